What follows belongs to an exercise in optimizing a design on an open flow for small area; a production flow would make more cautious choices. At most, simulation tests tie the RTL to the original design; equivalence was not proved. The runs stand in the order in which they began. Some may have run side by side, so a run need not build on the results above it, and the first need not be the original design. Some runs may be left out. An edit can pass the tests and still lose a function that they never use. Only the layout flow was run in runs 1, 2, 4 and 6 to 8; the RTL was not checked for function there. The flow treats the clock pin as an ideal source, which a real chip does not have.

--- config.mk ---
export PLATFORM = sky130hd
export DESIGN_NAME = Top
export DESIGN_NICKNAME = Top
export VERILOG_FILES = /design/flow/design.v
export SDC_FILE = /design/flow/constraint.sdc
export NUM_CORES = 8
export LEC_CHECK = 0
export CAP_MARGIN = 20
export CORE_MARGIN = 2
export CORE_UTILIZATION = 40
export SLEW_MARGIN = 20
--- constraint.sdc ---
create_clock -name core_clock -period 20.0 [get_ports {i_Clk}]
set_input_delay 4.0000 -clock core_clock [delete_from_list [all_inputs] [get_ports {i_Clk}]]
set_output_delay 4.0000 -clock core_clock [all_outputs]
set_load 0.01 [all_outputs]
--- design.v ---
parameter
    IDLE        = 3'b000,
    RUNNING     = 3'b001,
    MOVE        = 3'b010,
    LV_CHECK    = 3'b011,
    CLEAR       = 3'b100;
parameter
    PIXEL_EZ = 6'd40,
    PIXEL_MI = 6'd20,
    PIXEL_HD = 6'd16;
parameter
    ROW     = 6'd40,
    COLUMN  = 5'd30;
parameter
    LEFT    = 2'b00,
    UP      = 2'b01,
    DOWN    = 2'b10,
    RIGHT   = 2'b11;
parameter
    BLOCK_EZ_COL = 6'd16,  
    BLOCK_EZ_ROW = 5'd12,
    BLOCK_MI_COL = 6'd32,  
    BLOCK_MI_ROW = 5'd24,
    BLOCK_HD_COL = 6'd40,  
    BLOCK_HD_ROW = 5'd30;
parameter
    [ROW * COLUMN - 1:0] MAZE_EZ = {
        40'b1111111111111111000000000000000000000000,
        40'b1010000000000001000000000000000000000000,
        40'b1010101111111101000000000000000000000000,
        40'b1000100010000001000000000000000000000000,
        40'b1110111010010111000000000000000000000000,  
        40'b1000100011110001000000000000000000000000,
        40'b1011101110000101000000000000000000000000,
        40'b1000001011110111000000000000000000000000,
        40'b1011101000000001000000000000000000000000,
        40'b1010101111011101000000000000000000000000,  
        40'b1000100001000101000000000000000000000000,
        40'b1111111111111111000000000000000000000000,
        40'b0000000000000000000000000000000000000000,
        40'b0000000000000000000000000000000000000000,
        40'b0000000000000000000000000000000000000000,  
        40'b0000000000000000000000000000000000000000,
        40'b0000000000000000000000000000000000000000,
        40'b0000000000000000000000000000000000000000,
        40'b0000000000000000000000000000000000000000,
        40'b0000000000000000000000000000000000000000,  
        40'b0000000000000000000000000000000000000000,
        40'b0000000000000000000000000000000000000000,
        40'b0000000000000000000000000000000000000000,
        40'b0000000000000000000000000000000000000000,
        40'b0000000000000000000000000000000000000000,  
        40'b0000000000000000000000000000000000000000,
        40'b0000000000000000000000000000000000000000,
        40'b0000000000000000000000000000000000000000,
        40'b0000000000000000000000000000000000000000,
        40'b0000000000000000000000000000000000000000  
    },
    MAZE_MI = {
        40'b1111111111111111111111111111111100000000,
        40'b1000001000000000000100000000000100000000,
        40'b1011101011111111110111011111110100000000,
        40'b1010001000001000010000010001000100000000,
        40'b1011101110101101011111111101011100000000,  
        40'b1000100010100101000000000001000100000000,
        40'b1010111011110101111111011111110100000000,
        40'b1010001000000101010000010000010100000000,
        40'b1011101110101101010111110111010100000000,
        40'b1000101010100101000001000100000100000000,  
        40'b1111101010101001110111011101111100000000,
        40'b1000001000101010010100000101000100000000,
        40'b1011111110111011010101110101110100000000,
        40'b1000000010000010010101000101000100000000,
        40'b1011111011111110110101011101011100000000,  
        40'b1000001000000010100101000100010100000000,
        40'b1011101110111010111101111111010100000000,
        40'b1010000010001000100101000001000100000000,
        40'b1010111111101110101101011101110100000000,
        40'b1010101000111010101111010101011100000000,  
        40'b1010001010000010101000010001000100000000,
        40'b1011101010111011101011011011010100000000,
        40'b1000100010001000000001001000010100000000,
        40'b1111111111111111111111111111111100000000,
        40'b0000000000000000000000000000000000000000,  
        40'b0000000000000000000000000000000000000000,
        40'b0000000000000000000000000000000000000000,
        40'b0000000000000000000000000000000000000000,
        40'b0000000000000000000000000000000000000000,
        40'b0000000000000000000000000000000000000000  
    },
    MAZE_HD = {
        40'b1111111111111111111111111111111111111111,
        40'b1000001000000000010000000001000100000001,
        40'b1110101011101111011011110101011101010101,
        40'b1000100010001010001000010100000101010101,
        40'b1011111111101000100011011111111101011101,
        40'b1000000001000101010101000000000001010001,
        40'b1111111101111101011101111111111111010111,
        40'b1000000000000101000001000000010001010001,
        40'b1011111111111101011111110101110101011111,
        40'b1000100000010001010000010100000100000001,
        40'b1110101111010111110111010111111111111111,
        40'b1000100000100100010001000000000000000001,
        40'b1011101010111101011101111111111111111101,
        40'b1010001010000001000101010000000100000001,
        40'b1011111011111111110111010111110101111111,
        40'b1010000010000001000001000100010100000001,
        40'b1010111110111101011101011101110111111101,
        40'b1010101000100101010001110001010000000101,
        40'b1000001010001001011100000101000101110001,
        40'b1011111011111011010101111101111101010111,
        40'b1010000010000000000101000000000000010001,
        40'b1010111110111111111101111111111111111101,
        40'b1000100010100000000100010000000000000101,
        40'b1111101110111101111111010111111111011101,
        40'b1000100010000100000001000100000001000001,
        40'b1010101011110111110101111111011101111111,
        40'b1010001000010000000100010001010001000001,
        40'b1011111110111111111111010101110111011101,
        40'b1000000010000000000000000100000000000101,
        40'b1111111111111111111111111111111111111111
    };
module Key(i_Clk, i_Rst, i_Push, o_Push, o_fOut, o_LED);
    input i_Clk, i_Rst;
    input [3:0] i_Push;
    output [3:0] o_Push;
    output [3:0] o_LED;
    output o_fOut;
    reg c_State, n_State;
    reg [5:0] c_ClkCnt, n_ClkCnt;
    reg [3:0] c_Pushed, n_Pushed;
    reg [3:0] c_LED, n_LED;
    wire 
        fChanged,
        fLstClk;
    parameter
        IDLE = 1'b0,
        CHANGE = 1'b1;
    always@(posedge i_Clk, negedge i_Rst)
        if(!i_Rst) begin
            c_State <= IDLE;
            c_ClkCnt <= 0;
            c_Pushed <= 0;
            c_LED <= 0;
        end else begin
            c_State <= n_State;
            c_ClkCnt <= n_ClkCnt;
            c_Pushed <= n_Pushed;
            c_LED <= n_LED;
        end
    assign 
        fChanged = |(i_Push ^ c_Pushed),
        fLstClk = &c_ClkCnt;
    assign
        o_fOut = (fLstClk && fChanged) && |o_Push,
        o_Push = ~(i_Push | c_Pushed),
        o_LED = c_LED;
    always@*
    begin
        n_ClkCnt = fChanged ? c_ClkCnt + 1 : 0;
        n_Pushed = fChanged && fLstClk ? ~i_Push : c_Pushed;
        n_LED = o_fOut ? c_LED ^ o_Push : c_LED;
        n_State = c_State;
        case (c_State)
            IDLE:
                n_State = fChanged ? CHANGE : c_State;
            CHANGE:
                n_State = fLstClk ? IDLE : c_State;
        endcase
    end
endmodule
module Timer(
    input i_Clk,
    input i_Rst,
    input i_Enable,
    output [3:0] o_Sec0, o_Sec1, o_Sec2
);
    parameter LST_CLK = 1_000_000 / 20 - 1;
    reg [3:0] c_Sec0, n_Sec0;
    reg [3:0] c_Sec1, n_Sec1;
    reg [3:0] c_Sec2, n_Sec2;
    reg [25:0] c_ClkCnt, n_ClkCnt;
    wire fLstClk;
    wire fIncSec0, fIncSec1, fIncSec2;
    wire fLstSec0, fLstSec1, fLstSec2;
    always@ (posedge i_Clk, negedge i_Rst)
        if (!i_Rst) begin
            c_Sec0   <= 0;
            c_Sec1   <= 0;
            c_Sec2   <= 0;
            c_ClkCnt <= 0;
        end else begin
            c_Sec0   <= n_Sec0;
            c_Sec1   <= n_Sec1;
            c_Sec2   <= n_Sec2;
            c_ClkCnt <= n_ClkCnt;
        end
    assign  o_Sec0 = c_Sec0,
            o_Sec1 = c_Sec1,
            o_Sec2 = c_Sec2;
    assign  fLstClk = c_ClkCnt == LST_CLK;
    assign  fLstSec0 = c_Sec0 == 9,
            fLstSec1 = c_Sec1 == 9,
            fLstSec2 = c_Sec2 == 9;
    assign  fIncSec0 = fLstClk,
            fIncSec1 = fIncSec0 && fLstSec0,
            fIncSec2 = fIncSec1 && fLstSec1;
    always@*
    begin  
        n_ClkCnt = i_Enable ? (fLstClk ? 0 : c_ClkCnt + 1) : 0;
        n_Sec0 = i_Enable ? (fIncSec0 ? (fLstSec0 ? 0 : c_Sec0 + 1) : c_Sec0) : 0;
        n_Sec1 = i_Enable ? (fIncSec1 ? (fLstSec1 ? 0 : c_Sec1 + 1) : c_Sec1) : 0;
        n_Sec2 = i_Enable ? (fIncSec2 ? (fLstSec2 ? 0 : c_Sec2 + 1) : c_Sec2) : 0;
    end
endmodule
module FND(i_Data, o_FND);
input	[3:0] i_Data;
output	reg	[6:0] o_FND;	 
always@*
	case(i_Data)
		4'h0	: o_FND = 7'b1000000;
		4'h1	: o_FND = 7'b1111001;
		4'h2	: o_FND = 7'b0100100;
		4'h3	: o_FND = 7'b0110000;
		4'h4	: o_FND = 7'b0011001;
		4'h5	: o_FND = 7'b0010010;
		4'h6	: o_FND = 7'b0000010;
		4'h7	: o_FND = 7'b1011000;
		4'h8	: o_FND = 7'b0000000;
		4'h9	: o_FND = 7'b0011000;
		default	: o_FND = 7'h7f;
	endcase
endmodule
module ClkDiv(
	input Clk,
	input Rst,
	output Clk25m);
	reg r_Clk;
	assign Clk25m = r_Clk;
always@(posedge Clk, negedge Rst)
begin
	if (!Rst)
		r_Clk <= 0;
	else
		r_Clk <= ~r_Clk;
end
endmodule
module Draw (
    input i_Clk, i_Rst,
    input [1:0] i_Level,
    input [1199:0] i_Map,
    input [5:0] i_PlayerPos_X, i_GoalPos_X, 
    input [4:0] i_PlayerPos_Y, i_GoalPos_Y, 
    output wire [7:0] o_Red, o_Green, o_Blue, 
    output wire o_Clk, o_blank, o_hsync, o_vsync, o_fDrawDone);
    reg [9:0] r_PixelPos_X, r_PixelPos_Y;
	reg [5:0] r_BorderCnt_X, r_BorderCnt_Y, r_BlockPos_X; 
    reg [4:0] r_BlockPos_Y;
    wire [5:0] BlockSize;
    wire [10:0] BlockPosition;
    wire fPlayer, fWall, fGoal;
    wire fBorder_X, fBorder_Y;   
    wire halfClk;
    wire hDrawDone, vDrawDone;
    wire hBlank, vBlank;
    ClkDiv  clk25m(i_Clk, i_Rst, halfClk);
    parameter 
        PIXEL_EZ = 6'd40,
        PIXEL_MI = 6'd20,
        PIXEL_HD = 6'd16;
    parameter
        ROW      = 6'd40;
    parameter
        H_DISPLAY = 640,
        V_DISPLAY = 480,
        H_LIMIT = 800,
        V_LIMIT = 525;
    assign  BlockSize = i_Level == 2'b01 ? PIXEL_EZ : 
                       (i_Level == 2'b10 ? PIXEL_MI : 
                       (i_Level == 2'b11 ? PIXEL_HD : 6'b111_111));
    assign  fPlayer = (r_BlockPos_X == i_PlayerPos_X & r_BlockPos_Y == i_PlayerPos_Y),
            fWall   = i_Map[1199-BlockPosition],
            fGoal   = (r_BlockPos_X == i_GoalPos_X & r_BlockPos_Y == i_GoalPos_Y);
    assign  BlockPosition = (r_BlockPos_Y * ROW) + r_BlockPos_X;
    assign  o_Clk       = halfClk;
    assign  o_hsync     = r_PixelPos_X < 656 || r_PixelPos_X >= 752,
            o_vsync     = r_PixelPos_Y < 490 || r_PixelPos_Y >= 492;
    assign  hBlank 	    = r_PixelPos_X >= 640,
            vBlank 	    = r_PixelPos_Y >= 480,
            o_blank     = ~(hBlank || vBlank);
    assign  hDrawDone 	= r_PixelPos_X == H_DISPLAY - 1,
            vDrawDone 	= r_PixelPos_Y == V_DISPLAY - 1;
    assign  fBorder_X   = r_BorderCnt_X == BlockSize - 1,
            fBorder_Y   = r_BorderCnt_Y == BlockSize - 1;
    assign  o_Red   = fPlayer | fWall ? 8'b1111_1111 : 8'b0000_0000, 
            o_Green = fGoal | fWall ? 8'b1111_1111 : 8'b0000_0000, 
            o_Blue  = fWall ? 8'b1111_1111 : 8'b0000_0000;
    assign  o_fDrawDone  = hDrawDone & vDrawDone;
    always@(posedge i_Clk, negedge i_Rst)
		if (!i_Rst) begin
			r_PixelPos_X    <= 0;
            r_PixelPos_Y    <= 0;
			r_BorderCnt_X   <= 0;
            r_BorderCnt_Y   <= 0;
            r_BlockPos_X    <= 0;
            r_BlockPos_Y    <= 0;
		end else if (!halfClk) begin
			r_PixelPos_X    <= r_PixelPos_X < H_LIMIT ? r_PixelPos_X + 1 : 0;
            r_PixelPos_Y    <= r_PixelPos_X == H_LIMIT - 1 ? (r_PixelPos_Y == V_LIMIT - 1 ? 0 : r_PixelPos_Y + 1) : r_PixelPos_Y;
			r_BorderCnt_X   <= hBlank | fBorder_X ? 0 : r_BorderCnt_X + 1;
            r_BorderCnt_Y   <= hDrawDone ? (fBorder_Y | vBlank ? 0 : r_BorderCnt_Y + 1) : r_BorderCnt_Y;
            r_BlockPos_X    <= hBlank ? 0 : (fBorder_X ? r_BlockPos_X + 1 : r_BlockPos_X);
            r_BlockPos_Y    <= vBlank ? 0 : (hDrawDone & fBorder_Y ? r_BlockPos_Y + 1 : r_BlockPos_Y);
		end
endmodule
module Top(
    input i_Clk, i_Rst,
    input [3:0] i_Keyboard,
    output [6:0] o_FND0, o_FND1, o_FND2,
    output [7:0] o_Red, o_Green, o_Blue,
    output o_Clk, o_blank, o_hsync, o_vsync,
    output [1:0] o_LED0,
    output [3:0] o_LED1,
    output [3:0] o_LED2);
parameter
    IDLE        = 3'b000,
    RUNNING     = 3'b001,
    MOVE        = 3'b010,
    LV_CHECK    = 3'b011,
    CLEAR       = 3'b100;
parameter
    PIXEL_EZ = 6'd40,
    PIXEL_MI = 6'd20,
    PIXEL_HD = 6'd16;
parameter
    ROW     = 6'd40,
    COLUMN  = 5'd30;
parameter
    LEFT    = 2'b00,
    UP      = 2'b01,
    DOWN    = 2'b10,
    RIGHT   = 2'b11;
parameter
    BLOCK_EZ_COL = 6'd16,  
    BLOCK_EZ_ROW = 5'd12,
    BLOCK_MI_COL = 6'd32,  
    BLOCK_MI_ROW = 5'd24,
    BLOCK_HD_COL = 6'd40,  
    BLOCK_HD_ROW = 5'd30;
parameter
    [ROW * COLUMN - 1:0] MAZE_EZ = {
        40'b1111111111111111000000000000000000000000,
        40'b1010000000000001000000000000000000000000,
        40'b1010101111111101000000000000000000000000,
        40'b1000100010000001000000000000000000000000,
        40'b1110111010010111000000000000000000000000,  
        40'b1000100011110001000000000000000000000000,
        40'b1011101110000101000000000000000000000000,
        40'b1000001011110111000000000000000000000000,
        40'b1011101000000001000000000000000000000000,
        40'b1010101111011101000000000000000000000000,  
        40'b1000100001000101000000000000000000000000,
        40'b1111111111111111000000000000000000000000,
        40'b0000000000000000000000000000000000000000,
        40'b0000000000000000000000000000000000000000,
        40'b0000000000000000000000000000000000000000,  
        40'b0000000000000000000000000000000000000000,
        40'b0000000000000000000000000000000000000000,
        40'b0000000000000000000000000000000000000000,
        40'b0000000000000000000000000000000000000000,
        40'b0000000000000000000000000000000000000000,  
        40'b0000000000000000000000000000000000000000,
        40'b0000000000000000000000000000000000000000,
        40'b0000000000000000000000000000000000000000,
        40'b0000000000000000000000000000000000000000,
        40'b0000000000000000000000000000000000000000,  
        40'b0000000000000000000000000000000000000000,
        40'b0000000000000000000000000000000000000000,
        40'b0000000000000000000000000000000000000000,
        40'b0000000000000000000000000000000000000000,
        40'b0000000000000000000000000000000000000000  
    },
    MAZE_MI = {
        40'b1111111111111111111111111111111100000000,
        40'b1000001000000000000100000000000100000000,
        40'b1011101011111111110111011111110100000000,
        40'b1010001000001000010000010001000100000000,
        40'b1011101110101101011111111101011100000000,  
        40'b1000100010100101000000000001000100000000,
        40'b1010111011110101111111011111110100000000,
        40'b1010001000000101010000010000010100000000,
        40'b1011101110101101010111110111010100000000,
        40'b1000101010100101000001000100000100000000,  
        40'b1111101010101001110111011101111100000000,
        40'b1000001000101010010100000101000100000000,
        40'b1011111110111011010101110101110100000000,
        40'b1000000010000010010101000101000100000000,
        40'b1011111011111110110101011101011100000000,  
        40'b1000001000000010100101000100010100000000,
        40'b1011101110111010111101111111010100000000,
        40'b1010000010001000100101000001000100000000,
        40'b1010111111101110101101011101110100000000,
        40'b1010101000111010101111010101011100000000,  
        40'b1010001010000010101000010001000100000000,
        40'b1011101010111011101011011011010100000000,
        40'b1000100010001000000001001000010100000000,
        40'b1111111111111111111111111111111100000000,
        40'b0000000000000000000000000000000000000000,  
        40'b0000000000000000000000000000000000000000,
        40'b0000000000000000000000000000000000000000,
        40'b0000000000000000000000000000000000000000,
        40'b0000000000000000000000000000000000000000,
        40'b0000000000000000000000000000000000000000  
    },
    MAZE_HD = {
        40'b1111111111111111111111111111111111111111,
        40'b1000001000000000010000000001000100000001,
        40'b1110101011101111011011110101011101010101,
        40'b1000100010001010001000010100000101010101,
        40'b1011111111101000100011011111111101011101,
        40'b1000000001000101010101000000000001010001,
        40'b1111111101111101011101111111111111010111,
        40'b1000000000000101000001000000010001010001,
        40'b1011111111111101011111110101110101011111,
        40'b1000100000010001010000010100000100000001,
        40'b1110101111010111110111010111111111111111,
        40'b1000100000100100010001000000000000000001,
        40'b1011101010111101011101111111111111111101,
        40'b1010001010000001000101010000000100000001,
        40'b1011111011111111110111010111110101111111,
        40'b1010000010000001000001000100010100000001,
        40'b1010111110111101011101011101110111111101,
        40'b1010101000100101010001110001010000000101,
        40'b1000001010001001011100000101000101110001,
        40'b1011111011111011010101111101111101010111,
        40'b1010000010000000000101000000000000010001,
        40'b1010111110111111111101111111111111111101,
        40'b1000100010100000000100010000000000000101,
        40'b1111101110111101111111010111111111011101,
        40'b1000100010000100000001000100000001000001,
        40'b1010101011110111110101111111011101111111,
        40'b1010001000010000000100010001010001000001,
        40'b1011111110111111111111010101110111011101,
        40'b1000000010000000000000000100000000000101,
        40'b1111111111111111111111111111111111111111
    };
    reg [2:0] c_State, n_State;
    reg [ROW*COLUMN-1:0] c_Map, n_Map;
    reg [5:0] c_Col, n_Col;
    reg [4:0] c_Row, n_Row;
    reg [1:0] c_Level, n_Level;
    reg [5:0] c_PlayerPos_X, n_PlayerPos_X;  
    reg [4:0] c_PlayerPos_Y, n_PlayerPos_Y;  
    reg [1:0] c_NextDirection, n_NextDirection;
    reg c_NeedMove, n_NeedMove;
    wire [3:0] Key_o_Direction;
    wire Key_o_fOut;
    wire [3:0] Timer_o_Sec0, Timer_o_Sec1, Timer_o_Sec2;
    wire [5:0] GoalPos_X;
    wire [4:0] GoalPos_Y;
    wire fStart;
    wire fRunning;
    wire fMove, fLvCheck;
    wire fNeedMove, fNeedLevelUP;
    wire fLevelUP;
    wire fDrawDone;
    wire fLeft, fUp, fDown, fRight;
    wire [10:0] PlayerPos;
    Key K0(i_Clk, i_Rst, i_Keyboard, Key_o_Direction, Key_o_fOut, );
    Timer T0(i_Clk, i_Rst, fRunning, Timer_o_Sec0, Timer_o_Sec1, Timer_o_Sec2);
    Draw D0(i_Clk, i_Rst, c_Level, c_Map, c_PlayerPos_X, GoalPos_X, c_PlayerPos_Y, GoalPos_Y, o_Red, o_Green, o_Blue, o_Clk, o_blank, o_hsync, o_vsync, fDrawDone);
    FND F0(Timer_o_Sec0, o_FND0);
    FND F1(Timer_o_Sec1, o_FND1);
    FND F2(Timer_o_Sec2, o_FND2);
    assign  PlayerPos = (c_PlayerPos_Y * ROW) + c_PlayerPos_X;
    assign  GoalPos_X = c_Col - 2,
            GoalPos_Y = c_Row - 2;
    assign  fLeft   = !c_Map[1199 - (PlayerPos - 1)],
            fUp     = !c_Map[1199 - (PlayerPos - ROW)],
            fDown   = !c_Map[1199 - (PlayerPos + ROW)],
            fRight  = !c_Map[1199 - (PlayerPos + 1)];
    assign  fLevelUP = fLvCheck & fNeedLevelUP;
    assign  fStart      = c_State == IDLE & Key_o_fOut,
            fRunning    = c_State != IDLE,
            fMove       = c_State == MOVE,
            fLvCheck    = c_State == LV_CHECK,
            fNeedMove   = fRunning ? (
                (Key_o_Direction[3] & fLeft) |
                (Key_o_Direction[2] & fUp)   |
                (Key_o_Direction[1] & fDown) |
                (Key_o_Direction[0] & fRight)
            ) : 0,
            fNeedLevelUP = c_PlayerPos_X == GoalPos_X & c_PlayerPos_Y == GoalPos_Y;
    assign  o_LED0 = c_State,
            o_LED1 = i_Keyboard,
            o_LED2 = {fLeft, fUp, fDown, fRight};  
    always@ (posedge i_Clk, negedge i_Rst)
        if (!i_Rst) begin
            c_State <= IDLE;
            c_Map   <= 0;
            c_Col   <= 0;
            c_Row   <= 0;
            c_Level <= 0;
            c_PlayerPos_X   <= 0;
            c_PlayerPos_Y   <= 0;
            c_NeedMove      <= 0;
            c_NextDirection <= 0;
        end else begin
            c_State <= n_State;
            c_Map   <= n_Map;
            c_Col   <= n_Col;
            c_Row   <= n_Row;
            c_Level <= n_Level;
            c_PlayerPos_X   <= n_PlayerPos_X;
            c_PlayerPos_Y   <= n_PlayerPos_Y;
            c_NeedMove      <= n_NeedMove;
            c_NextDirection <= n_NextDirection;
        end
    always@*
    begin
        n_NeedMove = fNeedMove ? 1 : (fMove ? 0 : c_NeedMove);
        n_Map =  c_Level == 1 ? MAZE_EZ :
                (c_Level == 2 ? MAZE_MI :
                (c_Level == 3 ? MAZE_HD : 0));
        n_Col =  c_Level == 1 ? BLOCK_EZ_COL : 
                (c_Level == 2 ? BLOCK_MI_COL :
                (c_Level == 3 ? BLOCK_HD_COL : 0));
        n_Row =  c_Level == 1 ? BLOCK_EZ_ROW : 
                (c_Level == 2 ? BLOCK_MI_ROW :
                (c_Level == 3 ? BLOCK_HD_ROW : 0));
        n_PlayerPos_X = fLevelUP | fStart ? 1 : (fMove ? (c_NextDirection == LEFT  ? c_PlayerPos_X - 1 : 
                                                         (c_NextDirection == RIGHT ? c_PlayerPos_X + 1 : c_PlayerPos_X)) : c_PlayerPos_X);
        n_PlayerPos_Y = fLevelUP | fStart ? 1 : (fMove ? (c_NextDirection == UP    ? c_PlayerPos_Y - 1 :
                                                         (c_NextDirection == DOWN  ? c_PlayerPos_Y + 1 : c_PlayerPos_Y)) : c_PlayerPos_Y);
        n_Level = fStart | (fLevelUP & fNeedLevelUP) ? c_Level + 1 : c_Level;
        n_NextDirection = fNeedMove ? (Key_o_Direction[3] ? LEFT : 
                                      (Key_o_Direction[2] ? UP :
                                      (Key_o_Direction[1] ? DOWN : RIGHT))) : c_NextDirection;
        n_State = c_State;
        case(c_State)
            IDLE:
                n_State = fStart ? RUNNING : c_State;
            RUNNING:
                n_State = fDrawDone && c_NeedMove ? MOVE : c_State;
            MOVE:
                n_State = LV_CHECK;
            LV_CHECK:
                n_State = RUNNING;
        endcase
    end
endmodule
--- run.sh ---
#!/bin/bash
# synth_recipe.tcl (not shown) runs the flow's synth.tcl, then flattens the netlist and writes it again
# the make line also repeats each setting of config.mk as NAME=value (left out here)
make -C /OpenROAD-flow-scripts/flow DESIGN_CONFIG=/design/flow/config.mk WORK_HOME=/design/flow/orfs CLKGATE_MAP_FILE= SYNTH_SCRIPT=/design/flow/synth_recipe.tcl finish
==> summary.txt, run 1 <==
cell depth of the worst hold path: 1
Final TNS setup: 0 ns
worst-case clock buffer depth: 2
CTS tree: built
worst r2r path cells: 18
cell count after synthesis: 3745
number of global-route vias before repair: 28405
Main synth FF type: dfrtp_1
synth top area cells: dfrtp_1 (12%), o21ai_0 (7.6%), nand2_1 (6.5%)
critical path peak fanout: 47
Layout Nets: 3579
Clock Latency Late Sink: 0.43 ns
outcome: timing/DRC/antenna clean
Max-Slew Margin vs Limit: 14.9%
Finish-stage setup viols: 0
die area: 62900 sq um
starting density of the core: 40.4%
fmax: 88.0 MHz
cts repair resizes: 0
layout cells sized above 1: 6.42%
#FFs+latches synth: 117
largest net degree at the start of global routing: 81
most frequent cells in the layout: nand2_1 (419), o21ai_0 (366), nor2_1 (359)
Critical R2R Launch: c_PlayerPos_Y[0]$_DFFE_PN0P_
Tightest Pin Transition: 1.26 ns
Worst Hold Path EP: T0.c_ClkCnt[0]$_DFF_PN0_
Root Driver: clkbuf_16
Fin. Hold Viols: 0
vias per cell: 7.37
Post-CTS Setup Bufs: 0
synth unique cells: 116
global-route wire length before repair: 177000 um
dpl hpwl: 78300 um
RR Endpoint: c_NextDirection[0]$_DFFE_PN0P_
CTS Hold Bufs: 0
post-synthesis net count: 3830
via count: 31659
WL/cell: 27.6 um
Setup Skew: 0.0119 ns
commonest non-fill, non-tap cell in the layout: nand2_1
Crit Path Category: reg2out
HP Class: reg2reg
GRT Util Overall: 35.7%
die height: 251 um
Detailed Route Iter0 Violations: 6714
router iterations before antenna repair: 9
Critical Path Sink Type: output port
DRC viols: 0
top cell type's share of synthesized area: 12.0%
crit share post-route: 56.8%
Max Cap Violations: 0
Num CTS Buffers: 17
H-Tree Depth: 4
GR Overflow Total: 0
row count: 90
Worst-path clk slew: 0.06 ns
post-synthesis cell area: 24300 sq um
clock sinks: 117
antenna-violating nets left: 0
critical hold path startpoint: T0.c_ClkCnt[0]$_DFF_PN0_
Worst EP required: 16.00 ns
fin crit period: 11.37 ns
Synth async-reset ratio: 100%
Worst setup SP type: flip-flop
Max Slew Vio Count: 0
RSZ-0062 raised after global routing: no
sequential element share of the synthesized area: 12.0%
crit path DAT: 7.37 ns
yosys warns: 6
# IOs: 65
RePlAce Congestion: 1.10
fin util: 42.4%
biggest area consumer among synthesized cells: dfrtp_1
Area Growth Syn to Fin: 4.83%
average size of a mapped cell: 6.50 sq um
initial antenna violation count: 4
Core ar.: 60200 sq um
Routed WL: 118000 um
reg-to-reg setup timing slack: 12.61 ns
Post-synth EDFFs: 0
I/O Buffers: 64
Die Wd: 251 um
==> area by class of cell <==
type                            instances  area [sq um]
Antenna cell                            5          12.5
Clock buffer                           19           453
Clock inverter                         13           145
Fill cell                            6387         34700
Inverter                               71           267
Multi-Input combinational cell       3131         19400
Sequential cell                       117          2950
Tap cell                              782           978
Timing Repair Buffer                  156          1330
==> metal layers <==
metal	up-vias	track usage, %	wire length [um]
li1	13563	-	-
met1	14489	46.8	44400
met2	2867	50.6	46700
met3	734	12.4	18300
met4	6	20.2	8900
met5	-	0	78
==> flip-flops by register name, indices dropped and copies added (netlist names), 7 cells and up <==
| signal | flops |
|---|---|
| T0.c_ClkCnt | 26 |
| D0.r_PixelPos_Y | 10 |
| D0.r_PixelPos_X | 10 |
| c_Map | 7 |
==> kinds of logic (layout without fill, tap and decap cells) <==
logic type | count (synthesis) | after routing | share of synthesized area (%)
buffers and inverters | 497 | 259 | 8.91
DFF | 117 | 117 | 12.0
muxes | 40 | 40 | 1.95
AOI/OAI and AO/OA | 1500 | 1500 | 40.9
other | 0 | 5 | 0
and+or+nand+nor | 1344 | 1344 | 25.7
xor gates and xnor gates | 166 | 166 | 6.20
adders and majority gates | 81 | 81 | 4.33
==> Yosys cell counts, drive strengths merged, types with 43 or more instances <==
library cell    n
nand4          45
dfrtp         117
clkbuf        237
a22oi          43
nor3          108
o31ai          43
nand2b         55
nand3         129
a31oi          93
nor2b          44
a21oi         315
o211ai         81
ha             73
a211oi         73
nor2          366
o22ai          77
xnor2          90
xor2           73
buf           189
inv            62
nand2         420
o21ai         377
==> worst max path at each step <==
stage                            startpoint         to  slack, ns  cells after the start
4_1_cts        c_PlayerPos_Y[0]$_DFFE_PN0P_  o_LED2[3]       8.84                     17
5_1_grt        c_PlayerPos_Y[0]$_DFFE_PN0P_  o_LED2[3]       8.27                     18
6_report       c_PlayerPos_Y[0]$_DFFE_PN0P_  o_LED2[3]       8.63                     18
3_3_place_gp   c_PlayerPos_Y[0]$_DFFE_PN0P_  o_LED2[3]       9.38                     18
3_5_place_dp   c_PlayerPos_Y[0]$_DFFE_PN0P_  o_LED2[3]       9.34                     17
2_1_floorplan  c_PlayerPos_Y[0]$_DFFE_PN0P_  o_LED2[2]      10.68                     26
==> critical path, cell delays in order, from the launching register on <==
cell,delay [ns]
dfrtp_1,0.56
ha_4,0.23
inv_1,0.06
fa_1,1.01
clkinv_1,0.54
xnor2_2,0.27
buf_4,0.39
inv_1,0.07
buf_4,0.30
ha_1,0.98
nand2_1,0.15
nor2b_1,0.15
nor4b_1,0.31
a311oi_1,0.10
o311ai_0,0.33
a41oi_1,0.17
a311o_1,0.42
and2_1,0.28
clkdlybuf4s50_1,0.57
==> stage by stage <==
step           setup slack (ns)  area (sq um)  cells  hold slack, ns
5_1_grt                    8.27         25500   4289           0.489
4_1_cts                    8.84         25500   4289           0.453
3_5_place_dp               9.34         24900   4257           0.446
3_3_place_gp               9.38         24900   4257           0.440
6_report                   8.63         25500   4294           0.453
2_1_floorplan             10.68         24300   3745           0.425
Power of run 1 is not shown: the default activity estimate is doubtful for this run.
==> run 2, diff against run 1 <==
==> design.v (replaced) <==
localparam [12:0]
    START_WALLS_1 = 13'b0110100001111,
    START_WALLS_2 = 13'b0110000001111,
    START_WALLS_3 = 13'b0111000001111;
module Key(i_Clk, i_Rst, i_Push, o_Push, o_fOut);
    input i_Clk, i_Rst;
    input [3:0] i_Push;
    output [3:0] o_Push;
    output o_fOut;
    reg [5:0] c_ClkCnt;
    reg [3:0] c_Pushed;
    wire fChanged = |(i_Push ^ c_Pushed);
    wire fLstClk  = &c_ClkCnt;
    assign o_Push = ~(i_Push | c_Pushed),
           o_fOut = fLstClk && fChanged && |o_Push;
    always@(posedge i_Clk, negedge i_Rst)
        if(!i_Rst) begin
            c_ClkCnt <= 0;
            c_Pushed <= 0;
        end else begin
            c_ClkCnt <= fChanged ? c_ClkCnt + 6'd1 : 6'd0;
            if (fChanged && fLstClk) c_Pushed <= ~i_Push;
        end
endmodule
module Timer(
    input i_Clk,
    input i_Rst,
    input i_Enable,
    output reg [3:0] o_Sec0, o_Sec1, o_Sec2
);
    parameter LST_CLK = 1_000_000 / 20 - 1;
    reg [15:0] c_ClkCnt;
    wire fLstClk  = c_ClkCnt == LST_CLK;
    wire fLstSec0 = o_Sec0 == 9,
         fLstSec1 = o_Sec1 == 9,
         fLstSec2 = o_Sec2 == 9;
    wire fIncSec1 = fLstClk && fLstSec0,
         fIncSec2 = fIncSec1 && fLstSec1;
    always@ (posedge i_Clk, negedge i_Rst)
        if (!i_Rst) begin
            o_Sec0   <= 0;
            o_Sec1   <= 0;
            o_Sec2   <= 0;
            c_ClkCnt <= 0;
        end else if (!i_Enable) begin
            o_Sec0   <= 0;
            o_Sec1   <= 0;
            o_Sec2   <= 0;
            c_ClkCnt <= 0;
        end else begin
            c_ClkCnt <= fLstClk ? 16'd0 : c_ClkCnt + 16'd1;
            if (fLstClk)  o_Sec0 <= fLstSec0 ? 4'd0 : o_Sec0 + 4'd1;
            if (fIncSec1) o_Sec1 <= fLstSec1 ? 4'd0 : o_Sec1 + 4'd1;
            if (fIncSec2) o_Sec2 <= fLstSec2 ? 4'd0 : o_Sec2 + 4'd1;
        end
endmodule
module FND(i_Data, o_FND);
input	[3:0] i_Data;
output	reg	[6:0] o_FND;	 
always@*
	case(i_Data)
		4'h0	: o_FND = 7'b1000000;
		4'h1	: o_FND = 7'b1111001;
		4'h2	: o_FND = 7'b0100100;
		4'h3	: o_FND = 7'b0110000;
		4'h4	: o_FND = 7'b0011001;
		4'h5	: o_FND = 7'b0010010;
		4'h6	: o_FND = 7'b0000010;
		4'h7	: o_FND = 7'b1011000;
		4'h8	: o_FND = 7'b0000000;
		4'h9	: o_FND = 7'b0011000;
		default	: o_FND = 7'h7f;
	endcase
endmodule
module ClkDiv(
	input Clk,
	input Rst,
	output Clk25m);
	reg r_Clk;
	assign Clk25m = r_Clk;
always@(posedge Clk, negedge Rst)
begin
	if (!Rst)
		r_Clk <= 0;
	else
		r_Clk <= ~r_Clk;
end
endmodule
module Draw (
    input i_Clk, i_Rst,
    input [1:0] i_Level,
    output reg [5:0] o_BlockPos_X,
    output reg [4:0] o_BlockPos_Y,
    output o_Clk, o_blank, o_hsync, o_vsync, o_fDrawDone);
    reg [9:0] r_PixelPos_X, r_PixelPos_Y;
    reg [5:0] r_BorderCnt_X, r_BorderCnt_Y;
    wire halfClk;
    ClkDiv clk25m(i_Clk, i_Rst, halfClk);
    wire [5:0] BlockLast = i_Level == 2'b01 ? 6'd39 :
                          (i_Level == 2'b10 ? 6'd19 :
                          (i_Level == 2'b11 ? 6'd15 : 6'd62));
    wire hBlank    = r_PixelPos_X >= 640,
         vBlank    = r_PixelPos_Y >= 480,
         hDrawDone = r_PixelPos_X == 639,
         vDrawDone = r_PixelPos_Y == 479,
         fBorder_X = r_BorderCnt_X == BlockLast,
         fBorder_Y = r_BorderCnt_Y == BlockLast;
    assign o_Clk       = halfClk,
           o_hsync     = r_PixelPos_X < 656 || r_PixelPos_X >= 752,
           o_vsync     = r_PixelPos_Y < 490 || r_PixelPos_Y >= 492,
           o_blank     = ~(hBlank || vBlank),
           o_fDrawDone = hDrawDone & vDrawDone;
    always@(posedge i_Clk, negedge i_Rst)
        if (!i_Rst) begin
            r_PixelPos_X  <= 0;
            r_PixelPos_Y  <= 0;
            r_BorderCnt_X <= 0;
            r_BorderCnt_Y <= 0;
            o_BlockPos_X  <= 0;
            o_BlockPos_Y  <= 0;
        end else if (!halfClk) begin
            r_PixelPos_X  <= r_PixelPos_X < 800 ? r_PixelPos_X + 10'd1 : 10'd0;
            if (r_PixelPos_X == 799)
                r_PixelPos_Y <= r_PixelPos_Y == 524 ? 10'd0 : r_PixelPos_Y + 10'd1;
            r_BorderCnt_X <= hBlank | fBorder_X ? 6'd0 : r_BorderCnt_X + 6'd1;
            if (hDrawDone)
                r_BorderCnt_Y <= fBorder_Y | vBlank ? 6'd0 : r_BorderCnt_Y + 6'd1;
            o_BlockPos_X  <= hBlank ? 6'd0 : (fBorder_X ? o_BlockPos_X + 6'd1 : o_BlockPos_X);
            o_BlockPos_Y  <= vBlank ? 5'd0 : (hDrawDone & fBorder_Y ? o_BlockPos_Y + 5'd1 : o_BlockPos_Y);
        end
endmodule
module MazeRom(input [1:0] i_Level, input [4:0] i_Y, input [5:0] i_X, output reg o_Wall);
always @* begin
  case ({i_Level, i_Y, i_X})
    13'd2048: o_Wall = 1'b1;
    13'd2049: o_Wall = 1'b1;
    13'd2050: o_Wall = 1'b1;
    13'd2051: o_Wall = 1'b1;
    13'd2052: o_Wall = 1'b1;
    13'd2053: o_Wall = 1'b1;
    13'd2054: o_Wall = 1'b1;
    13'd2055: o_Wall = 1'b1;
    13'd2056: o_Wall = 1'b1;
    13'd2057: o_Wall = 1'b1;
    13'd2058: o_Wall = 1'b1;
    13'd2059: o_Wall = 1'b1;
    13'd2060: o_Wall = 1'b1;
    13'd2061: o_Wall = 1'b1;
    13'd2062: o_Wall = 1'b1;
    13'd2063: o_Wall = 1'b1;
    13'd2112: o_Wall = 1'b1;
    13'd2114: o_Wall = 1'b1;
    13'd2127: o_Wall = 1'b1;
    13'd2176: o_Wall = 1'b1;
    13'd2178: o_Wall = 1'b1;
    13'd2180: o_Wall = 1'b1;
    13'd2182: o_Wall = 1'b1;
    13'd2183: o_Wall = 1'b1;
    13'd2184: o_Wall = 1'b1;
    13'd2185: o_Wall = 1'b1;
    13'd2186: o_Wall = 1'b1;
    13'd2187: o_Wall = 1'b1;
    13'd2188: o_Wall = 1'b1;
    13'd2189: o_Wall = 1'b1;
    13'd2191: o_Wall = 1'b1;
    13'd2240: o_Wall = 1'b1;
    13'd2244: o_Wall = 1'b1;
    13'd2248: o_Wall = 1'b1;
    13'd2255: o_Wall = 1'b1;
    13'd2304: o_Wall = 1'b1;
    13'd2305: o_Wall = 1'b1;
    13'd2306: o_Wall = 1'b1;
    13'd2308: o_Wall = 1'b1;
    13'd2309: o_Wall = 1'b1;
    13'd2310: o_Wall = 1'b1;
    13'd2312: o_Wall = 1'b1;
    13'd2315: o_Wall = 1'b1;
    13'd2317: o_Wall = 1'b1;
    13'd2318: o_Wall = 1'b1;
    13'd2319: o_Wall = 1'b1;
    13'd2368: o_Wall = 1'b1;
    13'd2372: o_Wall = 1'b1;
    13'd2376: o_Wall = 1'b1;
    13'd2377: o_Wall = 1'b1;
    13'd2378: o_Wall = 1'b1;
    13'd2379: o_Wall = 1'b1;
    13'd2383: o_Wall = 1'b1;
    13'd2432: o_Wall = 1'b1;
    13'd2434: o_Wall = 1'b1;
    13'd2435: o_Wall = 1'b1;
    13'd2436: o_Wall = 1'b1;
    13'd2438: o_Wall = 1'b1;
    13'd2439: o_Wall = 1'b1;
    13'd2440: o_Wall = 1'b1;
    13'd2445: o_Wall = 1'b1;
    13'd2447: o_Wall = 1'b1;
    13'd2496: o_Wall = 1'b1;
    13'd2502: o_Wall = 1'b1;
    13'd2504: o_Wall = 1'b1;
    13'd2505: o_Wall = 1'b1;
    13'd2506: o_Wall = 1'b1;
    13'd2507: o_Wall = 1'b1;
    13'd2509: o_Wall = 1'b1;
    13'd2510: o_Wall = 1'b1;
    13'd2511: o_Wall = 1'b1;
    13'd2560: o_Wall = 1'b1;
    13'd2562: o_Wall = 1'b1;
    13'd2563: o_Wall = 1'b1;
    13'd2564: o_Wall = 1'b1;
    13'd2566: o_Wall = 1'b1;
    13'd2575: o_Wall = 1'b1;
    13'd2624: o_Wall = 1'b1;
    13'd2626: o_Wall = 1'b1;
    13'd2628: o_Wall = 1'b1;
    13'd2630: o_Wall = 1'b1;
    13'd2631: o_Wall = 1'b1;
    13'd2632: o_Wall = 1'b1;
    13'd2633: o_Wall = 1'b1;
    13'd2635: o_Wall = 1'b1;
    13'd2636: o_Wall = 1'b1;
    13'd2637: o_Wall = 1'b1;
    13'd2639: o_Wall = 1'b1;
    13'd2688: o_Wall = 1'b1;
    13'd2692: o_Wall = 1'b1;
    13'd2697: o_Wall = 1'b1;
    13'd2701: o_Wall = 1'b1;
    13'd2703: o_Wall = 1'b1;
    13'd2752: o_Wall = 1'b1;
    13'd2753: o_Wall = 1'b1;
    13'd2754: o_Wall = 1'b1;
    13'd2755: o_Wall = 1'b1;
    13'd2756: o_Wall = 1'b1;
    13'd2757: o_Wall = 1'b1;
    13'd2758: o_Wall = 1'b1;
    13'd2759: o_Wall = 1'b1;
    13'd2760: o_Wall = 1'b1;
    13'd2761: o_Wall = 1'b1;
    13'd2762: o_Wall = 1'b1;
    13'd2763: o_Wall = 1'b1;
    13'd2764: o_Wall = 1'b1;
    13'd2765: o_Wall = 1'b1;
    13'd2766: o_Wall = 1'b1;
    13'd2767: o_Wall = 1'b1;
    13'd4096: o_Wall = 1'b1;
    13'd4097: o_Wall = 1'b1;
    13'd4098: o_Wall = 1'b1;
    13'd4099: o_Wall = 1'b1;
    13'd4100: o_Wall = 1'b1;
    13'd4101: o_Wall = 1'b1;
    13'd4102: o_Wall = 1'b1;
    13'd4103: o_Wall = 1'b1;
    13'd4104: o_Wall = 1'b1;
    13'd4105: o_Wall = 1'b1;
    13'd4106: o_Wall = 1'b1;
    13'd4107: o_Wall = 1'b1;
    13'd4108: o_Wall = 1'b1;
    13'd4109: o_Wall = 1'b1;
    13'd4110: o_Wall = 1'b1;
    13'd4111: o_Wall = 1'b1;
    13'd4112: o_Wall = 1'b1;
    13'd4113: o_Wall = 1'b1;
    13'd4114: o_Wall = 1'b1;
    13'd4115: o_Wall = 1'b1;
    13'd4116: o_Wall = 1'b1;
    13'd4117: o_Wall = 1'b1;
    13'd4118: o_Wall = 1'b1;
    13'd4119: o_Wall = 1'b1;
    13'd4120: o_Wall = 1'b1;
    13'd4121: o_Wall = 1'b1;
    13'd4122: o_Wall = 1'b1;
    13'd4123: o_Wall = 1'b1;
    13'd4124: o_Wall = 1'b1;
    13'd4125: o_Wall = 1'b1;
    13'd4126: o_Wall = 1'b1;
    13'd4127: o_Wall = 1'b1;
    13'd4160: o_Wall = 1'b1;
    13'd4166: o_Wall = 1'b1;
    13'd4179: o_Wall = 1'b1;
    13'd4191: o_Wall = 1'b1;
    13'd4224: o_Wall = 1'b1;
    13'd4226: o_Wall = 1'b1;
    13'd4227: o_Wall = 1'b1;
    13'd4228: o_Wall = 1'b1;
    13'd4230: o_Wall = 1'b1;
    13'd4232: o_Wall = 1'b1;
    13'd4233: o_Wall = 1'b1;
    13'd4234: o_Wall = 1'b1;
    13'd4235: o_Wall = 1'b1;
    13'd4236: o_Wall = 1'b1;
    13'd4237: o_Wall = 1'b1;
    13'd4238: o_Wall = 1'b1;
    13'd4239: o_Wall = 1'b1;
    13'd4240: o_Wall = 1'b1;
    13'd4241: o_Wall = 1'b1;
    13'd4243: o_Wall = 1'b1;
    13'd4244: o_Wall = 1'b1;
    13'd4245: o_Wall = 1'b1;
    13'd4247: o_Wall = 1'b1;
    13'd4248: o_Wall = 1'b1;
    13'd4249: o_Wall = 1'b1;
    13'd4250: o_Wall = 1'b1;
    13'd4251: o_Wall = 1'b1;
    13'd4252: o_Wall = 1'b1;
    13'd4253: o_Wall = 1'b1;
    13'd4255: o_Wall = 1'b1;
    13'd4288: o_Wall = 1'b1;
    13'd4290: o_Wall = 1'b1;
    13'd4294: o_Wall = 1'b1;
    13'd4300: o_Wall = 1'b1;
    13'd4305: o_Wall = 1'b1;
    13'd4311: o_Wall = 1'b1;
    13'd4315: o_Wall = 1'b1;
    13'd4319: o_Wall = 1'b1;
    13'd4352: o_Wall = 1'b1;
    13'd4354: o_Wall = 1'b1;
    13'd4355: o_Wall = 1'b1;
    13'd4356: o_Wall = 1'b1;
    13'd4358: o_Wall = 1'b1;
    13'd4359: o_Wall = 1'b1;
    13'd4360: o_Wall = 1'b1;
    13'd4362: o_Wall = 1'b1;
    13'd4364: o_Wall = 1'b1;
    13'd4365: o_Wall = 1'b1;
    13'd4367: o_Wall = 1'b1;
    13'd4369: o_Wall = 1'b1;
    13'd4370: o_Wall = 1'b1;
    13'd4371: o_Wall = 1'b1;
    13'd4372: o_Wall = 1'b1;
    13'd4373: o_Wall = 1'b1;
    13'd4374: o_Wall = 1'b1;
    13'd4375: o_Wall = 1'b1;
    13'd4376: o_Wall = 1'b1;
    13'd4377: o_Wall = 1'b1;
    13'd4379: o_Wall = 1'b1;
    13'd4381: o_Wall = 1'b1;
    13'd4382: o_Wall = 1'b1;
    13'd4383: o_Wall = 1'b1;
    13'd4416: o_Wall = 1'b1;
    13'd4420: o_Wall = 1'b1;
    13'd4424: o_Wall = 1'b1;
    13'd4426: o_Wall = 1'b1;
    13'd4429: o_Wall = 1'b1;
    13'd4431: o_Wall = 1'b1;
    13'd4443: o_Wall = 1'b1;
    13'd4447: o_Wall = 1'b1;
    13'd4480: o_Wall = 1'b1;
    13'd4482: o_Wall = 1'b1;
    13'd4484: o_Wall = 1'b1;
    13'd4485: o_Wall = 1'b1;
    13'd4486: o_Wall = 1'b1;
    13'd4488: o_Wall = 1'b1;
    13'd4489: o_Wall = 1'b1;
    13'd4490: o_Wall = 1'b1;
    13'd4491: o_Wall = 1'b1;
    13'd4493: o_Wall = 1'b1;
    13'd4495: o_Wall = 1'b1;
    13'd4496: o_Wall = 1'b1;
    13'd4497: o_Wall = 1'b1;
    13'd4498: o_Wall = 1'b1;
    13'd4499: o_Wall = 1'b1;
    13'd4500: o_Wall = 1'b1;
    13'd4501: o_Wall = 1'b1;
    13'd4503: o_Wall = 1'b1;
    13'd4504: o_Wall = 1'b1;
    13'd4505: o_Wall = 1'b1;
    13'd4506: o_Wall = 1'b1;
    13'd4507: o_Wall = 1'b1;
    13'd4508: o_Wall = 1'b1;
    13'd4509: o_Wall = 1'b1;
    13'd4511: o_Wall = 1'b1;
    13'd4544: o_Wall = 1'b1;
    13'd4546: o_Wall = 1'b1;
    13'd4550: o_Wall = 1'b1;
    13'd4557: o_Wall = 1'b1;
    13'd4559: o_Wall = 1'b1;
    13'd4561: o_Wall = 1'b1;
    13'd4567: o_Wall = 1'b1;
    13'd4573: o_Wall = 1'b1;
    13'd4575: o_Wall = 1'b1;
    13'd4608: o_Wall = 1'b1;
    13'd4610: o_Wall = 1'b1;
    13'd4611: o_Wall = 1'b1;
    13'd4612: o_Wall = 1'b1;
    13'd4614: o_Wall = 1'b1;
    13'd4615: o_Wall = 1'b1;
    13'd4616: o_Wall = 1'b1;
    13'd4618: o_Wall = 1'b1;
    13'd4620: o_Wall = 1'b1;
    13'd4621: o_Wall = 1'b1;
    13'd4623: o_Wall = 1'b1;
    13'd4625: o_Wall = 1'b1;
    13'd4627: o_Wall = 1'b1;
    13'd4628: o_Wall = 1'b1;
    13'd4629: o_Wall = 1'b1;
    13'd4630: o_Wall = 1'b1;
    13'd4631: o_Wall = 1'b1;
    13'd4633: o_Wall = 1'b1;
    13'd4634: o_Wall = 1'b1;
    13'd4635: o_Wall = 1'b1;
    13'd4637: o_Wall = 1'b1;
    13'd4639: o_Wall = 1'b1;
    13'd4672: o_Wall = 1'b1;
    13'd4676: o_Wall = 1'b1;
    13'd4678: o_Wall = 1'b1;
    13'd4680: o_Wall = 1'b1;
    13'd4682: o_Wall = 1'b1;
    13'd4685: o_Wall = 1'b1;
    13'd4687: o_Wall = 1'b1;
    13'd4693: o_Wall = 1'b1;
    13'd4697: o_Wall = 1'b1;
    13'd4703: o_Wall = 1'b1;
    13'd4736: o_Wall = 1'b1;
    13'd4737: o_Wall = 1'b1;
    13'd4738: o_Wall = 1'b1;
    13'd4739: o_Wall = 1'b1;
    13'd4740: o_Wall = 1'b1;
    13'd4742: o_Wall = 1'b1;
    13'd4744: o_Wall = 1'b1;
    13'd4746: o_Wall = 1'b1;
    13'd4748: o_Wall = 1'b1;
    13'd4751: o_Wall = 1'b1;
    13'd4752: o_Wall = 1'b1;
    13'd4753: o_Wall = 1'b1;
    13'd4755: o_Wall = 1'b1;
    13'd4756: o_Wall = 1'b1;
    13'd4757: o_Wall = 1'b1;
    13'd4759: o_Wall = 1'b1;
    13'd4760: o_Wall = 1'b1;
    13'd4761: o_Wall = 1'b1;
    13'd4763: o_Wall = 1'b1;
    13'd4764: o_Wall = 1'b1;
    13'd4765: o_Wall = 1'b1;
    13'd4766: o_Wall = 1'b1;
    13'd4767: o_Wall = 1'b1;
    13'd4800: o_Wall = 1'b1;
    13'd4806: o_Wall = 1'b1;
    13'd4810: o_Wall = 1'b1;
    13'd4812: o_Wall = 1'b1;
    13'd4814: o_Wall = 1'b1;
    13'd4817: o_Wall = 1'b1;
    13'd4819: o_Wall = 1'b1;
    13'd4825: o_Wall = 1'b1;
    13'd4827: o_Wall = 1'b1;
    13'd4831: o_Wall = 1'b1;
    13'd4864: o_Wall = 1'b1;
    13'd4866: o_Wall = 1'b1;
    13'd4867: o_Wall = 1'b1;
    13'd4868: o_Wall = 1'b1;
    13'd4869: o_Wall = 1'b1;
    13'd4870: o_Wall = 1'b1;
    13'd4871: o_Wall = 1'b1;
    13'd4872: o_Wall = 1'b1;
    13'd4874: o_Wall = 1'b1;
    13'd4875: o_Wall = 1'b1;
    13'd4876: o_Wall = 1'b1;
    13'd4878: o_Wall = 1'b1;
    13'd4879: o_Wall = 1'b1;
    13'd4881: o_Wall = 1'b1;
    13'd4883: o_Wall = 1'b1;
    13'd4885: o_Wall = 1'b1;
    13'd4886: o_Wall = 1'b1;
    13'd4887: o_Wall = 1'b1;
    13'd4889: o_Wall = 1'b1;
    13'd4891: o_Wall = 1'b1;
    13'd4892: o_Wall = 1'b1;
    13'd4893: o_Wall = 1'b1;
    13'd4895: o_Wall = 1'b1;
    13'd4928: o_Wall = 1'b1;
    13'd4936: o_Wall = 1'b1;
    13'd4942: o_Wall = 1'b1;
    13'd4945: o_Wall = 1'b1;
    13'd4947: o_Wall = 1'b1;
    13'd4949: o_Wall = 1'b1;
    13'd4953: o_Wall = 1'b1;
    13'd4955: o_Wall = 1'b1;
    13'd4959: o_Wall = 1'b1;
    13'd4992: o_Wall = 1'b1;
    13'd4994: o_Wall = 1'b1;
    13'd4995: o_Wall = 1'b1;
    13'd4996: o_Wall = 1'b1;
    13'd4997: o_Wall = 1'b1;
    13'd4998: o_Wall = 1'b1;
    13'd5000: o_Wall = 1'b1;
    13'd5001: o_Wall = 1'b1;
    13'd5002: o_Wall = 1'b1;
    13'd5003: o_Wall = 1'b1;
    13'd5004: o_Wall = 1'b1;
    13'd5005: o_Wall = 1'b1;
    13'd5006: o_Wall = 1'b1;
    13'd5008: o_Wall = 1'b1;
    13'd5009: o_Wall = 1'b1;
    13'd5011: o_Wall = 1'b1;
    13'd5013: o_Wall = 1'b1;
    13'd5015: o_Wall = 1'b1;
    13'd5016: o_Wall = 1'b1;
    13'd5017: o_Wall = 1'b1;
    13'd5019: o_Wall = 1'b1;
    13'd5021: o_Wall = 1'b1;
    13'd5022: o_Wall = 1'b1;
    13'd5023: o_Wall = 1'b1;
    13'd5056: o_Wall = 1'b1;
    13'd5062: o_Wall = 1'b1;
    13'd5070: o_Wall = 1'b1;
    13'd5072: o_Wall = 1'b1;
    13'd5075: o_Wall = 1'b1;
    13'd5077: o_Wall = 1'b1;
    13'd5081: o_Wall = 1'b1;
    13'd5085: o_Wall = 1'b1;
    13'd5087: o_Wall = 1'b1;
    13'd5120: o_Wall = 1'b1;
    13'd5122: o_Wall = 1'b1;
    13'd5123: o_Wall = 1'b1;
    13'd5124: o_Wall = 1'b1;
    13'd5126: o_Wall = 1'b1;
    13'd5127: o_Wall = 1'b1;
    13'd5128: o_Wall = 1'b1;
    13'd5130: o_Wall = 1'b1;
    13'd5131: o_Wall = 1'b1;
    13'd5132: o_Wall = 1'b1;
    13'd5134: o_Wall = 1'b1;
    13'd5136: o_Wall = 1'b1;
    13'd5137: o_Wall = 1'b1;
    13'd5138: o_Wall = 1'b1;
    13'd5139: o_Wall = 1'b1;
    13'd5141: o_Wall = 1'b1;
    13'd5142: o_Wall = 1'b1;
    13'd5143: o_Wall = 1'b1;
    13'd5144: o_Wall = 1'b1;
    13'd5145: o_Wall = 1'b1;
    13'd5146: o_Wall = 1'b1;
    13'd5147: o_Wall = 1'b1;
    13'd5149: o_Wall = 1'b1;
    13'd5151: o_Wall = 1'b1;
    13'd5184: o_Wall = 1'b1;
    13'd5186: o_Wall = 1'b1;
    13'd5192: o_Wall = 1'b1;
    13'd5196: o_Wall = 1'b1;
    13'd5200: o_Wall = 1'b1;
    13'd5203: o_Wall = 1'b1;
    13'd5205: o_Wall = 1'b1;
    13'd5211: o_Wall = 1'b1;
    13'd5215: o_Wall = 1'b1;
    13'd5248: o_Wall = 1'b1;
    13'd5250: o_Wall = 1'b1;
    13'd5252: o_Wall = 1'b1;
    13'd5253: o_Wall = 1'b1;
    13'd5254: o_Wall = 1'b1;
    13'd5255: o_Wall = 1'b1;
    13'd5256: o_Wall = 1'b1;
    13'd5257: o_Wall = 1'b1;
    13'd5258: o_Wall = 1'b1;
    13'd5260: o_Wall = 1'b1;
    13'd5261: o_Wall = 1'b1;
    13'd5262: o_Wall = 1'b1;
    13'd5264: o_Wall = 1'b1;
    13'd5266: o_Wall = 1'b1;
    13'd5267: o_Wall = 1'b1;
    13'd5269: o_Wall = 1'b1;
    13'd5271: o_Wall = 1'b1;
    13'd5272: o_Wall = 1'b1;
    13'd5273: o_Wall = 1'b1;
    13'd5275: o_Wall = 1'b1;
    13'd5276: o_Wall = 1'b1;
    13'd5277: o_Wall = 1'b1;
    13'd5279: o_Wall = 1'b1;
    13'd5312: o_Wall = 1'b1;
    13'd5314: o_Wall = 1'b1;
    13'd5316: o_Wall = 1'b1;
    13'd5318: o_Wall = 1'b1;
    13'd5322: o_Wall = 1'b1;
    13'd5323: o_Wall = 1'b1;
    13'd5324: o_Wall = 1'b1;
    13'd5326: o_Wall = 1'b1;
    13'd5328: o_Wall = 1'b1;
    13'd5330: o_Wall = 1'b1;
    13'd5331: o_Wall = 1'b1;
    13'd5332: o_Wall = 1'b1;
    13'd5333: o_Wall = 1'b1;
    13'd5335: o_Wall = 1'b1;
    13'd5337: o_Wall = 1'b1;
    13'd5339: o_Wall = 1'b1;
    13'd5341: o_Wall = 1'b1;
    13'd5342: o_Wall = 1'b1;
    13'd5343: o_Wall = 1'b1;
    13'd5376: o_Wall = 1'b1;
    13'd5378: o_Wall = 1'b1;
    13'd5382: o_Wall = 1'b1;
    13'd5384: o_Wall = 1'b1;
    13'd5390: o_Wall = 1'b1;
    13'd5392: o_Wall = 1'b1;
    13'd5394: o_Wall = 1'b1;
    13'd5399: o_Wall = 1'b1;
    13'd5403: o_Wall = 1'b1;
    13'd5407: o_Wall = 1'b1;
    13'd5440: o_Wall = 1'b1;
    13'd5442: o_Wall = 1'b1;
    13'd5443: o_Wall = 1'b1;
    13'd5444: o_Wall = 1'b1;
    13'd5446: o_Wall = 1'b1;
    13'd5448: o_Wall = 1'b1;
    13'd5450: o_Wall = 1'b1;
    13'd5451: o_Wall = 1'b1;
    13'd5452: o_Wall = 1'b1;
    13'd5454: o_Wall = 1'b1;
    13'd5455: o_Wall = 1'b1;
    13'd5456: o_Wall = 1'b1;
    13'd5458: o_Wall = 1'b1;
    13'd5460: o_Wall = 1'b1;
    13'd5461: o_Wall = 1'b1;
    13'd5463: o_Wall = 1'b1;
    13'd5464: o_Wall = 1'b1;
    13'd5466: o_Wall = 1'b1;
    13'd5467: o_Wall = 1'b1;
    13'd5469: o_Wall = 1'b1;
    13'd5471: o_Wall = 1'b1;
    13'd5504: o_Wall = 1'b1;
    13'd5508: o_Wall = 1'b1;
    13'd5512: o_Wall = 1'b1;
    13'd5516: o_Wall = 1'b1;
    13'd5525: o_Wall = 1'b1;
    13'd5528: o_Wall = 1'b1;
    13'd5533: o_Wall = 1'b1;
    13'd5535: o_Wall = 1'b1;
    13'd5568: o_Wall = 1'b1;
    13'd5569: o_Wall = 1'b1;
    13'd5570: o_Wall = 1'b1;
    13'd5571: o_Wall = 1'b1;
    13'd5572: o_Wall = 1'b1;
    13'd5573: o_Wall = 1'b1;
    13'd5574: o_Wall = 1'b1;
    13'd5575: o_Wall = 1'b1;
    13'd5576: o_Wall = 1'b1;
    13'd5577: o_Wall = 1'b1;
    13'd5578: o_Wall = 1'b1;
    13'd5579: o_Wall = 1'b1;
    13'd5580: o_Wall = 1'b1;
    13'd5581: o_Wall = 1'b1;
    13'd5582: o_Wall = 1'b1;
    13'd5583: o_Wall = 1'b1;
    13'd5584: o_Wall = 1'b1;
    13'd5585: o_Wall = 1'b1;
    13'd5586: o_Wall = 1'b1;
    13'd5587: o_Wall = 1'b1;
    13'd5588: o_Wall = 1'b1;
    13'd5589: o_Wall = 1'b1;
    13'd5590: o_Wall = 1'b1;
    13'd5591: o_Wall = 1'b1;
    13'd5592: o_Wall = 1'b1;
    13'd5593: o_Wall = 1'b1;
    13'd5594: o_Wall = 1'b1;
    13'd5595: o_Wall = 1'b1;
    13'd5596: o_Wall = 1'b1;
    13'd5597: o_Wall = 1'b1;
    13'd5598: o_Wall = 1'b1;
    13'd5599: o_Wall = 1'b1;
    13'd6144: o_Wall = 1'b1;
    13'd6145: o_Wall = 1'b1;
    13'd6146: o_Wall = 1'b1;
    13'd6147: o_Wall = 1'b1;
    13'd6148: o_Wall = 1'b1;
    13'd6149: o_Wall = 1'b1;
    13'd6150: o_Wall = 1'b1;
    13'd6151: o_Wall = 1'b1;
    13'd6152: o_Wall = 1'b1;
    13'd6153: o_Wall = 1'b1;
    13'd6154: o_Wall = 1'b1;
    13'd6155: o_Wall = 1'b1;
    13'd6156: o_Wall = 1'b1;
    13'd6157: o_Wall = 1'b1;
    13'd6158: o_Wall = 1'b1;
    13'd6159: o_Wall = 1'b1;
    13'd6160: o_Wall = 1'b1;
    13'd6161: o_Wall = 1'b1;
    13'd6162: o_Wall = 1'b1;
    13'd6163: o_Wall = 1'b1;
    13'd6164: o_Wall = 1'b1;
    13'd6165: o_Wall = 1'b1;
    13'd6166: o_Wall = 1'b1;
    13'd6167: o_Wall = 1'b1;
    13'd6168: o_Wall = 1'b1;
    13'd6169: o_Wall = 1'b1;
    13'd6170: o_Wall = 1'b1;
    13'd6171: o_Wall = 1'b1;
    13'd6172: o_Wall = 1'b1;
    13'd6173: o_Wall = 1'b1;
    13'd6174: o_Wall = 1'b1;
    13'd6175: o_Wall = 1'b1;
    13'd6176: o_Wall = 1'b1;
    13'd6177: o_Wall = 1'b1;
    13'd6178: o_Wall = 1'b1;
    13'd6179: o_Wall = 1'b1;
    13'd6180: o_Wall = 1'b1;
    13'd6181: o_Wall = 1'b1;
    13'd6182: o_Wall = 1'b1;
    13'd6183: o_Wall = 1'b1;
    13'd6208: o_Wall = 1'b1;
    13'd6214: o_Wall = 1'b1;
    13'd6225: o_Wall = 1'b1;
    13'd6235: o_Wall = 1'b1;
    13'd6239: o_Wall = 1'b1;
    13'd6247: o_Wall = 1'b1;
    13'd6272: o_Wall = 1'b1;
    13'd6273: o_Wall = 1'b1;
    13'd6274: o_Wall = 1'b1;
    13'd6276: o_Wall = 1'b1;
    13'd6278: o_Wall = 1'b1;
    13'd6280: o_Wall = 1'b1;
    13'd6281: o_Wall = 1'b1;
    13'd6282: o_Wall = 1'b1;
    13'd6284: o_Wall = 1'b1;
    13'd6285: o_Wall = 1'b1;
    13'd6286: o_Wall = 1'b1;
    13'd6287: o_Wall = 1'b1;
    13'd6289: o_Wall = 1'b1;
    13'd6290: o_Wall = 1'b1;
    13'd6292: o_Wall = 1'b1;
    13'd6293: o_Wall = 1'b1;
    13'd6294: o_Wall = 1'b1;
    13'd6295: o_Wall = 1'b1;
    13'd6297: o_Wall = 1'b1;
    13'd6299: o_Wall = 1'b1;
    13'd6301: o_Wall = 1'b1;
    13'd6302: o_Wall = 1'b1;
    13'd6303: o_Wall = 1'b1;
    13'd6305: o_Wall = 1'b1;
    13'd6307: o_Wall = 1'b1;
    13'd6309: o_Wall = 1'b1;
    13'd6311: o_Wall = 1'b1;
    13'd6336: o_Wall = 1'b1;
    13'd6340: o_Wall = 1'b1;
    13'd6344: o_Wall = 1'b1;
    13'd6348: o_Wall = 1'b1;
    13'd6350: o_Wall = 1'b1;
    13'd6354: o_Wall = 1'b1;
    13'd6359: o_Wall = 1'b1;
    13'd6361: o_Wall = 1'b1;
    13'd6367: o_Wall = 1'b1;
    13'd6369: o_Wall = 1'b1;
    13'd6371: o_Wall = 1'b1;
    13'd6373: o_Wall = 1'b1;
    13'd6375: o_Wall = 1'b1;
    13'd6400: o_Wall = 1'b1;
    13'd6402: o_Wall = 1'b1;
    13'd6403: o_Wall = 1'b1;
    13'd6404: o_Wall = 1'b1;
    13'd6405: o_Wall = 1'b1;
    13'd6406: o_Wall = 1'b1;
    13'd6407: o_Wall = 1'b1;
    13'd6408: o_Wall = 1'b1;
    13'd6409: o_Wall = 1'b1;
    13'd6410: o_Wall = 1'b1;
    13'd6412: o_Wall = 1'b1;
    13'd6416: o_Wall = 1'b1;
    13'd6420: o_Wall = 1'b1;
    13'd6421: o_Wall = 1'b1;
    13'd6423: o_Wall = 1'b1;
    13'd6424: o_Wall = 1'b1;
    13'd6425: o_Wall = 1'b1;
    13'd6426: o_Wall = 1'b1;
    13'd6427: o_Wall = 1'b1;
    13'd6428: o_Wall = 1'b1;
    13'd6429: o_Wall = 1'b1;
    13'd6430: o_Wall = 1'b1;
    13'd6431: o_Wall = 1'b1;
    13'd6433: o_Wall = 1'b1;
    13'd6435: o_Wall = 1'b1;
    13'd6436: o_Wall = 1'b1;
    13'd6437: o_Wall = 1'b1;
    13'd6439: o_Wall = 1'b1;
    13'd6464: o_Wall = 1'b1;
    13'd6473: o_Wall = 1'b1;
    13'd6477: o_Wall = 1'b1;
    13'd6479: o_Wall = 1'b1;
    13'd6481: o_Wall = 1'b1;
    13'd6483: o_Wall = 1'b1;
    13'd6485: o_Wall = 1'b1;
    13'd6497: o_Wall = 1'b1;
    13'd6499: o_Wall = 1'b1;
    13'd6503: o_Wall = 1'b1;
    13'd6528: o_Wall = 1'b1;
    13'd6529: o_Wall = 1'b1;
    13'd6530: o_Wall = 1'b1;
    13'd6531: o_Wall = 1'b1;
    13'd6532: o_Wall = 1'b1;
    13'd6533: o_Wall = 1'b1;
    13'd6534: o_Wall = 1'b1;
    13'd6535: o_Wall = 1'b1;
    13'd6537: o_Wall = 1'b1;
    13'd6538: o_Wall = 1'b1;
    13'd6539: o_Wall = 1'b1;
    13'd6540: o_Wall = 1'b1;
    13'd6541: o_Wall = 1'b1;
    13'd6543: o_Wall = 1'b1;
    13'd6545: o_Wall = 1'b1;
    13'd6546: o_Wall = 1'b1;
    13'd6547: o_Wall = 1'b1;
    13'd6549: o_Wall = 1'b1;
    13'd6550: o_Wall = 1'b1;
    13'd6551: o_Wall = 1'b1;
    13'd6552: o_Wall = 1'b1;
    13'd6553: o_Wall = 1'b1;
    13'd6554: o_Wall = 1'b1;
    13'd6555: o_Wall = 1'b1;
    13'd6556: o_Wall = 1'b1;
    13'd6557: o_Wall = 1'b1;
    13'd6558: o_Wall = 1'b1;
    13'd6559: o_Wall = 1'b1;
    13'd6560: o_Wall = 1'b1;
    13'd6561: o_Wall = 1'b1;
    13'd6563: o_Wall = 1'b1;
    13'd6565: o_Wall = 1'b1;
    13'd6566: o_Wall = 1'b1;
    13'd6567: o_Wall = 1'b1;
    13'd6592: o_Wall = 1'b1;
    13'd6605: o_Wall = 1'b1;
    13'd6607: o_Wall = 1'b1;
    13'd6613: o_Wall = 1'b1;
    13'd6621: o_Wall = 1'b1;
    13'd6625: o_Wall = 1'b1;
    13'd6627: o_Wall = 1'b1;
    13'd6631: o_Wall = 1'b1;
    13'd6656: o_Wall = 1'b1;
    13'd6658: o_Wall = 1'b1;
    13'd6659: o_Wall = 1'b1;
    13'd6660: o_Wall = 1'b1;
    13'd6661: o_Wall = 1'b1;
    13'd6662: o_Wall = 1'b1;
    13'd6663: o_Wall = 1'b1;
    13'd6664: o_Wall = 1'b1;
    13'd6665: o_Wall = 1'b1;
    13'd6666: o_Wall = 1'b1;
    13'd6667: o_Wall = 1'b1;
    13'd6668: o_Wall = 1'b1;
    13'd6669: o_Wall = 1'b1;
    13'd6671: o_Wall = 1'b1;
    13'd6673: o_Wall = 1'b1;
    13'd6674: o_Wall = 1'b1;
    13'd6675: o_Wall = 1'b1;
    13'd6676: o_Wall = 1'b1;
    13'd6677: o_Wall = 1'b1;
    13'd6678: o_Wall = 1'b1;
    13'd6679: o_Wall = 1'b1;
    13'd6681: o_Wall = 1'b1;
    13'd6683: o_Wall = 1'b1;
    13'd6684: o_Wall = 1'b1;
    13'd6685: o_Wall = 1'b1;
    13'd6687: o_Wall = 1'b1;
    13'd6689: o_Wall = 1'b1;
    13'd6691: o_Wall = 1'b1;
    13'd6692: o_Wall = 1'b1;
    13'd6693: o_Wall = 1'b1;
    13'd6694: o_Wall = 1'b1;
    13'd6695: o_Wall = 1'b1;
    13'd6720: o_Wall = 1'b1;
    13'd6724: o_Wall = 1'b1;
    13'd6731: o_Wall = 1'b1;
    13'd6735: o_Wall = 1'b1;
    13'd6737: o_Wall = 1'b1;
    13'd6743: o_Wall = 1'b1;
    13'd6745: o_Wall = 1'b1;
    13'd6751: o_Wall = 1'b1;
    13'd6759: o_Wall = 1'b1;
    13'd6784: o_Wall = 1'b1;
    13'd6785: o_Wall = 1'b1;
    13'd6786: o_Wall = 1'b1;
    13'd6788: o_Wall = 1'b1;
    13'd6790: o_Wall = 1'b1;
    13'd6791: o_Wall = 1'b1;
    13'd6792: o_Wall = 1'b1;
    13'd6793: o_Wall = 1'b1;
    13'd6795: o_Wall = 1'b1;
    13'd6797: o_Wall = 1'b1;
    13'd6798: o_Wall = 1'b1;
    13'd6799: o_Wall = 1'b1;
    13'd6800: o_Wall = 1'b1;
    13'd6801: o_Wall = 1'b1;
    13'd6803: o_Wall = 1'b1;
    13'd6804: o_Wall = 1'b1;
    13'd6805: o_Wall = 1'b1;
    13'd6807: o_Wall = 1'b1;
    13'd6809: o_Wall = 1'b1;
    13'd6810: o_Wall = 1'b1;
    13'd6811: o_Wall = 1'b1;
    13'd6812: o_Wall = 1'b1;
    13'd6813: o_Wall = 1'b1;
    13'd6814: o_Wall = 1'b1;
    13'd6815: o_Wall = 1'b1;
    13'd6816: o_Wall = 1'b1;
    13'd6817: o_Wall = 1'b1;
    13'd6818: o_Wall = 1'b1;
    13'd6819: o_Wall = 1'b1;
    13'd6820: o_Wall = 1'b1;
    13'd6821: o_Wall = 1'b1;
    13'd6822: o_Wall = 1'b1;
    13'd6823: o_Wall = 1'b1;
    13'd6848: o_Wall = 1'b1;
    13'd6852: o_Wall = 1'b1;
    13'd6858: o_Wall = 1'b1;
    13'd6861: o_Wall = 1'b1;
    13'd6865: o_Wall = 1'b1;
    13'd6869: o_Wall = 1'b1;
    13'd6887: o_Wall = 1'b1;
    13'd6912: o_Wall = 1'b1;
    13'd6914: o_Wall = 1'b1;
    13'd6915: o_Wall = 1'b1;
    13'd6916: o_Wall = 1'b1;
    13'd6918: o_Wall = 1'b1;
    13'd6920: o_Wall = 1'b1;
    13'd6922: o_Wall = 1'b1;
    13'd6923: o_Wall = 1'b1;
    13'd6924: o_Wall = 1'b1;
    13'd6925: o_Wall = 1'b1;
    13'd6927: o_Wall = 1'b1;
    13'd6929: o_Wall = 1'b1;
    13'd6930: o_Wall = 1'b1;
    13'd6931: o_Wall = 1'b1;
    13'd6933: o_Wall = 1'b1;
    13'd6934: o_Wall = 1'b1;
    13'd6935: o_Wall = 1'b1;
    13'd6936: o_Wall = 1'b1;
    13'd6937: o_Wall = 1'b1;
    13'd6938: o_Wall = 1'b1;
    13'd6939: o_Wall = 1'b1;
    13'd6940: o_Wall = 1'b1;
    13'd6941: o_Wall = 1'b1;
    13'd6942: o_Wall = 1'b1;
    13'd6943: o_Wall = 1'b1;
    13'd6944: o_Wall = 1'b1;
    13'd6945: o_Wall = 1'b1;
    13'd6946: o_Wall = 1'b1;
    13'd6947: o_Wall = 1'b1;
    13'd6948: o_Wall = 1'b1;
    13'd6949: o_Wall = 1'b1;
    13'd6951: o_Wall = 1'b1;
    13'd6976: o_Wall = 1'b1;
    13'd6978: o_Wall = 1'b1;
    13'd6982: o_Wall = 1'b1;
    13'd6984: o_Wall = 1'b1;
    13'd6991: o_Wall = 1'b1;
    13'd6995: o_Wall = 1'b1;
    13'd6997: o_Wall = 1'b1;
    13'd6999: o_Wall = 1'b1;
    13'd7007: o_Wall = 1'b1;
    13'd7015: o_Wall = 1'b1;
    13'd7040: o_Wall = 1'b1;
    13'd7042: o_Wall = 1'b1;
    13'd7043: o_Wall = 1'b1;
    13'd7044: o_Wall = 1'b1;
    13'd7045: o_Wall = 1'b1;
    13'd7046: o_Wall = 1'b1;
    13'd7048: o_Wall = 1'b1;
    13'd7049: o_Wall = 1'b1;
    13'd7050: o_Wall = 1'b1;
    13'd7051: o_Wall = 1'b1;
    13'd7052: o_Wall = 1'b1;
    13'd7053: o_Wall = 1'b1;
    13'd7054: o_Wall = 1'b1;
    13'd7055: o_Wall = 1'b1;
    13'd7056: o_Wall = 1'b1;
    13'd7057: o_Wall = 1'b1;
    13'd7059: o_Wall = 1'b1;
    13'd7060: o_Wall = 1'b1;
    13'd7061: o_Wall = 1'b1;
    13'd7063: o_Wall = 1'b1;
    13'd7065: o_Wall = 1'b1;
    13'd7066: o_Wall = 1'b1;
    13'd7067: o_Wall = 1'b1;
    13'd7068: o_Wall = 1'b1;
    13'd7069: o_Wall = 1'b1;
    13'd7071: o_Wall = 1'b1;
    13'd7073: o_Wall = 1'b1;
    13'd7074: o_Wall = 1'b1;
    13'd7075: o_Wall = 1'b1;
    13'd7076: o_Wall = 1'b1;
    13'd7077: o_Wall = 1'b1;
    13'd7078: o_Wall = 1'b1;
    13'd7079: o_Wall = 1'b1;
    13'd7104: o_Wall = 1'b1;
    13'd7106: o_Wall = 1'b1;
    13'd7112: o_Wall = 1'b1;
    13'd7119: o_Wall = 1'b1;
    13'd7125: o_Wall = 1'b1;
    13'd7129: o_Wall = 1'b1;
    13'd7133: o_Wall = 1'b1;
    13'd7135: o_Wall = 1'b1;
    13'd7143: o_Wall = 1'b1;
    13'd7168: o_Wall = 1'b1;
    13'd7170: o_Wall = 1'b1;
    13'd7172: o_Wall = 1'b1;
    13'd7173: o_Wall = 1'b1;
    13'd7174: o_Wall = 1'b1;
    13'd7175: o_Wall = 1'b1;
    13'd7176: o_Wall = 1'b1;
    13'd7178: o_Wall = 1'b1;
    13'd7179: o_Wall = 1'b1;
    13'd7180: o_Wall = 1'b1;
    13'd7181: o_Wall = 1'b1;
    13'd7183: o_Wall = 1'b1;
    13'd7185: o_Wall = 1'b1;
    13'd7186: o_Wall = 1'b1;
    13'd7187: o_Wall = 1'b1;
    13'd7189: o_Wall = 1'b1;
    13'd7191: o_Wall = 1'b1;
    13'd7192: o_Wall = 1'b1;
    13'd7193: o_Wall = 1'b1;
    13'd7195: o_Wall = 1'b1;
    13'd7196: o_Wall = 1'b1;
    13'd7197: o_Wall = 1'b1;
    13'd7199: o_Wall = 1'b1;
    13'd7200: o_Wall = 1'b1;
    13'd7201: o_Wall = 1'b1;
    13'd7202: o_Wall = 1'b1;
    13'd7203: o_Wall = 1'b1;
    13'd7204: o_Wall = 1'b1;
    13'd7205: o_Wall = 1'b1;
    13'd7207: o_Wall = 1'b1;
    13'd7232: o_Wall = 1'b1;
    13'd7234: o_Wall = 1'b1;
    13'd7236: o_Wall = 1'b1;
    13'd7238: o_Wall = 1'b1;
    13'd7242: o_Wall = 1'b1;
    13'd7245: o_Wall = 1'b1;
    13'd7247: o_Wall = 1'b1;
    13'd7249: o_Wall = 1'b1;
    13'd7253: o_Wall = 1'b1;
    13'd7254: o_Wall = 1'b1;
    13'd7255: o_Wall = 1'b1;
    13'd7259: o_Wall = 1'b1;
    13'd7261: o_Wall = 1'b1;
    13'd7269: o_Wall = 1'b1;
    13'd7271: o_Wall = 1'b1;
    13'd7296: o_Wall = 1'b1;
    13'd7302: o_Wall = 1'b1;
    13'd7304: o_Wall = 1'b1;
    13'd7308: o_Wall = 1'b1;
    13'd7311: o_Wall = 1'b1;
    13'd7313: o_Wall = 1'b1;
    13'd7314: o_Wall = 1'b1;
    13'd7315: o_Wall = 1'b1;
    13'd7321: o_Wall = 1'b1;
    13'd7323: o_Wall = 1'b1;
    13'd7327: o_Wall = 1'b1;
    13'd7329: o_Wall = 1'b1;
    13'd7330: o_Wall = 1'b1;
    13'd7331: o_Wall = 1'b1;
    13'd7335: o_Wall = 1'b1;
    13'd7360: o_Wall = 1'b1;
    13'd7362: o_Wall = 1'b1;
    13'd7363: o_Wall = 1'b1;
    13'd7364: o_Wall = 1'b1;
    13'd7365: o_Wall = 1'b1;
    13'd7366: o_Wall = 1'b1;
    13'd7368: o_Wall = 1'b1;
    13'd7369: o_Wall = 1'b1;
    13'd7370: o_Wall = 1'b1;
    13'd7371: o_Wall = 1'b1;
    13'd7372: o_Wall = 1'b1;
    13'd7374: o_Wall = 1'b1;
    13'd7375: o_Wall = 1'b1;
    13'd7377: o_Wall = 1'b1;
    13'd7379: o_Wall = 1'b1;
    13'd7381: o_Wall = 1'b1;
    13'd7382: o_Wall = 1'b1;
    13'd7383: o_Wall = 1'b1;
    13'd7384: o_Wall = 1'b1;
    13'd7385: o_Wall = 1'b1;
    13'd7387: o_Wall = 1'b1;
    13'd7388: o_Wall = 1'b1;
    13'd7389: o_Wall = 1'b1;
    13'd7390: o_Wall = 1'b1;
    13'd7391: o_Wall = 1'b1;
    13'd7393: o_Wall = 1'b1;
    13'd7395: o_Wall = 1'b1;
    13'd7397: o_Wall = 1'b1;
    13'd7398: o_Wall = 1'b1;
    13'd7399: o_Wall = 1'b1;
    13'd7424: o_Wall = 1'b1;
    13'd7426: o_Wall = 1'b1;
    13'd7432: o_Wall = 1'b1;
    13'd7443: o_Wall = 1'b1;
    13'd7445: o_Wall = 1'b1;
    13'd7459: o_Wall = 1'b1;
    13'd7463: o_Wall = 1'b1;
    13'd7488: o_Wall = 1'b1;
    13'd7490: o_Wall = 1'b1;
    13'd7492: o_Wall = 1'b1;
    13'd7493: o_Wall = 1'b1;
    13'd7494: o_Wall = 1'b1;
    13'd7495: o_Wall = 1'b1;
    13'd7496: o_Wall = 1'b1;
    13'd7498: o_Wall = 1'b1;
    13'd7499: o_Wall = 1'b1;
    13'd7500: o_Wall = 1'b1;
    13'd7501: o_Wall = 1'b1;
    13'd7502: o_Wall = 1'b1;
    13'd7503: o_Wall = 1'b1;
    13'd7504: o_Wall = 1'b1;
    13'd7505: o_Wall = 1'b1;
    13'd7506: o_Wall = 1'b1;
    13'd7507: o_Wall = 1'b1;
    13'd7509: o_Wall = 1'b1;
    13'd7510: o_Wall = 1'b1;
    13'd7511: o_Wall = 1'b1;
    13'd7512: o_Wall = 1'b1;
    13'd7513: o_Wall = 1'b1;
    13'd7514: o_Wall = 1'b1;
    13'd7515: o_Wall = 1'b1;
    13'd7516: o_Wall = 1'b1;
    13'd7517: o_Wall = 1'b1;
    13'd7518: o_Wall = 1'b1;
    13'd7519: o_Wall = 1'b1;
    13'd7520: o_Wall = 1'b1;
    13'd7521: o_Wall = 1'b1;
    13'd7522: o_Wall = 1'b1;
    13'd7523: o_Wall = 1'b1;
    13'd7524: o_Wall = 1'b1;
    13'd7525: o_Wall = 1'b1;
    13'd7527: o_Wall = 1'b1;
    13'd7552: o_Wall = 1'b1;
    13'd7556: o_Wall = 1'b1;
    13'd7560: o_Wall = 1'b1;
    13'd7562: o_Wall = 1'b1;
    13'd7571: o_Wall = 1'b1;
    13'd7575: o_Wall = 1'b1;
    13'd7589: o_Wall = 1'b1;
    13'd7591: o_Wall = 1'b1;
    13'd7616: o_Wall = 1'b1;
    13'd7617: o_Wall = 1'b1;
    13'd7618: o_Wall = 1'b1;
    13'd7619: o_Wall = 1'b1;
    13'd7620: o_Wall = 1'b1;
    13'd7622: o_Wall = 1'b1;
    13'd7623: o_Wall = 1'b1;
    13'd7624: o_Wall = 1'b1;
    13'd7626: o_Wall = 1'b1;
    13'd7627: o_Wall = 1'b1;
    13'd7628: o_Wall = 1'b1;
    13'd7629: o_Wall = 1'b1;
    13'd7631: o_Wall = 1'b1;
    13'd7632: o_Wall = 1'b1;
    13'd7633: o_Wall = 1'b1;
    13'd7634: o_Wall = 1'b1;
    13'd7635: o_Wall = 1'b1;
    13'd7636: o_Wall = 1'b1;
    13'd7637: o_Wall = 1'b1;
    13'd7639: o_Wall = 1'b1;
    13'd7641: o_Wall = 1'b1;
    13'd7642: o_Wall = 1'b1;
    13'd7643: o_Wall = 1'b1;
    13'd7644: o_Wall = 1'b1;
    13'd7645: o_Wall = 1'b1;
    13'd7646: o_Wall = 1'b1;
    13'd7647: o_Wall = 1'b1;
    13'd7648: o_Wall = 1'b1;
    13'd7649: o_Wall = 1'b1;
    13'd7651: o_Wall = 1'b1;
    13'd7652: o_Wall = 1'b1;
    13'd7653: o_Wall = 1'b1;
    13'd7655: o_Wall = 1'b1;
    13'd7680: o_Wall = 1'b1;
    13'd7684: o_Wall = 1'b1;
    13'd7688: o_Wall = 1'b1;
    13'd7693: o_Wall = 1'b1;
    13'd7701: o_Wall = 1'b1;
    13'd7705: o_Wall = 1'b1;
    13'd7713: o_Wall = 1'b1;
    13'd7719: o_Wall = 1'b1;
    13'd7744: o_Wall = 1'b1;
    13'd7746: o_Wall = 1'b1;
    13'd7748: o_Wall = 1'b1;
    13'd7750: o_Wall = 1'b1;
    13'd7752: o_Wall = 1'b1;
    13'd7753: o_Wall = 1'b1;
    13'd7754: o_Wall = 1'b1;
    13'd7755: o_Wall = 1'b1;
    13'd7757: o_Wall = 1'b1;
    13'd7758: o_Wall = 1'b1;
    13'd7759: o_Wall = 1'b1;
    13'd7760: o_Wall = 1'b1;
    13'd7761: o_Wall = 1'b1;
    13'd7763: o_Wall = 1'b1;
    13'd7765: o_Wall = 1'b1;
    13'd7766: o_Wall = 1'b1;
    13'd7767: o_Wall = 1'b1;
    13'd7768: o_Wall = 1'b1;
    13'd7769: o_Wall = 1'b1;
    13'd7770: o_Wall = 1'b1;
    13'd7771: o_Wall = 1'b1;
    13'd7773: o_Wall = 1'b1;
    13'd7774: o_Wall = 1'b1;
    13'd7775: o_Wall = 1'b1;
    13'd7777: o_Wall = 1'b1;
    13'd7778: o_Wall = 1'b1;
    13'd7779: o_Wall = 1'b1;
    13'd7780: o_Wall = 1'b1;
    13'd7781: o_Wall = 1'b1;
    13'd7782: o_Wall = 1'b1;
    13'd7783: o_Wall = 1'b1;
    13'd7808: o_Wall = 1'b1;
    13'd7810: o_Wall = 1'b1;
    13'd7814: o_Wall = 1'b1;
    13'd7819: o_Wall = 1'b1;
    13'd7827: o_Wall = 1'b1;
    13'd7831: o_Wall = 1'b1;
    13'd7835: o_Wall = 1'b1;
    13'd7837: o_Wall = 1'b1;
    13'd7841: o_Wall = 1'b1;
    13'd7847: o_Wall = 1'b1;
    13'd7872: o_Wall = 1'b1;
    13'd7874: o_Wall = 1'b1;
    13'd7875: o_Wall = 1'b1;
    13'd7876: o_Wall = 1'b1;
    13'd7877: o_Wall = 1'b1;
    13'd7878: o_Wall = 1'b1;
    13'd7879: o_Wall = 1'b1;
    13'd7880: o_Wall = 1'b1;
    13'd7882: o_Wall = 1'b1;
    13'd7883: o_Wall = 1'b1;
    13'd7884: o_Wall = 1'b1;
    13'd7885: o_Wall = 1'b1;
    13'd7886: o_Wall = 1'b1;
    13'd7887: o_Wall = 1'b1;
    13'd7888: o_Wall = 1'b1;
    13'd7889: o_Wall = 1'b1;
    13'd7890: o_Wall = 1'b1;
    13'd7891: o_Wall = 1'b1;
    13'd7892: o_Wall = 1'b1;
    13'd7893: o_Wall = 1'b1;
    13'd7895: o_Wall = 1'b1;
    13'd7897: o_Wall = 1'b1;
    13'd7899: o_Wall = 1'b1;
    13'd7900: o_Wall = 1'b1;
    13'd7901: o_Wall = 1'b1;
    13'd7903: o_Wall = 1'b1;
    13'd7904: o_Wall = 1'b1;
    13'd7905: o_Wall = 1'b1;
    13'd7907: o_Wall = 1'b1;
    13'd7908: o_Wall = 1'b1;
    13'd7909: o_Wall = 1'b1;
    13'd7911: o_Wall = 1'b1;
    13'd7936: o_Wall = 1'b1;
    13'd7944: o_Wall = 1'b1;
    13'd7961: o_Wall = 1'b1;
    13'd7973: o_Wall = 1'b1;
    13'd7975: o_Wall = 1'b1;
    13'd8000: o_Wall = 1'b1;
    13'd8001: o_Wall = 1'b1;
    13'd8002: o_Wall = 1'b1;
    13'd8003: o_Wall = 1'b1;
    13'd8004: o_Wall = 1'b1;
    13'd8005: o_Wall = 1'b1;
    13'd8006: o_Wall = 1'b1;
    13'd8007: o_Wall = 1'b1;
    13'd8008: o_Wall = 1'b1;
    13'd8009: o_Wall = 1'b1;
    13'd8010: o_Wall = 1'b1;
    13'd8011: o_Wall = 1'b1;
    13'd8012: o_Wall = 1'b1;
    13'd8013: o_Wall = 1'b1;
    13'd8014: o_Wall = 1'b1;
    13'd8015: o_Wall = 1'b1;
    13'd8016: o_Wall = 1'b1;
    13'd8017: o_Wall = 1'b1;
    13'd8018: o_Wall = 1'b1;
    13'd8019: o_Wall = 1'b1;
    13'd8020: o_Wall = 1'b1;
    13'd8021: o_Wall = 1'b1;
    13'd8022: o_Wall = 1'b1;
    13'd8023: o_Wall = 1'b1;
    13'd8024: o_Wall = 1'b1;
    13'd8025: o_Wall = 1'b1;
    13'd8026: o_Wall = 1'b1;
    13'd8027: o_Wall = 1'b1;
    13'd8028: o_Wall = 1'b1;
    13'd8029: o_Wall = 1'b1;
    13'd8030: o_Wall = 1'b1;
    13'd8031: o_Wall = 1'b1;
    13'd8032: o_Wall = 1'b1;
    13'd8033: o_Wall = 1'b1;
    13'd8034: o_Wall = 1'b1;
    13'd8035: o_Wall = 1'b1;
    13'd8036: o_Wall = 1'b1;
    13'd8037: o_Wall = 1'b1;
    13'd8038: o_Wall = 1'b1;
    13'd8039: o_Wall = 1'b1;
    default: o_Wall = 1'b0;
  endcase
end
endmodule
module Top(
    input i_Clk, i_Rst,
    input [3:0] i_Keyboard,
    output [6:0] o_FND0, o_FND1, o_FND2,
    output [7:0] o_Red, o_Green, o_Blue,
    output o_Clk, o_blank, o_hsync, o_vsync,
    output [1:0] o_LED0,
    output [3:0] o_LED1,
    output [3:0] o_LED2);
localparam [12:0]
    START_WALLS_1 = 13'b0110100001111,
    START_WALLS_2 = 13'b0110000001111,
    START_WALLS_3 = 13'b0111000001111;
    localparam
        IDLE     = 2'b00,
        RUNNING  = 2'b01,
        MOVE     = 2'b10,
        LV_CHECK = 2'b11;
    localparam
        LEFT  = 2'b00,
        UP    = 2'b01,
        DOWN  = 2'b10,
        RIGHT = 2'b11;
    reg [1:0] c_State;
    reg [1:0] c_Level;
    reg       c_Lag;             
    reg [5:0] c_PlayerPos_X;     
    reg [4:0] c_PlayerPos_Y;     
    reg [1:0] c_NextDirection;
    reg       c_NeedMove;
    reg wC, wL, wU, wD, wR, wLL, wUU, wDD, wRR, wUL, wUR, wDL, wDR;
    wire [3:0] Key_o_Direction;
    wire       Key_o_fOut;
    wire [3:0] Timer_o_Sec0, Timer_o_Sec1, Timer_o_Sec2;
    wire [5:0] BlockPos_X;
    wire [4:0] BlockPos_Y;
    wire       fDrawDone;
    wire       RomWall;
    wire       fRunning = c_State != IDLE;
    Key K0(i_Clk, i_Rst, i_Keyboard, Key_o_Direction, Key_o_fOut);
    Timer T0(i_Clk, i_Rst, fRunning, Timer_o_Sec0, Timer_o_Sec1, Timer_o_Sec2);
    Draw D0(i_Clk, i_Rst, c_Level, BlockPos_X, BlockPos_Y, o_Clk, o_blank, o_hsync, o_vsync, fDrawDone);
    MazeRom R0(c_Level, BlockPos_Y, BlockPos_X, RomWall);
    FND F0(Timer_o_Sec0, o_FND0);
    FND F1(Timer_o_Sec1, o_FND1);
    FND F2(Timer_o_Sec2, o_FND2);
    wire [5:0] dX = BlockPos_X - c_PlayerPos_X;
    wire [4:0] dY = BlockPos_Y - c_PlayerPos_Y;
    wire dXm2 = dX == 6'd62, dXm1 = dX == 6'd63, dX0 = dX == 6'd0, dXp1 = dX == 6'd1, dXp2 = dX == 6'd2;
    wire dYm2 = dY == 5'd30, dYm1 = dY == 5'd31, dY0 = dY == 5'd0, dYp1 = dY == 5'd1, dYp2 = dY == 5'd2;
    wire fPlayer = dX0 & dY0;
    wire fWall   = RomWall & ~c_Lag & (c_Level != 2'd0);
    wire fGoal   = (c_Level == 2'd1 & BlockPos_X == 6'd14 & BlockPos_Y == 5'd10) |
                   (c_Level == 2'd2 & BlockPos_X == 6'd30 & BlockPos_Y == 5'd22) |
                   (c_Level == 2'd3 & BlockPos_X == 6'd38 & BlockPos_Y == 5'd28);
    assign o_Red   = {8{fPlayer | fWall}},
           o_Green = {8{fGoal | fWall}},
           o_Blue  = {8{fWall}};
    reg [3:0] LagFree;
    always @*
        case (c_Level)
            2'd2:    LagFree = ~START_WALLS_1[11:8];
            2'd3:    LagFree = ~START_WALLS_2[11:8];
            default: LagFree = 4'b1111;
        endcase
    wire [3:0] Free = c_Lag ? LagFree : ~{wL, wU, wD, wR};
    wire fLeft = Free[3], fUp = Free[2], fDown = Free[1], fRight = Free[0];
    wire fStart   = c_State == IDLE & Key_o_fOut,
         fMove    = c_State == MOVE,
         fLvCheck = c_State == LV_CHECK;
    wire fNeedMove = fRunning & |(Key_o_Direction & Free);
    wire fAtGoal = (c_Level == 2'd1 & c_PlayerPos_X == 6'd14 & c_PlayerPos_Y == 5'd10) |
                   (c_Level == 2'd2 & c_PlayerPos_X == 6'd30 & c_PlayerPos_Y == 5'd22) |
                   (c_Level == 2'd3 & c_PlayerPos_X == 6'd38 & c_PlayerPos_Y == 5'd28);
    wire fLevelUP = fLvCheck & fAtGoal;
    wire fLoad = fStart | fLevelUP;
    reg [12:0] StartWalls;
    always @*
        case (c_Level)
            2'd0:    StartWalls = START_WALLS_1;
            2'd1:    StartWalls = START_WALLS_2;
            default: StartWalls = START_WALLS_3;
        endcase
    assign o_LED0 = c_State,
           o_LED1 = i_Keyboard,
           o_LED2 = Free;
    always @(posedge i_Clk, negedge i_Rst)
        if (!i_Rst) begin
            c_State <= IDLE;
            c_Level <= 0;
            c_Lag   <= 0;
            c_PlayerPos_X   <= 0;
            c_PlayerPos_Y   <= 0;
            c_NeedMove      <= 0;
            c_NextDirection <= 0;
            {wC, wL, wU, wD, wR, wLL, wUU, wDD, wRR, wUL, wUR, wDL, wDR} <= 0;
        end else begin
            c_Lag <= fLoad;
            if (fLoad) c_Level <= c_Level + 2'd1;
            c_NeedMove <= fNeedMove ? 1'b1 : (fMove ? 1'b0 : c_NeedMove);
            if (fNeedMove)
                c_NextDirection <= Key_o_Direction[3] ? LEFT :
                                  (Key_o_Direction[2] ? UP :
                                  (Key_o_Direction[1] ? DOWN : RIGHT));
            case (c_State)
                IDLE:     if (fStart) c_State <= RUNNING;
                RUNNING:  if (fDrawDone && c_NeedMove) c_State <= MOVE;
                MOVE:     c_State <= LV_CHECK;
                LV_CHECK: c_State <= RUNNING;
            endcase
            if (fLoad) begin
                c_PlayerPos_X <= 1;
                c_PlayerPos_Y <= 1;
                {wC, wL, wU, wD, wR, wLL, wUU, wDD, wRR, wUL, wUR, wDL, wDR} <= StartWalls;
            end else if (fMove) begin
                case (c_NextDirection)
                    LEFT: begin
                        c_PlayerPos_X <= c_PlayerPos_X - 6'd1;
                        {wC, wL, wU, wD, wR} <= {wL, wLL, wUL, wDL, wC};
                        {wLL, wUU, wDD, wRR} <= {1'b0, 1'b0, 1'b0, wR};
                        {wUL, wUR, wDL, wDR} <= {1'b0, wU, 1'b0, wD};
                    end
                    RIGHT: begin
                        c_PlayerPos_X <= c_PlayerPos_X + 6'd1;
                        {wC, wL, wU, wD, wR} <= {wR, wC, wUR, wDR, wRR};
                        {wLL, wUU, wDD, wRR} <= {wL, 1'b0, 1'b0, 1'b0};
                        {wUL, wUR, wDL, wDR} <= {wU, 1'b0, wD, 1'b0};
                    end
                    UP: begin
                        c_PlayerPos_Y <= c_PlayerPos_Y - 5'd1;
                        {wC, wL, wU, wD, wR} <= {wU, wUL, wUU, wC, wUR};
                        {wLL, wUU, wDD, wRR} <= {1'b0, 1'b0, wD, 1'b0};
                        {wUL, wUR, wDL, wDR} <= {1'b0, 1'b0, wL, wR};
                    end
                    DOWN: begin
                        c_PlayerPos_Y <= c_PlayerPos_Y + 5'd1;
                        {wC, wL, wU, wD, wR} <= {wD, wDL, wC, wDD, wDR};
                        {wLL, wUU, wDD, wRR} <= {1'b0, wU, 1'b0, 1'b0};
                        {wUL, wUR, wDL, wDR} <= {wL, wR, 1'b0, 1'b0};
                    end
                endcase
            end else begin
                if (dX0  & dY0 ) wC  <= RomWall;
                if (dXm1 & dY0 ) wL  <= RomWall;
                if (dX0  & dYm1) wU  <= RomWall;
                if (dX0  & dYp1) wD  <= RomWall;
                if (dXp1 & dY0 ) wR  <= RomWall;
                if (dXm2 & dY0 ) wLL <= RomWall;
                if (dX0  & dYm2) wUU <= RomWall;
                if (dX0  & dYp2) wDD <= RomWall;
                if (dXp2 & dY0 ) wRR <= RomWall;
                if (dXm1 & dYm1) wUL <= RomWall;
                if (dXp1 & dYm1) wUR <= RomWall;
                if (dXm1 & dYp1) wDL <= RomWall;
                if (dXp1 & dYp1) wDR <= RomWall;
            end
        end
endmodule
==> run 2 against run 1 <==
Net effect:
- flip-flop and latch count decreased by 3
- critical path type unchanged
- largest cell class unchanged
- via count decreased by 58%
- final cell count decreased by 53%
==> summary.txt, run 2 <==
most instantiated cells after synthesis: nor2_1 (163), nand2_1 (138), dfrtp_1 (114) (was nand2_1 (419), o21ai_0 (368), nor2_1 (361))
delay of the slowest critical-path stage: 0.65 ns (was 1.01 ns)
Core ar.: 30700 sq um (was 60200 sq um)
die height: 181 um (was 251 um)
cts repair resizes: 0 (unchanged)
I/O Buffers: 64 (unchanged)
Area Growth Syn to Fin: 9.29% (was 4.83%)
starting density of the core: 40.8% (was 40.4%)
Finish-stage setup viols: 0 (unchanged)
Largest Register: T0.c_ClkCnt (unchanged)
Crit Path Category: reg2out (unchanged)
number of global-route vias before repair: 12656 (was 28405)
Synth async-reset ratio: 100% (unchanged)
layout cells sized above 1: 8.71% (was 6.42%)
outcome: timing/DRC/antenna clean (unchanged)
Tightest Pin Transition: 1.12 ns (was 1.26 ns)
worst-case clock buffer depth: 2 (unchanged)
average size of a mapped cell: 7.69 sq um (was 6.50 sq um)
Max-Slew Margin vs Limit: 25.4% (was 14.9%)
cell depth of the worst hold path: 1 (unchanged)
row count: 64 (was 90)
WL/cell: 27.8 um (was 27.6 um)
RePlAce Congestion: 1.06 (was 1.10)
fillers: 3104 (was 6387)
synth top area cells: dfrtp_1 (23%), ha_1 (5.8%), nor2_1 (4.9%) (was dfrtp_1 (12%), o21ai_0 (7.6%), nand2_1 (6.5%))
top cell type's share of synthesized area: 22.8% (was 12.0%)
Worst-path clk slew: 0.05 ns (was 0.06 ns)
crit path DAT: 5.98 ns (was 7.37 ns)
Critical Path Sink Type: output port (unchanged)
biggest area consumer among synthesized cells: dfrtp_1 (unchanged)
fin util: 44.6% (was 42.4%)
fmax: 100 MHz (was 88.0 MHz)
Post-CTS Setup Bufs: 0 (unchanged)
Max Slew Vio Count: 0 (unchanged)
slowest cell on the critical path: buf_4 (was fa_1)
CP dominant cell by count: buf_4
Num CTS Buffers: 17 (unchanged)
critical path peak fanout: 56 (was 47)
max reg flops: 16 (was 26)
clock sinks: 114 (was 117)
commonest non-fill, non-tap cell in the layout: nor2_1 (was nand2_1)
initial antenna violation count: 2 (was 4)
largest registers: T0.c_ClkCnt (16), D0.r_PixelPos_X (10), D0.r_PixelPos_Y (10) (was T0.c_ClkCnt (26), D0.r_PixelPos_X (10), D0.r_PixelPos_Y (10))
Final Non-Filler Cells: 2003 (was 4294)
cell with the most instances after synthesis: nor2_1 (was nand2_1)
CTS tree: built (unchanged)
cell count after synthesis: 1625 (was 3745)
GRT Util Overall: 33.3% (was 35.7%)
Root Driver: clkbuf_16 (unchanged)
synth unique cells: 106 (was 116)
Fin. Hold Viols: 0 (unchanged)
crit share post-route: 49.9% (was 56.8%)
worst r2r path cells: 11 (was 18)
#FFs+latches synth: 114 (was 117)
hold_ws: 0.460 ns (was 0.453 ns)
Worst EP required: 16.00 ns (about the same)
dpl hpwl: 40900 um (was 78300 um)
Worst setup SP type: flip-flop (unchanged)
fin crit period: 9.98 ns (was 11.37 ns)
HP Class: reg2reg (unchanged)
most frequent cells in the layout: nor2_1 (163), nand2_1 (138), dfrtp_1 (111) (was nand2_1 (419), o21ai_0 (366), nor2_1 (359))
via count: 13228 (was 31659)
Post-synth EDFFs: 0 (unchanged)
yosys warns: 7 (was 6)
GR Overflow Total: 0 (unchanged)
Main synth FF type: dfrtp_1 (unchanged)
largest net degree at the start of global routing: 66 (was 81)
Setup Skew: 0.0134 ns (was 0.0119 ns)
CTS Hold Bufs: 0 (unchanged)
Max Cap Violations: 0 (unchanged)
RSZ-0062 raised after global routing: no (unchanged)
Final TNS setup: 0 ns (unchanged)
Detailed Route Iter0 Violations: 1452 (was 6714)
die area: 32700 sq um (was 62900 sq um)
Die Wd: 181 um (was 251 um)
global-route wire length before repair: 82600 um (was 177000 um)
placed insts: 1971 (was 4257)
Antenna diodes: 0 (was 5)
router iterations before antenna repair: 6 (was 9)
vias per cell: 6.60 (was 7.37)
antenna-violating nets left: 0 (unchanged)
DRC viols: 0 (unchanged)
sequential element share of the synthesized area: 22.8% (was 12.0%)
Clock Latency Late Sink: 0.43 ns (about the same)
# IOs: 65 (unchanged)
post-synthesis cell area: 12500 sq um (was 24300 sq um)
CP cell instances: buf_4, buf_4, or2_1, nor3_1, or2_2, a2111oi_0, nand4_1, a32oi_1, o221ai_1, buf_4, nor3_1, o21ai_0, clkdlybuf4s50_1 (was ha_4, inv_1, fa_1, clkinv_1, xnor2_2, buf_4, inv_1, buf_4, ha_1, nand2_1, nor2b_1, nor4b_1, a311oi_1, o311ai_0, a41oi_1, a311o_1, and2_1, clkdlybuf4s50_1)
H-Tree Depth: 4 (unchanged)
Layout Nets: 1662 (was 3579)
Routed WL: 55600 um (was 118000 um)
post-synthesis net count: 1693 (was 3830)
[run 2: cell count changes after synthesis, sizes merged, moves of 76 or more]
cell / previous run / this run
clkbuf: 237 / 59
a21oi: 315 / 97
a31oi: 93 / 17
nor2: 366 / 164
nand2: 420 / 140
buf: 189 / 95
o21ai: 377 / 119
[run 2: critical path, delay by kind of cell (launching register included)]
kind | cells | cell delay, ns
buffers and inverters | 4 | 1.93
AND/OR/NAND/NOR | 5 | 1.74
AO/OA/AOI/OAI | 4 | 1.51
flip-flops | 1 | 0.33
[run 2: final timing paths]
check	from	to	slack (ns)
setup / recovery	D0.o_BlockPos_X[3]$_DFFE_PN0P_	o_Green[1]	10.02
hold / removal	T0.c_ClkCnt[0]$_DFF_PN0_	T0.c_ClkCnt[0]$_DFF_PN0_	0.46
setup reg to reg	D0.o_BlockPos_X[3]$_DFFE_PN0P_	wC$_DFFE_PN0P_	15.08
hold reg to reg	T0.c_ClkCnt[0]$_DFF_PN0_	T0.c_ClkCnt[0]$_DFF_PN0_	0.46
max in group asynchronous	i_Rst	D0.o_BlockPos_X[4]$_DFFE_PN0P_	15.07
min in group asynchronous	i_Rst	K0.c_ClkCnt[5]$_DFF_PN0_	3.59
[run 2: area by class of cell]
type | count | area, sq um | share of cell area, %
multi-input cells | 1293 | 8490 | 62.1
flip-flops and latches | 114 | 2860 | 20.9
repair buffers | 104 | 938 | 6.87
well taps | 396 | 495 | 3.63
clock buffers | 18 | 439 | 3.21
inverters | 64 | 240 | 1.76
clock inverters | 14 | 203 | 1.48
[run 2: cell families (layout without fill, tap and decap cells)]
group                    count (synthesis)  after routing  synth area share [%]
AO/OA/AOI/OAI                          448            448                  23.9
multiplexers                            29             29                  2.83
AND/OR/NAND/NOR                        679            679                  29.2
flip-flops                             114            114                  22.8
XOR/XNOR                                75             75                  5.31
adder cells (fa/ha/maj)                 62             62                  6.44
buffers and inverters                  218            200                  9.50
[run 2: per-stage QoR]
step,setup slack [ns],instance area (sq um)
2_1_floorplan,11.88,12500
3_3_place_gp,10.35,13000
3_5_place_dp,10.61,13000
4_1_cts,10.15,13700
5_1_grt,9.72,13700
6_report,10.02,13700
[run 2: metal layers]
layer / vias up / global-route usage, % / routed length, um
li1: 5870 / - / -
met1: 6432 / 44.0 / 23200
met2: 738 / 49.4 / 23900
met3: 188 / 8.57 / 5090
met4: 0 / 18.7 / 3360
met5: - / 0 / 0
Power of run 2 is not shown: the default activity estimate is doubtful for this run.
==> run 3, diff against run 2 <==
==> design.v (replaced) <==
localparam [12:0]
    START_WALLS_1 = 13'b0110100001111,
    START_WALLS_2 = 13'b0110000001111,
    START_WALLS_3 = 13'b0111000001111;
module Key(i_Clk, i_Rst, i_Push, o_Push, o_fOut);
    input i_Clk, i_Rst;
    input [3:0] i_Push;
    output [3:0] o_Push;
    output o_fOut;
    reg [5:0] c_ClkCnt;
    reg [3:0] c_Pushed;
    wire fChanged = |(i_Push ^ c_Pushed);
    wire fLstClk  = &c_ClkCnt;
    assign o_Push = ~(i_Push | c_Pushed),
           o_fOut = fLstClk && fChanged && |o_Push;
    always@(posedge i_Clk, negedge i_Rst)
        if(!i_Rst) begin
            c_ClkCnt <= 0;
            c_Pushed <= 0;
        end else begin
            c_ClkCnt <= fChanged ? c_ClkCnt + 6'd1 : 6'd0;
            if (fChanged && fLstClk) c_Pushed <= ~i_Push;
        end
endmodule
module Timer(
    input i_Clk,
    input i_Rst,
    input i_Enable,
    output reg [3:0] o_Sec0, o_Sec1, o_Sec2
);
    localparam [15:0] LST_CLK = 16'h9487;
    reg [15:0] c_ClkCnt;
    wire fLstClk  = c_ClkCnt == LST_CLK;
    wire fLstSec0 = o_Sec0 == 9,
         fLstSec1 = o_Sec1 == 9,
         fLstSec2 = o_Sec2 == 9;
    wire fIncSec1 = fLstClk && fLstSec0,
         fIncSec2 = fIncSec1 && fLstSec1;
    wire fFeedback = ~(c_ClkCnt[15] ^ c_ClkCnt[14] ^ c_ClkCnt[12] ^ c_ClkCnt[3]);
    always@ (posedge i_Clk, negedge i_Rst)
        if (!i_Rst) begin
            o_Sec0   <= 0;
            o_Sec1   <= 0;
            o_Sec2   <= 0;
            c_ClkCnt <= 0;
        end else if (!i_Enable) begin
            o_Sec0   <= 0;
            o_Sec1   <= 0;
            o_Sec2   <= 0;
            c_ClkCnt <= 0;
        end else begin
            c_ClkCnt <= fLstClk ? 16'd0 : {c_ClkCnt[14:0], fFeedback};
            if (fLstClk)  o_Sec0 <= fLstSec0 ? 4'd0 : o_Sec0 + 4'd1;
            if (fIncSec1) o_Sec1 <= fLstSec1 ? 4'd0 : o_Sec1 + 4'd1;
            if (fIncSec2) o_Sec2 <= fLstSec2 ? 4'd0 : o_Sec2 + 4'd1;
        end
endmodule
module FND(i_Data, o_FND);
input	[3:0] i_Data;
output	reg	[6:0] o_FND;	 
always@*
	case(i_Data)
		4'h0	: o_FND = 7'b1000000;
		4'h1	: o_FND = 7'b1111001;
		4'h2	: o_FND = 7'b0100100;
		4'h3	: o_FND = 7'b0110000;
		4'h4	: o_FND = 7'b0011001;
		4'h5	: o_FND = 7'b0010010;
		4'h6	: o_FND = 7'b0000010;
		4'h7	: o_FND = 7'b1011000;
		4'h8	: o_FND = 7'b0000000;
		4'h9	: o_FND = 7'b0011000;
		default	: o_FND = 7'h7f;
	endcase
endmodule
module ClkDiv(
	input Clk,
	input Rst,
	output Clk25m);
	reg r_Clk;
	assign Clk25m = r_Clk;
always@(posedge Clk, negedge Rst)
begin
	if (!Rst)
		r_Clk <= 0;
	else
		r_Clk <= ~r_Clk;
end
endmodule
module Draw (
    input i_Clk, i_Rst,
    input [1:0] i_Level,
    output reg [5:0] o_BlockPos_X,
    output reg [4:0] o_BlockPos_Y,
    output o_Clk, o_blank, o_hsync, o_vsync, o_fDrawDone);
    reg [9:0] r_PixelPos_X, r_PixelPos_Y;
    reg [5:0] r_BorderCnt_X, r_BorderCnt_Y;
    wire halfClk;
    ClkDiv clk25m(i_Clk, i_Rst, halfClk);
    wire [5:0] BlockLast = i_Level == 2'b01 ? 6'd39 :
                          (i_Level == 2'b10 ? 6'd19 :
                          (i_Level == 2'b11 ? 6'd15 : 6'd62));
    wire hBlank    = r_PixelPos_X >= 640,
         vBlank    = r_PixelPos_Y >= 480,
         hDrawDone = r_PixelPos_X == 639,
         vDrawDone = r_PixelPos_Y == 479,
         fBorder_X = r_BorderCnt_X == BlockLast,
         fBorder_Y = r_BorderCnt_Y == BlockLast;
    assign o_Clk       = halfClk,
           o_hsync     = r_PixelPos_X < 656 || r_PixelPos_X >= 752,
           o_vsync     = r_PixelPos_Y < 490 || r_PixelPos_Y >= 492,
           o_blank     = ~(hBlank || vBlank),
           o_fDrawDone = hDrawDone & vDrawDone;
    always@(posedge i_Clk, negedge i_Rst)
        if (!i_Rst) begin
            r_PixelPos_X  <= 0;
            r_PixelPos_Y  <= 0;
            r_BorderCnt_X <= 0;
            r_BorderCnt_Y <= 0;
            o_BlockPos_X  <= 0;
            o_BlockPos_Y  <= 0;
        end else if (!halfClk) begin
            r_PixelPos_X  <= r_PixelPos_X < 800 ? r_PixelPos_X + 10'd1 : 10'd0;
            if (r_PixelPos_X == 799)
                r_PixelPos_Y <= r_PixelPos_Y == 524 ? 10'd0 : r_PixelPos_Y + 10'd1;
            r_BorderCnt_X <= hBlank | fBorder_X ? 6'd0 : r_BorderCnt_X + 6'd1;
            if (hDrawDone)
                r_BorderCnt_Y <= fBorder_Y | vBlank ? 6'd0 : r_BorderCnt_Y + 6'd1;
            o_BlockPos_X  <= hBlank ? 6'd0 : (fBorder_X ? o_BlockPos_X + 6'd1 : o_BlockPos_X);
            o_BlockPos_Y  <= vBlank ? 5'd0 : (hDrawDone & fBorder_Y ? o_BlockPos_Y + 5'd1 : o_BlockPos_Y);
        end
endmodule
module MazeRom(input [1:0] i_Level, input [4:0] i_Y, input [5:0] i_X, output o_Wall);
  wire n0, n1, n2, n3, n4, n5, n6, n7, n8, n9, n10, n11, n12, n13, n14, n15, n16, n17, n18, n19, n20, n21, n22, n23, n24, n25, n26, n27, n28, n29, n30, n31, n32, n33, n34, n35, n36, n37, n38, n39, n40, n41, n42, n43, n44, n45, n46, n47, n48, n49, n50, n51, n52, n53, n54, n55, n56, n57, n58, n59, n60, n61, n62, n63, n64, n65, n66, n67, n68, n69, n70, n71, n72, n73, n74, n75, n76, n77, n78, n79, n80, n81, n82, n83, n84, n85, n86, n87, n88, n89, n90, n91, n92, n93, n94, n95, n96, n97, n98, n99, n100, n101, n102, n103, n104, n105, n106, n107, n108, n109, n110, n111, n112, n113, n114, n115, n116, n117, n118, n119, n120, n121, n122, n123, n124, n125, n126, n127, n128, n129, n130, n131, n132, n133, n134, n135, n136, n137, n138, n139, n140, n141, n142, n143, n144, n145, n146, n147, n148, n149, n150, n151, n152, n153, n154, n155, n156, n157, n158, n159, n160, n161, n162, n163, n164, n165, n166, n167, n168, n169, n170, n171, n172, n173, n174, n175, n176, n177, n178, n179, n180, n181, n182, n183, n184, n185, n186, n187, n188, n189, n190, n191, n192, n193, n194, n195, n196, n197, n198, n199, n200, n201, n202, n203, n204, n205, n206, n207, n208, n209, n210, n211, n212, n213, n214, n215, n216, n217, n218, n219, n220, n221, n222, n223, n224, n225, n226, n227, n228, n229, n230, n231, n232, n233, n234, n235, n236, n237, n238, n239, n240, n241, n242, n243, n244, n245, n246, n247, n248, n249, n250, n251, n252, n253, n254, n255, n256, n257, n258, n259, n260, n261, n262, n263, n264, n265, n266, n267, n268, n269, n270, n271, n272, n273, n274, n275, n276, n277, n278, n279, n280, n281, n282, n283, n284, n285, n286, n287, n288, n289, n290, n291, n292, n293, n294, n295, n296, n297, n298, n299, n300, n301, n302, n303, n304, n305, n306, n307, n308, n309, n310, n311, n312, n313, n314, n315, n316, n317, n318, n319, n320, n321, n322, n323;
  assign n0 = i_X[0] ? 1'b0 : 1'b1;
  assign n1 = i_X[2] ? 1'b0 : n0;
  assign n2 = i_X[0] ? 1'b1 : 1'b0;
  assign n3 = i_X[1] ? n2 : 1'b0;
  assign n4 = i_X[2] ? n3 : 1'b0;
  assign n5 = i_X[3] ? n4 : n1;
  assign n6 = i_Y[0] ? n5 : 1'b1;
  assign n7 = i_X[1] ? 1'b1 : n0;
  assign n8 = i_X[2] ? n7 : n0;
  assign n9 = i_X[1] ? n2 : 1'b1;
  assign n10 = i_X[2] ? n9 : 1'b1;
  assign n11 = i_X[3] ? n10 : n8;
  assign n12 = i_X[1] ? 1'b0 : n0;
  assign n13 = i_X[2] ? n3 : n12;
  assign n14 = i_X[3] ? n13 : n12;
  assign n15 = i_Y[0] ? n14 : n11;
  assign n16 = i_Y[1] ? n15 : n6;
  assign n17 = i_X[1] ? n0 : 1'b1;
  assign n18 = i_X[1] ? n2 : n0;
  assign n19 = i_X[1] ? 1'b1 : n2;
  assign n20 = i_X[2] ? n19 : n18;
  assign n21 = i_X[3] ? n20 : n17;
  assign n22 = i_X[2] ? n3 : 1'b1;
  assign n23 = i_X[3] ? n22 : n12;
  assign n24 = i_Y[0] ? n23 : n21;
  assign n25 = i_X[2] ? n2 : n12;
  assign n26 = i_X[3] ? n25 : n7;
  assign n27 = i_X[1] ? n0 : 1'b0;
  assign n28 = i_X[2] ? n27 : n12;
  assign n29 = i_X[2] ? n19 : 1'b1;
  assign n30 = i_X[3] ? n29 : n28;
  assign n31 = i_Y[0] ? n30 : n26;
  assign n32 = i_Y[1] ? n31 : n24;
  assign n33 = i_Y[2] ? n32 : n16;
  assign n34 = i_X[2] ? n0 : n7;
  assign n35 = i_X[3] ? n4 : n34;
  assign n36 = i_X[3] ? n9 : n8;
  assign n37 = i_Y[0] ? n36 : n35;
  assign n38 = i_X[1] ? 1'b0 : n2;
  assign n39 = i_X[2] ? n2 : n38;
  assign n40 = i_X[3] ? n39 : n12;
  assign n41 = i_Y[0] ? 1'b1 : n40;
  assign n42 = i_Y[1] ? n41 : n37;
  assign n43 = i_Y[3] ? n42 : n33;
  assign n44 = i_X[3] ? 1'b0 : n28;
  assign n45 = i_X[2] ? 1'b0 : n3;
  assign n46 = i_X[3] ? n4 : n45;
  assign n47 = i_X[4] ? n46 : n44;
  assign n48 = i_Y[0] ? n47 : 1'b1;
  assign n49 = i_X[3] ? 1'b1 : n34;
  assign n50 = i_X[3] ? n10 : n9;
  assign n51 = i_X[4] ? n50 : n49;
  assign n52 = i_X[2] ? n27 : n0;
  assign n53 = i_X[2] ? n12 : 1'b0;
  assign n54 = i_X[3] ? n53 : n52;
  assign n55 = i_X[2] ? n3 : n38;
  assign n56 = i_X[3] ? n3 : n55;
  assign n57 = i_X[4] ? n56 : n54;
  assign n58 = i_Y[0] ? n57 : n51;
  assign n59 = i_Y[1] ? n58 : n48;
  assign n60 = i_X[2] ? n9 : n0;
  assign n61 = i_X[3] ? n60 : n7;
  assign n62 = i_X[2] ? 1'b1 : n19;
  assign n63 = i_X[2] ? n19 : n9;
  assign n64 = i_X[3] ? n63 : n62;
  assign n65 = i_X[4] ? n64 : n61;
  assign n66 = i_X[2] ? n2 : n0;
  assign n67 = i_X[3] ? n66 : n12;
  assign n68 = i_X[3] ? n3 : 1'b0;
  assign n69 = i_X[4] ? n68 : n67;
  assign n70 = i_Y[0] ? n69 : n65;
  assign n71 = i_X[2] ? n17 : n0;
  assign n72 = i_X[2] ? n2 : 1'b1;
  assign n73 = i_X[3] ? n72 : n71;
  assign n74 = i_X[4] ? n10 : n73;
  assign n75 = i_X[2] ? n2 : 1'b0;
  assign n76 = i_X[3] ? n75 : n52;
  assign n77 = i_X[3] ? n75 : n55;
  assign n78 = i_X[4] ? n77 : n76;
  assign n79 = i_Y[0] ? n78 : n74;
  assign n80 = i_Y[1] ? n79 : n70;
  assign n81 = i_Y[2] ? n80 : n59;
  assign n82 = i_X[2] ? 1'b1 : n2;
  assign n83 = i_X[2] ? n2 : n19;
  assign n84 = i_X[3] ? n83 : n82;
  assign n85 = i_X[4] ? n84 : n61;
  assign n86 = i_X[2] ? n0 : n12;
  assign n87 = i_X[3] ? n66 : n86;
  assign n88 = i_X[2] ? n38 : 1'b0;
  assign n89 = i_X[3] ? n55 : n88;
  assign n90 = i_X[4] ? n89 : n87;
  assign n91 = i_Y[0] ? n90 : n85;
  assign n92 = i_X[2] ? n0 : 1'b1;
  assign n93 = i_X[2] ? n18 : n0;
  assign n94 = i_X[3] ? n93 : n92;
  assign n95 = i_X[2] ? 1'b1 : n9;
  assign n96 = i_X[3] ? n95 : n9;
  assign n97 = i_X[4] ? n96 : n94;
  assign n98 = i_X[2] ? n0 : n27;
  assign n99 = i_X[3] ? n98 : n28;
  assign n100 = i_X[2] ? 1'b0 : n2;
  assign n101 = i_X[2] ? n3 : n2;
  assign n102 = i_X[3] ? n101 : n100;
  assign n103 = i_X[4] ? n102 : n99;
  assign n104 = i_Y[0] ? n103 : n97;
  assign n105 = i_Y[1] ? n104 : n91;
  assign n106 = i_X[2] ? 1'b1 : n7;
  assign n107 = i_X[3] ? n7 : n106;
  assign n108 = i_X[2] ? n19 : n2;
  assign n109 = i_X[2] ? n9 : n2;
  assign n110 = i_X[3] ? n109 : n108;
  assign n111 = i_X[4] ? n110 : n107;
  assign n112 = i_X[2] ? 1'b0 : n12;
  assign n113 = i_X[3] ? n28 : n112;
  assign n114 = i_X[2] ? n38 : n2;
  assign n115 = i_X[3] ? n101 : n114;
  assign n116 = i_X[4] ? n115 : n113;
  assign n117 = i_Y[0] ? n116 : n111;
  assign n118 = i_X[2] ? n17 : n7;
  assign n119 = i_X[2] ? n17 : 1'b1;
  assign n120 = i_X[3] ? n119 : n118;
  assign n121 = i_X[2] ? n2 : n9;
  assign n122 = i_X[3] ? n63 : n121;
  assign n123 = i_X[4] ? n122 : n120;
  assign n124 = i_X[2] ? n27 : 1'b0;
  assign n125 = i_X[3] ? n124 : n28;
  assign n126 = i_X[2] ? n38 : n18;
  assign n127 = i_X[3] ? n39 : n126;
  assign n128 = i_X[4] ? n127 : n125;
  assign n129 = i_Y[0] ? n128 : n123;
  assign n130 = i_Y[1] ? n129 : n117;
  assign n131 = i_Y[2] ? n130 : n105;
  assign n132 = i_Y[3] ? n131 : n81;
  assign n133 = i_X[3] ? n34 : n7;
  assign n134 = i_X[3] ? n72 : n29;
  assign n135 = i_X[4] ? n134 : n133;
  assign n136 = i_X[3] ? n12 : n1;
  assign n137 = i_X[3] ? n3 : n126;
  assign n138 = i_X[4] ? n137 : n136;
  assign n139 = i_Y[0] ? n138 : n135;
  assign n140 = i_X[2] ? 1'b1 : n0;
  assign n141 = i_X[3] ? n17 : n140;
  assign n142 = i_X[2] ? n2 : n7;
  assign n143 = i_X[3] ? n9 : n142;
  assign n144 = i_X[4] ? n143 : n141;
  assign n145 = i_X[1] ? 1'b1 : 1'b0;
  assign n146 = i_X[2] ? n0 : n145;
  assign n147 = i_X[3] ? n146 : n0;
  assign n148 = i_X[2] ? n9 : n7;
  assign n149 = i_X[3] ? n108 : n148;
  assign n150 = i_X[4] ? n149 : n147;
  assign n151 = i_Y[0] ? n150 : n144;
  assign n152 = i_Y[1] ? n151 : n139;
  assign n153 = i_X[3] ? n28 : n52;
  assign n154 = i_X[2] ? n3 : n0;
  assign n155 = i_X[3] ? n3 : n154;
  assign n156 = i_X[4] ? n155 : n153;
  assign n157 = i_X[3] ? n7 : n34;
  assign n158 = i_X[3] ? n142 : n60;
  assign n159 = i_X[4] ? n158 : n157;
  assign n160 = i_Y[0] ? n159 : n156;
  assign n161 = i_X[3] ? n25 : n88;
  assign n162 = i_X[4] ? n161 : n12;
  assign n163 = i_Y[0] ? 1'b1 : n162;
  assign n164 = i_Y[1] ? n163 : n160;
  assign n165 = i_Y[2] ? n164 : n152;
  assign n166 = i_Y[4] ? n165 : n132;
  assign n167 = i_X[2] ? 1'b0 : n38;
  assign n168 = i_X[3] ? n3 : n167;
  assign n169 = i_X[4] ? n168 : n44;
  assign n170 = i_X[5] ? n4 : n169;
  assign n171 = i_Y[0] ? n170 : 1'b1;
  assign n172 = i_X[2] ? n0 : n17;
  assign n173 = i_X[2] ? 1'b1 : n17;
  assign n174 = i_X[3] ? n173 : n172;
  assign n175 = i_X[1] ? n0 : n2;
  assign n176 = i_X[2] ? 1'b1 : n175;
  assign n177 = i_X[3] ? n108 : n176;
  assign n178 = i_X[4] ? n177 : n174;
  assign n179 = i_X[5] ? n2 : n178;
  assign n180 = i_X[3] ? n86 : n12;
  assign n181 = i_X[2] ? n3 : n27;
  assign n182 = i_X[3] ? n55 : n181;
  assign n183 = i_X[4] ? n182 : n180;
  assign n184 = i_X[5] ? n2 : n183;
  assign n185 = i_Y[0] ? n184 : n179;
  assign n186 = i_Y[1] ? n185 : n171;
  assign n187 = i_X[2] ? n12 : n17;
  assign n188 = i_X[3] ? n187 : n106;
  assign n189 = i_X[2] ? n9 : n12;
  assign n190 = i_X[3] ? 1'b1 : n189;
  assign n191 = i_X[4] ? n190 : n188;
  assign n192 = i_X[5] ? n109 : n191;
  assign n193 = i_X[3] ? n39 : n112;
  assign n194 = i_X[3] ? 1'b0 : n114;
  assign n195 = i_X[4] ? n194 : n193;
  assign n196 = i_X[5] ? n101 : n195;
  assign n197 = i_Y[0] ? n196 : n192;
  assign n198 = i_X[2] ? n9 : n19;
  assign n199 = i_X[3] ? n198 : 1'b1;
  assign n200 = i_X[3] ? 1'b1 : n19;
  assign n201 = i_X[4] ? n200 : n199;
  assign n202 = i_X[5] ? n63 : n201;
  assign n203 = i_X[3] ? n75 : n112;
  assign n204 = i_X[4] ? n88 : n203;
  assign n205 = i_X[5] ? n101 : n204;
  assign n206 = i_Y[0] ? n205 : n202;
  assign n207 = i_Y[1] ? n206 : n197;
  assign n208 = i_Y[2] ? n207 : n186;
  assign n209 = i_X[3] ? n10 : n106;
  assign n210 = i_X[3] ? n109 : n62;
  assign n211 = i_X[4] ? n210 : n209;
  assign n212 = i_X[5] ? n84 : n211;
  assign n213 = i_X[3] ? n3 : n12;
  assign n214 = i_X[4] ? n55 : n213;
  assign n215 = i_X[5] ? n4 : n214;
  assign n216 = i_Y[0] ? n215 : n212;
  assign n217 = i_X[2] ? n7 : n17;
  assign n218 = i_X[3] ? n63 : n217;
  assign n219 = i_X[3] ? n62 : n9;
  assign n220 = i_X[4] ? n219 : n218;
  assign n221 = i_X[5] ? 1'b1 : n220;
  assign n222 = i_X[2] ? n38 : n27;
  assign n223 = i_X[3] ? n222 : n12;
  assign n224 = i_X[3] ? 1'b0 : n38;
  assign n225 = i_X[4] ? n224 : n223;
  assign n226 = i_X[5] ? n4 : n225;
  assign n227 = i_Y[0] ? n226 : n221;
  assign n228 = i_Y[1] ? n227 : n216;
  assign n229 = i_X[3] ? n148 : n34;
  assign n230 = i_X[4] ? n200 : n229;
  assign n231 = i_X[5] ? n10 : n230;
  assign n232 = i_X[3] ? n13 : n52;
  assign n233 = i_X[2] ? n2 : n3;
  assign n234 = i_X[3] ? n4 : n233;
  assign n235 = i_X[4] ? n234 : n232;
  assign n236 = i_X[5] ? n4 : n235;
  assign n237 = i_Y[0] ? n236 : n231;
  assign n238 = i_X[3] ? 1'b1 : n118;
  assign n239 = i_X[3] ? n198 : n9;
  assign n240 = i_X[4] ? n239 : n238;
  assign n241 = i_X[5] ? n64 : n240;
  assign n242 = i_X[3] ? n13 : n1;
  assign n243 = i_X[3] ? n39 : n88;
  assign n244 = i_X[4] ? n243 : n242;
  assign n245 = i_X[5] ? n4 : n244;
  assign n246 = i_Y[0] ? n245 : n241;
  assign n247 = i_Y[1] ? n246 : n237;
  assign n248 = i_Y[2] ? n247 : n228;
  assign n249 = i_Y[3] ? n248 : n208;
  assign n250 = i_X[3] ? n148 : n140;
  assign n251 = i_X[3] ? n9 : n83;
  assign n252 = i_X[4] ? n251 : n250;
  assign n253 = i_X[5] ? n10 : n252;
  assign n254 = i_X[2] ? n2 : n27;
  assign n255 = i_X[3] ? n254 : n0;
  assign n256 = i_X[2] ? n19 : n38;
  assign n257 = i_X[2] ? n38 : n3;
  assign n258 = i_X[3] ? n257 : n256;
  assign n259 = i_X[4] ? n258 : n255;
  assign n260 = i_X[5] ? n75 : n259;
  assign n261 = i_Y[0] ? n260 : n253;
  assign n262 = i_X[2] ? n18 : n12;
  assign n263 = i_X[3] ? n262 : n28;
  assign n264 = i_X[2] ? 1'b0 : n19;
  assign n265 = i_X[3] ? n101 : n264;
  assign n266 = i_X[4] ? n265 : n263;
  assign n267 = i_X[2] ? n3 : n19;
  assign n268 = i_X[5] ? n267 : n266;
  assign n269 = i_X[2] ? n7 : 1'b1;
  assign n270 = i_X[3] ? n269 : n118;
  assign n271 = i_X[3] ? n95 : n108;
  assign n272 = i_X[4] ? n271 : n270;
  assign n273 = i_X[5] ? n110 : n272;
  assign n274 = i_Y[0] ? n273 : n268;
  assign n275 = i_Y[1] ? n274 : n261;
  assign n276 = i_X[3] ? n112 : n1;
  assign n277 = i_X[3] ? 1'b0 : n257;
  assign n278 = i_X[4] ? n277 : n276;
  assign n279 = i_X[5] ? n3 : n278;
  assign n280 = i_X[3] ? n106 : n140;
  assign n281 = i_X[3] ? 1'b1 : n29;
  assign n282 = i_X[4] ? n281 : n280;
  assign n283 = i_X[5] ? n10 : n282;
  assign n284 = i_Y[0] ? n283 : n279;
  assign n285 = i_X[3] ? n1 : n12;
  assign n286 = i_X[3] ? 1'b0 : n3;
  assign n287 = i_X[4] ? n286 : n285;
  assign n288 = i_X[5] ? n75 : n287;
  assign n289 = i_X[3] ? n148 : n269;
  assign n290 = i_X[3] ? n62 : n10;
  assign n291 = i_X[4] ? n290 : n289;
  assign n292 = i_X[5] ? n50 : n291;
  assign n293 = i_Y[0] ? n292 : n288;
  assign n294 = i_Y[1] ? n293 : n284;
  assign n295 = i_Y[2] ? n294 : n275;
  assign n296 = i_X[2] ? n38 : n12;
  assign n297 = i_X[3] ? n296 : n12;
  assign n298 = i_X[3] ? n167 : n88;
  assign n299 = i_X[4] ? n298 : n297;
  assign n300 = i_X[5] ? n56 : n299;
  assign n301 = i_X[3] ? n29 : n0;
  assign n302 = i_X[3] ? n29 : n63;
  assign n303 = i_X[4] ? n302 : n301;
  assign n304 = i_X[5] ? n64 : n303;
  assign n305 = i_Y[0] ? n304 : n300;
  assign n306 = i_X[3] ? n45 : n52;
  assign n307 = i_X[3] ? n257 : n3;
  assign n308 = i_X[4] ? n307 : n306;
  assign n309 = i_X[5] ? n56 : n308;
  assign n310 = i_X[3] ? n109 : n10;
  assign n311 = i_X[4] ? n310 : n106;
  assign n312 = i_X[5] ? n50 : n311;
  assign n313 = i_Y[0] ? n312 : n309;
  assign n314 = i_Y[1] ? n313 : n305;
  assign n315 = i_X[3] ? n167 : 1'b0;
  assign n316 = i_X[4] ? n315 : n112;
  assign n317 = i_X[5] ? n75 : n316;
  assign n318 = i_Y[0] ? 1'b1 : n317;
  assign n319 = i_Y[2] ? n318 : n314;
  assign n320 = i_Y[3] ? n319 : n295;
  assign n321 = i_Y[4] ? n320 : n249;
  assign n322 = i_Level[0] ? n321 : n166;
  assign n323 = i_Level[1] ? n322 : n43;
  assign o_Wall = n323;
endmodule
module Top(
    input i_Clk, i_Rst,
    input [3:0] i_Keyboard,
    output [6:0] o_FND0, o_FND1, o_FND2,
    output [7:0] o_Red, o_Green, o_Blue,
    output o_Clk, o_blank, o_hsync, o_vsync,
    output [1:0] o_LED0,
    output [3:0] o_LED1,
    output [3:0] o_LED2);
localparam [12:0]
    START_WALLS_1 = 13'b0110100001111,
    START_WALLS_2 = 13'b0110000001111,
    START_WALLS_3 = 13'b0111000001111;
    localparam
        IDLE     = 2'b00,
        RUNNING  = 2'b01,
        MOVE     = 2'b10,
        LV_CHECK = 2'b11;
    localparam
        LEFT  = 2'b00,
        UP    = 2'b01,
        DOWN  = 2'b10,
        RIGHT = 2'b11;
    reg [1:0] c_State;
    reg [1:0] c_Level;
    reg       c_Lag;             
    reg [5:0] c_PlayerPos_X;     
    reg [4:0] c_PlayerPos_Y;     
    reg [1:0] c_NextDirection;
    reg       c_NeedMove;
    reg wC, wL, wU, wD, wR, wLL, wUU, wDD, wRR, wUL, wUR, wDL, wDR;
    wire [3:0] Key_o_Direction;
    wire       Key_o_fOut;
    wire [3:0] Timer_o_Sec0, Timer_o_Sec1, Timer_o_Sec2;
    wire [5:0] BlockPos_X;
    wire [4:0] BlockPos_Y;
    wire       fDrawDone;
    wire       RomWall;
    wire       fRunning = c_State != IDLE;
    Key K0(i_Clk, i_Rst, i_Keyboard, Key_o_Direction, Key_o_fOut);
    Timer T0(i_Clk, i_Rst, fRunning, Timer_o_Sec0, Timer_o_Sec1, Timer_o_Sec2);
    Draw D0(i_Clk, i_Rst, c_Level, BlockPos_X, BlockPos_Y, o_Clk, o_blank, o_hsync, o_vsync, fDrawDone);
    MazeRom R0(c_Level, BlockPos_Y, BlockPos_X, RomWall);
    FND F0(Timer_o_Sec0, o_FND0);
    FND F1(Timer_o_Sec1, o_FND1);
    FND F2(Timer_o_Sec2, o_FND2);
    wire [5:0] dX = BlockPos_X - c_PlayerPos_X;
    wire [4:0] dY = BlockPos_Y - c_PlayerPos_Y;
    wire dXm2 = dX == 6'd62, dXm1 = dX == 6'd63, dX0 = dX == 6'd0, dXp1 = dX == 6'd1, dXp2 = dX == 6'd2;
    wire dYm2 = dY == 5'd30, dYm1 = dY == 5'd31, dY0 = dY == 5'd0, dYp1 = dY == 5'd1, dYp2 = dY == 5'd2;
    wire fPlayer = dX0 & dY0;
    wire fWall   = RomWall & ~c_Lag & (c_Level != 2'd0);
    wire fGoal   = (c_Level == 2'd1 & BlockPos_X == 6'd14 & BlockPos_Y == 5'd10) |
                   (c_Level == 2'd2 & BlockPos_X == 6'd30 & BlockPos_Y == 5'd22) |
                   (c_Level == 2'd3 & BlockPos_X == 6'd38 & BlockPos_Y == 5'd28);
    assign o_Red   = {8{fPlayer | fWall}},
           o_Green = {8{fGoal | fWall}},
           o_Blue  = {8{fWall}};
    reg [3:0] LagFree;
    always @*
        case (c_Level)
            2'd2:    LagFree = ~START_WALLS_1[11:8];
            2'd3:    LagFree = ~START_WALLS_2[11:8];
            default: LagFree = 4'b1111;
        endcase
    wire [3:0] Free = c_Lag ? LagFree : ~{wL, wU, wD, wR};
    wire fLeft = Free[3], fUp = Free[2], fDown = Free[1], fRight = Free[0];
    wire fStart   = c_State == IDLE & Key_o_fOut,
         fMove    = c_State == MOVE,
         fLvCheck = c_State == LV_CHECK;
    wire fNeedMove = fRunning & |(Key_o_Direction & Free);
    wire fAtGoal = (c_Level == 2'd1 & c_PlayerPos_X == 6'd14 & c_PlayerPos_Y == 5'd10) |
                   (c_Level == 2'd2 & c_PlayerPos_X == 6'd30 & c_PlayerPos_Y == 5'd22) |
                   (c_Level == 2'd3 & c_PlayerPos_X == 6'd38 & c_PlayerPos_Y == 5'd28);
    wire fLevelUP = fLvCheck & fAtGoal;
    wire fLoad = fStart | fLevelUP;
    reg [12:0] StartWalls;
    always @*
        case (c_Level)
            2'd0:    StartWalls = START_WALLS_1;
            2'd1:    StartWalls = START_WALLS_2;
            default: StartWalls = START_WALLS_3;
        endcase
    assign o_LED0 = c_State,
           o_LED1 = i_Keyboard,
           o_LED2 = Free;
    always @(posedge i_Clk, negedge i_Rst)
        if (!i_Rst) begin
            c_State <= IDLE;
            c_Level <= 0;
            c_Lag   <= 0;
            c_PlayerPos_X   <= 0;
            c_PlayerPos_Y   <= 0;
            c_NeedMove      <= 0;
            c_NextDirection <= 0;
            {wC, wL, wU, wD, wR, wLL, wUU, wDD, wRR, wUL, wUR, wDL, wDR} <= 0;
        end else begin
            c_Lag <= fLoad;
            if (fLoad) c_Level <= c_Level + 2'd1;
            c_NeedMove <= fNeedMove ? 1'b1 : (fMove ? 1'b0 : c_NeedMove);
            if (fNeedMove)
                c_NextDirection <= Key_o_Direction[3] ? LEFT :
                                  (Key_o_Direction[2] ? UP :
                                  (Key_o_Direction[1] ? DOWN : RIGHT));
            case (c_State)
                IDLE:     if (fStart) c_State <= RUNNING;
                RUNNING:  if (fDrawDone && c_NeedMove) c_State <= MOVE;
                MOVE:     c_State <= LV_CHECK;
                LV_CHECK: c_State <= RUNNING;
            endcase
            if (fLoad) begin
                c_PlayerPos_X <= 1;
                c_PlayerPos_Y <= 1;
                {wC, wL, wU, wD, wR, wLL, wUU, wDD, wRR, wUL, wUR, wDL, wDR} <= StartWalls;
            end else if (fMove) begin
                case (c_NextDirection)
                    LEFT: begin
                        c_PlayerPos_X <= c_PlayerPos_X - 6'd1;
                        {wC, wL, wU, wD, wR} <= {wL, wLL, wUL, wDL, wC};
                        {wLL, wUU, wDD, wRR} <= {1'b0, 1'b0, 1'b0, wR};
                        {wUL, wUR, wDL, wDR} <= {1'b0, wU, 1'b0, wD};
                    end
                    RIGHT: begin
                        c_PlayerPos_X <= c_PlayerPos_X + 6'd1;
                        {wC, wL, wU, wD, wR} <= {wR, wC, wUR, wDR, wRR};
                        {wLL, wUU, wDD, wRR} <= {wL, 1'b0, 1'b0, 1'b0};
                        {wUL, wUR, wDL, wDR} <= {wU, 1'b0, wD, 1'b0};
                    end
                    UP: begin
                        c_PlayerPos_Y <= c_PlayerPos_Y - 5'd1;
                        {wC, wL, wU, wD, wR} <= {wU, wUL, wUU, wC, wUR};
                        {wLL, wUU, wDD, wRR} <= {1'b0, 1'b0, wD, 1'b0};
                        {wUL, wUR, wDL, wDR} <= {1'b0, 1'b0, wL, wR};
                    end
                    DOWN: begin
                        c_PlayerPos_Y <= c_PlayerPos_Y + 5'd1;
                        {wC, wL, wU, wD, wR} <= {wD, wDL, wC, wDD, wDR};
                        {wLL, wUU, wDD, wRR} <= {1'b0, wU, 1'b0, 1'b0};
                        {wUL, wUR, wDL, wDR} <= {wL, wR, 1'b0, 1'b0};
                    end
                endcase
            end else if (o_blank) begin
                if (dX0  & dY0 ) wC  <= RomWall;
                if (dXm1 & dY0 ) wL  <= RomWall;
                if (dX0  & dYm1) wU  <= RomWall;
                if (dX0  & dYp1) wD  <= RomWall;
                if (dXp1 & dY0 ) wR  <= RomWall;
                if (dXm2 & dY0 ) wLL <= RomWall;
                if (dX0  & dYm2) wUU <= RomWall;
                if (dX0  & dYp2) wDD <= RomWall;
                if (dXp2 & dY0 ) wRR <= RomWall;
                if (dXm1 & dYm1) wUL <= RomWall;
                if (dXp1 & dYm1) wUR <= RomWall;
                if (dXm1 & dYp1) wDL <= RomWall;
                if (dXp1 & dYp1) wDR <= RomWall;
            end
        end
endmodule
==> run 3 against run 2 <==
Net effect:
- final area is 14% lower
- routed wire length down 43%
- first-iteration DRC count decreased by 17%
- count of clock-buffer cells in the layout grew 4
- die area shrank 14%
- global-route usage shrank 11 points
- register-to-register slack better by 0.84 ns
- critical path type unchanged
- setup slack better by 0.47 ns
==> summary.txt, run 3 <==
Num CTS Buffers: 17 (unchanged)
dpl hpwl: 22200 um (was 40900 um)
Top Metal Used: met4 (unchanged)
DRC viols: 0 (unchanged)
Max Slew Vio Count: 0 (unchanged)
Worst Slack Setup Final: 10.50 ns (was 10.02 ns)
biggest area consumer among synthesized cells: dfrtp_1 (unchanged)
crit path DAT: 5.50 ns (was 5.98 ns)
Largest Register: T0.c_ClkCnt (unchanged)
global-route wire length before repair: 51600 um (was 82600 um)
crit share post-route: 47.5% (was 49.9%)
I/O Buffers: 64 (unchanged)
max reg flops: 16 (unchanged)
post-synthesis net count: 1394 (was 1693)
RePlAce Congestion: 0.980 (was 1.06)
cts repair resizes: 0 (unchanged)
Critical Path Sink Type: output port (unchanged)
metal2 WL: 13900 um (was 23900 um)
router iterations before antenna repair: 19 (was 6)
largest registers: T0.c_ClkCnt (16), D0.r_PixelPos_X (10), D0.r_PixelPos_Y (10) (unchanged)
synth unique cells: 99 (was 106)
row count: 59 (was 64)
Worst setup SP type: flip-flop (unchanged)
H-Tree Depth: 4 (unchanged)
worst-case clock buffer depth: 2 (unchanged)
Final TNS setup: 0 ns (unchanged)
#FFs+latches synth: 114 (unchanged)
Worst-path clk slew: 0.06 ns (was 0.05 ns)
DR WL met3: 2670 um (was 5090 um)
die height: 167 um (was 181 um)
Worst EP required: 16.00 ns (about the same)
Post-CTS Setup Bufs: 0 (unchanged)
slowest cell on the critical path: ha_1 (was buf_4)
Fin. Hold Viols: 0 (unchanged)
top cell type's share of synthesized area: 26.7% (was 22.8%)
Setup Skew: 0.00949 ns (was 0.0134 ns)
via count: 10003 (was 13228)
largest net degree at the start of global routing: 91 (was 66)
CTS tree: built (unchanged)
Post-synth EDFFs: 0 (unchanged)
fin util: 45.0% (was 44.6%)
commonest non-fill, non-tap cell in the layout: nor2_1 (unchanged)
vias per cell: 6.12 (was 6.60)
Root Driver: clkbuf_16 (unchanged)
Crit Path Category: reg2out (unchanged)
Tightest Pin Transition: 0.937 ns (was 1.12 ns)
post-synthesis cell area: 10700 sq um (was 12500 sq um)
Die Wd: 167 um (was 181 um)
Main synth FF type: dfrtp_1 (unchanged)
cell count after synthesis: 1312 (was 1625)
outcome: timing/DRC/antenna clean (unchanged)
worst slack at placement: 10.95 ns (was 10.61 ns)
wl on met1: 14100 um (was 23200 um)
CTS Hold Bufs: 0 (unchanged)
Max-Slew Margin vs Limit: 37.1% (was 25.4%)
synth top area cells: dfrtp_1 (27%), ha_1 (8.4%), o21ai_0 (4.7%) (was dfrtp_1 (23%), ha_1 (5.8%), nor2_1 (4.9%))
# IOs: 65 (unchanged)
Clock Latency Late Sink: 0.41 ns (was 0.43 ns)
Max Cap Violations: 0 (unchanged)
GR Overflow Total: 0 (unchanged)
yosys warns: 6 (was 7)
initial antenna violation count: 0 (was 2)
Area Growth Syn to Fin: 10.1% (was 9.29%)
antenna-violating nets left: 0 (unchanged)
critical path peak fanout: 19 (was 56)
RSZ-0062 raised after global routing: no (unchanged)
die area: 28000 sq um (was 32700 sq um)
average size of a mapped cell: 8.15 sq um (was 7.69 sq um)
delay of the slowest critical-path stage: 0.83 ns (was 0.65 ns)
HP Class: reg2reg (unchanged)
clock sinks: 114 (unchanged)
Routed WL: 31800 um (was 55600 um)
fmax: 105 MHz (was 100 MHz)
cell with the most instances after synthesis: nor2_1 (unchanged)
WL/cell: 19.4 um (was 27.8 um)
CP cell instances: inv_1, ha_1, and2b_1, a211oi_1, o311ai_0, a31oi_1, o32a_1, o221ai_4, nand2_2, o311ai_1, clkdlybuf4s50_1 (was buf_4, buf_4, or2_1, nor3_1, or2_2, a2111oi_0, nand4_1, a32oi_1, o221ai_1, buf_4, nor3_1, o21ai_0, clkdlybuf4s50_1)
GRT Util Overall: 22.7% (was 33.3%)
number of global-route vias before repair: 9377 (was 12656)
Synth async-reset ratio: 100% (unchanged)
starting density of the core: 40.9% (was 40.8%)
layout cells sized above 1: 7.62% (was 8.71%)
Antenna diodes: 0 (unchanged)
Layout Nets: 1369 (was 1662)
Core ar.: 26100 sq um (was 30700 sq um)
most instantiated cells after synthesis: nor2_1 (119), dfrtp_1 (114), o21ai_0 (101) (was nor2_1 (163), nand2_1 (138), dfrtp_1 (114))
Buffers & Inverters on Critical Path: 2 (was 4)
Detailed Route Iter0 Violations: 1206 (was 1452)
most frequent cells in the layout: nor2_1 (119), dfrtp_1 (111), o21ai_0 (101) (was nor2_1 (163), nand2_1 (138), dfrtp_1 (111))
fin crit period: 9.50 ns (was 9.98 ns)
Finish-stage setup viols: 0 (unchanged)
sequential element share of the synthesized area: 26.7% (was 22.8%)
Top Family by Delay on Critical Path: compound AO/OA/AOI/OAI gates (was buffers and inverters)
==> run 3: cell count changes after synthesis, sizes merged, moves of 23 or more <==
cell   change
nand2     -41
a21oi     -26
o22ai     -24
nor4      -27
nor2      -44
nand4     -23
==> run 3: metal layers <==
layer,global-route usage (%),up-vias
li1,-,4680
met1,31.2,4729
met2,34.6,493
met3,5.18,101
met4,9.19,0
met5,0,-
==> run 3: worst register-to-register path: cells and delay by family, from the launching register on <==
family          cells  cell delay (ns)
simple gates        3             0.85
buf+inv             1             0.36
flops               1             0.59
compound gates      5             1.32
fa+ha+maj           1             0.83
==> run 3: through the flow <==
step | hold slack (ns) | instance area (sq um) | cells
floorplan | 0.444 | 10700 | 1312
global placement | 0.454 | 11200 | 1603
detailed placement | 0.466 | 11200 | 1603
CTS | 0.480 | 11800 | 1635
global route | 0.508 | 11800 | 1635
finish | 0.477 | 11800 | 1635
==> run 3: cells by family (layout without fill, tap and decap cells) <==
logic type / Yosys count / in the layout / share of synthesized area (%)
flip-flops: 114 / 114 / 26.7
AO/OA/AOI/OAI: 384 / 384 / 24.7
adder cells (fa/ha/maj): 77 / 77 / 9.27
buffers and inverters: 184 / 172 / 8.66
AND/OR/NAND/NOR: 467 / 467 / 22.3
XOR/XNOR: 49 / 49 / 4.02
multiplexers: 37 / 37 / 4.38
==> run 3: path summary, 6_finish.rpt <==
| kind | end | cells after the start | slack [ns] | start |
|---|---|---|---|---|
| setup / recovery | o_Green[3] | 11 | 10.50 | D0.o_BlockPos_X[0]$_DFFE_PN0P_ |
| min in group asynchronous | wU$_DFFE_PN0P_ | 1 | 3.60 | i_Rst |
| hold / removal | T0.c_ClkCnt[8]$_DFF_PN0_ | 1 | 0.48 | T0.c_ClkCnt[7]$_DFF_PN0_ |
| hold reg to reg | T0.c_ClkCnt[8]$_DFF_PN0_ | 1 | 0.48 | T0.c_ClkCnt[7]$_DFF_PN0_ |
| setup reg to reg | wRR$_DFFE_PN0P_ | 10 | 15.92 | D0.o_BlockPos_X[0]$_DFFE_PN0P_ |
| max in group asynchronous | D0.o_BlockPos_X[4]$_DFFE_PN0P_ | 2 | 15.06 | i_Rst |
==> run 3: final cells by class <==
cell class	instances	area [sq um]
Clock buffer	22	494
Inverter	64	240
Sequential cell	114	2860
Tap cell	335	419
Fill cell	2579	14400
Clock inverter	10	124
Timing Repair Buffer	76	728
Multi-Input combinational cell	1014	6910
Power of run 3 is not shown: the default activity estimate is doubtful for this run.
==> run 4, diff against run 3 <==
--- a/design.v
+++ b/design.v
@@ -578,5 +578,3 @@
                         c_PlayerPos_X <= c_PlayerPos_X - 6'd1;
-                        {wC, wL, wU, wD, wR} <= {wL, wLL, wUL, wDL, wC};
-                        {wLL, wUU, wDD, wRR} <= {1'b0, 1'b0, 1'b0, wR};
-                        {wUL, wUR, wDL, wDR} <= {1'b0, wU, 1'b0, wD};
+                        {wL, wU, wD, wR} <= {wLL, wUL, wDL, wC};
                     end
@@ -584,5 +582,3 @@
                         c_PlayerPos_X <= c_PlayerPos_X + 6'd1;
-                        {wC, wL, wU, wD, wR} <= {wR, wC, wUR, wDR, wRR};
-                        {wLL, wUU, wDD, wRR} <= {wL, 1'b0, 1'b0, 1'b0};
-                        {wUL, wUR, wDL, wDR} <= {wU, 1'b0, wD, 1'b0};
+                        {wL, wU, wD, wR} <= {wC, wUR, wDR, wRR};
                     end
@@ -590,5 +586,3 @@
                         c_PlayerPos_Y <= c_PlayerPos_Y - 5'd1;
-                        {wC, wL, wU, wD, wR} <= {wU, wUL, wUU, wC, wUR};
-                        {wLL, wUU, wDD, wRR} <= {1'b0, 1'b0, wD, 1'b0};
-                        {wUL, wUR, wDL, wDR} <= {1'b0, 1'b0, wL, wR};
+                        {wL, wU, wD, wR} <= {wUL, wUU, wC, wUR};
                     end
@@ -596,13 +590,8 @@
                         c_PlayerPos_Y <= c_PlayerPos_Y + 5'd1;
-                        {wC, wL, wU, wD, wR} <= {wD, wDL, wC, wDD, wDR};
-                        {wLL, wUU, wDD, wRR} <= {1'b0, wU, 1'b0, 1'b0};
-                        {wUL, wUR, wDL, wDR} <= {wL, wR, 1'b0, 1'b0};
+                        {wL, wU, wD, wR} <= {wDL, wC, wDD, wDR};
                     end
                 endcase
+                {wC, wLL, wUU, wDD, wRR, wUL, wUR, wDL, wDR} <= 0;
             end else if (o_blank) begin
                 if (dX0  & dY0 ) wC  <= RomWall;
-                if (dXm1 & dY0 ) wL  <= RomWall;
-                if (dX0  & dYm1) wU  <= RomWall;
-                if (dX0  & dYp1) wD  <= RomWall;
-                if (dXp1 & dY0 ) wR  <= RomWall;
                 if (dXm2 & dY0 ) wLL <= RomWall;
==> flow/run.sh (new file) <==
#!/bin/bash
# Layout flow: the standard ORFS flow (standard.sh), changed only in how
# cells are chosen:
#  - synthesis is the standard flow's script (synth_recipe.tcl's steps, same registers),
#    except that ABC maps the logic with an area-oriented script (abc.script)
#    and adders are left to ABC instead of full/half-adder cells;
#    pass-through wires get buf_1 instead of buf_4
#  - ports are buffered with buf_1
# Every tool writes its full log under orfs/logs; make's output is in flow.log.
set -euo pipefail
F=$(cd "$(dirname "${BASH_SOURCE[0]}")" && pwd)
export MY_ABC_SCRIPT=$F/abc.script
bash standard.sh \
  SYNTH_SCRIPT=$F/synth.tcl \
  ADDER_MAP_FILE= \
  "MIN_BUF_CELL_AND_PORTS=sky130_fd_sc_hd__buf_1 A X" \
  "BUFFER_PORTS_ARGS=-buffer_cell sky130_fd_sc_hd__buf_1" \
  finish > flow.log 2>&1
==> flow/abc.script (new file) <==
strash
dch -f
map -a
strash
dc2
dch -f
map -a
strash
dc2
dch -f
map -a
topo
==> flow/synth.tcl (new file) <==
# synth_recipe.tcl with one change: the abc call uses $MY_ABC_SCRIPT.
proc synth {args} { yosys synth -nofsm -noshare {*}$args }
proc abc {args} {
  set i [lsearch -exact $args -script]
  if { $i >= 0 } { set args [lreplace $args [expr {$i + 1}] [expr {$i + 1}] $::env(MY_ABC_SCRIPT)] }
  yosys abc {*}$args
}
source $::env(SCRIPTS_DIR)/synth.tcl
# left out here: clear keep_hierarchy, flatten, clean up, hide names made inside functions, write 1_2_yosys.v
==> standard.sh (new file) <==
#!/bin/bash
# synth_recipe.tcl (not shown) runs the flow's synth.tcl, then flattens the netlist and writes it again
# the make line also repeats each setting of config.mk as NAME=value (left out here)
make -C /OpenROAD-flow-scripts/flow DESIGN_CONFIG=/design/flow/config.mk WORK_HOME=/design/flow/orfs CLKGATE_MAP_FILE= SYNTH_SCRIPT=/design/flow/synth_recipe.tcl "${@:-finish}"
--- a/config.mk
+++ b/config.mk
@@ -10,2 +10,5 @@
 export CORE_UTILIZATION = 40
+export CTS_BUF_LIST = sky130_fd_sc_hd__clkbuf_4 sky130_fd_sc_hd__clkbuf_8
+export CTS_CLUSTER_DIAMETER = 100
+export CTS_CLUSTER_SIZE = 30
 export SLEW_MARGIN = 20
removed: run.sh
==> run 4 against run 3 <==
Net effect:
- worst hold slack worse by 0.022 ns
- non-clock buffer count stayed put
- first-iteration DRC count shrank 9.4%
- count of clock-buffer cells in the layout shrank 1
- fmax fell by 8.2%
- area after synthesis shrank 26%
- final cell count is 4.2% lower
- clock skew up 0.0087 ns
- register-to-register slack got worse by 0.68 ns
- final area shrank 24%
- critical endpoint is now o_Green[2]
- highest routed layer unchanged
==> summary.txt, run 4 <==
crit path capture: o_Green[2] (was o_Green[3])
synth top area cells: dfrtp_1 (36%), nor2_1 (15%), clkinv_1 (9.1%) (was dfrtp_1 (27%), ha_1 (8.4%), o21ai_0 (4.7%))
CP Launch Point: D0.o_BlockPos_X[2]$_DFFE_PN0P_ (was D0.o_BlockPos_X[0]$_DFFE_PN0P_)
fin crit period: 10.36 ns (was 9.50 ns)
post-synthesis cell area: 7960 sq um (was 10700 sq um)
Critical R2R Launch: D0.o_BlockPos_X[2]$_DFFE_PN0P_ (was D0.o_BlockPos_X[0]$_DFFE_PN0P_)
router iterations before antenna repair: 8 (was 19)
Finish-stage setup viols: 0 (unchanged)
CTS Hold Bufs: 0 (unchanged)
die height: 145 um (was 167 um)
DRC viols: 0 (unchanged)
average size of a mapped cell: 6.51 sq um (was 8.15 sq um)
Post-CTS Setup Bufs: 0 (unchanged)
GRT Util Overall: 26.7% (was 22.7%)
Multi-input gate area: 4270 sq um (was 6910 sq um)
initial antenna violation count: 0 (unchanged)
Core ar.: 19500 sq um (was 26100 sq um)
Root Driver: clkbuf_8 (was clkbuf_16)
sequential element share of the synthesized area: 35.8% (was 26.7%)
fin util: 45.9% (was 45.0%)
#FFs+latches synth: 114 (unchanged)
most frequent cells in the layout: nor2_1 (308), clkinv_1 (194), nand2_1 (136) (was nor2_1 (119), dfrtp_1 (111), o21ai_0 (101))
synth unique cells: 36 (was 99)
Antenna diodes: 0 (unchanged)
Max Slew Vio Count: 0 (unchanged)
Max-Slew Margin vs Limit: 26.3% (was 37.1%)
CP dominant cell by count: nor2_1
largest registers: T0.c_ClkCnt (16), D0.r_PixelPos_X (10), D0.r_PixelPos_Y (10) (unchanged)
cell with the most instances after synthesis: nor2_1 (unchanged)
Top Family by Delay on Critical Path: simple AND/OR/NAND/NOR gates (was compound AO/OA/AOI/OAI gates)
Area Growth Syn to Fin: 12.5% (was 10.1%)
Fin. Hold Viols: 0 (unchanged)
Worst setup SP type: flip-flop (unchanged)
Setup Skew: 0.0182 ns (was 0.00949 ns)
Clock Latency Late Sink: 0.46 ns (was 0.41 ns)
critical path peak fanout: 12 (was 19)
FF/Latch Area: 2850 sq um (was 2860 sq um)
post-synthesis net count: 1229 (was 1394)
number of cells on the critical path: 19 (was 11)
dpl hpwl: 20900 um (was 22200 um)
HP Class: reg2reg (unchanged)
Worst-path clk slew: 0.07 ns (was 0.06 ns)
layout cells sized above 1: 4.07% (was 7.62%)
Main synth FF type: dfrtp_1 (unchanged)
Buffers & Inverters on Critical Path: 4 (was 2)
Num CTS Buffers: 17 (unchanged)
CTS tree: built (unchanged)
Routed WL: 28000 um (was 31800 um)
Post-synth EDFFs: 0 (unchanged)
most instantiated cells after synthesis: nor2_1 (308), clkinv_1 (194), nand2_1 (136) (was nor2_1 (119), dfrtp_1 (114), o21ai_0 (101))
via count: 9006 (was 10003)
CP cell instances: clkinv_1, nor2_1, clkinv_1, nor2_1, nor2_1, nor2_1, o21ai_0, a311oi_1, a31oi_1, nand2_1, a31oi_1, nor2_1, o311ai_0, o22ai_1, o21ai_0, nor3_1, clkinv_1, nand2_1, buf_1 (was inv_1, ha_1, and2b_1, a211oi_1, o311ai_0, a31oi_1, o32a_1, o221ai_4, nand2_2, o311ai_1, clkdlybuf4s50_1)
slowest cell on the critical path: nor3_1 (was ha_1)
# IOs: 65 (unchanged)
worst-case clock buffer depth: 2 (unchanged)
cell depth of the worst hold path: 1 (unchanged)
top cell type's share of synthesized area: 35.8% (was 26.7%)
fmax: 96.6 MHz (was 105 MHz)
worst r2r path cells: 17 (was 10)
clock sinks: 114 (unchanged)
Worst EP required: 16.00 ns (about the same)
commonest non-fill, non-tap cell in the layout: nor2_1 (unchanged)
crit path DAT: 6.36 ns (was 5.50 ns)
fillers: 2087 (was 2579)
Layout Nets: 1294 (was 1369)
starting density of the core: 40.8% (was 40.9%)
vias per cell: 5.75 (was 6.12)
antenna-violating nets left: 0 (unchanged)
biggest area consumer among synthesized cells: dfrtp_1 (unchanged)
Detailed Route Iter0 Violations: 1093 (was 1206)
max reg flops: 16 (unchanged)
Critical Path Sink Type: output port (unchanged)
row count: 51 (was 59)
delay of the slowest critical-path stage: 0.87 ns (was 0.83 ns)
Max Cap Violations: 0 (unchanged)
yosys warns: 6 (unchanged)
die area: 21000 sq um (was 28000 sq um)
crit share post-route: 51.8% (was 47.5%)
number of global-route vias before repair: 8298 (was 9377)
WL/cell: 17.9 um (was 19.4 um)
reg-to-reg setup timing slack: 15.24 ns (was 15.92 ns)
Final TNS setup: 0 ns (unchanged)
RR Endpoint: wUR$_DFFE_PN0P_ (was wRR$_DFFE_PN0P_)
RePlAce Congestion: 1.11 (was 0.980)
Tightest Pin Transition: 1.10 ns (was 0.937 ns)
Crit Path Category: reg2out (unchanged)
cts repair resizes: 0 (unchanged)
outcome: timing/DRC/antenna clean (unchanged)
largest net degree at the start of global routing: 63 (was 91)
RSZ-0062 raised after global routing: no (unchanged)
H-Tree Depth: 4 (unchanged)
I/O Buffers: 64 (unchanged)
Die Wd: 145 um (was 167 um)
Synth async-reset ratio: 100% (unchanged)
Largest Register: T0.c_ClkCnt (unchanged)
global-route wire length before repair: 44600 um (was 51600 um)
cell count after synthesis: 1223 (was 1312)
GR Overflow Total: 0 (unchanged)
-- run 4: cell types whose count changed in the layout (fill, tap and decap cells not counted), sizes merged, moves of 30 or more --
cell,before,now
clkinv,6,198
nor2b,31,0
ha,72,0
nor2,120,308
inv,64,1
buf,13,75
clkdlybuf4s50,63,0
nand2,99,136
nor3,28,58
-- run 4: layer usage --
layer  GRT usage (%)  routed length, um  vias to the layer above
li1                -                  -                     4272
met5               0                  0                        -
met2            39.0              11700                      500
met3            7.77               2890                      142
met1            35.9              11800                     4092
met4            13.3               1610                        0
-- run 4: how the worst min path moves through the flow --
stage	slack (ns)	startpoint	end
4_1_cts	0.46	K0.c_ClkCnt[0]$_DFF_PN0_	K0.c_ClkCnt[0]$_DFF_PN0_
3_3_place_gp	0.45	K0.c_ClkCnt[0]$_DFF_PN0_	K0.c_ClkCnt[0]$_DFF_PN0_
2_1_floorplan	0.43	K0.c_ClkCnt[0]$_DFF_PN0_	K0.c_ClkCnt[0]$_DFF_PN0_
5_1_grt	0.49	K0.c_ClkCnt[0]$_DFF_PN0_	K0.c_ClkCnt[0]$_DFF_PN0_
6_report	0.45	K0.c_ClkCnt[0]$_DFF_PN0_	K0.c_ClkCnt[0]$_DFF_PN0_
3_5_place_dp	0.45	K0.c_ClkCnt[0]$_DFF_PN0_	K0.c_ClkCnt[0]$_DFF_PN0_
-- run 4: layout make-up --
type	count	share of cell area, %
inverters	194	8.13
clock buffers	21	3.16
repair buffers	76	3.73
clock inverters	11	1.70
multi-input cells	885	47.7
well taps	265	3.70
flip-flops and latches	114	31.9
-- run 4: kinds of logic (layout without fill, tap and decap cells) --
family | Yosys count | count (layout) | synth area share (%)
AO/OA/AOI/OAI | 285 | 285 | 21.3
AND/OR/NAND/NOR | 582 | 582 | 30.3
XOR/XNOR | 18 | 18 | 1.98
buffers and inverters | 224 | 302 | 10.6
flip-flops | 114 | 114 | 35.8
-- run 4: per-stage QoR --
| stage | instances | area, sq um | setup slack, ns | hold WS (ns) |
|---|---|---|---|---|
| global route | 1566 | 8950 | 9.19 | 0.493 |
| CTS | 1566 | 8950 | 9.72 | 0.458 |
| floorplan | 1223 | 7960 | 11.88 | 0.426 |
| global placement | 1534 | 8510 | 10.35 | 0.447 |
| detailed placement | 1534 | 8510 | 10.24 | 0.447 |
| finish | 1566 | 8950 | 9.64 | 0.455 |
Power of run 4 is not shown: the default activity estimate is doubtful for this run.
==> run 5, diff against run 4 <==
==> design.v (replaced) <==
localparam [12:0]
    START_WALLS_1 = 13'b0110100001111,
    START_WALLS_2 = 13'b0110000001111,
    START_WALLS_3 = 13'b0111000001111;
module Key(i_Clk, i_Rst, i_Push, o_Push, o_fOut);
    input i_Clk, i_Rst;
    input [3:0] i_Push;
    output [3:0] o_Push;
    output o_fOut;
    reg [5:0] c_ClkCnt;
    reg [3:0] c_Pushed;
    wire fLowZero = ~|c_ClkCnt[4:0];
    wire fChanged = |(i_Push ^ c_Pushed);
    wire fLstClk  = c_ClkCnt[5] & fLowZero;
    assign o_Push = ~(i_Push | c_Pushed),
           o_fOut = fLstClk && fChanged && |o_Push;
    always@(posedge i_Clk, negedge i_Rst)
        if(!i_Rst) begin
            c_ClkCnt <= 0;
            c_Pushed <= 0;
        end else begin
            c_ClkCnt <= fChanged ? {c_ClkCnt[4:0], c_ClkCnt[5] ^ c_ClkCnt[4] ^ fLowZero} : 6'd0;
            if (fChanged && fLstClk) c_Pushed <= ~i_Push;
        end
endmodule
module Timer(
    input i_Clk,
    input i_Rst,
    input i_Enable,
    output reg [3:0] o_Sec0, o_Sec1, o_Sec2
);
    localparam [15:0] LST_CLK = 16'h9487;
    reg [15:0] c_ClkCnt;
    wire fLstClk  = c_ClkCnt == LST_CLK;
    wire fLstSec0 = o_Sec0 == 9,
         fLstSec1 = o_Sec1 == 9,
         fLstSec2 = o_Sec2 == 9;
    wire fIncSec1 = fLstClk && fLstSec0,
         fIncSec2 = fIncSec1 && fLstSec1;
    wire fFeedback = ~(c_ClkCnt[15] ^ c_ClkCnt[14] ^ c_ClkCnt[12] ^ c_ClkCnt[3]);
    always@ (posedge i_Clk, negedge i_Rst)
        if (!i_Rst) begin
            o_Sec0   <= 0;
            o_Sec1   <= 0;
            o_Sec2   <= 0;
            c_ClkCnt <= 0;
        end else if (!i_Enable) begin
            o_Sec0   <= 0;
            o_Sec1   <= 0;
            o_Sec2   <= 0;
            c_ClkCnt <= 0;
        end else begin
            c_ClkCnt <= fLstClk ? 16'd0 : {c_ClkCnt[14:0], fFeedback};
            if (fLstClk)  o_Sec0 <= fLstSec0 ? 4'd0 : o_Sec0 + 4'd1;
            if (fIncSec1) o_Sec1 <= fLstSec1 ? 4'd0 : o_Sec1 + 4'd1;
            if (fIncSec2) o_Sec2 <= fLstSec2 ? 4'd0 : o_Sec2 + 4'd1;
        end
endmodule
module FND(i_Data, o_FND);
input	[3:0] i_Data;
output	reg	[6:0] o_FND;	 
always@*
	case(i_Data)
		4'h0	: o_FND = 7'b1000000;
		4'h1	: o_FND = 7'b1111001;
		4'h2	: o_FND = 7'b0100100;
		4'h3	: o_FND = 7'b0110000;
		4'h4	: o_FND = 7'b0011001;
		4'h5	: o_FND = 7'b0010010;
		4'h6	: o_FND = 7'b0000010;
		4'h7	: o_FND = 7'b1011000;
		4'h8	: o_FND = 7'b0000000;
		4'h9	: o_FND = 7'b0011000;
		default	: o_FND = 7'h7f;
	endcase
endmodule
module ClkDiv(
	input Clk,
	input Rst,
	output Clk25m);
	reg r_Clk;
	assign Clk25m = r_Clk;
always@(posedge Clk, negedge Rst)
begin
	if (!Rst)
		r_Clk <= 0;
	else
		r_Clk <= ~r_Clk;
end
endmodule
module Draw (
    input i_Clk, i_Rst,
    input [1:0] i_Level,
    output reg [5:0] o_BlockPos_X,
    output reg [4:0] o_BlockPos_Y,
    output o_Clk, o_blank, o_hsync, o_vsync, o_fDrawDone);
    reg [9:0] r_PixelPos_X, r_PixelPos_Y;
    reg [5:0] r_BorderCnt_X, r_BorderCnt_Y;
    wire halfClk;
    ClkDiv clk25m(i_Clk, i_Rst, halfClk);
    wire [5:0] BlockLast = i_Level == 2'd2 ? 6'd39 :
                          (i_Level == 2'd3 ? 6'd19 :
                          (i_Level == 2'd0 ? 6'd15 : 6'd62));
    wire hBlank    = r_PixelPos_X >= 640,
         vBlank    = r_PixelPos_Y >= 480,
         hDrawDone = r_PixelPos_X == 639,
         vDrawDone = r_PixelPos_Y == 479,
         fBorder_X = r_BorderCnt_X == BlockLast,
         fBorder_Y = r_BorderCnt_Y == BlockLast;
    assign o_Clk       = halfClk,
           o_hsync     = r_PixelPos_X < 656 || r_PixelPos_X >= 752,
           o_vsync     = r_PixelPos_Y < 490 || r_PixelPos_Y >= 492,
           o_blank     = ~(hBlank || vBlank),
           o_fDrawDone = hDrawDone & vDrawDone;
    always@(posedge i_Clk, negedge i_Rst)
        if (!i_Rst) begin
            r_PixelPos_X  <= 0;
            r_PixelPos_Y  <= 0;
            r_BorderCnt_X <= 0;
            r_BorderCnt_Y <= 0;
            o_BlockPos_X  <= 0;
            o_BlockPos_Y  <= 0;
        end else if (!halfClk) begin
            r_PixelPos_X  <= r_PixelPos_X < 800 ? r_PixelPos_X + 10'd1 : 10'd0;
            if (r_PixelPos_X == 799)
                r_PixelPos_Y <= r_PixelPos_Y == 524 ? 10'd0 : r_PixelPos_Y + 10'd1;
            r_BorderCnt_X <= hBlank | fBorder_X ? 6'd0 : r_BorderCnt_X + 6'd1;
            if (hDrawDone)
                r_BorderCnt_Y <= fBorder_Y | vBlank ? 6'd0 : r_BorderCnt_Y + 6'd1;
            o_BlockPos_X  <= hBlank ? 6'd0 : (fBorder_X ? o_BlockPos_X + 6'd1 : o_BlockPos_X);
            o_BlockPos_Y  <= vBlank ? 5'd0 : (hDrawDone & fBorder_Y ? o_BlockPos_Y + 5'd1 : o_BlockPos_Y);
        end
endmodule
module MazeRom(input [1:0] i_Level, input [4:0] i_Y, input [5:0] i_X, output o_Wall);
  wire n0, n1, n2, n3, n4, n5, n6, n7, n8, n9, n10, n11, n12, n13, n14, n15, n16, n17, n18, n19, n20, n21, n22, n23, n24, n25, n26, n27, n28, n29, n30, n31, n32, n33, n34, n35, n36, n37, n38, n39, n40, n41, n42, n43, n44, n45, n46, n47, n48, n49, n50, n51, n52, n53, n54, n55, n56, n57, n58, n59, n60, n61, n62, n63, n64, n65, n66, n67, n68, n69, n70, n71, n72, n73, n74, n75, n76, n77, n78, n79, n80, n81, n82, n83, n84, n85, n86, n87, n88, n89, n90, n91, n92, n93, n94, n95, n96, n97, n98, n99, n100, n101, n102, n103, n104, n105, n106, n107, n108, n109, n110, n111, n112, n113, n114, n115, n116, n117, n118, n119, n120, n121, n122, n123, n124, n125, n126, n127, n128, n129, n130, n131, n132, n133, n134, n135, n136, n137, n138, n139, n140, n141, n142, n143, n144, n145, n146, n147, n148, n149, n150, n151, n152, n153, n154, n155, n156, n157, n158, n159, n160, n161, n162, n163, n164, n165, n166, n167, n168, n169, n170, n171, n172, n173, n174, n175, n176, n177, n178, n179, n180, n181, n182, n183, n184, n185, n186, n187, n188, n189, n190, n191, n192, n193, n194, n195, n196, n197, n198, n199, n200, n201, n202, n203, n204, n205, n206, n207, n208, n209, n210, n211, n212, n213, n214, n215, n216, n217, n218, n219, n220, n221, n222, n223, n224, n225, n226, n227, n228, n229, n230, n231, n232, n233, n234, n235, n236, n237, n238, n239, n240, n241, n242, n243, n244, n245, n246, n247, n248, n249, n250, n251, n252, n253, n254, n255, n256, n257, n258, n259, n260, n261, n262, n263, n264, n265, n266, n267, n268, n269, n270, n271, n272, n273, n274, n275, n276, n277, n278, n279, n280, n281, n282, n283, n284, n285, n286, n287, n288, n289, n290, n291, n292, n293, n294, n295, n296, n297, n298, n299, n300, n301, n302, n303, n304, n305, n306, n307, n308, n309, n310, n311, n312, n313, n314, n315, n316, n317, n318, n319, n320, n321, n322, n323, n324, n325, n326, n327, n328, n329, n330, n331, n332, n333, n334, n335, n336, n337, n338, n339, n340, n341, n342, n343, n344, n345, n346, n347, n348, n349, n350, n351, n352, n353;
  assign n0 = i_Y[1] ? 1'b0 : 1'b1;
  assign n1 = i_X[1] ? 1'b1 : n0;
  assign n2 = i_X[2] ? 1'b1 : n1;
  assign n3 = i_X[2] ? n1 : n0;
  assign n4 = i_X[3] ? n3 : n2;
  assign n5 = i_X[4] ? n4 : 1'b1;
  assign n6 = i_X[5] ? n0 : n5;
  assign n7 = i_X[1] ? n0 : 1'b1;
  assign n8 = i_X[2] ? n7 : 1'b1;
  assign n9 = i_X[3] ? n8 : 1'b1;
  assign n10 = i_Level[1] ? n9 : n6;
  assign n11 = i_X[2] ? n0 : n7;
  assign n12 = i_X[2] ? 1'b1 : n7;
  assign n13 = i_X[3] ? n12 : n11;
  assign n14 = i_X[3] ? 1'b1 : n12;
  assign n15 = i_X[4] ? n14 : n13;
  assign n16 = i_X[5] ? 1'b1 : n15;
  assign n17 = i_X[3] ? 1'b1 : n3;
  assign n18 = i_Level[1] ? n17 : n16;
  assign n19 = i_X[0] ? n18 : n10;
  assign n20 = i_X[3] ? n8 : n7;
  assign n21 = i_X[4] ? n20 : 1'b1;
  assign n22 = i_X[2] ? n0 : n1;
  assign n23 = i_X[3] ? 1'b1 : n22;
  assign n24 = i_X[4] ? 1'b1 : n23;
  assign n25 = i_X[0] ? n24 : n21;
  assign n26 = i_Level[0] ? n25 : n19;
  assign n27 = i_Y[1] ? 1'b1 : 1'b0;
  assign n28 = i_X[1] ? n27 : n0;
  assign n29 = i_X[2] ? n28 : n7;
  assign n30 = i_X[3] ? n29 : 1'b1;
  assign n31 = i_X[1] ? n0 : n27;
  assign n32 = i_X[2] ? n7 : n31;
  assign n33 = i_X[1] ? n27 : 1'b0;
  assign n34 = i_X[1] ? n27 : 1'b1;
  assign n35 = i_X[2] ? n34 : n33;
  assign n36 = i_X[3] ? n35 : n32;
  assign n37 = i_X[4] ? n36 : n30;
  assign n38 = i_X[2] ? 1'b1 : n27;
  assign n39 = i_X[5] ? n38 : n37;
  assign n40 = i_X[3] ? 1'b0 : n7;
  assign n41 = i_Level[1] ? n40 : n39;
  assign n42 = i_X[2] ? n1 : n31;
  assign n43 = i_X[3] ? 1'b1 : n42;
  assign n44 = i_X[4] ? 1'b1 : n43;
  assign n45 = i_X[5] ? 1'b1 : n44;
  assign n46 = i_X[1] ? n0 : 1'b0;
  assign n47 = i_X[2] ? 1'b0 : n46;
  assign n48 = i_X[1] ? 1'b0 : n27;
  assign n49 = i_X[1] ? 1'b1 : n27;
  assign n50 = i_X[2] ? n49 : n48;
  assign n51 = i_X[3] ? n50 : n47;
  assign n52 = i_Level[1] ? n51 : n45;
  assign n53 = i_X[0] ? n52 : n41;
  assign n54 = i_X[1] ? 1'b0 : 1'b1;
  assign n55 = i_X[2] ? n54 : 1'b1;
  assign n56 = i_X[3] ? n55 : 1'b1;
  assign n57 = i_X[2] ? n7 : n48;
  assign n58 = i_X[2] ? n27 : n31;
  assign n59 = i_X[3] ? n58 : n57;
  assign n60 = i_X[4] ? n59 : n56;
  assign n61 = i_X[2] ? n46 : n49;
  assign n62 = i_X[2] ? n1 : 1'b0;
  assign n63 = i_X[3] ? n62 : n61;
  assign n64 = i_X[4] ? 1'b1 : n63;
  assign n65 = i_X[0] ? n64 : n60;
  assign n66 = i_Level[0] ? n65 : n53;
  assign n67 = i_Y[3] ? n66 : n26;
  assign n68 = i_X[2] ? n1 : n7;
  assign n69 = i_X[2] ? n54 : n7;
  assign n70 = i_X[3] ? n69 : n68;
  assign n71 = i_X[1] ? 1'b1 : 1'b0;
  assign n72 = i_X[2] ? 1'b0 : n71;
  assign n73 = i_X[1] ? 1'b0 : n0;
  assign n74 = i_X[3] ? n73 : n72;
  assign n75 = i_X[4] ? n74 : n70;
  assign n76 = i_X[2] ? n73 : n1;
  assign n77 = i_X[5] ? n76 : n75;
  assign n78 = i_X[2] ? n46 : 1'b1;
  assign n79 = i_X[2] ? n48 : n7;
  assign n80 = i_X[3] ? n79 : n78;
  assign n81 = i_X[4] ? n80 : 1'b1;
  assign n82 = i_Level[1] ? n81 : n77;
  assign n83 = i_X[2] ? n0 : 1'b0;
  assign n84 = i_X[2] ? n1 : n46;
  assign n85 = i_X[3] ? n84 : n83;
  assign n86 = i_X[2] ? n0 : 1'b1;
  assign n87 = i_X[2] ? n1 : 1'b1;
  assign n88 = i_X[3] ? n87 : n86;
  assign n89 = i_X[4] ? n88 : n85;
  assign n90 = i_X[5] ? n87 : n89;
  assign n91 = i_X[2] ? n49 : n46;
  assign n92 = i_X[2] ? n48 : n31;
  assign n93 = i_X[3] ? n92 : n91;
  assign n94 = i_X[3] ? 1'b1 : n2;
  assign n95 = i_X[4] ? n94 : n93;
  assign n96 = i_Level[1] ? n95 : n90;
  assign n97 = i_X[0] ? n96 : n82;
  assign n98 = i_X[2] ? n28 : n34;
  assign n99 = i_X[2] ? 1'b0 : n73;
  assign n100 = i_X[3] ? n99 : n98;
  assign n101 = i_X[4] ? 1'b0 : n100;
  assign n102 = i_X[5] ? 1'b0 : n101;
  assign n103 = i_X[2] ? n73 : n33;
  assign n104 = i_X[3] ? n103 : 1'b0;
  assign n105 = i_X[2] ? n28 : n33;
  assign n106 = i_X[2] ? n48 : n28;
  assign n107 = i_X[3] ? n106 : n105;
  assign n108 = i_X[4] ? n107 : n104;
  assign n109 = i_X[2] ? n71 : n54;
  assign n110 = i_X[5] ? n109 : n108;
  assign n111 = i_X[0] ? n110 : n102;
  assign n112 = i_Y[3] ? n111 : n97;
  assign n113 = i_Y[4] ? n112 : n67;
  assign n114 = i_X[2] ? n54 : n1;
  assign n115 = i_X[3] ? n114 : 1'b1;
  assign n116 = i_X[3] ? 1'b1 : n28;
  assign n117 = i_X[4] ? n116 : n115;
  assign n118 = i_X[2] ? n28 : n48;
  assign n119 = i_X[5] ? n118 : n117;
  assign n120 = i_X[2] ? n46 : n54;
  assign n121 = i_X[3] ? n120 : 1'b1;
  assign n122 = i_Level[1] ? n121 : n119;
  assign n123 = i_X[2] ? 1'b1 : n49;
  assign n124 = i_X[2] ? n27 : n34;
  assign n125 = i_X[3] ? n124 : n123;
  assign n126 = i_X[3] ? 1'b1 : n38;
  assign n127 = i_X[4] ? n126 : n125;
  assign n128 = i_X[5] ? 1'b1 : n127;
  assign n129 = i_X[2] ? 1'b1 : n46;
  assign n130 = i_X[3] ? n129 : n28;
  assign n131 = i_Level[1] ? n130 : n128;
  assign n132 = i_X[0] ? n131 : n122;
  assign n133 = i_X[2] ? n73 : 1'b1;
  assign n134 = i_X[3] ? n133 : 1'b1;
  assign n135 = i_X[2] ? n7 : n49;
  assign n136 = i_X[2] ? n31 : n34;
  assign n137 = i_X[3] ? n136 : n135;
  assign n138 = i_X[4] ? n137 : n134;
  assign n139 = i_X[2] ? n31 : n46;
  assign n140 = i_X[3] ? n38 : n139;
  assign n141 = i_X[4] ? 1'b1 : n140;
  assign n142 = i_X[0] ? n141 : n138;
  assign n143 = i_Level[0] ? n142 : n132;
  assign n144 = i_X[2] ? n34 : 1'b1;
  assign n145 = i_X[3] ? n144 : 1'b1;
  assign n146 = i_X[2] ? n7 : n1;
  assign n147 = i_X[3] ? n146 : n31;
  assign n148 = i_X[4] ? n147 : n145;
  assign n149 = i_X[2] ? n34 : n1;
  assign n150 = i_X[5] ? n149 : n148;
  assign n151 = i_X[2] ? n46 : n48;
  assign n152 = i_X[3] ? n118 : n151;
  assign n153 = i_X[4] ? n152 : 1'b1;
  assign n154 = i_Level[1] ? n153 : n150;
  assign n155 = i_X[2] ? n48 : n71;
  assign n156 = i_X[3] ? n123 : n155;
  assign n157 = i_X[4] ? 1'b1 : n156;
  assign n158 = i_X[5] ? 1'b1 : n157;
  assign n159 = i_X[2] ? n7 : n71;
  assign n160 = i_X[2] ? n31 : n49;
  assign n161 = i_X[3] ? n160 : n159;
  assign n162 = i_X[4] ? 1'b1 : n161;
  assign n163 = i_Level[1] ? n162 : n158;
  assign n164 = i_X[0] ? n163 : n154;
  assign n165 = i_Y[3] ? n164 : n143;
  assign n166 = i_X[2] ? 1'b0 : n34;
  assign n167 = i_X[3] ? n166 : n79;
  assign n168 = i_X[4] ? 1'b0 : n167;
  assign n169 = i_X[5] ? 1'b0 : n168;
  assign n170 = i_X[2] ? n31 : n7;
  assign n171 = i_X[2] ? n31 : n54;
  assign n172 = i_X[3] ? n171 : n170;
  assign n173 = i_X[2] ? 1'b0 : n0;
  assign n174 = i_X[2] ? 1'b0 : n48;
  assign n175 = i_X[3] ? n174 : n173;
  assign n176 = i_X[4] ? n175 : n172;
  assign n177 = i_Level[1] ? n176 : n169;
  assign n178 = i_X[2] ? n28 : n71;
  assign n179 = i_X[3] ? 1'b0 : n178;
  assign n180 = i_X[4] ? n179 : 1'b0;
  assign n181 = i_X[5] ? n95 : n180;
  assign n182 = i_X[2] ? n31 : 1'b0;
  assign n183 = i_X[3] ? n91 : n182;
  assign n184 = i_X[4] ? n183 : 1'b0;
  assign n185 = i_Level[1] ? n184 : n181;
  assign n186 = i_X[0] ? n185 : n177;
  assign n187 = i_X[4] ? 1'b0 : n99;
  assign n188 = i_X[5] ? 1'b0 : n187;
  assign n189 = i_X[3] ? n99 : 1'b0;
  assign n190 = i_X[4] ? n189 : 1'b0;
  assign n191 = i_X[5] ? n38 : n190;
  assign n192 = i_X[0] ? n191 : n188;
  assign n193 = i_Y[3] ? n192 : n186;
  assign n194 = i_Y[4] ? n193 : n165;
  assign n195 = i_Y[2] ? n194 : n113;
  assign n196 = i_X[2] ? n27 : n48;
  assign n197 = i_X[3] ? n196 : n171;
  assign n198 = i_X[2] ? 1'b0 : n33;
  assign n199 = i_X[3] ? 1'b0 : n198;
  assign n200 = i_X[4] ? n199 : n197;
  assign n201 = i_X[5] ? 1'b0 : n200;
  assign n202 = i_X[3] ? n174 : n79;
  assign n203 = i_Level[1] ? n202 : n201;
  assign n204 = i_X[2] ? n33 : n73;
  assign n205 = i_X[2] ? n71 : n31;
  assign n206 = i_X[3] ? n205 : n204;
  assign n207 = i_X[4] ? n206 : 1'b0;
  assign n208 = i_X[2] ? n49 : n27;
  assign n209 = i_X[5] ? n208 : n207;
  assign n210 = i_X[2] ? n71 : 1'b0;
  assign n211 = i_X[3] ? n210 : 1'b0;
  assign n212 = i_Level[1] ? n211 : n209;
  assign n213 = i_X[0] ? n212 : n203;
  assign n214 = i_X[2] ? n71 : n34;
  assign n215 = i_X[2] ? n48 : 1'b0;
  assign n216 = i_X[3] ? n215 : n214;
  assign n217 = i_X[4] ? 1'b0 : n216;
  assign n218 = i_X[2] ? n33 : n31;
  assign n219 = i_X[2] ? n71 : n33;
  assign n220 = i_X[3] ? n219 : n218;
  assign n221 = i_X[4] ? n220 : 1'b0;
  assign n222 = i_X[0] ? n221 : n217;
  assign n223 = i_Level[0] ? n222 : n213;
  assign n224 = i_X[3] ? n198 : n54;
  assign n225 = i_X[4] ? 1'b0 : n224;
  assign n226 = i_X[5] ? 1'b0 : n225;
  assign n227 = i_X[3] ? n34 : 1'b1;
  assign n228 = i_Level[1] ? n227 : n226;
  assign n229 = i_X[3] ? n139 : 1'b0;
  assign n230 = i_X[2] ? n46 : n73;
  assign n231 = i_X[3] ? n230 : n171;
  assign n232 = i_X[4] ? n231 : n229;
  assign n233 = i_X[5] ? n210 : n232;
  assign n234 = i_X[3] ? 1'b1 : n208;
  assign n235 = i_Level[1] ? n234 : n233;
  assign n236 = i_X[0] ? n235 : n228;
  assign n237 = i_X[2] ? n1 : n54;
  assign n238 = i_X[2] ? n27 : n1;
  assign n239 = i_X[3] ? n238 : n237;
  assign n240 = i_X[4] ? 1'b0 : n239;
  assign n241 = i_X[3] ? n83 : 1'b0;
  assign n242 = i_X[2] ? n73 : n27;
  assign n243 = i_X[3] ? n214 : n242;
  assign n244 = i_X[4] ? n243 : n241;
  assign n245 = i_X[0] ? n244 : n240;
  assign n246 = i_Level[0] ? n245 : n236;
  assign n247 = i_Y[3] ? n246 : n223;
  assign n248 = i_X[2] ? n27 : n49;
  assign n249 = i_X[3] ? n248 : 1'b1;
  assign n250 = i_X[3] ? n196 : n210;
  assign n251 = i_X[4] ? n250 : n249;
  assign n252 = i_X[2] ? n33 : 1'b0;
  assign n253 = i_X[5] ? n252 : n251;
  assign n254 = i_X[2] ? n27 : 1'b1;
  assign n255 = i_X[2] ? n34 : n28;
  assign n256 = i_X[3] ? n255 : n254;
  assign n257 = i_X[2] ? n48 : n34;
  assign n258 = i_X[3] ? n252 : n257;
  assign n259 = i_X[4] ? n258 : n256;
  assign n260 = i_Level[1] ? n259 : n253;
  assign n261 = i_X[2] ? n48 : n33;
  assign n262 = i_X[2] ? n1 : n27;
  assign n263 = i_X[3] ? n262 : n261;
  assign n264 = i_X[2] ? 1'b1 : n34;
  assign n265 = i_X[2] ? n34 : n49;
  assign n266 = i_X[3] ? n265 : n264;
  assign n267 = i_X[4] ? n266 : n263;
  assign n268 = i_X[5] ? n38 : n267;
  assign n269 = i_X[3] ? n198 : 1'b0;
  assign n270 = i_X[2] ? n34 : n71;
  assign n271 = i_X[3] ? n49 : n270;
  assign n272 = i_X[4] ? n271 : n269;
  assign n273 = i_Level[1] ? n272 : n268;
  assign n274 = i_X[0] ? n273 : n260;
  assign n275 = i_X[2] ? n49 : 1'b1;
  assign n276 = i_X[3] ? n275 : 1'b1;
  assign n277 = i_X[2] ? n31 : n0;
  assign n278 = i_X[3] ? n277 : n136;
  assign n279 = i_X[4] ? n278 : n276;
  assign n280 = i_X[5] ? n36 : n279;
  assign n281 = i_X[2] ? n27 : n33;
  assign n282 = i_X[3] ? n2 : n281;
  assign n283 = i_X[4] ? 1'b1 : n282;
  assign n284 = i_X[5] ? 1'b1 : n283;
  assign n285 = i_X[0] ? n284 : n280;
  assign n286 = i_Y[3] ? n285 : n274;
  assign n287 = i_Y[4] ? n286 : n247;
  assign n288 = i_X[2] ? 1'b0 : n54;
  assign n289 = i_X[3] ? 1'b0 : n288;
  assign n290 = i_X[4] ? 1'b0 : n289;
  assign n291 = i_X[5] ? 1'b0 : n290;
  assign n292 = i_X[2] ? n28 : n54;
  assign n293 = i_X[2] ? n33 : 1'b1;
  assign n294 = i_X[3] ? n293 : n292;
  assign n295 = i_Level[1] ? n294 : n291;
  assign n296 = i_X[2] ? 1'b1 : n73;
  assign n297 = i_X[3] ? n296 : 1'b0;
  assign n298 = i_X[2] ? n54 : n0;
  assign n299 = i_X[3] ? n215 : n298;
  assign n300 = i_X[4] ? n299 : n297;
  assign n301 = i_X[2] ? n71 : 1'b1;
  assign n302 = i_X[5] ? n301 : n300;
  assign n303 = i_X[3] ? n275 : 1'b0;
  assign n304 = i_Level[1] ? n303 : n302;
  assign n305 = i_X[0] ? n304 : n295;
  assign n306 = i_X[3] ? n173 : n98;
  assign n307 = i_X[4] ? 1'b0 : n306;
  assign n308 = i_X[2] ? 1'b1 : 1'b0;
  assign n309 = i_X[3] ? n308 : 1'b0;
  assign n310 = i_X[2] ? n33 : n48;
  assign n311 = i_X[3] ? n91 : n310;
  assign n312 = i_X[4] ? n311 : n309;
  assign n313 = i_X[0] ? n312 : n307;
  assign n314 = i_Level[0] ? n313 : n305;
  assign n315 = i_X[3] ? n288 : n78;
  assign n316 = i_X[4] ? 1'b0 : n315;
  assign n317 = i_X[5] ? 1'b0 : n316;
  assign n318 = i_X[2] ? n33 : n54;
  assign n319 = i_X[2] ? n71 : n73;
  assign n320 = i_X[3] ? n319 : n318;
  assign n321 = i_X[3] ? 1'b0 : n174;
  assign n322 = i_X[4] ? n321 : n320;
  assign n323 = i_Level[1] ? n322 : n317;
  assign n324 = i_X[2] ? n7 : n46;
  assign n325 = i_X[3] ? n50 : n324;
  assign n326 = i_X[4] ? n325 : n211;
  assign n327 = i_X[5] ? n210 : n326;
  assign n328 = i_X[2] ? n49 : n7;
  assign n329 = i_X[3] ? n328 : n114;
  assign n330 = i_X[4] ? n329 : 1'b0;
  assign n331 = i_Level[1] ? n330 : n327;
  assign n332 = i_X[0] ? n331 : n323;
  assign n333 = i_Y[3] ? n332 : n314;
  assign n334 = i_X[2] ? n31 : 1'b1;
  assign n335 = i_X[3] ? n2 : n334;
  assign n336 = i_X[4] ? n335 : n9;
  assign n337 = i_X[5] ? n69 : n336;
  assign n338 = i_X[3] ? n254 : n144;
  assign n339 = i_X[4] ? n338 : 1'b1;
  assign n340 = i_Level[1] ? n339 : n337;
  assign n341 = i_X[2] ? 1'b1 : n71;
  assign n342 = i_X[3] ? n341 : n262;
  assign n343 = i_X[4] ? 1'b1 : n342;
  assign n344 = i_X[5] ? 1'b1 : n343;
  assign n345 = i_X[3] ? n49 : n248;
  assign n346 = i_X[3] ? n123 : n38;
  assign n347 = i_X[4] ? n346 : n345;
  assign n348 = i_Level[1] ? n347 : n344;
  assign n349 = i_X[0] ? n348 : n340;
  assign n350 = i_Y[3] ? 1'b1 : n349;
  assign n351 = i_Y[4] ? n350 : n333;
  assign n352 = i_Y[2] ? n351 : n287;
  assign n353 = i_Y[0] ? n352 : n195;
  assign o_Wall = n353;
endmodule
module Top(
    input i_Clk, i_Rst,
    input [3:0] i_Keyboard,
    output [6:0] o_FND0, o_FND1, o_FND2,
    output [7:0] o_Red, o_Green, o_Blue,
    output o_Clk, o_blank, o_hsync, o_vsync,
    output [1:0] o_LED0,
    output [3:0] o_LED1,
    output [3:0] o_LED2);
localparam [12:0]
    START_WALLS_1 = 13'b0110100001111,
    START_WALLS_2 = 13'b0110000001111,
    START_WALLS_3 = 13'b0111000001111;
    localparam
        IDLE     = 2'b00,
        RUNNING  = 2'b01,
        MOVE     = 2'b10,
        LV_CHECK = 2'b11;
    localparam
        LV_IDLE = 2'd1,
        LV_1    = 2'd2,
        LV_2    = 2'd3,
        LV_3    = 2'd0;
    localparam
        LEFT  = 2'b00,
        UP    = 2'b01,
        DOWN  = 2'b10,
        RIGHT = 2'b11;
    reg [1:0] c_State;
    reg [1:0] c_Level;           
    reg       c_Lag;             
    reg [5:0] c_PlayerPos_X;     
    reg [4:0] c_PlayerPos_Y;     
    reg [1:0] c_NextDirection;
    reg       c_NeedMove;
    reg wC, wL, wU, wD, wR, wLL, wUU, wDD, wRR, wUL, wUR, wDL, wDR;
    wire [3:0] Key_o_Direction;
    wire       Key_o_fOut;
    wire [3:0] Timer_o_Sec0, Timer_o_Sec1, Timer_o_Sec2;
    wire [5:0] BlockPos_X;
    wire [4:0] BlockPos_Y;
    wire       fDrawDone;
    wire       RomWall;
    wire       fRunning = c_State != IDLE;
    Key K0(i_Clk, i_Rst, i_Keyboard, Key_o_Direction, Key_o_fOut);
    Timer T0(i_Clk, i_Rst, fRunning, Timer_o_Sec0, Timer_o_Sec1, Timer_o_Sec2);
    Draw D0(i_Clk, i_Rst, c_Level, BlockPos_X, BlockPos_Y, o_Clk, o_blank, o_hsync, o_vsync, fDrawDone);
    MazeRom R0(c_Level, BlockPos_Y, BlockPos_X, RomWall);
    FND F0(Timer_o_Sec0, o_FND0);
    FND F1(Timer_o_Sec1, o_FND1);
    FND F2(Timer_o_Sec2, o_FND2);
    wire [5:0] dX = BlockPos_X - c_PlayerPos_X;
    wire [4:0] dY = BlockPos_Y - c_PlayerPos_Y;
    wire dXm2 = dX == 6'd62, dXm1 = dX == 6'd63, dX0 = dX == 6'd0, dXp1 = dX == 6'd1, dXp2 = dX == 6'd2;
    wire dYm2 = dY == 5'd30, dYm1 = dY == 5'd31, dY0 = dY == 5'd0, dYp1 = dY == 5'd1, dYp2 = dY == 5'd2;
    wire fPlayer = dX0 & dY0;
    wire fWall   = RomWall & ~c_Lag & (c_Level != LV_IDLE);
    wire fGoal   = (c_Level == LV_1 & BlockPos_X == 6'd14 & BlockPos_Y == 5'd10) |
                   (c_Level == LV_2 & BlockPos_X == 6'd30 & BlockPos_Y == 5'd22) |
                   (c_Level == LV_3 & BlockPos_X == 6'd38 & BlockPos_Y == 5'd28);
    assign o_Red   = {8{fPlayer | fWall}},
           o_Green = {8{fGoal | fWall}},
           o_Blue  = {8{fWall}};
    reg [3:0] LagFree;
    always @*
        case (c_Level)
            LV_2:    LagFree = ~START_WALLS_1[11:8];
            LV_3:    LagFree = ~START_WALLS_2[11:8];
            default: LagFree = 4'b1111;
        endcase
    wire [3:0] Free = c_Lag ? LagFree : ~{wL, wU, wD, wR};
    wire fLeft = Free[3], fUp = Free[2], fDown = Free[1], fRight = Free[0];
    wire fStart   = c_State == IDLE & Key_o_fOut,
         fMove    = c_State == MOVE,
         fLvCheck = c_State == LV_CHECK;
    wire fNeedMove = fRunning & |(Key_o_Direction & Free);
    wire fAtGoal = (c_Level == LV_1 & c_PlayerPos_X == 6'd14 & c_PlayerPos_Y == 5'd10) |
                   (c_Level == LV_2 & c_PlayerPos_X == 6'd30 & c_PlayerPos_Y == 5'd22) |
                   (c_Level == LV_3 & c_PlayerPos_X == 6'd38 & c_PlayerPos_Y == 5'd28);
    wire fLevelUP = fLvCheck & fAtGoal;
    wire fLoad = fStart | fLevelUP;
    reg [12:0] StartWalls;
    always @*
        case (c_Level)
            LV_IDLE: StartWalls = START_WALLS_1;
            LV_1:    StartWalls = START_WALLS_2;
            default: StartWalls = START_WALLS_3;
        endcase
    assign o_LED0 = c_State,
           o_LED1 = i_Keyboard,
           o_LED2 = Free;
    always @(posedge i_Clk, negedge i_Rst)
        if (!i_Rst) begin
            c_State <= IDLE;
            c_Level <= LV_IDLE;
            c_Lag   <= 0;
            c_PlayerPos_X   <= 0;
            c_PlayerPos_Y   <= 0;
            c_NeedMove      <= 0;
            c_NextDirection <= 0;
            {wC, wL, wU, wD, wR, wLL, wUU, wDD, wRR, wUL, wUR, wDL, wDR} <= 0;
        end else begin
            c_Lag <= fLoad;
            if (fLoad) c_Level <= c_Level + 2'd1;
            c_NeedMove <= fNeedMove ? 1'b1 : (fMove ? 1'b0 : c_NeedMove);
            if (fNeedMove)
                c_NextDirection <= Key_o_Direction[3] ? LEFT :
                                  (Key_o_Direction[2] ? UP :
                                  (Key_o_Direction[1] ? DOWN : RIGHT));
            case (c_State)
                IDLE:     if (fStart) c_State <= RUNNING;
                RUNNING:  if (fDrawDone && c_NeedMove) c_State <= MOVE;
                MOVE:     c_State <= LV_CHECK;
                LV_CHECK: c_State <= RUNNING;
            endcase
            if (fLoad) begin
                c_PlayerPos_X <= 1;
                c_PlayerPos_Y <= 1;
                {wC, wL, wU, wD, wR, wLL, wUU, wDD, wRR, wUL, wUR, wDL, wDR} <= StartWalls;
            end else if (fMove) begin
                case (c_NextDirection)
                    LEFT: begin
                        c_PlayerPos_X <= c_PlayerPos_X - 6'd1;
                        {wL, wU, wD, wR} <= {wLL, wUL, wDL, wC};
                    end
                    RIGHT: begin
                        c_PlayerPos_X <= c_PlayerPos_X + 6'd1;
                        {wL, wU, wD, wR} <= {wC, wUR, wDR, wRR};
                    end
                    UP: begin
                        c_PlayerPos_Y <= c_PlayerPos_Y - 5'd1;
                        {wL, wU, wD, wR} <= {wUL, wUU, wC, wUR};
                    end
                    DOWN: begin
                        c_PlayerPos_Y <= c_PlayerPos_Y + 5'd1;
                        {wL, wU, wD, wR} <= {wDL, wC, wDD, wDR};
                    end
                endcase
                {wC, wLL, wUU, wDD, wRR, wUL, wUR, wDL, wDR} <= 0;
            end else if (o_blank) begin
                if (dX0  & dY0 ) wC  <= RomWall;
                if (dXm2 & dY0 ) wLL <= RomWall;
                if (dX0  & dYm2) wUU <= RomWall;
                if (dX0  & dYp2) wDD <= RomWall;
                if (dXp2 & dY0 ) wRR <= RomWall;
                if (dXm1 & dYm1) wUL <= RomWall;
                if (dXp1 & dYm1) wUR <= RomWall;
                if (dXm1 & dYp1) wDL <= RomWall;
                if (dXp1 & dYp1) wDR <= RomWall;
            end
        end
endmodule
--- a/flow/run.sh
+++ b/flow/run.sh
@@ -8,2 +8,3 @@
 #  - ports are buffered with buf_1
+#  - clock tree: clkbuf_8 buffers, no dummy loads
 # Every tool writes its full log under orfs/logs; make's output is in flow.log.
@@ -17,2 +18,3 @@
   "BUFFER_PORTS_ARGS=-buffer_cell sky130_fd_sc_hd__buf_1" \
+  "CTS_ARGS=-sink_clustering_enable -repair_clock_nets -buf_list sky130_fd_sc_hd__clkbuf_8 -dont_use_dummy_load" \
   finish > flow.log 2>&1
==> flow/abc.script (replaced) <==
strash
&get -n
&deepsyn -T 120
&dch -f
&nf -p -R 1000 -C 32 -F 8 -A 8
&put
topo
--- a/config.mk
+++ b/config.mk
@@ -10,5 +10,2 @@
 export CORE_UTILIZATION = 40
-export CTS_BUF_LIST = sky130_fd_sc_hd__clkbuf_4 sky130_fd_sc_hd__clkbuf_8
-export CTS_CLUSTER_DIAMETER = 100
-export CTS_CLUSTER_SIZE = 30
 export SLEW_MARGIN = 20
==> run 5 against run 4 <==
Net effect:
- clock skew grew 0.0043 ns
- critical endpoint unchanged
- critical path depth is 5 lower
- setup slack improved by 1.9 ns
- via count is 18% lower
- area after synthesis decreased by 5.7%
- first-iteration DRC count fell by 17%
- still clean on timing, DRC and antenna
==> summary.txt, run 5 <==
synth top area cells: dfrtp_1 (38%), nor2_1 (6.7%), a21oi_1 (5.7%) (was dfrtp_1 (36%), nor2_1 (15%), clkinv_1 (9.1%))
Finish-stage setup viols: 0 (unchanged)
Post-Synth Simple-Gate Area: 30.9% (was 30.3%)
RePlAce Congestion: 0.991 (was 1.11)
Routed WL: 22100 um (was 28000 um)
RSZ-0062 raised after global routing: no (unchanged)
cts repair resizes: 0 (unchanged)
Tightest Pin Transition: 0.974 ns (was 1.10 ns)
GRT Util Overall: 22.3% (was 26.7%)
fmax: 118 MHz (was 96.6 MHz)
number of global-route vias before repair: 6880 (was 8298)
most frequent cells in the layout: nor2_1 (133), dfrtp_1 (113), a21oi_1 (85) (was nor2_1 (308), clkinv_1 (194), nand2_1 (136))
delay of the slowest critical-path stage: 0.47 ns (was 0.87 ns)
Max Cap Violations: 0 (unchanged)
CTS tree: built (unchanged)
Final TNS setup: 0 ns (unchanged)
row count: 50 (was 51)
#FFs+latches synth: 114 (unchanged)
router iterations before antenna repair: 5 (was 8)
Worst setup SP type: flip-flop (unchanged)
top cell type's share of synthesized area: 37.7% (was 35.8%)
biggest area consumer among synthesized cells: dfrtp_1 (unchanged)
Die Wd: 141 um (was 145 um)
cell count after synthesis: 944 (was 1223)
H-Tree Depth: 4 (unchanged)
Synth Area in Adders: 0% (unchanged)
worst-case clock buffer depth: 2 (unchanged)
CP dominant cell by count: a31oi_1 (was nor2_1)
largest registers: T0.c_ClkCnt (16), D0.r_PixelPos_X (10), D0.r_PixelPos_Y (10) (unchanged)
Synth Area in Compound Gates: 22.4% (was 21.3%)
Top Family by Delay on Critical Path: compound AO/OA/AOI/OAI gates (was simple AND/OR/NAND/NOR gates)
XOR/XNOR share of the synthesized area: 4.55% (was 1.98%)
crit path DAT: 4.48 ns (was 6.36 ns)
Main synth FF type: dfrtp_1 (unchanged)
Antenna diodes: 0 (unchanged)
post-synthesis net count: 950 (was 1229)
Area Growth Syn to Fin: 10.1% (was 12.5%)
Core ar.: 18600 sq um (was 19500 sq um)
layout cells sized above 1: 3.17% (was 4.07%)
Synth async-reset ratio: 100% (unchanged)
Worst Slack Setup Final: 11.52 ns (was 9.64 ns)
most instantiated cells after synthesis: nor2_1 (133), dfrtp_1 (113), a21oi_1 (85) (was nor2_1 (308), clkinv_1 (194), nand2_1 (136))
largest family of logic cells by synthesized area: simple AND/OR/NAND/NOR gates (unchanged)
Num CTS Buffers: 17 (unchanged)
Buffers & Inverters on Critical Path: 3 (was 4)
dpl hpwl: 15500 um (was 20900 um)
Largest Register: T0.c_ClkCnt (unchanged)
post-synthesis cell area: 7510 sq um (was 7960 sq um)
largest net degree at the start of global routing: 73 (was 63)
antenna-violating nets left: 0 (unchanged)
starting density of the core: 40.4% (was 40.8%)
average size of a mapped cell: 7.95 sq um (was 6.51 sq um)
Final Cell Area: 8260 sq um (was 8950 sq um)
Worst-path clk slew: 0.07 ns (about the same)
max reg flops: 16 (unchanged)
die height: 141 um (was 145 um)
Worst EP required: 16.00 ns (about the same)
reg-to-reg setup timing slack: 16.14 ns (was 15.24 ns)
via count: 7421 (was 9006)
slowest cell on the critical path: a31oi_1 (was nor3_1)
worst slack at placement: 11.63 ns (was 10.24 ns)
Detailed Route Iter0 Violations: 902 (was 1093)
Max-Slew Margin vs Limit: 34.2% (was 26.3%)
crit share post-route: 42.4% (was 51.8%)
Post-synth EDFFs: 0 (unchanged)
CTS Hold Bufs: 0 (unchanged)
WL/cell: 17.8 um (was 17.9 um)
vias per cell: 5.98 (was 5.75)
Clock Latency Late Sink: 0.42 ns (was 0.46 ns)
synth unique cells: 58 (was 36)
initial antenna violation count: 0 (unchanged)
GR Overflow Total: 0 (unchanged)
sequential element share of the synthesized area: 38.0% (was 35.8%)
yosys warns: 6 (unchanged)
Critical Path Sink Type: output port (unchanged)
commonest non-fill, non-tap cell in the layout: nor2_1 (unchanged)
Root Driver: clkbuf_8 (unchanged)
DRC viols: 0 (unchanged)
fin crit period: 8.48 ns (was 10.36 ns)
global-route wire length before repair: 35900 um (was 44600 um)
Fin. Hold Viols: 0 (unchanged)
Area after DPL: 8030 sq um (was 8510 sq um)
post-synthesis mux area share: 1.80% (was 0%)
critical path peak fanout: 22 (was 12)
I/O Buffers: 64 (unchanged)
HP Class: reg2reg (unchanged)
cell with the most instances after synthesis: nor2_1 (unchanged)
CP cell instances: buf_4, clkinv_1, nor2_1, nand2b_1, o21ai_0, a31oi_1, o2111ai_1, and4_1, o311ai_0, a21oi_1, a31oi_1, nand2_1, o41ai_1, buf_1 (was clkinv_1, nor2_1, clkinv_1, nor2_1, nor2_1, nor2_1, o21ai_0, a311oi_1, a31oi_1, nand2_1, a31oi_1, nor2_1, o311ai_0, o22ai_1, o21ai_0, nor3_1, clkinv_1, nand2_1, buf_1)
# IOs: 65 (unchanged)
Max Slew Vio Count: 0 (unchanged)
Setup Skew: 0.0225 ns (was 0.0182 ns)
die area: 19900 sq um (was 21000 sq um)
clock sinks: 114 (unchanged)
Crit Path Category: reg2out (unchanged)
outcome: timing/DRC/antenna clean (unchanged)
Layout Nets: 1016 (was 1294)
Post-CTS Setup Bufs: 0 (unchanged)
run 5: cell types whose count changed after synthesis, moves of 9 or more:
cell,previous run,this run
xnor2_1,10,28
clkinv_1,194,16
nor2_1,308,133
and3_1,0,22
o21ai_0,93,58
nor4_1,15,5
and2_0,0,19
nand4_1,23,13
nand2b_1,0,28
nor2b_1,0,36
nand2_1,136,80
mux2i_1,0,9
run 5: per-stage QoR:
stage          util (%)  hold WS, ns  instances
5_1_grt            44.5        0.496       1242
3_3_place_gp       43.2        0.461       1225
3_5_place_dp       43.2        0.461       1225
4_1_cts            44.5        0.477       1242
6_report           44.5        0.474       1242
2_1_floorplan         -        0.447        944
run 5: worst register-to-register path: stages, from the launching register on:
cell and delay, ns:
dfrtp_1 0.40, buf_4 0.31, clkinv_1 0.36, nor2_1 0.36
nand2b_1 0.28, o21ai_0 0.14, a31oi_1 0.24, o2111ai_1 0.13
and4_1 0.22, o311ai_0 0.31, a21oi_1 0.08, a31oi_1 0.47
nand2_1 0.22, o211ai_1 0.23
run 5: logic make-up (layout without fill, tap and decap cells):
group	Yosys count	count (layout)
simple gates	463	463
compound gates	269	269
flops	114	114
buf+inv	46	110
xor+xnor	39	39
mux	13	13
run 5: worst paths after layout:
kind,from,endpoint,cells past startpoint
max in group asynchronous,i_Rst,c_NextDirection[1]$_DFFE_PN0P_,2
setup / recovery,D0.o_BlockPos_X[1]$_DFFE_PN0P_,o_Green[2],14
min in group asynchronous,i_Rst,T0.c_ClkCnt[14]$_DFF_PN0_,1
setup reg to reg,D0.o_BlockPos_X[1]$_DFFE_PN0P_,wDL$_DFFE_PN0P_,13
hold reg to reg,T0.c_ClkCnt[2]$_DFF_PN0_,T0.c_ClkCnt[3]$_DFF_PN0_,1
hold / removal,T0.c_ClkCnt[2]$_DFF_PN0_,T0.c_ClkCnt[3]$_DFF_PN0_,1
run 5: cell type report:
| class | count | area (sq um) |
|---|---|---|
| Sequential cell | 114 | 2850 |
| Clock buffer | 17 | 234 |
| Multi-Input combinational cell | 784 | 4480 |
| Tap cell | 234 | 293 |
| Inverter | 16 | 60.1 |
| Fill cell | 1850 | 10300 |
| Timing Repair Buffer | 77 | 342 |
run 5: routing by layer:
metal / global-route usage (%) / wire [um] / vias to the layer above
met5: 0 / 0 / -
met4: 8.00 / 537 / 0
met3: 5.30 / 1630 / 48
met2: 33.8 / 9830 / 313
met1: 31.1 / 10100 / 3462
li1: - / - / 3598
Power of run 5 is not shown: the default activity estimate is doubtful for this run.
==> run 6, diff against run 5 <==
--- a/design.v
+++ b/design.v
@@ -45,3 +45,2 @@
             o_Sec2   <= 0;
-            c_ClkCnt <= 0;
         end else if (!i_Enable) begin
@@ -50,5 +49,3 @@
             o_Sec2   <= 0;
-            c_ClkCnt <= 0;
         end else begin
-            c_ClkCnt <= fLstClk ? 16'd0 : {c_ClkCnt[14:0], fFeedback};
             if (fLstClk)  o_Sec0 <= fLstSec0 ? 4'd0 : o_Sec0 + 4'd1;
@@ -57,2 +54,4 @@
         end
+    always@ (posedge i_Clk)
+        c_ClkCnt <= (!i_Enable | fLstClk) ? 16'd0 : {c_ClkCnt[14:0], fFeedback};
 endmodule
@@ -586,3 +585,2 @@
             c_Level <= LV_IDLE;
-            c_Lag   <= 0;
             c_PlayerPos_X   <= 0;
@@ -590,12 +588,5 @@
             c_NeedMove      <= 0;
-            c_NextDirection <= 0;
-            {wC, wL, wU, wD, wR, wLL, wUU, wDD, wRR, wUL, wUR, wDL, wDR} <= 0;
         end else begin
-            c_Lag <= fLoad;
             if (fLoad) c_Level <= c_Level + 2'd1;
             c_NeedMove <= fNeedMove ? 1'b1 : (fMove ? 1'b0 : c_NeedMove);
-            if (fNeedMove)
-                c_NextDirection <= Key_o_Direction[3] ? LEFT :
-                                  (Key_o_Direction[2] ? UP :
-                                  (Key_o_Direction[1] ? DOWN : RIGHT));
             case (c_State)
@@ -609,35 +600,38 @@
                 c_PlayerPos_Y <= 1;
-                {wC, wL, wU, wD, wR, wLL, wUU, wDD, wRR, wUL, wUR, wDL, wDR} <= StartWalls;
-            end else if (fMove) begin
+            end else if (fMove)
                 case (c_NextDirection)
-                    LEFT: begin
-                        c_PlayerPos_X <= c_PlayerPos_X - 6'd1;
-                        {wL, wU, wD, wR} <= {wLL, wUL, wDL, wC};
-                    end
-                    RIGHT: begin
-                        c_PlayerPos_X <= c_PlayerPos_X + 6'd1;
-                        {wL, wU, wD, wR} <= {wC, wUR, wDR, wRR};
-                    end
-                    UP: begin
-                        c_PlayerPos_Y <= c_PlayerPos_Y - 5'd1;
-                        {wL, wU, wD, wR} <= {wUL, wUU, wC, wUR};
-                    end
-                    DOWN: begin
-                        c_PlayerPos_Y <= c_PlayerPos_Y + 5'd1;
-                        {wL, wU, wD, wR} <= {wDL, wC, wDD, wDR};
-                    end
+                    LEFT:  c_PlayerPos_X <= c_PlayerPos_X - 6'd1;
+                    RIGHT: c_PlayerPos_X <= c_PlayerPos_X + 6'd1;
+                    UP:    c_PlayerPos_Y <= c_PlayerPos_Y - 5'd1;
+                    DOWN:  c_PlayerPos_Y <= c_PlayerPos_Y + 5'd1;
                 endcase
-                {wC, wLL, wUU, wDD, wRR, wUL, wUR, wDL, wDR} <= 0;
-            end else if (o_blank) begin
-                if (dX0  & dY0 ) wC  <= RomWall;
-                if (dXm2 & dY0 ) wLL <= RomWall;
-                if (dX0  & dYm2) wUU <= RomWall;
-                if (dX0  & dYp2) wDD <= RomWall;
-                if (dXp2 & dY0 ) wRR <= RomWall;
-                if (dXm1 & dYm1) wUL <= RomWall;
-                if (dXp1 & dYm1) wUR <= RomWall;
-                if (dXm1 & dYp1) wDL <= RomWall;
-                if (dXp1 & dYp1) wDR <= RomWall;
-            end
         end
+    always @(posedge i_Clk) begin
+        c_Lag <= fLoad;
+        if (fNeedMove)
+            c_NextDirection <= Key_o_Direction[3] ? LEFT :
+                              (Key_o_Direction[2] ? UP :
+                              (Key_o_Direction[1] ? DOWN : RIGHT));
+        if (fLoad)
+            {wC, wL, wU, wD, wR, wLL, wUU, wDD, wRR, wUL, wUR, wDL, wDR} <= StartWalls;
+        else if (fMove) begin
+            case (c_NextDirection)
+                LEFT:  {wL, wU, wD, wR} <= {wLL, wUL, wDL, wC};
+                RIGHT: {wL, wU, wD, wR} <= {wC, wUR, wDR, wRR};
+                UP:    {wL, wU, wD, wR} <= {wUL, wUU, wC, wUR};
+                DOWN:  {wL, wU, wD, wR} <= {wDL, wC, wDD, wDR};
+            endcase
+            {wC, wLL, wUU, wDD, wRR, wUL, wUR, wDL, wDR} <= 0;
+        end else if (o_blank) begin
+            if (dX0  & dY0 ) wC  <= RomWall;
+            if (dXm2 & dY0 ) wLL <= RomWall;
+            if (dX0  & dYm2) wUU <= RomWall;
+            if (dX0  & dYp2) wDD <= RomWall;
+            if (dXp2 & dY0 ) wRR <= RomWall;
+            if (dXm1 & dYm1) wUL <= RomWall;
+            if (dXp1 & dYm1) wUR <= RomWall;
+            if (dXm1 & dYp1) wDL <= RomWall;
+            if (dXp1 & dYp1) wDR <= RomWall;
+        end
+    end
 endmodule
==> run 6 against run 5 <==
Net effect:
- first-iteration DRC count increased by 14%
- final area decreased by 1.6%
- critical endpoint is now o_Green[1]
- critical path type unchanged
- count of clock-buffer cells in the layout unchanged
- largest cell class unchanged
- routed wire length up 1.2%
- flip-flop and latch count did not move
- die area fell by 1.4%
- area after synthesis fell by 1.5%
==> summary.txt, run 6 <==
outcome: timing/DRC/antenna clean (unchanged)
Post-synth EDFFs: 15 (was 0)
Tightest Pin Transition: 0.993 ns (was 0.974 ns)
H-Tree Depth: 4 (unchanged)
post-synthesis net count: 939 (was 950)
Die Wd: 140 um (was 141 um)
Setup Skew: 0.0220 ns (was 0.0225 ns)
Top Metal Used: met4 (unchanged)
starting density of the core: 41.0% (was 40.4%)
fmax: 113 MHz (was 118 MHz)
largest net degree at the start of global routing: 46 (was 73)
commonest non-fill, non-tap cell in the layout: nor2_1 (unchanged)
crit share post-route: 44.4% (was 42.4%)
router iterations before antenna repair: 7 (was 5)
yosys warns: 6 (unchanged)
Final TNS setup: 0 ns (unchanged)
reg-to-reg setup timing slack: 15.71 ns (was 16.14 ns)
Fin. Hold Viols: 0 (unchanged)
global-route wire length before repair: 35900 um (unchanged)
clock sinks: 114 (unchanged)
Synth async-reset ratio: 71.9% (was 100%)
Antenna diodes: 0 (unchanged)
hold_ws: 0.452 ns (was 0.474 ns)
Main synth FF type: dfrtp_1 (unchanged)
fin crit period: 8.89 ns (was 8.48 ns)
max reg flops: 16 (unchanged)
Max-Slew Margin vs Limit: 33.3% (was 34.2%)
RePlAce Congestion: 1.06 (was 0.991)
cell with the most instances after synthesis: nor2_1 (unchanged)
die area: 19600 sq um (was 19900 sq um)
die height: 140 um (was 141 um)
#FFs+latches synth: 114 (unchanged)
Finish-stage setup viols: 0 (unchanged)
Critical Path Sink Type: output port (unchanged)
row count: 49 (was 50)
top cell type's share of synthesized area: 27.4% (was 37.7%)
I/O Buffers: 64 (unchanged)
Area after DPL: 7900 sq um (was 8030 sq um)
biggest area consumer among synthesized cells: dfrtp_1 (unchanged)
WL/cell: 18.3 um (was 17.8 um)
layout cells sized above 1: 3.42% (was 3.17%)
wl on met1: 9970 um (was 10100 um)
Max Slew Vio Count: 0 (unchanged)
number of global-route vias before repair: 6823 (was 6880)
CTS tree: built (unchanged)
largest registers: T0.c_ClkCnt (16), D0.r_PixelPos_X (10), D0.r_PixelPos_Y (10) (unchanged)
worst slack at placement: 11.63 ns (about the same)
via count: 7487 (was 7421)
post-synthesis cell area: 7390 sq um (was 7510 sq um)
Core ar.: 18000 sq um (was 18600 sq um)
sequential element share of the synthesized area: 38.5% (was 38.0%)
RSZ-0062 raised after global routing: no (unchanged)
Final Cell Area: 8130 sq um (was 8260 sq um)
Worst setup SP type: flip-flop (unchanged)
vias per cell: 6.12 (was 5.98)
Worst-path clk slew: 0.06 ns (was 0.07 ns)
metal2 WL: 9530 um (was 9830 um)
Worst Slack Setup Final: 11.11 ns (was 11.52 ns)
initial antenna violation count: 0 (unchanged)
crit path DAT: 4.89 ns (was 4.48 ns)
DR WL met3: 1880 um (was 1630 um)
GRT Util Overall: 22.6% (was 22.3%)
Num CTS Buffers: 17 (unchanged)
dpl hpwl: 15900 um (was 15500 um)
cell count after synthesis: 933 (was 944)
CTS Hold Bufs: 0 (unchanged)
Crit Path Category: reg2out (unchanged)
Area Growth Syn to Fin: 9.93% (was 10.1%)
Detailed Route Iter0 Violations: 1028 (was 902)
Layout Nets: 1003 (was 1016)
worst-case clock buffer depth: 2 (unchanged)
Root Driver: clkbuf_8 (unchanged)
Post-CTS Setup Bufs: 0 (unchanged)
DRC viols: 0 (unchanged)
synth top area cells: dfrtp_1 (27%), nor2_1 (6.9%), edfxtp_1 (6.1%) (was dfrtp_1 (38%), nor2_1 (6.7%), a21oi_1 (5.7%))
HP Class: reg2reg (unchanged)
Clock Latency Late Sink: 0.43 ns (was 0.42 ns)
Max Cap Violations: 0 (unchanged)
cts repair resizes: 0 (unchanged)
synth unique cells: 61 (was 58)
# IOs: 65 (unchanged)
antenna-violating nets left: 0 (unchanged)
Largest Register: T0.c_ClkCnt (unchanged)
critical path peak fanout: 13 (was 22)
most frequent cells in the layout: nor2_1 (135), nand2_1 (87), a21oi_1 (83) (was nor2_1 (133), dfrtp_1 (113), a21oi_1 (85))
GR Overflow Total: 0 (unchanged)
average size of a mapped cell: 7.93 sq um (was 7.95 sq um)
Worst EP required: 16.00 ns (about the same)
most instantiated cells after synthesis: nor2_1 (135), nand2_1 (87), a21oi_1 (83) (was nor2_1 (133), dfrtp_1 (113), a21oi_1 (85))
Routed WL: 22400 um (was 22100 um)
==> run 6: changes by cell type after synthesis, sizes merged, moves of 6 or more <==
| cell | previous run | this run |
|---|---|---|
| and2 | 19 | 26 |
| clkinv | 16 | 24 |
| dfrtp | 113 | 81 |
| dfxtp | 0 | 17 |
| edfxtp | 0 | 15 |
| nand2 | 80 | 87 |
| nand3 | 34 | 20 |
| o211ai | 13 | 7 |
| o41ai | 2 | 8 |
==> run 6: path summary, 6_finish.rpt <==
| check | from | to | depth (start not counted) |
|---|---|---|---|
| max | D0.o_BlockPos_Y[1]$_DFFE_PN0P_ | o_Green[1] | 13 |
| min reg2reg | T0.c_ClkCnt[2]$_SDFF_PP0_ | T0.c_ClkCnt[3]$_SDFF_PP0_ | 1 |
| max in group asynchronous | i_Rst | D0.r_BorderCnt_X[4]$_DFFE_PN0N_ | 2 |
| max reg2reg | D0.o_BlockPos_X[3]$_DFFE_PN0P_ | wDL$_DFFE_PP_ | 12 |
| min | T0.c_ClkCnt[2]$_SDFF_PP0_ | T0.c_ClkCnt[3]$_SDFF_PP0_ | 1 |
| min in group asynchronous | i_Rst | T0.o_Sec1[3]$_DFFE_PN0P_ | 1 |
==> run 6: cell type report <==
cell class / instances / area, sq um
repair buffers: 75 / 327
flip-flops and latches: 114 / 2840
well taps: 229 / 287
multi-input cells: 765 / 4350
clock buffers: 17 / 234
inverters: 24 / 90.1
fillers: 1869 / 9900
==> run 6: cells by family (layout without fill, tap and decap cells) <==
logic type | count (synthesis) | count (layout) | share of synthesized area, %
simple gates | 456 | 456 | 30.5
compound gates | 266 | 266 | 22.4
flops | 114 | 114 | 38.5
buf+inv | 54 | 116 | 2.74
xor+xnor | 33 | 33 | 3.91
mux | 10 | 10 | 2.05
==> run 6: through the flow <==
| step | cells | utilization, % |
|---|---|---|
| 2_1_floorplan | 933 | - |
| 3_3_place_gp | 1207 | 43.8 |
| 3_5_place_dp | 1207 | 43.8 |
| 4_1_cts | 1224 | 45.1 |
| 5_1_grt | 1224 | 45.1 |
| 6_report | 1224 | 45.1 |
==> run 6: layer usage <==
layer  track usage [%]  up-vias
met5                 0        -
met4              10.1        0
met3              5.13      105
met2              33.4      402
met1              31.8     3433
li1                  -     3547
==> run 6: critical path: stages, from the launching register on <==
cell       delay (ns)
dfrtp_1          0.62
clkinv_1         0.49
nor2_1           0.47
a2111oi_0        0.24
a311o_1          0.46
a221oi_1         0.41
nor3_1           0.10
o21ai_0          0.19
o211ai_1         0.12
o311ai_0         0.13
o21ai_0          0.29
or3_1            0.48
o21ai_0          0.27
buf_1            0.21
Power of run 6 is not shown: the default activity estimate is doubtful for this run.
==> run 7, diff against run 6 <==
--- a/config.mk
+++ b/config.mk
@@ -9,3 +9,3 @@
 export CORE_MARGIN = 2
-export CORE_UTILIZATION = 40
+export CORE_UTILIZATION = 65
 export SLEW_MARGIN = 20
==> run 7 against run 6 <==
Net effect:
- setup slack got worse by 0.062 ns
- register-to-register slack worse by 0.06 ns
- count of clock-buffer cells in the layout did not move
- worst hold slack improved by 0.0094 ns
- critical endpoint is now o_Green[7]
- largest cell class unchanged
- highest routed layer unchanged
==> summary.txt, run 7 <==
outcome: timing/DRC/antenna clean (unchanged)
Area after DPL: 7770 sq um (was 7900 sq um)
synth top area cells: dfrtp_1 (27%), nor2_1 (6.9%), edfxtp_1 (6.1%) (unchanged)
via count: 8088 (was 7487)
Routed WL: 24500 um (was 22400 um)
dpl hpwl: 16300 um (was 15900 um)
Layout Nets: 1001 (was 1003)
Largest Register: T0.c_ClkCnt (unchanged)
Post-CTS Setup Bufs: 0 (unchanged)
Worst EP required: 16.00 ns (about the same)
global-route wire length before repair: 39300 um (was 35900 um)
I/O Buffers: 64 (unchanged)
Buffers & Inverters on Critical Path: 1 (was 2)
Core ar.: 11000 sq um (was 18000 sq um)
CTS tree: built (unchanged)
fmax: 112 MHz (was 113 MHz)
CTS Hold Bufs: 0 (unchanged)
worst-case clock buffer depth: 2 (unchanged)
commonest non-fill, non-tap cell in the layout: nor2_1 (unchanged)
# IOs: 65 (unchanged)
post-synthesis cell area: 7390 sq um (unchanged)
Fin. Hold Viols: 0 (unchanged)
cell count after synthesis: 933 (unchanged)
Synth async-reset ratio: 71.9% (unchanged)
synth unique cells: 61 (unchanged)
Critical Path Sink Type: output port (unchanged)
row count: 38 (was 49)
layout cells sized above 1: 3.22% (was 3.42%)
most instantiated cells after synthesis: nor2_1 (135), nand2_1 (87), a21oi_1 (83) (unchanged)
Main synth FF type: dfrtp_1 (unchanged)
Antenna diodes: 0 (unchanged)
post-synthesis net count: 939 (unchanged)
cts repair resizes: 0 (unchanged)
CP dominant cell by count: o21ai_0 (unchanged)
starting density of the core: 67.3% (was 41.0%)
RePlAce Congestion: 1.08 (was 1.06)
Setup Skew: 0.0314 ns (was 0.0220 ns)
H-Tree Depth: 4 (unchanged)
placed insts: 1116 (was 1207)
cell with the most instances after synthesis: nor2_1 (unchanged)
Detailed Route Iter0 Violations: 1502 (was 1028)
critical path peak fanout: 20 (was 13)
max reg flops: 16 (unchanged)
WL/cell: 21.6 um (was 18.3 um)
Clock Latency Late Sink: 0.46 ns (was 0.43 ns)
Tightest Pin Transition: 1.09 ns (was 0.993 ns)
router iterations before antenna repair: 10 (was 7)
GRT Util Overall: 39.6% (was 22.6%)
slowest cell on the critical path: nor2_1 (was dfrtp_1)
top cell type's share of synthesized area: 27.4% (unchanged)
biggest area consumer among synthesized cells: dfrtp_1 (unchanged)
initial antenna violation count: 0 (unchanged)
GR Overflow Total: 0 (unchanged)
vias per cell: 7.14 (was 6.12)
die area: 12200 sq um (was 19600 sq um)
hold_ws: 0.461 ns (was 0.452 ns)
Crit Path Category: reg2out (unchanged)
#FFs+latches synth: 114 (unchanged)
Final Non-Filler Cells: 1133 (was 1224)
largest net degree at the start of global routing: 83 (was 46)
Top Family by Delay on Critical Path: compound AO/OA/AOI/OAI gates (unchanged)
clock sinks: 114 (unchanged)
die height: 111 um (was 140 um)
Root Driver: clkbuf_8 (unchanged)
largest registers: T0.c_ClkCnt (16), D0.r_PixelPos_X (10), D0.r_PixelPos_Y (10) (unchanged)
Final Cell Area: 8010 sq um (was 8130 sq um)
Finish-stage setup viols: 0 (unchanged)
crit path DAT: 4.95 ns (was 4.89 ns)
most frequent cells in the layout: nor2_1 (135), nand2_1 (87), a21oi_1 (83) (unchanged)
Post-synth EDFFs: 15 (unchanged)
Die Wd: 111 um (was 140 um)
Max Cap Violations: 0 (unchanged)
DRC viols: 0 (unchanged)
Worst setup SP type: flip-flop (unchanged)
Worst-path clk slew: 0.08 ns (was 0.06 ns)
Num CTS Buffers: 17 (unchanged)
Area Growth Syn to Fin: 8.27% (was 9.93%)
crit share post-route: 44.8% (was 44.4%)
average size of a mapped cell: 7.93 sq um (unchanged)
CP cell instances: nor2_1, a21boi_0, nand2_1, a311o_1, a221oi_1, nor3_1, o21ai_0, o211ai_1, o311ai_0, o21ai_0, or3_1, o21ai_0, buf_1 (was clkinv_1, nor2_1, a2111oi_0, a311o_1, a221oi_1, nor3_1, o21ai_0, o211ai_1, o311ai_0, o21ai_0, or3_1, o21ai_0, buf_1)
number of global-route vias before repair: 7691 (was 6823)
fin crit period: 8.95 ns (was 8.89 ns)
Max Slew Vio Count: 0 (unchanged)
RSZ-0062 raised after global routing: no (unchanged)
antenna-violating nets left: 0 (unchanged)
sequential element share of the synthesized area: 38.5% (unchanged)
Max-Slew Margin vs Limit: 27.0% (was 33.3%)
Final TNS setup: 0 ns (unchanged)
HP Class: reg2reg (unchanged)
yosys warns: 6 (unchanged)
delay of the slowest critical-path stage: 0.74 ns (was 0.62 ns)
## run 7: cells by family (layout without fill, tap and decap cells)
logic type	count (synthesis)	after routing	share of synthesized area, %
muxes	10	10	2.05
xor gates and xnor gates	33	33	3.91
DFF	114	114	38.5
buffers and inverters	54	114	2.74
and+or+nand+nor	456	456	30.5
AOI/OAI and AO/OA	266	266	22.4
## run 7: worst reg2reg max path, cell delays in order (launching register included)
cell	delay [ns]
dfrtp_1	0.64
nor2_1	0.75
a21boi_0	0.54
nand2_1	0.14
o21ai_0	0.17
a21oi_1	0.13
o21ai_0	0.12
a31oi_1	0.11
a211oi_1	0.41
a41oi_1	0.18
o21ai_0	0.42
nor2_1	0.18
or2_0	0.29
## run 7: layer usage
layer / routed length, um / vias up / track usage, %
li1: - / 3548 / -
met2: 11300 / 638 / 62.7
met4: 1570 / 0 / 23.8
met3: 2710 / 189 / 8.86
met5: 0 / - / 0
met1: 8870 / 3713 / 49.8
## run 7: final cells by class
| class | count | area (sq um) |
|---|---|---|
| clock buffers | 17 | 234 |
| fillers | 777 | 2980 |
| inverters | 24 | 90.1 |
| multi-input cells | 765 | 4350 |
| flip-flops and latches | 114 | 2840 |
| well taps | 140 | 175 |
| repair buffers | 73 | 315 |
## run 7: metrics by stage
step	util [%]	worst slack [ns]
6_report	72.9	11.05
5_1_grt	72.9	10.82
4_1_cts	72.9	11.22
3_5_place_dp	70.7	11.61
3_3_place_gp	70.7	11.65
2_1_floorplan	-	11.88
## run 7: worst paths after layout
check | slack, ns | end | cells after the start | start
max | 11.05 | o_Green[7] | 13 | D0.o_BlockPos_X[5]$_DFFE_PN0P_
min reg2reg | 0.46 | T0.c_ClkCnt[3]$_SDFF_PP0_ | 1 | T0.c_ClkCnt[2]$_SDFF_PP0_
min in group asynchronous | 3.72 | T0.o_Sec0[2]$_DFFE_PN0P_ | 2 | i_Rst
max in group asynchronous | 15.75 | D0.r_PixelPos_Y[2]$_DFFE_PN0P_ | 2 | i_Rst
max reg2reg | 15.65 | wDL$_DFFE_PP_ | 12 | D0.o_BlockPos_X[5]$_DFFE_PN0P_
min | 0.46 | T0.c_ClkCnt[3]$_SDFF_PP0_ | 1 | T0.c_ClkCnt[2]$_SDFF_PP0_
Power of run 7 is not shown: the default activity estimate is doubtful for this run.
==> run 8, diff against run 7 <==
--- a/flow/run.sh
+++ b/flow/run.sh
@@ -8,3 +8,3 @@
 #  - ports are buffered with buf_1
-#  - clock tree: clkbuf_8 buffers, no dummy loads
+#  - clock tree: built by cts_pre.tcl (root + leaf clkbuf_8 buffers)
 # Every tool writes its full log under orfs/logs; make's output is in flow.log.
@@ -13,2 +13,3 @@
 export MY_ABC_SCRIPT=$F/abc.script
+export MANUAL_CTS_NLEAF=8
 bash standard.sh \
@@ -18,3 +19,4 @@
   "BUFFER_PORTS_ARGS=-buffer_cell sky130_fd_sc_hd__buf_1" \
-  "CTS_ARGS=-sink_clustering_enable -repair_clock_nets -buf_list sky130_fd_sc_hd__clkbuf_8 -dont_use_dummy_load" \
+  PRE_CTS_TCL=$F/cts_pre.tcl \
+  "CTS_ARGS=-buf_list sky130_fd_sc_hd__clkbuf_8 -dont_use_dummy_load -clk_nets i_Clk" \
   finish > flow.log 2>&1
==> flow/cts_pre.tcl (new file) <==
# Hand-built two-level clock tree (ORFS PRE_CTS hook): a root clkbuf_8 fed by
# the clock port drives NLEAF clkbuf_8 leaf buffers, each placed at the centre
# of a cluster of flip-flops (k-means on their positions). CTS then skips the
# clock net (CTS_ARGS -clk_nets i_Clk), and the flow goes on as usual
# (detailed placement, timing repair).
source [file join [file dirname [info script]] manual_cts_lib.tcl]
manual_clock_tree i_Clk $::env(MANUAL_CTS_NLEAF) sky130_fd_sc_hd__clkbuf_8 sky130_fd_sc_hd__clkbuf_8
==> flow/manual_cts_lib.tcl (new file) <==
# Build a two-level clock tree by hand: root buffer at the sinks' centre,
# driving NLEAF leaf buffers, each at the centre of a cluster of flip-flops.
proc manual_clock_tree { clk_port_net nleaf leaf_master root_master } {
  set block [ord::get_db_block]
  set db [ord::get_db]
  set clk [$block findNet $clk_port_net]
  set sinks {}
  foreach it [$clk getITerms] {
    lappend sinks $it
  }
  # positions
  set pts {}
  foreach it $sinks {
    set b [[$it getInst] getBBox]
    lappend pts [list [expr {([$b xMin]+[$b xMax])/2}] [expr {([$b yMin]+[$b yMax])/2}]]
  }
  set n [llength $sinks]
  # k-means init: sort by x then y slices
  set idx [lsort -integer -increasing -command {apply {{a b} {expr {0}}}} {}]
  set cents {}
  set order [lsort -real -index 0 [lmap p $pts i [lrange [lsearch -all $pts *] 0 end] {list [lindex $p 0] $i}]]
  for {set k 0} {$k < $nleaf} {incr k} {
    set i [lindex [lindex $order [expr {int(($k + 0.5) * $n / $nleaf)}]] 1]
    lappend cents [lindex $pts $i]
  }
  for {set iter 0} {$iter < 30} {incr iter} {
    set asg {}
    foreach p $pts {
      set best 0; set bd 1e30
      for {set k 0} {$k < $nleaf} {incr k} {
        set c [lindex $cents $k]
        set d [expr {abs([lindex $p 0]-[lindex $c 0]) + abs([lindex $p 1]-[lindex $c 1])}]
        if {$d < $bd} {set bd $d; set best $k}
      }
      lappend asg $best
    }
    set nc {}
    for {set k 0} {$k < $nleaf} {incr k} {
      set sx 0; set sy 0; set cnt 0
      foreach p $pts a $asg { if {$a == $k} { set sx [expr {$sx+[lindex $p 0]}]; set sy [expr {$sy+[lindex $p 1]}]; incr cnt } }
      if {$cnt > 0} { lappend nc [list [expr {$sx/$cnt}] [expr {$sy/$cnt}]] } else { lappend nc [lindex $cents $k] }
    }
    set cents $nc
  }
  set lm [$db findMaster $leaf_master]
  set rm [$db findMaster $root_master]
  set rnet [odb::dbNet_create $block clk_root]
  $rnet setSigType CLOCK
  set rx 0; set ry 0
  for {set k 0} {$k < $nleaf} {incr k} {
    set c [lindex $cents $k]
    set rx [expr {$rx + [lindex $c 0]}]; set ry [expr {$ry + [lindex $c 1]}]
    set inst [odb::dbInst_create $block $lm clkleaf_$k]
    set net [odb::dbNet_create $block clk_leaf_$k]
    $net setSigType CLOCK
    [$inst findITerm A] connect $rnet
    [$inst findITerm X] connect $net
    $inst setLocation [expr {int([lindex $c 0])}] [expr {int([lindex $c 1])}]
    $inst setPlacementStatus PLACED
    foreach it $sinks a $asg {
      if {$a == $k} { $it disconnect; $it connect $net }
    }
  }
  set root [odb::dbInst_create $block $rm clkroot]
  [$root findITerm A] connect $clk
  [$root findITerm X] connect $rnet
  $root setLocation [expr {int($rx/$nleaf)}] [expr {int($ry/$nleaf)}]
  $root setPlacementStatus PLACED
}
--- a/config.mk
+++ b/config.mk
@@ -9,3 +9,3 @@
 export CORE_MARGIN = 2
-export CORE_UTILIZATION = 65
+export CORE_UTILIZATION = 40
 export SLEW_MARGIN = 20
==> run 8 against run 7 <==
Net effect:
- die area grew 60%
- via count decreased by 7.7%
- synthesized cell count stayed put
- routed wire length is 9.5% lower
- core utilization decreased by 28 points
- flip-flop and latch count unchanged
- worst hold slack is essentially flat
- fmax grew 0.42%
- sequential share of layout area decreased by 0.055 points
- critical endpoint is now o_Green[1]
- largest cell class unchanged
==> summary.txt, run 8 <==
synth unique cells: 61 (unchanged)
Routed WL: 22100 um (was 24500 um)
Worst-path clk slew: 0.10 ns (was 0.08 ns)
fillers: 1877 (was 777)
Max Cap Violations: 0 (unchanged)
Post-CTS Setup Bufs: 0 (unchanged)
RSZ-0062 raised after global routing: no (unchanged)
Worst setup SP type: flip-flop (unchanged)
router iterations before antenna repair: 8 (was 10)
synth top area cells: dfrtp_1 (27%), nor2_1 (6.9%), edfxtp_1 (6.1%) (unchanged)
cts repair resizes: 0 (unchanged)
Layout Nets: 995 (was 1001)
largest net degree at the start of global routing: 46 (was 83)
Tightest Pin Transition: 0.940 ns (was 1.09 ns)
layout cells sized above 1: 2.63% (was 3.22%)
number of global-route vias before repair: 6725 (was 7691)
antenna-violating nets left: 0 (unchanged)
Critical Path Sink Type: output port (unchanged)
Worst EP required: 16.00 ns (about the same)
Finish-stage setup viols: 0 (unchanged)
Die Wd: 140 um (was 111 um)
Main synth FF type: dfrtp_1 (unchanged)
dpl hpwl: 15900 um (was 16300 um)
# IOs: 65 (unchanged)
starting density of the core: 41.0% (was 67.3%)
Final Non-Filler Cells: 1216 (was 1133)
die area: 19600 sq um (was 12200 sq um)
cell with the most instances after synthesis: nor2_1 (unchanged)
Final TNS setup: 0 ns (unchanged)
row count: 49 (was 38)
Clock Latency Late Sink: 0.40 ns (was 0.46 ns)
initial antenna violation count: 0 (unchanged)
DRC viols: 0 (unchanged)
Fin. Hold Viols: 0 (unchanged)
Area Growth Syn to Fin: 8.44% (was 8.27%)
placed insts: 1207 (was 1116)
GR Overflow Total: 0 (unchanged)
fin util: 44.5% (was 72.9%)
crit share post-route: 44.6% (was 44.8%)
post-synthesis net count: 939 (unchanged)
via count: 7467 (was 8088)
Largest Register: T0.c_ClkCnt (unchanged)
Max Slew Vio Count: 0 (unchanged)
cell count after synthesis: 933 (unchanged)
Setup Skew: 0.0254 ns (was 0.0314 ns)
Post-synth EDFFs: 15 (unchanged)
Detailed Route Iter0 Violations: 948 (was 1502)
critical path peak fanout: 13 (was 20)
global-route wire length before repair: 35700 um (was 39300 um)
Max-Slew Margin vs Limit: 36.9% (was 27.0%)
yosys warns: 6 (unchanged)
GRT Util Overall: 21.7% (was 39.6%)
outcome: timing/DRC/antenna clean (unchanged)
sequential element share of the synthesized area: 38.5% (unchanged)
largest registers: T0.c_ClkCnt (16), D0.r_PixelPos_X (10), D0.r_PixelPos_Y (10) (unchanged)
HP Class: reg2reg (unchanged)
most instantiated cells after synthesis: nor2_1 (135), nand2_1 (87), a21oi_1 (83) (unchanged)
WL/cell: 18.2 um (was 21.6 um)
fmax: 112 MHz (about the same)
vias per cell: 6.14 (was 7.14)
biggest area consumer among synthesized cells: dfrtp_1 (unchanged)
I/O Buffers: 64 (unchanged)
Core ar.: 18000 sq um (was 11000 sq um)
#FFs+latches synth: 114 (unchanged)
max reg flops: 16 (unchanged)
commonest non-fill, non-tap cell in the layout: nor2_1 (unchanged)
fin crit period: 8.91 ns (was 8.95 ns)
Antenna diodes: 0 (unchanged)
Crit Path Category: reg2out (unchanged)
top cell type's share of synthesized area: 27.4% (unchanged)
Synth async-reset ratio: 71.9% (unchanged)
RePlAce Congestion: 1.06 (was 1.08)
crit path DAT: 4.91 ns (was 4.95 ns)
CTS Hold Bufs: 0 (unchanged)
most frequent cells in the layout: nor2_1 (135), nand2_1 (87), a21oi_1 (83) (unchanged)
die height: 140 um (was 111 um)
post-synthesis cell area: 7390 sq um (unchanged)
average size of a mapped cell: 7.93 sq um (unchanged)
-- run 8: worst paths after layout --
path,startpoint,to,slack [ns],depth (start not counted)
setup / recovery,D0.o_BlockPos_Y[1]$_DFFE_PN0P_,o_Green[1],11.09,13
hold / removal,T0.c_ClkCnt[2]$_SDFF_PP0_,T0.c_ClkCnt[3]$_SDFF_PP0_,0.46,1
setup reg to reg,D0.o_BlockPos_Y[1]$_DFFE_PN0P_,wDL$_DFFE_PP_,15.70,13
hold reg to reg,T0.c_ClkCnt[2]$_SDFF_PP0_,T0.c_ClkCnt[3]$_SDFF_PP0_,0.46,1
max in group asynchronous,i_Rst,D0.r_BorderCnt_Y[1]$_DFFE_PN0P_,15.38,2
min in group asynchronous,i_Rst,T0.o_Sec1[3]$_DFFE_PN0P_,3.60,1
-- run 8: cell families after synthesis --
family	Yosys count	synth area share (%)
flops	114	38.5
simple gates	456	30.5
buf+inv	54	2.74
mux	10	2.05
compound gates	266	22.4
xor+xnor	33	3.91
-- run 8: area by class of cell --
cell class | count | area, sq um | share of cell area (%)
flip-flops and latches | 114 | 2840 | 35.5
plain buffers | 9 | 124 | 1.54
well taps | 229 | 287 | 3.57
repair buffers | 75 | 327 | 4.07
multi-input cells | 765 | 4350 | 54.2
inverters | 24 | 90.1 | 1.12
-- run 8: metal layers --
metal / global-route usage (%) / vias up / wire length, um
met5: 0 / - / 0
met4: 7.26 / 0 / 959
met3: 2.94 / 90 / 1750
met2: 33.1 / 393 / 9500
met1: 31.9 / 3459 / 9940
li1: - / 3525 / -
-- run 8: critical path, stage by stage, from the launching register on --
cell and delay [ns]:
dfrtp_1 0.65, clkinv_1 0.49, nor2_1 0.47, a2111oi_0 0.24, a311o_1 0.46, a221oi_1 0.40, nor3_1 0.10, o21ai_0 0.20
o211ai_1 0.12, o311ai_0 0.12, o21ai_0 0.29, or3_1 0.48, o21ai_0 0.27, buf_1 0.21
-- run 8: stage by stage --
stage / cell area, sq um / hold slack, ns / setup slack, ns
detailed placement: 7900 / 0.439 / 11.63
global placement: 7900 / 0.431 / 11.65
finish: 8020 / 0.461 / 11.09
global route: 8020 / 0.478 / 10.91
CTS: 8020 / 0.441 / 11.63
floorplan: 7390 / 0.422 / 11.88
Power of run 8 is not shown: the default activity estimate is doubtful for this run.
==> run 9, diff against run 8 <==
==> design.v: back to that of run 5 <==
--- a/flow/run.sh
+++ b/flow/run.sh
@@ -13,3 +13,2 @@
 export MY_ABC_SCRIPT=$F/abc.script
-export MANUAL_CTS_NLEAF=8
 bash standard.sh \
--- a/flow/abc.script
+++ b/flow/abc.script
@@ -1 +1,7 @@
+strash
+&get -n
+&deepsyn -T 120
+&dch -f
+&nf -p -R 1000 -C 32 -F 8 -A 8
+&put
 strash
==> flow/cts_pre.tcl (replaced) <==
# Hand-built two-level clock tree (ORFS PRE_CTS hook): a root clkbuf_8 fed by
# the clock port drives leaf clkbuf_8 buffers (clkbuf_16 where a cluster needs it), each placed at the centre of a
# cluster of flip-flops (k-means on their positions). The number of leaves is
# the smallest (from 4) whose estimated clock pin slew is at most 88 ps. CTS
# then skips the clock net (CTS_ARGS -clk_nets i_Clk), and the flow goes on as
# usual (detailed placement, timing repair).
source [file join [file dirname [info script]] manual_cts_lib.tcl]
build_clock_tree i_Clk 4 24 0.088 sky130_fd_sc_hd__clkbuf_8 sky130_fd_sc_hd__clkbuf_16 sky130_fd_sc_hd__clkbuf_8
--- a/flow/manual_cts_lib.tcl
+++ b/flow/manual_cts_lib.tcl
@@ -18,3 +18,2 @@
   # k-means init: sort by x then y slices
-  set idx [lsort -integer -increasing -command {apply {{a b} {expr {0}}}} {}]
   set cents {}
@@ -69 +68,62 @@
 }
+
+# Undo manual_clock_tree: sinks back on the clock net, tree cells removed.
+proc remove_manual_clock_tree { clk_port_net nleaf } {
+  set block [ord::get_db_block]
+  set clk [$block findNet $clk_port_net]
+  for {set k 0} {$k < $nleaf} {incr k} {
+    set net [$block findNet clk_leaf_$k]
+    foreach it [$net getITerms] {
+      if {[[$it getInst] getName] ne "clkleaf_$k"} { $it disconnect; $it connect $clk }
+    }
+    odb::dbInst_destroy [$block findInst clkleaf_$k]
+    odb::dbNet_destroy $net
+  }
+  odb::dbInst_destroy [$block findInst clkroot]
+  odb::dbNet_destroy [$block findNet clk_root]
+}
+
+# Largest slew (ns) at a flip-flop clock pin, from placement parasitics.
+proc max_clock_pin_slew { } {
+  estimate_parasitics -placement
+  set mx 0
+  foreach pin [get_pins -hierarchical */CLK] {
+    set s [get_property $pin slew_max]
+    if {$s > $mx} { set mx $s }
+  }
+  return $mx
+}
+
+# Largest clock pin slew (ns) among the sinks of leaf k.
+proc leaf_slew { k } {
+  set block [ord::get_db_block]
+  set mx 0
+  foreach it [[$block findNet clk_leaf_$k] getITerms] {
+    if {[[$it getInst] getName] eq "clkleaf_$k"} continue
+    set pin [get_pins [[$it getInst] getName]/[[$it getMTerm] getName]]
+    set s [get_property $pin slew_max]
+    if {$s > $mx} { set mx $s }
+  }
+  return $mx
+}
+
+# Smallest tree (from nmin leaves up) whose estimated clock pin slew is at
+# most limit_ns; a leaf over the limit is first given the bigger buffer big.
+proc build_clock_tree { clk_port_net nmin nmax limit_ns leaf big root } {
+  set db [ord::get_db]
+  set block [ord::get_db_block]
+  for {set n $nmin} {$n <= $nmax} {incr n} {
+    manual_clock_tree $clk_port_net $n $leaf $root
+    set_propagated_clock [all_clocks]
+    estimate_parasitics -placement
+    for {set k 0} {$k < $n} {incr k} {
+      if {[leaf_slew $k] > $limit_ns} {
+        [$block findInst clkleaf_$k] swapMaster [$db findMaster $big]
+      }
+    }
+    set s [max_clock_pin_slew]
+    puts "manual clock tree: $n leaves, estimated clock pin slew $s ns"
+    if {$s <= $limit_ns || $n == $nmax} { return $n }
+    remove_manual_clock_tree $clk_port_net $n
+  }
+}
==> run 9 against run 8 <==
Net effect:
- flip-flop and latch count stayed put
- still clean on timing, DRC and antenna
- register-to-register slack better by 0.03 ns
- global-route usage is 0.23 points lower
- largest cell class unchanged
- worst hold slack better by 0.019 ns
- critical path depth is 3 higher
- sequential share of layout area is 0.35 points lower
- core utilization is 0.45 points higher
==> summary.txt, run 9 <==
outcome: timing/DRC/antenna clean (unchanged)
synth unique cells: 59 (was 61)
I/O Buffers: 64 (unchanged)
RSZ-0062 raised after global routing: no (unchanged)
crit path DAT: 4.82 ns (was 4.91 ns)
critical path peak fanout: 19 (was 13)
Layout Nets: 1007 (was 995)
CP cell instances: buf_4, clkinv_1, nor2_1, nor2_1, nand2_1, a21oi_1, o311ai_0, nor2_1, o21ai_0, nor3_1, or3_1, a31oi_1, nor2_1, o21ai_0, clkinv_1, buf_1 (was clkinv_1, nor2_1, a2111oi_0, a311o_1, a221oi_1, nor3_1, o21ai_0, o211ai_1, o311ai_0, o21ai_0, or3_1, o21ai_0, buf_1)
crit share post-route: 44.1% (was 44.6%)
Clock Latency Late Sink: 0.42 ns (was 0.40 ns)
Worst setup SP type: flip-flop (unchanged)
via count: 7480 (was 7467)
Area Growth Syn to Fin: 9.18% (was 8.44%)
row count: 49 (unchanged)
most frequent cells in the layout: nor2_1 (134), dfrtp_1 (113), nand2_1 (91) (was nor2_1 (135), nand2_1 (87), a21oi_1 (83))
Synth async-reset ratio: 100% (was 71.9%)
largest registers: T0.c_ClkCnt (16), D0.r_PixelPos_X (10), D0.r_PixelPos_Y (10) (unchanged)
hold_ws: 0.480 ns (was 0.461 ns)
Main synth FF type: dfrtp_1 (unchanged)
DRC viols: 0 (unchanged)
cell depth of the worst hold path: 1 (unchanged)
top cell type's share of synthesized area: 38.0% (was 27.4%)
RePlAce Congestion: 1.08 (was 1.06)
Tightest Pin Transition: 0.896 ns (was 0.940 ns)
Final TNS setup: 0 ns (unchanged)
sequential element share of the synthesized area: 38.3% (was 38.5%)
Antenna diodes: 0 (unchanged)
cell with the most instances after synthesis: nor2_1 (unchanged)
Worst EP required: 16.00 ns (about the same)
Final Non-Filler Cells: 1228 (was 1216)
Setup Skew: 0.0238 ns (was 0.0254 ns)
Max-Slew Margin vs Limit: 39.8% (was 36.9%)
dpl hpwl: 15700 um (was 15900 um)
worst r2r path cells: 14 (was 13)
most instantiated cells after synthesis: nor2_1 (134), dfrtp_1 (113), nand2_1 (91) (was nor2_1 (135), nand2_1 (87), a21oi_1 (83))
initial antenna violation count: 0 (unchanged)
Largest Register: T0.c_ClkCnt (unchanged)
HP Class: reg2reg (unchanged)
Critical Path Sink Type: output port (unchanged)
router iterations before antenna repair: 8 (unchanged)
slowest cell on the critical path: a31oi_1 (was dfrtp_1)
die height: 140 um (about the same)
Routed WL: 21900 um (was 22100 um)
GRT Util Overall: 21.5% (was 21.7%)
Crit Path Category: reg2out (unchanged)
vias per cell: 6.09 (was 6.14)
average size of a mapped cell: 7.89 sq um (was 7.93 sq um)
CP Launch Point: D0.o_BlockPos_X[2]$_DFFE_PN0P_ (was D0.o_BlockPos_Y[1]$_DFFE_PN0P_)
cts repair resizes: 0 (unchanged)
die area: 19700 sq um (was 19600 sq um)
Post-CTS Setup Bufs: 0 (unchanged)
Post-synth EDFFs: 0 (was 15)
#FFs+latches synth: 114 (unchanged)
antenna-violating nets left: 0 (unchanged)
max reg flops: 16 (unchanged)
critical hold path startpoint: c_NeedMove$_DFFE_PN0P_ (was T0.c_ClkCnt[2]$_SDFF_PP0_)
number of global-route vias before repair: 6861 (was 6725)
Core ar.: 18100 sq um (was 18000 sq um)
fillers: 1835 (was 1877)
Max Slew Vio Count: 0 (unchanged)
starting density of the core: 41.2% (was 41.0%)
biggest area consumer among synthesized cells: dfrtp_1 (unchanged)
yosys warns: 6 (unchanged)
post-synthesis cell area: 7440 sq um (was 7390 sq um)
fmax: 113 MHz (was 112 MHz)
Detailed Route Iter0 Violations: 960 (was 948)
global-route wire length before repair: 35500 um (was 35700 um)
Fin. Hold Viols: 0 (unchanged)
# IOs: 65 (unchanged)
largest net degree at the start of global routing: 82 (was 46)
Max Cap Violations: 0 (unchanged)
layout cells sized above 1: 2.40% (was 2.63%)
fin crit period: 8.82 ns (was 8.91 ns)
synth top area cells: dfrtp_1 (38%), nor2_1 (6.8%), a21oi_1 (5.4%) (was dfrtp_1 (27%), nor2_1 (6.9%), edfxtp_1 (6.1%))
WL/cell: 17.8 um (was 18.2 um)
delay of the slowest critical-path stage: 0.67 ns (was 0.65 ns)
cell count after synthesis: 943 (was 933)
Finish-stage setup viols: 0 (unchanged)
Worst-path clk slew: 0.07 ns (was 0.10 ns)
Die Wd: 140 um (about the same)
commonest non-fill, non-tap cell in the layout: nor2_1 (unchanged)
Critical R2R Launch: D0.o_BlockPos_X[2]$_DFFE_PN0P_ (was D0.o_BlockPos_Y[1]$_DFFE_PN0P_)
post-synthesis net count: 949 (was 939)
CTS Hold Bufs: 0 (unchanged)
CP dominant cell by count: nor2_1 (was o21ai_0)
placed insts: 1218 (was 1207)
GR Overflow Total: 0 (unchanged)
## run 9: cell types whose count changed after synthesis, sizes merged, moves of 7 or more
cell and change:
dfxtp -17, nand3 +22, o22ai -7, edfxtp -15, o21ai -8, dfrtp +32, nor3 -9
## run 9: per-layer routing
layer	track usage, %	share of wire, %	vias to the layer above
li1	-	-	3544
met1	32.0	45	3468
met2	31.9	42	380
met3	3.62	9.5	88
met4	6.54	3.5	0
met5	0	0	-
## run 9: worst paths after layout
check,slack (ns),end
worst max register to register,15.73,wDR$_DFFE_PN0P_
min in group asynchronous,3.56,T0.o_Sec2[1]$_DFFE_PN0P_
worst max-delay path,11.18,o_Blue[3]
max in group asynchronous,15.36,D0.r_BorderCnt_Y[2]$_DFFE_PN0P_
worst min register to register,0.48,c_NeedMove$_DFFE_PN0P_
worst min-delay path,0.48,c_NeedMove$_DFFE_PN0P_
## run 9: area by class of cell
cell class / count / area, sq um / share of cell area [%]
multi-input combinational: 777 / 4400 / 54.1
sequential: 114 / 2850 / 35.1
timing repair buffer: 76 / 338 / 4.16
tap: 229 / 287 / 3.53
buffer: 10 / 171 / 2.11
inverter: 22 / 82.6 / 1.02
## run 9: cell families (layout without fill, tap and decap cells)
logic type      count (synthesis)  count (layout)  share of synthesized area [%]
simple gates                  470             470                           31.1
compound gates                264             264                           22.7
flops                         114             114                           38.3
buf+inv                        52             108                           2.62
xor+xnor                       35              35                           4.12
mux                             6               6                          0.857
fa+ha+maj                       2               2                          0.269
## run 9: per-stage QoR
step | worst slack (ns) | cell area, sq um | utilization, %
2_1_floorplan | 11.88 | 7440 | -
3_3_place_gp | 11.64 | 7950 | 44.0
3_5_place_dp | 11.64 | 7950 | 44.0
4_1_cts | 11.29 | 8120 | 44.9
5_1_grt | 10.90 | 8130 | 44.9
6_report | 11.18 | 8130 | 44.9
## run 9: worst max-delay path: cells and delay by family, from the launching register on
| kind | cells | cell delay (ns) |
|---|---|---|
| compound gates | 5 | 1.50 |
| flops | 1 | 0.47 |
| simple gates | 7 | 1.24 |
| buf+inv | 4 | 1.16 |
Power of run 9 is not shown: the default activity estimate is doubtful for this run.
==> run 10, diff against run 9 <==
--- a/design.v
+++ b/design.v
@@ -45,3 +45,2 @@
             o_Sec2   <= 0;
-            c_ClkCnt <= 0;
         end else if (!i_Enable) begin
@@ -50,5 +49,3 @@
             o_Sec2   <= 0;
-            c_ClkCnt <= 0;
         end else begin
-            c_ClkCnt <= fLstClk ? 16'd0 : {c_ClkCnt[14:0], fFeedback};
             if (fLstClk)  o_Sec0 <= fLstSec0 ? 4'd0 : o_Sec0 + 4'd1;
@@ -57,2 +54,4 @@
         end
+    always@ (posedge i_Clk)
+        c_ClkCnt <= (!i_Enable | fLstClk) ? 16'd0 : {c_ClkCnt[14:0], fFeedback};
 endmodule
@@ -582,2 +581,5 @@
            o_LED2 = Free;
+    wire [1:0] NewDirection = Key_o_Direction[3] ? LEFT :
+                             (Key_o_Direction[2] ? UP :
+                             (Key_o_Direction[1] ? DOWN : RIGHT));
     always @(posedge i_Clk, negedge i_Rst)
@@ -586,3 +588,2 @@
             c_Level <= LV_IDLE;
-            c_Lag   <= 0;
             c_PlayerPos_X   <= 0;
@@ -591,11 +592,6 @@
             c_NextDirection <= 0;
-            {wC, wL, wU, wD, wR, wLL, wUU, wDD, wRR, wUL, wUR, wDL, wDR} <= 0;
         end else begin
-            c_Lag <= fLoad;
+            if (fNeedMove) c_NextDirection <= NewDirection;
             if (fLoad) c_Level <= c_Level + 2'd1;
             c_NeedMove <= fNeedMove ? 1'b1 : (fMove ? 1'b0 : c_NeedMove);
-            if (fNeedMove)
-                c_NextDirection <= Key_o_Direction[3] ? LEFT :
-                                  (Key_o_Direction[2] ? UP :
-                                  (Key_o_Direction[1] ? DOWN : RIGHT));
             case (c_State)
@@ -609,35 +605,34 @@
                 c_PlayerPos_Y <= 1;
-                {wC, wL, wU, wD, wR, wLL, wUU, wDD, wRR, wUL, wUR, wDL, wDR} <= StartWalls;
-            end else if (fMove) begin
+            end else if (fMove)
                 case (c_NextDirection)
-                    LEFT: begin
-                        c_PlayerPos_X <= c_PlayerPos_X - 6'd1;
-                        {wL, wU, wD, wR} <= {wLL, wUL, wDL, wC};
-                    end
-                    RIGHT: begin
-                        c_PlayerPos_X <= c_PlayerPos_X + 6'd1;
-                        {wL, wU, wD, wR} <= {wC, wUR, wDR, wRR};
-                    end
-                    UP: begin
-                        c_PlayerPos_Y <= c_PlayerPos_Y - 5'd1;
-                        {wL, wU, wD, wR} <= {wUL, wUU, wC, wUR};
-                    end
-                    DOWN: begin
-                        c_PlayerPos_Y <= c_PlayerPos_Y + 5'd1;
-                        {wL, wU, wD, wR} <= {wDL, wC, wDD, wDR};
-                    end
+                    LEFT:  c_PlayerPos_X <= c_PlayerPos_X - 6'd1;
+                    RIGHT: c_PlayerPos_X <= c_PlayerPos_X + 6'd1;
+                    UP:    c_PlayerPos_Y <= c_PlayerPos_Y - 5'd1;
+                    DOWN:  c_PlayerPos_Y <= c_PlayerPos_Y + 5'd1;
                 endcase
-                {wC, wLL, wUU, wDD, wRR, wUL, wUR, wDL, wDR} <= 0;
-            end else if (o_blank) begin
-                if (dX0  & dY0 ) wC  <= RomWall;
-                if (dXm2 & dY0 ) wLL <= RomWall;
-                if (dX0  & dYm2) wUU <= RomWall;
-                if (dX0  & dYp2) wDD <= RomWall;
-                if (dXp2 & dY0 ) wRR <= RomWall;
-                if (dXm1 & dYm1) wUL <= RomWall;
-                if (dXp1 & dYm1) wUR <= RomWall;
-                if (dXm1 & dYp1) wDL <= RomWall;
-                if (dXp1 & dYp1) wDR <= RomWall;
-            end
         end
+    wire fScan = ~fLoad & ~fMove & o_blank;    
+    wire fKeep = ~fLoad & ~fMove;
+    reg [3:0] MovedN;
+    always @*
+        case (c_NextDirection)
+            LEFT:  MovedN = {wLL, wUL, wDL, wC};
+            RIGHT: MovedN = {wC, wUR, wDR, wRR};
+            UP:    MovedN = {wUL, wUU, wC, wUR};
+            DOWN:  MovedN = {wDL, wC, wDD, wDR};
+        endcase
+    wire [8:0] Hit = {dX0 & dY0, dXm2 & dY0, dX0 & dYm2, dX0 & dYp2, dXp2 & dY0,
+                      dXm1 & dYm1, dXp1 & dYm1, dXm1 & dYp1, dXp1 & dYp1};
+    wire [8:0] Far = {wC, wLL, wUU, wDD, wRR, wUL, wUR, wDL, wDR};
+    wire [8:0] FarNext = ({9{fLoad}} & {StartWalls[12], StartWalls[7:0]}) |
+                         ({9{fKeep}} & ~({9{fScan}} & Hit) & Far) |
+                         ({9{fScan}} & Hit & {9{RomWall}});
+    wire [3:0] NearNext = ({4{fLoad}} & StartWalls[11:8]) |
+                          ({4{~fLoad & fMove}} & MovedN) |
+                          ({4{fKeep}} & {wL, wU, wD, wR});
+    always @(posedge i_Clk) begin
+        c_Lag <= fLoad;
+        {wC, wLL, wUU, wDD, wRR, wUL, wUR, wDL, wDR} <= FarNext;
+        {wL, wU, wD, wR} <= NearNext;
+    end
 endmodule
==> run 10 against run 9 <==
Net effect:
- clock skew shrank 0.014 ns
- critical path depth up 2
- routed wire length rose by 3.8%
- sequential share of layout area fell by 1.4 points
- via count is 1.5% higher
==> summary.txt, run 10 <==
Synth async-reset ratio: 73.7% (was 100%)
router iterations before antenna repair: 7 (was 8)
Layout Nets: 1014 (was 1007)
critical path peak fanout: 44 (was 19)
starting density of the core: 40.9% (was 41.2%)
vias per cell: 6.14 (was 6.09)
Main synth FF type: dfrtp_1 (unchanged)
commonest non-fill, non-tap cell in the layout: nor2_1 (unchanged)
yosys warns: 6 (unchanged)
Synth Area in Compound Gates: 24.1% (was 22.7%)
cts repair resizes: 0 (unchanged)
XOR/XNOR share of the synthesized area: 4.30% (was 4.12%)
post-synthesis cell area: 7340 sq um (was 7440 sq um)
DRC viols: 0 (unchanged)
Post-CTS Setup Bufs: 0 (unchanged)
Largest Register: T0.c_ClkCnt (unchanged)
Critical Path Sink Type: output port (unchanged)
most instantiated cells after synthesis: nor2_1 (118), nand2_1 (92), a21oi_1 (90) (was nor2_1 (134), dfrtp_1 (113), nand2_1 (91))
cell with the most instances after synthesis: nor2_1 (unchanged)
Worst EP required: 16.00 ns (about the same)
layout cells sized above 1: 2.19% (was 2.40%)
sequential element share of the synthesized area: 36.8% (was 38.3%)
Die Wd: 139 um (was 140 um)
fillers: 1830 (was 1835)
Top Family by Delay on Critical Path: simple AND/OR/NAND/NOR gates (was compound AO/OA/AOI/OAI gates)
Crit Path Category: reg2out (unchanged)
most frequent cells in the layout: nor2_1 (118), nand2_1 (92), a21oi_1 (90) (was nor2_1 (134), dfrtp_1 (113), nand2_1 (91))
global-route wire length before repair: 36800 um (was 35500 um)
Core ar.: 18000 sq um (was 18100 sq um)
slowest cell on the critical path: nor2b_1 (was a31oi_1)
Synth Area in Adders: 0.273% (was 0.269%)
Tightest Pin Transition: 1.01 ns (was 0.896 ns)
worst slack at placement: 11.47 ns (was 11.64 ns)
#FFs+latches synth: 114 (unchanged)
Worst Slack Setup Final: 10.87 ns (was 11.18 ns)
dpl hpwl: 16000 um (was 15700 um)
Routed WL: 22700 um (was 21900 um)
average size of a mapped cell: 7.71 sq um (was 7.89 sq um)
die height: 139 um (was 140 um)
post-synthesis net count: 958 (was 949)
Setup Skew: 0.00961 ns (was 0.0238 ns)
HP Class: reg2reg (unchanged)
Finish-stage setup viols: 0 (unchanged)
# IOs: 65 (unchanged)
fin crit period: 9.13 ns (was 8.82 ns)
GR Overflow Total: 0 (unchanged)
crit share post-route: 45.7% (was 44.1%)
post-synthesis mux area share: 0.409% (was 0.857%)
initial antenna violation count: 0 (unchanged)
via count: 7589 (was 7480)
CP cell instances: buf_4, nor2b_1, nand2_1, o21a_1, nand3_1, nand3_1, o311ai_0, nand3_1, a21oi_1, a21oi_1, nand3_1, a21oi_1, nor3_1, a21oi_1, a22oi_1, or3_1, o31ai_1, buf_1 (was buf_4, clkinv_1, nor2_1, nor2_1, nand2_1, a21oi_1, o311ai_0, nor2_1, o21ai_0, nor3_1, or3_1, a31oi_1, nor2_1, o21ai_0, clkinv_1, buf_1)
CTS Hold Bufs: 0 (unchanged)
Max Slew Vio Count: 0 (unchanged)
I/O Buffers: 64 (unchanged)
synth unique cells: 59 (unchanged)
Post-Synth Simple-Gate Area: 31.4% (was 31.1%)
GRT Util Overall: 22.5% (was 21.5%)
Max Cap Violations: 0 (unchanged)
antenna-violating nets left: 0 (unchanged)
Area Growth Syn to Fin: 9.34% (was 9.18%)
Final TNS setup: 0 ns (unchanged)
die area: 19400 sq um (was 19700 sq um)
Post-synth EDFFs: 0 (unchanged)
cell count after synthesis: 952 (was 943)
Clock Latency Late Sink: 0.41 ns (was 0.42 ns)
RSZ-0062 raised after global routing: no (unchanged)
largest net degree at the start of global routing: 70 (was 82)
outcome: timing/DRC/antenna clean (unchanged)
synth top area cells: dfrtp_1 (28%), dfxtp_1 (8.2%), a21oi_1 (6.1%) (was dfrtp_1 (38%), nor2_1 (6.8%), a21oi_1 (5.4%))
Antenna diodes: 0 (unchanged)
Worst setup SP type: flip-flop (unchanged)
Fin. Hold Viols: 0 (unchanged)
largest registers: T0.c_ClkCnt (16), D0.r_PixelPos_X (10), D0.r_PixelPos_Y (10) (unchanged)
fmax: 110 MHz (was 113 MHz)
WL/cell: 18.4 um (was 17.8 um)
top cell type's share of synthesized area: 28.3% (was 38.0%)
Worst-path clk slew: 0.07 ns (about the same)
biggest area consumer among synthesized cells: dfrtp_1 (unchanged)
Detailed Route Iter0 Violations: 799 (was 960)
max reg flops: 16 (unchanged)
RePlAce Congestion: 1.01 (was 1.08)
delay of the slowest critical-path stage: 0.72 ns (was 0.67 ns)
number of global-route vias before repair: 7049 (was 6861)
Buffers & Inverters on Critical Path: 2 (was 4)
largest family of logic cells by synthesized area: simple AND/OR/NAND/NOR gates (unchanged)
crit path DAT: 5.13 ns (was 4.82 ns)
Max-Slew Margin vs Limit: 32.8% (was 39.8%)
row count: 49 (unchanged)
==> run 10: cell count changes after synthesis, moves of 11 or more <==
cell and delta:
dfrtp_1 -30, dfxtp_1 +30, nand3_1 -14, nor2_1 -16
o21ai_0 +23, xor2_1 +11
==> run 10: worst paths after layout <==
check | start | endpoint | slack, ns | cells after the start
max in group asynchronous | i_Rst | D0.r_BorderCnt_X[1]$_DFFE_PN0N_ | 15.40 | 2
hold / removal | wU$_DFF_P_ | wU$_DFF_P_ | 0.44 | 2
setup reg to reg | D0.o_BlockPos_X[3]$_DFFE_PN0P_ | wUR$_DFF_P_ | 15.71 | 16
setup / recovery | D0.o_BlockPos_X[3]$_DFFE_PN0P_ | o_Green[6] | 10.87 | 18
min in group asynchronous | i_Rst | T0.o_Sec0[2]$_DFFE_PN0P_ | 3.47 | 1
hold reg to reg | wU$_DFF_P_ | wU$_DFF_P_ | 0.44 | 2
==> run 10: final cells by class <==
class | count | area [sq um] | share of cell area (%)
Sequential cell | 114 | 2700 | 33.7
Buffer | 8 | 178 | 2.21
Tap cell | 229 | 287 | 3.57
Multi-Input combinational cell | 787 | 4440 | 55.4
Inverter | 21 | 78.8 | 0.982
Timing Repair Buffer | 76 | 334 | 4.16
==> run 10: layer usage <==
metal	share of wire (%)	up-vias	track usage (%)	wire length, um
met5	0	-	0	0
met4	4.7	0	8.98	1060
met3	8.0	102	3.06	1820
met2	44	387	35.9	10100
met1	43	3495	31.1	9750
li1	-	3605	-	-
==> run 10: kinds of logic after synthesis <==
| family | after synthesis |
|---|---|
| AND/OR/NAND/NOR | 460 |
| AO/OA/AOI/OAI | 286 |
| flip-flops | 114 |
| buffers and inverters | 51 |
| XOR/XNOR | 36 |
| multiplexers | 3 |
| adder cells (fa/ha/maj) | 2 |
==> run 10: through the flow <==
step | hold WS, ns | std cells | util [%] | area (sq um)
after floorplan | 0.416 | 952 | - | 7340
after global placement | 0.427 | 1227 | 43.7 | 7850
after detailed placement | 0.433 | 1227 | 43.7 | 7850
after CTS | 0.445 | 1235 | 44.7 | 8020
after global routing | 0.458 | 1235 | 44.7 | 8020
final | 0.442 | 1235 | 44.7 | 8020
==> run 10: tightest hold or removal path: stages, from the launching register on <==
cell	delay (ns)
dfxtp_1	0.31
clkinv_1	0.04
a21oi_1	0.05
Power of run 10 is not shown: the default activity estimate is doubtful for this run.
==> run 11, diff against run 10 <==
--- a/flow/run.sh
+++ b/flow/run.sh
@@ -8,3 +8,3 @@
 #  - ports are buffered with buf_1
-#  - clock tree: built by cts_pre.tcl (root + leaf clkbuf_8 buffers)
+#  - clock tree: built by cts_pre.tcl (root clkbuf_8, leaf clkbuf_4/8 buffers)
 # Every tool writes its full log under orfs/logs; make's output is in flow.log.
==> flow/cts_pre.tcl (replaced) <==
# Hand-built two-level clock tree (ORFS PRE_CTS hook): a root clkbuf_8 fed by
# the clock port drives leaf clkbuf_4 buffers (clkbuf_8 where a cluster needs it), each placed at the centre of a
# cluster of flip-flops (k-means on their positions). The number of leaves is
# the smallest (from 6) whose estimated clock pin slew is at most 88 ps. CTS
# then skips the clock net (CTS_ARGS -clk_nets i_Clk), and the flow goes on as
# usual (detailed placement, timing repair).
source [file join [file dirname [info script]] manual_cts_lib.tcl]
build_clock_tree i_Clk 6 30 0.088 sky130_fd_sc_hd__clkbuf_4 sky130_fd_sc_hd__clkbuf_8 sky130_fd_sc_hd__clkbuf_8
==> run 11 against run 10 <==
Net effect:
- global-route usage is 0.051 points lower
- clock skew is 0.023 ns higher
- still clean
- highest routed layer unchanged
- area after synthesis stayed put
- setup slack worse by 0.031 ns
- die area stayed put
- final cell count is 0.57% higher
- routed wire length is 0.33% lower
- register-to-register slack worse by 0.02 ns
- critical endpoint unchanged
==> summary.txt, run 11 <==
GRT Util Overall: 22.5% (about the same)
Finish-stage setup viols: 0 (unchanged)
post-synthesis cell area: 7340 sq um (unchanged)
vias per cell: 6.15 (was 6.14)
antenna-violating nets left: 0 (unchanged)
fin util: 44.5% (was 44.7%)
Tightest Pin Transition: 0.991 ns (was 1.01 ns)
crit path DAT: 5.16 ns (was 5.13 ns)
initial antenna violation count: 0 (unchanged)
Setup Skew: 0.0329 ns (was 0.00961 ns)
fmax: 109 MHz (was 110 MHz)
critical path peak fanout: 44 (unchanged)
fin crit period: 9.16 ns (was 9.13 ns)
Fin. Hold Viols: 0 (unchanged)
Main synth FF type: dfrtp_1 (unchanged)
starting density of the core: 40.9% (unchanged)
WL/cell: 18.2 um (was 18.4 um)
hold_ws: 0.440 ns (was 0.442 ns)
Clock Latency Late Sink: 0.44 ns (was 0.41 ns)
Max Slew Vio Count: 0 (unchanged)
Synth async-reset ratio: 73.7% (unchanged)
synth unique cells: 59 (unchanged)
biggest area consumer among synthesized cells: dfrtp_1 (unchanged)
Layout Nets: 1021 (was 1014)
global-route wire length before repair: 36700 um (was 36800 um)
post-synthesis net count: 958 (unchanged)
Core ar.: 18000 sq um (unchanged)
RSZ-0062 raised after global routing: no (unchanged)
die area: 19400 sq um (unchanged)
via count: 7634 (was 7589)
most frequent cells in the layout: nor2_1 (118), nand2_1 (92), a21oi_1 (90) (unchanged)
dpl hpwl: 16000 um (unchanged)
largest net degree at the start of global routing: 70 (unchanged)
Routed WL: 22600 um (was 22700 um)
most instantiated cells after synthesis: nor2_1 (118), nand2_1 (92), a21oi_1 (90) (unchanged)
#FFs+latches synth: 114 (unchanged)
sequential element share of the synthesized area: 36.8% (unchanged)
Worst setup SP type: flip-flop (unchanged)
cell with the most instances after synthesis: nor2_1 (unchanged)
GR Overflow Total: 0 (unchanged)
average size of a mapped cell: 7.71 sq um (unchanged)
Area after DPL: 7850 sq um (unchanged)
max reg flops: 16 (unchanged)
layout cells sized above 1: 2.86% (was 2.19%)
Crit Path Category: reg2out (unchanged)
Antenna diodes: 0 (unchanged)
cts repair resizes: 0 (unchanged)
fillers: 1837 (was 1830)
Worst EP required: 16.00 ns (about the same)
CTS Hold Bufs: 0 (unchanged)
die height: 139 um (unchanged)
# IOs: 65 (unchanged)
DRC viols: 0 (unchanged)
cell count after synthesis: 952 (unchanged)
top cell type's share of synthesized area: 28.3% (unchanged)
crit share post-route: 45.8% (was 45.7%)
Post-synth EDFFs: 0 (unchanged)
Max Cap Violations: 0 (unchanged)
FF/Latch Area: 2700 sq um (unchanged)
Final TNS setup: 0 ns (unchanged)
number of global-route vias before repair: 7086 (was 7049)
Largest Register: T0.c_ClkCnt (unchanged)
Detailed Route Iter0 Violations: 873 (was 799)
yosys warns: 6 (unchanged)
synth top area cells: dfrtp_1 (28%), dfxtp_1 (8.2%), a21oi_1 (6.1%) (unchanged)
Critical Path Sink Type: output port (unchanged)
HP Class: reg2reg (unchanged)
commonest non-fill, non-tap cell in the layout: nor2_1 (unchanged)
outcome: timing/DRC/antenna clean (unchanged)
Die Wd: 139 um (unchanged)
row count: 49 (unchanged)
largest registers: T0.c_ClkCnt (16), D0.r_PixelPos_X (10), D0.r_PixelPos_Y (10) (unchanged)
Post-CTS Setup Bufs: 0 (unchanged)
Area Growth Syn to Fin: 9.05% (was 9.34%)
Max-Slew Margin vs Limit: 33.9% (was 32.8%)
router iterations before antenna repair: 7 (unchanged)
RePlAce Congestion: 1.01 (unchanged)
I/O Buffers: 64 (unchanged)
Multi-input gate area: 4440 sq um (unchanged)
Final Cell Area: 8000 sq um (was 8020 sq um)
Worst-path clk slew: 0.06 ns (was 0.07 ns)
[run 11: cell counts after synthesis]
No cell type changed its count.
[run 11: per-layer routing]
| metal | GRT usage [%] | wire length (um) | part of all wire (%) |
|---|---|---|---|
| met1 | 30.7 | 9680 | 43 |
| met3 | 3.41 | 1840 | 8.1 |
| met5 | 0 | 0 | 0 |
| met4 | 9.20 | 1210 | 5.4 |
| met2 | 35.8 | 9900 | 44 |
[run 11: cell type report]
cell class / count / area share, %
inverter: 21 / 0.985
multi-input combinational: 787 / 55.5
buffer: 15 / 1.95
tap: 229 / 3.58
sequential: 114 / 33.8
timing repair buffer: 76 / 4.17
[run 11: kinds of logic after synthesis]
family / Yosys count / share of synthesized area (%)
AOI/OAI and AO/OA: 286 / 24.1
xor gates and xnor gates: 36 / 4.30
adders and majority gates: 2 / 0.273
buffers and inverters: 51 / 2.61
DFF: 114 / 36.8
muxes: 3 / 0.409
and+or+nand+nor: 460 / 31.4
[run 11: path summary, 6_finish.rpt]
| check | cells after the start | slack [ns] | from | to |
|---|---|---|---|---|
| worst max register to register | 16 | 15.69 | D0.o_BlockPos_X[3]$_DFFE_PN0P_ | wUR$_DFF_P_ |
| worst min-delay path | 2 | 0.44 | wU$_DFF_P_ | wU$_DFF_P_ |
| max in group asynchronous | 2 | 15.39 | i_Rst | D0.r_PixelPos_X[7]$_DFFE_PN0N_ |
| min in group asynchronous | 1 | 3.45 | i_Rst | T0.o_Sec0[1]$_DFFE_PN0P_ |
| worst min register to register | 2 | 0.44 | wU$_DFF_P_ | wU$_DFF_P_ |
| worst max-delay path | 18 | 10.84 | D0.o_BlockPos_X[3]$_DFFE_PN0P_ | o_Green[6] |
[run 11: through the flow]
stage | instances | setup slack [ns]
CTS | 1242 | 10.99
global route | 1242 | 10.49
floorplan | 952 | 11.88
finish | 1242 | 10.84
detailed placement | 1227 | 11.47
global placement | 1227 | 11.36
[run 11: critical path, stage by stage (launching register included)]
cell and delay [ns]:
dfrtp_1 0.32, buf_4 0.39, nor2b_1 0.73, nand2_1 0.40
o21a_1 0.27, nand3_1 0.14, nand3_1 0.09, o311ai_0 0.14
nand3_1 0.12, a21oi_1 0.15, a21oi_1 0.05, nand3_1 0.09
a21oi_1 0.09, nor3_1 0.20, a21oi_1 0.09, a22oi_1 0.68
or3_1 0.35, o31ai_1 0.25, buf_1 0.19
Power of run 11 is not shown: the default activity estimate is doubtful for this run.
==> run 12, diff against run 11 <==
--- a/flow/run.sh
+++ b/flow/run.sh
@@ -4,3 +4,4 @@
 #  - synthesis is the standard flow's script (synth_recipe.tcl's steps, same registers),
-#    except that ABC maps the logic with an area-oriented script (abc.script)
+#    except that ABC maps the logic with an area-oriented script (abc.script,
+#    run with four &deepsyn seeds, keeping the smallest result)
 #    and adders are left to ABC instead of full/half-adder cells;
@@ -12,3 +13,4 @@
 F=$(cd "$(dirname "${BASH_SOURCE[0]}")" && pwd)
-export MY_ABC_SCRIPT=$F/abc.script
+export MY_FLOW_DIR=$F
+export MY_ABC_SEEDS="0 1 2 3"
 bash standard.sh \
==> flow/synth.tcl (replaced) <==
# synth_recipe.tcl with one change: the abc call maps with abc.script, run once
# per seed in $MY_ABC_SEEDS (the seed of ABC's &deepsyn), keeping the mapping
# with the smallest cell area.
proc synth {args} { yosys synth -nofsm -noshare {*}$args }
proc abc {args} {
  set i [lsearch -exact $args -script]
  set base [file join $::env(MY_FLOW_DIR) abc.script]
  set best_area ""
  set best_seed ""
  yosys design -save pre_abc
  foreach seed $::env(MY_ABC_SEEDS) {
    yosys design -load pre_abc
    set f [open $base r]; set txt [read $f]; close $f
    set script [file join $::env(OBJECTS_DIR) abc_seed$seed.script]
    set f [open $script w]; puts -nonewline $f [string map [list "&deepsyn " "&deepsyn -S $seed "] $txt]; close $f
    set a [lreplace $args [expr {$i + 1}] [expr {$i + 1}] $script]
    yosys abc {*}$a
    set st [tee -q -s result.string stat {*}$::lib_args]
    regexp {Chip area for module[^:]*:\s*([0-9.]+)} $st -> area
    puts "abc seed $seed: area $area"
    if { $best_area eq "" || $area < $best_area } {
      set best_area $area
      set best_seed $seed
      yosys design -save best_abc
    }
  }
  puts "abc: keeping seed $best_seed (area $best_area)"
  yosys design -load best_abc
}
source $::env(SCRIPTS_DIR)/synth.tcl
# left out here: clear keep_hierarchy, flatten, clean up, hide names made inside functions, write 1_2_yosys.v
==> run 12 against run 11 <==
Net effect:
- still clean on timing, DRC and antenna
- global-route usage rose by 0.10 points
- flip-flop and latch count stayed put
- setup slack worse by 0.069 ns
- die area shrank 1.4%
- critical path depth is the same
- sequential share of layout area grew 0.43 points
- critical endpoint is now o_Green[3]
- largest cell class unchanged
- highest routed layer unchanged
==> summary.txt, run 12 <==
cell count after synthesis: 951 (was 952)
Setup Skew: 0.0277 ns (was 0.0329 ns)
Area Growth Syn to Fin: 9.24% (was 9.05%)
WL/cell: 18.2 um (about the same)
crit path DAT: 5.23 ns (was 5.16 ns)
die height: 138 um (was 139 um)
fin crit period: 9.23 ns (was 9.16 ns)
largest registers: T0.c_ClkCnt (16), D0.r_PixelPos_X (10), D0.r_PixelPos_Y (10) (unchanged)
most instantiated cells after synthesis: nor2_1 (136), nand2_1 (100), a21oi_1 (86) (was nor2_1 (118), nand2_1 (92), a21oi_1 (90))
GRT Util Overall: 22.6% (was 22.5%)
DRC viols: 0 (unchanged)
XOR/XNOR share of the synthesized area: 4.24% (was 4.30%)
worst r2r path cells: 16 (unchanged)
Multi-input gate area: 4330 sq um (was 4440 sq um)
RePlAce Congestion: 1.01 (about the same)
number of global-route vias before repair: 6948 (was 7086)
via count: 7532 (was 7634)
cell with the most instances after synthesis: nor2_1 (unchanged)
Synth Area in Compound Gates: 22.2% (was 24.1%)
GR Overflow Total: 0 (unchanged)
critical path peak fanout: 20 (was 44)
CP dominant cell by count: a21oi_1
antenna-violating nets left: 0 (unchanged)
outcome: timing/DRC/antenna clean (unchanged)
CP cell instances: buf_4, nand2_1, nor2_1, a21oi_1, a21oi_1, o21ai_0, o2111ai_1, a22oi_1, a211oi_1, a2111oi_0, a31oi_1, nor2_1, a21oi_1, nor2_1, a21oi_1, nand3b_1, o21ai_0, buf_1 (was buf_4, nor2b_1, nand2_1, o21a_1, nand3_1, nand3_1, o311ai_0, nand3_1, a21oi_1, a21oi_1, nand3_1, a21oi_1, nor3_1, a21oi_1, a22oi_1, or3_1, o31ai_1, buf_1)
I/O Buffers: 64 (unchanged)
dpl hpwl: 16300 um (was 16000 um)
cts repair resizes: 0 (unchanged)
Largest Register: T0.c_ClkCnt (unchanged)
Worst-path clk slew: 0.07 ns (was 0.06 ns)
Final TNS setup: 0 ns (unchanged)
average size of a mapped cell: 7.61 sq um (was 7.71 sq um)
Post-Synth Simple-Gate Area: 32.3% (was 31.4%)
Top Family by Delay on Critical Path: compound AO/OA/AOI/OAI gates (was simple AND/OR/NAND/NOR gates)
Finish-stage setup viols: 0 (unchanged)
Critical R2R Launch: D0.o_BlockPos_X[3]$_DFFE_PN0P_ (unchanged)
most frequent cells in the layout: nor2_1 (135), nand2_1 (100), a21oi_1 (86) (was nor2_1 (118), nand2_1 (92), a21oi_1 (90))
Main synth FF type: dfrtp_1 (unchanged)
Critical Path Sink Type: output port (unchanged)
Synth async-reset ratio: 73.7% (unchanged)
RSZ-0062 raised after global routing: no (unchanged)
top cell type's share of synthesized area: 28.7% (was 28.3%)
Routed WL: 22600 um (about the same)
critical hold path startpoint: T0.c_ClkCnt[1]$_SDFF_PP0_ (was wU$_DFF_P_)
Worst setup SP type: flip-flop (unchanged)
RR Endpoint: wUU$_DFF_P_ (was wUR$_DFF_P_)
HP Class: reg2reg (unchanged)
synth top area cells: dfrtp_1 (29%), dfxtp_1 (8.3%), nor2_1 (7.1%) (was dfrtp_1 (28%), dfxtp_1 (8.2%), a21oi_1 (6.1%))
vias per cell: 6.06 (was 6.15)
Clock Latency Late Sink: 0.45 ns (was 0.44 ns)
biggest area consumer among synthesized cells: dfrtp_1 (unchanged)
Buffers & Inverters on Critical Path: 2 (unchanged)
Antenna diodes: 0 (unchanged)
Max-Slew Margin vs Limit: 37.5% (was 33.9%)
post-synthesis cell area: 7230 sq um (was 7340 sq um)
Fin. Hold Viols: 0 (unchanged)
fillers: 1880 (was 1837)
Worst Hold Path EP: T0.c_ClkCnt[2]$_SDFF_PP0_ (was wU$_DFF_P_)
Synth Area in Adders: 0.277% (was 0.273%)
commonest non-fill, non-tap cell in the layout: nor2_1 (unchanged)
Tightest Pin Transition: 0.938 ns (was 0.991 ns)
post-synthesis net count: 957 (was 958)
Die Wd: 138 um (was 139 um)
router iterations before antenna repair: 6 (was 7)
#FFs+latches synth: 114 (unchanged)
sequential element share of the synthesized area: 37.4% (was 36.8%)
starting density of the core: 40.5% (was 40.9%)
FF/Latch Area: 2700 sq um (unchanged)
global-route wire length before repair: 36500 um (was 36700 um)
slowest cell on the critical path: dfrtp_1 (was nor2b_1)
Max Slew Vio Count: 0 (unchanged)
Post-synth EDFFs: 0 (unchanged)
CTS Hold Bufs: 0 (unchanged)
synth unique cells: 61 (was 59)
largest family of logic cells by synthesized area: simple AND/OR/NAND/NOR gates (unchanged)
Layout Nets: 1021 (unchanged)
Crit Path Category: reg2out (unchanged)
initial antenna violation count: 0 (unchanged)
Max Cap Violations: 0 (unchanged)
crit share post-route: 46.1% (was 45.8%)
max reg flops: 16 (unchanged)
largest net degree at the start of global routing: 59 (was 70)
cell depth of the worst hold path: 1 (was 2)
yosys warns: 6 (unchanged)
# IOs: 65 (unchanged)
reg-to-reg setup timing slack: 15.60 ns (was 15.69 ns)
layout cells sized above 1: 3.06% (was 2.86%)
post-synthesis mux area share: 0.882% (was 0.409%)
Worst EP required: 16.00 ns (about the same)
Detailed Route Iter0 Violations: 877 (was 873)
Core ar.: 17800 sq um (was 18000 sq um)
delay of the slowest critical-path stage: 0.68 ns (was 0.73 ns)
Post-CTS Setup Bufs: 0 (unchanged)
die area: 19200 sq um (was 19400 sq um)
row count: 49 (unchanged)
fmax: 108 MHz (was 109 MHz)
[run 12: per-stage QoR]
| stage | area [sq um] | instances | hold WS, ns | worst slack [ns] | util, % |
|---|---|---|---|---|---|
| floorplan | 7230 | 951 | 0.422 | 11.88 | - |
| global placement | 7730 | 1224 | 0.436 | 11.34 | 43.3 |
| detailed placement | 7730 | 1224 | 0.444 | 11.38 | 43.3 |
| CTS | 7900 | 1242 | 0.456 | 10.91 | 44.3 |
| global route | 7900 | 1242 | 0.469 | 10.37 | 44.3 |
| finish | 7900 | 1242 | 0.448 | 10.77 | 44.3 |
[run 12: routing by layer]
layer	share of wire, %	track usage (%)	wire length (um)	vias to the layer above
li1	-	-	-	3578
met1	45	31.9	10100	3472
met3	7.8	2.84	1760	94
met4	4.4	8.54	991	0
met5	0	0	0	-
met2	43	35.5	9790	388
[run 12: final cells by class]
| class | count | share of cell area [%] |
|---|---|---|
| multi-input combinational | 783 | 54.8 |
| sequential | 114 | 34.2 |
| timing repair buffer | 74 | 4.04 |
| tap | 229 | 3.63 |
| buffer | 18 | 2.19 |
| inverter | 24 | 1.14 |
[run 12: cell families (layout without fill, tap and decap cells)]
| logic type | count (synthesis) | count (layout) |
|---|---|---|
| buffers and inverters | 54 | 116 |
| XOR/XNOR | 35 | 35 |
| AND/OR/NAND/NOR | 476 | 476 |
| multiplexers | 6 | 6 |
| AO/OA/AOI/OAI | 264 | 264 |
| flip-flops | 114 | 114 |
| adder cells (fa/ha/maj) | 2 | 2 |
[run 12: worst register-to-register path, cell delays in order (launching register included)]
cell and delay (ns):
dfrtp_1 0.68, buf_4 0.37, nand2_1 0.26, nor2_1 0.33
a21oi_1 0.19, a21oi_1 0.36, o21ai_0 0.18, o2111ai_1 0.14
a22oi_1 0.11, a211oi_1 0.18, a2111oi_0 0.10, a31oi_1 0.23
nor2_1 0.06, a21oi_1 0.18, nor2_1 0.06, a21oi_1 0.62
o21ai_0 0.21
[run 12: worst max path at each step]
| stage | start | end | slack (ns) | depth (start not counted) |
|---|---|---|---|---|
| 2_1_floorplan | i_Keyboard[0] | o_LED1[0] | 11.88 | 1 |
| 3_3_place_gp | D0.o_BlockPos_X[3]$_DFFE_PN0P_ | o_Green[4] | 11.34 | 18 |
| 3_5_place_dp | D0.o_BlockPos_X[3]$_DFFE_PN0P_ | o_Green[2] | 11.38 | 18 |
| 4_1_cts | D0.o_BlockPos_X[3]$_DFFE_PN0P_ | o_Green[2] | 10.91 | 18 |
| 5_1_grt | D0.o_BlockPos_X[3]$_DFFE_PN0P_ | o_Green[5] | 10.37 | 18 |
| 6_report | D0.o_BlockPos_X[3]$_DFFE_PN0P_ | o_Green[3] | 10.77 | 18 |
Power of run 12 is not shown: the default activity estimate is doubtful for this run.
==> run 13, diff against run 12 <==
--- a/flow/run.sh
+++ b/flow/run.sh
@@ -9,3 +9,3 @@
 #  - ports are buffered with buf_1
-#  - clock tree: built by cts_pre.tcl (root clkbuf_8, leaf clkbuf_4/8 buffers)
+#  - clock tree: built by cts_pre.tcl (root clkbuf_8, leaf clkbuf_4/8/16 buffers)
 # Every tool writes its full log under orfs/logs; make's output is in flow.log.
==> flow/cts_pre.tcl (replaced) <==
# Hand-built two-level clock tree (ORFS PRE_CTS hook): a root clkbuf_8 fed by
# the clock port drives leaf buffers, each placed at the centre of a cluster
# of flip-flops (k-means on their positions). Each leaf is the smallest of
# clkbuf_4/8/16 that keeps its flip-flops' estimated clock pin slew at most
# 88 ps; the number of leaves (4 to 16) is the one with the smallest total
# buffer area. CTS then skips the clock net (CTS_ARGS -clk_nets i_Clk), and
# the flow goes on as usual (detailed placement, timing repair).
source [file join [file dirname [info script]] manual_cts_lib.tcl]
best_clock_tree i_Clk 4 16 0.088 {sky130_fd_sc_hd__clkbuf_4 sky130_fd_sc_hd__clkbuf_8 sky130_fd_sc_hd__clkbuf_16} sky130_fd_sc_hd__clkbuf_8
--- a/flow/manual_cts_lib.tcl
+++ b/flow/manual_cts_lib.tcl
@@ -6,5 +6,10 @@
   set clk [$block findNet $clk_port_net]
+  # sinks in name order, so that the result does not depend on net order
+  set named {}
+  foreach it [$clk getITerms] {
+    lappend named [list [[$it getInst] getName] $it]
+  }
   set sinks {}
-  foreach it [$clk getITerms] {
-    lappend sinks $it
+  foreach p [lsort -index 0 $named] {
+    lappend sinks [lindex $p 1]
   }
@@ -129 +134,55 @@
 }
+
+# Tree area (um^2) of the root and leaf buffers.
+proc clock_tree_area { n } {
+  set block [ord::get_db_block]
+  set a 0
+  foreach name [concat clkroot [lmap k [lrange [lsearch -all [lrepeat $n x] x] 0 end] {string cat clkleaf_ $k}]] {
+    set m [[$block findInst $name] getMaster]
+    set a [expr {$a + [$m getWidth] * [$m getHeight] / 1e6}]
+  }
+  return $a
+}
+
+# Build the tree with n leaves; a leaf whose sinks see a slew over limit_ns
+# is moved up the list of buffers sizes. Returns the tree area, or -1 when
+# some leaf stays over the limit.
+proc sized_clock_tree { clk_port_net n limit_ns sizes root } {
+  set db [ord::get_db]
+  set block [ord::get_db_block]
+  manual_clock_tree $clk_port_net $n [lindex $sizes 0] $root
+  set_propagated_clock [all_clocks]
+  for {set step 1} {$step < [llength $sizes]} {incr step} {
+    estimate_parasitics -placement
+    set changed 0
+    for {set k 0} {$k < $n} {incr k} {
+      if {[leaf_slew $k] > $limit_ns} {
+        set inst [$block findInst clkleaf_$k]
+        set cur [lsearch -exact $sizes [[$inst getMaster] getName]]
+        if {$cur < [llength $sizes] - 1} {
+          $inst swapMaster [$db findMaster [lindex $sizes [expr {$cur + 1}]]]
+          set changed 1
+        }
+      }
+    }
+    if {!$changed} break
+  }
+  if {[max_clock_pin_slew] > $limit_ns} { return -1 }
+  return [clock_tree_area $n]
+}
+
+# The smallest-area tree over nmin..nmax leaves.
+proc best_clock_tree { clk_port_net nmin nmax limit_ns sizes root } {
+  set best_n -1
+  set best_a 0
+  for {set n $nmin} {$n <= $nmax} {incr n} {
+    set a [sized_clock_tree $clk_port_net $n $limit_ns $sizes $root]
+    puts "manual clock tree: $n leaves, area $a"
+    remove_manual_clock_tree $clk_port_net $n
+    if {$a > 0 && ($best_n < 0 || $a < $best_a)} { set best_n $n; set best_a $a }
+  }
+  if {$best_n < 0} { set best_n $nmax }
+  set a [sized_clock_tree $clk_port_net $best_n $limit_ns $sizes $root]
+  puts "manual clock tree: using $best_n leaves, area $a, estimated clock pin slew [max_clock_pin_slew] ns"
+  return $best_n
+}
--- a/config.mk
+++ b/config.mk
@@ -9,3 +9,3 @@
 export CORE_MARGIN = 2
-export CORE_UTILIZATION = 40
+export CORE_UTILIZATION = 50
 export SLEW_MARGIN = 20
==> run 13 against run 12 <==
Net effect:
- still clean on timing, DRC and antenna
- first-iteration DRC count increased by 6.8%
- worst hold slack lost 0.00096 ns
- synthesized cell count unchanged
- fmax about the same
- flip-flop and latch count did not move
- global-route usage grew 6.9 points
- area after synthesis unchanged
- final area shrank 0.97%
- setup slack gained 0.0021 ns
- largest cell class unchanged
- highest routed layer unchanged
==> summary.txt, run 13 <==
GRT Util Overall: 29.5% (was 22.6%)
Max Slew Vio Count: 0 (unchanged)
CTS Hold Bufs: 0 (unchanged)
cell with the most instances after synthesis: nor2_1 (unchanged)
most instantiated cells after synthesis: nor2_1 (136), nand2_1 (100), a21oi_1 (86) (unchanged)
Worst setup SP type: flip-flop (unchanged)
max reg flops: 16 (unchanged)
WL/cell: 19.8 um (was 18.2 um)
cts repair resizes: 0 (unchanged)
Finish-stage setup viols: 0 (unchanged)
Crit Path Category: reg2out (unchanged)
die area: 15400 sq um (was 19200 sq um)
yosys warns: 6 (unchanged)
Critical Path Sink Type: output port (unchanged)
biggest area consumer among synthesized cells: dfrtp_1 (unchanged)
via count: 7773 (was 7532)
die height: 124 um (was 138 um)
synth top area cells: dfrtp_1 (29%), dfxtp_1 (8.3%), nor2_1 (7.1%) (unchanged)
synth unique cells: 61 (unchanged)
post-synthesis cell area: 7230 sq um (unchanged)
Max Cap Violations: 0 (unchanged)
commonest non-fill, non-tap cell in the layout: nor2_1 (unchanged)
Clock Latency Late Sink: 0.43 ns (was 0.45 ns)
sequential element share of the synthesized area: 37.4% (unchanged)
I/O Buffers: 64 (unchanged)
Setup Skew: 0.0455 ns (was 0.0277 ns)
Post-synth EDFFs: 0 (unchanged)
Layout Nets: 1018 (was 1021)
Worst EP required: 16.00 ns (about the same)
Main synth FF type: dfrtp_1 (unchanged)
Detailed Route Iter0 Violations: 937 (was 877)
#FFs+latches synth: 114 (unchanged)
fin util: 55.9% (was 44.3%)
critical hold path startpoint: T0.c_ClkCnt[7]$_SDFF_PP0_ (was T0.c_ClkCnt[1]$_SDFF_PP0_)
row count: 43 (was 49)
initial antenna violation count: 0 (unchanged)
largest registers: T0.c_ClkCnt (16), D0.r_PixelPos_X (10), D0.r_PixelPos_Y (10) (unchanged)
crit path DAT: 5.23 ns (about the same)
Critical R2R Launch: D0.o_BlockPos_X[2]$_DFFE_PN0P_ (was D0.o_BlockPos_X[3]$_DFFE_PN0P_)
Area Growth Syn to Fin: 8.18% (was 9.24%)
Synth async-reset ratio: 73.7% (unchanged)
Routed WL: 23600 um (was 22600 um)
Max-Slew Margin vs Limit: 32.9% (was 37.5%)
GR Overflow Total: 0 (unchanged)
post-synthesis net count: 957 (unchanged)
number of global-route vias before repair: 7325 (was 6948)
starting density of the core: 51.7% (was 40.5%)
outcome: timing/DRC/antenna clean (unchanged)
router iterations before antenna repair: 6 (unchanged)
critical path peak fanout: 27 (was 20)
DRC viols: 0 (unchanged)
Worst-path clk slew: 0.07 ns (about the same)
fin crit period: 9.23 ns (about the same)
top cell type's share of synthesized area: 28.7% (unchanged)
Fin. Hold Viols: 0 (unchanged)
layout cells sized above 1: 2.67% (was 3.06%)
# IOs: 65 (unchanged)
Largest Register: T0.c_ClkCnt (unchanged)
largest net degree at the start of global routing: 80 (was 59)
RePlAce Congestion: 1.06 (was 1.01)
global-route wire length before repair: 38300 um (was 36500 um)
RSZ-0062 raised after global routing: no (unchanged)
crit share post-route: 46.1% (about the same)
Post-CTS Setup Bufs: 0 (unchanged)
Final TNS setup: 0 ns (unchanged)
CP Launch Point: D0.o_BlockPos_X[2]$_DFFE_PN0P_ (was D0.o_BlockPos_X[3]$_DFFE_PN0P_)
average size of a mapped cell: 7.61 sq um (unchanged)
dpl hpwl: 17000 um (was 16300 um)
Core ar.: 14000 sq um (was 17800 sq um)
Tightest Pin Transition: 1.00 ns (was 0.938 ns)
antenna-violating nets left: 0 (unchanged)
HP Class: reg2reg (unchanged)
Die Wd: 124 um (was 138 um)
vias per cell: 6.53 (was 6.06)
cell count after synthesis: 951 (unchanged)
most frequent cells in the layout: nor2_1 (136), nand2_1 (100), a21oi_1 (86) (was nor2_1 (135), nand2_1 (100), a21oi_1 (86))
Antenna diodes: 0 (unchanged)
fmax: 108 MHz (about the same)
## run 13: cell counts after synthesis
No cell type changed its count.
## run 13: cells by family after synthesis
family,count (synthesis),synth area share [%]
and+or+nand+nor,476,32.3
DFF,114,37.4
xor gates and xnor gates,35,4.24
muxes,6,0.882
AOI/OAI and AO/OA,264,22.2
adders and majority gates,2,0.277
buffers and inverters,54,2.80
## run 13: layer usage
layer / GRT usage, % / part of all wire, % / up-vias / routed length (um)
met3: 3.44 / 10 / 111 / 2350
met2: 48.2 / 45 / 500 / 10600
met5: 0 / 0 / - / 0
met1: 40.5 / 40 / 3581 / 9500
met4: 11.0 / 4.7 / 0 / 1110
li1: - / - / 3581 / -
## run 13: area by class of cell
type,instances,area (sq um)
Fill cell,1353,6160
Multi-Input combinational cell,783,4330
Sequential cell,114,2700
Timing Repair Buffer,74,323
Tap cell,180,225
Buffer,15,156
Inverter,24,90.1
## run 13: path summary, 6_finish.rpt
path,end,slack (ns),cells past startpoint
min,T0.c_ClkCnt[8]$_SDFF_PP0_,0.45,1
min reg2reg,T0.c_ClkCnt[8]$_SDFF_PP0_,0.45,1
max in group asynchronous,T0.o_Sec2[3]$_DFFE_PN0P_,15.61,2
min in group asynchronous,c_PlayerPos_Y[1]$_DFFE_PN0P_,3.42,1
max,o_Green[4],10.77,17
max reg2reg,wRR$_DFF_P_,15.58,15
## run 13: worst max-delay path, stage by stage, from the launching register on
cell,delay (ns)
dfrtp_1,0.91
nand2_1,0.37
nor2_1,0.37
a21oi_1,0.18
a21oi_1,0.36
o21ai_0,0.20
o2111ai_1,0.16
a22oi_1,0.10
a211oi_1,0.25
a2111oi_0,0.16
a31oi_1,0.19
nor2_1,0.06
a21oi_1,0.16
nor2_1,0.06
a21oi_1,0.56
nand3b_1,0.27
o21ai_0,0.27
buf_1,0.20
## run 13: metrics by stage
step           setup slack (ns)  instance area [sq um]  instances  hold WS, ns
5_1_grt                   10.33                   7830       1190        0.463
6_report                  10.77                   7830       1190        0.447
4_1_cts                   10.94                   7820       1190        0.452
3_5_place_dp              11.40                   7660       1175        0.446
2_1_floorplan             11.88                   7230        951        0.422
3_3_place_gp              11.59                   7660       1175        0.442
Power of run 13 is not shown: the default activity estimate is doubtful for this run.
==> run 14, diff against run 13 <==
--- a/config.mk
+++ b/config.mk
@@ -9,3 +9,3 @@
 export CORE_MARGIN = 2
-export CORE_UTILIZATION = 50
+export CORE_UTILIZATION = 30
 export SLEW_MARGIN = 20
==> run 14 against run 13 <==
Net effect:
- flip-flop and latch count unchanged
- fmax decreased by 1.5%
- first-iteration DRC count decreased by 30%
- setup slack got worse by 0.14 ns
- die area increased by 64%
- critical path type unchanged
==> summary.txt, run 14 <==
Worst-path clk slew: 0.08 ns (was 0.07 ns)
dpl hpwl: 16300 um (was 17000 um)
CTS Hold Bufs: 0 (unchanged)
Worst Slack Setup Final: 10.64 ns (was 10.77 ns)
top cell type's share of synthesized area: 28.7% (unchanged)
I/O Buffers: 64 (unchanged)
delay of the slowest critical-path stage: 0.97 ns (was 0.91 ns)
DRC viols: 0 (unchanged)
yosys warns: 6 (unchanged)
Max-Slew Margin vs Limit: 33.3% (was 32.9%)
FF/Latch Area: 2700 sq um (unchanged)
cts repair resizes: 0 (unchanged)
Die Wd: 159 um (was 124 um)
Fin. Hold Viols: 0 (unchanged)
Detailed Route Iter0 Violations: 652 (was 937)
reg-to-reg setup timing slack: 15.55 ns (was 15.58 ns)
Routed WL: 23100 um (was 23600 um)
row count: 56 (was 43)
CP dominant cell by count: a21oi_1 (unchanged)
Finish-stage setup viols: 0 (unchanged)
Crit Path Category: reg2out (unchanged)
crit path DAT: 5.36 ns (was 5.23 ns)
Multi-input gate area: 4330 sq um (unchanged)
largest registers: T0.c_ClkCnt (16), D0.r_PixelPos_X (10), D0.r_PixelPos_Y (10) (unchanged)
Core ar.: 23500 sq um (was 14000 sq um)
Final TNS setup: 0 ns (unchanged)
layout cells sized above 1: 2.29% (was 2.67%)
synth unique cells: 61 (unchanged)
router iterations before antenna repair: 8 (was 6)
Clock Latency Late Sink: 0.42 ns (was 0.43 ns)
post-synthesis cell area: 7230 sq um (unchanged)
Area Growth Syn to Fin: 10.6% (was 8.18%)
fin crit period: 9.36 ns (was 9.23 ns)
initial antenna violation count: 0 (unchanged)
most instantiated cells after synthesis: nor2_1 (136), nand2_1 (100), a21oi_1 (86) (unchanged)
Post-CTS Setup Bufs: 0 (unchanged)
outcome: timing/DRC/antenna clean (unchanged)
Max Cap Violations: 0 (unchanged)
synth top area cells: dfrtp_1 (29%), dfxtp_1 (8.3%), nor2_1 (7.1%) (unchanged)
Worst Hold Path EP: T0.c_ClkCnt[3]$_SDFF_PP0_ (was T0.c_ClkCnt[8]$_SDFF_PP0_)
WL/cell: 17.4 um (was 19.8 um)
RR Endpoint: wDR$_DFF_P_ (was wRR$_DFF_P_)
starting density of the core: 30.7% (was 51.7%)
largest net degree at the start of global routing: 55 (was 80)
via count: 7504 (was 7773)
commonest non-fill, non-tap cell in the layout: nor2_1 (unchanged)
crit share post-route: 46.8% (was 46.1%)
critical path peak fanout: 27 (unchanged)
cell count after synthesis: 951 (unchanged)
Tightest Pin Transition: 0.997 ns (was 1.00 ns)
die height: 159 um (was 124 um)
fillers: 2529 (was 1353)
Worst setup SP type: flip-flop (unchanged)
vias per cell: 5.66 (was 6.53)
Max Slew Vio Count: 0 (unchanged)
RePlAce Congestion: 1.02 (was 1.06)
Critical R2R Launch: D0.o_BlockPos_X[2]$_DFFE_PN0P_ (unchanged)
Largest Register: T0.c_ClkCnt (unchanged)
Antenna diodes: 0 (unchanged)
global-route wire length before repair: 37100 um (was 38300 um)
cell with the most instances after synthesis: nor2_1 (unchanged)
Post-synth EDFFs: 0 (unchanged)
GR Overflow Total: 0 (unchanged)
CP cell instances: nand2_1, nor2_1, a21oi_1, a21oi_1, o21ai_0, o2111ai_1, a22oi_1, a211oi_1, a2111oi_0, a31oi_1, nor2_1, a21oi_1, nor2_1, a21oi_1, nand3b_1, o21ai_0, buf_1 (unchanged)
RSZ-0062 raised after global routing: no (unchanged)
slowest cell on the critical path: dfrtp_1 (unchanged)
antenna-violating nets left: 0 (unchanged)
cell depth of the worst hold path: 1 (unchanged)
number of global-route vias before repair: 6885 (was 7325)
Synth async-reset ratio: 73.7% (unchanged)
average size of a mapped cell: 7.61 sq um (unchanged)
Worst EP required: 16.00 ns (about the same)
Main synth FF type: dfrtp_1 (unchanged)
die area: 25400 sq um (was 15400 sq um)
worst r2r path cells: 15 (unchanged)
critical hold path startpoint: T0.c_ClkCnt[2]$_SDFF_PP0_ (was T0.c_ClkCnt[7]$_SDFF_PP0_)
Critical Path Sink Type: output port (unchanged)
post-synthesis net count: 957 (unchanged)
HP Class: reg2reg (unchanged)
Setup Skew: 0.0208 ns (was 0.0455 ns)
fin util: 34.0% (was 55.9%)
most frequent cells in the layout: nor2_1 (136), nand2_1 (100), a21oi_1 (86) (unchanged)
fmax: 107 MHz (was 108 MHz)
GRT Util Overall: 17.5% (was 29.5%)
sequential element share of the synthesized area: 37.4% (unchanged)
Layout Nets: 1014 (was 1018)
max reg flops: 16 (unchanged)
# IOs: 65 (unchanged)
worst slack at placement: 11.25 ns (was 11.40 ns)
#FFs+latches synth: 114 (unchanged)
biggest area consumer among synthesized cells: dfrtp_1 (unchanged)
run 14: cell counts after synthesis:
No cell type changed its count.
run 14: critical path: cells and delay by family, from the launching register on:
family                 cells  cell delay (ns)
AOI/OAI and AO/OA         11             2.55
buffers and inverters      1             0.22
DFF                        1             0.97
and+or+nand+nor            5             1.20
run 14: final cells by class:
type	instances	area share, %
multi-input cells	783	54.1
repair buffers	74	3.99
flip-flops and latches	114	33.8
well taps	319	4.99
plain buffers	11	2.03
inverters	24	1.13
run 14: logic make-up (layout without fill, tap and decap cells):
group,count (synthesis),count (layout),share of synthesized area (%)
compound gates,264,264,22.2
xor+xnor,35,35,4.24
fa+ha+maj,2,2,0.277
buf+inv,54,109,2.80
flops,114,114,37.4
mux,6,6,0.882
simple gates,476,476,32.3
run 14: how the worst max path moves through the flow:
stage                                         startpoint  slack, ns         end  cells after the start
final                     D0.o_BlockPos_X[2]$_DFFE_PN0P_      10.64  o_Green[5]                     17
after global routing      D0.o_BlockPos_X[2]$_DFFE_PN0P_      10.14  o_Green[6]                     17
after CTS                 D0.o_BlockPos_X[2]$_DFFE_PN0P_      10.75  o_Green[5]                     17
after detailed placement  D0.o_BlockPos_X[2]$_DFFE_PN0P_      11.25  o_Green[5]                     17
after global placement    D0.o_BlockPos_X[3]$_DFFE_PN0P_      11.34  o_Green[0]                     17
after floorplan                            i_Keyboard[0]      11.88   o_LED1[0]                      1
run 14: routing by layer:
layer | vias to the layer above | track usage, % | share of wire [%]
met4 | 0 | 7.23 | 4.8
met2 | 383 | 27.5 | 43
met1 | 3481 | 24.1 | 44
li1 | 3549 | - | -
met5 | - | 0 | 0
met3 | 91 | 2.45 | 8.2
run 14: through the flow:
step           instance area [sq um]  hold WS [ns]  instances
4_1_cts                         8000         0.466       1325
3_3_place_gp                    7840         0.443       1314
3_5_place_dp                    7840         0.439       1314
6_report                        8000         0.462       1325
2_1_floorplan                   7230         0.422        951
5_1_grt                         8000         0.474       1325
Power of run 14 is not shown: the default activity estimate is doubtful for this run.
==> run 15, diff against run 14 <==
--- a/config.mk
+++ b/config.mk
@@ -9,3 +9,3 @@
 export CORE_MARGIN = 2
-export CORE_UTILIZATION = 30
+export CORE_UTILIZATION = 40
 export SLEW_MARGIN = 20
==> run 15 against run 14 <==
Net effect:
- routed wire length down 2.2%
- critical path depth up 1
- setup slack better by 0.097 ns
- die area down 24%
- worst hold slack worse by 0.014 ns
- register-to-register slack about the same
==> summary.txt, run 15 <==
outcome: timing/DRC/antenna clean (unchanged)
Synth async-reset ratio: 73.7% (unchanged)
DRC viols: 0 (unchanged)
number of global-route vias before repair: 6924 (was 6885)
synth unique cells: 61 (unchanged)
Finish-stage setup viols: 0 (unchanged)
Core ar.: 17800 sq um (was 23500 sq um)
Max Cap Violations: 0 (unchanged)
#FFs+latches synth: 114 (unchanged)
row count: 49 (was 56)
Max-Slew Margin vs Limit: 38.3% (was 33.3%)
global-route wire length before repair: 36400 um (was 37100 um)
layout cells sized above 1: 2.67% (was 2.29%)
sequential element share of the synthesized area: 37.4% (unchanged)
CTS Hold Bufs: 0 (unchanged)
yosys warns: 6 (unchanged)
cell count after synthesis: 951 (unchanged)
vias per cell: 6.08 (was 5.66)
largest net degree at the start of global routing: 59 (was 55)
Die Wd: 138 um (was 159 um)
Routed WL: 22600 um (was 23100 um)
commonest non-fill, non-tap cell in the layout: nor2_1 (unchanged)
fmax: 108 MHz (was 107 MHz)
Antenna diodes: 0 (unchanged)
cell with the most instances after synthesis: nor2_1 (unchanged)
Clock Latency Late Sink: 0.41 ns (was 0.42 ns)
Crit Path Category: reg2out (unchanged)
I/O Buffers: 64 (unchanged)
router iterations before antenna repair: 10 (was 8)
Setup Skew: 0.0229 ns (was 0.0208 ns)
most instantiated cells after synthesis: nor2_1 (136), nand2_1 (100), a21oi_1 (86) (unchanged)
Post-synth EDFFs: 0 (unchanged)
critical path peak fanout: 20 (was 27)
dpl hpwl: 16300 um (about the same)
fillers: 1884 (was 2529)
via count: 7537 (was 7504)
Area Growth Syn to Fin: 9.24% (was 10.6%)
cell depth of the worst hold path: 1 (unchanged)
largest registers: T0.c_ClkCnt (16), D0.r_PixelPos_X (10), D0.r_PixelPos_Y (10) (unchanged)
Tightest Pin Transition: 0.918 ns (was 0.997 ns)
starting density of the core: 40.5% (was 30.7%)
fin crit period: 9.27 ns (was 9.36 ns)
crit path DAT: 5.27 ns (was 5.36 ns)
GR Overflow Total: 0 (unchanged)
average size of a mapped cell: 7.61 sq um (unchanged)
Layout Nets: 1018 (was 1014)
Worst EP required: 16.00 ns (about the same)
crit share post-route: 46.3% (was 46.8%)
Main synth FF type: dfrtp_1 (unchanged)
Final TNS setup: 0 ns (unchanged)
synth top area cells: dfrtp_1 (29%), dfxtp_1 (8.3%), nor2_1 (7.1%) (unchanged)
max reg flops: 16 (unchanged)
# IOs: 65 (unchanged)
WL/cell: 18.2 um (was 17.4 um)
initial antenna violation count: 0 (unchanged)
most frequent cells in the layout: nor2_1 (136), nand2_1 (100), a21oi_1 (86) (unchanged)
RSZ-0062 raised after global routing: no (unchanged)
Post-CTS Setup Bufs: 0 (unchanged)
die area: 19200 sq um (was 25400 sq um)
RePlAce Congestion: 1.01 (was 1.02)
GRT Util Overall: 22.5% (was 17.5%)
Largest Register: T0.c_ClkCnt (unchanged)
cts repair resizes: 0 (unchanged)
die height: 138 um (was 159 um)
Critical Path Sink Type: output port (unchanged)
Detailed Route Iter0 Violations: 946 (was 652)
top cell type's share of synthesized area: 28.7% (unchanged)
Worst setup SP type: flip-flop (unchanged)
post-synthesis cell area: 7230 sq um (unchanged)
antenna-violating nets left: 0 (unchanged)
biggest area consumer among synthesized cells: dfrtp_1 (unchanged)
post-synthesis net count: 957 (unchanged)
Worst-path clk slew: 0.08 ns (about the same)
HP Class: reg2reg (unchanged)
Max Slew Vio Count: 0 (unchanged)
Fin. Hold Viols: 0 (unchanged)
worst r2r path cells: 16 (was 15)
## run 15: changes by cell type in the layout (fill, tap and decap cells not counted)
cell / previous run / this run
buf_4: 10 / 11
clkbuf_16: 1 / 0
clkbuf_4: 1 / 5
## run 15: layout make-up
| type | instances | area, sq um | share of cell area, % |
|---|---|---|---|
| Multi-Input combinational cell | 783 | 4330 | 54.8 |
| Sequential cell | 114 | 2700 | 34.2 |
| Timing Repair Buffer | 75 | 327 | 4.13 |
| Tap cell | 229 | 287 | 3.63 |
| Buffer | 14 | 168 | 2.12 |
| Inverter | 24 | 90.1 | 1.14 |
## run 15: final timing paths
path	end	slack [ns]	startpoint
min reg2reg	T0.c_ClkCnt[6]$_SDFF_PP0_	0.45	T0.c_ClkCnt[5]$_SDFF_PP0_
max reg2reg	wUU$_DFF_P_	15.54	D0.o_BlockPos_X[3]$_DFFE_PN0P_
max in group asynchronous	D0.r_PixelPos_X[5]$_DFFE_PN0N_	15.37	i_Rst
min	T0.c_ClkCnt[6]$_SDFF_PP0_	0.45	T0.c_ClkCnt[5]$_SDFF_PP0_
max	o_Green[3]	10.73	D0.o_BlockPos_X[3]$_DFFE_PN0P_
min in group asynchronous	c_NextDirection[1]$_DFFE_PN0P_	3.54	i_Rst
## run 15: through the flow
stage / util [%] / hold slack (ns) / setup WS (ns) / cell area [sq um] / instances
after floorplan: - / 0.422 / 11.88 / 7230 / 951
after global placement: 43.3 / 0.436 / 11.34 / 7730 / 1224
after detailed placement: 43.3 / 0.444 / 11.38 / 7730 / 1224
after CTS: 44.2 / 0.446 / 10.91 / 7890 / 1238
after global routing: 44.3 / 0.472 / 10.38 / 7900 / 1239
final: 44.3 / 0.448 / 10.73 / 7900 / 1239
## run 15: worst max-delay path: stages (launching register included)
cell and delay (ns):
dfrtp_1 0.69, buf_4 0.37, nand2_1 0.26, nor2_1 0.33, a21oi_1 0.20, a21oi_1 0.36
o21ai_0 0.18, o2111ai_1 0.15, a22oi_1 0.11, a211oi_1 0.18, a2111oi_0 0.11, a31oi_1 0.22
nor2_1 0.05, a21oi_1 0.18, nor2_1 0.07, a21oi_1 0.61, nand3b_1 0.28, o21ai_0 0.28
buf_1 0.21
## run 15: routing by layer
layer  global-route usage, %  share of wire, %
met1                    31.8                45
met2                    35.7                43
met3                    2.53               7.3
met4                    8.06               3.9
met5                       0                 0
## run 15: kinds of logic (layout without fill, tap and decap cells)
logic type | Yosys count | after routing | share of synthesized area [%]
adders and majority gates | 2 | 2 | 0.277
AOI/OAI and AO/OA | 264 | 264 | 22.2
xor gates and xnor gates | 35 | 35 | 4.24
DFF | 114 | 114 | 37.4
muxes | 6 | 6 | 0.882
buffers and inverters | 54 | 113 | 2.80
and+or+nand+nor | 476 | 476 | 32.3
Power of run 15 is not shown: the default activity estimate is doubtful for this run.
==> run 16, diff against run 15 <==
--- a/design.v
+++ b/design.v
@@ -99,5 +99,9 @@
     ClkDiv clk25m(i_Clk, i_Rst, halfClk);
-    wire [5:0] BlockLast = i_Level == 2'd2 ? 6'd39 :
-                          (i_Level == 2'd3 ? 6'd19 :
-                          (i_Level == 2'd0 ? 6'd15 : 6'd62));
+    wire [5:0] BlockLast = i_Level == 2'd2 ? 6'b011011 :
+                          (i_Level == 2'd3 ? 6'b001111 :
+                          (i_Level == 2'd0 ? 6'b010100 : 6'b110000));
+    function [5:0] Step;
+        input [5:0] s;
+        Step = {s[4:0], s[5] ^ s[4] ^ ~|s[4:0]};
+    endfunction
     wire hBlank    = r_PixelPos_X >= 640,
@@ -125,5 +129,5 @@
                 r_PixelPos_Y <= r_PixelPos_Y == 524 ? 10'd0 : r_PixelPos_Y + 10'd1;
-            r_BorderCnt_X <= hBlank | fBorder_X ? 6'd0 : r_BorderCnt_X + 6'd1;
+            r_BorderCnt_X <= hBlank | fBorder_X ? 6'd0 : Step(r_BorderCnt_X);
             if (hDrawDone)
-                r_BorderCnt_Y <= fBorder_Y | vBlank ? 6'd0 : r_BorderCnt_Y + 6'd1;
+                r_BorderCnt_Y <= fBorder_Y | vBlank ? 6'd0 : Step(r_BorderCnt_Y);
             o_BlockPos_X  <= hBlank ? 6'd0 : (fBorder_X ? o_BlockPos_X + 6'd1 : o_BlockPos_X);
==> run 16 against run 15 <==
Net effect:
- flip-flop and latch count stayed put
- sequential share of layout area is 0.17 points lower
- final area is 0.51% higher
- die area is 0.19% higher
- synthesized cell count is 1.2% lower
- global-route usage is 0.20 points higher
- core utilization is 0.22 points higher
- setup slack better by 0.11 ns
- critical path type unchanged
==> summary.txt, run 16 <==
number of global-route vias before repair: 7169 (was 6924)
cell with the most instances after synthesis: nor2_1 (unchanged)
initial antenna violation count: 0 (unchanged)
Crit Path Category: reg2out (unchanged)
row count: 49 (unchanged)
# IOs: 65 (unchanged)
layout cells sized above 1: 3.28% (was 2.67%)
Max Slew Vio Count: 0 (unchanged)
fin crit period: 9.16 ns (was 9.27 ns)
global-route wire length before repair: 37000 um (was 36400 um)
starting density of the core: 40.6% (was 40.5%)
Max Cap Violations: 0 (unchanged)
most instantiated cells after synthesis: nor2_1 (127), nand2_1 (108), dfrtp_1 (83) (was nor2_1 (136), nand2_1 (100), a21oi_1 (86))
crit share post-route: 45.8% (was 46.3%)
Core ar.: 17800 sq um (unchanged)
DRC viols: 0 (unchanged)
Layout Nets: 1013 (was 1018)
max reg flops: 16 (unchanged)
Post-synth EDFFs: 0 (unchanged)
met1 usage in global routing: 32.0% (was 31.8%)
synth top area cells: dfrtp_1 (29%), dfxtp_1 (8.3%), nor2_1 (6.6%) (was dfrtp_1 (29%), dfxtp_1 (8.3%), nor2_1 (7.1%))
Worst setup SP type: flip-flop (unchanged)
yosys warns: 6 (unchanged)
HP Class: reg2reg (unchanged)
reg-to-reg setup timing slack: 15.61 ns (was 15.54 ns)
critical path peak fanout: 24 (was 20)
Antenna diodes: 0 (unchanged)
antenna-violating nets left: 0 (unchanged)
Largest Register: T0.c_ClkCnt (unchanged)
Max-Slew Margin vs Limit: 34.5% (was 38.3%)
GR Util met3: 3.42% (was 2.53%)
commonest non-fill, non-tap cell in the layout: nor2_1 (unchanged)
RSZ-0062 raised after global routing: no (unchanged)
Routed WL: 22400 um (was 22600 um)
I/O Buffers: 64 (unchanged)
biggest area consumer among synthesized cells: dfrtp_1 (unchanged)
vias per cell: 6.13 (was 6.08)
router iterations before antenna repair: 12 (was 10)
Clock Latency Late Sink: 0.43 ns (was 0.41 ns)
top cell type's share of synthesized area: 28.7% (about the same)
via count: 7559 (was 7537)
WL/cell: 18.2 um (about the same)
Post-CTS Setup Bufs: 0 (unchanged)
Final TNS setup: 0 ns (unchanged)
GR Util met2: 35.4% (was 35.7%)
most frequent cells in the layout: nor2_1 (127), nand2_1 (108), dfrtp_1 (83) (was nor2_1 (136), nand2_1 (100), a21oi_1 (86))
worst slack at placement: 11.48 ns (was 11.38 ns)
Die Wd: 139 um (was 138 um)
fmax: 109 MHz (was 108 MHz)
average size of a mapped cell: 7.71 sq um (was 7.61 sq um)
Critical Path Sink Type: output port (unchanged)
Multi-input gate area: 4340 sq um (was 4330 sq um)
post-synthesis net count: 946 (was 957)
largest registers: T0.c_ClkCnt (16), D0.r_PixelPos_X (10), D0.r_PixelPos_Y (10) (unchanged)
post-synthesis cell area: 7250 sq um (was 7230 sq um)
Setup Skew: 0.0276 ns (was 0.0229 ns)
synth unique cells: 57 (was 61)
Main synth FF type: dfrtp_1 (unchanged)
Tightest Pin Transition: 0.975 ns (was 0.918 ns)
Detailed Route Iter0 Violations: 939 (was 946)
Synth async-reset ratio: 73.7% (unchanged)
dpl hpwl: 16000 um (was 16300 um)
die height: 139 um (was 138 um)
Area Growth Syn to Fin: 9.58% (was 9.24%)
CTS Hold Bufs: 0 (unchanged)
Finish-stage setup viols: 0 (unchanged)
#FFs+latches synth: 114 (unchanged)
cell count after synthesis: 940 (was 951)
Most Crowded Layer GR: met2 (unchanged)
FF/Latch Area: 2700 sq um (unchanged)
largest net degree at the start of global routing: 63 (was 59)
Worst EP required: 16.00 ns (about the same)
GR Overflow Total: 0 (unchanged)
GRT Util Overall: 22.7% (was 22.5%)
cts repair resizes: 0 (unchanged)
fillers: 1826 (was 1884)
Worst Slack Setup Final: 10.84 ns (was 10.73 ns)
Fin. Hold Viols: 0 (unchanged)
RePlAce Congestion: 1.04 (was 1.01)
outcome: timing/DRC/antenna clean (unchanged)
crit path DAT: 5.16 ns (was 5.27 ns)
sequential element share of the synthesized area: 37.3% (was 37.4%)
die area: 19200 sq um (about the same)
Worst-path clk slew: 0.08 ns (about the same)
## run 16: final timing paths
path                                                     start                        endpoint  cells after the start
max in group asynchronous                                i_Rst  D0.r_PixelPos_X[2]$_DFFE_PN0N_                      2
worst max-delay path            D0.o_BlockPos_X[1]$_DFFE_PN0P_                      o_Green[2]                     17
worst min register to register       T0.c_ClkCnt[2]$_SDFF_PP0_       T0.c_ClkCnt[3]$_SDFF_PP0_                      1
worst max register to register  D0.o_BlockPos_X[1]$_DFFE_PN0P_                     wDD$_DFF_P_                     12
worst min-delay path                 T0.c_ClkCnt[2]$_SDFF_PP0_       T0.c_ClkCnt[3]$_SDFF_PP0_                      1
min in group asynchronous                                i_Rst        T0.o_Sec1[1]$_DFFE_PN0P_                      1
## run 16: worst max-delay path, stage by stage, from the launching register on
cell	delay, ns
dfrtp_1	0.33
buf_4	0.30
clkinv_1	0.48
nor2_1	0.49
nand2_1	0.19
o211ai_1	0.14
nand2_1	0.07
nand3_1	0.09
o21ai_0	0.12
o221ai_1	0.21
a221oi_1	0.11
or4_1	0.54
o311ai_0	0.10
a21o_1	0.17
a41oi_1	0.41
or3_1	0.54
o41ai_1	0.21
buf_1	0.22
## run 16: area by class of cell
type                    count  share of cell area (%)
multi-input cells         772                    54.7
flip-flops and latches    114                    34.0
repair buffers             79                    4.49
well taps                 229                    3.61
plain buffers              16                    2.06
inverters                  24                    1.13
## run 16: cell families after synthesis
kind of cell	share of synthesized area (%)
and+or+nand+nor	29.8
DFF	37.3
muxes	0.881
AOI/OAI and AO/OA	25.1
buffers and inverters	2.80
xor gates and xnor gates	4.11
## run 16: routing by layer
layer	share of wire (%)	routed length, um
met1	44	9890
met2	44	9850
met3	8.0	1800
met4	3.8	857
met5	0	0
## run 16: stage by stage
step,util [%],area [sq um],hold WS [ns],cells
floorplan,-,7250,0.420,940
global placement,43.6,7780,0.434,1218
detailed placement,43.6,7780,0.441,1218
CTS,44.5,7940,0.460,1234
global route,44.5,7940,0.478,1234
finish,44.5,7940,0.452,1234
Power of run 16 is not shown: the default activity estimate is doubtful for this run.
==> run 17, diff against run 16 <==
--- a/flow/run.sh
+++ b/flow/run.sh
@@ -5,3 +5,3 @@
 #    except that ABC maps the logic with an area-oriented script (abc.script,
-#    run with four &deepsyn seeds, keeping the smallest result)
+#    run with eight &deepsyn seeds, keeping the smallest result)
 #    and adders are left to ABC instead of full/half-adder cells;
@@ -14,3 +14,3 @@
 export MY_FLOW_DIR=$F
-export MY_ABC_SEEDS="0 1 2 3"
+export MY_ABC_SEEDS="0 1 2 3 4 5 6 7"
 bash standard.sh \
==> run 17 against run 16 <==
Net effect:
- critical path depth unchanged
- flip-flop and latch count unchanged
- via count rose by 0.25%
- routed wire length grew 0.75%
- synthesized cell count fell by 1.1%
- final cell count fell by 1.5%
- area after synthesis is 0.62% lower
- first-iteration DRC count is 17% higher
- critical endpoint is now o_Red[2]
==> summary.txt, run 17 <==
outcome: timing/DRC/antenna clean (unchanged)
Max Slew Vio Count: 0 (unchanged)
Area Growth Syn to Fin: 9.42% (was 9.58%)
Critical Path Sink Type: output port (unchanged)
Worst EP required: 16.00 ns (about the same)
slowest cell on the critical path: a41oi_1 (was or4_1)
Layout Nets: 994 (was 1013)
Max Cap Violations: 0 (unchanged)
Worst Slack Setup Final: 10.74 ns (was 10.84 ns)
dpl hpwl: 16000 um (about the same)
Largest Register: T0.c_ClkCnt (unchanged)
biggest area consumer among synthesized cells: dfrtp_1 (unchanged)
Worst setup SP type: flip-flop (unchanged)
die height: 138 um (was 139 um)
average size of a mapped cell: 7.74 sq um (was 7.71 sq um)
FF/Latch Area: 2700 sq um (unchanged)
layout cells sized above 1: 2.43% (was 3.28%)
antenna-violating nets left: 0 (unchanged)
crit path capture: o_Red[2] (was o_Green[2])
GR Overflow Total: 0 (unchanged)
vias per cell: 6.24 (was 6.13)
number of cells on the critical path: 17 (unchanged)
global-route wire length before repair: 36100 um (was 37000 um)
XOR/XNOR share of the synthesized area: 4.38% (was 4.11%)
row count: 49 (unchanged)
synth unique cells: 62 (was 57)
DRC viols: 0 (unchanged)
delay of the slowest critical-path stage: 0.67 ns (was 0.54 ns)
Post-synth EDFFs: 0 (unchanged)
starting density of the core: 40.4% (was 40.6%)
Synth async-reset ratio: 73.7% (unchanged)
fmax: 108 MHz (was 109 MHz)
die area: 19100 sq um (was 19200 sq um)
post-synthesis cell area: 7200 sq um (was 7250 sq um)
Buffers & Inverters on Critical Path: 3 (unchanged)
cell count after synthesis: 930 (was 940)
crit path DAT: 5.26 ns (was 5.16 ns)
Multi-input gate area: 4330 sq um (was 4340 sq um)
CP dominant cell by count: nor2_1 (was nand2_1)
Finish-stage setup viols: 0 (unchanged)
synth top area cells: dfrtp_1 (29%), dfxtp_1 (8.3%), nor2_1 (7.3%) (was dfrtp_1 (29%), dfxtp_1 (8.3%), nor2_1 (6.6%))
largest family of logic cells by synthesized area: simple AND/OR/NAND/NOR gates (unchanged)
cts repair resizes: 0 (unchanged)
post-synthesis mux area share: 0.591% (was 0.881%)
RePlAce Congestion: 1.05 (was 1.04)
router iterations before antenna repair: 8 (was 12)
Tightest Pin Transition: 0.862 ns (was 0.975 ns)
top cell type's share of synthesized area: 28.8% (was 28.7%)
CTS Hold Bufs: 0 (unchanged)
initial antenna violation count: 0 (unchanged)
most frequent cells in the layout: nor2_1 (141), nand2_1 (99), dfrtp_1 (83) (was nor2_1 (127), nand2_1 (108), dfrtp_1 (83))
worst slack at placement: 11.26 ns (was 11.48 ns)
number of global-route vias before repair: 6696 (was 7169)
Synth Area in Compound Gates: 23.5% (was 25.1%)
reg-to-reg setup timing slack: 15.51 ns (was 15.61 ns)
post-synthesis net count: 936 (was 946)
crit share post-route: 46.3% (was 45.8%)
Routed WL: 22600 um (was 22400 um)
CP cell instances: buf_4, clkinv_1, nor2_1, nor2_1, o21a_1, o22ai_1, a31oi_1, a211oi_1, nand3_1, a211oi_1, o22ai_1, a32oi_1, nor2_1, a41oi_1, or3_1, nand2_1, buf_1 (was buf_4, clkinv_1, nor2_1, nand2_1, o211ai_1, nand2_1, nand3_1, o21ai_0, o221ai_1, a221oi_1, or4_1, o311ai_0, a21o_1, a41oi_1, or3_1, o41ai_1, buf_1)
Critical R2R Launch: D0.o_BlockPos_Y[1]$_DFFE_PN0P_ (was D0.o_BlockPos_X[1]$_DFFE_PN0P_)
CP Launch Point: D0.o_BlockPos_Y[1]$_DFFE_PN0P_ (was D0.o_BlockPos_X[1]$_DFFE_PN0P_)
Worst-path clk slew: 0.07 ns (was 0.08 ns)
via count: 7578 (was 7559)
Clock Latency Late Sink: 0.40 ns (was 0.43 ns)
Post-Synth Simple-Gate Area: 31.4% (was 29.8%)
Final Cell Area: 7880 sq um (was 7940 sq um)
WL/cell: 18.6 um (was 18.2 um)
yosys warns: 6 (unchanged)
hold_ws: 0.456 ns (was 0.452 ns)
worst r2r path cells: 15 (was 12)
Synth Area in Adders: 0.139% (was 0%)
RR Endpoint: wDR$_DFF_P_ (was wDD$_DFF_P_)
Setup Skew: 0.0120 ns (was 0.0276 ns)
Crit Path Category: reg2out (unchanged)
Area after DPL: 7720 sq um (was 7780 sq um)
Core ar.: 17800 sq um (unchanged)
Main synth FF type: dfrtp_1 (unchanged)
largest registers: T0.c_ClkCnt (16), D0.r_PixelPos_X (10), D0.r_PixelPos_Y (10) (unchanged)
fin crit period: 9.26 ns (was 9.16 ns)
cell with the most instances after synthesis: nor2_1 (unchanged)
Top Family by Delay on Critical Path: compound AO/OA/AOI/OAI gates (was simple AND/OR/NAND/NOR gates)
Post-CTS Setup Bufs: 0 (unchanged)
RSZ-0062 raised after global routing: no (unchanged)
critical path peak fanout: 34 (was 24)
#FFs+latches synth: 114 (unchanged)
sequential element share of the synthesized area: 37.5% (was 37.3%)
HP Class: reg2reg (unchanged)
I/O Buffers: 64 (unchanged)
most instantiated cells after synthesis: nor2_1 (141), nand2_1 (99), dfrtp_1 (83) (was nor2_1 (127), nand2_1 (108), dfrtp_1 (83))
Fin. Hold Viols: 0 (unchanged)
Max-Slew Margin vs Limit: 41.8% (was 34.5%)
GRT Util Overall: 22.3% (was 22.7%)
Final TNS setup: 0 ns (unchanged)
# IOs: 65 (unchanged)
max reg flops: 16 (unchanged)
commonest non-fill, non-tap cell in the layout: nor2_1 (unchanged)
fillers: 1857 (was 1826)
Detailed Route Iter0 Violations: 1102 (was 939)
Antenna diodes: 0 (unchanged)
largest net degree at the start of global routing: 70 (was 63)
Die Wd: 138 um (was 139 um)
[run 17: worst min-delay path by stage]
| stage | startpoint | to | cells past startpoint |
|---|---|---|---|
| finish | T0.c_ClkCnt[1]$_SDFF_PP0_ | T0.c_ClkCnt[2]$_SDFF_PP0_ | 1 |
| CTS | T0.c_ClkCnt[1]$_SDFF_PP0_ | T0.c_ClkCnt[2]$_SDFF_PP0_ | 1 |
| global route | T0.c_ClkCnt[1]$_SDFF_PP0_ | T0.c_ClkCnt[2]$_SDFF_PP0_ | 1 |
| floorplan | wR$_DFF_P_ | wR$_DFF_P_ | 2 |
| detailed placement | T0.c_ClkCnt[1]$_SDFF_PP0_ | T0.c_ClkCnt[2]$_SDFF_PP0_ | 1 |
| global placement | T0.c_ClkCnt[4]$_SDFF_PP0_ | T0.c_ClkCnt[5]$_SDFF_PP0_ | 1 |
[run 17: final cells by class]
cell class	instances	share of cell area (%)
multi-input cells	770	54.9
flip-flops and latches	114	34.3
repair buffers	77	4.33
well taps	229	3.64
plain buffers	9	2.06
inverters	16	0.762
[run 17: logic make-up (layout without fill, tap and decap cells)]
logic type	after synthesis	count (layout)
AOI/OAI and AO/OA	261	261
DFF	114	114
adders and majority gates	1	1
xor gates and xnor gates	36	36
muxes	4	4
buffers and inverters	46	102
and+or+nand+nor	468	468
[run 17: per-stage QoR]
| stage | std cells | utilization [%] |
|---|---|---|
| after floorplan | 930 | - |
| after global placement | 1206 | 43.3 |
| after detailed placement | 1206 | 43.3 |
| after CTS | 1215 | 44.2 |
| after global routing | 1215 | 44.2 |
| final | 1215 | 44.2 |
[run 17: per-layer routing]
metal  GRT usage [%]  part of all wire [%]  vias to the layer above
met1            32.8                    44                     3549
met3            2.81                   8.6                       84
li1                -                     -                     3538
met4            6.23                   3.1                        0
met2            34.7                    45                      407
met5               0                     0                        -
[run 17: worst reg2reg max path, cell delays in order (launching register included)]
cell and delay [ns]:
dfrtp_1 0.32, buf_4 0.35, clkinv_1 0.32, nor2_1 0.57
nor2_1 0.36, o21a_1 0.27, o22ai_1 0.15, a31oi_1 0.09
a211oi_1 0.39, nand3_1 0.12, a211oi_1 0.22, o22ai_1 0.09
a32oi_1 0.18, nor2_1 0.06, a41oi_1 0.67, a31oi_1 0.17
Power of run 17 is not shown: the default activity estimate is doubtful for this run.

==> static timing again, ports no longer ideal <==
Ports are ideal in the flow. The routed layouts listed here were re-timed in OpenROAD.
Step 1, drivers: a clkbuf_16 drives i_Clk and a buf_2 each remaining input, both assumed.
Step 2 adds t to the input delays and takes it off the output delays; t is the mean of the earliest and latest rising clock arrival at the registers after step 1. Input paths then give back, and output paths get back, about the clock's delay inside the block.
Three values: ideal, step 1, step 2; two values: the first two.
| run | t, ns | slack for setup (ns) | hold slack, ns | latest minus earliest clock arrival (ns) | slew at the worst register clock pin (ns) |
|---|---|---|---|---|---|
| run 1 | 0.470 | 8.631 / 8.584 / 9.054 | 0.453 / 0.453 / 0.453 | 0.012 / 0.012 | 0.06 / 0.06 |
| run 2 | 0.471 | 10.024 / 9.976 / 10.447 | 0.460 / 0.460 / 0.460 | 0.013 / 0.014 | 0.06 / 0.06 |
| run 3 | 0.454 | 10.496 / 10.452 / 10.906 | 0.477 / 0.477 / 0.477 | 0.011 / 0.012 | 0.06 / 0.06 |
| run 4 | 0.489 | 9.644 / 9.601 / 10.091 | 0.455 / 0.455 / 0.455 | 0.019 / 0.019 | 0.08 / 0.08 |
| run 5 | 0.447 | 11.522 / 11.486 / 11.614 | 0.474 / 0.474 / 0.474 | 0.024 / 0.024 | 0.07 / 0.07 |
| run 6 | 0.455 | 11.112 / 11.075 / 11.530 | 0.452 / 0.452 / 0.452 | 0.023 / 0.023 | 0.07 / 0.07 |
| run 7 | 0.485 | 11.050 / 11.008 / 11.493 | 0.461 / 0.461 / 0.461 | 0.031 / 0.031 | 0.08 / 0.08 |
| run 8 | 0.428 | 11.087 / 11.051 / 11.479 | 0.461 / 0.461 / 0.461 | 0.026 / 0.026 | 0.10 / 0.10 |
| run 9 | 0.447 | 11.180 / 11.144 / 11.591 | 0.480 / 0.480 / 0.480 | 0.024 / 0.025 | 0.08 / 0.08 |
| run 10 | 0.446 | 10.870 / 10.833 / 11.279 | 0.442 / 0.442 / 0.442 | 0.010 / 0.010 | 0.08 / 0.08 |
| run 11 | 0.455 | 10.839 / 10.811 / 11.266 | 0.440 / 0.440 / 0.440 | 0.033 / 0.033 | 0.09 / 0.09 |
| run 12 | 0.466 | 10.770 / 10.736 / 11.202 | 0.448 / 0.448 / 0.448 | 0.030 / 0.030 | 0.09 / 0.09 |
| run 13 | 0.433 | 10.773 / 10.743 / 11.176 | 0.447 / 0.447 / 0.447 | 0.046 / 0.047 | 0.09 / 0.09 |
| run 14 | 0.436 | 10.636 / 10.605 / 11.041 | 0.462 / 0.462 / 0.462 | 0.021 / 0.021 | 0.08 / 0.08 |
| run 15 | 0.428 | 10.733 / 10.699 / 11.127 | 0.448 / 0.448 / 0.448 | 0.024 / 0.024 | 0.08 / 0.08 |
| run 16 | 0.444 | 10.841 / 10.809 / 11.253 | 0.452 / 0.452 / 0.452 | 0.028 / 0.028 | 0.09 / 0.09 |
| run 17 | 0.433 | 10.742 / 10.707 / 11.140 | 0.456 / 0.456 / 0.456 | 0.013 / 0.014 | 0.08 / 0.08 |
After both steps setup and hold are still met in every run listed.
